This is an optimization exercise on Yosys and OpenROAD, whose aim is small area and a short achievable clock period, not a production implementation. RTL that was checked went through simulation tests only; none was proved equivalent to the original. The runs stand in the order in which they began. Some may have run side by side, so a run need not build on the results above it, and the first need not be the original design. Some runs may be left out. An edit can pass the tests and still lose a function that they never use. For runs 1 to 7, 9, 10, 12, 15, 17, 20 to 22, 28, 30, 32, 33 and 39 to 42, only the layout was checked, not whether the RTL still works.

File: design/flow/run.sh
#!/bin/bash
# synth_recipe.tcl (not shown) runs the flow's synth.tcl, then flattens the netlist and writes it again
# the make line also repeats each setting of config.mk as NAME=value (left out here)
make -C /OpenROAD-flow-scripts/flow DESIGN_CONFIG=/design/flow/config.mk WORK_HOME=/design/flow/orfs CLKGATE_MAP_FILE= SYNTH_SCRIPT=/design/flow/synth_recipe.tcl finish
File: design/flow/constraint.sdc
create_clock -name core_clock -period 12.0 [get_ports {clk}]
set_input_delay 2.4000 -clock core_clock [delete_from_list [all_inputs] [get_ports {clk}]]
set_output_delay 2.4000 -clock core_clock [all_outputs]
set_load 0.01 [all_outputs]
File: design/flow/design.v
module fir ( clk, coefs, in, out );
parameter INPUT_SZ = 16;	
parameter COEF_SZ = 16;	
parameter REGS_NUM   = 2;	
localparam MULT_SZ = (INPUT_SZ+COEF_SZ); 
localparam RESULT_SZ = (MULT_SZ+REGS_NUM-1); 
input  wire clk;
input  wire [INPUT_SZ-1:0]in;
input  wire [REGS_NUM*32-1:0]coefs; 
output wire [RESULT_SZ-1:0]out; 
genvar i;
generate
	for( i=0; i<REGS_NUM; i=i+1 )
	begin:registers
		reg [INPUT_SZ-1:0]r;
		if(i==0) begin
			always @(posedge clk)
				r <= in;
		end
		else begin
			always @(posedge clk)
				registers[i].r <= registers[i-1].r;
		end
		wire [COEF_SZ-1:0]c;
		assign c = coefs[((REGS_NUM-1-i)*32+COEF_SZ-1):(REGS_NUM-1-i)*32];
		reg [MULT_SZ-1:0]m;
		always @(posedge clk)
			m <= $signed(r) * $signed( c );
		reg [MULT_SZ-1+i:0]a;
		if(i==0) begin
			always @*
				registers[i].a = $signed(registers[i].m);
		end
		else
		begin
			always @*
				registers[i].a = $signed(registers[i].m)+$signed(registers[i-1].a);
		end
	end
endgenerate
reg [RESULT_SZ-1:0]result;
always @(posedge clk)
	result <= registers[REGS_NUM-1].a;
assign out = result;
endmodule
module fir_bandstop ( clk, in, out );
input  wire clk;
input  wire [15:0]in;
output wire [57:0]out;
fir #( .REGS_NUM(27) ) fir_bs_inst(
	.clk(clk),
	.coefs( {
-32'd441,
32'd2765,
32'd1814,
-32'd7291,
-32'd2145,
32'd9223,
-32'd2888,
-32'd5755,
32'd12740,
32'd237,
-32'd17515,
32'd2829,
32'd8435,
-32'd3418,
32'd8435,
32'd2829,
-32'd17515,
32'd237,
32'd12740,
-32'd5755,
-32'd2888,
32'd9223,
-32'd2145,
-32'd7291,
32'd1814,
32'd2765,
-32'd441
		} ),
	.in(in),
	.out(out)
	);
endmodule
File: design/flow/config.mk
export PLATFORM = sky130hd
export DESIGN_NAME = fir_bandstop
export DESIGN_NICKNAME = fir_bandstop
export VERILOG_FILES = /design/flow/design.v
export SDC_FILE = /design/flow/constraint.sdc
export NUM_CORES = 4
export LEC_CHECK = 0
export CAP_MARGIN = 20
export CORE_MARGIN = 2
export CORE_UTILIZATION = 40
export SLEW_MARGIN = 20
==> reports/results.txt, run 1 <==
Filler Cell Count: 36200
FFs w/ async S/R, synth: 0%
Setup crit end kind: flop
H-tree depth: 4
Proportion of layout cells with a drive suffix above 1: 2.80%
CORE AREA: 376000 sq um
Clock sink total: 1222
Final core utilization: 43.5%
Antenna violations before repair: 24
Via/cell ratio: 4.78
Xor and xnor fraction of the mapped netlist area: 4.63%
Die width: 618 microns
Die area: 382000 sq um
Syn avg cell area: 10.3 sq um
FF-to-FF path depth: 26
Final min period: 8.37 ns
Post-synthesis mux area share: 0.364%
Ys flop type: dfxtp_1
PortBufs: 74
Synth top area cells: fa_1, ha_1, dfxtp_1
Synthesis-to-finish area growth: 8.31%
Fmax: 0.120 GHz
First-pass GRT wire length: 607000 microns
Yosys reg bits: 1222
Worst-path fanout max: 11
CTS Buffer Depth: 4
Initial Util: 40.2%
Post-detailed-route wirelength per cell: 19.5 microns
Worst-path clk slew: 0.06 ns
DR pass1 iterations: 5
Number of global-route vias before repair: 102000
Largest family of logic cells by synthesized area: adder cells
ANT nets after route: 0
Seq/Total Area, Yosys: 16.2%
Final Hold Vio Count: 0
Total Neg Setup Slack: 0 ns
Crit path arrival time: 9.19 ns
Leading area contributor after synthesis: fa_1
Finish-stage setup viols: 0
Largest net degree at the start of global routing: 42
CP Launch Type: flop
Mapped Cells: 14700
RSZ-0062 raised after global routing: no
DRT Wirelength: 389000 microns
Num CTS Buffers: 160
Post-synth EDFFs: 0
Count leader, synth: inv_1
Synthesized area: 151000 sq um
Final worst path period share: 69.7%
CTS resizes: 0
Post-Synth Adder-Cell Area: 56.5%
Worst skew pair latency: 0.90 ns
Chip height: 618 microns
List of most frequent post-synthesis cells: inv_1, ha_1, fa_1, dfxtp_1, a21oi_1
Overall routing resource usage: 21.0%
CTS Hold Bufs: 0
Relative slew slack: 22.8%
DRT iter0 DRCs: 4762
Simple-gate share of the synthesized area: 4.26%
GRT overflow: 0
Nets: 20200
CTS tree: done
# Post-CTS Setup Buffers: 0
I/O pins: 75
Top-area cell type share of the netlist area: 33.2%
Worst EP required: 12.82 ns
Status: no timing/DRC/antenna violations
Final Skew: 0.0661 ns
Via Count: 95800
Hold crit path type: flop to flop
Hpwl dp: 339000 microns
Site row count: 225
CTS root buffer: clkbuf_16
Yosys warnings: 1
DRC Markers: 0
Routability Congestion: 0.971
Max_cap viols: 0
Slew of the pin with the lowest slew margin: 1.14 ns
Fin. max-slew vios: 0
Distinct cells, synth: 100
Hold path depth: 0
Compound-gate portion of the synthesized area: 7.68%
Setup CP Type: flop to flop
final cells by class:
| cell class | count | area, sq um | share of cell area, % |
|---|---|---|---|
| tap | 4994 | 6250 | 3.82 |
| timing repair buffer | 102 | 951 | 0.582 |
| multi-input combinational | 9271 | 111000 | 67.8 |
| clock buffer | 199 | 4450 | 2.72 |
| antenna | 18 | 45.0 | 0.0276 |
| inverter | 4116 | 15400 | 9.45 |
| sequential | 1222 | 24500 | 15.0 |
| clock inverter | 90 | 1090 | 0.668 |
layout by cell type (no fill, tap or decap), types with 21 or more instances in the layout:
cell / synthesis / routed
nor3_1: 114 / 114
nor2_1: 375 / 375
o31ai_1: 28 / 28
nand3_1: 117 / 117
and2_1: 39 / 39
clkbuf_16: 0 / 164
or3_1: 24 / 24
clkinv_2: 0 / 27
mux2i_1: 38 / 38
a21o_1: 240 / 240
inv_1: 4113 / 4113
nor2b_1: 68 / 67
clkdlybuf4s50_1: 0 / 74
a211oi_1: 57 / 57
o21ai_0: 321 / 321
clkinvlp_4: 0 / 22
nand2_1: 290 / 290
fa_1: 2502 / 2502
a21oi_1: 583 / 583
or2_2: 45 / 45
ha_1: 2804 / 2804
nand2b_1: 87 / 87
xor2_1: 237 / 237
a31oi_1: 57 / 57
o211ai_1: 31 / 31
and3_1: 61 / 61
dfxtp_1: 1222 / 1221
o21a_1: 92 / 92
buf_4: 2 / 28
xnor2_1: 560 / 560
o21bai_1: 92 / 92
clkbuf_8: 0 / 21
nand4_1: 40 / 40
cells by family after synthesis:
kind of cell,after synthesis
fa+ha+maj,5307
buf+inv,4179
compound gates,1791
simple gates,1323
flops,1222
xor+xnor,797
mux,53
per-stage QoR:
step                hold WS (ns)  std cells  setup slack, ns  cell area (sq um)
floorplan                  0.371      14700             4.75             151000
global placement           0.380      19700             3.61             158000
detailed placement         0.385      19700             3.59             158000
CTS                        0.393      20000             3.59             163000
global route               0.407      20000             3.22             163000
finish                     0.399      20000             3.63             163000
critical path, cell delays in order, from the launching register on:
cell	delay [ns]
dfxtp_1	0.43
fa_1	0.59
ha_1	0.16
inv_1	0.06
fa_1	0.63
inv_1	0.07
ha_1	0.30
fa_1	0.54
fa_1	0.52
fa_1	0.53
inv_1	0.06
fa_1	0.53
inv_1	0.05
fa_1	0.36
ha_1	0.31
ha_1	0.22
fa_1	0.46
a21oi_1	0.31
nor3_1	0.10
o21ai_0	0.44
a211oi_1	0.16
o31ai_1	0.41
o21ai_1	0.16
or2_1	0.27
a311oi_2	0.24
buf_4	0.27
o22a_1	0.18
flip-flops by register name (all words and copies together) (netlist names):
name,count
fir_bs_inst.result,58
fir_bs_inst.registers.m,732
fir_bs_inst.registers.r,432
path summary, 6_finish.rpt:
check                                             start                               endpoint  slack (ns)
setup / recovery  fir_bs_inst.registers[3].r[0]$_DFF_P_         fir_bs_inst.result[45]$_DFF_P_        3.63
hold / removal    fir_bs_inst.registers[2].r[7]$_DFF_P_  fir_bs_inst.registers[3].r[7]$_DFF_P_        0.40
setup reg to reg  fir_bs_inst.registers[3].r[0]$_DFF_P_         fir_bs_inst.result[45]$_DFF_P_        3.63
hold reg to reg   fir_bs_inst.registers[2].r[7]$_DFF_P_  fir_bs_inst.registers[3].r[7]$_DFF_P_        0.40
per-layer routing:
layer / vias to the layer above / global-route usage (%) / share of wire (%)
li1: 46300 / - / -
met1: 47500 / 28.1 / 45
met2: 1527 / 34.6 / 46
met3: 417 / 2.79 / 4.5
met4: 2 / 7.85 / 4.4
met5: - / 0 / 0.0033
Power of run 1 is left out: the tool's default activity adds up to more than one toggle a clock period on the data nets, which glitch-free logic cannot reach.
## Run 2: large edit since run 1, in outline
design/flow/design.v: 84 -> 2316 lines; modules unchanged: 0
  fir: edited, 45 -> 2292 lines, shown in part
  fir_fa: new, 6 lines
  fir_ha: new, 6 lines
  fir_bandstop: edited, 39 -> 12 lines
==> module fir, changes in run 2, first 78 of 2336 lines <==
@@ -1,45 +1,2292 @@
-module fir ( clk, coefs, in, out );
-parameter INPUT_SZ = 16;	
-parameter COEF_SZ = 16;	
-parameter REGS_NUM   = 2;	
-localparam MULT_SZ = (INPUT_SZ+COEF_SZ); 
-localparam RESULT_SZ = (MULT_SZ+REGS_NUM-1); 
+module fir ( clk, in, y );
 input  wire clk;
-input  wire [INPUT_SZ-1:0]in;
-input  wire [REGS_NUM*32-1:0]coefs; 
-output wire [RESULT_SZ-1:0]out; 
-genvar i;
-generate
-	for( i=0; i<REGS_NUM; i=i+1 )
-	begin:registers
-		reg [INPUT_SZ-1:0]r;
-		if(i==0) begin
-			always @(posedge clk)
-				r <= in;
-		end
-		else begin
-			always @(posedge clk)
-				registers[i].r <= registers[i-1].r;
-		end
-		wire [COEF_SZ-1:0]c;
-		assign c = coefs[((REGS_NUM-1-i)*32+COEF_SZ-1):(REGS_NUM-1-i)*32];
-		reg [MULT_SZ-1:0]m;
-		always @(posedge clk)
-			m <= $signed(r) * $signed( c );
-		reg [MULT_SZ-1+i:0]a;
-		if(i==0) begin
-			always @*
-				registers[i].a = $signed(registers[i].m);
-		end
-		else
-		begin
-			always @*
-				registers[i].a = $signed(registers[i].m)+$signed(registers[i-1].a);
-		end
-	end
-endgenerate
-reg [RESULT_SZ-1:0]result;
-always @(posedge clk)
-	result <= registers[REGS_NUM-1].a;
-assign out = result;
+input  wire [15:0] in;
+output reg  [33:0] y;
+reg [15:0] r0;
+reg [15:0] r1;
+reg [15:0] r2;
+reg [15:0] r3;
+reg [15:0] r4;
+reg [15:0] r5;
+reg [15:0] r6;
+reg [15:0] r7;
+reg [15:0] r8;
+reg [15:0] r9;
+reg [15:0] r10;
+reg [15:0] r11;
+reg [15:0] r12;
+reg [15:0] r13;
+reg [15:0] r14;
+reg [15:0] r15;
+reg [15:0] r16;
+reg [15:0] r17;
+reg [15:0] r18;
+reg [15:0] r19;
+reg [15:0] r20;
+reg [15:0] r21;
+reg [15:0] r22;
+reg [15:0] r23;
+reg [15:0] r24;
+always @(posedge clk) r0 <= in;
+always @(posedge clk) r1 <= r0;
+always @(posedge clk) r2 <= r1;
+always @(posedge clk) r3 <= r2;
+always @(posedge clk) r4 <= r3;
==> module fir_fa as of run 2 <==
module fir_fa ( a, b, c, s, co );
input wire a, b, c;
output wire s, co;
assign s = a ^ b ^ c;
assign co = (a & b) | (a & c) | (b & c);
endmodule
==> module fir_ha as of run 2 <==
module fir_ha ( a, b, s, co );
input wire a, b;
output wire s, co;
assign s = a ^ b;
assign co = a & b;
endmodule
==> module fir_bandstop as of run 2 <==
module fir_bandstop ( clk, in, out );
input  wire clk;
input  wire [15:0]in;
output wire [57:0]out;
wire [33:0] y;
fir fir_bs_inst(
	.clk(clk),
	.in(in),
	.y(y)
	);
assign out = {{24{y[33]}}, y};
endmodule
--- a/design/flow/config.mk
+++ b/design/flow/config.mk
@@ -7,5 +7,7 @@
 export LEC_CHECK = 0
 export CAP_MARGIN = 20
 export CORE_MARGIN = 2
-export CORE_UTILIZATION = 40
+export CORE_UTILIZATION = 50
 export SLEW_MARGIN = 20
+export SYNTH_HIERARCHICAL = 1
+export SYNTH_MINIMUM_KEEP_SIZE = 0
==> run 2 against run 1 <==
Die area fell by 70%. Non-clock buffer count rose by 92. Critical path depth fell by 15. Core utilization rose by 13 points. Synthesized cell count fell by 74%. Via count fell by 68%. First-iteration DRC count fell by 49%. Area after synthesis fell by 63%. Wire length fell by 57%. Critical endpoint is now fir_bs_inst.q3_583$_DFF_P_.
==> reports/results.txt, run 2 <==
Status: no timing/DRC/antenna violations
Ys flop type: dfxtp_1
Final Skew: 0.0222 ns
Finish-stage setup viols: 0
Count leader, synth: fa_1
Relative slew slack: 19.3%
Fmax: 0.192 GHz
Synthesis-to-finish area growth: 13.2%
# Post-CTS Setup Buffers: 0
Commonest non-fill, non-tap cells in the layout: fa_1, dfxtp_1, inv_1
Synthesized area: 56600 sq um
CORE AREA: 112000 sq um
Final min period: 5.21 ns
DRT iter0 DRCs: 2435
CTS Buffer Depth: 3
Worst skew pair latency: 0.71 ns
First-pass GRT wire length: 241000 microns
Initial Util: 50.3%
CTS root buffer: clkbuf_16
Slew of the pin with the lowest slew margin: 1.20 ns
Synth top area cells: fa_1, dfxtp_1, ha_1
CTS resizes: 0
Mapped Cells: 3826
Yosys warnings: 7
FFs w/ async S/R, synth: 0%
Hold crit path type: flop to flop
DRT Wirelength: 166000 microns
GRT overflow: 0
Die area: 116000 sq um
Die width: 340 microns
Site row count: 123
Max_cap viols: 0
Seq/Total Area, Yosys: 35.2%
Fin. max-slew vios: 0
Yosys reg bits: 995
Proportion of layout cells with a drive suffix above 1: 8.70%
Clock sink total: 995
Hpwl dp: 142000 microns
DR pass1 iterations: 5
Setup CP Type: flop to flop
Post-synth EDFFs: 0
Crit path arrival time: 5.79 ns
I/O pins: 75
Top-area cell type share of the netlist area: 47.1%
Post-detailed-route wirelength per cell: 29.1 microns
CTS tree: done
Overall routing resource usage: 29.8%
Routability Congestion: 0.950
List of most frequent post-synthesis cells: fa_1, dfxtp_1, inv_1, ha_1, a21oi_1
CTS Hold Bufs: 0
PortBufs: 74
Commonest non-fill, non-tap cell in the layout: fa_1
Area after DPL: 60100 sq um
Largest net degree at the start of global routing: 26
Syn avg cell area: 14.8 sq um
Nets: 5657
Distinct cells, synth: 79
Final worst path period share: 43.4%
Chip height: 340 microns
Total Neg Setup Slack: 0 ns
Via Count: 30700
Antenna violations before repair: 5
CP Launch Type: flop
ANT nets after route: 0
RSZ-0062 raised after global routing: no
Finished Cell Area: 64000 sq um
Num CTS Buffers: 108
Final Hold Vio Count: 0
DRC Markers: 0
Top reg by flops: fir_bs_inst.y
Number of global-route vias before repair: 34500
Worst-path fanout max: 8
Worst EP required: 12.58 ns
Setup crit end kind: flop
Max reg flops: 34
Via/cell ratio: 5.37
H-tree depth: 3
Worst-path clk slew: 0.06 ns
Leading area contributor after synthesis: fa_1
==> run 2: changes by cell type after synthesis, moves of 288 or more <==
| cell | previous run | this run |
|---|---|---|
| nor2_1 | 375 | 87 |
| a21oi_1 | 583 | 128 |
| ha_1 | 2804 | 193 |
| inv_1 | 4113 | 336 |
| xnor2_1 | 560 | 110 |
| fa_1 | 2502 | 1332 |
==> run 2: metrics by stage <==
| stage | utilization [%] | instances | worst slack (ns) | hold slack [ns] |
|---|---|---|---|---|
| global route | 57.0 | 5708 | 6.56 | 0.326 |
| detailed placement | 53.5 | 5505 | 6.80 | 0.312 |
| finish | 57.0 | 5711 | 6.79 | 0.322 |
| floorplan | - | 3841 | 7.61 | 0.310 |
| global placement | 53.5 | 5504 | 6.66 | 0.310 |
| CTS | 57.0 | 5708 | 6.78 | 0.321 |
==> run 2: final cells by class <==
class / instances / area [sq um]
fillers: 9070 / 48300
multi-input cells: 2480 / 35400
flip-flops and latches: 995 / 19900
clock buffers: 142 / 2990
well taps: 1500 / 1880
repair buffers: 194 / 1640
inverters: 336 / 1260
clock inverters: 61 / 872
diodes: 3 / 7.51
==> run 2: final timing paths <==
kind / from / endpoint / slack [ns] / cells after the start
setup / recovery: fir_bs_inst.r0[1]$_DFF_P_ / fir_bs_inst.q3_583$_DFF_P_ / 6.79 / 11
setup reg to reg: fir_bs_inst.r0[1]$_DFF_P_ / fir_bs_inst.q3_583$_DFF_P_ / 6.79 / 11
hold / removal: fir_bs_inst.r23[9]$_DFF_P_ / fir_bs_inst.r24[9]$_DFF_P_ / 0.32 / 0
hold reg to reg: fir_bs_inst.r23[9]$_DFF_P_ / fir_bs_inst.r24[9]$_DFF_P_ / 0.32 / 0
==> run 2: modules after synthesis (local to each module, per instance) <==
module,cell area (sq um),flip-flops and latches,copies in the design,cells inside
fir,30000,995,1,2482
fir_fa,20.0,0,1320,1
fir_bandstop,180,0,1,24
==> run 2: worst max-delay path: stages, from the launching register on <==
cell       delay (ns)
dfxtp_1          0.79
inv_1            0.47
fa_1             0.60
inv_1            0.08
a21o_1           0.13
a211oi_1         0.14
o2bb2ai_1        0.23
o21ai_1          0.40
xor2_1           0.81
fa_1             0.57
fa_1             0.40
fa_1             0.46
==> run 2: cells by family after synthesis <==
kind of cell / share of synthesized area [%]
compound gates: 5.15
mux: 0.0531
buf+inv: 2.61
simple gates: 2.94
flops: 35.2
other cells: 0.0133
fa+ha+maj: 51.4
xor+xnor: 2.60
==> run 2: metal layers <==
layer | wire (microns) | vias up | global-route usage (%)
met4 | 6880 | 2 | 11.2
met2 | 77700 | 1153 | 48.1
met5 | 13 | - | 0
met3 | 11200 | 349 | 5.20
met1 | 70700 | 16400 | 40.7
li1 | - | 12800 | -
Power of run 2 is left out for the same reason.
==> run 3: too many edits to list; what changed since run 2 <==
design/flow/design.v: 2316 -> 2152 lines; modules unchanged: 3
  fir: edited, 2292 -> 2128 lines, shown in part
==> module fir as of run 3, first 66 of 2128 lines <==
module fir ( clk, in, y );
input  wire clk;
input  wire [15:0] in;
output reg  [33:0] y;
reg [15:0] r0;
reg [15:0] r1;
reg [15:0] r2;
reg [15:0] r3;
reg [15:0] r4;
reg [15:0] r5;
reg [15:0] r6;
reg [15:0] r7;
reg [15:0] r8;
reg [15:0] r9;
reg [15:0] r10;
reg [15:0] r11;
reg [15:0] r12;
reg [15:0] r13;
reg [15:0] r14;
reg [15:0] r15;
reg [15:0] r16;
reg [15:0] r17;
reg [15:0] r18;
reg [15:0] r19;
reg [15:0] r20;
reg [15:0] r21;
reg [15:0] r22;
reg [15:0] r23;
reg [15:0] r24;
reg [15:0] r25;
reg [15:0] r26;
always @(posedge clk) r0 <= in;
always @(posedge clk) r1 <= r0;
always @(posedge clk) r2 <= r1;
always @(posedge clk) r3 <= r2;
always @(posedge clk) r4 <= r3;
always @(posedge clk) r5 <= r4;
always @(posedge clk) r6 <= r5;
always @(posedge clk) r7 <= r6;
always @(posedge clk) r8 <= r7;
always @(posedge clk) r9 <= r8;
always @(posedge clk) r10 <= r9;
always @(posedge clk) r11 <= r10;
always @(posedge clk) r12 <= r11;
always @(posedge clk) r13 <= r12;
always @(posedge clk) r14 <= r13;
always @(posedge clk) r15 <= r14;
always @(posedge clk) r16 <= r15;
always @(posedge clk) r17 <= r16;
always @(posedge clk) r18 <= r17;
always @(posedge clk) r19 <= r18;
always @(posedge clk) r20 <= r19;
always @(posedge clk) r21 <= r20;
always @(posedge clk) r22 <= r21;
always @(posedge clk) r23 <= r22;
always @(posedge clk) r24 <= r23;
always @(posedge clk) r25 <= r24;
always @(posedge clk) r26 <= r25;
wire [16:0] u1 = {r6[15],r6} + {r14[15],r14};
wire n2 = ~u1[4];
wire s3, c4; fir_fa fa_s3 (.a(u1[0]), .b(u1[2]), .c(n2), .s(s3), .co(c4));
wire n5 = ~u1[5];
wire s6, c7; fir_fa fa_s6 (.a(u1[1]), .b(u1[3]), .c(n5), .s(s6), .co(c7));
wire n8 = ~u1[6];
wire s9, c10; fir_fa fa_s9 (.a(u1[2]), .b(u1[4]), .c(n8), .s(s9), .co(c10));
wire n11 = ~u1[7];
==> run 3 against run 2 <==
Still clean. Fmax rose by 0.66%. Die area is 3.1% lower. Register-to-register slack better by 0.03 ns. Critical endpoint is now fir_bs_inst.q2_2016$_DFF_P_.
==> reports/results.txt, run 3 <==
Status: no timing/DRC/antenna violations
Largest net degree at the start of global routing: 26
FFs w/ async S/R, synth: 0%
Max_cap viols: 0
Reg2reg start: fir_bs_inst.r1[0]$_DFF_P_
DRC Markers: 0
Overall routing resource usage: 31.4%
Commonest non-fill, non-tap cells in the layout: fa_1, dfxtp_1, inv_1
Worst Hold Path EP: fir_bs_inst.r26[5]$_DFF_P_
Nets: 5591
GRT overflow: 0
Reg-to-reg endpoint: fir_bs_inst.q2_2016$_DFF_P_
Hpwl dp: 140000 microns
Syn avg cell area: 14.3 sq um
CTS Hold Bufs: 0
Post-synth EDFFs: 0
CP cell instances: ha_1 -> fa_1 -> a21o_1 -> a21oi_1 -> o21ai_0 -> nand3_1 -> a31oi_1 -> o2bb2ai_2 -> fa_1 -> fa_1 -> fa_1 -> fa_1
Die area: 112000 sq um
Final Skew: 0.0410 ns
I/O pins: 75
Ys flop type: dfxtp_1
Fmax: 0.193 GHz
Kind of cell adding the most delay to the critical path: adder cells
Fin. max-slew vios: 0
Max reg flops: 34
Synthesis-to-finish area growth: 13.1%
Top-area cell type share of the netlist area: 46.4%
CORE AREA: 109000 sq um
Num CTS Buffers: 102
Relative slew slack: 19.7%
Final min period: 5.17 ns
Chip height: 335 microns
Number of global-route vias before repair: 34000
Final worst path period share: 43.1%
Distinct cells, synth: 84
Commonest non-fill, non-tap cell in the layout: fa_1
Finish-stage setup viols: 0
Post-detailed-route wirelength per cell: 30.4 microns
Mapped Cells: 3841
CTS root buffer: clkbuf_16
Crit path largest cell delay: 0.85 ns
Count leader, synth: fa_1
Buf+Inv Stages, Crit Path: 0
Setup slack after layout: 6.83 ns
Synthesized area: 54800 sq um
DRT iter0 DRCs: 2961
CP Launch Type: flop
Via/cell ratio: 5.57
Total Neg Setup Slack: 0 ns
Worst-path clk slew: 0.06 ns
Hold_sp: fir_bs_inst.r25[5]$_DFF_P_
CTS tree: done
Proportion of layout cells with a drive suffix above 1: 8.84%
H-tree depth: 3
Final Hold Vio Count: 0
CTS resizes: 0
CTS Buffer Depth: 3
DR pass1 iterations: 8
Worst skew pair latency: 0.71 ns
Seq/Total Area, Yosys: 33.7%
Routability Congestion: 0.977
Worst EP required: 12.57 ns
PortBufs: 74
List of most frequent post-synthesis cells: fa_1, dfxtp_1, inv_1, ha_1, a21oi_1
RSZ-0062 raised after global routing: no
Yosys reg bits: 923
Site row count: 121
DRT Wirelength: 170000 microns
Slowest-stage cell, CP: o2bb2ai_2
Antenna violations before repair: 3
FF-to-FF path depth: 12
Crit path top cell by count: fa_1
R2R setup slack: 6.83 ns
Yosys warnings: 7
Top reg by flops: fir_bs_inst.y
Setup CP Type: flop to flop
Setup WS pre-CTS: 6.80 ns
Worst-path fanout max: 5
Hold crit path type: flop to flop
Clock sink total: 923
Synth top area cells: fa_1, dfxtp_1, ha_1
Hold path depth: 0
Via Count: 31100
Initial Util: 50.4%
ANT nets after route: 0
# Post-CTS Setup Buffers: 0
Setup crit end kind: flop
Leading area contributor after synthesis: fa_1
First-pass GRT wire length: 243000 microns
Crit path arrival time: 5.75 ns
Die width: 335 microns
Slew of the pin with the lowest slew margin: 1.20 ns
-- run 3: cell count changes after synthesis, sizes merged, moves of 15 or more --
| cell | before | now |
|---|---|---|
| a21o | 72 | 57 |
| dfxtp | 995 | 923 |
| fa | 1332 | 1269 |
| ha | 193 | 213 |
| inv | 336 | 387 |
| nor2 | 88 | 112 |
| o21ai | 62 | 81 |
| o21bai | 18 | 39 |
-- run 3: layout make-up --
| cell class | count | area (sq um) |
|---|---|---|
| antenna | 2 | 5.00 |
| clock buffer | 142 | 3000 |
| clock inverter | 42 | 478 |
| fill | 8764 | 46800 |
| inverter | 387 | 1450 |
| multi-input combinational | 2512 | 35300 |
| sequential | 923 | 18500 |
| tap | 1414 | 1770 |
| timing repair buffer | 166 | 1440 |
-- run 3: modules after synthesis (local to each module, per instance) --
module,cell area (sq um),copies in the design
fir_bandstop,180,1
fir_fa,20.0,1256
fir,29500,1
-- run 3: cells by family after synthesis --
kind of cell	after synthesis	synth area share, %
adders and majority gates	1482	51.2
xor gates and xnor gates	170	2.72
other	2	0.0137
buffers and inverters	421	3.06
DFF	923	33.7
and+or+nand+nor	372	3.38
AOI/OAI and AO/OA	464	5.74
muxes	7	0.132
-- run 3: metal layers --
layer	GRT usage, %	part of all wire, %	vias to the layer above	wire (microns)
met2	48.7	45	1503	76500
met5	0	0	-	0
met4	13.1	4.9	0	8340
met1	42.3	40	16400	68500
li1	-	-	12800	-
met3	8.18	9.6	379	16300
-- run 3: worst register-to-register path, cell delays in order, from the launching register on --
cell and delay [ns]:
dfxtp_1 0.32, ha_1 0.23, fa_1 0.43, a21o_1 0.20, a21oi_1 0.49, o21ai_0 0.33
nand3_1 0.22, a31oi_1 0.14, o2bb2ai_2 0.85, fa_1 0.60, fa_1 0.40, fa_1 0.41
fa_1 0.44
-- run 3: worst max-delay path by stage --
stage                                       end                        from  slack [ns]  depth (start not counted)
global placement    fir_bs_inst.q2_2015$_DFF_P_   fir_bs_inst.r2[0]$_DFF_P_        6.84                         13
detailed placement  fir_bs_inst.q2_2003$_DFF_P_  fir_bs_inst.r14[0]$_DFF_P_        6.80                         14
floorplan           fir_bs_inst.q2_2002$_DFF_P_   fir_bs_inst.r0[1]$_DFF_P_        7.43                         13
global route        fir_bs_inst.q2_2003$_DFF_P_  fir_bs_inst.r14[0]$_DFF_P_        6.51                         14
finish              fir_bs_inst.q2_2016$_DFF_P_   fir_bs_inst.r1[0]$_DFF_P_        6.83                         12
CTS                 fir_bs_inst.q2_2016$_DFF_P_   fir_bs_inst.r1[0]$_DFF_P_        6.80                         12
-- run 3: per-stage QoR --
step	hold slack [ns]	utilization, %	std cells	instance area [sq um]
after global routing	0.323	57.0	5586	61900
after global placement	0.310	53.7	5401	58400
after floorplan	0.310	-	3856	54800
after CTS	0.323	57.0	5586	61900
after detailed placement	0.312	53.8	5402	58400
final	0.321	57.0	5588	61900
Power of run 3 is left out for the same reason.
==> run 4, diff against run 3 <==
--- a/design/flow/config.mk
+++ b/design/flow/config.mk
@@ -5,9 +5,9 @@
 export SDC_FILE = /design/flow/constraint.sdc
 export NUM_CORES = 4
 export LEC_CHECK = 0
-export CAP_MARGIN = 20
+export CAP_MARGIN = 50
 export CORE_MARGIN = 2
 export CORE_UTILIZATION = 50
-export SLEW_MARGIN = 20
+export SLEW_MARGIN = 75
 export SYNTH_HIERARCHICAL = 1
 export SYNTH_MINIMUM_KEEP_SIZE = 0
==> run 4 against run 3 <==
Die area unchanged. Synthesized cell count is the same. Still clean. Clock skew is 0.0021 ns higher. Area after synthesis did not move. Hold slack worse by 0.0040 ns.
==> reports/results.txt, run 4 <==
Clock sink total: 923
Top reg by flops: fir_bs_inst.y
Proportion of layout cells with a drive suffix above 1: 17.1%
Largest family of logic cells by synthesized area: adder cells
Leading area contributor after synthesis: fa_1
Commonest non-fill, non-tap cell in the layout: fa_1
Distinct cells, synth: 84
Total Neg Setup Slack: 0 ns
# Post-CTS Setup Buffers: 0
Site row count: 121
Fin. max-slew vios: 0
Fmax: 0.200 GHz
Synth top area cells: fa_1, dfxtp_1, ha_1
H-tree depth: 3
CP cell instances: ha_4 -> fa_4 -> a211oi_1 -> nor2_1 -> o31a_2 -> o21a_1 -> a21oi_1 -> nor2b_1 -> o31a_2 -> buf_4 -> fa_1 -> fa_1 -> fa_1 -> fa_1
RSZ-0062 raised after global routing: no
Post-Synth Adder-Cell Area: 51.2%
Worst EP required: 12.59 ns
DRC Markers: 0
Ys flop type: dfxtp_1
Worst-path fanout max: 4
Crit path top cell by count: fa_1
Post-synthesis mux area share: 0.132%
DRT Wirelength: 171000 microns
Nets: 5742
Chip height: 335 microns
Final Skew: 0.0431 ns
Die width: 335 microns
Crit path arrival time: 5.60 ns
Final Hold Vio Count: 0
Number of global-route vias before repair: 35200
Seq/Total Area, Yosys: 33.7%
Met1 WL: 68400 microns
Synthesis-to-finish area growth: 18.9%
Simple-gate share of the synthesized area: 3.38%
Routability Congestion: 0.977
Die area: 112000 sq um
CORE AREA: 109000 sq um
Xor and xnor fraction of the mapped netlist area: 2.72%
Post-detailed-route wirelength per cell: 29.8 microns
Mapped Cells: 3841
Crit path largest cell delay: 0.48 ns
Hpwl dp: 145000 microns
Largest net degree at the start of global routing: 26
Finish-stage setup viols: 0
CTS resizes: 0
Max_cap viols: 0
List of most frequent post-synthesis cells: fa_1, dfxtp_1, inv_1, ha_1, a21oi_1
DRT iter0 DRCs: 2823
Status: no timing/DRC/antenna violations
Count leader, synth: fa_1
Worst-path clk slew: 0.06 ns
Antenna violations before repair: 3
First-pass GRT wire length: 248000 microns
Met2 wire length: 77500 microns
Yosys reg bits: 923
ANT nets after route: 0
Max reg flops: 34
Initial Util: 50.4%
Hold crit path type: flop to flop
Syn avg cell area: 14.3 sq um
Slowest-stage cell, CP: fa_4
Setup CP Type: flop to flop
Overall routing resource usage: 31.8%
Compound-gate portion of the synthesized area: 5.74%
DR pass1 iterations: 7
Synthesized area: 54800 sq um
CP Launch Type: flop
Top-area cell type share of the netlist area: 46.4%
DR top layer: met4
PortBufs: 74
FFs w/ async S/R, synth: 0%
CTS root buffer: clkbuf_16
Via Count: 31900
Final min period: 5.01 ns
Commonest non-fill, non-tap cells in the layout: fa_1, dfxtp_1, inv_1
Worst skew pair latency: 0.72 ns
Num CTS Buffers: 101
CTS Buffer Depth: 3
Met3 wire len: 16700 microns
Setup crit end kind: flop
Final worst path period share: 41.8%
Post-synth EDFFs: 0
I/O pins: 75
Yosys warnings: 7
CTS Hold Bufs: 0
GRT overflow: 0
Via/cell ratio: 5.55
CTS tree: done
## run 4: stage by stage
stage	worst slack (ns)	utilization (%)	instances	cell area [sq um]	hold WS, ns
5_1_grt	6.87	59.9	5745	65100	0.327
3_3_place_gp	6.84	53.7	5401	58400	0.310
6_report	6.99	59.9	5747	65100	0.317
3_5_place_dp	7.08	56.3	5550	61200	0.312
2_1_floorplan	7.43	-	3856	54800	0.310
4_1_cts	7.02	59.7	5741	64900	0.320
## run 4: layout make-up
| cell class | count | area (sq um) |
|---|---|---|
| antenna | 2 | 5.00 |
| clock buffer | 133 | 2900 |
| clock inverter | 58 | 841 |
| fill | 8448 | 43600 |
| inverter | 387 | 1450 |
| multi-input combinational | 2512 | 37100 |
| sequential | 923 | 18600 |
| tap | 1414 | 1770 |
| timing repair buffer | 318 | 2430 |
## run 4: worst max-delay path, delay by kind of cell, from the launching register on
family	cells	cell delay [ns]
buf+inv	1	0.23
compound gates	5	1.61
flops	1	0.35
fa+ha+maj	6	2.48
simple gates	2	0.21
## run 4: modules after synthesis (local to each module, per instance)
module / flip-flops and latches / cells inside / times used
fir: 923 / 2561 / 1
fir_bandstop: 0 / 24 / 1
fir_fa: 0 / 1 / 1256
## run 4: logic make-up after synthesis
family                   count (synthesis)
adder cells (fa/ha/maj)               1482
flip-flops                             923
AO/OA/AOI/OAI                          464
buffers and inverters                  421
AND/OR/NAND/NOR                        372
XOR/XNOR                               170
multiplexers                             7
other                                    2
## run 4: layer usage
| metal | track usage, % | up-vias |
|---|---|---|
| met4 | 13.2 | 0 |
| li1 | - | 13100 |
| met5 | 0 | - |
| met3 | 8.03 | 413 |
| met2 | 49.6 | 1566 |
| met1 | 42.9 | 16800 |
## run 4: worst paths after layout
kind	from	endpoint	slack, ns	depth (start not counted)
hold reg to reg	fir_bs_inst.r15[5]$_DFF_P_	fir_bs_inst.r16[5]$_DFF_P_	0.32	0
setup / recovery	fir_bs_inst.r5[0]$_DFF_P_	fir_bs_inst.q2_2003$_DFF_P_	6.99	14
hold / removal	fir_bs_inst.r15[5]$_DFF_P_	fir_bs_inst.r16[5]$_DFF_P_	0.32	0
setup reg to reg	fir_bs_inst.r5[0]$_DFF_P_	fir_bs_inst.q2_2003$_DFF_P_	6.99	14
Power of run 4 is left out for the same reason.
==> run 5, diff against run 4 <==
==> design/flow/design.v: back to that of run 2 <==
==> run 5 against run 4 <==
Clock skew fell by 0.016 ns. Via count is 2.5% lower. Critical path type unchanged. Area after synthesis rose by 3.2%.
==> reports/results.txt, run 5 <==
Commonest non-fill, non-tap cells in the layout: fa_1, dfxtp_1, inv_1
Die width: 340 microns
Final min period: 5.06 ns
Yosys reg bits: 995
Initial Util: 50.3%
Clock sink total: 995
I/O pins: 75
Hpwl dp: 144000 microns
CORE AREA: 112000 sq um
Fin. max-slew vios: 0
Setup CP Type: flop to flop
PortBufs: 74
DRT iter0 DRCs: 2454
CTS resizes: 0
Commonest non-fill, non-tap cell in the layout: fa_1
Worst skew pair latency: 0.70 ns
Multi-input combinational cell area: 36700 sq um
# Post-CTS Setup Buffers: 0
Synth top area cells: fa_1, dfxtp_1, ha_1
Total Neg Setup Slack: 0 ns
Routability Congestion: 0.950
Nets: 5745
First-pass GRT wire length: 243000 microns
Final Hold Vio Count: 0
Post-synth EDFFs: 0
Syn avg cell area: 14.8 sq um
Crit path arrival time: 5.62 ns
DRT Wirelength: 168000 microns
Setup WS pre-CTS: 6.96 ns
Finish-stage setup viols: 0
Max_cap viols: 0
Largest net degree at the start of global routing: 26
GRT overflow: 0
List of most frequent post-synthesis cells: fa_1, dfxtp_1, inv_1, ha_1, a21oi_1
Via/cell ratio: 5.36
Yosys warnings: 7
Hold crit path type: flop to flop
FFs w/ async S/R, synth: 0%
Max reg flops: 34
Via Count: 31100
H-tree depth: 3
Ys flop type: dfxtp_1
CTS Hold Bufs: 0
Synthesis-to-finish area growth: 16.9%
Synthesized area: 56600 sq um
Setup slack after layout: 6.94 ns
Fmax: 0.198 GHz
Number of global-route vias before repair: 34900
Setup crit end kind: flop
Post-detailed-route wirelength per cell: 28.9 microns
Num CTS Buffers: 109
Top reg by flops: fir_bs_inst.y
Worst-path clk slew: 0.06 ns
Chip height: 340 microns
Distinct cells, synth: 79
Leading area contributor after synthesis: fa_1
Worst EP required: 12.56 ns
Proportion of layout cells with a drive suffix above 1: 15.6%
Seq/Total Area, Yosys: 35.2%
RSZ-0062 raised after global routing: no
Status: no timing/DRC/antenna violations
Final worst path period share: 42.2%
Overall routing resource usage: 29.9%
CTS Buffer Depth: 3
Final Skew: 0.0270 ns
Die area: 116000 sq um
DRC Markers: 0
CTS tree: done
CTS root buffer: clkbuf_16
Filler Cell Count: 8785
Mapped Cells: 3826
Worst-path fanout max: 8
DR pass1 iterations: 7
Count leader, synth: fa_1
CP Launch Type: flop
Min Hold Slack: 0.320 ns
Top-area cell type share of the netlist area: 47.1%
Site row count: 123
ANT nets after route: 0
Antenna violations before repair: 6
Register area: 20100 sq um
==> run 5: cell count changes after synthesis, sizes merged, moves of 9 or more <==
cell and change:
nor2 -24, ha -20, o21ai -19, o21bai -21, a21o +15, nor2b -9
inv -51, fa +63, nand2b +12, dfxtp +72
==> run 5: cell type report <==
| class | count | area share, % |
|---|---|---|
| well taps | 1500 | 2.84 |
| flip-flops and latches | 995 | 30.4 |
| diodes | 3 | 0.0114 |
| inverters | 336 | 1.91 |
| clock buffers | 151 | 4.95 |
| repair buffers | 281 | 3.31 |
| multi-input cells | 2480 | 55.5 |
| clock inverters | 55 | 1.02 |
==> run 5: Yosys stat by module (local to each module, per instance) <==
module        cell area, sq um  copies in the design  cells inside  flops+latches
fir_fa                    20.0                  1320             1              0
fir_bandstop               180                     1            24              0
fir                      30000                     1          2482            995
==> run 5: path summary, 6_finish.rpt <==
path	start	end	slack, ns	depth (start not counted)
max	fir_bs_inst.r0[0]$_DFF_P_	fir_bs_inst.q2_2235$_DFF_P_	6.94	17
min	fir_bs_inst.r23[2]$_DFF_P_	fir_bs_inst.r24[2]$_DFF_P_	0.32	0
max reg2reg	fir_bs_inst.r0[0]$_DFF_P_	fir_bs_inst.q2_2235$_DFF_P_	6.94	17
min reg2reg	fir_bs_inst.r23[2]$_DFF_P_	fir_bs_inst.r24[2]$_DFF_P_	0.32	0
==> run 5: cells by family after synthesis <==
logic type	count (synthesis)	share of synthesized area, %
fa+ha+maj	1525	51.4
compound gates	433	5.15
buf+inv	366	2.61
xor+xnor	168	2.60
simple gates	334	2.94
mux	3	0.0531
other cells	2	0.0133
flops	995	35.2
==> run 5: metal layers <==
metal  global-route usage (%)  part of all wire (%)  vias up
met3                     5.22                   6.8      361
met5                        0                     0        -
met1                     41.0                    42    16600
met4                     11.8                   4.5        0
met2                     48.0                    46     1180
li1                         -                     -    13000
==> run 5: stage by stage <==
stage          instance area (sq um)  utilization, %  std cells
2_1_floorplan                  56600               -       3841
4_1_cts                        65900            58.7       5794
3_3_place_gp                   60100            53.5       5504
6_report                       66100            58.9       5801
3_5_place_dp                   62000            55.2       5588
5_1_grt                        66100            58.8       5798
==> run 5: worst max-delay path, stage by stage (launching register included) <==
cell and delay (ns):
dfxtp_1 0.29, buf_4 0.21, ha_2 0.24, fa_2 0.39, a21oi_1 0.19, o21ai_1 0.14
o41ai_2 0.35, buf_1 0.18, clkdlybuf4s50_1 0.55, clkdlybuf4s25_1 0.29, o21ai_2 0.10, a31oi_1 0.20
nor2_1 0.06, o22ai_1 0.10, buf_4 0.25, fa_1 0.45, fa_1 0.43, fa_1 0.48
Power of run 5 is left out for the same reason.
==> run 6, diff against run 5 <==
==> design/flow/design.v: back to that of run 3 <==
==> design/flow/config.mk (replaced) <==
export PLATFORM = sky130hd
export DESIGN_NAME = fir_bandstop
export DESIGN_NICKNAME = fir_bandstop
export VERILOG_FILES = /design/flow/design.v
export SDC_FILE = /design/flow/constraint.sdc
export NUM_CORES = 4
export LEC_CHECK = 0
export CAP_MARGIN = 20
export CORE_MARGIN = 2
export CORE_UTILIZATION = 55
export CTS_BUF_LIST = sky130_fd_sc_hd__clkbuf_4 sky130_fd_sc_hd__clkbuf_8
export CTS_CLUSTER_SIZE = 25
export SLEW_MARGIN = 20
export SYNTH_HIERARCHICAL = 1
export SYNTH_MINIMUM_KEEP_SIZE = 0
==> run 6 against run 5 <==
Die area shrank 12%. First-iteration DRC count grew 12%. Cell count shrank 4.1%. Sequential share of layout area shrank 0.55 points. Count of clock-buffer cells in the layout grew 95. Highest routed layer is now met5.
==> reports/results.txt, run 6 <==
First-pass GRT wire length: 246000 microns
CTS Hold Bufs: 0
Slowest-stage cell, CP: o21ai_0
RSZ-0062 raised after global routing: no
Yosys reg bits: 923
Slew of the pin with the lowest slew margin: 1.21 ns
Via Count: 31500
List of most frequent post-synthesis cells: fa_1, dfxtp_1, inv_1, ha_1, a21oi_1
H-tree depth: 4
Max reg flops: 34
Mapped Cells: 3841
Distinct cells, synth: 84
Proportion of layout cells with a drive suffix above 1: 11.5%
Final worst path period share: 43.7%
Initial Util: 55.6%
Overall routing resource usage: 35.0%
Post-synth EDFFs: 0
Worst EP required: 12.72 ns
Finish-stage setup viols: 0
Finished Layout Cells: 5566
Commonest non-fill, non-tap cell in the layout: fa_1
Status: no timing/DRC/antenna violations
Finished Cell Area: 61800 sq um
Largest net degree at the start of global routing: 26
CORE AREA: 98600 sq um
PortBufs: 74
Site row count: 115
Final min period: 5.24 ns
Yosys warnings: 7
Top-area cell type share of the netlist area: 46.4%
Setup crit end kind: flop
Post-detailed-route wirelength per cell: 30.6 microns
Routability Congestion: 0.998
Worst skew pair latency: 0.86 ns
Area after DPL: 58300 sq um
Chip height: 320 microns
Die area: 102000 sq um
Relative slew slack: 18.1%
CP Launch Type: flop
GRT overflow: 0
Num CTS Buffers: 162
DRT iter0 DRCs: 2744
Filler Cell Count: 7611
DRC Markers: 0
Ys flop type: dfxtp_1
Die width: 320 microns
Hold crit path type: flop to flop
Commonest non-fill, non-tap cells in the layout: fa_1, dfxtp_1, inv_1
Crit path largest cell delay: 0.82 ns
Final Skew: 0.0449 ns
Hpwl dp: 140000 microns
Final Hold Vio Count: 0
CTS Buffer Depth: 3
Synthesized area: 54800 sq um
CTS root buffer: clkbuf_8
Crit path top cell by count: fa_1
CTS tree: done
Crit path arrival time: 5.96 ns
Nets: 5653
Setup CP Type: flop to flop
# Post-CTS Setup Buffers: 0
Clock sink total: 923
Number of global-route vias before repair: 35100
Seq/Total Area, Yosys: 33.7%
Syn avg cell area: 14.3 sq um
FFs w/ async S/R, synth: 0%
Antenna violations before repair: 6
I/O pins: 75
Top reg by flops: fir_bs_inst.y
Via/cell ratio: 5.66
Synth top area cells: fa_1, dfxtp_1, ha_1
DR pass1 iterations: 5
Count leader, synth: fa_1
Placed Cells: 5275
CP cell instances: ha_1 -> a21o_1 -> a21oi_1 -> o21ai_0 -> nand2_1 -> o21ai_0 -> a2111o_1 -> nand3_1 -> fa_1 -> fa_1 -> fa_1 -> fa_1
Min Hold Slack: 0.321 ns
ANT nets after route: 0
Worst-path fanout max: 6
Synthesis-to-finish area growth: 12.9%
Leading area contributor after synthesis: fa_1
Fmax: 0.191 GHz
Max_cap viols: 0
CTS resizes: 0
DRT Wirelength: 170000 microns
Total Neg Setup Slack: 0 ns
Fin. max-slew vios: 0
Worst-path clk slew: 0.06 ns
-- run 6: cell count changes in the layout (fill, tap and decap cells not counted), moves of 28 or more --
| cell | delta |
|---|---|
| buf_4 | -55 |
| clkbuf_8 | +178 |
| buf_2 | -41 |
| dfxtp_2 | -39 |
| xnor2_2 | +43 |
| clkbuf_16 | -116 |
| fa_1 | -56 |
| inv_1 | +57 |
| ha_1 | +38 |
| clkbuf_4 | +42 |
| dfxtp_4 | -40 |
| xnor2_1 | -28 |
-- run 6: Yosys stat by module, one instance, submodules excluded --
module        flops+latches  cells inside
fir                     923          2561
fir_fa                    0             1
fir_bandstop              0            24
-- run 6: layout make-up --
type / count / area, sq um / share of cell area, %
antenna: 2 / 5.00 / 0.00809
tap: 1287 / 1610 / 2.60
clock buffer: 246 / 3110 / 5.03
timing repair buffer: 168 / 1450 / 2.35
sequential: 923 / 18500 / 29.9
multi-input combinational: 2512 / 35400 / 57.2
clock inverter: 41 / 357 / 0.577
inverter: 387 / 1450 / 2.35
-- run 6: cells by family after synthesis --
| group | share of synthesized area (%) |
|---|---|
| buffers and inverters | 3.06 |
| XOR/XNOR | 2.72 |
| AND/OR/NAND/NOR | 3.38 |
| multiplexers | 0.132 |
| flip-flops | 33.7 |
| adder cells (fa/ha/maj) | 51.2 |
| AO/OA/AOI/OAI | 5.74 |
| other | 0.0137 |
-- run 6: path summary, 6_finish.rpt --
kind | cells after the start | startpoint | end | slack, ns
max | 12 | fir_bs_inst.r14[1]$_DFF_P_ | fir_bs_inst.q2_2015$_DFF_P_ | 6.76
min | 0 | fir_bs_inst.r25[2]$_DFF_P_ | fir_bs_inst.r26[2]$_DFF_P_ | 0.32
max reg2reg | 12 | fir_bs_inst.r14[1]$_DFF_P_ | fir_bs_inst.q2_2015$_DFF_P_ | 6.76
min reg2reg | 0 | fir_bs_inst.r25[2]$_DFF_P_ | fir_bs_inst.r26[2]$_DFF_P_ | 0.32
-- run 6: critical path: cells and delay by family (launching register included) --
family / cells / cell delay [ns]
AO/OA/AOI/OAI: 5 / 1.67
AND/OR/NAND/NOR: 2 / 0.74
adder cells (fa/ha/maj): 5 / 2.34
flip-flops: 1 / 0.36
-- run 6: layer usage --
layer  vias to the layer above  GRT usage (%)  share of wire (%)
li1                      12900              -                  -
met1                     16500           46.8                 40
met2                      1583           53.9                 45
met3                       470           8.17                9.1
met4                         2           17.9                5.9
met5                         -              0             0.0076
-- run 6: metrics by stage --
stage                     util, %  worst slack [ns]
after global routing         62.7              6.61
after global placement       59.1              6.85
final                        62.7              6.76
after detailed placement     59.2              6.78
after floorplan                 -              7.43
after CTS                    62.7              6.76
Power of run 6 is left out for the same reason.
--- run 7: outline of the changes from run 6 ---
design/flow/design.v: 2152 -> 2134 lines; modules unchanged: 3
  fir: edited, 2128 -> 2110 lines, shown in part
==> module fir as of run 7, first 61 of 2110 lines <==
module fir ( clk, in, y );
input  wire clk;
input  wire [15:0] in;
output reg  [33:0] y;
reg [15:0] r0;
reg [15:0] r1;
reg [15:0] r2;
reg [15:0] r3;
reg [15:0] r4;
reg [15:0] r5;
reg [15:0] r6;
reg [15:0] r7;
reg [15:0] r8;
reg [15:0] r9;
reg [15:0] r10;
reg [15:0] r11;
reg [15:0] r12;
reg [15:0] r13;
reg [15:0] r14;
reg [15:0] r15;
reg [15:0] r16;
reg [15:0] r17;
reg [15:0] r18;
reg [15:0] r19;
reg [15:0] r20;
reg [15:0] r21;
reg [15:0] r22;
reg [15:0] r23;
reg [15:0] r24;
always @(posedge clk) r0 <= in;
always @(posedge clk) r1 <= r0;
always @(posedge clk) r2 <= r1;
always @(posedge clk) r3 <= r2;
always @(posedge clk) r4 <= r3;
always @(posedge clk) r5 <= r4;
always @(posedge clk) r6 <= r5;
always @(posedge clk) r7 <= r6;
always @(posedge clk) r8 <= r7;
always @(posedge clk) r9 <= r8;
always @(posedge clk) r10 <= r9;
always @(posedge clk) r11 <= r10;
always @(posedge clk) r12 <= r11;
always @(posedge clk) r13 <= r12;
always @(posedge clk) r14 <= r13;
always @(posedge clk) r15 <= r14;
always @(posedge clk) r16 <= r15;
always @(posedge clk) r17 <= r16;
always @(posedge clk) r18 <= r17;
always @(posedge clk) r19 <= r18;
always @(posedge clk) r20 <= r19;
always @(posedge clk) r21 <= r20;
always @(posedge clk) r22 <= r21;
always @(posedge clk) r23 <= r22;
always @(posedge clk) r24 <= r23;
reg [16:0] ur1; always @(posedge clk) ur1 <= {r8[15],r8} + {r10[15],r10};
wire [16:0] u2 = {r10[15],r10};
wire s3, c4; fir_ha ha_s3 (.a(r6[0]), .b(r14[0]), .s(s3), .co(c4));
wire s5, c6; fir_fa fa_s5 (.a(r6[1]), .b(r14[1]), .c(c4), .s(s5), .co(c6));
wire s7, c8; fir_fa fa_s7 (.a(r6[2]), .b(r14[2]), .c(c6), .s(s7), .co(c8));
wire s9, c10; fir_fa fa_s9 (.a(r6[3]), .b(r14[3]), .c(c8), .s(s9), .co(c10));
wire s11, c12; fir_fa fa_s11 (.a(r6[4]), .b(r14[4]), .c(c10), .s(s11), .co(c12));
==> design/flow/config.mk (replaced) <==
export PLATFORM = sky130hd
export DESIGN_NAME = fir_bandstop
export DESIGN_NICKNAME = fir_bandstop
export VERILOG_FILES = /design/flow/design.v
export SDC_FILE = /design/flow/constraint.sdc
export NUM_CORES = 4
export LEC_CHECK = 0
export CAP_MARGIN = 20
export CORE_MARGIN = 2
export CORE_UTILIZATION = 50
export SLEW_MARGIN = 20
export SYNTH_HIERARCHICAL = 1
export SYNTH_MINIMUM_KEEP_SIZE = 0
==> run 7 against run 6 <==
Still clean. Non-clock buffer count is 67 lower. Area after synthesis rose by 1.4%. Worst setup slack better by 0.73 ns. Cell count fell by 1.1%. Critical path type is now flop to output pin. Critical endpoint is now out[47]. Highest routed layer unchanged.
==> reports/results.txt, run 7 <==
DRT Wirelength: 165000 microns
Worst skew pair latency: 0.71 ns
Leading area contributor after synthesis: fa_1
Max_cap viols: 0
H-tree depth: 3
Relative slew slack: 15.8%
Routability Congestion: 1.01
I/O pins: 75
Overall routing resource usage: 30.5%
Commonest non-fill, non-tap cell in the layout: fa_1
Yosys warnings: 7
Setup crit end kind: output pin
DRC Markers: 0
List of most frequent post-synthesis cells: fa_1, dfxtp_1, inv_1, ha_1, a21oi_1
Chip height: 337 microns
Yosys reg bits: 958
CP Launch Type: flop
RSZ-0062 raised after global routing: no
Die width: 337 microns
ANT nets after route: 0
Final worst path period share: 37.6%
Initial Util: 50.3%
Slew of the pin with the lowest slew margin: 1.25 ns
# Post-CTS Setup Buffers: 0
Proportion of layout cells with a drive suffix above 1: 5.98%
Total Neg Setup Slack: 0 ns
Synthesized area: 55600 sq um
First-pass GRT wire length: 238000 microns
Buf+Inv Stages, Crit Path: 1
Synth top area cells: fa_1, dfxtp_1, ha_1
Max reg flops: 34
Clock sink total: 958
Commonest non-fill, non-tap cells in the layout: fa_1, dfxtp_1, inv_1
Final Hold Vio Count: 0
Finished Cell Area: 61900 sq um
CTS Buffer Depth: 3
Synthesis-to-finish area growth: 11.5%
Post-synth EDFFs: 0
Via/cell ratio: 5.36
Setup CP Type: flop to output pin
DR pass1 iterations: 5
Filler Cell Count: 9012
Num CTS Buffers: 102
PortBufs: 74
Post-detailed-route wirelength per cell: 30.0 microns
Area after DPL: 58200 sq um
Slowest-stage cell, CP: dfxtp_1
Fmax: 0.222 GHz
Top-area cell type share of the netlist area: 48.5%
Kind of cell adding the most delay to the critical path: flip-flops
Count leader, synth: fa_1
Nets: 5468
Largest net degree at the start of global routing: 26
Worst-path clk slew: 0.07 ns
CTS root buffer: clkbuf_16
Worst EP required: 9.60 ns
Worst-path fanout max: 25
Distinct cells, synth: 78
GRT overflow: 0
Finish-stage setup viols: 0
Number of global-route vias before repair: 33500
CORE AREA: 111000 sq um
Mapped Cells: 3738
CTS Hold Bufs: 0
Hpwl dp: 140000 microns
Fin. max-slew vios: 0
Crit path largest cell delay: 0.74 ns
Die area: 114000 sq um
Antenna violations before repair: 4
Top reg by flops: fir_bs_inst.y
Final min period: 4.51 ns
Hold crit path type: flop to flop
DRT iter0 DRCs: 2298
CTS resizes: 0
Seq/Total Area, Yosys: 34.5%
FFs w/ async S/R, synth: 0%
Crit path arrival time: 2.11 ns
Syn avg cell area: 14.9 sq um
CTS tree: done
Final Skew: 0.0773 ns
Ys flop type: dfxtp_1
CP cell instances: clkdlybuf4s50_1
Via Count: 29500
Status: no timing/DRC/antenna violations
Site row count: 122
-- run 7: layout make-up --
| type | instances | area, sq um | share of cell area [%] |
|---|---|---|---|
| Antenna cell | 1 | 2.50 | 0.00404 |
| Clock buffer | 133 | 2840 | 4.58 |
| Clock inverter | 58 | 858 | 1.39 |
| Inverter | 366 | 1370 | 2.22 |
| Multi-Input combinational cell | 2397 | 34900 | 56.3 |
| Sequential cell | 958 | 19200 | 31.0 |
| Tap cell | 1488 | 1860 | 3.01 |
| Timing Repair Buffer | 101 | 943 | 1.52 |
-- run 7: stage by stage --
stage	util (%)	hold slack [ns]	setup slack (ns)	std cells
3_5_place_dp	52.7	0.312	7.95	5310
4_1_cts	56.0	0.312	7.43	5501
6_report	56.0	0.319	7.49	5502
5_1_grt	56.0	0.325	7.36	5501
3_3_place_gp	52.7	0.310	7.85	5310
2_1_floorplan	-	0.310	8.37	3753
-- run 7: kinds of logic after synthesis --
family | count (synthesis) | synth area share [%]
adder cells (fa/ha/maj) | 1525 | 52.5
flip-flops | 958 | 34.5
AO/OA/AOI/OAI | 417 | 5.12
buffers and inverters | 398 | 2.85
AND/OR/NAND/NOR | 278 | 2.44
XOR/XNOR | 157 | 2.47
multiplexers | 3 | 0.0563
other | 2 | 0.0135
-- run 7: worst reg2reg max path, delay by kind of cell, from the launching register on --
| kind | cells | cell delay (ns) |
|---|---|---|
| flops | 1 | 0.84 |
| fa+ha+maj | 6 | 3.14 |
-- run 7: worst paths after layout --
kind	start	to	depth (start not counted)	slack, ns
hold / removal	fir_bs_inst.r15[5]$_DFF_P_	fir_bs_inst.r16[5]$_DFF_P_	0	0.32
setup / recovery	fir_bs_inst.y[33]$_DFF_P_	out[47]	1	7.49
setup reg to reg	fir_bs_inst.r17[14]$_DFF_P_	fir_bs_inst.q1_2724$_DFF_P_	6	7.85
hold reg to reg	fir_bs_inst.r15[5]$_DFF_P_	fir_bs_inst.r16[5]$_DFF_P_	0	0.32
-- run 7: routing by layer --
| metal | vias to the layer above | routed length (microns) | share of wire, % | global-route usage [%] |
|---|---|---|---|---|
| met1 | 15900 | 68000 | 41 | 40.3 |
| met4 | 2 | 7430 | 4.5 | 12.5 |
| li1 | 12200 | - | - | - |
| met3 | 319 | 10800 | 6.5 | 5.60 |
| met2 | 1050 | 78600 | 48 | 50.1 |
| met5 | - | 10 | 0.0061 | 0 |
-- run 7: per-module statistics from Yosys (local to each module, per instance) --
module / flops+latches / times used / cells
fir_ha: 0 / 1 / 1
fir_fa: 0 / 1336 / 1
fir: 958 / 1 / 2377
fir_bandstop: 0 / 1 / 24
Power of run 7 is left out for the same reason.
## Run 8: large edit since run 7, in outline
design/flow/design.v: 2134 -> 1930 lines; modules unchanged: 3
  fir: edited, 2110 -> 1906 lines, shown in part
==> module fir as of run 8, first 60 of 1906 lines <==
module fir ( clk, in, y );
input  wire clk;
input  wire [15:0] in;
output reg  [33:0] y;
reg [15:0] r0;
reg [15:0] r1;
reg [15:0] r2;
reg [15:0] r3;
reg [15:0] r4;
reg [15:0] r5;
reg [15:0] r6;
reg [15:0] r7;
reg [15:0] r8;
reg [15:0] r9;
reg [15:0] r10;
reg [15:0] r11;
reg [15:0] r12;
reg [15:0] r13;
reg [15:0] r14;
reg [15:0] r15;
reg [15:0] r16;
reg [15:0] r17;
reg [15:0] r18;
reg [15:0] r19;
reg [15:0] r20;
reg [15:0] r21;
reg [15:0] r22;
reg [15:0] r23;
reg [15:0] r24;
always @(posedge clk) r0 <= in;
always @(posedge clk) r1 <= r0;
always @(posedge clk) r2 <= r1;
always @(posedge clk) r3 <= r2;
always @(posedge clk) r4 <= r3;
always @(posedge clk) r5 <= r4;
always @(posedge clk) r6 <= r5;
always @(posedge clk) r7 <= r6;
always @(posedge clk) r8 <= r7;
always @(posedge clk) r9 <= r8;
always @(posedge clk) r10 <= r9;
always @(posedge clk) r11 <= r10;
always @(posedge clk) r12 <= r11;
always @(posedge clk) r13 <= r12;
always @(posedge clk) r14 <= r13;
always @(posedge clk) r15 <= r14;
always @(posedge clk) r16 <= r15;
always @(posedge clk) r17 <= r16;
always @(posedge clk) r18 <= r17;
always @(posedge clk) r19 <= r18;
always @(posedge clk) r20 <= r19;
always @(posedge clk) r21 <= r20;
always @(posedge clk) r22 <= r21;
always @(posedge clk) r23 <= r22;
always @(posedge clk) r24 <= r23;
reg [16:0] ur1; always @(posedge clk) ur1 <= {r0[15],r0} + {r20[15],r20};
reg [16:0] ur2; always @(posedge clk) ur2 <= {r2[15],r2} + {r18[15],r18};
reg [16:0] ur3; always @(posedge clk) ur3 <= {r4[15],r4} + {r16[15],r16};
reg [16:0] ur4; always @(posedge clk) ur4 <= {r6[15],r6} + {r14[15],r14};
reg [16:0] ur5; always @(posedge clk) ur5 <= {r7[15],r7} + {r13[15],r13};
reg [16:0] ur6; always @(posedge clk) ur6 <= {r8[15],r8} + {r12[15],r12};
==> run 8 against run 7 <==
Via count increased by 3.4%. Hold slack got worse by 0.011 ns. Sequential share of layout area decreased by 3.1 points. Critical path depth unchanged. Register-to-register slack got worse by 0.30 ns. Design area decreased by 3.8%. Wire length increased by 9.9%. Clock skew decreased by 0.029 ns. Fmax decreased by 0.33%. First-iteration DRC count increased by 18%. Sequential cell count decreased by 129. Critical endpoint is now out[55]. Largest cell class unchanged. Highest routed layer unchanged.
==> reports/results.txt, run 8 <==
H-tree depth: 3
Top reg by flops: fir_bs_inst.y
DRT Wirelength: 181000 microns
Yosys warnings: 7
Filler Cell Count: 8652
Setup crit end kind: output pin
Top-area cell type share of the netlist area: 49.7%
Fin. max-slew vios: 0
Number of global-route vias before repair: 33800
Post-synth EDFFs: 0
CTS tree: done
ANT nets after route: 0
CTS resizes: 0
Worst EP required: 9.60 ns
Max_cap viols: 0
Finish-stage setup viols: 0
Slowest-stage cell, CP: dfxtp_1
Total Neg Setup Slack: 0 ns
Via/cell ratio: 5.66
# Post-CTS Setup Buffers: 0
CORE AREA: 107000 sq um
Finished Cell Area: 59600 sq um
Num CTS Buffers: 91
CP cell instances: clkdlybuf4s50_1
Post-detailed-route wirelength per cell: 33.6 microns
Chip height: 332 microns
DR pass1 iterations: 7
Ys flop type: dfxtp_1
Worst-path fanout max: 25
Slew of the pin with the lowest slew margin: 1.12 ns
Synthesis-to-finish area growth: 11.2%
Distinct cells, synth: 83
Area after DPL: 56200 sq um
Worst-path clk slew: 0.06 ns
Site row count: 120
PortBufs: 74
CTS Buffer Depth: 3
Crit path largest cell delay: 0.76 ns
Overall routing resource usage: 34.3%
Die area: 110000 sq um
CP Launch Type: flop
RSZ-0062 raised after global routing: no
Status: no timing/DRC/antenna violations
Hold crit path type: flop to flop
First-pass GRT wire length: 256000 microns
Fmax: 0.221 GHz
Relative slew slack: 25.4%
Mapped Cells: 3722
Final Hold Vio Count: 0
FFs w/ async S/R, synth: 0%
Final core utilization: 55.8%
Final Skew: 0.0484 ns
Initial Util: 50.2%
DRC Markers: 0
Largest net degree at the start of global routing: 26
Crit path arrival time: 2.13 ns
Synth top area cells: fa_1, dfxtp_1, ha_1
Leading area contributor after synthesis: fa_1
Proportion of layout cells with a drive suffix above 1: 5.90%
Routability Congestion: 1.04
Setup CP Type: flop to output pin
Hpwl dp: 153000 microns
Clock sink total: 829
I/O pins: 75
Count leader, synth: fa_1
Synthesized area: 53600 sq um
Final worst path period share: 37.7%
CTS Hold Bufs: 0
Antenna violations before repair: 17
Commonest non-fill, non-tap cells in the layout: fa_1, dfxtp_1, inv_1
Worst skew pair latency: 0.73 ns
Seq/Total Area, Yosys: 30.9%
GRT overflow: 0
List of most frequent post-synthesis cells: fa_1, dfxtp_1, inv_1, ha_1, nor2_1
CTS root buffer: clkbuf_16
Buf+Inv Stages, Crit Path: 1
Kind of cell adding the most delay to the critical path: flip-flops
Max reg flops: 34
Yosys reg bits: 829
Nets: 5446
Final min period: 4.53 ns
Commonest non-fill, non-tap cell in the layout: fa_1
Via Count: 30500
Die width: 332 microns
Syn avg cell area: 14.4 sq um
DRT iter0 DRCs: 2704
run 8: cell count changes in the layout (fill, tap and decap cells not counted), sizes merged, moves of 16 or more:
cell    previous run  this run
a211oi            16        33
a21oi            119        95
clkbuf           133       111
dfxtp            958       829
nor2              91       122
nor3              16        42
o31ai              7        23
run 8: stage by stage:
stage | hold WS (ns) | cells | setup slack, ns
CTS | 0.299 | 5384 | 7.36
floorplan | 0.310 | 3737 | 8.12
detailed placement | 0.312 | 5214 | 7.53
finish | 0.308 | 5388 | 7.47
global placement | 0.310 | 5214 | 7.59
global route | 0.306 | 5384 | 7.27
run 8: layout make-up:
cell class / instances / area [sq um] / area share (%)
multi-input combinational: 2513 / 35500 / 59.6
sequential: 829 / 16600 / 27.8
clock buffer: 111 / 2470 / 4.15
tap: 1403 / 1760 / 2.94
inverter: 367 / 1380 / 2.31
timing repair buffer: 102 / 951 / 1.60
clock inverter: 59 / 930 / 1.56
antenna: 4 / 10.0 / 0.0168
run 8: worst paths after layout:
kind / from / end / slack (ns) / depth (start not counted)
worst max-delay path: fir_bs_inst.y[33]$_DFF_P_ / out[55] / 7.47 / 1
worst min-delay path: fir_bs_inst.r19[1]$_DFF_P_ / fir_bs_inst.r20[1]$_DFF_P_ / 0.31 / 0
worst max register to register: fir_bs_inst.ur3[9]$_DFF_P_ / fir_bs_inst.q2_1670$_DFF_P_ / 7.55 / 7
worst min register to register: fir_bs_inst.r19[1]$_DFF_P_ / fir_bs_inst.r20[1]$_DFF_P_ / 0.31 / 0
run 8: metal layers:
metal | vias to the layer above | GRT usage [%] | wire [microns] | part of all wire [%]
li1 | 12300 | - | - | -
met1 | 16300 | 44.3 | 71600 | 40
met2 | 1443 | 54.5 | 84000 | 46
met3 | 400 | 9.51 | 16200 | 9.0
met4 | 6 | 14.9 | 9290 | 5.1
met5 | - | 0 | 41 | 0.023
run 8: logic make-up after synthesis:
kind of cell / synth area share, %
muxes: 0.0560
DFF: 30.9
other: 0.0140
xor gates and xnor gates: 2.42
AOI/OAI and AO/OA: 5.93
and+or+nand+nor: 3.48
adders and majority gates: 54.2
buffers and inverters: 2.93
run 8: per-module statistics from Yosys (local to each module, per instance):
module | flops+latches | cells inside | area (sq um) | copies in the design
fir_bandstop | 0 | 24 | 180 | 1
fir_fa | 0 | 1 | 20.0 | 1320
fir | 829 | 2378 | 27000 | 1
Power of run 8 is left out for the same reason.
## Run 9: large edit since run 8, in outline
design/flow/design.v: 1930 -> 2080 lines; modules unchanged: 2
  fir: edited, 1906 -> 2041 lines, shown in part
  fir_sreg: new, 5 lines
  fir_bandstop: edited, 12 -> 22 lines
==> module fir as of run 9, first 61 of 2041 lines <==
module fir ( clk, in, y, ys );
input  wire clk;
input  wire [15:0] in;
output reg  [33:0] y;
output wire ys;   
reg [15:0] r0;
reg [15:0] r1;
reg [15:0] r2;
reg [15:0] r3;
reg [15:0] r4;
reg [15:0] r5;
reg [15:0] r6;
reg [15:0] r7;
reg [15:0] r8;
reg [15:0] r9;
reg [15:0] r10;
reg [15:0] r11;
reg [15:0] r12;
reg [15:0] r13;
reg [15:0] r14;
reg [15:0] r15;
reg [15:0] r16;
reg [15:0] r17;
reg [15:0] r18;
reg [15:0] r19;
reg [15:0] r20;
reg [15:0] r21;
reg [15:0] r22;
reg [15:0] r23;
reg [15:0] r24;
always @(posedge clk) r0 <= in;
always @(posedge clk) r1 <= r0;
always @(posedge clk) r2 <= r1;
always @(posedge clk) r3 <= r2;
always @(posedge clk) r4 <= r3;
always @(posedge clk) r5 <= r4;
always @(posedge clk) r6 <= r5;
always @(posedge clk) r7 <= r6;
always @(posedge clk) r8 <= r7;
always @(posedge clk) r9 <= r8;
always @(posedge clk) r10 <= r9;
always @(posedge clk) r11 <= r10;
always @(posedge clk) r12 <= r11;
always @(posedge clk) r13 <= r12;
always @(posedge clk) r14 <= r13;
always @(posedge clk) r15 <= r14;
always @(posedge clk) r16 <= r15;
always @(posedge clk) r17 <= r16;
always @(posedge clk) r18 <= r17;
always @(posedge clk) r19 <= r18;
always @(posedge clk) r20 <= r19;
always @(posedge clk) r21 <= r20;
always @(posedge clk) r22 <= r21;
always @(posedge clk) r23 <= r22;
always @(posedge clk) r24 <= r23;
reg [16:0] ur1; always @(posedge clk) ur1 <= {r0[15],r0} + {r20[15],r20};
reg [16:0] ur2; always @(posedge clk) ur2 <= {r2[15],r2} + {r18[15],r18};
reg [16:0] ur3; always @(posedge clk) ur3 <= {r3[15],r3} + {r17[15],r17};
reg [16:0] ur4; always @(posedge clk) ur4 <= {r7[15],r7} + {r13[15],r13};
reg [16:0] ur5; always @(posedge clk) ur5 <= {r8[15],r8} + {r12[15],r12};
wire [16:0] u6 = {r11[15],r11};
==> module fir_sreg as of run 9 <==
module fir_sreg ( clk, d, q );
input wire clk, d;
output reg q;
always @(posedge clk) q <= d;
endmodule
==> module fir_bandstop as of run 9 <==
module fir_bandstop ( clk, in, out );
input  wire clk;
input  wire [15:0]in;
output wire [57:0]out;
wire [33:0] y;
wire ys;
wire [7:0] sg;
fir fir_bs_inst(
	.clk(clk),
	.in(in),
	.y(y),
	.ys(ys)
	);
genvar i;
generate
	for (i=0; i<8; i=i+1) begin: sign
		fir_sreg r ( .clk(clk), .d(ys), .q(sg[i]) );
	end
endgenerate
assign out = {sg[7],sg[7],sg[7],sg[6],sg[6],sg[6],sg[5],sg[5],sg[5],sg[4],sg[4],sg[4],
              sg[3],sg[3],sg[3],sg[2],sg[2],sg[2],sg[1],sg[1],sg[1],sg[0],sg[0],sg[0], y};
endmodule
==> run 9 against run 8 <==
Still clean on timing, DRC and antenna. Worst setup slack improved by 0.51 ns. Core utilization increased by 0.070 points. Clock skew decreased by 0.025 ns. Synthesized cell count increased by 0.75%. Via count decreased by 1.9%. Hold slack got worse by 0.0053 ns. Global-route usage decreased by 2.7 points. Critical path type unchanged. Highest routed layer unchanged.
==> reports/results.txt, run 9 <==
Worst-path clk slew: 0.06 ns
Hold crit path type: flop to flop
Nets: 5484
Yosys warnings: 8
Post-Synth Adder-Cell Area: 52.4%
Distinct cells, synth: 73
Final Skew: 0.0238 ns
Max_cap viols: 0
Final worst path period share: 33.5%
Post-synth EDFFs: 0
FFs w/ async S/R, synth: 0%
Number of global-route vias before repair: 33500
Total Neg Setup Slack: 0 ns
Final Hold Vio Count: 0
CORE AREA: 110000 sq um
Die area: 114000 sq um
Count leader, synth: fa_1
Yosys reg bits: 946
Via Count: 30000
Top reg by flops: fir_bs_inst.y
CTS Hold Bufs: 0
I/O pins: 75
Via/cell ratio: 5.43
Commonest non-fill, non-tap cell in the layout: fa_1
Relative slew slack: 22.9%
Xor and xnor fraction of the mapped netlist area: 2.68%
DRT iter0 DRCs: 2440
Proportion of layout cells with a drive suffix above 1: 5.82%
DRT Wirelength: 171000 microns
CTS Buffer Depth: 3
Ys flop type: dfxtp_1
Chip height: 337 microns
Leading area contributor after synthesis: fa_1
Synth top area cells: fa_1, dfxtp_1, ha_1
List of most frequent post-synthesis cells: fa_1, dfxtp_1, inv_1, ha_1, a21oi_1
Fmax: 0.249 GHz
CP Launch Type: flop
CTS root buffer: clkbuf_16
ANT nets after route: 0
Buf+Inv Stages, Crit Path: 1
Max reg flops: 34
# Post-CTS Setup Buffers: 0
PortBufs: 74
First-pass GRT wire length: 245000 microns
Worst EP required: 9.60 ns
RSZ-0062 raised after global routing: no
Seq/Total Area, Yosys: 34.1%
Synthesis-to-finish area growth: 11.2%
Slowest-stage cell, CP: clkdlybuf4s50_1
R2R setup slack: 8.03 ns
DRC Markers: 0
CTS resizes: 0
GRT overflow: 0
H-tree depth: 3
Status: no timing/DRC/antenna violations
Mapped Cells: 3750
DR pass1 iterations: 6
Filler Cell Count: 8879
Setup CP Type: flop to output pin
Finish-stage setup viols: 0
Crit path from: sign[4].r.q$_DFF_P_
Slew of the pin with the lowest slew margin: 1.15 ns
Crit path arrival time: 1.62 ns
Worst skew pair latency: 0.71 ns
Synthesized area: 55500 sq um
Commonest non-fill, non-tap cells in the layout: fa_1, dfxtp_1, inv_1
Num CTS Buffers: 102
Hold_sp: fir_bs_inst.r19[10]$_DFF_P_
Overall routing resource usage: 31.6%
Site row count: 122
Setup crit end kind: output pin
Clock sink total: 946
Largest family of logic cells by synthesized area: adder cells
Setup slack after layout: 7.98 ns
Worst-path fanout max: 3
Final min period: 4.02 ns
Routability Congestion: 0.983
Syn avg cell area: 14.8 sq um
Largest net degree at the start of global routing: 15
Kind of cell adding the most delay to the critical path: buffers and inverters
Reg2reg start: fir_bs_inst.r24[14]$_DFF_P_
Simple-gate share of the synthesized area: 2.72%
Setup WS pre-CTS: 8.01 ns
CTS tree: done
Antenna violations before repair: 7
Hpwl dp: 143000 microns
CP cell instances: clkdlybuf4s50_1
Fin. max-slew vios: 0
Compound-gate portion of the synthesized area: 5.40%
Post-synthesis mux area share: 0.0564%
Die width: 337 microns
Post-detailed-route wirelength per cell: 31.1 microns
Initial Util: 50.3%
Crit path largest cell delay: 0.56 ns
Top-area cell type share of the netlist area: 48.1%
## run 9: cell count changes after synthesis, sizes merged, moves of 13 or more
cell and delta:
a211oi -17, a21oi +46, dfxtp +117, inv -26, nor2 -34, nor3 -19
o21bai +15, o31ai -15, or3 -13, xnor2 +22
## run 9: metal layers
metal,global-route usage (%),wire length [microns]
met1,42.3,70200
met2,50.5,80100
met3,6.79,13100
met4,12.7,7840
met5,0,20
## run 9: metrics by stage
stage / std cells / hold WS [ns] / cell area (sq um) / utilization, %
floorplan: 3766 / 0.310 / 55500 / -
global placement: 5325 / 0.310 / 58100 / 52.7
CTS: 5512 / 0.292 / 61700 / 55.9
global route: 5512 / 0.297 / 61700 / 55.9
finish: 5513 / 0.302 / 61700 / 55.9
detailed placement: 5325 / 0.312 / 58200 / 52.7
## run 9: cell type report
type                       instances  area (sq um)  share of cell area, %
antenna                            1          2.50                0.00406
tap                             1488          1860                   3.02
sequential                       946         18900                   30.7
clock buffer                     134          2860                   4.64
multi-input combinational       2458         35200                   57.1
inverter                         341          1280                   2.07
timing repair buffer              92           876                   1.42
clock inverter                    53           673                   1.09
## run 9: modules after synthesis (local to each module, per instance)
module	times used	flops+latches
fir_bandstop	1	0
fir_fa	1320	0
fir	1	938
fir_sreg	8	1
## run 9: cell families (layout without fill, tap and decap cells)
group           after synthesis  count (layout)
flops                       946             946
fa+ha+maj                  1526            1526
compound gates              437             437
buf+inv                     362             620
mux                           3               3
simple gates                304             304
other cells                   2              19
xor+xnor                    170             170
## run 9: path summary, 6_finish.rpt
path | endpoint | cells after the start
hold reg to reg | fir_bs_inst.r20[10]$_DFF_P_ | 0
setup reg to reg | fir_bs_inst.q2_1460$_DFF_P_ | 6
hold / removal | fir_bs_inst.r20[10]$_DFF_P_ | 0
setup / recovery | out[48] | 1
Power of run 9 is left out for the same reason.
==> run 10: too many edits to list; what changed since run 9 <==
design/flow/design.v: 2080 -> 1948 lines; modules unchanged: 4
  fir: edited, 2041 -> 1909 lines, shown in part
==> module fir as of run 10, first 61 of 1909 lines <==
module fir ( clk, in, y, ys );
input  wire clk;
input  wire [15:0] in;
output reg  [33:0] y;
output wire ys;   
reg [15:0] r0;
reg [15:0] r1;
reg [15:0] r2;
reg [15:0] r3;
reg [15:0] r4;
reg [15:0] r5;
reg [15:0] r6;
reg [15:0] r7;
reg [15:0] r8;
reg [15:0] r9;
reg [15:0] r10;
reg [15:0] r11;
reg [15:0] r12;
reg [15:0] r13;
reg [15:0] r14;
reg [15:0] r15;
reg [15:0] r16;
reg [15:0] r17;
reg [15:0] r18;
reg [15:0] r19;
reg [15:0] r20;
reg [15:0] r21;
reg [15:0] r22;
reg [15:0] r23;
reg [15:0] r24;
always @(posedge clk) r0 <= in;
always @(posedge clk) r1 <= r0;
always @(posedge clk) r2 <= r1;
always @(posedge clk) r3 <= r2;
always @(posedge clk) r4 <= r3;
always @(posedge clk) r5 <= r4;
always @(posedge clk) r6 <= r5;
always @(posedge clk) r7 <= r6;
always @(posedge clk) r8 <= r7;
always @(posedge clk) r9 <= r8;
always @(posedge clk) r10 <= r9;
always @(posedge clk) r11 <= r10;
always @(posedge clk) r12 <= r11;
always @(posedge clk) r13 <= r12;
always @(posedge clk) r14 <= r13;
always @(posedge clk) r15 <= r14;
always @(posedge clk) r16 <= r15;
always @(posedge clk) r17 <= r16;
always @(posedge clk) r18 <= r17;
always @(posedge clk) r19 <= r18;
always @(posedge clk) r20 <= r19;
always @(posedge clk) r21 <= r20;
always @(posedge clk) r22 <= r21;
always @(posedge clk) r23 <= r22;
always @(posedge clk) r24 <= r23;
reg [16:0] ur1; always @(posedge clk) ur1 <= {r0[15],r0} + {r20[15],r20};
reg [16:0] ur2; always @(posedge clk) ur2 <= {r2[15],r2} + {r18[15],r18};
reg [16:0] ur3; always @(posedge clk) ur3 <= {r4[15],r4} + {r16[15],r16};
reg [16:0] ur4; always @(posedge clk) ur4 <= {r6[15],r6} + {r14[15],r14};
reg [16:0] ur5; always @(posedge clk) ur5 <= {r7[15],r7} + {r13[15],r13};
reg [16:0] ur6; always @(posedge clk) ur6 <= {r8[15],r8} + {r12[15],r12};
==> run 10 against run 9 <==
Still clean. Fmax decreased by 10%. Critical path depth increased by 6. Wire length increased by 2.2%. Count of clock-buffer cells in the layout decreased by 15. Sequential share of layout area decreased by 2.3 points. Register-to-register slack got worse by 0.52 ns. Non-clock buffer count decreased by 3. Core utilization increased by 0.088 points. Clock skew increased by 0.0081 ns. Largest cell class unchanged. Critical endpoint is now fir_bs_inst.q2_1693$_DFF_P_.
==> reports/results.txt, run 10 <==
Status: no timing/DRC/antenna violations
Routability Congestion: 1.03
Kind of cell adding the most delay to the critical path: adder cells
Fmax: 0.223 GHz
CORE AREA: 106000 sq um
Final min period: 4.49 ns
Commonest non-fill, non-tap cells in the layout: fa_1, dfxtp_1, inv_1
Finished Cell Area: 59100 sq um
R2R setup slack: 7.51 ns
Setup crit end kind: flop
Initial Util: 50.5%
Chip height: 331 microns
Reg2reg start: fir_bs_inst.r16[13]$_DFF_P_
FFs w/ async S/R, synth: 0%
Final worst path period share: 37.4%
Fin. max-slew vios: 0
Antenna violations before repair: 13
Ys flop type: dfxtp_1
Clock sink total: 837
Total Neg Setup Slack: 0 ns
Worst Hold Path EP: fir_bs_inst.r6[12]$_DFF_P_
Synthesis-to-finish area growth: 10.9%
DRT iter0 DRCs: 2619
Post-detailed-route wirelength per cell: 32.9 microns
Post-synth EDFFs: 0
Met1 WL: 69500 microns
Leading area contributor after synthesis: fa_1
Largest net degree at the start of global routing: 15
# Post-CTS Setup Buffers: 0
Worst-path fanout max: 7
Top-area cell type share of the netlist area: 50.0%
Distinct cells, synth: 70
Die area: 109000 sq um
Crit path arrival time: 5.03 ns
Critical path depth: 7
Number of global-route vias before repair: 33000
Hold crit path type: flop to flop
Reg-to-reg endpoint: fir_bs_inst.q2_1693$_DFF_P_
Setup CP Type: flop to flop
Commonest non-fill, non-tap cell in the layout: fa_1
CP Launch Type: flop
Synthesized area: 53300 sq um
RSZ-0062 raised after global routing: no
CTS root buffer: clkbuf_16
PortBufs: 74
Buf+Inv Stages, Crit Path: 0
ANT nets after route: 0
CTS tree: done
DRT Wirelength: 175000 microns
Final core utilization: 56.0%
Count leader, synth: fa_1
Crit path largest cell delay: 0.92 ns
Final Hold Vio Count: 0
Area after DPL: 55800 sq um
Max reg flops: 34
CP cell instances: fa_1 -> fa_1 -> fa_1 -> fa_1 -> fa_1 -> fa_1 -> fa_1
Met2 wire length: 78000 microns
Overall routing resource usage: 33.5%
Met3 wire len: 19600 microns
Worst-path clk slew: 0.06 ns
FF-to-FF path depth: 7
Slowest-stage cell, CP: dfxtp_1
Crit path top cell by count: fa_1
Yosys warnings: 8
Nets: 5380
DR pass1 iterations: 5
DRC Markers: 0
Hold_sp: fir_bs_inst.r5[12]$_DFF_P_
Num CTS Buffers: 92
Mapped Cells: 3664
Hold path depth: 0
Max_cap viols: 0
I/O pins: 75
Proportion of layout cells with a drive suffix above 1: 4.68%
CTS Hold Bufs: 0
Site row count: 119
Hpwl dp: 150000 microns
H-tree depth: 3
CTS Buffer Depth: 3
Relative slew slack: 30.8%
DR top layer: met5
Top reg by flops: fir_bs_inst.y
Filler Cell Count: 8487
Finish-stage setup viols: 0
Die width: 331 microns
Via/cell ratio: 5.59
First-pass GRT wire length: 246000 microns
List of most frequent post-synthesis cells: fa_1, dfxtp_1, inv_1, ha_1, a21oi_1
Worst skew pair latency: 0.69 ns
Final Skew: 0.0319 ns
Syn avg cell area: 14.6 sq um
Slew of the pin with the lowest slew margin: 1.04 ns
GRT overflow: 0
Worst EP required: 12.54 ns
Synth top area cells: fa_1, dfxtp_1, ha_1
Via Count: 29700
Yosys reg bits: 837
CTS resizes: 0
Seq/Total Area, Yosys: 31.4%
==> run 10: cells by family after synthesis <==
| group | share of synthesized area (%) |
|---|---|
| DFF | 31.4 |
| xor gates and xnor gates | 2.87 |
| other | 0.0141 |
| AOI/OAI and AO/OA | 5.69 |
| muxes | 0.0188 |
| buffers and inverters | 2.79 |
| adders and majority gates | 54.5 |
| and+or+nand+nor | 2.64 |
==> run 10: area by class of cell <==
class	count	area (sq um)	share of cell area [%]
multi-input combinational	2462	35100	59.4
clock buffer	119	2620	4.43
sequential	837	16800	28.3
inverter	356	1340	2.26
timing repair buffer	89	853	1.44
tap	1391	1740	2.94
antenna	7	17.5	0.0296
clock inverter	50	663	1.12
==> run 10: through the flow <==
step,std cells,hold WS (ns),setup slack [ns]
floorplan,3679,0.310,8.12
global placement,5135,0.310,7.55
detailed placement,5135,0.312,7.60
CTS,5304,0.311,7.58
global route,5304,0.316,7.47
finish,5311,0.311,7.51
==> run 10: Yosys stat by module (local to each module, per instance) <==
module	copies in the design	flip-flops and latches	cells
fir_fa	1320	0	1
fir_sreg	8	1	1
fir_bandstop	1	0	16
fir	1	829	2320
==> run 10: metal layers <==
layer  GRT usage [%]  vias to the layer above
met1            43.3                    15900
met5               0                        -
met2            51.0                     1393
li1                -                    12000
met4            13.4                        4
met3            13.0                      356
==> run 10: how the worst max path moves through the flow <==
| stage | endpoint | from |
|---|---|---|
| final | fir_bs_inst.q2_1693$_DFF_P_ | fir_bs_inst.r16[13]$_DFF_P_ |
| after global routing | fir_bs_inst.q2_1684$_DFF_P_ | fir_bs_inst.r16[13]$_DFF_P_ |
| after CTS | fir_bs_inst.q2_1684$_DFF_P_ | fir_bs_inst.r16[13]$_DFF_P_ |
| after detailed placement | fir_bs_inst.q2_1684$_DFF_P_ | fir_bs_inst.r16[5]$_DFF_P_ |
| after global placement | fir_bs_inst.q2_1684$_DFF_P_ | fir_bs_inst.r16[4]$_DFF_P_ |
| after floorplan | fir_bs_inst.q2_1684$_DFF_P_ | fir_bs_inst.r11[1]$_DFF_P_ |
Power of run 10 is left out for the same reason.
## Run 11: large edit since run 10, in outline
design/flow/design.v: 1948 -> 2080 lines; modules unchanged: 3
  fir: edited, 1909 -> 2042 lines, shown in part
  fir_bandstop: edited, 22 -> 21 lines
==> module fir as of run 11, first 61 of 2042 lines <==
module fir ( clk, in, y, ys );
input  wire clk;
input  wire [15:0] in;
output reg  [33:0] y;
output wire ys;   
reg [15:0] r0;
reg [15:0] r1;
reg [15:0] r2;
reg [15:0] r3;
reg [15:0] r4;
reg [15:0] r5;
reg [15:0] r6;
reg [15:0] r7;
reg [15:0] r8;
reg [15:0] r9;
reg [15:0] r10;
reg [15:0] r11;
reg [15:0] r12;
reg [15:0] r13;
reg [15:0] r14;
reg [15:0] r15;
reg [15:0] r16;
reg [15:0] r17;
reg [15:0] r18;
reg [15:0] r19;
reg [15:0] r20;
reg [15:0] r21;
reg [15:0] r22;
reg [15:0] r23;
reg [15:0] r24;
always @(posedge clk) r0 <= in;
always @(posedge clk) r1 <= r0;
always @(posedge clk) r2 <= r1;
always @(posedge clk) r3 <= r2;
always @(posedge clk) r4 <= r3;
always @(posedge clk) r5 <= r4;
always @(posedge clk) r6 <= r5;
always @(posedge clk) r7 <= r6;
always @(posedge clk) r8 <= r7;
always @(posedge clk) r9 <= r8;
always @(posedge clk) r10 <= r9;
always @(posedge clk) r11 <= r10;
always @(posedge clk) r12 <= r11;
always @(posedge clk) r13 <= r12;
always @(posedge clk) r14 <= r13;
always @(posedge clk) r15 <= r14;
always @(posedge clk) r16 <= r15;
always @(posedge clk) r17 <= r16;
always @(posedge clk) r18 <= r17;
always @(posedge clk) r19 <= r18;
always @(posedge clk) r20 <= r19;
always @(posedge clk) r21 <= r20;
always @(posedge clk) r22 <= r21;
always @(posedge clk) r23 <= r22;
always @(posedge clk) r24 <= r23;
reg [16:0] ur1; always @(posedge clk) ur1 <= {r0[15],r0} + {r20[15],r20};
reg [16:0] ur2; always @(posedge clk) ur2 <= {r1[15],r1} + {r19[15],r19};
reg [16:0] ur3; always @(posedge clk) ur3 <= {r2[15],r2} + {r18[15],r18};
reg [16:0] ur4; always @(posedge clk) ur4 <= {r3[15],r3} + {r17[15],r17};
reg [16:0] ur5; always @(posedge clk) ur5 <= {r4[15],r4} + {r16[15],r16};
reg [16:0] ur6; always @(posedge clk) ur6 <= {r6[15],r6} + {r14[15],r14};
==> module fir_bandstop as of run 11 <==
module fir_bandstop ( clk, in, out );
input  wire clk;
input  wire [15:0]in;
output wire [57:0]out;
wire [33:0] y;
wire ys;
wire [23:0] sg;
fir fir_bs_inst(
	.clk(clk),
	.in(in),
	.y(y),
	.ys(ys)
	);
genvar i;
generate
	for (i=0; i<24; i=i+1) begin: sign
		fir_sreg r ( .clk(clk), .d(ys), .q(sg[i]) );
	end
endgenerate
assign out = {sg, y};
endmodule
--- a/design/flow/config.mk
+++ b/design/flow/config.mk
@@ -8,6 +8,8 @@
 export CAP_MARGIN = 20
 export CORE_MARGIN = 2
 export CORE_UTILIZATION = 50
+export CTS_CLUSTER_DIAMETER = 60
+export CTS_CLUSTER_SIZE = 30
 export SLEW_MARGIN = 20
 export SYNTH_HIERARCHICAL = 1
 export SYNTH_MINIMUM_KEEP_SIZE = 0
==> run 11 against run 10 <==
Wire length rose by 6.3%. Clock skew grew 0.012 ns. Die area rose by 5.0%. Synthesized cell count up 0.16%. Non-clock buffer count rose by 22. Cell count grew 2.4%. Sequential cell count is 93 higher. Count of clock-buffer cells in the layout shrank 25. Global-route usage barely moved. Design area up 5.2%. Worst setup slack improved by 0.49 ns. Core utilization barely moved.
==> reports/results.txt, run 11 <==
Final core utilization: 56.0%
CTS resizes: 0
PortBufs: 74
Final min period: 3.99 ns
CORE AREA: 111000 sq um
Finish-stage setup viols: 0
Synthesis-to-finish area growth: 10.9%
Proportion of layout cells with a drive suffix above 1: 5.35%
Clock sink total: 930
Hold crit path type: flop to flop
FFs w/ async S/R, synth: 0%
Leading area contributor after synthesis: fa_1
CTS Buffer Depth: 3
Status: no timing/DRC/antenna violations
CTS tree: done
Worst skew pair latency: 0.71 ns
Fin. max-slew vios: 0
Crit path from: fir_bs_inst.y[30]$_DFF_P_
Final Skew: 0.0441 ns
Met3 wire len: 20300 microns
DRC Markers: 0
Site row count: 122
Synthesized area: 56000 sq um
DRT iter0 DRCs: 2702
Largest net degree at the start of global routing: 27
Finished Layout Cells: 5436
Max_cap viols: 0
DR pass1 iterations: 5
GRT overflow: 0
Post-synth EDFFs: 0
Max reg flops: 34
I/O pins: 75
Slew of the pin with the lowest slew margin: 1.12 ns
Routability Congestion: 1.04
List of most frequent post-synthesis cells: fa_1, dfxtp_1, inv_1, ha_1, a21oi_1
Setup CP Type: flop to output pin
Distinct cells, synth: 67
Count leader, synth: fa_1
Finished Cell Area: 62200 sq um
Antenna violations before repair: 5
Yosys warnings: 8
Synth top area cells: fa_1, dfxtp_1, ha_1
Seq/Total Area, Yosys: 33.2%
Overall routing resource usage: 33.5%
CP cell instances: clkdlybuf4s50_1
Post-detailed-route wirelength per cell: 34.2 microns
CTS root buffer: clkbuf_16
DRT Wirelength: 186000 microns
# Post-CTS Setup Buffers: 0
Nets: 5506
RSZ-0062 raised after global routing: no
Placed Cells: 5275
Hold_sp: fir_bs_inst.r5[3]$_DFF_P_
Die area: 115000 sq um
Top reg by flops: fir_bs_inst.y
Via/cell ratio: 5.56
Crit path arrival time: 1.59 ns
Commonest non-fill, non-tap cells in the layout: fa_1, dfxtp_1, inv_1
Met2 wire length: 81900 microns
Final worst path period share: 33.3%
Final Hold Vio Count: 0
Buf+Inv Stages, Crit Path: 1
Hpwl dp: 155000 microns
H-tree depth: 3
CTS Hold Bufs: 0
DR top layer: met4
Reg2reg start: fir_bs_inst.r7[4]$_DFF_P_
First-pass GRT wire length: 260000 microns
Yosys reg bits: 930
ANT nets after route: 0
Relative slew slack: 24.9%
Kind of cell adding the most delay to the critical path: buffers and inverters
Met1 WL: 74000 microns
Worst EP required: 9.60 ns
Top-area cell type share of the netlist area: 51.3%
Initial Util: 50.5%
Syn avg cell area: 15.3 sq um
Chip height: 339 microns
Commonest non-fill, non-tap cell in the layout: fa_1
Num CTS Buffers: 85
Mapped Cells: 3670
CP Launch Type: flop
Worst-path fanout max: 1
Area after DPL: 58900 sq um
Largest regs: fir_bs_inst.y (34), sign.r.q (24)
Setup crit end kind: output pin
Crit path largest cell delay: 0.58 ns
Fmax: 0.250 GHz
Worst-path clk slew: 0.08 ns
Number of global-route vias before repair: 33800
Via Count: 30200
Die width: 339 microns
Slowest-stage cell, CP: clkdlybuf4s50_1
Total Neg Setup Slack: 0 ns
Ys flop type: dfxtp_1
run 11: final timing paths:
| path | depth (start not counted) | to | slack, ns |
|---|---|---|---|
| max | 1 | out[30] | 8.01 |
| min | 0 | fir_bs_inst.r6[3]$_DFF_P_ | 0.33 |
| max reg2reg | 6 | fir_bs_inst.q1_2962$_DFF_P_ | 8.10 |
| min reg2reg | 0 | fir_bs_inst.r6[3]$_DFF_P_ | 0.33 |
run 11: per-layer routing:
layer  vias up  global-route usage (%)
li1      12100                       -
met1     16200                    43.9
met2      1505                    50.5
met3       433                    11.7
met4         0                    15.2
met5         -                       0
run 11: kinds of logic after synthesis:
family	after synthesis	share of synthesized area [%]
compound gates	388	4.58
xor+xnor	150	2.34
fa+ha+maj	1615	55.3
buf+inv	309	2.07
flops	930	33.2
mux	4	0.0715
other cells	2	0.0134
simple gates	272	2.38
run 11: modules after synthesis, one instance, submodules excluded, excerpt:
module	area [sq um]	flip-flops and latches	times used
fir	27000	906	1
fir_fa	20.0	0	1427
fir_sreg	20.0	1	24
run 11: cell type report:
class,instances,area (sq um)
diodes,2,5.00
inverters,298,1120
repair buffers,111,1020
fillers,8899,48800
clock inverters,65,960
well taps,1488,1860
clock buffers,94,2250
multi-input cells,2448,36300
flip-flops and latches,930,18600
run 11: per-stage QoR:
stage               setup WS (ns)  hold WS, ns
global route                 7.93        0.326
floorplan                    8.35        0.310
detailed placement           8.15        0.312
global placement             8.02        0.310
finish                       8.01        0.328
CTS                          7.94        0.320
Power of run 11 is left out for the same reason.
--- run 12: outline of the changes from run 11 ---
design/flow/design.v: 2080 -> 2286 lines; modules unchanged: 4
  fir: edited, 2042 -> 2248 lines, shown in part
==> module fir as of run 12, first 62 of 2248 lines <==
module fir ( clk, in, y, ys );
input  wire clk;
input  wire [15:0] in;
output reg  [33:0] y;
output wire ys;   
reg [15:0] r0;
reg [15:0] r1;
reg [15:0] r2;
reg [15:0] r3;
reg [15:0] r4;
reg [15:0] r5;
reg [15:0] r6;
reg [15:0] r7;
reg [15:0] r8;
reg [15:0] r9;
reg [15:0] r10;
reg [15:0] r11;
reg [15:0] r12;
reg [15:0] r13;
reg [15:0] r14;
reg [15:0] r15;
reg [15:0] r16;
reg [15:0] r17;
reg [15:0] r18;
reg [15:0] r19;
reg [15:0] r20;
reg [15:0] r21;
reg [15:0] r22;
always @(posedge clk) r0 <= in;
always @(posedge clk) r1 <= r0;
always @(posedge clk) r2 <= r1;
always @(posedge clk) r3 <= r2;
always @(posedge clk) r4 <= r3;
always @(posedge clk) r5 <= r4;
always @(posedge clk) r6 <= r5;
always @(posedge clk) r7 <= r6;
always @(posedge clk) r8 <= r7;
always @(posedge clk) r9 <= r8;
always @(posedge clk) r10 <= r9;
always @(posedge clk) r11 <= r10;
always @(posedge clk) r12 <= r11;
always @(posedge clk) r13 <= r12;
always @(posedge clk) r14 <= r13;
always @(posedge clk) r15 <= r14;
always @(posedge clk) r16 <= r15;
always @(posedge clk) r17 <= r16;
always @(posedge clk) r18 <= r17;
always @(posedge clk) r19 <= r18;
always @(posedge clk) r20 <= r19;
always @(posedge clk) r21 <= r20;
always @(posedge clk) r22 <= r21;
reg [16:0] ur1; always @(posedge clk) ur1 <= {r4[15],r4} + {r12[15],r12};
wire n2 = ~r22[0];
wire s3, c4; fir_fa fa_s3 (.a(n2), .b(ur1[0]), .c(r21[0]), .s(s3), .co(c4));
wire n5 = ~r22[1];
wire s6, c7; fir_fa fa_s6 (.a(n5), .b(ur1[1]), .c(r21[1]), .s(s6), .co(c7));
wire n8 = ~ur1[2];
wire s9, c10; fir_fa fa_s9 (.a(r22[2]), .b(ur1[0]), .c(n8), .s(s9), .co(c10));
wire n11 = ~r21[2];
wire s12, c13; fir_fa fa_s12 (.a(r21[0]), .b(n11), .c(s9), .s(s12), .co(c13));
wire s14, c15; fir_fa fa_s14 (.a(n2), .b(r22[3]), .c(ur1[1]), .s(s14), .co(c15));
wire n16 = ~r21[1];
==> run 12 against run 11 <==
Synthesized cell count is 3.2% higher. Non-clock buffer count is 1 higher. Sequential cell count is 37 higher. Fmax is 7.0% lower. Wire length is 14% lower. Register-to-register slack worse by 0.39 ns. Design area is 1.7% higher. Area after synthesis is 1.9% higher. Worst setup slack worse by 0.30 ns. Hold slack worse by 0.034 ns. First-iteration DRC count is 18% lower.
==> reports/results.txt, run 12 <==
Commonest non-fill, non-tap cell in the layout: fa_1
Seq/Total Area, Yosys: 33.9%
Final worst path period share: 35.8%
DRC Markers: 0
Crit path from: fir_bs_inst.q0_3511$_DFF_P_
Setup crit end kind: flop
Overall routing resource usage: 28.9%
Met3 wire len: 11300 microns
Ys flop type: dfxtp_1
Fin. max-slew vios: 0
Crit path arrival time: 4.94 ns
Clock sink total: 967
Worst EP required: 12.65 ns
First-pass GRT wire length: 235000 microns
Synth top area cells: fa_1, dfxtp_1, ha_1
Top reg by flops: fir_bs_inst.y
CP Launch Type: flop
FFs w/ async S/R, synth: 0%
Largest regs: fir_bs_inst.y (34), sign.r.q (24)
CTS resizes: 0
Max reg flops: 34
Max_cap viols: 0
Hpwl dp: 132000 microns
Multi-input combinational cell area: 36300 sq um
Fmax: 0.233 GHz
Synthesized area: 57100 sq um
# Post-CTS Setup Buffers: 0
DRT Wirelength: 161000 microns
Proportion of layout cells with a drive suffix above 1: 5.09%
Die width: 342 microns
Routability Congestion: 0.982
Count leader, synth: fa_1
CTS Buffer Depth: 3
Initial Util: 50.6%
PortBufs: 74
Final Skew: 0.0537 ns
Met1 WL: 65800 microns
Filler Cell Count: 9149
Commonest non-fill, non-tap cells in the layout: fa_1, dfxtp_1, inv_1
Site row count: 123
Met2 wire length: 76500 microns
Number of global-route vias before repair: 34000
Worst-path clk slew: 0.10 ns
List of most frequent post-synthesis cells: fa_1, dfxtp_1, inv_1, ha_1, a21oi_1
Num CTS Buffers: 82
Final min period: 4.29 ns
H-tree depth: 3
Distinct cells, synth: 68
CTS root buffer: clkbuf_16
Total Neg Setup Slack: 0 ns
Largest net degree at the start of global routing: 31
Via Count: 29900
DRT iter0 DRCs: 2224
Reg-to-reg endpoint: sign[8].r.q$_DFF_P_
GRT overflow: 0
Worst skew pair latency: 0.72 ns
Setup CP Type: flop to flop
Yosys reg bits: 967
Reg2reg start: fir_bs_inst.q0_3511$_DFF_P_
Critical Path End: sign[8].r.q$_DFF_P_
CTS tree: done
DR top layer: met5
R2R setup slack: 7.71 ns
Die area: 117000 sq um
I/O pins: 75
Final Hold Vio Count: 0
Top-area cell type share of the netlist area: 50.4%
CORE AREA: 113000 sq um
Slew of the pin with the lowest slew margin: 1.21 ns
Antenna violations before repair: 4
Status: no timing/DRC/antenna violations
Via/cell ratio: 5.37
Synthesis-to-finish area growth: 10.7%
DR pass1 iterations: 5
Hold crit path type: flop to flop
Nets: 5629
Register area: 19400 sq um
Mapped Cells: 3788
Yosys warnings: 8
FF-to-FF path depth: 12
Worst-path fanout max: 14
Post-synth EDFFs: 0
Relative slew slack: 19.5%
CTS Hold Bufs: 0
Finish-stage setup viols: 0
Post-detailed-route wirelength per cell: 28.8 microns
Chip height: 342 microns
Syn avg cell area: 15.1 sq um
RSZ-0062 raised after global routing: no
Leading area contributor after synthesis: fa_1
ANT nets after route: 0
-- run 12: cell count changes after synthesis, moves of 11 or more --
cell | before | now
inv_1 | 298 | 393
dfxtp_1 | 930 | 967
a21oi_1 | 124 | 103
nand2_1 | 46 | 67
nand3_1 | 39 | 20
o21ai_1 | 7 | 18
-- run 12: stage by stage --
step | hold WS (ns) | worst slack [ns] | cells | instance area (sq um) | util [%]
finish | 0.294 | 7.71 | 5570 | 63200 | 56.0
global route | 0.307 | 7.44 | 5566 | 63200 | 56.0
CTS | 0.291 | 7.47 | 5565 | 63200 | 56.0
detailed placement | 0.312 | 7.50 | 5412 | 60000 | 53.2
global placement | 0.310 | 7.52 | 5411 | 60000 | 53.2
floorplan | 0.310 | 8.25 | 3805 | 57200 | -
-- run 12: final cells by class --
| cell class | instances | area share [%] |
|---|---|---|
| sequential | 967 | 30.6 |
| inverter | 393 | 2.33 |
| antenna | 4 | 0.0158 |
| multi-input combinational | 2441 | 57.4 |
| timing repair buffer | 112 | 1.62 |
| clock buffer | 83 | 3.25 |
| tap | 1500 | 2.97 |
| clock inverter | 70 | 1.72 |
-- run 12: worst min-delay path by stage --
stage	startpoint	endpoint	slack, ns	depth (start not counted)
finish	fir_bs_inst.r5[2]$_DFF_P_	fir_bs_inst.r6[2]$_DFF_P_	0.29	0
CTS	fir_bs_inst.r5[2]$_DFF_P_	fir_bs_inst.r6[2]$_DFF_P_	0.29	0
detailed placement	fir_bs_inst.r15[5]$_DFF_P_	fir_bs_inst.r16[5]$_DFF_P_	0.31	0
global route	fir_bs_inst.r5[2]$_DFF_P_	fir_bs_inst.r6[2]$_DFF_P_	0.31	0
floorplan	fir_bs_inst.q1_3035$_DFF_P_	fir_bs_inst.q0_3506$_DFF_P_	0.31	0
global placement	fir_bs_inst.r13[2]$_DFF_P_	fir_bs_inst.r14[2]$_DFF_P_	0.31	0
-- run 12: per-module statistics from Yosys, one instance, submodules excluded, a selection --
module / flops+latches / cell area (sq um) / cells inside
fir_sreg: 1 / 20.0 / 1
fir: 943 / 28000 / 2337
fir_fa: 0 / 20.0 / 1
-- run 12: kinds of logic after synthesis --
logic type | Yosys count | synth area share, %
adders and majority gates | 1615 | 54.3
DFF | 967 | 33.9
buffers and inverters | 397 | 2.62
AOI/OAI and AO/OA | 384 | 4.54
and+or+nand+nor | 269 | 2.26
xor gates and xnor gates | 150 | 2.30
muxes | 4 | 0.0723
other | 2 | 0.0132
-- run 12: worst max-delay path: stages, from the launching register on --
cell and delay [ns]:
dfxtp_1 0.31, inv_1 0.05, fa_1 0.38, fa_1 0.38, ha_1 0.32, a41o_1 0.29
a41oi_2 0.34, o41ai_1 0.20, or4_1 0.49, and2_1 0.29, o21a_1 0.24, a221oi_2 0.66
buf_4 0.28
-- run 12: routing by layer --
metal  GRT usage [%]  vias to the layer above
met2            47.5                     1151
met4            11.2                        4
li1                -                    12400
met5               0                        -
met1            38.0                    16000
met3            5.99                      360
Power of run 12 is left out for the same reason.
==> run 13, diff against run 12 <==
==> design/flow/design.v: back to that of run 11 <==
==> design/flow/flow/run.sh (new file) <==
#!/bin/bash
# The standard layout (standard.sh: ORFS synthesis to final layout), with one change:
# the buffers that ORFS puts on every input and output port are sky130_fd_sc_hd__buf_2
# instead of the delay cell that buffer_ports picks by default.
set -euo pipefail
export BUFFER_PORTS_ARGS="-buffer_cell sky130_fd_sc_hd__buf_2"
bash standard.sh > standard.log 2>&1
==> design/flow/standard.sh (new file) <==
#!/bin/bash
# synth_recipe.tcl (not shown) runs the flow's synth.tcl, then flattens the netlist and writes it again
# the make line also repeats each setting of config.mk as NAME=value (left out here)
make -C /OpenROAD-flow-scripts/flow DESIGN_CONFIG=/design/flow/config.mk WORK_HOME=/design/flow/orfs CLKGATE_MAP_FILE= SYNTH_SCRIPT=/design/flow/synth_recipe.tcl "${@:-finish}"
removed: design/flow/run.sh
==> run 13 against run 12 <==
Still clean on timing, DRC and antenna. Design area fell by 2.1%. Clock skew fell by 0.018 ns. Cell count fell by 2.3%. Sequential cell count fell by 37. Hold slack improved by 0.022 ns. Sequential share of layout area fell by 0.55 points. Non-clock buffer count fell by 3. Via count rose by 0.86%. First-iteration DRC count rose by 27%. Global-route usage rose by 4.0 points. Fmax rose by 10%. Critical path depth fell by 6.
==> reports/results.txt, run 13 <==
Mapped Cells: 3670
Largest net degree at the start of global routing: 26
Clock sink total: 930
CP Launch Type: flop
Top reg by flops: fir_bs_inst.y
Max_cap viols: 0
CP cell instances: fa_1 -> fa_1 -> fa_1 -> fa_1 -> fa_1 -> fa_1
Post-synth EDFFs: 0
DRT Wirelength: 182000 microns
Hold_sp: fir_bs_inst.r9[9]$_DFF_P_
Number of global-route vias before repair: 34300
Count leader, synth: fa_1
RSZ-0062 raised after global routing: no
Worst-path fanout max: 7
Leading area contributor after synthesis: fa_1
I/O pins: 75
CTS tree: done
Final Hold Vio Count: 0
CTS resizes: 0
Seq/Total Area, Yosys: 33.2%
Chip height: 339 microns
GRT overflow: 0
Total Neg Setup Slack: 0 ns
Synthesis-to-finish area growth: 10.4%
Syn avg cell area: 15.3 sq um
Crit path largest cell delay: 0.91 ns
Initial Util: 50.5%
Worst EP required: 12.56 ns
Finish-stage setup viols: 0
Largest regs: fir_bs_inst.y (34), sign.r.q (24)
Via/cell ratio: 5.55
Max reg flops: 34
Final worst path period share: 32.5%
Worst skew pair latency: 0.71 ns
Slowest-stage cell, CP: dfxtp_1
Proportion of layout cells with a drive suffix above 1: 7.24%
Synth top area cells: fa_1, dfxtp_1, ha_1
Crit path from: fir_bs_inst.r17[4]$_DFF_P_
Setup crit end kind: flop
DRC Markers: 0
FFs w/ async S/R, synth: 0%
Ys flop type: dfxtp_1
Overall routing resource usage: 32.9%
Final min period: 3.90 ns
PortBufs: 74
Commonest non-fill, non-tap cells in the layout: fa_1, dfxtp_1, inv_1
CTS root buffer: clkbuf_16
CTS Buffer Depth: 3
Via Count: 30200
Commonest non-fill, non-tap cell in the layout: fa_1
Yosys warnings: 8
Fmax: 0.256 GHz
Antenna violations before repair: 6
Slew of the pin with the lowest slew margin: 1.20 ns
Hpwl dp: 152000 microns
Worst-path clk slew: 0.09 ns
Num CTS Buffers: 87
Final Skew: 0.0353 ns
H-tree depth: 3
First-pass GRT wire length: 258000 microns
Routability Congestion: 1.07
Yosys reg bits: 930
Crit path arrival time: 4.46 ns
Nets: 5506
Distinct cells, synth: 67
Die area: 115000 sq um
ANT nets after route: 0
CORE AREA: 111000 sq um
# Post-CTS Setup Buffers: 0
Setup CP Type: flop to flop
Site row count: 122
CTS Hold Bufs: 0
Fin. max-slew vios: 0
Crit path top cell by count: fa_1
Status: no timing/DRC/antenna violations
Hold crit path type: flop to flop
Reg2reg start: fir_bs_inst.r17[4]$_DFF_P_
Post-detailed-route wirelength per cell: 33.5 microns
Top-area cell type share of the netlist area: 51.3%
DRT iter0 DRCs: 2822
Die width: 339 microns
DR pass1 iterations: 5
Filler Cell Count: 8985
Synthesized area: 56000 sq um
Relative slew slack: 19.5%
List of most frequent post-synthesis cells: fa_1, dfxtp_1, inv_1, ha_1, a21oi_1
run 13: per-module statistics from Yosys (local to each module, per instance), a selection:
module | times used | cells inside | flip-flops and latches | cell area, sq um
fir | 1 | 2219 | 906 | 27000
fir_fa | 1427 | 1 | 0 | 20.0
fir_sreg | 24 | 1 | 1 | 20.0
run 13: layer usage:
| layer | global-route usage (%) | up-vias | share of wire, % |
|---|---|---|---|
| met2 | 49.3 | 1503 | 44 |
| met4 | 16.0 | 2 | 5.8 |
| met5 | 0 | - | 0.0071 |
| met1 | 42.9 | 16100 | 40 |
| li1 | - | 12100 | - |
| met3 | 11.8 | 480 | 11 |
run 13: cell families after synthesis:
logic type / share of synthesized area [%]
AO/OA/AOI/OAI: 4.58
buffers and inverters: 2.07
adder cells (fa/ha/maj): 55.3
other: 0.0134
flip-flops: 33.2
multiplexers: 0.0715
XOR/XNOR: 2.34
AND/OR/NAND/NOR: 2.38
run 13: final timing paths:
check / cells past startpoint / to / slack (ns)
worst min-delay path: 0 / fir_bs_inst.r10[9]$_DFF_P_ / 0.32
worst max-delay path: 6 / fir_bs_inst.q1_2962$_DFF_P_ / 8.10
worst max register to register: 6 / fir_bs_inst.q1_2962$_DFF_P_ / 8.10
worst min register to register: 0 / fir_bs_inst.r10[9]$_DFF_P_ / 0.32
run 13: critical path, delay by kind of cell (launching register included):
family / cells / cell delay (ns)
adders and majority gates: 6 / 2.81
DFF: 1 / 0.91
run 13: cell type report:
type / count / area, sq um / area share (%)
multi-input combinational: 2448 / 36300 / 58.7
sequential: 930 / 18600 / 30.1
clock buffer: 93 / 2220 / 3.59
tap: 1488 / 1860 / 3.01
inverter: 298 / 1120 / 1.81
clock inverter: 71 / 1090 / 1.75
timing repair buffer: 109 / 633 / 1.02
antenna: 4 / 10.0 / 0.0162
run 13: per-stage QoR:
step / area, sq um / utilization, % / hold slack, ns / setup slack (ns) / cells
2_1_floorplan: 56100 / - / 0.310 / 8.35 / 3687
3_3_place_gp: 58600 / 52.8 / 0.310 / 8.03 / 5273
3_5_place_dp: 58600 / 52.8 / 0.312 / 7.92 / 5273
4_1_cts: 61900 / 55.7 / 0.316 / 7.89 / 5437
5_1_grt: 61900 / 55.8 / 0.327 / 7.94 / 5437
6_report: 61900 / 55.8 / 0.317 / 8.10 / 5441
Power of run 13 is left out for the same reason.
==> run 14, diff against run 13 <==
--- a/design/flow/flow/run.sh
+++ b/design/flow/flow/run.sh
@@ -4,4 +4,5 @@
 # instead of the delay cell that buffer_ports picks by default.
 set -euo pipefail
 export BUFFER_PORTS_ARGS="-buffer_cell sky130_fd_sc_hd__buf_2"
+export SETUP_SLACK_MARGIN=8.3
 bash standard.sh > standard.log 2>&1
==> run 14 against run 13 <==
Still clean on timing, DRC and antenna. Critical path depth decreased by 1. Non-clock buffer count increased by 1. Sequential share of layout area increased by 0.076 points. Count of clock-buffer cells in the layout unchanged. Largest cell class unchanged.
==> reports/results.txt, run 14 <==
Status: no timing/DRC/antenna violations
CTS tree: done
Count leader, synth: fa_1
Max reg flops: 34
Synthesized area: 56000 sq um
CORE AREA: 111000 sq um
Largest net degree at the start of global routing: 26
Setup crit end kind: flop
Slowest-stage cell, CP: dfxtp_1
Hold path depth: 0
Reg-to-reg endpoint: fir_bs_inst.q2_1773$_DFF_P_
Final Skew: 0.0335 ns
Kind of cell adding the most delay to the critical path: adder cells
Proportion of layout cells with a drive suffix above 1: 9.09%
Final min period: 3.70 ns
Chip height: 339 microns
FFs w/ async S/R, synth: 0%
DRT iter0 DRCs: 2724
CTS root buffer: clkbuf_16
Worst EP required: 12.58 ns
Via Count: 30200
Post-detailed-route wirelength per cell: 33.5 microns
Routability Congestion: 1.07
Relative slew slack: 21.8%
I/O pins: 75
Syn avg cell area: 15.3 sq um
Hold crit path type: flop to flop
Clock sink total: 930
Leading area contributor after synthesis: fa_1
Number of global-route vias before repair: 34300
Final core utilization: 55.9%
Fin. max-slew vios: 0
Overall routing resource usage: 33.0%
Crit path largest cell delay: 0.93 ns
CP Launch Type: flop
RSZ-0062 raised after global routing: no
Nets: 5508
Yosys warnings: 8
Top reg by flops: fir_bs_inst.y
CP cell instances: fa_1 -> fa_1 -> fa_1 -> fa_1 -> fa_1
DRC Markers: 0
Worst-path fanout max: 6
Hpwl dp: 152000 microns
Ys flop type: dfxtp_1
Fmax: 0.270 GHz
Crit path from: fir_bs_inst.ur8[5]$_DFF_P_
Yosys reg bits: 930
Seq/Total Area, Yosys: 33.2%
DR pass1 iterations: 5
Final Hold Vio Count: 0
CTS Buffer Depth: 3
Reg2reg start: fir_bs_inst.ur8[5]$_DFF_P_
Setup slack after layout: 8.30 ns
ANT nets after route: 0
Total Neg Setup Slack: 0 ns
Largest regs: fir_bs_inst.y (34), sign.r.q (24)
Mapped Cells: 3670
Num CTS Buffers: 87
Crit path arrival time: 4.28 ns
PortBufs: 74
Setup CP Type: flop to flop
List of most frequent post-synthesis cells: fa_1, dfxtp_1, inv_1, ha_1, a21oi_1
H-tree depth: 3
First-pass GRT wire length: 258000 microns
Final worst path period share: 30.8%
FF-to-FF path depth: 5
Die area: 115000 sq um
Buf+Inv Stages, Crit Path: 0
Worst Hold Path EP: fir_bs_inst.r10[9]$_DFF_P_
Post-synth EDFFs: 0
Crit path top cell by count: fa_1
Top-area cell type share of the netlist area: 51.3%
Synth top area cells: fa_1, dfxtp_1, ha_1
DRT Wirelength: 183000 microns
Antenna violations before repair: 6
Commonest non-fill, non-tap cell in the layout: fa_1
Filler Cell Count: 8962
Distinct cells, synth: 67
R2R setup slack: 8.30 ns
Initial Util: 50.5%
Max_cap viols: 0
Site row count: 122
Worst skew pair latency: 0.71 ns
Finish-stage setup viols: 0
GRT overflow: 0
Hold_sp: fir_bs_inst.r9[9]$_DFF_P_
Slew of the pin with the lowest slew margin: 1.16 ns
Synthesis-to-finish area growth: 10.7%
Worst-path clk slew: 0.09 ns
Die width: 339 microns
Commonest non-fill, non-tap cells in the layout: fa_1, dfxtp_1, inv_1
Setup WS pre-CTS: 7.92 ns
Via/cell ratio: 5.55
[run 14: cell count changes in the layout (fill, tap and decap cells not counted), sizes merged]
| cell | delta |
|---|---|
| diode | +1 |
| a221oi | +1 |
| buf | +1 |
[run 14: metal layers]
layer / routed length (microns) / track usage [%] / share of wire [%] / vias to the layer above
met1: 72900 / 43.1 / 40 / 16100
met3: 19800 / 11.8 / 11 / 476
met4: 10500 / 16.0 / 5.8 / 2
li1: - / - / - / 12100
met5: 13 / 0 / 0.0071 / -
met2: 79300 / 49.3 / 43 / 1482
[run 14: worst register-to-register path: cells and delay by family, from the launching register on]
kind / cells / cell delay, ns
flops: 1 / 0.93
fa+ha+maj: 5 / 2.65
[run 14: cells by family after synthesis]
logic type	Yosys count	synth area share, %
multiplexers	4	0.0715
XOR/XNOR	150	2.34
other	2	0.0134
flip-flops	930	33.2
AO/OA/AOI/OAI	388	4.58
AND/OR/NAND/NOR	272	2.38
buffers and inverters	309	2.07
adder cells (fa/ha/maj)	1615	55.3
[run 14: worst max-delay path by stage]
| stage | end | slack, ns | cells past startpoint |
|---|---|---|---|
| 2_1_floorplan | fir_bs_inst.y[33]$_DFF_P_ | 8.35 | 10 |
| 3_3_place_gp | sign[12].r.q$_DFF_P_ | 8.03 | 10 |
| 3_5_place_dp | sign[19].r.q$_DFF_P_ | 7.92 | 10 |
| 4_1_cts | fir_bs_inst.q2_1758$_DFF_P_ | 8.30 | 6 |
| 5_1_grt | fir_bs_inst.q2_1773$_DFF_P_ | 8.31 | 6 |
| 6_report | fir_bs_inst.q2_1773$_DFF_P_ | 8.30 | 5 |
[run 14: final cells by class]
| type | instances | area [sq um] | area share, % |
|---|---|---|---|
| multi-input cells | 2449 | 36400 | 58.6 |
| flip-flops and latches | 930 | 18700 | 30.2 |
| clock buffers | 93 | 2220 | 3.58 |
| well taps | 1488 | 1860 | 3.00 |
| inverters | 298 | 1120 | 1.80 |
| clock inverters | 71 | 1090 | 1.75 |
| repair buffers | 110 | 653 | 1.05 |
| diodes | 5 | 12.5 | 0.0202 |
[run 14: per-module statistics from Yosys, one instance, submodules excluded, a selection]
module	flip-flops and latches	cell area (sq um)	copies in the design	cells inside
fir_fa	0	20.0	1427	1
fir	906	27000	1	2219
fir_sreg	1	20.0	24	1
[run 14: repair_timing]
action / CTS / global route
gates cloned: 1 / 0
gates resized for setup: 48 / 27
setup endpoints to repair: 49 / 38
pin swaps: 1 / 1
setup buffers: 0 / 1
hold buffers: 0 / 0
[run 14: per-stage QoR]
| stage | std cells | hold slack (ns) | cell area, sq um |
|---|---|---|---|
| CTS | 5438 | 0.316 | 62000 |
| floorplan | 3687 | 0.310 | 56100 |
| global route | 5439 | 0.327 | 62000 |
| detailed placement | 5273 | 0.312 | 58600 |
| finish | 5444 | 0.319 | 62000 |
| global placement | 5273 | 0.310 | 58600 |
Power of run 14 is left out for the same reason.
==> run 15: too many edits to list; what changed since run 14 <==
design/flow/design.v: 2080 -> 2325 lines; modules unchanged: 4
  fir: edited, 2042 -> 2287 lines, shown in part
==> module fir as of run 15, first 59 of 2287 lines <==
module fir ( clk, in, y, ys );
input  wire clk;
input  wire [15:0] in;
output reg  [33:0] y;
output wire ys;   
reg [15:0] r0;
reg [15:0] r1;
reg [15:0] r2;
reg [15:0] r3;
reg [15:0] r4;
reg [15:0] r5;
reg [15:0] r6;
reg [15:0] r7;
reg [15:0] r8;
reg [15:0] r9;
reg [15:0] r10;
reg [15:0] r11;
reg [15:0] r12;
reg [15:0] r13;
reg [15:0] r14;
reg [15:0] r15;
reg [15:0] r16;
reg [15:0] r17;
reg [15:0] r18;
reg [15:0] r19;
reg [15:0] r20;
reg [15:0] r21;
reg [15:0] r22;
always @(posedge clk) r0 <= in;
always @(posedge clk) r1 <= r0;
always @(posedge clk) r2 <= r1;
always @(posedge clk) r3 <= r2;
always @(posedge clk) r4 <= r3;
always @(posedge clk) r5 <= r4;
always @(posedge clk) r6 <= r5;
always @(posedge clk) r7 <= r6;
always @(posedge clk) r8 <= r7;
always @(posedge clk) r9 <= r8;
always @(posedge clk) r10 <= r9;
always @(posedge clk) r11 <= r10;
always @(posedge clk) r12 <= r11;
always @(posedge clk) r13 <= r12;
always @(posedge clk) r14 <= r13;
always @(posedge clk) r15 <= r14;
always @(posedge clk) r16 <= r15;
always @(posedge clk) r17 <= r16;
always @(posedge clk) r18 <= r17;
always @(posedge clk) r19 <= r18;
always @(posedge clk) r20 <= r19;
always @(posedge clk) r21 <= r20;
always @(posedge clk) r22 <= r21;
reg [16:0] ur1; always @(posedge clk) ur1 <= {r2[15],r2} + {r14[15],r14};
reg [16:0] ur2; always @(posedge clk) ur2 <= {r5[15],r5} + {r11[15],r11};
reg [16:0] ur3; always @(posedge clk) ur3 <= {r6[15],r6} + {r10[15],r10};
wire s4, c5; fir_fa fa_s4 (.a(ur1[0]), .b(ur2[0]), .c(ur3[0]), .s(s4), .co(c5));
wire s6, c7; fir_fa fa_s6 (.a(ur1[1]), .b(ur2[1]), .c(ur3[1]), .s(s6), .co(c7));
wire n8 = ~c5;
wire s9, c10; fir_fa fa_s9 (.a(r22[1]), .b(r9[0]), .c(n8), .s(s9), .co(c10));
wire s11, c12; fir_fa fa_s11 (.a(r14[0]), .b(ur1[0]), .c(ur1[2]), .s(s11), .co(c12));
==> design/flow/flow/run.sh (replaced) <==
#!/bin/bash
set -euo pipefail
export BUFFER_PORTS_ARGS="-buffer_cell sky130_fd_sc_hd__buf_2"
export SETUP_SLACK_MARGIN=8.45
bash standard.sh > standard.log 2>&1
==> run 15 against run 14 <==
Register-to-register slack gained 0.15 ns. Non-clock buffer count grew 3. Sequential cell count grew 95. Via count shrank 0.71%. Count of clock-buffer cells in the layout grew 7. Critical path depth is the same. Design area grew 4.3%. Core utilization is essentially flat. Area after synthesis grew 3.6%. Global-route usage shrank 5.0 points. Hold slack lost 0.0097 ns. Worst setup slack gained 0.15 ns.
==> reports/results.txt, run 15 <==
Mapped Cells: 3808
Chip height: 345 microns
Final core utilization: 55.9%
Die width: 345 microns
Antenna Cells: 0
Crit path arrival time: 4.10 ns
Largest net degree at the start of global routing: 30
Seq/Total Area, Yosys: 35.3%
Hold_sp: fir_bs_inst.r7[0]$_DFF_P_
Nets: 5668
List of most frequent post-synthesis cells: fa_1, dfxtp_1, inv_1, ha_1, xnor2_1
Initial Util: 50.2%
Proportion of layout cells with a drive suffix above 1: 8.50%
FF-to-FF path depth: 5
R2R setup slack: 8.45 ns
Die area: 119000 sq um
DRC Markers: 0
Antenna violations before repair: 4
Worst skew pair latency: 0.71 ns
Final worst path period share: 29.6%
Finish-stage setup viols: 0
Yosys reg bits: 1025
Final min period: 3.55 ns
H-tree depth: 3
Number of global-route vias before repair: 34000
DRT Wirelength: 158000 microns
I/O pins: 75
Fin. max-slew vios: 0
Setup crit end kind: flop
Final Hold Vio Count: 0
Commonest non-fill, non-tap cells in the layout: fa_1, dfxtp_1, inv_1
Worst-path fanout max: 8
Post-synth EDFFs: 0
Slew of the pin with the lowest slew margin: 1.01 ns
Clock sink total: 1025
DR pass1 iterations: 7
Fmax: 0.282 GHz
Worst Hold Path EP: fir_bs_inst.r8[0]$_DFF_P_
Reg2reg start: fir_bs_inst.r5[5]$_DFF_P_
Largest regs: fir_bs_inst.y (34), sign.r.q (24)
Post-detailed-route wirelength per cell: 28.0 microns
Site row count: 125
Crit path from: fir_bs_inst.r5[5]$_DFF_P_
CP Launch Type: flop
Hpwl dp: 128000 microns
DRT iter0 DRCs: 2418
Final Skew: 0.0450 ns
First-pass GRT wire length: 232000 microns
Routability Congestion: 1.00
Hold crit path type: flop to flop
Distinct cells, synth: 68
Worst EP required: 12.55 ns
PortBufs: 74
Max_cap viols: 0
Synthesis-to-finish area growth: 11.4%
Synth top area cells: fa_1, dfxtp_1, ha_1
Relative slew slack: 33.0%
Overall routing resource usage: 28.0%
CTS root buffer: clkbuf_16
RSZ-0062 raised after global routing: yes
Worst-path clk slew: 0.10 ns
GRT overflow: 0
Commonest non-fill, non-tap cell in the layout: fa_1
Top reg by flops: fir_bs_inst.y
Count leader, synth: fa_1
Setup CP Type: flop to flop
CTS Hold Bufs: 0
Total Neg Setup Slack: 0 ns
Via Count: 30000
Num CTS Buffers: 95
CTS tree: done
Leading area contributor after synthesis: fa_1
Max reg flops: 34
Top-area cell type share of the netlist area: 49.5%
ANT nets after route: 0
Syn avg cell area: 15.3 sq um
Yosys warnings: 8
Reg-to-reg endpoint: fir_bs_inst.q3_2312$_DFF_P_
FFs w/ async S/R, synth: 0%
Via/cell ratio: 5.32
Synthesized area: 58100 sq um
Hold path depth: 0
CORE AREA: 116000 sq um
Status: no timing/DRC/antenna violations
Ys flop type: dfxtp_1
CTS Buffer Depth: 3
[run 15: stage by stage]
step | worst slack (ns) | instances | hold WS, ns | cell area (sq um)
final | 8.45 | 5643 | 0.309 | 64700
after global routing | 8.40 | 5643 | 0.311 | 64700
after CTS | 8.41 | 5642 | 0.313 | 64500
after detailed placement | 7.97 | 5459 | 0.312 | 60700
after global placement | 7.73 | 5459 | 0.310 | 60700
after floorplan | 8.51 | 3825 | 0.310 | 58100
[run 15: layout make-up]
class / instances / area [sq um]
Clock buffer: 100 / 2480
Clock inverter: 80 / 1240
Fill cell: 9399 / 51000
Inverter: 364 / 1370
Multi-Input combinational cell: 2437 / 36300
Sequential cell: 1025 / 20600
Tap cell: 1524 / 1910
Timing Repair Buffer: 113 / 826
[run 15: logic make-up after synthesis]
logic type / after synthesis / synth area share [%]
DFF: 1025 / 35.3
adders and majority gates: 1615 / 53.4
muxes: 1 / 0.0172
xor gates and xnor gates: 154 / 2.32
other: 2 / 0.0129
AOI/OAI and AO/OA: 377 / 4.33
buffers and inverters: 365 / 2.36
and+or+nand+nor: 269 / 2.26
[run 15: worst max path at each step]
stage | endpoint | slack, ns | cells after the start
after floorplan | fir_bs_inst.y[33]$_DFF_P_ | 8.51 | 10
after global placement | sign[0].r.q$_DFF_P_ | 7.73 | 10
after detailed placement | sign[15].r.q$_DFF_P_ | 7.97 | 10
after CTS | out[24] | 8.41 | 1
after global routing | out[23] | 8.40 | 1
final | fir_bs_inst.q3_2312$_DFF_P_ | 8.45 | 5
[run 15: modules after synthesis, one instance, submodules excluded, excerpt]
module    cell area (sq um)  cells inside
fir_sreg               20.0             1
fir_fa                 20.0             1
fir                   29000          2357
[run 15: routing by layer]
layer	track usage [%]	vias up	share of wire [%]
met5	0	-	0
met4	12.8	0	5.1
li1	-	12500	-
met3	4.90	338	6.7
met1	37.1	16100	41
met2	45.6	1086	47
[run 15: timing repair]
item                                    in CTS  in global routing
resized for setup                           11                 58
setup buffers                                1                  1
gates cloned                                 2                  0
endpoints found under the setup margin      81                 99
pin swaps                                    2                  2
[run 15: worst max-delay path, cell delays in order (launching register included)]
cell     delay [ns]
dfxtp_1        0.95
fa_1           0.58
fa_1           0.53
fa_1           0.41
fa_1           0.46
fa_1           0.46
Power of run 15 is left out for the same reason.
==> run 16, diff against run 15 <==
==> design/flow/design.v: back to that of run 11 <==
==> run 16 against run 15 <==
Count of clock-buffer cells in the layout decreased by 13. Core utilization increased by 0.23 points. Wire length increased by 17%. Worst setup slack improved by 0.0077 ns. Largest cell class unchanged.
==> reports/results.txt, run 16 <==
Status: no timing/DRC/antenna violations
Finished Cell Area: 62300 sq um
CTS tree: done
Post-synth EDFFs: 0
Fmax: 0.282 GHz
H-tree depth: 3
Chip height: 339 microns
Post-synthesis mux area share: 0.0715%
Proportion of layout cells with a drive suffix above 1: 12.3%
Finish-stage setup viols: 0
Nets: 5512
Commonest non-fill, non-tap cells in the layout: fa_1, dfxtp_1, inv_1
DRC Markers: 0
Final Hold Vio Count: 0
Site row count: 122
Post-Synth Adder-Cell Area: 55.3%
Max reg flops: 34
Seq/Total Area, Yosys: 33.2%
Placed Cells: 5280
Antenna violations before repair: 11
DR pass1 iterations: 7
Largest net degree at the start of global routing: 26
PortBufs: 74
Post-detailed-route wirelength per cell: 34.0 microns
Clock sink total: 930
Syn avg cell area: 15.3 sq um
Final min period: 3.54 ns
Worst skew pair latency: 0.70 ns
Xor and xnor fraction of the mapped netlist area: 2.34%
Setup CP Type: flop to output pin
Via Count: 30200
Slew of the pin with the lowest slew margin: 1.17 ns
FFs w/ async S/R, synth: 0%
Synth top area cells: fa_1, dfxtp_1, ha_1
Slowest-stage cell, CP: dfxtp_1
GRT overflow: 0
Ys flop type: dfxtp_1
Die width: 339 microns
Largest regs: fir_bs_inst.y (34), sign.r.q (24)
RSZ-0062 raised after global routing: yes
I/O pins: 75
Largest family of logic cells by synthesized area: adder cells
Mapped Cells: 3670
List of most frequent post-synthesis cells: fa_1, dfxtp_1, inv_1, ha_1, a21oi_1
Top reg by flops: fir_bs_inst.y
Number of global-route vias before repair: 33900
Relative slew slack: 21.4%
Commonest non-fill, non-tap cell in the layout: fa_1
Initial Util: 50.5%
Overall routing resource usage: 33.4%
First-pass GRT wire length: 260000 microns
Distinct cells, synth: 67
DRT iter0 DRCs: 2694
Area after DPL: 58600 sq um
Top-area cell type share of the netlist area: 51.3%
Setup crit end kind: output pin
DRT Wirelength: 185000 microns
Leading area contributor after synthesis: fa_1
Fin. max-slew vios: 0
Compound-gate portion of the synthesized area: 4.58%
Yosys reg bits: 930
Finished Layout Cells: 5443
Via/cell ratio: 5.54
Buf+Inv Stages, Crit Path: 1
Hpwl dp: 155000 microns
Die area: 115000 sq um
CTS Buffer Depth: 3
Worst EP required: 9.60 ns
CTS root buffer: clkbuf_16
Final Skew: 0.0375 ns
Crit path largest cell delay: 0.32 ns
CTS Hold Bufs: 0
Synthesized area: 56000 sq um
Hold crit path type: flop to flop
Max_cap viols: 0
CP cell instances: buf_2
CP Launch Type: flop
Total Neg Setup Slack: 0 ns
Yosys warnings: 8
ANT nets after route: 0
Routability Congestion: 1.05
Count leader, synth: fa_1
Worst-path clk slew: 0.09 ns
Simple-gate share of the synthesized area: 2.38%
Worst-path fanout max: 1
Kind of cell adding the most delay to the critical path: flip-flops
Synthesis-to-finish area growth: 11.2%
Num CTS Buffers: 85
Final worst path period share: 29.5%
CORE AREA: 111000 sq um
Crit path arrival time: 1.14 ns
==> run 16: logic make-up after synthesis <==
kind of cell | after synthesis
AOI/OAI and AO/OA | 388
xor gates and xnor gates | 150
adders and majority gates | 1615
buffers and inverters | 309
DFF | 930
muxes | 4
other | 2
and+or+nand+nor | 272
==> run 16: path summary, 6_finish.rpt <==
| kind | depth (start not counted) | slack (ns) | end | start |
|---|---|---|---|---|
| setup / recovery | 1 | 8.46 | out[56] | sign[22].r.q$_DFF_P_ |
| hold / removal | 0 | 0.31 | fir_bs_inst.r22[4]$_DFF_P_ | fir_bs_inst.r21[4]$_DFF_P_ |
| setup reg to reg | 6 | 8.47 | fir_bs_inst.q2_1773$_DFF_P_ | fir_bs_inst.ur7[9]$_DFF_P_ |
| hold reg to reg | 0 | 0.31 | fir_bs_inst.r22[4]$_DFF_P_ | fir_bs_inst.r21[4]$_DFF_P_ |
==> run 16: area by class of cell <==
class / instances / area [sq um]
Timing Repair Buffer: 117 / 803
Tap cell: 1488 / 1860
Antenna cell: 4 / 10.0
Sequential cell: 930 / 18900
Clock buffer: 87 / 2150
Clock inverter: 71 / 1100
Multi-Input combinational cell: 2448 / 36400
Fill cell: 8901 / 48700
Inverter: 298 / 1120
==> run 16: per-stage QoR <==
step | setup WS (ns) | utilization, % | hold WS (ns)
after floorplan | 8.59 | - | 0.310
after global placement | 8.02 | 52.8 | 0.310
after detailed placement | 8.15 | 52.8 | 0.312
after CTS | 8.36 | 56.0 | 0.321
after global routing | 8.40 | 56.1 | 0.325
final | 8.46 | 56.1 | 0.315
==> run 16: routing by layer <==
layer  vias up  share of wire (%)  wire length [microns]  global-route usage (%)
met1     16100                 40                  73800                    43.6
met2      1448                 44                  81900                    50.5
met3       413                 11                  19800                    11.7
met5         -              0.013                     25                       0
met4         4                5.2                   9670                    15.2
li1      12100                  -                      -                       -
==> run 16: timing repair <==
item / CTS / global route
pin swaps: 0 / 1
setup endpoints to repair: 155 / 82
setup buffers: 0 / 1
resized for setup: 155 / 76
==> run 16: modules after synthesis, one instance, submodules excluded, excerpt <==
module,cells inside,cell area (sq um),flops+latches,times used
fir_fa,1,20.0,0,1427
fir_sreg,1,20.0,1,24
fir,2219,27000,906,1
Power of run 16 is left out for the same reason.
==> run 17: too many edits to list; what changed since run 16 <==
design/flow/design.v: 2080 -> 1947 lines; modules unchanged: 4
  fir: edited, 2042 -> 1909 lines, shown in part
==> module fir as of run 17, first 61 of 1909 lines <==
module fir ( clk, in, y, ys );
input  wire clk;
input  wire [15:0] in;
output reg  [33:0] y;
output wire ys;   
reg [15:0] r0;
reg [15:0] r1;
reg [15:0] r2;
reg [15:0] r3;
reg [15:0] r4;
reg [15:0] r5;
reg [15:0] r6;
reg [15:0] r7;
reg [15:0] r8;
reg [15:0] r9;
reg [15:0] r10;
reg [15:0] r11;
reg [15:0] r12;
reg [15:0] r13;
reg [15:0] r14;
reg [15:0] r15;
reg [15:0] r16;
reg [15:0] r17;
reg [15:0] r18;
reg [15:0] r19;
reg [15:0] r20;
reg [15:0] r21;
reg [15:0] r22;
reg [15:0] r23;
reg [15:0] r24;
always @(posedge clk) r0 <= in;
always @(posedge clk) r1 <= r0;
always @(posedge clk) r2 <= r1;
always @(posedge clk) r3 <= r2;
always @(posedge clk) r4 <= r3;
always @(posedge clk) r5 <= r4;
always @(posedge clk) r6 <= r5;
always @(posedge clk) r7 <= r6;
always @(posedge clk) r8 <= r7;
always @(posedge clk) r9 <= r8;
always @(posedge clk) r10 <= r9;
always @(posedge clk) r11 <= r10;
always @(posedge clk) r12 <= r11;
always @(posedge clk) r13 <= r12;
always @(posedge clk) r14 <= r13;
always @(posedge clk) r15 <= r14;
always @(posedge clk) r16 <= r15;
always @(posedge clk) r17 <= r16;
always @(posedge clk) r18 <= r17;
always @(posedge clk) r19 <= r18;
always @(posedge clk) r20 <= r19;
always @(posedge clk) r21 <= r20;
always @(posedge clk) r22 <= r21;
always @(posedge clk) r23 <= r22;
always @(posedge clk) r24 <= r23;
reg [16:0] ur1; always @(posedge clk) ur1 <= {r0[15],r0} + {r20[15],r20};
reg [16:0] ur2; always @(posedge clk) ur2 <= {r2[15],r2} + {r18[15],r18};
reg [16:0] ur3; always @(posedge clk) ur3 <= {r4[15],r4} + {r16[15],r16};
reg [16:0] ur4; always @(posedge clk) ur4 <= {r6[15],r6} + {r14[15],r14};
reg [16:0] ur5; always @(posedge clk) ur5 <= {r7[15],r7} + {r13[15],r13};
reg [16:0] ur6; always @(posedge clk) ur6 <= {r8[15],r8} + {r12[15],r12};
==> run 17 against run 16 <==
Wire length is 5.5% lower. Still clean. Design area grew 1.2%. Clock skew grew 0.0042 ns. Fmax is 8.0% lower. Sequential share of layout area is 1.8 points lower. Non-clock buffer count rose by 206. Register-to-register slack got worse by 0.32 ns. Die area fell by 4.4%. Synthesized cell count shrank 0.16%. Global-route usage is 0.23 points lower. Area after synthesis is 4.5% lower.
==> reports/results.txt, run 17 <==
Post-synth EDFFs: 0
Crit path top cell by count: fa_1
Top-area cell type share of the netlist area: 49.8%
Total Neg Setup Slack: 0 ns
Relative slew slack: 40.9%
FFs w/ async S/R, synth: 0%
RSZ-0062 raised after global routing: yes
DR pass1 iterations: 5
Top reg by flops: fir_bs_inst.y
Simple-gate share of the synthesized area: 2.63%
Synthesized area: 53500 sq um
Hpwl dp: 143000 microns
Leading area contributor after synthesis: fa_1
Worst-path clk slew: 0.10 ns
Number of global-route vias before repair: 33600
First-pass GRT wire length: 246000 microns
Die area: 110000 sq um
Met2 usage: 50.2%
Proportion of layout cells with a drive suffix above 1: 28.5%
Via Count: 30800
I/O pins: 75
Chip height: 331 microns
Crit path largest cell delay: 0.59 ns
DRT iter0 DRCs: 2408
Via/cell ratio: 5.55
ANT nets after route: 0
Hold crit path type: flop to flop
Site row count: 120
Yosys warnings: 8
List of most frequent post-synthesis cells: fa_1, dfxtp_1, inv_1, ha_1, a21oi_1
Clock sink total: 853
Initial Util: 50.2%
Yosys reg bits: 853
Compound-gate portion of the synthesized area: 5.67%
Num CTS Buffers: 79
Finish-stage setup viols: 0
Final Hold Vio Count: 0
PortBufs: 74
Status: no timing/DRC/antenna violations
Max_cap viols: 0
Overall routing resource usage: 33.2%
Fmax: 0.260 GHz
Met1 Track Usage GR: 42.7%
DRT Wirelength: 175000 microns
DRC Markers: 0
GRT overflow: 0
CORE AREA: 107000 sq um
Final min period: 3.85 ns
Setup CP Type: flop to flop
Most used routing layer: met2
Die width: 331 microns
Post-Synth Adder-Cell Area: 54.3%
Largest family of logic cells by synthesized area: adder cells
Slowest-stage cell, CP: fa_1
Final Skew: 0.0417 ns
CP cell instances: fa_1 -> fa_1 -> fa_1 -> fa_1 -> inv_1 -> fa_1 -> fa_1
Seq/Total Area, Yosys: 31.9%
Count leader, synth: fa_1
Filler Cell Count: 8338
Post-synthesis mux area share: 0.0187%
Antenna violations before repair: 10
Synthesis-to-finish area growth: 17.8%
Fin. max-slew vios: 0
CP Launch Type: flop
Final worst path period share: 32.1%
Setup crit end kind: flop
CTS root buffer: clkbuf_16
Xor and xnor fraction of the mapped netlist area: 2.86%
Worst-path fanout max: 4
CTS tree: done
Mapped Cells: 3664
Slew of the pin with the lowest slew margin: 0.880 ns
Worst EP required: 12.55 ns
Crit path arrival time: 4.40 ns
Ys flop type: dfxtp_1
Global-route track usage on met3: 11.9%
Commonest non-fill, non-tap cell in the layout: fa_1
CTS Buffer Depth: 3
H-tree depth: 3
Largest regs: fir_bs_inst.y (34), sign.r.q (24)
Worst skew pair latency: 0.69 ns
Nets: 5617
Commonest non-fill, non-tap cells in the layout: fa_1, dfxtp_1, fa_2
Largest net degree at the start of global routing: 31
Distinct cells, synth: 69
Max reg flops: 34
Syn avg cell area: 14.6 sq um
Routability Congestion: 1.00
Synth top area cells: fa_1, dfxtp_1, ha_1
Post-detailed-route wirelength per cell: 31.6 microns
run 17: cell types whose count changed in the layout (fill, tap and decap cells not counted), sizes merged, moves of 13 or more:
cell / change
a21o: +27
nand3: -16
inv: +46
o21ai: +28
ha: +15
fa: -105
buf: +206
dfxtp: -77
xor2: +13
run 17: per-layer routing:
layer  wire (microns)  up-vias
li1                 -    12600
met1            67100    16200
met2            77500     1582
met3            20200      463
met4            10200        4
met5               22        -
run 17: cell type report:
| cell class | count | area, sq um | area share [%] |
|---|---|---|---|
| antenna | 4 | 10.0 | 0.0159 |
| clock buffer | 85 | 2060 | 3.27 |
| clock inverter | 61 | 913 | 1.45 |
| inverter | 356 | 1340 | 2.13 |
| multi-input combinational | 2462 | 36100 | 57.3 |
| sequential | 853 | 18000 | 28.5 |
| tap | 1403 | 1760 | 2.78 |
| timing repair buffer | 323 | 2890 | 4.59 |
run 17: Yosys stat by module, one instance, submodules excluded, a selection:
module,flops+latches,area (sq um)
fir_sreg,1,20.0
fir_fa,0,20.0
fir,829,26600
run 17: kinds of logic after synthesis:
| family | after synthesis |
|---|---|
| AO/OA/AOI/OAI | 463 |
| XOR/XNOR | 175 |
| adder cells (fa/ha/maj) | 1525 |
| buffers and inverters | 364 |
| flip-flops | 853 |
| multiplexers | 1 |
| other | 2 |
| AND/OR/NAND/NOR | 281 |
run 17: critical path, delay by kind of cell (launching register included):
kind                     cells  cell delay, ns
buffers and inverters        1            0.09
flip-flops                   1            0.47
adder cells (fa/ha/maj)      6            3.13
run 17: what timing repair did:
| action | in CTS | in global routing |
|---|---|---|
| setup buffers | 175 | 62 |
| pin swaps | 114 | 123 |
| setup endpoints to repair | 151 | 150 |
| endpoints found under the hold margin | 0 | 0 |
| hold buffers | 0 | 0 |
| gates resized for setup | 515 | 229 |
run 17: path summary, 6_finish.rpt:
kind | start | endpoint | slack, ns | cells after the start
max | fir_bs_inst.r24[8]$_DFF_P_ | fir_bs_inst.q2_1684$_DFF_P_ | 8.15 | 7
min | fir_bs_inst.r10[14]$_DFF_P_ | fir_bs_inst.r11[14]$_DFF_P_ | 0.32 | 0
max reg2reg | fir_bs_inst.r24[8]$_DFF_P_ | fir_bs_inst.q2_1684$_DFF_P_ | 8.15 | 7
min reg2reg | fir_bs_inst.r10[14]$_DFF_P_ | fir_bs_inst.r11[14]$_DFF_P_ | 0.32 | 0
run 17: metrics by stage:
step / std cells / util [%] / setup slack (ns) / hold WS, ns / area (sq um)
2_1_floorplan: 3679 / - / 8.39 / 0.309 / 54000
3_3_place_gp: 5160 / 52.7 / 7.82 / 0.309 / 56200
3_5_place_dp: 5160 / 52.7 / 7.85 / 0.312 / 56200
4_1_cts: 5481 / 58.0 / 8.19 / 0.319 / 61900
5_1_grt: 5543 / 59.1 / 8.12 / 0.322 / 63000
6_report: 5547 / 59.1 / 8.15 / 0.319 / 63000
Power of run 17 is left out for the same reason.
==> run 18, diff against run 17 <==
==> design/flow/design.v: back to that of run 11 <==
==> design/flow/flow/run.sh (replaced) <==
#!/bin/bash
set -euo pipefail
export BUFFER_PORTS_ARGS="-buffer_cell sky130_fd_sc_hd__buf_2"
export SETUP_SLACK_MARGIN=8.7
bash standard.sh > standard.log 2>&1
--- a/design/flow/config.mk
+++ b/design/flow/config.mk
@@ -7,7 +7,7 @@
 export LEC_CHECK = 0
 export CAP_MARGIN = 20
 export CORE_MARGIN = 2
-export CORE_UTILIZATION = 50
+export CORE_UTILIZATION = 60
 export CTS_CLUSTER_DIAMETER = 60
 export CTS_CLUSTER_SIZE = 30
 export SLEW_MARGIN = 20
==> run 18 against run 17 <==
Non-clock buffer count shrank 154. Clock skew increased by 0.014 ns. Fmax rose by 6.7%. Wire length increased by 18%. Still clean. Global-route usage grew 11 points. Core utilization rose by 9.1 points.
==> reports/results.txt, run 18 <==
Status: no timing/DRC/antenna violations
I/O pins: 75
Clock sink total: 930
R2R setup slack: 8.59 ns
Yosys reg bits: 930
Proportion of layout cells with a drive suffix above 1: 18.2%
Yosys warnings: 8
Slew of the pin with the lowest slew margin: 0.951 ns
Count leader, synth: fa_1
Post-detailed-route wirelength per cell: 39.4 microns
Largest regs: fir_bs_inst.y (34), sign.r.q (24)
Relative slew slack: 36.1%
Worst-path clk slew: 0.11 ns
Leading area contributor after synthesis: fa_1
H-tree depth: 3
Overall routing resource usage: 44.6%
Reg-to-reg endpoint: fir_bs_inst.q1_2976$_DFF_P_
Worst Hold Path EP: fir_bs_inst.r16[3]$_DFF_P_
Distinct cells, synth: 67
Final worst path period share: 30.1%
Final Hold Vio Count: 0
Buf+Inv Stages, Crit Path: 1
Reg2reg start: fir_bs_inst.q2_1776$_DFF_P_
Commonest non-fill, non-tap cells in the layout: fa_1, dfxtp_1, inv_1
Setup crit end kind: output pin
Top reg by flops: fir_bs_inst.y
Antenna violations before repair: 21
Seq/Total Area, Yosys: 33.2%
Final min period: 3.61 ns
Hold crit path type: flop to flop
Critical path depth: 1
Ys flop type: dfxtp_1
DRT Wirelength: 207000 microns
CTS Buffer Depth: 3
Post-synth EDFFs: 0
Site row count: 112
CORE AREA: 92900 sq um
CP cell instances: buf_6
Fin. max-slew vios: 0
PortBufs: 74
Slowest-stage cell, CP: dfxtp_2
Die area: 95900 sq um
Crit path arrival time: 1.21 ns
GRT overflow: 0
Via Count: 32700
Hold_sp: fir_bs_inst.r15[3]$_DFF_P_
DRT iter0 DRCs: 3590
Via/cell ratio: 6.24
Synthesized area: 56000 sq um
Fmax: 0.277 GHz
List of most frequent post-synthesis cells: fa_1, dfxtp_1, inv_1, ha_1, a21oi_1
Setup CP Type: flop to output pin
CP Launch Type: flop
Max reg flops: 34
Crit path largest cell delay: 0.38 ns
RSZ-0062 raised after global routing: yes
Largest net degree at the start of global routing: 31
Syn avg cell area: 15.3 sq um
FF-to-FF path depth: 7
Chip height: 310 microns
Finished Layout Cells: 5241
Mapped Cells: 3670
Number of global-route vias before repair: 37300
Initial Util: 60.3%
Finish-stage setup viols: 0
Synth top area cells: fa_1, dfxtp_1, ha_1
Top-area cell type share of the netlist area: 51.3%
Die width: 310 microns
Worst-path fanout max: 1
Hold path depth: 0
Worst EP required: 9.60 ns
Max_cap viols: 0
Hpwl dp: 160000 microns
DR pass1 iterations: 6
DRC Markers: 0
Crit path from: fir_bs_inst.y[17]$_DFF_P_
Final Skew: 0.0559 ns
CTS root buffer: clkbuf_16
ANT nets after route: 0
Placed Cells: 5038
Synthesis-to-finish area growth: 13.2%
Routability Congestion: 1.09
Commonest non-fill, non-tap cell in the layout: fa_1
First-pass GRT wire length: 283000 microns
Kind of cell adding the most delay to the critical path: flip-flops
Total Neg Setup Slack: 0 ns
Nets: 5555
Num CTS Buffers: 75
CTS tree: done
FFs w/ async S/R, synth: 0%
Worst skew pair latency: 0.72 ns
## run 18: worst max-delay path by stage
stage               slack [ns]                     endpoint
global route              8.37                      out[38]
global placement          8.08  fir_bs_inst.q2_1729$_DFF_P_
CTS                       8.40                      out[56]
finish                    8.39                      out[17]
floorplan                 8.72  fir_bs_inst.q1_2962$_DFF_P_
detailed placement        8.02    fir_bs_inst.y[33]$_DFF_P_
## run 18: modules after synthesis (local to each module, per instance), excerpt
module / flops+latches / copies in the design / area [sq um]
fir: 906 / 1 / 27000
fir_fa: 0 / 1427 / 20.0
fir_sreg: 1 / 24 / 20.0
## run 18: cells by family (layout without fill, tap and decap cells)
family | Yosys count | count (layout) | share of synthesized area (%)
other cells | 2 | 21 | 0.0134
compound gates | 388 | 389 | 4.58
simple gates | 272 | 272 | 2.38
flops | 930 | 930 | 33.2
xor+xnor | 150 | 150 | 2.34
buf+inv | 309 | 606 | 2.07
mux | 4 | 4 | 0.0715
fa+ha+maj | 1615 | 1615 | 55.3
## run 18: metrics by stage
stage	cell area, sq um	setup WS (ns)	util, %	hold slack (ns)
2_1_floorplan	56100	8.72	-	0.310
3_3_place_gp	58300	8.08	62.7	0.310
3_5_place_dp	58300	8.02	62.7	0.312
4_1_cts	62700	8.40	67.5	0.322
5_1_grt	63400	8.37	68.2	0.314
6_report	63400	8.39	68.3	0.324
## run 18: layout make-up
class                      count  area (sq um)
clock buffer                  79          1920
multi-input combinational   2449         36700
inverter                     298          1120
fill                        5903         29500
timing repair buffer         169          1540
tap                         1254          1570
sequential                   930         19400
antenna                        2          5.00
clock inverter                60          1110
## run 18: what timing repair did
| action | in CTS | in global routing |
|---|---|---|
| endpoints found under the setup margin | 290 | 145 |
| buffers inserted | 39 | 22 |
| pin swaps | 18 | 35 |
| hold buffers | 0 | 0 |
| cloned | 1 | 0 |
| gates resized for setup | 469 | 177 |
| hold endpoints to repair | 0 | 0 |
## run 18: per-layer routing
layer / vias up / global-route usage (%) / wire length [microns]
met3: 688 / 18.0 / 27300
met1: 17500 / 55.5 / 73300
met4: 16 / 22.5 / 13700
li1: 12200 / - / -
met2: 2327 / 68.0 / 92300
met5: - / 0 / 99
Power of run 18 is left out for the same reason.
==> run 19, diff against run 18 <==
==> design/flow/flow/run.sh (replaced) <==
#!/bin/bash
set -euo pipefail
export BUFFER_PORTS_ARGS="-buffer_cell sky130_fd_sc_hd__buf_2"
export SETUP_SLACK_MARGIN=8.45
bash standard.sh > standard.log 2>&1
--- a/design/flow/config.mk
+++ b/design/flow/config.mk
@@ -7,9 +7,9 @@
 export LEC_CHECK = 0
 export CAP_MARGIN = 20
 export CORE_MARGIN = 2
-export CORE_UTILIZATION = 60
-export CTS_CLUSTER_DIAMETER = 60
-export CTS_CLUSTER_SIZE = 30
+export CORE_UTILIZATION = 50
+export CTS_CLUSTER_DIAMETER = 45
+export CTS_CLUSTER_SIZE = 40
 export SLEW_MARGIN = 20
 export SYNTH_HIERARCHICAL = 1
 export SYNTH_MINIMUM_KEEP_SIZE = 0
==> run 19 against run 18 <==
Still clean on timing, DRC and antenna. Non-clock buffer count decreased by 52. Design area shrank 0.54%. Clock skew down 0.019 ns. Via count decreased by 6.9%.
==> reports/results.txt, run 19 <==
Final Skew: 0.0374 ns
Finish-stage setup viols: 0
Clock sink total: 930
Mapped Cells: 3670
FF-to-FF path depth: 5
Synthesis-to-finish area growth: 12.5%
DRT Wirelength: 186000 microns
Yosys warnings: 8
Overall routing resource usage: 33.5%
Post-synth EDFFs: 0
Hold crit path type: flop to flop
Hold path depth: 0
Via/cell ratio: 5.53
Relative slew slack: 20.7%
Slew of the pin with the lowest slew margin: 1.18 ns
Slowest-stage cell, CP: dfxtp_1
Largest net degree at the start of global routing: 21
Max reg flops: 34
R2R setup slack: 8.45 ns
CTS Hold Bufs: 0
CORE AREA: 111000 sq um
DR pass1 iterations: 5
Reg2reg start: fir_bs_inst.r11[12]$_DFF_P_
Setup slack after layout: 8.44 ns
FFs w/ async S/R, synth: 0%
Worst Hold Path EP: fir_bs_inst.r22[4]$_DFF_P_
Total Neg Setup Slack: 0 ns
Synthesized area: 56000 sq um
Final min period: 3.56 ns
Top-area cell type share of the netlist area: 51.3%
Initial Util: 50.5%
I/O pins: 75
Hold_sp: fir_bs_inst.r21[4]$_DFF_P_
Crit path arrival time: 1.16 ns
Nets: 5539
RSZ-0062 raised after global routing: yes
PortBufs: 74
Worst-path fanout max: 1
Commonest non-fill, non-tap cells in the layout: fa_1, dfxtp_1, inv_1
CP Launch Type: flop
Buf+Inv Stages, Crit Path: 1
CTS root buffer: clkbuf_16
Seq/Total Area, Yosys: 33.2%
Worst-path clk slew: 0.07 ns
CTS Buffer Depth: 3
Setup crit end kind: output pin
ANT nets after route: 0
Fmax: 0.281 GHz
Post-detailed-route wirelength per cell: 33.8 microns
Via Count: 30400
Proportion of layout cells with a drive suffix above 1: 13.4%
Setup CP Type: flop to output pin
CTS tree: done
Worst EP required: 9.60 ns
Crit path largest cell delay: 0.31 ns
First-pass GRT wire length: 261000 microns
Max_cap viols: 0
Fin. max-slew vios: 0
Count leader, synth: fa_1
Hpwl dp: 155000 microns
Antenna violations before repair: 11
Largest regs: fir_bs_inst.y (34), sign.r.q (24)
Commonest non-fill, non-tap cell in the layout: fa_1
Setup WS pre-CTS: 8.15 ns
Top reg by flops: fir_bs_inst.y
Final Hold Vio Count: 0
Yosys reg bits: 930
Synth top area cells: fa_1, dfxtp_1, ha_1
Site row count: 122
DRC Markers: 0
Status: no timing/DRC/antenna violations
Syn avg cell area: 15.3 sq um
Routability Congestion: 1.05
Leading area contributor after synthesis: fa_1
Ys flop type: dfxtp_1
Worst skew pair latency: 0.72 ns
Die area: 115000 sq um
Chip height: 339 microns
Die width: 339 microns
DRT iter0 DRCs: 2599
Number of global-route vias before repair: 34400
GRT overflow: 0
Distinct cells, synth: 67
Final worst path period share: 29.7%
List of most frequent post-synthesis cells: fa_1, dfxtp_1, inv_1, ha_1, a21oi_1
Reg-to-reg endpoint: fir_bs_inst.q2_1773$_DFF_P_
H-tree depth: 3
Kind of cell adding the most delay to the critical path: flip-flops
CP cell instances: buf_2
Num CTS Buffers: 112
## run 19: worst max-delay path by stage
stage / startpoint / endpoint / slack [ns] / cells after the start
2_1_floorplan: fir_bs_inst.r0[6]$_DFF_P_ / fir_bs_inst.q0_3327$_DFF_P_ / 8.59 / 6
3_3_place_gp: fir_bs_inst.q0_3314$_DFF_P_ / sign[2].r.q$_DFF_P_ / 8.02 / 10
3_5_place_dp: fir_bs_inst.ur5[2]$_DFF_P_ / fir_bs_inst.q2_1773$_DFF_P_ / 8.15 / 6
4_1_cts: fir_bs_inst.ur8[5]$_DFF_P_ / fir_bs_inst.q2_1773$_DFF_P_ / 8.36 / 5
5_1_grt: fir_bs_inst.r11[4]$_DFF_P_ / fir_bs_inst.q2_1773$_DFF_P_ / 8.37 / 6
6_report: sign[20].r.q$_DFF_P_ / out[54] / 8.44 / 1
## run 19: kinds of logic (layout without fill, tap and decap cells)
| group | count (synthesis) | count (layout) | synth area share (%) |
|---|---|---|---|
| buffers and inverters | 309 | 627 | 2.07 |
| DFF | 930 | 930 | 33.2 |
| other | 2 | 26 | 0.0134 |
| adders and majority gates | 1615 | 1615 | 55.3 |
| AOI/OAI and AO/OA | 388 | 388 | 4.58 |
| and+or+nand+nor | 272 | 272 | 2.38 |
| muxes | 4 | 4 | 0.0715 |
| xor gates and xnor gates | 150 | 150 | 2.34 |
## run 19: through the flow
step	hold slack [ns]	instance area, sq um	instances	utilization [%]
2_1_floorplan	0.310	56100	3687	-
3_3_place_gp	0.310	58600	5279	52.8
3_5_place_dp	0.312	58600	5280	52.8
4_1_cts	0.321	62900	5492	56.7
5_1_grt	0.321	63000	5493	56.8
6_report	0.313	63100	5500	56.8
## run 19: Yosys stat by module, one instance, submodules excluded, a selection
module    cells  cell area, sq um  copies in the design  flip-flops and latches
fir_fa        1              20.0                  1427                       0
fir        2219             27000                     1                     906
fir_sreg      1              20.0                    24                       1
## run 19: layout make-up
class / instances / area (sq um)
Clock buffer: 120 / 2920
Fill cell: 8851 / 47900
Sequential cell: 930 / 18900
Multi-Input combinational cell: 2448 / 36400
Timing Repair Buffer: 117 / 797
Clock inverter: 92 / 1110
Inverter: 298 / 1120
Antenna cell: 7 / 17.5
Tap cell: 1488 / 1860
## run 19: per-layer routing
| layer | track usage (%) | share of wire, % | vias to the layer above |
|---|---|---|---|
| li1 | - | - | 12200 |
| met1 | 43.8 | 40 | 16300 |
| met2 | 51.0 | 44 | 1485 |
| met3 | 11.3 | 11 | 439 |
| met4 | 15.4 | 5.2 | 2 |
| met5 | 0 | 0.0038 | - |
## run 19: repair_timing
action	in CTS	in global routing
setup endpoints to repair	160	98
gates resized for setup	158	70
pin swaps	0	1
buffers inserted	0	1
Power of run 19 is left out for the same reason.
--- run 20: outline of the changes from run 19 ---
design/flow/design.v: 2080 -> 1931 lines; modules unchanged: 4
  fir: edited, 2042 -> 1893 lines, shown in part
==> module fir as of run 20, first 61 of 1893 lines <==
module fir ( clk, in, y, ys );
input  wire clk;
input  wire [15:0] in;
output reg  [33:0] y;
output wire ys;   
reg [15:0] r0;
reg [15:0] r1;
reg [15:0] r2;
reg [15:0] r3;
reg [15:0] r4;
reg [15:0] r5;
reg [15:0] r6;
reg [15:0] r7;
reg [15:0] r8;
reg [15:0] r9;
reg [15:0] r10;
reg [15:0] r11;
reg [15:0] r12;
reg [15:0] r13;
reg [15:0] r14;
reg [15:0] r15;
reg [15:0] r16;
reg [15:0] r17;
reg [15:0] r18;
reg [15:0] r19;
reg [15:0] r20;
reg [15:0] r21;
reg [15:0] r22;
reg [15:0] r23;
reg [15:0] r24;
always @(posedge clk) r0 <= in;
always @(posedge clk) r1 <= r0;
always @(posedge clk) r2 <= r1;
always @(posedge clk) r3 <= r2;
always @(posedge clk) r4 <= r3;
always @(posedge clk) r5 <= r4;
always @(posedge clk) r6 <= r5;
always @(posedge clk) r7 <= r6;
always @(posedge clk) r8 <= r7;
always @(posedge clk) r9 <= r8;
always @(posedge clk) r10 <= r9;
always @(posedge clk) r11 <= r10;
always @(posedge clk) r12 <= r11;
always @(posedge clk) r13 <= r12;
always @(posedge clk) r14 <= r13;
always @(posedge clk) r15 <= r14;
always @(posedge clk) r16 <= r15;
always @(posedge clk) r17 <= r16;
always @(posedge clk) r18 <= r17;
always @(posedge clk) r19 <= r18;
always @(posedge clk) r20 <= r19;
always @(posedge clk) r21 <= r20;
always @(posedge clk) r22 <= r21;
always @(posedge clk) r23 <= r22;
always @(posedge clk) r24 <= r23;
reg [16:0] ur1; always @(posedge clk) ur1 <= {r0[15],r0} + {r20[15],r20};
reg [16:0] ur2; always @(posedge clk) ur2 <= {r1[15],r1} + {r19[15],r19};
reg [16:0] ur3; always @(posedge clk) ur3 <= {r2[15],r2} + {r18[15],r18};
reg [16:0] ur4; always @(posedge clk) ur4 <= {r3[15],r3} + {r17[15],r17};
reg [16:0] ur5; always @(posedge clk) ur5 <= {r4[15],r4} + {r16[15],r16};
reg [16:0] ur6; always @(posedge clk) ur6 <= {r6[15],r6} + {r14[15],r14};
--- a/design/flow/config.mk
+++ b/design/flow/config.mk
@@ -8,8 +8,8 @@
 export CAP_MARGIN = 20
 export CORE_MARGIN = 2
 export CORE_UTILIZATION = 50
-export CTS_CLUSTER_DIAMETER = 45
-export CTS_CLUSTER_SIZE = 40
+export CTS_CLUSTER_DIAMETER = 60
+export CTS_CLUSTER_SIZE = 30
 export SLEW_MARGIN = 20
 export SYNTH_HIERARCHICAL = 1
 export SYNTH_MINIMUM_KEEP_SIZE = 0
==> run 20 against run 19 <==
Still clean. Critical path depth increased by 13. Worst setup slack got worse by 0.67 ns. Cell count decreased by 2.7%. Core utilization decreased by 1.1 points. Non-clock buffer count decreased by 22. Area after synthesis decreased by 3.5%. Clock skew increased by 0.012 ns. Die area decreased by 3.5%. Via count decreased by 3.1%. Sequential share of layout area increased by 1.7 points. Critical endpoint is now sign[10].r.q$_DFF_P_. Largest cell class unchanged. Highest routed layer unchanged.
==> reports/results.txt, run 20 <==
Setup slack after layout: 7.77 ns
Seq/Total Area, Yosys: 34.7%
Commonest non-fill, non-tap cells in the layout: fa_1, dfxtp_1, inv_1
Overall routing resource usage: 30.1%
Fmax: 0.236 GHz
Slowest-stage cell, CP: fa_1
DRT Wirelength: 160000 microns
Finish-stage setup viols: 0
Crit path largest cell delay: 0.50 ns
CTS tree: done
List of most frequent post-synthesis cells: fa_1, dfxtp_1, inv_1, ha_1, a21oi_1
FFs w/ async S/R, synth: 0%
Initial Util: 50.4%
Register area: 18900 sq um
Distinct cells, synth: 79
Yosys reg bits: 937
Total Neg Setup Slack: 0 ns
Worst-path clk slew: 0.09 ns
Finished Layout Cells: 5353
Synth top area cells: fa_1, dfxtp_1, ha_1
Worst skew pair latency: 0.70 ns
Worst-path fanout max: 13
ANT nets after route: 0
First-pass GRT wire length: 231000 microns
Number of global-route vias before repair: 32900
Largest net degree at the start of global routing: 28
Leading area contributor after synthesis: fa_1
Post-synth EDFFs: 0
Filler Cell Count: 8689
Crit path top cell by count: fa_2
CP cell instances: fa_1 -> fa_2 -> fa_2 -> fa_2 -> fa_2 -> fa_2 -> nor3_4 -> and3_4 -> nand3_2 -> o21bai_4 -> a21boi_2 -> o2111a_2 -> a211oi_4 -> buf_12
Kind of cell adding the most delay to the critical path: adder cells
Clock sink total: 937
Yosys warnings: 8
Compound-gate portion of the synthesized area: 5.29%
Final worst path period share: 35.3%
Final min period: 4.23 ns
Post-Synth Adder-Cell Area: 51.4%
Final Skew: 0.0495 ns
Synthesized area: 54100 sq um
Syn avg cell area: 14.6 sq um
Nets: 5362
Slew of the pin with the lowest slew margin: 1.01 ns
Post-detailed-route wirelength per cell: 29.9 microns
Hold path depth: 0
CORE AREA: 107000 sq um
FF-to-FF path depth: 14
I/O pins: 75
Hold crit path type: flop to flop
CTS Buffer Depth: 3
Commonest non-fill, non-tap cell in the layout: fa_1
Fin. max-slew vios: 0
Setup WS pre-CTS: 7.48 ns
Via/cell ratio: 5.51
Largest regs: fir_bs_inst.y (34), sign.r.q (24)
Final Hold Vio Count: 0
Routability Congestion: 1.03
Largest family of logic cells by synthesized area: adder cells
Multi-input combinational cell area: 34300 sq um
DRC Markers: 0
Num CTS Buffers: 81
GRT overflow: 0
Crit path arrival time: 4.82 ns
PortBufs: 74
Xor and xnor fraction of the mapped netlist area: 2.93%
Critical path depth: 14
Top-area cell type share of the netlist area: 46.7%
Max reg flops: 34
Top reg by flops: fir_bs_inst.y
Ys flop type: dfxtp_1
Relative slew slack: 32.2%
Count leader, synth: fa_1
Setup CP Type: flop to flop
Mapped Cells: 3706
H-tree depth: 3
CTS root buffer: clkbuf_16
CP Launch Type: flop
Hpwl dp: 135000 microns
Synthesis-to-finish area growth: 10.5%
Die width: 333 microns
Buf+Inv Stages, Crit Path: 1
DRT iter0 DRCs: 2132
Max_cap viols: 0
RSZ-0062 raised after global routing: yes
Status: no timing/DRC/antenna violations
Min Hold Slack: 0.323 ns
Placed Cells: 5190
Worst EP required: 12.59 ns
DR pass1 iterations: 7
Die area: 111000 sq um
Site row count: 120
Simple-gate share of the synthesized area: 3.18%
Proportion of layout cells with a drive suffix above 1: 10.4%
Setup crit end kind: flop
Chip height: 333 microns
Post-synthesis mux area share: 0.222%
Via Count: 29500
Antenna violations before repair: 8
## run 20: cell type report
| cell class | count | area share (%) |
|---|---|---|
| Clock inverter | 65 | 1.57 |
| Clock buffer | 85 | 3.49 |
| Antenna cell | 4 | 0.0168 |
| Sequential cell | 937 | 31.7 |
| Tap cell | 1403 | 2.94 |
| Timing Repair Buffer | 95 | 1.08 |
| Inverter | 302 | 1.90 |
| Multi-Input combinational cell | 2462 | 57.4 |
## run 20: layer usage
metal  vias up  share of wire [%]  global-route usage, %
li1      12300                  -                      -
met3       436                8.6                   7.74
met5         -              0.014                      0
met4         4                5.9                   15.1
met1     15500                 40                   38.7
met2      1231                 46                   47.6
## run 20: Yosys stat by module (local to each module, per instance), a selection
module / cells inside / cell area (sq um) / copies in the design
fir_sreg: 1 / 20.0 / 24
fir: 2434 / 28600 / 1
fir_fa: 1 / 20.0 / 1248
## run 20: kinds of logic (layout without fill, tap and decap cells)
family,Yosys count,count (layout)
adders and majority gates,1466,1466
DFF,937,937
AOI/OAI and AO/OA,435,436
and+or+nand+nor,352,352
buffers and inverters,322,547
xor gates and xnor gates,181,181
muxes,11,11
other,2,20
## run 20: final timing paths
check,to,start,slack [ns]
worst max-delay path,sign[10].r.q$_DFF_P_,fir_bs_inst.q0_2970$_DFF_P_,7.77
worst min-delay path,fir_bs_inst.r24[1]$_DFF_P_,fir_bs_inst.r23[1]$_DFF_P_,0.32
worst max register to register,sign[10].r.q$_DFF_P_,fir_bs_inst.q0_2970$_DFF_P_,7.77
worst min register to register,fir_bs_inst.r24[1]$_DFF_P_,fir_bs_inst.r23[1]$_DFF_P_,0.32
## run 20: what timing repair did
| action | CTS | global route |
|---|---|---|
| hold endpoints to repair | 0 | 0 |
| gates resized for setup | 86 | 67 |
| hold buffers | 0 | 0 |
| cloned | 1 | 0 |
| endpoints found under the setup margin | 122 | 107 |
| pin swaps | 10 | 6 |
| buffers inserted | 5 | 3 |
## run 20: worst reg2reg max path, stage by stage (launching register included)
cell and delay, ns:
dfxtp_2 0.33, fa_1 0.50, fa_2 0.42, fa_2 0.38, fa_2 0.35, fa_2 0.35
fa_2 0.48, nor3_4 0.16, and3_4 0.24, nand3_2 0.09, o21bai_4 0.19, a21boi_2 0.18
o2111a_2 0.28, a211oi_4 0.07, buf_12 0.15
## run 20: through the flow
step                      util, %  instance area, sq um
after floorplan                 -                 54200
after CTS                    55.6                 59600
after global placement       52.5                 56300
after detailed placement     52.5                 56300
final                        55.7                 59800
after global routing         55.7                 59700
Power of run 20 is left out for the same reason.
--- run 21: outline of the changes from run 20 ---
design/flow/design.v: 1931 -> 2135 lines; modules unchanged: 4
  fir: edited, 1893 -> 2097 lines, shown in part
==> module fir as of run 21, first 63 of 2097 lines <==
module fir ( clk, in, y, ys );
input  wire clk;
input  wire [15:0] in;
output reg  [33:0] y;
output wire ys;   
reg [15:0] r0;
reg [15:0] r1;
reg [15:0] r2;
reg [15:0] r3;
reg [15:0] r4;
reg [15:0] r5;
reg [15:0] r6;
reg [15:0] r7;
reg [15:0] r8;
reg [15:0] r9;
reg [15:0] r10;
reg [15:0] r11;
reg [15:0] r12;
reg [15:0] r13;
reg [15:0] r14;
reg [15:0] r15;
reg [15:0] r16;
reg [15:0] r17;
reg [15:0] r18;
reg [15:0] r19;
reg [15:0] r20;
reg [15:0] r21;
reg [15:0] r22;
reg [15:0] r23;
reg [15:0] r24;
always @(posedge clk) r0 <= in;
always @(posedge clk) r1 <= r0;
always @(posedge clk) r2 <= r1;
always @(posedge clk) r3 <= r2;
always @(posedge clk) r4 <= r3;
always @(posedge clk) r5 <= r4;
always @(posedge clk) r6 <= r5;
always @(posedge clk) r7 <= r6;
always @(posedge clk) r8 <= r7;
always @(posedge clk) r9 <= r8;
always @(posedge clk) r10 <= r9;
always @(posedge clk) r11 <= r10;
always @(posedge clk) r12 <= r11;
always @(posedge clk) r13 <= r12;
always @(posedge clk) r14 <= r13;
always @(posedge clk) r15 <= r14;
always @(posedge clk) r16 <= r15;
always @(posedge clk) r17 <= r16;
always @(posedge clk) r18 <= r17;
always @(posedge clk) r19 <= r18;
always @(posedge clk) r20 <= r19;
always @(posedge clk) r21 <= r20;
always @(posedge clk) r22 <= r21;
always @(posedge clk) r23 <= r22;
always @(posedge clk) r24 <= r23;
reg [16:0] ur1; always @(posedge clk) ur1 <= {r2[15],r2} + {r16[15],r16};
reg [16:0] ur2; always @(posedge clk) ur2 <= {r5[15],r5} + {r13[15],r13};
reg [16:0] ur3; always @(posedge clk) ur3 <= {r7[15],r7} + {r11[15],r11};
wire n4 = ~r23[0];
wire s5, c6; fir_fa fa_s5 (.a(n4), .b(ur2[0]), .c(ur3[0]), .s(s5), .co(c6));
wire n7 = ~r23[1];
wire s8, c9; fir_fa fa_s8 (.a(n7), .b(ur2[1]), .c(ur3[1]), .s(s8), .co(c9));
wire n10 = ~r10[0];
==> run 21 against run 20 <==
Global-route usage is 1.5 points lower. Clock skew decreased by 0.016 ns. Fmax up 21%. Wire length shrank 0.88%.
==> reports/results.txt, run 21 <==
Status: no timing/DRC/antenna violations
Commonest non-fill, non-tap cell in the layout: fa_1
Commonest non-fill, non-tap cells in the layout: fa_1, dfxtp_1, inv_1
Final Hold Vio Count: 0
Post-synth EDFFs: 0
Yosys reg bits: 987
Final worst path period share: 29.2%
Distinct cells, synth: 68
Ys flop type: dfxtp_1
Largest net degree at the start of global routing: 30
Seq/Total Area, Yosys: 35.2%
List of most frequent post-synthesis cells: fa_1, dfxtp_1, inv_1, ha_1, a21oi_1
I/O pins: 75
Min Hold Slack: 0.319 ns
Setup crit end kind: output pin
CTS Buffer Depth: 3
Relative slew slack: 31.7%
Final Skew: 0.0338 ns
Clock sink total: 987
Finished Layout Cells: 5571
Top-area cell type share of the netlist area: 47.5%
Buf+Inv Stages, Crit Path: 1
Crit path arrival time: 1.11 ns
Num CTS Buffers: 84
Leading area contributor after synthesis: fa_1
Overall routing resource usage: 28.7%
Mapped Cells: 3815
Hold crit path type: flop to flop
Post-detailed-route wirelength per cell: 28.5 microns
Worst-path clk slew: 0.08 ns
Proportion of layout cells with a drive suffix above 1: 12.2%
Slowest-stage cell, CP: dfxtp_1
Die area: 115000 sq um
DRC Markers: 0
Max_cap viols: 0
ANT nets after route: 0
Number of global-route vias before repair: 33700
First-pass GRT wire length: 231000 microns
Antenna violations before repair: 14
Fmax: 0.285 GHz
Fin. max-slew vios: 0
CP Launch Type: flop
Crit path largest cell delay: 0.32 ns
Top reg by flops: fir_bs_inst.y
Die width: 339 microns
Site row count: 122
Via/cell ratio: 5.29
Kind of cell adding the most delay to the critical path: flip-flops
Synth top area cells: fa_1, dfxtp_1, ha_1
Chip height: 339 microns
CORE AREA: 111000 sq um
Synthesized area: 56200 sq um
Count leader, synth: fa_1
DRT iter0 DRCs: 1938
Placed Cells: 5406
Total Neg Setup Slack: 0 ns
CTS root buffer: clkbuf_16
DRT Wirelength: 159000 microns
CP cell instances: buf_2
Largest regs: fir_bs_inst.y (34), sign.r.q (24)
Syn avg cell area: 14.7 sq um
RSZ-0062 raised after global routing: yes
H-tree depth: 3
Hpwl dp: 132000 microns
Worst skew pair latency: 0.69 ns
Setup CP Type: flop to output pin
Slew of the pin with the lowest slew margin: 1.02 ns
GRT overflow: 0
Via Count: 29500
Nets: 5555
Routability Congestion: 0.970
Yosys warnings: 8
Final min period: 3.51 ns
Initial Util: 50.6%
FFs w/ async S/R, synth: 0%
Synthesis-to-finish area growth: 11.0%
Worst-path fanout max: 1
CTS Hold Bufs: 0
PortBufs: 74
DR pass1 iterations: 5
Worst EP required: 9.60 ns
Max reg flops: 34
CTS tree: done
Finish-stage setup viols: 0
## run 21: stage by stage
step	util [%]	instance area, sq um	worst slack [ns]
6_report	56.2	62400	8.49
5_1_grt	56.2	62400	8.43
4_1_cts	55.9	62100	8.44
3_5_place_dp	52.8	58600	7.90
3_3_place_gp	52.8	58600	7.97
2_1_floorplan	-	56200	8.56
## run 21: area by class of cell
type	count	area (sq um)
Clock buffer	93	2240
Sequential cell	987	20100
Antenna cell	2	5.00
Timing Repair Buffer	105	723
Tap cell	1488	1860
Multi-Input combinational cell	2454	35100
Inverter	380	1430
Clock inverter	62	857
Fill cell	9125	48600
## run 21: kinds of logic (layout without fill, tap and decap cells)
family                   after synthesis  in the layout  share of synthesized area [%]
AO/OA/AOI/OAI                        440            441                           5.17
XOR/XNOR                             171            171                           2.67
adder cells (fa/ha/maj)             1526           1526                           51.8
buffers and inverters                391            640                           2.61
flip-flops                           987            987                           35.2
multiplexers                           1              1                         0.0178
other                                  2             20                         0.0134
AND/OR/NAND/NOR                      297            297                           2.54
## run 21: path summary, 6_finish.rpt
check / startpoint / slack [ns] / cells past startpoint / endpoint
setup / recovery: fir_bs_inst.y[5]$_DFF_P_ / 8.49 / 1 / out[5]
hold / removal: fir_bs_inst.r4[2]$_DFF_P_ / 0.32 / 0 / fir_bs_inst.r5[2]$_DFF_P_
setup reg to reg: fir_bs_inst.ur1674[5]$_DFF_P_ / 8.49 / 6 / fir_bs_inst.q1_2768$_DFF_P_
hold reg to reg: fir_bs_inst.r4[2]$_DFF_P_ / 0.32 / 0 / fir_bs_inst.r5[2]$_DFF_P_
## run 21: what timing repair did
| item | CTS | global route |
|---|---|---|
| pin swaps | 4 | 4 |
| setup buffers | 2 | 5 |
| setup endpoints to repair | 120 | 93 |
| resized for setup | 162 | 110 |
| cloned | 1 | 0 |
## run 21: routing by layer
metal	track usage (%)	routed length, microns	up-vias
li1	-	-	12500
met1	36.5	64200	15600
met2	48.2	77100	1018
met3	5.50	9610	320
met4	12.1	7880	2
met5	0	13	-
## run 21: worst reg2reg max path: stages, from the launching register on
cell and delay (ns):
dfxtp_1 0.52, fa_1 0.52, fa_1 0.45, fa_1 0.55
fa_1 0.46, fa_1 0.45, fa_1 0.44
## run 21: Yosys stat by module (local to each module, per instance), a selection
module / times used / area, sq um / cells inside
fir: 1 / 29300 / 2471
fir_fa: 1320 / 20.0 / 1
fir_sreg: 24 / 20.0 / 1
Power of run 21 is left out for the same reason.
--- run 22: outline of the changes from run 21 ---
design/flow/design.v: 2135 -> 2058 lines; modules unchanged: 4
  fir: edited, 2097 -> 2020 lines, shown in part
==> module fir as of run 22, first 61 of 2020 lines <==
module fir ( clk, in, y, ys );
input  wire clk;
input  wire [15:0] in;
output reg  [33:0] y;
output wire ys;   
reg [15:0] r0;
reg [15:0] r1;
reg [15:0] r2;
reg [15:0] r3;
reg [15:0] r4;
reg [15:0] r5;
reg [15:0] r6;
reg [15:0] r7;
reg [15:0] r8;
reg [15:0] r9;
reg [15:0] r10;
reg [15:0] r11;
reg [15:0] r12;
reg [15:0] r13;
reg [15:0] r14;
reg [15:0] r15;
reg [15:0] r16;
reg [15:0] r17;
reg [15:0] r18;
reg [15:0] r19;
reg [15:0] r20;
reg [15:0] r21;
reg [15:0] r22;
reg [15:0] r23;
reg [15:0] r24;
always @(posedge clk) r0 <= in;
always @(posedge clk) r1 <= r0;
always @(posedge clk) r2 <= r1;
always @(posedge clk) r3 <= r2;
always @(posedge clk) r4 <= r3;
always @(posedge clk) r5 <= r4;
always @(posedge clk) r6 <= r5;
always @(posedge clk) r7 <= r6;
always @(posedge clk) r8 <= r7;
always @(posedge clk) r9 <= r8;
always @(posedge clk) r10 <= r9;
always @(posedge clk) r11 <= r10;
always @(posedge clk) r12 <= r11;
always @(posedge clk) r13 <= r12;
always @(posedge clk) r14 <= r13;
always @(posedge clk) r15 <= r14;
always @(posedge clk) r16 <= r15;
always @(posedge clk) r17 <= r16;
always @(posedge clk) r18 <= r17;
always @(posedge clk) r19 <= r18;
always @(posedge clk) r20 <= r19;
always @(posedge clk) r21 <= r20;
always @(posedge clk) r22 <= r21;
always @(posedge clk) r23 <= r22;
always @(posedge clk) r24 <= r23;
reg [16:0] ur1; always @(posedge clk) ur1 <= {r0[15],r0} + {r20[15],r20};
reg [16:0] ur2; always @(posedge clk) ur2 <= {r1[15],r1} + {r19[15],r19};
reg [16:0] ur3; always @(posedge clk) ur3 <= {r3[15],r3} + {r17[15],r17};
reg [16:0] ur4; always @(posedge clk) ur4 <= {r4[15],r4} + {r16[15],r16};
reg [16:0] ur5; always @(posedge clk) ur5 <= {r7[15],r7} + {r13[15],r13};
reg [16:0] ur6; always @(posedge clk) ur6 <= {r8[15],r8} + {r12[15],r12};
==> run 22 against run 21 <==
Via count up 1.5%. Critical path type unchanged. Hold slack worse by 0.0088 ns. Worst setup slack worse by 0.058 ns. Die area is 1.8% lower. Non-clock buffer count is 56 higher.
==> reports/results.txt, run 22 <==
Status: no timing/DRC/antenna violations
Setup CP Type: flop to output pin
Top reg by flops: fir_bs_inst.y
Die area: 113000 sq um
RSZ-0062 raised after global routing: yes
Max reg flops: 34
Finished Cell Area: 62800 sq um
List of most frequent post-synthesis cells: fa_1, dfxtp_1, inv_1, ha_1, xnor2_1
H-tree depth: 3
Overall routing resource usage: 31.1%
Distinct cells, synth: 63
Met1 WL: 65100 microns
Met2 wire length: 76000 microns
CORE AREA: 109000 sq um
Worst-path fanout max: 1
DRT Wirelength: 168000 microns
Count leader, synth: fa_1
Crit path largest cell delay: 0.34 ns
Commonest non-fill, non-tap cells in the layout: fa_1, dfxtp_1, inv_1
Yosys warnings: 8
Leading area contributor after synthesis: fa_1
Final worst path period share: 29.7%
Hpwl dp: 138000 microns
FFs w/ async S/R, synth: 0%
Post-synth EDFFs: 0
Fmax: 0.280 GHz
Final Hold Vio Count: 0
DRC Markers: 0
Max_cap viols: 0
Initial Util: 50.5%
I/O pins: 75
Relative slew slack: 32.1%
Slowest-stage cell, CP: dfxtp_2
CTS root buffer: clkbuf_16
DR pass1 iterations: 5
Fin. max-slew vios: 0
ANT nets after route: 0
Worst-path clk slew: 0.10 ns
Chip height: 336 microns
Met3 wire len: 17100 microns
CP Launch Type: flop
Slew of the pin with the lowest slew margin: 1.01 ns
Crit path arrival time: 1.17 ns
Post-detailed-route wirelength per cell: 30.4 microns
Largest net degree at the start of global routing: 30
Final min period: 3.57 ns
DR top layer: met5
Nets: 5511
Top-area cell type share of the netlist area: 48.4%
Finish-stage setup viols: 0
Kind of cell adding the most delay to the critical path: flip-flops
Setup crit end kind: output pin
Area after DPL: 57600 sq um
Buf+Inv Stages, Crit Path: 1
Num CTS Buffers: 89
Routability Congestion: 1.02
Synthesis-to-finish area growth: 13.8%
CP cell instances: buf_6
Hold crit path type: flop to flop
Largest regs: fir_bs_inst.y (34), sign.r.q (24)
Ys flop type: dfxtp_1
Antenna violations before repair: 9
Clock sink total: 949
Mapped Cells: 3701
Seq/Total Area, Yosys: 34.5%
Via/cell ratio: 5.42
Site row count: 121
Die width: 336 microns
CTS tree: done
Worst EP required: 9.60 ns
CTS Hold Bufs: 0
Total Neg Setup Slack: 0 ns
GRT overflow: 0
Final Skew: 0.0488 ns
Synthesized area: 55100 sq um
Final core utilization: 57.5%
Syn avg cell area: 14.9 sq um
Number of global-route vias before repair: 33300
Synth top area cells: fa_1, dfxtp_1, ha_1
Worst skew pair latency: 0.72 ns
First-pass GRT wire length: 240000 microns
Yosys reg bits: 949
PortBufs: 74
Commonest non-fill, non-tap cell in the layout: fa_1
Proportion of layout cells with a drive suffix above 1: 15.8%
CTS Buffer Depth: 3
DRT iter0 DRCs: 2387
Via Count: 29900
-- run 22: cell types whose count changed in the layout (fill, tap and decap cells not counted), moves of 20 or more --
cell	delta
fa_1	-69
xnor2_1	+20
dfxtp_4	+103
a21oi_1	-21
fa_2	+69
dfxtp_1	-53
inv_1	-58
dfxtp_2	-88
a31oi_1	+23
buf_4	+42
-- run 22: worst paths after layout --
path	start	to	slack [ns]	depth (start not counted)
hold / removal	fir_bs_inst.r21[13]$_DFF_P_	fir_bs_inst.r22[13]$_DFF_P_	0.31	0
setup / recovery	fir_bs_inst.y[24]$_DFF_P_	out[24]	8.43	1
setup reg to reg	fir_bs_inst.ur1[7]$_DFF_P_	fir_bs_inst.q2_1616$_DFF_P_	8.45	8
hold reg to reg	fir_bs_inst.r21[13]$_DFF_P_	fir_bs_inst.r22[13]$_DFF_P_	0.31	0
-- run 22: layout make-up --
cell class,count,area [sq um]
Antenna cell,5,12.5
Clock buffer,94,2270
Clock inverter,73,1200
Fill cell,8602,46400
Inverter,322,1210
Multi-Input combinational cell,2446,35200
Sequential cell,949,19600
Tap cell,1476,1850
Timing Repair Buffer,161,1350
-- run 22: Yosys stat by module (local to each module, per instance), excerpt --
module | cell area (sq um) | times used | cells inside
fir | 28200 | 1 | 2357
fir_fa | 20.0 | 1320 | 1
fir_sreg | 20.0 | 24 | 1
-- run 22: timing repair --
item,4_1_cts,5_1_grt
buffers inserted,9,53
pin swaps,6,40
setup endpoints to repair,182,131
gates cloned,0,1
resized for setup,309,160
-- run 22: cells by family after synthesis --
logic type | synth area share [%]
buffers and inverters | 2.19
AND/OR/NAND/NOR | 2.66
adder cells (fa/ha/maj) | 52.8
AO/OA/AOI/OAI | 5.14
other | 0.0136
flip-flops | 34.5
XOR/XNOR | 2.78
-- run 22: per-stage QoR --
stage,hold WS (ns),setup WS (ns),instances
after floorplan,0.310,8.45,3716
after global placement,0.309,7.89,5291
after detailed placement,0.312,7.81,5291
after CTS,0.305,8.37,5467
after global routing,0.312,8.37,5521
final,0.310,8.43,5526
-- run 22: metal layers --
| layer | vias to the layer above | track usage [%] |
|---|---|---|
| met5 | - | 0 |
| met4 | 6 | 15.6 |
| met3 | 413 | 10.2 |
| met2 | 1351 | 48.3 |
| met1 | 15700 | 39.4 |
| li1 | 12400 | - |
Power of run 22 is left out for the same reason.
==> run 23, diff against run 22 <==
==> design/flow/design.v: back to that of run 11 <==
==> design/flow/flow/run.sh (replaced) <==
#!/bin/bash
set -euo pipefail
export BUFFER_PORTS_ARGS="-buffer_cell sky130_fd_sc_hd__buf_2"
export SETUP_SLACK_MARGIN=8.45
export CTS_ARGS="-sink_clustering_enable -repair_clock_nets -sink_clustering_size 30 -sink_clustering_max_diameter 60 -dont_use_dummy_load"
bash standard.sh > standard.log 2>&1
==> run 23 against run 22 <==
Still clean. Core utilization fell by 2.4 points. Critical path depth increased by 5. Wire length is 9.8% higher. Via count increased by 0.13%. Fmax up 0.62%.
==> reports/results.txt, run 23 <==
Clock sink total: 930
Slew of the pin with the lowest slew margin: 1.05 ns
List of most frequent post-synthesis cells: fa_1, dfxtp_1, inv_1, ha_1, a21oi_1
Worst EP required: 12.52 ns
Filler Cell Count: 9021
Post-detailed-route wirelength per cell: 34.4 microns
DRC Markers: 0
Crit path largest cell delay: 0.67 ns
Crit path arrival time: 4.06 ns
Largest net degree at the start of global routing: 26
FF-to-FF path depth: 6
Routability Congestion: 1.05
Via Count: 30000
Final worst path period share: 29.6%
CP Launch Type: flop
Setup CP Type: flop to flop
Mapped Cells: 3670
Distinct cells, synth: 67
Reg2reg start: fir_bs_inst.ur7[9]$_DFF_P_
ANT nets after route: 0
Reg-to-reg endpoint: fir_bs_inst.q2_1773$_DFF_P_
PortBufs: 74
Slowest-stage cell, CP: dfxtp_2
CTS Buffer Depth: 3
Syn avg cell area: 15.3 sq um
Synthesized area: 56000 sq um
DRT iter0 DRCs: 2720
Synthesis-to-finish area growth: 9.13%
Site row count: 122
Leading area contributor after synthesis: fa_1
Antenna violations before repair: 11
Die width: 339 microns
Ys flop type: dfxtp_1
Post-synth EDFFs: 0
GRT overflow: 0
Hpwl dp: 155000 microns
Status: no timing/DRC/antenna violations
CTS Hold Bufs: 0
Via/cell ratio: 5.58
Fin. max-slew vios: 0
Setup crit end kind: flop
Number of global-route vias before repair: 33800
Fmax: 0.282 GHz
Total Neg Setup Slack: 0 ns
Nets: 5512
Synth top area cells: fa_1, dfxtp_1, ha_1
Die area: 115000 sq um
Worst-path clk slew: 0.09 ns
Kind of cell adding the most delay to the critical path: adder cells
Chip height: 339 microns
Count leader, synth: fa_1
Setup slack after layout: 8.45 ns
Commonest non-fill, non-tap cell in the layout: fa_1
Final Skew: 0.0996 ns
Final min period: 3.55 ns
Finish-stage setup viols: 0
Hold path depth: 0
CP cell instances: fa_1 -> fa_1 -> fa_1 -> fa_1 -> fa_1 -> fa_1
CTS tree: done
Largest regs: fir_bs_inst.y (34), sign.r.q (24)
Yosys reg bits: 930
Multi-input combinational cell area: 36400 sq um
R2R setup slack: 8.45 ns
CTS root buffer: clkbuf_16
Final Hold Vio Count: 0
Commonest non-fill, non-tap cells in the layout: fa_1, dfxtp_1, inv_1
Worst skew pair latency: 0.70 ns
Worst-path fanout max: 6
Overall routing resource usage: 33.4%
H-tree depth: 3
Relative slew slack: 29.4%
Proportion of layout cells with a drive suffix above 1: 10.5%
FFs w/ async S/R, synth: 0%
First-pass GRT wire length: 259000 microns
Seq/Total Area, Yosys: 33.2%
Yosys warnings: 8
Top reg by flops: fir_bs_inst.y
RSZ-0062 raised after global routing: yes
Top-area cell type share of the netlist area: 51.3%
Register area: 18900 sq um
Setup WS pre-CTS: 8.15 ns
CORE AREA: 111000 sq um
Max_cap viols: 0
I/O pins: 75
DR pass1 iterations: 8
DRT Wirelength: 185000 microns
Worst Hold Path EP: fir_bs_inst.r10[13]$_DFF_P_
Initial Util: 50.5%
Hold crit path type: flop to flop
Hold_sp: fir_bs_inst.r9[13]$_DFF_P_
Num CTS Buffers: 85
Crit path top cell by count: fa_1
Max reg flops: 34
Buf+Inv Stages, Crit Path: 0
==> run 23: cell count changes after synthesis, moves of 19 or more <==
cell	previous run	this run
fa_1	1332	1437
dfxtp_1	949	930
xnor2_1	134	108
inv_1	322	298
nor2_1	108	78
==> run 23: per-layer routing <==
metal / wire, microns / share of wire (%) / vias to the layer above / global-route usage, %
met5: 13 / 0.0070 / - / 0
met4: 9810 / 5.3 / 2 / 15.0
met3: 20000 / 11 / 441 / 11.4
met2: 81600 / 44 / 1497 / 50.7
met1: 73400 / 40 / 16000 / 43.6
li1: - / - / 12000 / -
==> run 23: area by class of cell <==
cell class | instances | share of cell area, %
Clock buffer | 85 | 3.48
Inverter | 298 | 1.83
Timing Repair Buffer | 117 | 1.24
Tap cell | 1488 | 3.04
Sequential cell | 930 | 30.9
Antenna cell | 7 | 0.0286
Multi-Input combinational cell | 2448 | 59.5
==> run 23: per-stage QoR <==
stage               hold slack (ns)  util [%]  area, sq um  instances
floorplan                     0.310         -        56100       3687
global placement              0.310      52.8        58600       5279
detailed placement            0.312      52.8        58600       5280
CTS                           0.292      55.0        61000       5365
global route                  0.295      55.1        61100       5366
finish                        0.304      55.1        61100       5373
==> run 23: logic make-up (layout without fill, tap and decap cells) <==
group                      Yosys count  after routing  share of synthesized area (%)
muxes                                4              4                         0.0715
buffers and inverters              309            500                           2.07
and+or+nand+nor                    272            272                           2.38
xor gates and xnor gates           150            150                           2.34
adders and majority gates         1615           1615                           55.3
other                                2             26                         0.0134
DFF                                930            930                           33.2
AOI/OAI and AO/OA                  388            388                           4.58
==> run 23: what timing repair did <==
item                                    4_1_cts  5_1_grt
setup buffers                                 0        1
gates resized for setup                     153       68
endpoints found under the setup margin      133       69
pin swaps                                     0        1
==> run 23: per-module statistics from Yosys, one instance, submodules excluded, a selection <==
module | flip-flops and latches | cells
fir_sreg | 1 | 1
fir | 906 | 2219
fir_fa | 0 | 1
==> run 23: how the worst max path moves through the flow <==
stage / startpoint / end / slack, ns / cells past startpoint
floorplan: fir_bs_inst.r0[6]$_DFF_P_ / fir_bs_inst.q0_3327$_DFF_P_ / 8.59 / 6
global placement: fir_bs_inst.q0_3314$_DFF_P_ / sign[2].r.q$_DFF_P_ / 8.02 / 10
detailed placement: fir_bs_inst.ur5[2]$_DFF_P_ / fir_bs_inst.q2_1773$_DFF_P_ / 8.15 / 6
CTS: fir_bs_inst.ur2[8]$_DFF_P_ / fir_bs_inst.q2_1773$_DFF_P_ / 8.36 / 6
global route: fir_bs_inst.r11[4]$_DFF_P_ / fir_bs_inst.q2_1773$_DFF_P_ / 8.38 / 6
finish: fir_bs_inst.ur7[9]$_DFF_P_ / fir_bs_inst.q2_1773$_DFF_P_ / 8.45 / 6
Power of run 23 is left out for the same reason.
==> run 24, diff against run 23 <==
==> design/flow/flow/run.sh (replaced) <==
#!/bin/bash
set -euo pipefail
export BUFFER_PORTS_ARGS="-buffer_cell sky130_fd_sc_hd__buf_2"
export SETUP_SLACK_MARGIN=8.45
export CTS_ARGS="-sink_clustering_enable -repair_clock_nets -sink_clustering_size 12 -sink_clustering_max_diameter 40 -root_buf sky130_fd_sc_hd__clkbuf_16 -sink_clustering_buffer sky130_fd_sc_hd__clkbuf_4 -dont_use_dummy_load"
bash standard.sh > standard.log 2>&1
==> run 24 against run 23 <==
Die area unchanged. Via count increased by 0.88%. Count of clock-buffer cells in the layout increased by 49. Still clean on timing, DRC and antenna. Critical endpoint is now out[50]. Global-route usage increased by 0.11 points. Area after synthesis unchanged. First-iteration DRC count decreased by 7.4%. Wire length increased by 0.10%.
==> reports/results.txt, run 24 <==
Reg-to-reg endpoint: fir_bs_inst.q2_1773$_DFF_P_
Initial Util: 50.5%
Commonest non-fill, non-tap cells in the layout: fa_1, dfxtp_1, inv_1
FF-to-FF path depth: 6
Reg2reg start: fir_bs_inst.ur4[3]$_DFF_P_
Crit path largest cell delay: 0.33 ns
Largest regs: fir_bs_inst.y (34), sign.r.q (24)
Mapped Cells: 3670
CP Launch Type: flop
Largest net degree at the start of global routing: 19
Hold_sp: fir_bs_inst.r15[4]$_DFF_P_
Commonest non-fill, non-tap cell in the layout: fa_1
Hold path depth: 0
Worst Hold Path EP: fir_bs_inst.r16[4]$_DFF_P_
H-tree depth: 4
Num CTS Buffers: 134
Crit path from: sign[16].r.q$_DFF_P_
R2R setup slack: 8.41 ns
First-pass GRT wire length: 259000 microns
Count leader, synth: fa_1
DR pass1 iterations: 5
DRC Markers: 0
Worst EP required: 9.60 ns
Yosys reg bits: 930
Chip height: 339 microns
Finish-stage setup viols: 0
CTS tree: done
Via Count: 30200
Setup crit end kind: output pin
CORE AREA: 111000 sq um
Top reg by flops: fir_bs_inst.y
DRT Wirelength: 185000 microns
RSZ-0062 raised after global routing: yes
Setup CP Type: flop to output pin
Synthesized area: 56000 sq um
FFs w/ async S/R, synth: 0%
Slew of the pin with the lowest slew margin: 1.06 ns
Number of global-route vias before repair: 34200
ANT nets after route: 0
Final min period: 3.59 ns
Worst-path clk slew: 0.12 ns
Yosys warnings: 8
Ys flop type: dfxtp_1
Overall routing resource usage: 33.5%
CP cell instances: buf_2
DRT iter0 DRCs: 2518
Via/cell ratio: 5.58
Fin. max-slew vios: 0
Die width: 339 microns
Relative slew slack: 28.3%
Final worst path period share: 29.9%
Antenna violations before repair: 8
Worst-path fanout max: 1
I/O pins: 75
Hpwl dp: 155000 microns
PortBufs: 74
CTS root buffer: clkbuf_16
Synth top area cells: fa_1, dfxtp_1, ha_1
Crit path arrival time: 1.19 ns
Leading area contributor after synthesis: fa_1
Buf+Inv Stages, Crit Path: 1
Routability Congestion: 1.05
Post-synth EDFFs: 0
Post-detailed-route wirelength per cell: 34.1 microns
Total Neg Setup Slack: 0 ns
Top-area cell type share of the netlist area: 51.3%
List of most frequent post-synthesis cells: fa_1, dfxtp_1, inv_1, ha_1, a21oi_1
Slowest-stage cell, CP: dfxtp_1
Worst skew pair latency: 0.74 ns
Seq/Total Area, Yosys: 33.2%
Distinct cells, synth: 67
Final Hold Vio Count: 0
Synthesis-to-finish area growth: 7.74%
Hold crit path type: flop to flop
Syn avg cell area: 15.3 sq um
Kind of cell adding the most delay to the critical path: flip-flops
Nets: 5561
CTS Buffer Depth: 3
Proportion of layout cells with a drive suffix above 1: 11.8%
CTS Hold Bufs: 0
Clock sink total: 930
Status: no timing/DRC/antenna violations
Fmax: 0.279 GHz
GRT overflow: 0
Die area: 115000 sq um
Site row count: 122
Max reg flops: 34
Max_cap viols: 0
Final Skew: 0.0869 ns
[run 24: layout make-up]
class                   count  area [sq um]
fillers                  9135         50600
flip-flops and latches    930         18900
multi-input cells        2448         36400
clock buffers             134          1300
inverters                 298          1120
well taps                1488          1860
diodes                      4          10.0
repair buffers            117           808
[run 24: metal layers]
layer / GRT usage, % / wire, microns
met1: 43.2 / 72700
met2: 50.5 / 81700
met3: 12.5 / 20600
met4: 15.5 / 9820
met5: 0 / 20
[run 24: worst max path at each step]
stage / depth (start not counted) / end / slack [ns]
after global placement: 10 / sign[2].r.q$_DFF_P_ / 8.02
final: 1 / out[50] / 8.41
after CTS: 6 / fir_bs_inst.q2_1773$_DFF_P_ / 8.33
after floorplan: 6 / fir_bs_inst.q0_3327$_DFF_P_ / 8.59
after global routing: 6 / fir_bs_inst.q2_1773$_DFF_P_ / 8.34
after detailed placement: 6 / fir_bs_inst.q2_1773$_DFF_P_ / 8.15
[run 24: Yosys stat by module (local to each module, per instance), excerpt]
module | times used | cells inside | cell area [sq um] | flops+latches
fir | 1 | 2219 | 27000 | 906
fir_sreg | 24 | 1 | 20.0 | 1
fir_fa | 1427 | 1 | 20.0 | 0
[run 24: stage by stage]
stage	std cells	util [%]	hold WS [ns]	setup slack [ns]	instance area [sq um]
after detailed placement	5280	52.8	0.312	8.15	58600
after floorplan	3687	-	0.310	8.59	56100
after global placement	5279	52.8	0.310	8.02	58600
final	5419	54.4	0.292	8.41	60400
after CTS	5414	54.2	0.295	8.33	60200
after global routing	5415	54.4	0.301	8.34	60400
[run 24: kinds of logic (layout without fill, tap and decap cells)]
| logic type | count (synthesis) | in the layout | share of synthesized area [%] |
|---|---|---|---|
| and+or+nand+nor | 272 | 272 | 2.38 |
| buffers and inverters | 309 | 549 | 2.07 |
| other | 2 | 23 | 0.0134 |
| adders and majority gates | 1615 | 1615 | 55.3 |
| xor gates and xnor gates | 150 | 150 | 2.34 |
| AOI/OAI and AO/OA | 388 | 388 | 4.58 |
| muxes | 4 | 4 | 0.0715 |
| DFF | 930 | 930 | 33.2 |
[run 24: what timing repair did]
action,CTS,global route
resized for setup,153,84
pin swaps,0,1
buffers inserted,0,1
endpoints found under the setup margin,175,105
Power of run 24 is left out for the same reason.
==> run 25, diff against run 24 <==
==> design/flow/flow/run.sh (replaced) <==
#!/bin/bash
set -euo pipefail
export BUFFER_PORTS_ARGS="-buffer_cell sky130_fd_sc_hd__buf_2"
export SETUP_SLACK_MARGIN=8.45
export CTS_ARGS="-sink_clustering_enable -repair_clock_nets -sink_clustering_size 20 -sink_clustering_max_diameter 50 -root_buf sky130_fd_sc_hd__clkbuf_16 -sink_clustering_buffer sky130_fd_sc_hd__clkbuf_8 -dont_use_dummy_load"
bash standard.sh > standard.log 2>&1
==> run 25 against run 24 <==
Still clean on timing, DRC and antenna. Die area unchanged. Cell count decreased by 0.54%. Critical path depth increased by 5. Global-route usage decreased by 0.11 points. First-iteration DRC count decreased by 2.4%.
==> reports/results.txt, run 25 <==
Global-route track usage on met3: 12.2%
RSZ-0062 raised after global routing: yes
Hpwl dp: 155000 microns
Yosys reg bits: 930
Setup CP Type: flop to flop
DRT Wirelength: 185000 microns
GRT overflow: 0
CORE AREA: 111000 sq um
Crit path top cell by count: fa_1
Clock sink total: 930
Reg2reg start: fir_bs_inst.r24[12]$_DFF_P_
Nets: 5527
Setup crit end kind: flop
Slowest-stage cell, CP: fa_1
DR pass1 iterations: 5
Chip height: 339 microns
Distinct cells, synth: 67
Reg-to-reg endpoint: fir_bs_inst.q2_1758$_DFF_P_
Post-detailed-route wirelength per cell: 34.3 microns
Die area: 115000 sq um
Count leader, synth: fa_1
Commonest non-fill, non-tap cell in the layout: fa_1
H-tree depth: 3
Final Skew: 0.0776 ns
Hold crit path type: flop to flop
Filler Cell Count: 9100
Synthesis-to-finish area growth: 8.02%
Seq/Total Area, Yosys: 33.2%
Ys flop type: dfxtp_1
Min Hold Slack: 0.257 ns
Hold path depth: 0
Die width: 339 microns
Max_cap viols: 0
Synthesized area: 56000 sq um
CTS root buffer: clkbuf_16
CTS tree: done
First-pass GRT wire length: 259000 microns
Syn avg cell area: 15.3 sq um
Met2 usage: 50.6%
Largest net degree at the start of global routing: 21
Crit path largest cell delay: 0.54 ns
Crit path arrival time: 4.03 ns
Routability Congestion: 1.05
Worst-path fanout max: 4
DRT iter0 DRCs: 2458
CTS Buffer Depth: 3
Top reg by flops: fir_bs_inst.y
Site row count: 122
Worst skew pair latency: 0.68 ns
ANT nets after route: 0
CP Launch Type: flop
R2R setup slack: 8.47 ns
Area after DPL: 58600 sq um
Status: no timing/DRC/antenna violations
Hold_sp: fir_bs_inst.r15[4]$_DFF_P_
I/O pins: 75
List of most frequent post-synthesis cells: fa_1, dfxtp_1, inv_1, ha_1, a21oi_1
Number of global-route vias before repair: 34000
Final Hold Vio Count: 0
Post-synth EDFFs: 0
Worst-path clk slew: 0.09 ns
Max reg flops: 34
Finish-stage setup viols: 0
Met1 Track Usage GR: 43.2%
Via Count: 30000
Synth top area cells: fa_1, dfxtp_1, ha_1
Total Neg Setup Slack: 0 ns
FF-to-FF path depth: 6
CTS Hold Bufs: 0
Final worst path period share: 29.4%
Num CTS Buffers: 100
Antenna violations before repair: 11
Proportion of layout cells with a drive suffix above 1: 11.0%
PortBufs: 74
Relative slew slack: 19.2%
CP cell instances: fa_1 -> fa_1 -> fa_1 -> fa_1 -> fa_1 -> fa_1
Finished Cell Area: 60500 sq um
Initial Util: 50.5%
Via/cell ratio: 5.56
Largest regs: fir_bs_inst.y (34), sign.r.q (24)
Fin. max-slew vios: 0
Final min period: 3.53 ns
Mapped Cells: 3670
Final core utilization: 54.5%
Worst EP required: 12.50 ns
Commonest non-fill, non-tap cells in the layout: fa_1, dfxtp_1, inv_1
Yosys warnings: 8
DRC Markers: 0
Fmax: 0.283 GHz
Slew of the pin with the lowest slew margin: 1.20 ns
Top-area cell type share of the netlist area: 51.3%
FFs w/ async S/R, synth: 0%
Overall routing resource usage: 33.4%
Worst Hold Path EP: fir_bs_inst.r16[4]$_DFF_P_
Leading area contributor after synthesis: fa_1
Most used routing layer: met2
run 25: kinds of logic after synthesis:
logic type | Yosys count | share of synthesized area [%]
adders and majority gates | 1615 | 55.3
xor gates and xnor gates | 150 | 2.34
other | 2 | 0.0134
AOI/OAI and AO/OA | 388 | 4.58
buffers and inverters | 309 | 2.07
DFF | 930 | 33.2
and+or+nand+nor | 272 | 2.38
muxes | 4 | 0.0715
run 25: final cells by class:
class | count | area (sq um) | share of cell area (%)
antenna | 9 | 22.5 | 0.0372
clock buffer | 100 | 1480 | 2.44
inverter | 298 | 1120 | 1.85
multi-input combinational | 2448 | 36400 | 60.1
sequential | 930 | 18900 | 31.3
tap | 1488 | 1860 | 3.08
timing repair buffer | 117 | 738 | 1.22
run 25: per-stage QoR:
| stage | cells | setup WS [ns] |
|---|---|---|
| 4_1_cts | 5380 | 8.38 |
| 2_1_floorplan | 3687 | 8.59 |
| 5_1_grt | 5381 | 8.43 |
| 3_3_place_gp | 5279 | 8.02 |
| 3_5_place_dp | 5280 | 8.15 |
| 6_report | 5390 | 8.47 |
run 25: layer usage:
metal	part of all wire [%]	vias up
met5	0.0070	-
met4	5.0	2
met3	11	422
met2	44	1481
met1	40	16000
li1	-	12100
run 25: modules after synthesis, one instance, submodules excluded, a selection:
module    cells  flops+latches  times used
fir_fa        1              0        1427
fir_sreg      1              1          24
fir        2219            906           1
run 25: repair_timing:
item / 4_1_cts / 5_1_grt
resized for setup: 146 / 91
pin swaps: 0 / 1
setup buffers: 0 / 1
setup endpoints to repair: 129 / 66
run 25: worst max path at each step:
stage / from / end / slack (ns) / cells after the start
2_1_floorplan: fir_bs_inst.r0[6]$_DFF_P_ / fir_bs_inst.q0_3327$_DFF_P_ / 8.59 / 6
3_3_place_gp: fir_bs_inst.q0_3314$_DFF_P_ / sign[2].r.q$_DFF_P_ / 8.02 / 10
3_5_place_dp: fir_bs_inst.ur5[2]$_DFF_P_ / fir_bs_inst.q2_1773$_DFF_P_ / 8.15 / 6
4_1_cts: fir_bs_inst.ur3[7]$_DFF_P_ / fir_bs_inst.q2_1729$_DFF_P_ / 8.38 / 7
5_1_grt: sign[17].r.q$_DFF_P_ / out[51] / 8.43 / 1
6_report: fir_bs_inst.r24[12]$_DFF_P_ / fir_bs_inst.q2_1758$_DFF_P_ / 8.47 / 6
run 25: critical path: cells and delay by family, from the launching register on:
family     cells  cell delay (ns)
fa+ha+maj      6             2.85
flops          1             0.52
Power of run 25 is left out for the same reason.
==> run 26, diff against run 25 <==
==> design/flow/flow/run.sh (replaced) <==
#!/bin/bash
set -euo pipefail
export BUFFER_PORTS_ARGS="-buffer_cell sky130_fd_sc_hd__buf_2"
export SETUP_SLACK_MARGIN=8.45
export CTS_ARGS="-sink_clustering_enable -repair_clock_nets -sink_clustering_size 20 -sink_clustering_max_diameter 50 -root_buf sky130_fd_sc_hd__clkbuf_16 -sink_clustering_buffer sky130_fd_sc_hd__clkbuf_8 -dont_use_dummy_load"
bash standard.sh > standard.log 2>&1   # ORFS's own logs stay under orfs/logs/
==> run 26 against run 25 <==
Fmax is the same. Worst setup slack unchanged. Clock skew is the same. Non-clock buffer count unchanged. Area after synthesis unchanged. Core utilization did not move. Via count unchanged. Synthesized cell count is the same. Critical endpoint unchanged. Largest cell class unchanged.
==> reports/results.txt, run 26 <==
Ys flop type: dfxtp_1
DRT iter0 DRCs: 2458
Worst skew pair latency: 0.68 ns
Register area: 18900 sq um
Final min period: 3.53 ns
Yosys reg bits: 930
Top-area cell type share of the netlist area: 51.3%
Number of global-route vias before repair: 34000
I/O pins: 75
Post-detailed-route wirelength per cell: 34.3 microns
Antenna violations before repair: 11
Total Neg Setup Slack: 0 ns
Leading area contributor after synthesis: fa_1
CTS tree: done
Proportion of layout cells with a drive suffix above 1: 11.0%
Finish-stage setup viols: 0
CTS root buffer: clkbuf_16
Multi-input combinational cell area: 36400 sq um
Relative slew slack: 19.2%
Syn avg cell area: 15.3 sq um
Placed Cells: 5280
Synthesis-to-finish area growth: 8.02%
Worst-path fanout max: 4
Overall routing resource usage: 33.4%
Mapped Cells: 3670
Routability Congestion: 1.05
DRC Markers: 0
Synth top area cells: fa_1, dfxtp_1, ha_1
Setup crit end kind: flop
Initial Util: 50.5%
Seq/Total Area, Yosys: 33.2%
Area after DPL: 58600 sq um
First-pass GRT wire length: 259000 microns
Clock sink total: 930
Largest net degree at the start of global routing: 21
H-tree depth: 3
Largest regs: fir_bs_inst.y (34), sign.r.q (24)
Fmax: 0.283 GHz
Synthesized area: 56000 sq um
Commonest non-fill, non-tap cell in the layout: fa_1
Via Count: 30000
Filler Cell Count: 9100
RSZ-0062 raised after global routing: yes
FFs w/ async S/R, synth: 0%
Finished Layout Cells: 5390
Final worst path period share: 29.4%
GRT overflow: 0
Die width: 339 microns
Final Skew: 0.0776 ns
Site row count: 122
Post-synth EDFFs: 0
Worst-path clk slew: 0.09 ns
PortBufs: 74
DR pass1 iterations: 5
CP Launch Type: flop
Chip height: 339 microns
Count leader, synth: fa_1
Finished Cell Area: 60500 sq um
Final Hold Vio Count: 0
CTS Buffer Depth: 3
Commonest non-fill, non-tap cells in the layout: fa_1, dfxtp_1, inv_1
Fin. max-slew vios: 0
Die area: 115000 sq um
Distinct cells, synth: 67
Slew of the pin with the lowest slew margin: 1.20 ns
Hold crit path type: flop to flop
Crit path arrival time: 4.03 ns
ANT nets after route: 0
Num CTS Buffers: 100
DRT Wirelength: 185000 microns
List of most frequent post-synthesis cells: fa_1, dfxtp_1, inv_1, ha_1, a21oi_1
Status: no timing/DRC/antenna violations
CORE AREA: 111000 sq um
Top reg by flops: fir_bs_inst.y
Worst EP required: 12.50 ns
Setup CP Type: flop to flop
Max_cap viols: 0
Nets: 5527
Hpwl dp: 155000 microns
Yosys warnings: 8
Via/cell ratio: 5.56
Max reg flops: 34
CTS Hold Bufs: 0
==> run 26: cell counts in the layout (fill, tap and decap cells not counted) <==
Identical to the previous run, type by type.
==> run 26: repair_timing <==
action,CTS,global route
pin swaps,0,1
gates cloned,0,0
setup endpoints to repair,129,66
setup buffers,0,1
gates resized for setup,146,91
==> run 26: cell type report <==
class	count	area share (%)
well taps	1488	3.08
clock buffers	100	2.44
multi-input cells	2448	60.1
flip-flops and latches	930	31.3
repair buffers	117	1.22
diodes	9	0.0372
inverters	298	1.85
==> run 26: stage by stage <==
step	hold WS (ns)	util, %	setup WS, ns
2_1_floorplan	0.310	-	8.59
3_3_place_gp	0.310	52.8	8.02
3_5_place_dp	0.312	52.8	8.15
4_1_cts	0.263	54.3	8.38
5_1_grt	0.270	54.5	8.43
6_report	0.257	54.5	8.47
==> run 26: per-layer routing <==
metal  share of wire (%)  GRT usage, %
met5              0.0070             0
met4                 5.0          14.8
met3                  11          12.2
met2                  44          50.6
met1                  40          43.2
==> run 26: logic make-up after synthesis <==
kind of cell	Yosys count	synth area share (%)
compound gates	388	4.58
xor+xnor	150	2.34
fa+ha+maj	1615	55.3
buf+inv	309	2.07
flops	930	33.2
mux	4	0.0715
other cells	2	0.0134
simple gates	272	2.38
==> run 26: critical path, cell delays in order (launching register included) <==
cell and delay [ns]:
dfxtp_2 0.52, fa_1 0.53, fa_1 0.54, fa_1 0.41, fa_1 0.51, fa_1 0.43, fa_1 0.43
==> run 26: per-module statistics from Yosys, one instance, submodules excluded, excerpt <==
module	times used	area [sq um]	cells inside
fir	1	27000	2219
fir_fa	1427	20.0	1
fir_sreg	24	20.0	1
==> run 26: final timing paths <==
kind | from | end | slack [ns] | cells past startpoint
setup / recovery | fir_bs_inst.r24[12]$_DFF_P_ | fir_bs_inst.q2_1758$_DFF_P_ | 8.47 | 6
hold / removal | fir_bs_inst.r15[4]$_DFF_P_ | fir_bs_inst.r16[4]$_DFF_P_ | 0.26 | 0
setup reg to reg | fir_bs_inst.r24[12]$_DFF_P_ | fir_bs_inst.q2_1758$_DFF_P_ | 8.47 | 6
hold reg to reg | fir_bs_inst.r15[4]$_DFF_P_ | fir_bs_inst.r16[4]$_DFF_P_ | 0.26 | 0
Power of run 26 is left out for the same reason.
==> run 27, diff against run 26 <==
==> design/flow/flow/run.sh (replaced) <==
#!/bin/bash
set -euo pipefail
export BUFFER_PORTS_ARGS="-buffer_cell sky130_fd_sc_hd__buf_2"
export SETUP_SLACK_MARGIN=8.6
export CTS_ARGS="-sink_clustering_enable -repair_clock_nets -sink_clustering_size 20 -sink_clustering_max_diameter 50 -root_buf sky130_fd_sc_hd__clkbuf_16 -sink_clustering_buffer sky130_fd_sc_hd__clkbuf_8 -dont_use_dummy_load"
bash standard.sh > standard.log 2>&1   # ORFS's own logs stay under orfs/logs/
--- a/design/flow/config.mk
+++ b/design/flow/config.mk
@@ -7,7 +7,7 @@
 export LEC_CHECK = 0
 export CAP_MARGIN = 20
 export CORE_MARGIN = 2
-export CORE_UTILIZATION = 50
+export CORE_UTILIZATION = 62
 export CTS_CLUSTER_DIAMETER = 60
 export CTS_CLUSTER_SIZE = 30
 export SLEW_MARGIN = 20
==> run 27 against run 26 <==
Still clean on timing, DRC and antenna. Sequential cell count unchanged. Global-route usage increased by 9.9 points. Critical path depth decreased by 5. Critical path type is now flop to output pin. Largest cell class unchanged.
==> reports/results.txt, run 27 <==
Initial Util: 62.4%
Antenna Cells: 0
Synthesized area: 56000 sq um
DRC Markers: 0
Synth top area cells: fa_1, dfxtp_1, ha_1
Count leader, synth: fa_1
Overall routing resource usage: 43.3%
Slew of the pin with the lowest slew margin: 1.11 ns
Proportion of layout cells with a drive suffix above 1: 15.0%
FFs w/ async S/R, synth: 0%
Largest net degree at the start of global routing: 21
Final core utilization: 68.1%
CORE AREA: 89700 sq um
Setup WS pre-CTS: 7.94 ns
Nets: 5558
Final Hold Vio Count: 0
CTS Hold Bufs: 0
DRT Wirelength: 195000 microns
Antenna violations before repair: 11
Finished Layout Cells: 5100
Hpwl dp: 157000 microns
Setup crit end kind: output pin
Largest regs: fir_bs_inst.y (34), sign.r.q (24)
Max reg flops: 34
Leading area contributor after synthesis: fa_1
Fin. max-slew vios: 0
Kind of cell adding the most delay to the critical path: flip-flops
Num CTS Buffers: 89
Commonest non-fill, non-tap cell in the layout: fa_1
Post-synth EDFFs: 0
GRT overflow: 0
Buf+Inv Stages, Crit Path: 1
H-tree depth: 3
Final worst path period share: 29.7%
Via/cell ratio: 6.32
PortBufs: 74
Seq/Total Area, Yosys: 33.2%
Mapped Cells: 3670
Clock sink total: 930
CP Launch Type: flop
DR pass1 iterations: 6
First-pass GRT wire length: 270000 microns
Relative slew slack: 25.0%
Finish-stage setup viols: 0
Total Neg Setup Slack: 0 ns
Chip height: 305 microns
Yosys warnings: 8
Crit path arrival time: 1.16 ns
Distinct cells, synth: 67
Worst skew pair latency: 0.68 ns
CTS Buffer Depth: 3
Top reg by flops: fir_bs_inst.y
Yosys reg bits: 930
Die area: 92800 sq um
Crit path largest cell delay: 0.34 ns
Via Count: 32200
Hold crit path type: flop to flop
Setup slack after layout: 8.44 ns
Filler Cell Count: 5877
Synthesis-to-finish area growth: 9.01%
Fmax: 0.281 GHz
Worst-path fanout max: 1
Worst-path clk slew: 0.11 ns
RSZ-0062 raised after global routing: yes
Post-detailed-route wirelength per cell: 38.2 microns
Slowest-stage cell, CP: dfxtp_1
Ys flop type: dfxtp_1
CP cell instances: buf_2
Final min period: 3.56 ns
Routability Congestion: 1.08
Site row count: 110
Final Skew: 0.0884 ns
Syn avg cell area: 15.3 sq um
CTS tree: done
Setup CP Type: flop to output pin
ANT nets after route: 0
Number of global-route vias before repair: 36700
Commonest non-fill, non-tap cells in the layout: fa_1, dfxtp_1, inv_1
I/O pins: 75
Status: no timing/DRC/antenna violations
Worst EP required: 9.60 ns
Max_cap viols: 0
CTS root buffer: clkbuf_16
Placed Cells: 4951
Top-area cell type share of the netlist area: 51.3%
Die width: 305 microns
List of most frequent post-synthesis cells: fa_1, dfxtp_1, inv_1, ha_1, a21oi_1
DRT iter0 DRCs: 3659
==> run 27: cell count changes in the layout (fill, tap and decap cells not counted), sizes merged <==
| cell | before | now |
|---|---|---|
| diode | 9 | 0 |
| a221oi | 5 | 7 |
| buf | 117 | 157 |
| clkbuf | 100 | 89 |
==> run 27: cell families after synthesis <==
logic type / Yosys count / synth area share, %
adder cells (fa/ha/maj): 1615 / 55.3
flip-flops: 930 / 33.2
AO/OA/AOI/OAI: 388 / 4.58
buffers and inverters: 309 / 2.07
AND/OR/NAND/NOR: 272 / 2.38
XOR/XNOR: 150 / 2.34
multiplexers: 4 / 0.0715
other: 2 / 0.0134
==> run 27: routing by layer <==
| metal | routed length [microns] | up-vias | GRT usage, % |
|---|---|---|---|
| li1 | - | 12100 | - |
| met2 | 87100 | 2236 | 65.6 |
| met3 | 24700 | 685 | 15.9 |
| met5 | 40 | - | 0 |
| met4 | 14200 | 6 | 25.2 |
| met1 | 69000 | 17200 | 54.1 |
==> run 27: per-module statistics from Yosys (local to each module, per instance), a selection <==
| module | cells inside | flip-flops and latches | area (sq um) | copies in the design |
|---|---|---|---|---|
| fir | 2219 | 906 | 27000 | 1 |
| fir_fa | 1 | 0 | 20.0 | 1427 |
| fir_sreg | 1 | 1 | 20.0 | 24 |
==> run 27: through the flow <==
step           hold WS [ns]  area (sq um)
2_1_floorplan         0.310         56100
3_3_place_gp          0.310         58100
3_5_place_dp          0.312         58100
4_1_cts               0.313         60200
5_1_grt               0.303         61100
6_report              0.306         61100
==> run 27: final timing paths <==
check,start,to,slack (ns),depth (start not counted)
max,sign[9].r.q$_DFF_P_,out[43],8.44,1
min,fir_bs_inst.r5[7]$_DFF_P_,fir_bs_inst.r6[7]$_DFF_P_,0.31,0
max reg2reg,fir_bs_inst.r7[15]$_DFF_P_,fir_bs_inst.q1_2972$_DFF_P_,8.56,5
min reg2reg,fir_bs_inst.r5[7]$_DFF_P_,fir_bs_inst.r6[7]$_DFF_P_,0.31,0
==> run 27: final cells by class <==
class	count	area, sq um	share of cell area (%)
tap	1176	1470	2.41
sequential	930	19200	31.5
inverter	298	1120	1.83
multi-input combinational	2450	36600	59.8
timing repair buffer	157	1360	2.23
clock buffer	89	1330	2.17
==> run 27: timing repair <==
action	in CTS	in global routing
gates cloned	1	1
pin swaps	1	11
setup buffers	11	47
setup endpoints to repair	263	125
gates resized for setup	340	152
Power of run 27 is left out for the same reason.
==> run 28, diff against run 27 <==
==> design/flow/design.v: back to that of run 21 <==
--- a/design/flow/config.mk
+++ b/design/flow/config.mk
@@ -7,7 +7,7 @@
 export LEC_CHECK = 0
 export CAP_MARGIN = 20
 export CORE_MARGIN = 2
-export CORE_UTILIZATION = 62
+export CORE_UTILIZATION = 50
 export CTS_CLUSTER_DIAMETER = 60
 export CTS_CLUSTER_SIZE = 30
 export SLEW_MARGIN = 20
==> run 28 against run 27 <==
First-iteration DRC count fell by 49%. Highest routed layer is now met4. Die area rose by 24%. Via count decreased by 8.0%. Worst setup slack better by 0.026 ns. Sequential cell count grew 57. Still clean. Core utilization shrank 12 points.
==> reports/results.txt, run 28 <==
Final Skew: 0.0924 ns
Global-route track usage on met3: 5.48%
Worst skew pair latency: 0.68 ns
Hold path depth: 0
CTS root buffer: clkbuf_16
Yosys reg bits: 987
Finish-stage setup viols: 0
Number of global-route vias before repair: 34000
Buf+Inv Stages, Crit Path: 1
Final min period: 3.54 ns
Setup crit end kind: output pin
CTS Hold Bufs: 0
Crit path arrival time: 1.14 ns
Fmax: 0.283 GHz
Total Neg Setup Slack: 0 ns
Initial Util: 50.6%
Worst-path clk slew: 0.10 ns
Via/cell ratio: 5.32
DRT Wirelength: 161000 microns
Clock sink total: 987
Routability Congestion: 0.960
CP Launch Type: flop
Final worst path period share: 29.5%
Site row count: 122
Max_cap viols: 0
Chip height: 339 microns
Most used routing layer: met2
Via Count: 29600
Hpwl dp: 133000 microns
Num CTS Buffers: 106
CP cell instances: buf_2
Ys flop type: dfxtp_1
DR pass1 iterations: 5
Largest net degree at the start of global routing: 21
Setup CP Type: flop to output pin
List of most frequent post-synthesis cells: fa_1, dfxtp_1, inv_1, ha_1, a21oi_1
Die width: 339 microns
Synthesized area: 56200 sq um
Post-synth EDFFs: 0
Slew of the pin with the lowest slew margin: 1.07 ns
Synth top area cells: fa_1, dfxtp_1, ha_1
RSZ-0062 raised after global routing: yes
DRT iter0 DRCs: 1857
Die area: 115000 sq um
Hold_sp: fir_bs_inst.r4[4]$_DFF_P_
Slowest-stage cell, CP: dfxtp_1
Final Hold Vio Count: 0
Crit path largest cell delay: 0.33 ns
Commonest non-fill, non-tap cell in the layout: fa_1
FF-to-FF path depth: 6
Overall routing resource usage: 29.1%
FFs w/ async S/R, synth: 0%
Worst-path fanout max: 1
H-tree depth: 3
Reg2reg start: fir_bs_inst.q3_1099$_DFF_P_
Kind of cell adding the most delay to the critical path: flip-flops
Met1 Track Usage GR: 36.6%
First-pass GRT wire length: 235000 microns
Fin. max-slew vios: 0
Seq/Total Area, Yosys: 35.2%
Met2 usage: 49.6%
Syn avg cell area: 14.7 sq um
Distinct cells, synth: 68
Worst EP required: 9.60 ns
ANT nets after route: 0
I/O pins: 75
Yosys warnings: 8
Proportion of layout cells with a drive suffix above 1: 16.5%
Nets: 5627
Max reg flops: 34
Hold crit path type: flop to flop
Relative slew slack: 28.2%
R2R setup slack: 8.56 ns
Antenna violations before repair: 5
CTS tree: done
GRT overflow: 0
Worst Hold Path EP: fir_bs_inst.r5[4]$_DFF_P_
CTS Buffer Depth: 3
Top reg by flops: fir_bs_inst.y
Mapped Cells: 3815
PortBufs: 74
Status: no timing/DRC/antenna violations
Top-area cell type share of the netlist area: 47.5%
Post-detailed-route wirelength per cell: 28.9 microns
Commonest non-fill, non-tap cells in the layout: fa_1, dfxtp_1, inv_1
CORE AREA: 111000 sq um
Reg-to-reg endpoint: fir_bs_inst.q2_1651$_DFF_P_
Leading area contributor after synthesis: fa_1
Count leader, synth: fa_1
DRC Markers: 0
Synthesis-to-finish area growth: 10.2%
Largest regs: fir_bs_inst.y (34), sign.r.q (24)
==> run 28: changes by cell type in the layout (fill, tap and decap cells not counted), sizes merged, moves of 14 or more <==
cell / previous run / this run
fa: 1437 / 1332
inv: 298 / 379
dfxtp: 930 / 987
a21oi: 126 / 150
o21ai: 51 / 74
nor2: 78 / 100
clkbuf: 89 / 106
ha: 178 / 194
xor2: 42 / 58
nand3: 39 / 25
==> run 28: kinds of logic after synthesis <==
family,synth area share [%]
XOR/XNOR,2.67
AND/OR/NAND/NOR,2.54
other,0.0134
adder cells (fa/ha/maj),51.8
multiplexers,0.0178
AO/OA/AOI/OAI,5.17
buffers and inverters,2.61
flip-flops,35.2
==> run 28: cell type report <==
class / instances / area, sq um
Inverter: 380 / 1430
Antenna cell: 3 / 7.51
Tap cell: 1488 / 1860
Fill cell: 9109 / 49100
Timing Repair Buffer: 155 / 1220
Multi-Input combinational cell: 2454 / 35500
Sequential cell: 987 / 20400
Clock buffer: 106 / 1560
==> run 28: worst max-delay path by stage <==
stage	from	to	slack [ns]	cells past startpoint
after floorplan	fir_bs_inst.r5[7]$_DFF_P_	fir_bs_inst.q3_1090$_DFF_P_	8.64	6
after global placement	fir_bs_inst.r0[0]$_DFF_P_	fir_bs_inst.q1_2806$_DFF_P_	7.96	11
after detailed placement	fir_bs_inst.r0[0]$_DFF_P_	fir_bs_inst.q1_2798$_DFF_P_	7.91	11
after CTS	sign[0].r.q$_DFF_P_	out[34]	8.41	1
after global routing	sign[16].r.q$_DFF_P_	out[50]	8.39	1
final	sign[2].r.q$_DFF_P_	out[36]	8.46	1
==> run 28: Yosys stat by module (local to each module, per instance), excerpt <==
module,flip-flops and latches,area (sq um),times used,cells inside
fir_fa,0,20.0,1320,1
fir_sreg,1,20.0,24,1
fir,963,29300,1,2471
==> run 28: timing repair <==
action / CTS / global route
gates resized for setup: 344 / 192
setup buffers: 27 / 30
endpoints found under the hold margin: 0 / 0
endpoints found under the setup margin: 264 / 146
cloned: 1 / 0
pin swaps: 16 / 39
==> run 28: through the flow <==
stage	cell area (sq um)	util, %	hold WS, ns	instances	setup slack (ns)
floorplan	56200	-	0.310	3831	8.64
global placement	58600	52.8	0.310	5406	7.96
detailed placement	58600	52.8	0.312	5406	7.91
CTS	61100	55.0	0.288	5540	8.41
global route	61900	55.8	0.286	5570	8.39
finish	61900	55.8	0.285	5573	8.46
==> run 28: routing by layer <==
metal  part of all wire (%)  up-vias
li1                       -    12500
met1                     40    15800
met2                     49      964
met3                    5.4      359
met4                    4.8        0
met5                      0        -
Power of run 28 is left out for the same reason.
==> run 29, diff against run 28 <==
==> design/flow/design.v: back to that of run 11 <==
==> run 29 against run 28 <==
Non-clock buffer count shrank 11. Wire length grew 17%. Cell count shrank 2.8%. Via count grew 2.0%. Design area shrank 1.0%. Critical path depth is the same. Die area shrank 0.23%. First-iteration DRC count grew 38%. Area after synthesis shrank 0.23%. Critical path type unchanged.
==> reports/results.txt, run 29 <==
Final Hold Vio Count: 0
Nets: 5557
Post-synth EDFFs: 0
CTS tree: done
CTS Buffer Depth: 3
CTS Hold Bufs: 0
Reg-to-reg endpoint: fir_bs_inst.q2_1729$_DFF_P_
Crit path arrival time: 1.12 ns
FFs w/ async S/R, synth: 0%
Finish-stage setup viols: 0
Die width: 339 microns
Hpwl dp: 156000 microns
Leading area contributor after synthesis: fa_1
CORE AREA: 111000 sq um
CP Launch Type: flop
Initial Util: 50.5%
Critical path depth: 1
Crit path largest cell delay: 0.32 ns
Site row count: 122
Worst Hold Path EP: fir_bs_inst.r16[4]$_DFF_P_
DR pass1 iterations: 5
PortBufs: 74
Seq/Total Area, Yosys: 33.2%
Ys flop type: dfxtp_1
Clock sink total: 930
Slew of the pin with the lowest slew margin: 1.06 ns
Setup CP Type: flop to output pin
DRC Markers: 0
Max reg flops: 34
ANT nets after route: 0
Relative slew slack: 29.2%
Chip height: 339 microns
Worst skew pair latency: 0.68 ns
Total Neg Setup Slack: 0 ns
Reg2reg start: fir_bs_inst.ur1[5]$_DFF_P_
Post-detailed-route wirelength per cell: 34.7 microns
DRT Wirelength: 188000 microns
Setup crit end kind: output pin
Fin. max-slew vios: 0
Final min period: 3.52 ns
Yosys reg bits: 930
Hold_sp: fir_bs_inst.r15[4]$_DFF_P_
Commonest non-fill, non-tap cells in the layout: fa_1, dfxtp_1, inv_1
Slowest-stage cell, CP: dfxtp_1
Max_cap viols: 0
First-pass GRT wire length: 263000 microns
Filler Cell Count: 9073
Synthesis-to-finish area growth: 9.36%
Largest regs: fir_bs_inst.y (34), sign.r.q (24)
H-tree depth: 3
CTS root buffer: clkbuf_16
Largest net degree at the start of global routing: 21
Number of global-route vias before repair: 34100
Worst-path fanout max: 1
Via/cell ratio: 5.58
Proportion of layout cells with a drive suffix above 1: 14.1%
Top reg by flops: fir_bs_inst.y
Mapped Cells: 3670
Kind of cell adding the most delay to the critical path: flip-flops
GRT overflow: 0
Num CTS Buffers: 103
Die area: 115000 sq um
Worst-path clk slew: 0.10 ns
Overall routing resource usage: 33.8%
Status: no timing/DRC/antenna violations
DRT iter0 DRCs: 2560
RSZ-0062 raised after global routing: yes
Distinct cells, synth: 67
Hold crit path type: flop to flop
Yosys warnings: 8
Fmax: 0.284 GHz
Worst EP required: 9.60 ns
Via Count: 30200
Antenna violations before repair: 7
CP cell instances: buf_2
Commonest non-fill, non-tap cell in the layout: fa_1
List of most frequent post-synthesis cells: fa_1, dfxtp_1, inv_1, ha_1, a21oi_1
Final Skew: 0.0841 ns
I/O pins: 75
FF-to-FF path depth: 6
Synth top area cells: fa_1, dfxtp_1, ha_1
Count leader, synth: fa_1
Top-area cell type share of the netlist area: 51.3%
Syn avg cell area: 15.3 sq um
R2R setup slack: 8.60 ns
Final worst path period share: 29.4%
Buf+Inv Stages, Crit Path: 1
Synthesized area: 56000 sq um
Hold path depth: 0
Routability Congestion: 1.03
[run 29: changes by cell type after synthesis, sizes merged, moves of 13 or more]
cell	change
fa	+105
nand3	+14
nor2	-22
ha	-16
inv	-82
o21ai	-23
a31oi	+13
a21oi	-24
dfxtp	-57
xor2	-16
[run 29: cell type report]
cell class	instances	area (sq um)	share of cell area, %
tap	1488	1860	3.04
antenna	4	10.0	0.0163
inverter	298	1120	1.83
sequential	930	19200	31.3
clock buffer	103	1520	2.48
timing repair buffer	144	1090	1.78
multi-input combinational	2448	36500	59.6
[run 29: routing by layer]
layer / up-vias / GRT usage [%] / share of wire [%]
li1: 12100 / - / -
met1: 16400 / 44.5 / 40
met2: 1370 / 52.1 / 45
met3: 409 / 10.9 / 9.9
met4: 0 / 13.9 / 4.8
met5: - / 0 / 0
[run 29: through the flow]
stage | setup WS [ns] | std cells | util [%] | hold WS [ns] | area, sq um
after global routing | 8.44 | 5411 | 55.2 | 0.287 | 61300
after floorplan | 8.60 | 3687 | - | 0.310 | 56100
after global placement | 8.01 | 5275 | 52.8 | 0.310 | 58600
final | 8.48 | 5415 | 55.2 | 0.291 | 61300
after detailed placement | 8.13 | 5276 | 52.8 | 0.312 | 58600
after CTS | 8.43 | 5383 | 54.7 | 0.294 | 60700
[run 29: cells by family after synthesis]
kind of cell	Yosys count	synth area share [%]
flops	930	33.2
compound gates	388	4.58
xor+xnor	150	2.34
other cells	2	0.0134
fa+ha+maj	1615	55.3
mux	4	0.0715
simple gates	272	2.38
buf+inv	309	2.07
[run 29: timing repair]
action                     4_1_cts  5_1_grt
setup buffers                    4       27
pin swaps                        5       19
gates cloned                     0        1
gates resized for setup        309      115
setup endpoints to repair      267      118
[run 29: worst max-delay path by stage]
stage | startpoint | end | slack [ns]
after floorplan | fir_bs_inst.r0[3]$_DFF_P_ | fir_bs_inst.q0_3327$_DFF_P_ | 8.60
after global placement | fir_bs_inst.q0_3314$_DFF_P_ | sign[23].r.q$_DFF_P_ | 8.01
after detailed placement | fir_bs_inst.r0[3]$_DFF_P_ | fir_bs_inst.q0_3327$_DFF_P_ | 8.13
after CTS | sign[16].r.q$_DFF_P_ | out[50] | 8.43
after global routing | sign[16].r.q$_DFF_P_ | out[50] | 8.44
final | sign[16].r.q$_DFF_P_ | out[50] | 8.48
[run 29: Yosys stat by module (local to each module, per instance), a selection]
module | area [sq um] | cells inside | flip-flops and latches
fir | 27000 | 2219 | 906
fir_fa | 20.0 | 1 | 0
fir_sreg | 20.0 | 1 | 1
Power of run 29 is left out for the same reason.
==> run 30: too many edits to list; what changed since run 29 <==
design/flow/design.v: 2080 -> 2015 lines; modules unchanged: 4
  fir: edited, 2042 -> 1977 lines, shown in part
==> module fir as of run 30, first 61 of 1977 lines <==
module fir ( clk, in, y, ys );
input  wire clk;
input  wire [15:0] in;
output reg  [33:0] y;
output wire ys;   
reg [15:0] r0;
reg [15:0] r1;
reg [15:0] r2;
reg [15:0] r3;
reg [15:0] r4;
reg [15:0] r5;
reg [15:0] r6;
reg [15:0] r7;
reg [15:0] r8;
reg [15:0] r9;
reg [15:0] r10;
reg [15:0] r11;
reg [15:0] r12;
reg [15:0] r13;
reg [15:0] r14;
reg [15:0] r15;
reg [15:0] r16;
reg [15:0] r17;
reg [15:0] r18;
reg [15:0] r19;
reg [15:0] r20;
reg [15:0] r21;
reg [15:0] r22;
reg [15:0] r23;
reg [15:0] r24;
always @(posedge clk) r0 <= in;
always @(posedge clk) r1 <= r0;
always @(posedge clk) r2 <= r1;
always @(posedge clk) r3 <= r2;
always @(posedge clk) r4 <= r3;
always @(posedge clk) r5 <= r4;
always @(posedge clk) r6 <= r5;
always @(posedge clk) r7 <= r6;
always @(posedge clk) r8 <= r7;
always @(posedge clk) r9 <= r8;
always @(posedge clk) r10 <= r9;
always @(posedge clk) r11 <= r10;
always @(posedge clk) r12 <= r11;
always @(posedge clk) r13 <= r12;
always @(posedge clk) r14 <= r13;
always @(posedge clk) r15 <= r14;
always @(posedge clk) r16 <= r15;
always @(posedge clk) r17 <= r16;
always @(posedge clk) r18 <= r17;
always @(posedge clk) r19 <= r18;
always @(posedge clk) r20 <= r19;
always @(posedge clk) r21 <= r20;
always @(posedge clk) r22 <= r21;
always @(posedge clk) r23 <= r22;
always @(posedge clk) r24 <= r23;
reg [16:0] ur1; always @(posedge clk) ur1 <= {r0[15],r0} + {r20[15],r20};
reg [16:0] ur2; always @(posedge clk) ur2 <= {r1[15],r1} + {r19[15],r19};
reg [16:0] ur3; always @(posedge clk) ur3 <= {r2[15],r2} + {r18[15],r18};
reg [16:0] ur4; always @(posedge clk) ur4 <= {r3[15],r3} + {r17[15],r17};
reg [16:0] ur5; always @(posedge clk) ur5 <= {r4[15],r4} + {r16[15],r16};
reg [16:0] ur6; always @(posedge clk) ur6 <= {r5[15],r5} + {r15[15],r15};
==> run 30 against run 29 <==
Critical path depth rose by 13. Core utilization decreased by 0.60 points. Via count is 2.0% higher. Global-route usage is 0.39 points lower. Register-to-register slack worse by 0.22 ns. Critical path type is now flop to flop.
==> reports/results.txt, run 30 <==
Fmax: 0.276 GHz
Synthesized area: 56300 sq um
Reg2reg start: fir_bs_inst.q0_3186$_DFF_P_
Worst skew pair latency: 0.67 ns
Final Hold Vio Count: 0
H-tree depth: 3
Initial Util: 50.2%
Overall routing resource usage: 33.4%
Final worst path period share: 30.1%
Die width: 339 microns
DRC Markers: 0
DRT iter0 DRCs: 2650
First-pass GRT wire length: 263000 microns
Via Count: 30800
Worst EP required: 12.48 ns
RSZ-0062 raised after global routing: yes
DR pass1 iterations: 5
Yosys reg bits: 948
DRT Wirelength: 186000 microns
Via/cell ratio: 5.60
Reg-to-reg endpoint: sign[20].r.q$_DFF_P_
Relative slew slack: 28.2%
Largest regs: fir_bs_inst.y (34), sign.r.q (24)
Max_cap viols: 0
Clock sink total: 948
Commonest non-fill, non-tap cell in the layout: fa_1
CTS Hold Bufs: 0
Ys flop type: dfxtp_1
Total Neg Setup Slack: 0 ns
Worst-path fanout max: 7
Crit path from: fir_bs_inst.q0_3186$_DFF_P_
CP Launch Type: flop
FFs w/ async S/R, synth: 0%
CTS tree: done
Top reg by flops: fir_bs_inst.y
Status: no timing/DRC/antenna violations
Syn avg cell area: 14.9 sq um
Yosys warnings: 8
I/O pins: 75
GRT overflow: 0
Chip height: 339 microns
Antenna violations before repair: 11
Setup CP Type: flop to flop
Worst-path clk slew: 0.11 ns
FF-to-FF path depth: 14
Setup slack after layout: 8.38 ns
Post-synth EDFFs: 0
Largest net degree at the start of global routing: 21
Nets: 5598
Multi-input combinational cell area: 36600 sq um
Site row count: 123
Final min period: 3.62 ns
Top-area cell type share of the netlist area: 48.6%
Proportion of layout cells with a drive suffix above 1: 13.2%
Post-detailed-route wirelength per cell: 33.7 microns
Seq/Total Area, Yosys: 33.7%
R2R setup slack: 8.38 ns
Crit path arrival time: 4.10 ns
Num CTS Buffers: 102
List of most frequent post-synthesis cells: fa_1, dfxtp_1, inv_1, ha_1, a21oi_1
Number of global-route vias before repair: 34900
Setup WS pre-CTS: 8.01 ns
CTS Buffer Depth: 3
CORE AREA: 112000 sq um
Mapped Cells: 3779
Synthesis-to-finish area growth: 8.75%
Max reg flops: 34
Hpwl dp: 155000 microns
ANT nets after route: 0
Setup crit end kind: flop
Hold crit path type: flop to flop
Finished Layout Cells: 5513
Register area: 19400 sq um
Distinct cells, synth: 69
PortBufs: 74
Final Skew: 0.0945 ns
Die area: 115000 sq um
Filler Cell Count: 9245
CTS root buffer: clkbuf_16
Leading area contributor after synthesis: fa_1
Routability Congestion: 1.04
Slew of the pin with the lowest slew margin: 1.08 ns
Fin. max-slew vios: 0
Commonest non-fill, non-tap cells in the layout: fa_1, dfxtp_1, inv_1
Critical Path End: sign[20].r.q$_DFF_P_
Count leader, synth: fa_1
Synth top area cells: fa_1, dfxtp_1, ha_1
Placed Cells: 5385
Finish-stage setup viols: 0
==> run 30: cell count changes in the layout (fill, tap and decap cells not counted), sizes merged, moves of 10 or more <==
cell,previous run,this run
fa,1437,1367
nor2,78,117
o21ai,51,88
inv,297,269
buf,144,118
ha,178,202
dfxtp,930,948
nand2,46,63
xnor2,108,122
nand3,39,26
a211oi,10,22
a21o,63,74
nand2b,12,22
==> run 30: worst min-delay path by stage <==
stage | to | from | slack (ns) | cells past startpoint
final | fir_bs_inst.r22[2]$_DFF_P_ | fir_bs_inst.r21[2]$_DFF_P_ | 0.27 | 0
after global routing | fir_bs_inst.r22[2]$_DFF_P_ | fir_bs_inst.r21[2]$_DFF_P_ | 0.27 | 0
after CTS | fir_bs_inst.r22[2]$_DFF_P_ | fir_bs_inst.r21[2]$_DFF_P_ | 0.28 | 0
after detailed placement | fir_bs_inst.r10[14]$_DFF_P_ | fir_bs_inst.r9[14]$_DFF_P_ | 0.31 | 0
after global placement | fir_bs_inst.r22[10]$_DFF_P_ | fir_bs_inst.r21[10]$_DFF_P_ | 0.31 | 0
after floorplan | fir_bs_inst.q0_3162$_DFF_P_ | fir_bs_inst.q1_2821$_DFF_P_ | 0.31 | 0
==> run 30: layout make-up <==
cell class                      instances  share of cell area (%)
Antenna cell                            3                  0.0123
Clock buffer                          102                    2.46
Inverter                              269                    1.65
Timing Repair Buffer                  118                    1.30
Tap cell                             1500                    3.07
Sequential cell                       948                    31.7
Multi-Input combinational cell       2573                    59.9
==> run 30: per-layer routing <==
layer | global-route usage, % | vias to the layer above | wire, microns
met5 | 0 | - | 31
met4 | 14.4 | 6 | 9670
li1 | - | 12600 | -
met2 | 51.7 | 1410 | 83500
met3 | 9.03 | 431 | 16700
met1 | 44.7 | 16500 | 75900
==> run 30: cell families after synthesis <==
| family | Yosys count | share of synthesized area (%) |
|---|---|---|
| xor gates and xnor gates | 169 | 2.63 |
| buffers and inverters | 278 | 1.85 |
| AOI/OAI and AO/OA | 469 | 5.64 |
| and+or+nand+nor | 342 | 2.96 |
| muxes | 2 | 0.0400 |
| DFF | 948 | 33.7 |
| other | 2 | 0.0133 |
| adders and majority gates | 1569 | 53.1 |
==> run 30: per-module statistics from Yosys (local to each module, per instance), excerpt <==
module | cells inside | times used | flip-flops and latches | cell area, sq um
fir | 2401 | 1 | 924 | 28700
fir_fa | 1 | 1354 | 0 | 20.0
fir_sreg | 1 | 24 | 1 | 20.0
==> run 30: what timing repair did <==
item | in CTS | in global routing
cloned | 3 | 0
buffers inserted | 4 | 16
pin swaps | 13 | 20
gates resized for setup | 232 | 100
endpoints found under the setup margin | 206 | 123
==> run 30: per-stage QoR <==
| step | util, % | instance area (sq um) | hold WS (ns) |
|---|---|---|---|
| floorplan | - | 56400 | 0.310 |
| global placement | 52.5 | 58800 | 0.310 |
| detailed placement | 52.5 | 58800 | 0.312 |
| CTS | 54.3 | 60800 | 0.276 |
| global route | 54.6 | 61200 | 0.269 |
| finish | 54.6 | 61200 | 0.275 |
==> run 30: worst max-delay path: stages (launching register included) <==
cell and delay, ns:
dfxtp_2 0.32, inv_2 0.03, fa_2 0.33, fa_2 0.36, fa_2 0.40, fa_2 0.37
ha_4 0.28, and4_4 0.24, and2_1 0.13, nand4_1 0.20, nand3_4 0.18, a21o_1 0.20
a31oi_4 0.11, buf_12 0.16, xor2_4 0.17
Power of run 30 is left out for the same reason.
--- run 31: outline of the changes from run 30 ---
design/flow/design.v: 2015 -> 1912 lines; modules unchanged: 4
  fir: edited, 1977 -> 1874 lines, shown in part
==> module fir as of run 31, first 61 of 1874 lines <==
module fir ( clk, in, y, ys );
input  wire clk;
input  wire [15:0] in;
output reg  [33:0] y;
output wire ys;   
reg [15:0] r0;
reg [15:0] r1;
reg [15:0] r2;
reg [15:0] r3;
reg [15:0] r4;
reg [15:0] r5;
reg [15:0] r6;
reg [15:0] r7;
reg [15:0] r8;
reg [15:0] r9;
reg [15:0] r10;
reg [15:0] r11;
reg [15:0] r12;
reg [15:0] r13;
reg [15:0] r14;
reg [15:0] r15;
reg [15:0] r16;
reg [15:0] r17;
reg [15:0] r18;
reg [15:0] r19;
reg [15:0] r20;
reg [15:0] r21;
reg [15:0] r22;
reg [15:0] r23;
reg [15:0] r24;
always @(posedge clk) r0 <= in;
always @(posedge clk) r1 <= r0;
always @(posedge clk) r2 <= r1;
always @(posedge clk) r3 <= r2;
always @(posedge clk) r4 <= r3;
always @(posedge clk) r5 <= r4;
always @(posedge clk) r6 <= r5;
always @(posedge clk) r7 <= r6;
always @(posedge clk) r8 <= r7;
always @(posedge clk) r9 <= r8;
always @(posedge clk) r10 <= r9;
always @(posedge clk) r11 <= r10;
always @(posedge clk) r12 <= r11;
always @(posedge clk) r13 <= r12;
always @(posedge clk) r14 <= r13;
always @(posedge clk) r15 <= r14;
always @(posedge clk) r16 <= r15;
always @(posedge clk) r17 <= r16;
always @(posedge clk) r18 <= r17;
always @(posedge clk) r19 <= r18;
always @(posedge clk) r20 <= r19;
always @(posedge clk) r21 <= r20;
always @(posedge clk) r22 <= r21;
always @(posedge clk) r23 <= r22;
always @(posedge clk) r24 <= r23;
reg [16:0] ur1; always @(posedge clk) ur1 <= {r0[15],r0} + {r20[15],r20};
reg [16:0] ur2; always @(posedge clk) ur2 <= {r1[15],r1} + {r19[15],r19};
reg [16:0] ur3; always @(posedge clk) ur3 <= {r2[15],r2} + {r18[15],r18};
reg [16:0] ur4; always @(posedge clk) ur4 <= {r3[15],r3} + {r17[15],r17};
reg [16:0] ur5; always @(posedge clk) ur5 <= {r4[15],r4} + {r16[15],r16};
reg [16:0] ur6; always @(posedge clk) ur6 <= {r5[15],r5} + {r15[15],r15};
==> run 31 against run 30 <==
Worst setup slack better by 0.10 ns. Via count fell by 4.1%. Core utilization up 0.28 points. Die area down 4.1%. Non-clock buffer count decreased by 10. Sequential share of layout area is 0.88 points higher. Design area decreased by 4.0%. Critical path depth shrank 13. Area after synthesis shrank 4.2%. Critical endpoint is now out[46]. Largest cell class unchanged. Highest routed layer unchanged.
==> reports/results.txt, run 31 <==
Finished Cell Area: 58800 sq um
Relative slew slack: 20.0%
Post-detailed-route wirelength per cell: 30.9 microns
Finish-stage setup viols: 0
Hold crit path type: flop to flop
Crit path largest cell delay: 0.33 ns
Register area: 19100 sq um
CP cell instances: buf_2
ANT nets after route: 0
Slowest-stage cell, CP: dfxtp_1
Mapped Cells: 3689
Max reg flops: 34
Chip height: 332 microns
Status: no timing/DRC/antenna violations
Worst-path fanout max: 1
Slew of the pin with the lowest slew margin: 1.19 ns
Initial Util: 50.4%
Site row count: 120
Synthesized area: 53900 sq um
Yosys warnings: 8
Kind of cell adding the most delay to the critical path: flip-flops
Setup crit end kind: output pin
DRC Markers: 0
Final worst path period share: 29.3%
Worst skew pair latency: 0.67 ns
Final min period: 3.52 ns
Met1 Track Usage GR: 38.7%
Setup CP Type: flop to output pin
FFs w/ async S/R, synth: 0%
Hold path depth: 0
DRT Wirelength: 164000 microns
Top reg by flops: fir_bs_inst.y
Area after DPL: 56200 sq um
Via Count: 29600
Leading area contributor after synthesis: fa_1
Via/cell ratio: 5.57
I/O pins: 75
Yosys reg bits: 932
Distinct cells, synth: 64
DR pass1 iterations: 5
FF-to-FF path depth: 12
RSZ-0062 raised after global routing: yes
Ys flop type: dfxtp_1
Die width: 332 microns
Count leader, synth: fa_1
Final core utilization: 54.9%
List of most frequent post-synthesis cells: fa_1, dfxtp_1, inv_1, ha_1, a21oi_1
Nets: 5405
Met2 usage: 49.6%
H-tree depth: 3
CTS Buffer Depth: 3
Routability Congestion: 1.04
Buf+Inv Stages, Crit Path: 1
CTS Hold Bufs: 0
First-pass GRT wire length: 237000 microns
Fin. max-slew vios: 0
Clock sink total: 932
Antenna violations before repair: 6
PortBufs: 74
Top-area cell type share of the netlist area: 46.6%
Crit path arrival time: 1.12 ns
Proportion of layout cells with a drive suffix above 1: 13.1%
Worst EP required: 9.60 ns
CTS root buffer: clkbuf_16
Hpwl dp: 138000 microns
Number of global-route vias before repair: 33800
Worst-path clk slew: 0.10 ns
Final Hold Vio Count: 0
Die area: 110000 sq um
Min Hold Slack: 0.300 ns
Largest net degree at the start of global routing: 21
Fmax: 0.284 GHz
CORE AREA: 107000 sq um
Syn avg cell area: 14.6 sq um
Max_cap viols: 0
Commonest non-fill, non-tap cell in the layout: fa_1
GRT overflow: 0
CP Launch Type: flop
Post-synth EDFFs: 0
Num CTS Buffers: 99
Most used routing layer: met2
Global-route track usage on met3: 8.75%
DRT iter0 DRCs: 2108
Antenna Cells: 0
Largest regs: fir_bs_inst.y (34), sign.r.q (24)
Multi-input combinational cell area: 34400 sq um
Seq/Total Area, Yosys: 34.6%
Filler Cell Count: 8870
Synthesis-to-finish area growth: 9.01%
Synth top area cells: fa_1, dfxtp_1, ha_1
Commonest non-fill, non-tap cells in the layout: fa_1, dfxtp_1, inv_1
Overall routing resource usage: 30.9%
Total Neg Setup Slack: 0 ns
Final Skew: 0.103 ns
Critical path depth: 1
CTS tree: done
run 31: cell type report:
type	count	share of cell area [%]
repair buffers	108	1.34
clock buffers	99	2.49
inverters	324	2.07
well taps	1403	2.99
multi-input cells	2443	58.6
flip-flops and latches	932	32.5
run 31: layer usage:
| metal | vias to the layer above | wire length (microns) |
|---|---|---|
| met4 | 4 | 9560 |
| li1 | 12300 | - |
| met5 | - | 25 |
| met3 | 450 | 14600 |
| met2 | 1279 | 76000 |
| met1 | 15600 | 63900 |
run 31: final timing paths:
kind                          startpoint                        end  slack [ns]
max reg2reg  fir_bs_inst.q0_2963$_DFF_P_       sign[13].r.q$_DFF_P_        8.53
min            fir_bs_inst.r7[3]$_DFF_P_  fir_bs_inst.r8[3]$_DFF_P_        0.30
min reg2reg    fir_bs_inst.r7[3]$_DFF_P_  fir_bs_inst.r8[3]$_DFF_P_        0.30
max                 sign[12].r.q$_DFF_P_                    out[46]        8.48
run 31: kinds of logic (layout without fill, tap and decap cells):
kind of cell             count (synthesis)  after routing  share of synthesized area [%]
AO/OA/AOI/OAI                          454            455                           5.46
XOR/XNOR                               182            182                           2.96
adder cells (fa/ha/maj)               1480           1480                           51.8
buffers and inverters                  327            531                           2.28
flip-flops                             932            932                           34.6
multiplexers                             1              1                         0.0209
other                                    2             14                         0.0139
AND/OR/NAND/NOR                        311            311                           2.82
run 31: Yosys stat by module (local to each module, per instance), excerpt:
| module | copies in the design | area [sq um] |
|---|---|---|
| fir | 1 | 28600 |
| fir_fa | 1241 | 20.0 |
| fir_sreg | 24 | 20.0 |
run 31: metrics by stage:
step                std cells  setup WS [ns]
global route             5309           8.43
CTS                      5292           8.43
floorplan                3701           8.43
finish                   5309           8.48
detailed placement       5181           7.85
global placement         5181           7.95
run 31: timing repair:
action | 4_1_cts | 5_1_grt
hold endpoints to repair | 0 | 0
resized for setup | 256 | 124
pin swaps | 21 | 25
buffers inserted | 11 | 17
gates cloned | 1 | 0
endpoints found under the setup margin | 195 | 132
Power of run 31 is left out for the same reason.
==> run 32: too many edits to list; what changed since run 31 <==
design/flow/design.v: 1912 -> 1881 lines; modules unchanged: 4
  fir: edited, 1874 -> 1843 lines, shown in part
==> module fir as of run 32, first 63 of 1843 lines <==
module fir ( clk, in, y, ys );
input  wire clk;
input  wire [15:0] in;
output reg  [33:0] y;
output wire ys;   
reg [15:0] r0;
reg [15:0] r1;
reg [15:0] r2;
reg [15:0] r3;
reg [15:0] r4;
reg [15:0] r5;
reg [15:0] r6;
reg [15:0] r7;
reg [15:0] r8;
reg [15:0] r9;
reg [15:0] r10;
reg [15:0] r11;
reg [15:0] r12;
reg [15:0] r13;
reg [15:0] r14;
reg [15:0] r15;
reg [15:0] r16;
reg [15:0] r17;
reg [15:0] r18;
reg [15:0] r19;
reg [15:0] r20;
reg [15:0] r21;
reg [15:0] r22;
reg [15:0] r23;
reg [15:0] r24;
always @(posedge clk) r0 <= in;
always @(posedge clk) r1 <= r0;
always @(posedge clk) r2 <= r1;
always @(posedge clk) r3 <= r2;
always @(posedge clk) r4 <= r3;
always @(posedge clk) r5 <= r4;
always @(posedge clk) r6 <= r5;
always @(posedge clk) r7 <= r6;
always @(posedge clk) r8 <= r7;
always @(posedge clk) r9 <= r8;
always @(posedge clk) r10 <= r9;
always @(posedge clk) r11 <= r10;
always @(posedge clk) r12 <= r11;
always @(posedge clk) r13 <= r12;
always @(posedge clk) r14 <= r13;
always @(posedge clk) r15 <= r14;
always @(posedge clk) r16 <= r15;
always @(posedge clk) r17 <= r16;
always @(posedge clk) r18 <= r17;
always @(posedge clk) r19 <= r18;
always @(posedge clk) r20 <= r19;
always @(posedge clk) r21 <= r20;
always @(posedge clk) r22 <= r21;
always @(posedge clk) r23 <= r22;
always @(posedge clk) r24 <= r23;
reg [16:0] ur1; always @(posedge clk) ur1 <= {r0[15],r0} + {r20[15],r20};
reg [16:0] ur2; always @(posedge clk) ur2 <= {r6[15],r6} + {r14[15],r14};
reg [16:0] ur3; always @(posedge clk) ur3 <= {r9[15],r9} + {r11[15],r11};
wire n4 = ~r24[0];
wire s5, c6; fir_fa fa_s5 (.a(n4), .b(ur2[0]), .c(ur1[0]), .s(s5), .co(c6));
wire n7 = ~r24[1];
wire s8, c9; fir_fa fa_s8 (.a(n7), .b(ur2[1]), .c(ur1[1]), .s(s8), .co(c9));
wire n10 = ~ur3[1];
==> run 32 against run 31 <==
Core utilization rose by 1.4 points. Via count rose by 0.55%. Sequential share of layout area fell by 1.3 points. Cell count rose by 2.7%.
==> reports/results.txt, run 32 <==
RSZ-0062 raised after global routing: yes
Initial Util: 50.3%
Synth top area cells: fa_1, dfxtp_1, ha_1
Commonest non-fill, non-tap cell in the layout: fa_1
PortBufs: 74
Final min period: 3.91 ns
Ys flop type: dfxtp_1
Synthesis-to-finish area growth: 12.0%
Distinct cells, synth: 72
GRT overflow: 0
Reg2reg start: fir_bs_inst.q0_2863$_DFF_P_
Hold path depth: 0
CTS Buffer Depth: 3
Die width: 332 microns
Chip height: 332 microns
Post-synth EDFFs: 0
Synthesized area: 53800 sq um
Overall routing resource usage: 29.6%
Reg-to-reg endpoint: sign[11].r.q$_DFF_P_
CTS root buffer: clkbuf_16
Final worst path period share: 32.6%
Fmax: 0.256 GHz
Setup CP Type: flop to flop
Worst-path clk slew: 0.09 ns
Top reg by flops: fir_bs_inst.y
Worst skew pair latency: 0.69 ns
Clock sink total: 909
FF-to-FF path depth: 13
DRC Markers: 0
Count leader, synth: fa_1
Yosys warnings: 8
Number of global-route vias before repair: 33000
Num CTS Buffers: 100
First-pass GRT wire length: 229000 microns
Site row count: 120
Commonest non-fill, non-tap cells in the layout: fa_1, dfxtp_1, inv_1
DR pass1 iterations: 5
Status: no timing/DRC/antenna violations
ANT nets after route: 0
Top-area cell type share of the netlist area: 46.7%
Crit path arrival time: 4.42 ns
Fin. max-slew vios: 0
Total Neg Setup Slack: 0 ns
Largest net degree at the start of global routing: 21
Yosys reg bits: 909
I/O pins: 75
Via Count: 29800
Final Hold Vio Count: 0
Proportion of layout cells with a drive suffix above 1: 19.2%
Worst-path fanout max: 7
Final Skew: 0.109 ns
H-tree depth: 3
DRT Wirelength: 158000 microns
CORE AREA: 107000 sq um
Hold_sp: fir_bs_inst.r7[14]$_DFF_P_
List of most frequent post-synthesis cells: fa_1, dfxtp_1, inv_1, ha_1, a21oi_1
Filler Cell Count: 8672
Seq/Total Area, Yosys: 33.8%
CTS tree: done
Finish-stage setup viols: 0
FFs w/ async S/R, synth: 0%
Largest regs: fir_bs_inst.y (34), sign.r.q (24)
Hpwl dp: 133000 microns
CP Launch Type: flop
Nets: 5544
Max_cap viols: 0
Post-detailed-route wirelength per cell: 29.0 microns
R2R setup slack: 8.09 ns
Relative slew slack: 32.5%
Via/cell ratio: 5.46
Setup crit end kind: flop
Mapped Cells: 3714
Leading area contributor after synthesis: fa_1
Routability Congestion: 1.05
DRT iter0 DRCs: 2066
Syn avg cell area: 14.5 sq um
Slew of the pin with the lowest slew margin: 1.00 ns
Hold crit path type: flop to flop
Max reg flops: 34
Worst EP required: 12.51 ns
Worst Hold Path EP: fir_bs_inst.r8[14]$_DFF_P_
Antenna violations before repair: 12
Die area: 110000 sq um
run 32: cell types whose count changed after synthesis, sizes merged, moves of 11 or more:
cell | before | now
a21o | 75 | 88
a21oi | 148 | 136
a31oi | 35 | 23
dfxtp | 932 | 909
nand2 | 56 | 68
nand2b | 10 | 28
nand4 | 24 | 13
o21a | 10 | 21
o21bai | 39 | 22
run 32: final cells by class:
type	count	area, sq um	share of cell area [%]
multi-input cells	2484	35200	58.4
flip-flops and latches	909	18800	31.3
repair buffers	225	1790	2.96
well taps	1403	1760	2.91
clock buffers	100	1480	2.45
inverters	325	1220	2.03
diodes	5	12.5	0.0208
run 32: worst max-delay path, cell delays in order, from the launching register on:
cell,delay [ns]
dfxtp_2,0.32
fa_2,0.35
inv_2,0.06
fa_1,0.42
fa_2,0.36
fa_2,0.47
ha_4,0.30
nand4_1,0.21
nor4_1,0.28
nand4_1,0.19
nand3_4,0.18
o311ai_4,0.15
buf_12,0.17
o311a_4,0.34
run 32: per-layer routing:
metal  global-route usage (%)  share of wire, %  vias to the layer above  routed length (microns)
met2                     48.5                47                     1194                    74400
met5                        0             0.018                        -                       28
met1                     37.4                40                    15600                    62600
met3                     6.91               7.7                      420                    12200
met4                     14.0               5.7                        4                     9000
li1                         -                 -                    12600                        -
run 32: modules after synthesis, one instance, submodules excluded, a selection:
| module | area [sq um] | cells | times used | flip-flops and latches |
|---|---|---|---|---|
| fir | 28600 | 2454 | 1 | 885 |
| fir_fa | 20.0 | 1 | 1236 | 0 |
| fir_sreg | 20.0 | 1 | 24 | 1 |
run 32: logic make-up after synthesis:
group | after synthesis | synth area share [%]
flops | 909 | 33.8
other cells | 2 | 0.0140
mux | 2 | 0.0372
fa+ha+maj | 1482 | 52.0
buf+inv | 337 | 2.35
simple gates | 352 | 3.26
xor+xnor | 179 | 2.92
compound gates | 451 | 5.59
run 32: metrics by stage:
step | setup slack [ns] | utilization (%) | hold WS, ns | instance area, sq um | cells
after floorplan | 8.39 | - | 0.310 | 53900 | 3728
after global placement | 7.95 | 52.5 | 0.310 | 56100 | 5213
after detailed placement | 7.95 | 52.5 | 0.312 | 56100 | 5213
after CTS | 8.11 | 55.0 | 0.280 | 58800 | 5351
after global routing | 7.99 | 56.3 | 0.289 | 60200 | 5446
final | 8.09 | 56.3 | 0.280 | 60200 | 5451
run 32: worst max-delay path by stage:
stage                                 to  slack, ns                        start  cells past startpoint
2_1_floorplan  fir_bs_inst.y[33]$_DFF_P_       8.39  fir_bs_inst.q0_2857$_DFF_P_                     15
3_3_place_gp         sign[0].r.q$_DFF_P_       7.95  fir_bs_inst.q0_2857$_DFF_P_                     13
3_5_place_dp         sign[0].r.q$_DFF_P_       7.95  fir_bs_inst.q0_2857$_DFF_P_                     13
4_1_cts             sign[11].r.q$_DFF_P_       8.11  fir_bs_inst.q0_2863$_DFF_P_                     13
5_1_grt        fir_bs_inst.y[33]$_DFF_P_       7.99  fir_bs_inst.q0_2863$_DFF_P_                     13
6_report            sign[11].r.q$_DFF_P_       8.09  fir_bs_inst.q0_2863$_DFF_P_                     13
run 32: timing repair:
| item | in CTS | in global routing |
|---|---|---|
| pin swaps | 30 | 91 |
| setup endpoints to repair | 230 | 146 |
| gates resized for setup | 412 | 212 |
| gates cloned | 2 | 0 |
| hold buffers | 0 | 0 |
| buffers inserted | 36 | 95 |
Power of run 32 is left out for the same reason.
## Run 33: large edit since run 32, in outline
design/flow/design.v: 1881 -> 1856 lines; modules unchanged: 4
  fir: edited, 1843 -> 1818 lines, shown in part
==> module fir as of run 33, first 61 of 1818 lines <==
module fir ( clk, in, y, ys );
input  wire clk;
input  wire [15:0] in;
output reg  [33:0] y;
output wire ys;   
reg [15:0] r0;
reg [15:0] r1;
reg [15:0] r2;
reg [15:0] r3;
reg [15:0] r4;
reg [15:0] r5;
reg [15:0] r6;
reg [15:0] r7;
reg [15:0] r8;
reg [15:0] r9;
reg [15:0] r10;
reg [15:0] r11;
reg [15:0] r12;
reg [15:0] r13;
reg [15:0] r14;
reg [15:0] r15;
reg [15:0] r16;
reg [15:0] r17;
reg [15:0] r18;
reg [15:0] r19;
reg [15:0] r20;
reg [15:0] r21;
reg [15:0] r22;
reg [15:0] r23;
reg [15:0] r24;
always @(posedge clk) r0 <= in;
always @(posedge clk) r1 <= r0;
always @(posedge clk) r2 <= r1;
always @(posedge clk) r3 <= r2;
always @(posedge clk) r4 <= r3;
always @(posedge clk) r5 <= r4;
always @(posedge clk) r6 <= r5;
always @(posedge clk) r7 <= r6;
always @(posedge clk) r8 <= r7;
always @(posedge clk) r9 <= r8;
always @(posedge clk) r10 <= r9;
always @(posedge clk) r11 <= r10;
always @(posedge clk) r12 <= r11;
always @(posedge clk) r13 <= r12;
always @(posedge clk) r14 <= r13;
always @(posedge clk) r15 <= r14;
always @(posedge clk) r16 <= r15;
always @(posedge clk) r17 <= r16;
always @(posedge clk) r18 <= r17;
always @(posedge clk) r19 <= r18;
always @(posedge clk) r20 <= r19;
always @(posedge clk) r21 <= r20;
always @(posedge clk) r22 <= r21;
always @(posedge clk) r23 <= r22;
always @(posedge clk) r24 <= r23;
reg [16:0] ur1; always @(posedge clk) ur1 <= {r0[15],r0} + {r20[15],r20};
reg [16:0] ur2; always @(posedge clk) ur2 <= {r1[15],r1} + {r19[15],r19};
reg [16:0] ur3; always @(posedge clk) ur3 <= {r3[15],r3} + {r17[15],r17};
reg [16:0] ur4; always @(posedge clk) ur4 <= {r4[15],r4} + {r16[15],r16};
reg [16:0] ur5; always @(posedge clk) ur5 <= {r5[15],r5} + {r15[15],r15};
reg [16:0] ur6; always @(posedge clk) ur6 <= {r6[15],r6} + {r14[15],r14};
==> run 33 against run 32 <==
Register-to-register slack better by 0.29 ns. Worst setup slack better by 0.29 ns. Sequential cell count is 22 higher. Synthesized cell count is 1.6% lower. Count of clock-buffer cells in the layout is 4 lower. Critical path type unchanged. Wire length is 1.9% higher. First-iteration DRC count is 11% higher. Critical endpoint is now sign[5].r.q$_DFF_P_. Sequential share of layout area is 1.2 points higher. Global-route usage is 0.64 points higher. Die area hardly changed.
==> reports/results.txt, run 33 <==
Status: no timing/DRC/antenna violations
Fin. max-slew vios: 0
Global-route track usage on met3: 7.23%
CTS Buffer Depth: 3
Commonest non-fill, non-tap cell in the layout: fa_1
Post-synth EDFFs: 0
Initial Util: 50.3%
Synthesized area: 53800 sq um
Synth top area cells: fa_1, dfxtp_1, ha_1
Seq/Total Area, Yosys: 34.6%
Top reg by flops: fir_bs_inst.y
Worst-path clk slew: 0.09 ns
Number of global-route vias before repair: 33300
Via/cell ratio: 5.57
Hold path depth: 0
Worst-path fanout max: 13
Setup CP Type: flop to flop
Via Count: 29600
Hpwl dp: 132000 microns
Relative slew slack: 30.9%
R2R setup slack: 8.39 ns
GRT overflow: 0
DRT iter0 DRCs: 2284
Worst Hold Path EP: fir_bs_inst.r18[0]$_DFF_P_
Die area: 110000 sq um
CTS root buffer: clkbuf_16
Largest net degree at the start of global routing: 21
Final core utilization: 55.6%
Slew of the pin with the lowest slew margin: 1.03 ns
Hold_sp: fir_bs_inst.r17[0]$_DFF_P_
H-tree depth: 3
Count leader, synth: fa_1
Ys flop type: dfxtp_1
Routability Congestion: 1.03
Reg2reg start: fir_bs_inst.q0_2850$_DFF_P_
DR pass1 iterations: 5
Synthesis-to-finish area growth: 10.5%
RSZ-0062 raised after global routing: yes
List of most frequent post-synthesis cells: fa_1, dfxtp_1, inv_1, ha_1, a21oi_1
Finished Cell Area: 59500 sq um
I/O pins: 75
Area after DPL: 56100 sq um
Leading area contributor after synthesis: fa_1
Clock sink total: 931
Max_cap viols: 0
Yosys reg bits: 931
Mapped Cells: 3655
ANT nets after route: 0
Reg-to-reg endpoint: sign[5].r.q$_DFF_P_
PortBufs: 74
FF-to-FF path depth: 14
Finish-stage setup viols: 0
FFs w/ async S/R, synth: 0%
Met1 Track Usage GR: 37.9%
Distinct cells, synth: 71
Crit path arrival time: 4.18 ns
DRT Wirelength: 161000 microns
Die width: 332 microns
Setup WS pre-CTS: 7.83 ns
Final min period: 3.61 ns
Proportion of layout cells with a drive suffix above 1: 15.9%
Final Skew: 0.0979 ns
Commonest non-fill, non-tap cells in the layout: fa_1, dfxtp_1, inv_1
Post-detailed-route wirelength per cell: 30.3 microns
Syn avg cell area: 14.7 sq um
Worst EP required: 12.56 ns
Setup slack after layout: 8.39 ns
DRC Markers: 0
Yosys warnings: 8
Final Hold Vio Count: 0
CORE AREA: 107000 sq um
Chip height: 332 microns
Met2 usage: 49.4%
CTS tree: done
Antenna violations before repair: 14
Final worst path period share: 30.1%
Top-area cell type share of the netlist area: 46.6%
Fmax: 0.277 GHz
Most used routing layer: met2
Site row count: 120
Overall routing resource usage: 30.3%
Max reg flops: 34
CP Launch Type: flop
Worst skew pair latency: 0.69 ns
Nets: 5411
First-pass GRT wire length: 231000 microns
Total Neg Setup Slack: 0 ns
Hold crit path type: flop to flop
Setup crit end kind: flop
Largest regs: fir_bs_inst.y (34), sign.r.q (24)
Num CTS Buffers: 96
==> run 33: critical path, stage by stage, from the launching register on <==
cell and delay [ns]:
dfxtp_2 0.32, fa_2 0.38, fa_2 0.34, fa_1 0.50
inv_2 0.05, ha_4 0.23, and2_4 0.14, a221o_1 0.36
nor2b_4 0.14, a211o_4 0.29, o2111ai_4 0.23, a211oi_4 0.10
buf_12 0.16, xnor2_4 0.12, buf_12 0.16
==> run 33: what timing repair did <==
action / CTS / global route
gates resized for setup: 370 / 163
endpoints found under the setup margin: 229 / 138
endpoints found under the hold margin: 0 / 0
pin swaps: 21 / 36
setup buffers: 27 / 33
hold buffers: 0 / 0
gates cloned: 2 / 0
==> run 33: worst max-delay path by stage <==
stage / startpoint / to / cells after the start
3_3_place_gp: fir_bs_inst.q0_2850$_DFF_P_ / sign[15].r.q$_DFF_P_ / 12
3_5_place_dp: fir_bs_inst.q0_2850$_DFF_P_ / sign[20].r.q$_DFF_P_ / 11
2_1_floorplan: fir_bs_inst.q0_2850$_DFF_P_ / fir_bs_inst.y[33]$_DFF_P_ / 12
4_1_cts: fir_bs_inst.q0_2850$_DFF_P_ / sign[5].r.q$_DFF_P_ / 14
5_1_grt: fir_bs_inst.q0_2876$_DFF_P_ / sign[5].r.q$_DFF_P_ / 13
6_report: fir_bs_inst.q0_2850$_DFF_P_ / sign[5].r.q$_DFF_P_ / 14
==> run 33: cell type report <==
| cell class | instances | area, sq um |
|---|---|---|
| antenna | 1 | 2.50 |
| inverter | 279 | 1050 |
| tap | 1403 | 1760 |
| sequential | 931 | 19300 |
| timing repair buffer | 146 | 1170 |
| clock buffer | 96 | 1420 |
| fill | 8704 | 47400 |
| multi-input combinational | 2459 | 34800 |
==> run 33: layer usage <==
layer  wire [microns]  vias up
met5               41        -
met3            13700      479
met4             9480        6
met1            61700    15500
li1                 -    12300
met2            76300     1346
==> run 33: kinds of logic after synthesis <==
family,share of synthesized area [%]
AO/OA/AOI/OAI,5.55
XOR/XNOR,3.01
adder cells (fa/ha/maj),51.9
buffers and inverters,1.95
flip-flops,34.6
multiplexers,0.0186
other,0.0140
AND/OR/NAND/NOR,2.90
==> run 33: Yosys stat by module, one instance, submodules excluded, excerpt <==
module    cells  flip-flops and latches  cell area [sq um]
fir        2394                     907              28600
fir_fa        1                       0               20.0
fir_sreg      1                       1               20.0
==> run 33: metrics by stage <==
| step | hold slack [ns] | cells |
|---|---|---|
| floorplan | 0.310 | 3668 |
| global placement | 0.310 | 5156 |
| detailed placement | 0.312 | 5156 |
| CTS | 0.273 | 5281 |
| global route | 0.280 | 5314 |
| finish | 0.276 | 5315 |
Power of run 33 is left out for the same reason.
==> run 34, diff against run 33 <==
==> design/flow/design.v: back to that of run 31 <==
==> design/flow/flow/run.sh (replaced) <==
#!/bin/bash
set -euo pipefail
export BUFFER_PORTS_ARGS="-buffer_cell sky130_fd_sc_hd__buf_2"
export SETUP_SLACK_MARGIN=8.5
export CTS_ARGS="-sink_clustering_enable -repair_clock_nets -sink_clustering_size 20 -sink_clustering_max_diameter 50 -root_buf sky130_fd_sc_hd__clkbuf_16 -sink_clustering_buffer sky130_fd_sc_hd__clkbuf_8 -dont_use_dummy_load"
bash standard.sh > standard.log 2>&1   # ORFS's own logs stay under orfs/logs/
==> run 34 against run 33 <==
Die area is 0.18% higher. Cell count shrank 0.40%. First-iteration DRC count fell by 7.0%. Still clean. Area after synthesis increased by 0.18%. Hold slack improved by 0.026 ns. Clock skew grew 0.0027 ns. Fmax is 2.7% higher.
==> reports/results.txt, run 34 <==
Top-area cell type share of the netlist area: 46.6%
Buf+Inv Stages, Crit Path: 1
Final Skew: 0.101 ns
Via Count: 29600
CTS Hold Bufs: 0
Multi-input combinational cell area: 34300 sq um
Total Neg Setup Slack: 0 ns
Via/cell ratio: 5.59
Synthesis-to-finish area growth: 8.23%
Worst-path clk slew: 0.10 ns
CP Launch Type: flop
Max reg flops: 34
Chip height: 332 microns
Commonest non-fill, non-tap cells in the layout: fa_1, dfxtp_1, inv_1
Antenna violations before repair: 5
Routability Congestion: 1.04
Finish-stage setup viols: 0
Die width: 332 microns
Ys flop type: dfxtp_1
Initial Util: 50.4%
Kind of cell adding the most delay to the critical path: flip-flops
Number of global-route vias before repair: 33700
Count leader, synth: fa_1
DRT iter0 DRCs: 2125
Proportion of layout cells with a drive suffix above 1: 11.4%
Mapped Cells: 3689
Crit path largest cell delay: 0.33 ns
Overall routing resource usage: 30.9%
DRC Markers: 0
Commonest non-fill, non-tap cell in the layout: fa_1
Seq/Total Area, Yosys: 34.6%
Slew of the pin with the lowest slew margin: 1.17 ns
Worst EP required: 9.60 ns
Finished Layout Cells: 5294
Synth top area cells: fa_1, dfxtp_1, ha_1
Fmax: 0.284 GHz
Antenna Cells: 0
Setup crit end kind: output pin
Hpwl dp: 138000 microns
Placed Cells: 5181
Post-synth EDFFs: 0
CTS Buffer Depth: 3
RSZ-0062 raised after global routing: yes
Site row count: 120
Leading area contributor after synthesis: fa_1
Yosys warnings: 8
Post-detailed-route wirelength per cell: 31.0 microns
Setup WS pre-CTS: 7.85 ns
Max_cap viols: 0
First-pass GRT wire length: 237000 microns
Filler Cell Count: 8894
Status: no timing/DRC/antenna violations
Fin. max-slew vios: 0
Clock sink total: 932
Nets: 5390
Worst skew pair latency: 0.67 ns
Num CTS Buffers: 99
CORE AREA: 107000 sq um
Final min period: 3.52 ns
DRT Wirelength: 164000 microns
Relative slew slack: 20.8%
Distinct cells, synth: 64
PortBufs: 74
Worst-path fanout max: 1
Final worst path period share: 29.3%
Largest net degree at the start of global routing: 21
Final core utilization: 54.5%
Setup CP Type: flop to output pin
DR pass1 iterations: 6
H-tree depth: 3
I/O pins: 75
Syn avg cell area: 14.6 sq um
Crit path arrival time: 1.12 ns
Largest regs: fir_bs_inst.y (34), sign.r.q (24)
ANT nets after route: 0
Top reg by flops: fir_bs_inst.y
Hold crit path type: flop to flop
Synthesized area: 53900 sq um
FFs w/ async S/R, synth: 0%
GRT overflow: 0
List of most frequent post-synthesis cells: fa_1, dfxtp_1, inv_1, ha_1, a21oi_1
Die area: 110000 sq um
Slowest-stage cell, CP: dfxtp_2
CTS tree: done
Yosys reg bits: 932
Setup slack after layout: 8.48 ns
CTS root buffer: clkbuf_16
Final Hold Vio Count: 0
CP cell instances: buf_6
Register area: 19000 sq um
-- run 34: cell types whose count changed after synthesis, sizes merged, moves of 10 or more --
cell	previous run	this run
nor3	25	38
a31oi	17	35
nand4	8	24
nand2b	20	10
inv	279	324
nand2	69	56
-- run 34: worst register-to-register path, cell delays in order (launching register included) --
cell and delay, ns:
dfxtp_2 0.55, fa_1 0.53, fa_1 0.48, fa_1 0.48, fa_1 0.42, fa_1 0.52, fa_1 0.41
-- run 34: stage by stage --
step	cell area (sq um)	hold WS, ns
detailed placement	56200	0.312
global route	58300	0.301
CTS	58000	0.298
floorplan	54000	0.310
finish	58300	0.302
global placement	56200	0.310
-- run 34: area by class of cell --
class                           count  share of cell area (%)
Timing Repair Buffer               93                    1.07
Inverter                          324                    2.08
Multi-Input combinational cell   2443                    58.8
Sequential cell                   932                    32.5
Clock buffer                       99                    2.51
Tap cell                         1403                    3.01
-- run 34: worst paths after layout --
| path | start | end | slack (ns) | depth (start not counted) |
|---|---|---|---|---|
| max | sign[11].r.q$_DFF_P_ | out[45] | 8.48 | 1 |
| min | fir_bs_inst.r20[14]$_DFF_P_ | fir_bs_inst.r21[14]$_DFF_P_ | 0.30 | 0 |
| max reg2reg | fir_bs_inst.ur3[3]$_DFF_P_ | fir_bs_inst.q2_1749$_DFF_P_ | 8.51 | 6 |
| min reg2reg | fir_bs_inst.r20[14]$_DFF_P_ | fir_bs_inst.r21[14]$_DFF_P_ | 0.30 | 0 |
-- run 34: what timing repair did --
| item | in CTS | in global routing |
|---|---|---|
| buffers inserted | 10 | 3 |
| endpoints found under the setup margin | 129 | 93 |
| pin swaps | 14 | 17 |
| hold endpoints to repair | 0 | 0 |
| resized for setup | 163 | 97 |
| cloned | 1 | 0 |
-- run 34: cell families (layout without fill, tap and decap cells) --
kind of cell,Yosys count,in the layout,share of synthesized area [%]
buffers and inverters,327,516,2.28
DFF,932,932,34.6
AOI/OAI and AO/OA,454,455,5.46
muxes,1,1,0.0209
other,2,14,0.0139
adders and majority gates,1480,1480,51.8
and+or+nand+nor,311,311,2.82
xor gates and xnor gates,182,182,2.96
-- run 34: routing by layer --
| layer | up-vias | wire, microns | track usage (%) |
|---|---|---|---|
| li1 | 12200 | - | - |
| met1 | 15600 | 64900 | 39.3 |
| met2 | 1271 | 76100 | 49.8 |
| met3 | 467 | 13400 | 7.83 |
| met4 | 0 | 9530 | 14.9 |
| met5 | - | 0 | 0 |
-- run 34: Yosys stat by module, one instance, submodules excluded, excerpt --
module	area, sq um	cells inside	flip-flops and latches	times used
fir	28600	2424	908	1
fir_fa	20.0	1	0	1241
fir_sreg	20.0	1	1	24
Power of run 34 is left out for the same reason.
==> run 35, diff against run 34 <==
==> design/flow/flow/run.sh (replaced) <==
#!/bin/bash
set -euo pipefail
export BUFFER_PORTS_ARGS="-buffer_cell sky130_fd_sc_hd__buf_2"
export SETUP_SLACK_MARGIN=8.6
export CTS_ARGS="-sink_clustering_enable -repair_clock_nets -sink_clustering_size 24 -sink_clustering_max_diameter 45 -root_buf sky130_fd_sc_hd__clkbuf_16 -sink_clustering_buffer sky130_fd_sc_hd__clkbuf_8 -dont_use_dummy_load"
bash standard.sh > standard.log 2>&1   # ORFS's own logs stay under orfs/logs/
==> run 35 against run 34 <==
Worst setup slack gained 0.012 ns. Highest routed layer is now met5. Still clean on timing, DRC and antenna. Die area did not move. Fmax grew 0.35%. Register-to-register slack better by 0.04 ns. Via count hardly changed. Count of clock-buffer cells in the layout increased by 6. Global-route usage about the same. Non-clock buffer count grew 14.
==> reports/results.txt, run 35 <==
Number of global-route vias before repair: 33600
Slowest-stage cell, CP: dfxtp_2
Initial Util: 50.4%
Hold crit path type: flop to flop
Via Count: 29600
Mapped Cells: 3689
Synthesized area: 53900 sq um
Seq/Total Area, Yosys: 34.6%
Final Hold Vio Count: 0
FF-to-FF path depth: 12
Post-synthesis mux area share: 0.0209%
Final worst path period share: 29.2%
CP Launch Type: flop
List of most frequent post-synthesis cells: fa_1, dfxtp_1, inv_1, ha_1, a21oi_1
Overall routing resource usage: 30.9%
R2R setup slack: 8.55 ns
Count leader, synth: fa_1
Distinct cells, synth: 64
Met1 WL: 64100 microns
CTS Hold Bufs: 0
CORE AREA: 107000 sq um
Finish-stage setup viols: 0
Largest family of logic cells by synthesized area: adder cells
I/O pins: 75
Yosys warnings: 8
Die area: 110000 sq um
Yosys reg bits: 932
Proportion of layout cells with a drive suffix above 1: 13.3%
Relative slew slack: 25.3%
CTS root buffer: clkbuf_16
DR pass1 iterations: 5
Post-detailed-route wirelength per cell: 30.9 microns
Met3 wire len: 14000 microns
PortBufs: 74
CTS tree: done
DR top layer: met5
Total Neg Setup Slack: 0 ns
Via/cell ratio: 5.57
Nets: 5410
Commonest non-fill, non-tap cell in the layout: fa_1
Setup slack after layout: 8.49 ns
Final min period: 3.51 ns
Top reg by flops: fir_bs_inst.y
Worst-path clk slew: 0.09 ns
Crit path largest cell delay: 0.33 ns
Post-synth EDFFs: 0
Final Skew: 0.0758 ns
Worst skew pair latency: 0.67 ns
Setup CP Type: flop to output pin
Fin. max-slew vios: 0
Setup WS pre-CTS: 7.85 ns
Setup crit end kind: output pin
Max_cap viols: 0
Synth top area cells: fa_1, dfxtp_1, ha_1
Reg-to-reg endpoint: sign[21].r.q$_DFF_P_
Compound-gate portion of the synthesized area: 5.46%
Worst-path fanout max: 1
RSZ-0062 raised after global routing: yes
Met2 wire length: 76300 microns
Num CTS Buffers: 105
Commonest non-fill, non-tap cells in the layout: fa_1, dfxtp_1, inv_1
Fmax: 0.285 GHz
DRC Markers: 0
Largest net degree at the start of global routing: 21
Die width: 332 microns
Simple-gate share of the synthesized area: 2.82%
Syn avg cell area: 14.6 sq um
First-pass GRT wire length: 236000 microns
Crit path arrival time: 1.11 ns
Largest regs: fir_bs_inst.y (34), sign.r.q (24)
Worst EP required: 9.60 ns
Chip height: 332 microns
Max reg flops: 34
Worst Hold Path EP: fir_bs_inst.r21[7]$_DFF_P_
GRT overflow: 0
Routability Congestion: 1.04
Status: no timing/DRC/antenna violations
Xor and xnor fraction of the mapped netlist area: 2.96%
Leading area contributor after synthesis: fa_1
Kind of cell adding the most delay to the critical path: flip-flops
Antenna Cells: 0
Hold_sp: fir_bs_inst.r20[7]$_DFF_P_
Ys flop type: dfxtp_1
Top-area cell type share of the netlist area: 46.6%
ANT nets after route: 0
CP cell instances: buf_6
Reg2reg start: fir_bs_inst.q0_2963$_DFF_P_
H-tree depth: 3
FFs w/ async S/R, synth: 0%
Site row count: 120
Buf+Inv Stages, Crit Path: 1
Hold path depth: 0
DRT Wirelength: 164000 microns
Post-Synth Adder-Cell Area: 51.8%
Hpwl dp: 138000 microns
Slew of the pin with the lowest slew margin: 1.11 ns
CTS Buffer Depth: 3
Synthesis-to-finish area growth: 9.13%
Antenna violations before repair: 6
Clock sink total: 932
DRT iter0 DRCs: 2194
-- run 35: modules after synthesis, one instance, submodules excluded, a selection --
| module | cells | cell area (sq um) | flip-flops and latches |
|---|---|---|---|
| fir_fa | 1 | 20.0 | 0 |
| fir_sreg | 1 | 20.0 | 1 |
| fir | 2424 | 28600 | 908 |
-- run 35: what timing repair did --
item                                    4_1_cts  5_1_grt
pin swaps                                    20       34
resized for setup                           249      125
endpoints found under the setup margin      190      135
cloned                                        1        0
setup buffers                                11       16
-- run 35: worst max-delay path by stage --
stage               cells after the start                   endpoint                        start  slack [ns]
finish                                  1                    out[55]         sign[21].r.q$_DFF_P_        8.49
global placement                       11       sign[12].r.q$_DFF_P_  fir_bs_inst.q0_2962$_DFF_P_        7.95
global route                           12       sign[17].r.q$_DFF_P_  fir_bs_inst.q0_2981$_DFF_P_        8.44
detailed placement                     11        sign[6].r.q$_DFF_P_  fir_bs_inst.q0_2962$_DFF_P_        7.85
floorplan                              11  fir_bs_inst.y[33]$_DFF_P_  fir_bs_inst.q0_2963$_DFF_P_        8.43
CTS                                     1                    out[50]         sign[16].r.q$_DFF_P_        8.44
-- run 35: kinds of logic after synthesis --
| logic type | Yosys count |
|---|---|
| compound gates | 454 |
| fa+ha+maj | 1480 |
| mux | 1 |
| simple gates | 311 |
| xor+xnor | 182 |
| buf+inv | 327 |
| flops | 932 |
| other cells | 2 |
-- run 35: metal layers --
metal,vias to the layer above,GRT usage (%)
li1,12300,-
met1,15500,38.9
met2,1279,49.8
met3,480,8.21
met4,4,15.0
met5,-,0
-- run 35: metrics by stage --
stage                     hold WS [ns]  util (%)  std cells  cell area (sq um)
after global placement           0.310      52.5       5181              56200
after global routing             0.278      55.0       5314              58800
final                            0.287      55.0       5314              58800
after floorplan                  0.310         -       3701              54000
after CTS                        0.283      54.5       5298              58300
after detailed placement         0.312      52.5       5181              56200
-- run 35: layout make-up --
type	count	area, sq um
timing repair buffer	107	777
multi-input combinational	2443	34400
clock buffer	105	1550
inverter	324	1220
fill	8834	48200
sequential	932	19100
tap	1403	1760
Power of run 35 is left out for the same reason.
==> run 36, diff against run 35 <==
==> design/flow/flow/run.sh (replaced) <==
#!/bin/bash
set -euo pipefail
export BUFFER_PORTS_ARGS="-buffer_cell sky130_fd_sc_hd__buf_2"
export SETUP_SLACK_MARGIN=8.5
export CTS_ARGS="-sink_clustering_enable -repair_clock_nets -sink_clustering_size 24 -sink_clustering_max_diameter 45 -root_buf sky130_fd_sc_hd__clkbuf_16 -sink_clustering_buffer sky130_fd_sc_hd__clkbuf_8 -dont_use_dummy_load"
bash standard.sh > standard.log 2>&1   # ORFS's own logs stay under orfs/logs/
==> run 36 against run 35 <==
Still clean on timing, DRC and antenna. Synthesized cell count is the same. Sequential share of layout area is 0.062 points lower. Area after synthesis is the same. Clock skew shrank 0.0062 ns. Critical path depth did not move. Hold slack gained 0.0057 ns. Largest cell class unchanged. Highest routed layer unchanged.
==> reports/results.txt, run 36 <==
Yosys reg bits: 932
Post-detailed-route wirelength per cell: 30.9 microns
Setup CP Type: flop to output pin
Max reg flops: 34
Synth top area cells: fa_1, dfxtp_1, ha_1
Distinct cells, synth: 64
Crit path from: sign[21].r.q$_DFF_P_
CTS tree: done
Leading area contributor after synthesis: fa_1
CP Launch Type: flop
DRT iter0 DRCs: 2314
Final Skew: 0.0695 ns
Area after DPL: 56200 sq um
Finish-stage setup viols: 0
GRT overflow: 0
Synthesized area: 53900 sq um
List of most frequent post-synthesis cells: fa_1, dfxtp_1, inv_1, ha_1, a21oi_1
Total Neg Setup Slack: 0 ns
Worst-path clk slew: 0.09 ns
Largest regs: fir_bs_inst.y (34), sign.r.q (24)
PortBufs: 74
Syn avg cell area: 14.6 sq um
Top-area cell type share of the netlist area: 46.6%
Via Count: 29500
CTS root buffer: clkbuf_16
Count leader, synth: fa_1
Commonest non-fill, non-tap cell in the layout: fa_1
Fin. max-slew vios: 0
Setup slack after layout: 8.49 ns
Die area: 110000 sq um
Fmax: 0.285 GHz
DRC Markers: 0
Number of global-route vias before repair: 33600
First-pass GRT wire length: 236000 microns
Routability Congestion: 1.04
Final Hold Vio Count: 0
Antenna violations before repair: 6
Initial Util: 50.4%
FFs w/ async S/R, synth: 0%
Proportion of layout cells with a drive suffix above 1: 11.8%
Setup WS pre-CTS: 7.85 ns
Reg2reg start: fir_bs_inst.ur2[3]$_DFF_P_
Hold_sp: fir_bs_inst.r20[7]$_DFF_P_
CTS Buffer Depth: 3
Setup crit end kind: output pin
Via/cell ratio: 5.56
Overall routing resource usage: 30.9%
Kind of cell adding the most delay to the critical path: flip-flops
Final worst path period share: 29.3%
Clock sink total: 932
I/O pins: 75
CORE AREA: 107000 sq um
CP cell instances: buf_6
ANT nets after route: 0
Nets: 5399
Site row count: 120
DRT Wirelength: 164000 microns
Slew of the pin with the lowest slew margin: 1.16 ns
Ys flop type: dfxtp_1
Buf+Inv Stages, Crit Path: 1
Top reg by flops: fir_bs_inst.y
Crit path largest cell delay: 0.34 ns
Worst skew pair latency: 0.67 ns
Commonest non-fill, non-tap cells in the layout: fa_1, dfxtp_1, inv_1
Seq/Total Area, Yosys: 34.6%
Finished Cell Area: 58500 sq um
Die width: 332 microns
RSZ-0062 raised after global routing: yes
Largest net degree at the start of global routing: 21
Synthesis-to-finish area growth: 8.50%
Hpwl dp: 138000 microns
Num CTS Buffers: 105
Antenna Cells: 0
Post-synth EDFFs: 0
H-tree depth: 3
DR pass1 iterations: 5
Max_cap viols: 0
Chip height: 332 microns
Yosys warnings: 8
Hold crit path type: flop to flop
Worst EP required: 9.60 ns
Status: no timing/DRC/antenna violations
Slowest-stage cell, CP: dfxtp_2
Mapped Cells: 3689
Crit path arrival time: 1.11 ns
Final min period: 3.51 ns
Relative slew slack: 21.9%
Worst-path fanout max: 1
run 36: cell count changes in the layout (fill, tap and decap cells not counted), sizes merged:
cell,change
buf,-11
run 36: layout make-up:
type / count / area, sq um
tap: 1403 / 1760
clock buffer: 105 / 1550
multi-input combinational: 2443 / 34400
inverter: 324 / 1220
sequential: 932 / 19000
fill: 8845 / 48600
timing repair buffer: 96 / 662
run 36: cell families (layout without fill, tap and decap cells):
family / count (synthesis) / after routing / share of synthesized area (%)
buffers and inverters: 327 / 525 / 2.28
AO/OA/AOI/OAI: 454 / 455 / 5.46
other: 2 / 14 / 0.0139
multiplexers: 1 / 1 / 0.0209
XOR/XNOR: 182 / 182 / 2.96
AND/OR/NAND/NOR: 311 / 311 / 2.82
flip-flops: 932 / 932 / 34.6
adder cells (fa/ha/maj): 1480 / 1480 / 51.8
run 36: path summary, 6_finish.rpt:
kind | endpoint | slack, ns | cells after the start
hold reg to reg | fir_bs_inst.r21[7]$_DFF_P_ | 0.29 | 0
hold / removal | fir_bs_inst.r21[7]$_DFF_P_ | 0.29 | 0
setup / recovery | out[55] | 8.49 | 1
setup reg to reg | fir_bs_inst.q2_1742$_DFF_P_ | 8.53 | 6
run 36: repair_timing:
action	in CTS	in global routing
gates resized for setup	170	101
hold buffers	0	0
gates cloned	1	0
hold endpoints to repair	0	0
setup endpoints to repair	146	110
buffers inserted	10	6
pin swaps	14	16
run 36: routing by layer:
layer	vias up	part of all wire (%)	track usage [%]	routed length [microns]
li1	12300	-	-	-
met1	15500	39	38.6	64200
met2	1259	47	49.7	76300
met3	465	8.5	8.73	13900
met4	2	5.8	14.9	9440
met5	-	0.0073	0	12
run 36: metrics by stage:
stage / utilization (%) / hold slack (ns) / cells
after CTS: 54.3 / 0.283 / 5297
after floorplan: - / 0.310 / 3701
after global routing: 54.6 / 0.278 / 5303
final: 54.6 / 0.293 / 5303
after global placement: 52.5 / 0.310 / 5181
after detailed placement: 52.5 / 0.312 / 5181
run 36: Yosys stat by module (local to each module, per instance), a selection:
module	cells inside	cell area (sq um)	times used	flip-flops and latches
fir_sreg	1	20.0	24	1
fir	2424	28600	1	908
fir_fa	1	20.0	1241	0
run 36: worst reg2reg max path: stages, from the launching register on:
cell     delay, ns
dfxtp_2       0.53
fa_1          0.51
fa_1          0.47
fa_1          0.46
fa_1          0.49
fa_1          0.44
fa_1          0.44
Power of run 36 is left out for the same reason.
==> run 37, diff against run 36 <==
--- a/design/flow/config.mk
+++ b/design/flow/config.mk
@@ -5,6 +5,7 @@
 export SDC_FILE = /design/flow/constraint.sdc
 export NUM_CORES = 4
 export LEC_CHECK = 0
+export ABC_AREA = 1
 export CAP_MARGIN = 20
 export CORE_MARGIN = 2
 export CORE_UTILIZATION = 50
==> run 37 against run 36 <==
Still clean. Via count grew 17%. Fmax decreased by 0.64%. Global-route usage increased by 3.2 points. Design area up 5.7%. Sequential share of layout area decreased by 1.6 points. First-iteration DRC count grew 26%. Clock skew increased by 0.034 ns. Sequential cell count did not move. Die area rose by 5.4%. Critical path depth did not move.
==> reports/results.txt, run 37 <==
FF-to-FF path depth: 6
Ys flop type: dfxtp_1
Antenna violations before repair: 7
Total Neg Setup Slack: 0 ns
Worst EP required: 9.60 ns
DRT iter0 DRCs: 2926
Count leader, synth: fa_1
Fin. max-slew vios: 0
CTS tree: done
Slowest-stage cell, CP: dfxtp_1
List of most frequent post-synthesis cells: fa_1, dfxtp_1, nand2_1, inv_1
Crit path largest cell delay: 0.32 ns
CP Launch Type: flop
Worst-path fanout max: 1
Setup CP Type: flop to output pin
Routability Congestion: 1.06
Hpwl dp: 165000 microns
CORE AREA: 113000 sq um
Top reg by flops: fir_bs_inst.y
Die area: 116000 sq um
Worst Hold Path EP: fir_bs_inst.r24[1]$_DFF_P_
Num CTS Buffers: 119
Setup crit end kind: output pin
FFs w/ async S/R, synth: 0%
Site row count: 123
First-pass GRT wire length: 271000 microns
Relative slew slack: 44.6%
Largest regs: fir_bs_inst.y (34), sign.r.q (24)
Leading area contributor after synthesis: fa_1
Seq/Total Area, Yosys: 32.8%
Max reg flops: 34
Finish-stage setup viols: 0
Distinct cells, synth: 32
Reg2reg start: fir_bs_inst.ur8[5]$_DFF_P_
I/O pins: 75
Syn avg cell area: 12.2 sq um
Commonest non-fill, non-tap cells in the layout: fa_1, nand2_1, dfxtp_1
Initial Util: 50.5%
Worst-path clk slew: 0.12 ns
Final Skew: 0.104 ns
Hold path depth: 0
Mapped Cells: 4672
Crit path arrival time: 1.13 ns
Hold crit path type: flop to flop
Commonest non-fill, non-tap cell in the layout: fa_1
Via/cell ratio: 5.38
Final min period: 3.53 ns
Reg-to-reg endpoint: fir_bs_inst.q2_1749$_DFF_P_
Nets: 6411
CTS root buffer: clkbuf_16
CTS Hold Bufs: 0
Overall routing resource usage: 34.0%
Synthesized area: 56800 sq um
Kind of cell adding the most delay to the critical path: flip-flops
PortBufs: 74
Largest net degree at the start of global routing: 26
Buf+Inv Stages, Crit Path: 1
Status: no timing/DRC/antenna violations
Slew of the pin with the lowest slew margin: 0.830 ns
Post-detailed-route wirelength per cell: 30.0 microns
CTS Buffer Depth: 3
CP cell instances: buf_2
Number of global-route vias before repair: 37000
ANT nets after route: 0
Final Hold Vio Count: 0
R2R setup slack: 8.50 ns
GRT overflow: 0
Final worst path period share: 29.5%
Proportion of layout cells with a drive suffix above 1: 9.69%
DR pass1 iterations: 6
Worst skew pair latency: 0.72 ns
Chip height: 341 microns
Synthesis-to-finish area growth: 8.77%
Hold_sp: fir_bs_inst.r23[1]$_DFF_P_
Yosys reg bits: 932
Top-area cell type share of the netlist area: 44.2%
Fmax: 0.283 GHz
Post-synth EDFFs: 0
Via Count: 34500
DRT Wirelength: 192000 microns
Die width: 341 microns
Yosys warnings: 8
Clock sink total: 932
Synth top area cells: fa_1, dfxtp_1, nand2_1
H-tree depth: 3
DRC Markers: 0
Max_cap viols: 0
RSZ-0062 raised after global routing: yes
[run 37: cell count changes in the layout (fill, tap and decap cells not counted), moves of 25 or more]
cell	before	now
o21ai_0	64	39
nand3_1	32	223
a21o_1	75	31
nand3b_1	3	29
nor2_1	87	211
xor2_1	57	127
dfxtp_2	164	138
xnor2_1	124	8
nand2_1	55	769
inv_1	322	553
dfxtp_4	26	60
[run 37: metrics by stage]
step | utilization, % | hold WS (ns) | cell area [sq um] | setup WS [ns] | cells
after CTS | 54.4 | 0.256 | 61300 | 8.40 | 6385
final | 54.9 | 0.251 | 61800 | 8.47 | 6416
after floorplan | - | 0.310 | 56900 | 8.72 | 4684
after global routing | 54.9 | 0.243 | 61800 | 8.40 | 6412
after detailed placement | 52.6 | 0.312 | 59200 | 7.99 | 6266
after global placement | 52.6 | 0.310 | 59200 | 7.95 | 6266
[run 37: repair_timing]
action                                  in CTS  in global routing
endpoints found under the setup margin     170                130
cloned                                       0                  2
pin swaps                                    0                  6
buffers inserted                             0                 25
gates resized for setup                    218                 94
endpoints found under the hold margin        0                  0
[run 37: per-module statistics from Yosys, one instance, submodules excluded, a selection]
module    cells inside  copies in the design  flops+latches  area, sq um
fir_sreg             1                    24              1         20.0
fir               3407                     1            908        31500
fir_fa               1                  1241              0         20.0
[run 37: worst max-delay path by stage]
stage                     slack (ns)                        start                          end  depth (start not counted)
after CTS                       8.40         sign[16].r.q$_DFF_P_                      out[50]                          1
after floorplan                 8.72  fir_bs_inst.q0_2981$_DFF_P_    fir_bs_inst.y[33]$_DFF_P_                         12
after detailed placement        7.99  fir_bs_inst.ur3[13]$_DFF_P_  fir_bs_inst.q2_1749$_DFF_P_                          6
after global placement          7.95  fir_bs_inst.ur3[13]$_DFF_P_  fir_bs_inst.q2_1749$_DFF_P_                          6
final                           8.47          sign[5].r.q$_DFF_P_                      out[39]                          1
after global routing            8.40         sign[17].r.q$_DFF_P_                      out[51]                          1
[run 37: layout make-up]
cell class                 count  area, sq um
tap                         1500         1880
clock buffer                 119         1740
timing repair buffer         107          774
antenna                        4         10.0
fill                        9656        50800
inverter                     554         2080
sequential                   932        19100
multi-input combinational   3200        36300
[run 37: cells by family (layout without fill, tap and decap cells)]
kind of cell             Yosys count  after routing  share of synthesized area (%)
flip-flops                       932            932                           32.8
AO/OA/AOI/OAI                    272            272                           2.76
other                              2             18                         0.0132
XOR/XNOR                         135            135                           2.08
buffers and inverters            554            780                           3.66
AND/OR/NAND/NOR                 1297           1299                           9.51
adder cells (fa/ha/maj)         1480           1480                           49.2
[run 37: routing by layer]
| layer | wire, microns | track usage, % |
|---|---|---|
| met1 | 76500 | 43.9 |
| met2 | 87600 | 53.5 |
| met3 | 18300 | 10.4 |
| met4 | 9780 | 14.5 |
| met5 | 14 | 0 |
Power of run 37 is left out for the same reason.
==> run 38, diff against run 37 <==
--- a/design/flow/config.mk
+++ b/design/flow/config.mk
@@ -5,7 +5,7 @@
 export SDC_FILE = /design/flow/constraint.sdc
 export NUM_CORES = 4
 export LEC_CHECK = 0
-export ABC_AREA = 1
+export ABC_CLOCK_PERIOD_IN_PS = 3000
 export CAP_MARGIN = 20
 export CORE_MARGIN = 2
 export CORE_UTILIZATION = 50
==> run 38 against run 37 <==
Core utilization down 0.25 points. Synthesized cell count down 21%. Register-to-register slack improved by 0.03 ns. Clock skew is 0.034 ns lower. Non-clock buffer count down 11. First-iteration DRC count shrank 21%. Cell count fell by 17%. Die area is 5.1% lower. Largest cell class unchanged.
==> reports/results.txt, run 38 <==
Final min period: 3.51 ns
Top-area cell type share of the netlist area: 46.6%
Antenna Cells: 0
Setup crit end kind: output pin
Hold_sp: fir_bs_inst.r20[7]$_DFF_P_
DR top layer: met5
Die width: 332 microns
Seq/Total Area, Yosys: 34.6%
CP Launch Type: flop
Register area: 19000 sq um
Synthesized area: 53900 sq um
Die area: 110000 sq um
Min Hold Slack: 0.293 ns
Met3 wire len: 13900 microns
Crit path largest cell delay: 0.34 ns
RSZ-0062 raised after global routing: yes
Worst-path fanout max: 1
Synthesis-to-finish area growth: 8.50%
CTS tree: done
DR pass1 iterations: 5
DRC Markers: 0
Final worst path period share: 29.3%
Overall routing resource usage: 30.9%
Fmax: 0.285 GHz
Buf+Inv Stages, Crit Path: 1
Nets: 5399
Slowest-stage cell, CP: dfxtp_2
ANT nets after route: 0
Relative slew slack: 21.9%
Post-synth EDFFs: 0
Max reg flops: 34
Number of global-route vias before repair: 33600
Syn avg cell area: 14.6 sq um
Status: no timing/DRC/antenna violations
Hold path depth: 0
List of most frequent post-synthesis cells: fa_1, dfxtp_1, inv_1, ha_1, a21oi_1
Slew of the pin with the lowest slew margin: 1.16 ns
Clock sink total: 932
Finish-stage setup viols: 0
CTS Hold Bufs: 0
Via/cell ratio: 5.56
Hold crit path type: flop to flop
Routability Congestion: 1.04
Leading area contributor after synthesis: fa_1
DRT iter0 DRCs: 2314
I/O pins: 75
R2R setup slack: 8.53 ns
Met2 wire length: 76300 microns
FFs w/ async S/R, synth: 0%
Worst Hold Path EP: fir_bs_inst.r21[7]$_DFF_P_
Commonest non-fill, non-tap cell in the layout: fa_1
Max_cap viols: 0
CORE AREA: 107000 sq um
Site row count: 120
Yosys warnings: 8
Setup CP Type: flop to output pin
Commonest non-fill, non-tap cells in the layout: fa_1, dfxtp_1, inv_1
Final Hold Vio Count: 0
CP cell instances: buf_6
GRT overflow: 0
Largest regs: fir_bs_inst.y (34), sign.r.q (24)
Reg-to-reg endpoint: fir_bs_inst.q2_1742$_DFF_P_
Crit path arrival time: 1.11 ns
Ys flop type: dfxtp_1
Chip height: 332 microns
PortBufs: 74
Final Skew: 0.0695 ns
Mapped Cells: 3689
Multi-input combinational cell area: 34400 sq um
Yosys reg bits: 932
Via Count: 29500
Count leader, synth: fa_1
Worst-path clk slew: 0.09 ns
Synth top area cells: fa_1, dfxtp_1, ha_1
Top reg by flops: fir_bs_inst.y
DRT Wirelength: 164000 microns
Fin. max-slew vios: 0
Distinct cells, synth: 64
Kind of cell adding the most delay to the critical path: flip-flops
Initial Util: 50.4%
Num CTS Buffers: 105
Largest net degree at the start of global routing: 21
Total Neg Setup Slack: 0 ns
CTS Buffer Depth: 3
Post-detailed-route wirelength per cell: 30.9 microns
Filler Cell Count: 8845
FF-to-FF path depth: 6
Worst skew pair latency: 0.67 ns
H-tree depth: 3
Proportion of layout cells with a drive suffix above 1: 11.8%
Hpwl dp: 138000 microns
Reg2reg start: fir_bs_inst.ur2[3]$_DFF_P_
Met1 WL: 64200 microns
First-pass GRT wire length: 236000 microns
Worst EP required: 9.60 ns
Antenna violations before repair: 6
CTS root buffer: clkbuf_16
-- run 38: area by class of cell --
class	instances	area share (%)
Tap cell	1403	3.00
Timing Repair Buffer	96	1.13
Multi-Input combinational cell	2443	58.7
Clock buffer	105	2.64
Sequential cell	932	32.4
Inverter	324	2.08
-- run 38: logic make-up (layout without fill, tap and decap cells) --
kind of cell / Yosys count / in the layout / share of synthesized area, %
compound gates: 454 / 455 / 5.46
xor+xnor: 182 / 182 / 2.96
fa+ha+maj: 1480 / 1480 / 51.8
buf+inv: 327 / 525 / 2.28
flops: 932 / 932 / 34.6
mux: 1 / 1 / 0.0209
other cells: 2 / 14 / 0.0139
simple gates: 311 / 311 / 2.82
-- run 38: metal layers --
| metal | global-route usage (%) | vias up |
|---|---|---|
| li1 | - | 12300 |
| met1 | 38.6 | 15500 |
| met2 | 49.7 | 1259 |
| met3 | 8.73 | 465 |
| met4 | 14.9 | 2 |
| met5 | 0 | - |
-- run 38: what timing repair did --
item                       CTS  global route
setup endpoints to repair  146           110
buffers inserted            10             6
gates resized for setup    170           101
cloned                       1             0
pin swaps                   14            16
-- run 38: metrics by stage --
step / setup WS, ns / cell area (sq um) / util, % / cells
finish: 8.49 / 58500 / 54.6 / 5303
CTS: 8.44 / 58100 / 54.3 / 5297
global placement: 7.95 / 56200 / 52.5 / 5181
detailed placement: 7.85 / 56200 / 52.5 / 5181
floorplan: 8.43 / 54000 / - / 3701
global route: 8.44 / 58500 / 54.6 / 5303
-- run 38: worst max path at each step --
| stage | slack [ns] | depth (start not counted) | start | end |
|---|---|---|---|---|
| after CTS | 8.44 | 1 | sign[16].r.q$_DFF_P_ | out[50] |
| after detailed placement | 7.85 | 11 | fir_bs_inst.q0_2962$_DFF_P_ | sign[6].r.q$_DFF_P_ |
| after global routing | 8.44 | 12 | fir_bs_inst.q0_2963$_DFF_P_ | sign[21].r.q$_DFF_P_ |
| after global placement | 7.95 | 11 | fir_bs_inst.q0_2962$_DFF_P_ | sign[12].r.q$_DFF_P_ |
| final | 8.49 | 1 | sign[21].r.q$_DFF_P_ | out[55] |
| after floorplan | 8.43 | 11 | fir_bs_inst.q0_2963$_DFF_P_ | fir_bs_inst.y[33]$_DFF_P_ |
-- run 38: per-module statistics from Yosys, one instance, submodules excluded, a selection --
module	area [sq um]	flip-flops and latches	copies in the design	cells inside
fir_fa	20.0	0	1241	1
fir	28600	908	1	2424
fir_sreg	20.0	1	24	1
Power of run 38 is left out for the same reason.
## Run 39: large edit since run 38, in outline
design/flow/design.v: 1912 -> 1883 lines; modules unchanged: 4
  fir: edited, 1874 -> 1845 lines, shown in part
==> module fir as of run 39, first 61 of 1845 lines <==
module fir ( clk, in, y, ys );
input  wire clk;
input  wire [15:0] in;
output reg  [33:0] y;
output wire ys;   
reg [15:0] r0;
reg [15:0] r1;
reg [15:0] r2;
reg [15:0] r3;
reg [15:0] r4;
reg [15:0] r5;
reg [15:0] r6;
reg [15:0] r7;
reg [15:0] r8;
reg [15:0] r9;
reg [15:0] r10;
reg [15:0] r11;
reg [15:0] r12;
reg [15:0] r13;
reg [15:0] r14;
reg [15:0] r15;
reg [15:0] r16;
reg [15:0] r17;
reg [15:0] r18;
reg [15:0] r19;
reg [15:0] r20;
reg [15:0] r21;
reg [15:0] r22;
reg [15:0] r23;
reg [15:0] r24;
always @(posedge clk) r0 <= in;
always @(posedge clk) r1 <= r0;
always @(posedge clk) r2 <= r1;
always @(posedge clk) r3 <= r2;
always @(posedge clk) r4 <= r3;
always @(posedge clk) r5 <= r4;
always @(posedge clk) r6 <= r5;
always @(posedge clk) r7 <= r6;
always @(posedge clk) r8 <= r7;
always @(posedge clk) r9 <= r8;
always @(posedge clk) r10 <= r9;
always @(posedge clk) r11 <= r10;
always @(posedge clk) r12 <= r11;
always @(posedge clk) r13 <= r12;
always @(posedge clk) r14 <= r13;
always @(posedge clk) r15 <= r14;
always @(posedge clk) r16 <= r15;
always @(posedge clk) r17 <= r16;
always @(posedge clk) r18 <= r17;
always @(posedge clk) r19 <= r18;
always @(posedge clk) r20 <= r19;
always @(posedge clk) r21 <= r20;
always @(posedge clk) r22 <= r21;
always @(posedge clk) r23 <= r22;
always @(posedge clk) r24 <= r23;
reg [16:0] ur1; always @(posedge clk) ur1 <= {r0[15],r0} + {r20[15],r20};
reg [16:0] ur2; always @(posedge clk) ur2 <= {r1[15],r1} + {r19[15],r19};
reg [16:0] ur3; always @(posedge clk) ur3 <= {r2[15],r2} + {r18[15],r18};
reg [16:0] ur4; always @(posedge clk) ur4 <= {r3[15],r3} + {r17[15],r17};
reg [16:0] ur5; always @(posedge clk) ur5 <= {r4[15],r4} + {r16[15],r16};
reg [16:0] ur6; always @(posedge clk) ur6 <= {r5[15],r5} + {r15[15],r15};
--- a/design/flow/config.mk
+++ b/design/flow/config.mk
@@ -5,7 +5,6 @@
 export SDC_FILE = /design/flow/constraint.sdc
 export NUM_CORES = 4
 export LEC_CHECK = 0
-export ABC_CLOCK_PERIOD_IN_PS = 3000
 export CAP_MARGIN = 20
 export CORE_MARGIN = 2
 export CORE_UTILIZATION = 50
==> run 39 against run 38 <==
Worst setup slack got worse by 0.30 ns. Global-route usage rose by 0.21 points. Cell count rose by 0.79%. Critical path depth rose by 12. Wire length fell by 0.70%. Non-clock buffer count rose by 70. Synthesized cell count fell by 0.60%. Register-to-register slack got worse by 0.34 ns.
==> reports/results.txt, run 39 <==
Multi-input combinational cell area: 34900 sq um
DRT Wirelength: 163000 microns
Reg2reg start: fir_bs_inst.q0_2938$_DFF_P_
Finish-stage setup viols: 0
Clock sink total: 897
Final worst path period share: 31.7%
Proportion of layout cells with a drive suffix above 1: 20.4%
Worst EP required: 12.57 ns
Site row count: 119
Worst Hold Path EP: fir_bs_inst.r22[2]$_DFF_P_
Commonest non-fill, non-tap cell in the layout: fa_1
Synthesis-to-finish area growth: 11.9%
Crit path arrival time: 4.38 ns
Hold_sp: fir_bs_inst.r21[2]$_DFF_P_
CTS tree: done
Largest regs: fir_bs_inst.y (34), sign.r.q (24)
GRT overflow: 0
DRC Markers: 0
Mapped Cells: 3667
Fin. max-slew vios: 0
Crit path largest cell delay: 0.49 ns
Crit path top cell by count: fa_2
First-pass GRT wire length: 232000 microns
Hpwl dp: 137000 microns
Ys flop type: dfxtp_1
Antenna violations before repair: 7
Relative slew slack: 32.1%
Via/cell ratio: 5.49
Overall routing resource usage: 31.1%
Initial Util: 50.5%
Register area: 18700 sq um
Hold path depth: 0
Worst-path clk slew: 0.09 ns
Setup CP Type: flop to flop
CTS Buffer Depth: 3
CTS Hold Bufs: 0
Distinct cells, synth: 70
Worst skew pair latency: 0.67 ns
Filler Cell Count: 8504
Chip height: 331 microns
Max reg flops: 34
H-tree depth: 3
Nets: 5449
FF-to-FF path depth: 13
Commonest non-fill, non-tap cells in the layout: fa_1, dfxtp_1, inv_1
FFs w/ async S/R, synth: 0%
Top-area cell type share of the netlist area: 47.3%
Number of global-route vias before repair: 32700
Top reg by flops: fir_bs_inst.y
R2R setup slack: 8.19 ns
RSZ-0062 raised after global routing: yes
I/O pins: 75
Slowest-stage cell, CP: fa_1
Total Neg Setup Slack: 0 ns
Fmax: 0.263 GHz
ANT nets after route: 0
Num CTS Buffers: 106
Hold crit path type: flop to flop
Final min period: 3.81 ns
DR pass1 iterations: 5
CP cell instances: fa_1 -> fa_2 -> fa_2 -> fa_2 -> inv_2 -> fa_2 -> and4bb_2 -> and3_4 -> a31o_4 -> a41o_4 -> a211oi_4 -> nor2_2 -> xor2_1
Seq/Total Area, Yosys: 33.7%
Post-synth EDFFs: 0
Post-detailed-route wirelength per cell: 30.4 microns
Count leader, synth: fa_1
Worst-path fanout max: 3
CTS root buffer: clkbuf_16
CORE AREA: 106000 sq um
Yosys reg bits: 897
Slew of the pin with the lowest slew margin: 1.02 ns
Setup crit end kind: flop
Final Skew: 0.0817 ns
Routability Congestion: 1.04
Synthesized area: 53300 sq um
Largest net degree at the start of global routing: 18
Leading area contributor after synthesis: fa_1
CP Launch Type: flop
Final Hold Vio Count: 0
PortBufs: 74
DRT iter0 DRCs: 2024
Yosys warnings: 8
List of most frequent post-synthesis cells: fa_1, dfxtp_1, inv_1, ha_1, xnor2_1
Via Count: 29300
Die area: 109000 sq um
Status: no timing/DRC/antenna violations
Die width: 331 microns
Reg-to-reg endpoint: fir_bs_inst.y[32]$_DFF_P_
Max_cap viols: 0
Syn avg cell area: 14.5 sq um
Synth top area cells: fa_1, dfxtp_1, ha_1
[run 39: changes by cell type in the layout (fill, tap and decap cells not counted), sizes merged, moves of 9 or more]
cell    before  now
buf         96  166
inv        324  340
a31oi       35   25
nand3       34   20
dfxtp      932  897
a21o        75   65
nor2        89  121
o21bai      39   24
o21a        10   19
nor3        38   28
a21oi      148  129
[run 39: how the worst max path moves through the flow]
| stage | from | endpoint | cells after the start |
|---|---|---|---|
| after floorplan | fir_bs_inst.q0_2939$_DFF_P_ | fir_bs_inst.y[30]$_DFF_P_ | 13 |
| after global placement | fir_bs_inst.q0_2928$_DFF_P_ | sign[13].r.q$_DFF_P_ | 10 |
| after detailed placement | fir_bs_inst.q0_2928$_DFF_P_ | sign[1].r.q$_DFF_P_ | 10 |
| after CTS | fir_bs_inst.q0_2938$_DFF_P_ | fir_bs_inst.y[30]$_DFF_P_ | 13 |
| after global routing | fir_bs_inst.q0_2938$_DFF_P_ | fir_bs_inst.y[30]$_DFF_P_ | 13 |
| final | fir_bs_inst.q0_2938$_DFF_P_ | fir_bs_inst.y[32]$_DFF_P_ | 13 |
[run 39: repair_timing]
action / in CTS / in global routing
resized for setup: 520 / 185
pin swaps: 65 / 61
gates cloned: 1 / 1
buffers inserted: 52 / 31
endpoints found under the setup margin: 194 / 143
[run 39: Yosys stat by module (local to each module, per instance), a selection]
module,flops+latches,copies in the design,cell area (sq um)
fir_fa,0,1246,20.0
fir,873,1,27900
fir_sreg,1,24,20.0
[run 39: critical path, delay by kind of cell (launching register included)]
family / cells / cell delay [ns]
buf+inv: 1 / 0.07
compound gates: 3 / 0.76
flops: 1 / 0.32
xor+xnor: 1 / 0.14
fa+ha+maj: 5 / 1.95
simple gates: 3 / 0.52
[run 39: per-layer routing]
layer  wire, microns  GRT usage (%)  part of all wire, %
met4            7860           12.7                  4.8
met3           16400           10.5                   10
met2           74000           49.0                   46
met1           64400           39.5                   40
met5               0              0                    0
[run 39: kinds of logic after synthesis]
kind of cell,after synthesis,share of synthesized area [%]
simple gates,341,3.16
buf+inv,344,2.42
flops,897,33.7
compound gates,429,5.43
fa+ha+maj,1480,52.4
xor+xnor,173,2.84
mux,1,0.0188
other cells,2,0.0141
[run 39: final cells by class]
type | count | share of cell area [%]
Timing Repair Buffer | 166 | 2.52
Multi-Input combinational cell | 2441 | 58.5
Antenna cell | 4 | 0.0168
Inverter | 340 | 2.14
Sequential cell | 897 | 31.3
Tap cell | 1391 | 2.92
Clock buffer | 106 | 2.61
[run 39: stage by stage]
stage	cell area (sq um)	instances	utilization (%)	setup slack [ns]	hold WS, ns
floorplan	53400	3681	-	8.34	0.310
global placement	55600	5150	52.7	7.77	0.310
detailed placement	55600	5150	52.7	7.72	0.312
CTS	58800	5309	55.7	8.15	0.308
global route	59700	5342	56.5	8.08	0.313
finish	59700	5345	56.5	8.19	0.310
Power of run 39 is left out for the same reason.
--- run 40: outline of the changes from run 39 ---
design/flow/design.v: 1883 -> 1871 lines; modules unchanged: 4
  fir: edited, 1845 -> 1833 lines, shown in part
==> module fir as of run 40, first 61 of 1833 lines <==
module fir ( clk, in, y, ys );
input  wire clk;
input  wire [15:0] in;
output reg  [33:0] y;
output wire ys;   
reg [15:0] r0;
reg [15:0] r1;
reg [15:0] r2;
reg [15:0] r3;
reg [15:0] r4;
reg [15:0] r5;
reg [15:0] r6;
reg [15:0] r7;
reg [15:0] r8;
reg [15:0] r9;
reg [15:0] r10;
reg [15:0] r11;
reg [15:0] r12;
reg [15:0] r13;
reg [15:0] r14;
reg [15:0] r15;
reg [15:0] r16;
reg [15:0] r17;
reg [15:0] r18;
reg [15:0] r19;
reg [15:0] r20;
reg [15:0] r21;
reg [15:0] r22;
reg [15:0] r23;
reg [15:0] r24;
always @(posedge clk) r0 <= in;
always @(posedge clk) r1 <= r0;
always @(posedge clk) r2 <= r1;
always @(posedge clk) r3 <= r2;
always @(posedge clk) r4 <= r3;
always @(posedge clk) r5 <= r4;
always @(posedge clk) r6 <= r5;
always @(posedge clk) r7 <= r6;
always @(posedge clk) r8 <= r7;
always @(posedge clk) r9 <= r8;
always @(posedge clk) r10 <= r9;
always @(posedge clk) r11 <= r10;
always @(posedge clk) r12 <= r11;
always @(posedge clk) r13 <= r12;
always @(posedge clk) r14 <= r13;
always @(posedge clk) r15 <= r14;
always @(posedge clk) r16 <= r15;
always @(posedge clk) r17 <= r16;
always @(posedge clk) r18 <= r17;
always @(posedge clk) r19 <= r18;
always @(posedge clk) r20 <= r19;
always @(posedge clk) r21 <= r20;
always @(posedge clk) r22 <= r21;
always @(posedge clk) r23 <= r22;
always @(posedge clk) r24 <= r23;
reg [16:0] ur1; always @(posedge clk) ur1 <= {r0[15],r0} + {r20[15],r20};
reg [16:0] ur2; always @(posedge clk) ur2 <= {r1[15],r1} + {r19[15],r19};
reg [16:0] ur3; always @(posedge clk) ur3 <= {r2[15],r2} + {r18[15],r18};
reg [16:0] ur4; always @(posedge clk) ur4 <= {r3[15],r3} + {r17[15],r17};
reg [16:0] ur5; always @(posedge clk) ur5 <= {r4[15],r4} + {r16[15],r16};
reg [16:0] ur6; always @(posedge clk) ur6 <= {r5[15],r5} + {r15[15],r15};
==> run 40 against run 39 <==
Core utilization grew 1.2 points. Non-clock buffer count grew 99. Area after synthesis grew 0.28%. Critical endpoint is now sign[16].r.q$_DFF_P_. Critical path type unchanged. Die area grew 0.28%. Still clean.
==> reports/results.txt, run 40 <==
DRT Wirelength: 171000 microns
Status: no timing/DRC/antenna violations
Setup CP Type: flop to flop
Relative slew slack: 28.2%
CTS Buffer Depth: 3
CTS tree: done
ANT nets after route: 0
Proportion of layout cells with a drive suffix above 1: 24.8%
DRT iter0 DRCs: 2488
Distinct cells, synth: 62
Final min period: 3.94 ns
Antenna violations before repair: 5
Fmax: 0.254 GHz
Total Neg Setup Slack: 0 ns
Post-detailed-route wirelength per cell: 31.0 microns
Top reg by flops: fir_bs_inst.y
CP Launch Type: flop
Commonest non-fill, non-tap cells in the layout: fa_1, dfxtp_1, fa_2
Nets: 5641
Worst EP required: 12.61 ns
Reg2reg start: fir_bs_inst.q0_2937$_DFF_P_
CTS root buffer: clkbuf_16
Max reg flops: 34
RSZ-0062 raised after global routing: yes
Yosys warnings: 8
Leading area contributor after synthesis: fa_1
Final Skew: 0.0733 ns
Via Count: 31200
Site row count: 119
PortBufs: 74
Ys flop type: dfxtp_1
Chip height: 331 microns
Setup crit end kind: flop
CTS Hold Bufs: 0
Final Hold Vio Count: 0
Max_cap viols: 0
Synthesis-to-finish area growth: 14.2%
GRT overflow: 0
Mapped Cells: 3772
Hold_sp: fir_bs_inst.r23[2]$_DFF_P_
Crit path from: fir_bs_inst.q0_2937$_DFF_P_
CORE AREA: 106000 sq um
Hpwl dp: 139000 microns
Finish-stage setup viols: 0
FFs w/ async S/R, synth: 0%
I/O pins: 75
Via/cell ratio: 5.63
Largest net degree at the start of global routing: 20
DRC Markers: 0
Hold crit path type: flop to flop
Clock sink total: 875
Worst-path fanout max: 6
Filler Cell Count: 8421
Largest regs: fir_bs_inst.y (34), sign.r.q (24)
Num CTS Buffers: 107
Yosys reg bits: 875
Post-synth EDFFs: 0
Number of global-route vias before repair: 34400
Initial Util: 50.6%
Worst skew pair latency: 0.68 ns
Slew of the pin with the lowest slew margin: 1.06 ns
Commonest non-fill, non-tap cell in the layout: fa_1
Fin. max-slew vios: 0
Routability Congestion: 1.03
Overall routing resource usage: 32.4%
First-pass GRT wire length: 243000 microns
DR pass1 iterations: 5
Count leader, synth: fa_1
Crit path arrival time: 4.55 ns
Final worst path period share: 32.8%
H-tree depth: 3
Worst-path clk slew: 0.08 ns
Syn avg cell area: 14.2 sq um
Die width: 331 microns
Synth top area cells: fa_1, dfxtp_1, ha_1
List of most frequent post-synthesis cells: fa_1, dfxtp_1, inv_1, ha_1, a21oi_1
Die area: 110000 sq um
Top-area cell type share of the netlist area: 47.2%
Seq/Total Area, Yosys: 32.7%
Synthesized area: 53500 sq um
==> run 40: cell count changes after synthesis, sizes merged, moves of 13 or more <==
| cell | delta |
|---|---|
| o21ai | +35 |
| nand2 | +31 |
| a21oi | +23 |
| o211ai | +23 |
| dfxtp | -22 |
| xnor2 | +18 |
| a21o | -17 |
| nand3 | +16 |
| nor2 | -14 |
| clkbuf | +13 |
==> run 40: kinds of logic (layout without fill, tap and decap cells) <==
group	count (synthesis)	count (layout)	synth area share (%)
AO/OA/AOI/OAI	512	513	6.16
other	2	17	0.0140
AND/OR/NAND/NOR	360	360	3.21
multiplexers	2	2	0.0421
XOR/XNOR	185	185	3.03
adder cells (fa/ha/maj)	1479	1479	52.3
flip-flops	875	875	32.7
buffers and inverters	357	713	2.51
==> run 40: worst max-delay path, cell delays in order (launching register included) <==
cell and delay [ns]:
dfxtp_2 0.32, fa_2 0.35, fa_2 0.35, fa_2 0.34
fa_2 0.34, fa_2 0.36, fa_2 0.36, inv_2 0.07
ha_4 0.15, a311oi_2 0.15, nor2_2 0.21, nor2_1 0.10
a21oi_4 0.20, nor4b_4 0.06, buf_4 0.17, a211oi_4 0.20
buf_6 0.16
==> run 40: path summary, 6_finish.rpt <==
check / cells past startpoint / slack (ns) / to
min: 0 / 0.30 / fir_bs_inst.r24[2]$_DFF_P_
max reg2reg: 16 / 8.06 / sign[16].r.q$_DFF_P_
min reg2reg: 0 / 0.30 / fir_bs_inst.r24[2]$_DFF_P_
max: 16 / 8.06 / sign[16].r.q$_DFF_P_
==> run 40: cell type report <==
cell class	instances	area [sq um]	area share, %
Clock buffer	107	1570	2.58
Multi-Input combinational cell	2555	35600	58.4
Sequential cell	875	18300	30.0
Antenna cell	1	2.50	0.00410
Timing Repair Buffer	265	2500	4.10
Inverter	341	1290	2.11
Tap cell	1391	1740	2.85
==> run 40: modules after synthesis, one instance, submodules excluded, excerpt <==
module,flip-flops and latches,area (sq um),cells,times used
fir_sreg,1,20.0,1,24
fir_fa,0,20.0,1,1247
fir,851,28000,2501,1
==> run 40: per-stage QoR <==
stage / cells / area, sq um / worst slack [ns] / hold WS [ns] / utilization [%]
after floorplan: 3786 / 53800 / 8.27 / 0.309 / -
after global placement: 5241 / 55900 / 7.49 / 0.310 / 52.8
after detailed placement: 5241 / 55900 / 7.42 / 0.312 / 52.8
after CTS: 5468 / 60000 / 8.01 / 0.297 / 56.8
after global routing: 5534 / 61100 / 7.89 / 0.293 / 57.8
final: 5535 / 61100 / 8.06 / 0.299 / 57.8
==> run 40: repair_timing <==
action | 4_1_cts | 5_1_grt
setup endpoints to repair | 215 | 179
pin swaps | 152 | 111
gates cloned | 1 | 0
endpoints found under the hold margin | 0 | 0
gates resized for setup | 589 | 179
setup buffers | 119 | 66
==> run 40: layer usage <==
layer	routed length, microns	track usage (%)	vias to the layer above	part of all wire (%)
li1	-	-	12800	-
met1	64500	39.9	16300	38
met4	10500	16.2	0	6.1
met3	15900	8.77	498	9.3
met5	0	0	-	0
met2	80600	52.8	1558	47
Power of run 40 is left out for the same reason.
==> run 41: too many edits to list; what changed since run 40 <==
design/flow/design.v: 1871 -> 1900 lines; modules unchanged: 4
  fir: edited, 1833 -> 1862 lines, shown in part
==> module fir as of run 41, first 61 of 1862 lines <==
module fir ( clk, in, y, ys );
input  wire clk;
input  wire [15:0] in;
output reg  [33:0] y;
output wire ys;   
reg [15:0] r0;
reg [15:0] r1;
reg [15:0] r2;
reg [15:0] r3;
reg [15:0] r4;
reg [15:0] r5;
reg [15:0] r6;
reg [15:0] r7;
reg [15:0] r8;
reg [15:0] r9;
reg [15:0] r10;
reg [15:0] r11;
reg [15:0] r12;
reg [15:0] r13;
reg [15:0] r14;
reg [15:0] r15;
reg [15:0] r16;
reg [15:0] r17;
reg [15:0] r18;
reg [15:0] r19;
reg [15:0] r20;
reg [15:0] r21;
reg [15:0] r22;
reg [15:0] r23;
reg [15:0] r24;
always @(posedge clk) r0 <= in;
always @(posedge clk) r1 <= r0;
always @(posedge clk) r2 <= r1;
always @(posedge clk) r3 <= r2;
always @(posedge clk) r4 <= r3;
always @(posedge clk) r5 <= r4;
always @(posedge clk) r6 <= r5;
always @(posedge clk) r7 <= r6;
always @(posedge clk) r8 <= r7;
always @(posedge clk) r9 <= r8;
always @(posedge clk) r10 <= r9;
always @(posedge clk) r11 <= r10;
always @(posedge clk) r12 <= r11;
always @(posedge clk) r13 <= r12;
always @(posedge clk) r14 <= r13;
always @(posedge clk) r15 <= r14;
always @(posedge clk) r16 <= r15;
always @(posedge clk) r17 <= r16;
always @(posedge clk) r18 <= r17;
always @(posedge clk) r19 <= r18;
always @(posedge clk) r20 <= r19;
always @(posedge clk) r21 <= r20;
always @(posedge clk) r22 <= r21;
always @(posedge clk) r23 <= r22;
always @(posedge clk) r24 <= r23;
reg [16:0] ur1; always @(posedge clk) ur1 <= {r0[15],r0} + {r20[15],r20};
reg [16:0] ur2; always @(posedge clk) ur2 <= {r1[15],r1} + {r19[15],r19};
reg [16:0] ur3; always @(posedge clk) ur3 <= {r2[15],r2} + {r18[15],r18};
reg [16:0] ur4; always @(posedge clk) ur4 <= {r3[15],r3} + {r17[15],r17};
reg [16:0] ur5; always @(posedge clk) ur5 <= {r4[15],r4} + {r16[15],r16};
reg [16:0] ur6; always @(posedge clk) ur6 <= {r5[15],r5} + {r15[15],r15};
==> run 41 against run 40 <==
Global-route usage down 2.5 points. Via count shrank 6.6%. Largest cell class unchanged. Critical path type unchanged. Count of clock-buffer cells in the layout is 2 higher. Still clean on timing, DRC and antenna.
==> reports/results.txt, run 41 <==
Status: no timing/DRC/antenna violations
Slowest-stage cell, CP: dfxtp_2
PortBufs: 74
Relative slew slack: 32.0%
GRT overflow: 0
Proportion of layout cells with a drive suffix above 1: 13.4%
Seq/Total Area, Yosys: 34.5%
First-pass GRT wire length: 229000 microns
Total Neg Setup Slack: 0 ns
Leading area contributor after synthesis: fa_1
Slew of the pin with the lowest slew margin: 1.02 ns
FF-to-FF path depth: 6
Routability Congestion: 1.07
Fmax: 0.285 GHz
CORE AREA: 107000 sq um
Critical Path End: fir_bs_inst.q2_1743$_DFF_P_
Yosys reg bits: 925
Final worst path period share: 29.2%
Nets: 5356
Largest regs: fir_bs_inst.y (34), sign.r.q (24)
Site row count: 120
CTS tree: done
Hold crit path type: flop to flop
Via/cell ratio: 5.53
Ys flop type: dfxtp_1
R2R setup slack: 8.49 ns
Worst-path clk slew: 0.10 ns
CTS Hold Bufs: 0
RSZ-0062 raised after global routing: yes
Largest net degree at the start of global routing: 20
Post-synth EDFFs: 0
Die width: 331 microns
DRT Wirelength: 159000 microns
Area after DPL: 55900 sq um
Mapped Cells: 3633
Commonest non-fill, non-tap cells in the layout: fa_1, dfxtp_1, inv_1
Placed Cells: 5134
Count leader, synth: fa_1
Top-area cell type share of the netlist area: 46.9%
Final min period: 3.51 ns
Finish-stage setup viols: 0
Syn avg cell area: 14.8 sq um
Synthesis-to-finish area growth: 8.97%
H-tree depth: 3
ANT nets after route: 0
Synthesized area: 53600 sq um
Worst EP required: 12.52 ns
Top reg by flops: fir_bs_inst.y
I/O pins: 75
Final Skew: 0.0944 ns
Reg-to-reg endpoint: fir_bs_inst.q2_1743$_DFF_P_
Crit path arrival time: 4.02 ns
Via Count: 29100
Max_cap viols: 0
Post-detailed-route wirelength per cell: 30.1 microns
Register area: 18900 sq um
Setup CP Type: flop to flop
CTS root buffer: clkbuf_16
Clock sink total: 925
Reg2reg start: fir_bs_inst.ur3[10]$_DFF_P_
Chip height: 331 microns
Initial Util: 50.2%
Fin. max-slew vios: 0
Setup WS pre-CTS: 7.96 ns
Worst skew pair latency: 0.68 ns
Filler Cell Count: 8760
Num CTS Buffers: 109
List of most frequent post-synthesis cells: fa_1, dfxtp_1, inv_1, ha_1, a21oi_1
FFs w/ async S/R, synth: 0%
Finished Layout Cells: 5263
Critical path depth: 6
Buf+Inv Stages, Crit Path: 0
Multi-input combinational cell area: 34200 sq um
DRC Markers: 0
Number of global-route vias before repair: 32900
Commonest non-fill, non-tap cell in the layout: fa_1
DR pass1 iterations: 8
Setup slack after layout: 8.49 ns
CP Launch Type: flop
Distinct cells, synth: 71
Hold_sp: fir_bs_inst.r20[10]$_DFF_P_
Die area: 110000 sq um
Overall routing resource usage: 29.8%
Worst-path fanout max: 4
Setup crit end kind: flop
Crit path largest cell delay: 0.58 ns
Yosys warnings: 8
Final Hold Vio Count: 0
Max reg flops: 34
DRT iter0 DRCs: 2245
Crit path from: fir_bs_inst.ur3[10]$_DFF_P_
Finished Cell Area: 58400 sq um
Antenna violations before repair: 4
Synth top area cells: fa_1, dfxtp_1, ha_1
Hpwl dp: 133000 microns
CP cell instances: fa_1 -> fa_1 -> fa_1 -> fa_1 -> fa_1 -> fa_1
Crit path top cell by count: fa_1
CTS Buffer Depth: 3
Kind of cell adding the most delay to the critical path: adder cells
==> run 41: cell types whose count changed in the layout (fill, tap and decap cells not counted), moves of 34 or more <==
cell	delta
dfxtp_1	+94
fa_1	+298
dfxtp_2	+94
buf_4	-112
buf_12	-34
dfxtp_4	-138
fa_2	-302
nor2_1	-38
==> run 41: modules after synthesis, one instance, submodules excluded, a selection <==
module	area, sq um	flops+latches	cells inside	copies in the design
fir	28300	901	2367	1
fir_fa	20.0	0	1	1242
fir_sreg	20.0	1	1	24
==> run 41: what timing repair did <==
| item | 4_1_cts | 5_1_grt |
|---|---|---|
| pin swaps | 15 | 19 |
| setup endpoints to repair | 149 | 107 |
| buffers inserted | 9 | 7 |
| resized for setup | 229 | 130 |
| cloned | 1 | 0 |
==> run 41: worst min-delay path by stage <==
stage                     depth (start not counted)                     endpoint  slack (ns)
after global placement                            0  fir_bs_inst.r22[11]$_DFF_P_        0.31
final                                             0  fir_bs_inst.r21[10]$_DFF_P_        0.28
after CTS                                         0  fir_bs_inst.r21[10]$_DFF_P_        0.28
after floorplan                                   0  fir_bs_inst.q0_2983$_DFF_P_        0.31
after detailed placement                          0  fir_bs_inst.r10[10]$_DFF_P_        0.31
after global routing                              0  fir_bs_inst.r21[10]$_DFF_P_        0.28
==> run 41: cells by family (layout without fill, tap and decap cells) <==
family                     count (synthesis)  count (layout)  share of synthesized area (%)
buffers and inverters                    326             536                           2.28
xor gates and xnor gates                 185             185                           3.02
AOI/OAI and AO/OA                        433             433                           5.43
DFF                                      925             925                           34.5
and+or+nand+nor                          282             283                           2.58
other                                      2              18                         0.0140
adders and majority gates               1480            1480                           52.1
==> run 41: metrics by stage <==
stage / hold WS [ns] / util, %
after global routing: 0.276 / 54.7
after CTS: 0.279 / 54.3
after detailed placement: 0.312 / 52.4
after global placement: 0.310 / 52.4
final: 0.285 / 54.7
after floorplan: 0.310 / -
==> run 41: final cells by class <==
cell class	count	share of cell area [%]
multi-input combinational	2396	58.5
sequential	925	32.4
tap	1403	3.00
clock buffer	109	2.74
inverter	326	2.09
timing repair buffer	101	1.27
antenna	3	0.0128
==> run 41: layer usage <==
metal  wire length [microns]  vias to the layer above  part of all wire [%]  global-route usage, %
li1                        -                    12000                     -                      -
met1                   60900                    15100                    38                   37.3
met2                   70800                     1489                    45                   45.7
met3                   17100                      467                    11                   10.6
met4                    9820                        0                   6.2                   15.8
met5                       0                        -                     0                      0
Power of run 41 is left out for the same reason.
--- run 42: outline of the changes from run 41 ---
design/flow/design.v: 1900 -> 1916 lines; modules unchanged: 4
  fir: edited, 1862 -> 1878 lines, shown in part
==> module fir as of run 42, first 61 of 1878 lines <==
module fir ( clk, in, y, ys );
input  wire clk;
input  wire [15:0] in;
output reg  [33:0] y;
output wire ys;   
reg [15:0] r0;
reg [15:0] r1;
reg [15:0] r2;
reg [15:0] r3;
reg [15:0] r4;
reg [15:0] r5;
reg [15:0] r6;
reg [15:0] r7;
reg [15:0] r8;
reg [15:0] r9;
reg [15:0] r10;
reg [15:0] r11;
reg [15:0] r12;
reg [15:0] r13;
reg [15:0] r14;
reg [15:0] r15;
reg [15:0] r16;
reg [15:0] r17;
reg [15:0] r18;
reg [15:0] r19;
reg [15:0] r20;
reg [15:0] r21;
reg [15:0] r22;
reg [15:0] r23;
reg [15:0] r24;
always @(posedge clk) r0 <= in;
always @(posedge clk) r1 <= r0;
always @(posedge clk) r2 <= r1;
always @(posedge clk) r3 <= r2;
always @(posedge clk) r4 <= r3;
always @(posedge clk) r5 <= r4;
always @(posedge clk) r6 <= r5;
always @(posedge clk) r7 <= r6;
always @(posedge clk) r8 <= r7;
always @(posedge clk) r9 <= r8;
always @(posedge clk) r10 <= r9;
always @(posedge clk) r11 <= r10;
always @(posedge clk) r12 <= r11;
always @(posedge clk) r13 <= r12;
always @(posedge clk) r14 <= r13;
always @(posedge clk) r15 <= r14;
always @(posedge clk) r16 <= r15;
always @(posedge clk) r17 <= r16;
always @(posedge clk) r18 <= r17;
always @(posedge clk) r19 <= r18;
always @(posedge clk) r20 <= r19;
always @(posedge clk) r21 <= r20;
always @(posedge clk) r22 <= r21;
always @(posedge clk) r23 <= r22;
always @(posedge clk) r24 <= r23;
reg [16:0] ur1; always @(posedge clk) ur1 <= {r0[15],r0} + {r20[15],r20};
reg [16:0] ur2; always @(posedge clk) ur2 <= {r1[15],r1} + {r19[15],r19};
reg [16:0] ur3; always @(posedge clk) ur3 <= {r2[15],r2} + {r18[15],r18};
reg [16:0] ur4; always @(posedge clk) ur4 <= {r3[15],r3} + {r17[15],r17};
reg [16:0] ur5; always @(posedge clk) ur5 <= {r4[15],r4} + {r16[15],r16};
reg [16:0] ur6; always @(posedge clk) ur6 <= {r5[15],r5} + {r15[15],r15};
==> run 42 against run 41 <==
Global-route usage increased by 1.0 points. Hold slack improved by 0.0063 ns. Register-to-register slack got worse by 0.09 ns. Synthesized cell count increased by 4.8%.
==> reports/results.txt, run 42 <==
Mapped Cells: 3808
Status: no timing/DRC/antenna violations
Crit path arrival time: 4.20 ns
Finish-stage setup viols: 0
Hpwl dp: 138000 microns
Post-synth EDFFs: 0
Site row count: 121
RSZ-0062 raised after global routing: yes
Fmax: 0.278 GHz
Hold crit path type: flop to flop
PortBufs: 74
Number of global-route vias before repair: 34800
Setup CP Type: flop to flop
Setup crit end kind: flop
Overall routing resource usage: 30.9%
Final Hold Vio Count: 0
Initial Util: 50.4%
Worst-path fanout max: 13
CTS Buffer Depth: 3
Via Count: 30800
Fin. max-slew vios: 0
Yosys warnings: 8
CTS Hold Bufs: 0
Die area: 112000 sq um
Proportion of layout cells with a drive suffix above 1: 10.3%
FFs w/ async S/R, synth: 0%
CORE AREA: 109000 sq um
DRT Wirelength: 166000 microns
Worst-path clk slew: 0.09 ns
Num CTS Buffers: 115
Max reg flops: 34
Count leader, synth: fa_1
Top reg by flops: fir_bs_inst.y
Routability Congestion: 1.05
Chip height: 335 microns
H-tree depth: 3
Commonest non-fill, non-tap cell in the layout: fa_1
Relative slew slack: 39.2%
I/O pins: 75
Largest regs: fir_bs_inst.y (34), sign.r.q (24)
DRT iter0 DRCs: 2232
DRC Markers: 0
Antenna violations before repair: 5
Total Neg Setup Slack: 0 ns
Yosys reg bits: 946
Synthesized area: 54900 sq um
Slew of the pin with the lowest slew margin: 0.910 ns
Syn avg cell area: 14.4 sq um
Final worst path period share: 30.0%
Distinct cells, synth: 71
CTS tree: done
Final Skew: 0.0924 ns
Synth top area cells: fa_1, dfxtp_1, ha_1
Via/cell ratio: 5.65
Ys flop type: dfxtp_1
Worst EP required: 12.60 ns
Final min period: 3.60 ns
CP Launch Type: flop
Max_cap viols: 0
Worst skew pair latency: 0.69 ns
Seq/Total Area, Yosys: 34.5%
Largest net degree at the start of global routing: 20
GRT overflow: 0
Leading area contributor after synthesis: fa_1
Synthesis-to-finish area growth: 8.34%
Commonest non-fill, non-tap cells in the layout: fa_1, dfxtp_1, inv_1
Die width: 335 microns
Post-detailed-route wirelength per cell: 30.5 microns
ANT nets after route: 0
Nets: 5524
First-pass GRT wire length: 240000 microns
Top-area cell type share of the netlist area: 45.8%
List of most frequent post-synthesis cells: fa_1, dfxtp_1, inv_1, ha_1, a21oi_1
DR pass1 iterations: 5
CTS root buffer: clkbuf_16
Clock sink total: 946
run 42: final timing paths:
path	start	slack (ns)	endpoint	depth (start not counted)
worst min register to register	fir_bs_inst.r23[14]$_DFF_P_	0.29	fir_bs_inst.r24[14]$_DFF_P_	0
worst max-delay path	fir_bs_inst.q0_2960$_DFF_P_	8.40	sign[0].r.q$_DFF_P_	13
worst max register to register	fir_bs_inst.q0_2960$_DFF_P_	8.40	sign[0].r.q$_DFF_P_	13
worst min-delay path	fir_bs_inst.r23[14]$_DFF_P_	0.29	fir_bs_inst.r24[14]$_DFF_P_	0
run 42: modules after synthesis (local to each module, per instance), excerpt:
| module | times used | cell area, sq um | flip-flops and latches |
|---|---|---|---|
| fir_fa | 1241 | 20.0 | 0 |
| fir_sreg | 24 | 20.0 | 1 |
| fir | 1 | 29600 | 922 |
run 42: routing by layer:
| metal | wire length [microns] | GRT usage, % | vias to the layer above |
|---|---|---|---|
| li1 | - | - | 12700 |
| met1 | 64600 | 38.3 | 16200 |
| met2 | 76900 | 49.5 | 1345 |
| met3 | 13900 | 7.95 | 511 |
| met4 | 10800 | 17.1 | 4 |
| met5 | 26 | 0 | - |
run 42: per-stage QoR:
step | area, sq um | instances | util, % | setup WS, ns | hold slack, ns
after floorplan | 55000 | 3820 | - | 8.42 | 0.310
after global placement | 57100 | 5307 | 52.5 | 7.99 | 0.310
after detailed placement | 57100 | 5307 | 52.5 | 7.88 | 0.312
after CTS | 59300 | 5439 | 54.4 | 8.41 | 0.284
after global routing | 59500 | 5439 | 54.6 | 8.28 | 0.287
final | 59500 | 5443 | 54.6 | 8.40 | 0.291
run 42: worst max-delay path, cell delays in order (launching register included):
cell	delay, ns
dfxtp_2	0.32
fa_1	0.49
fa_2	0.36
fa_2	0.36
fa_2	0.37
inv_2	0.08
ha_4	0.13
nor3b_4	0.29
a211oi_2	0.14
nor3_2	0.26
nor2_4	0.10
a41o_4	0.30
a211oi_4	0.20
buf_12	0.16
run 42: layout make-up:
type	instances	area (sq um)
flip-flops and latches	946	19100
well taps	1414	1770
clock buffers	115	1680
repair buffers	96	657
inverters	324	1220
diodes	4	10.0
multi-input cells	2544	35000
fillers	8982	49400
run 42: cells by family (layout without fill, tap and decap cells):
kind of cell,count (synthesis),count (layout),share of synthesized area (%)
AOI/OAI and AO/OA,473,474,5.71
buffers and inverters,331,535,2.26
other,2,18,0.0137
DFF,946,946,34.5
and+or+nand+nor,391,391,3.60
muxes,13,13,0.246
adders and majority gates,1480,1480,50.9
xor gates and xnor gates,172,172,2.74
run 42: repair_timing:
| item | 4_1_cts | 5_1_grt |
|---|---|---|
| pin swaps | 12 | 8 |
| buffers inserted | 16 | 0 |
| cloned | 1 | 0 |
| gates resized for setup | 127 | 83 |
| setup endpoints to repair | 127 | 117 |
Power of run 42 is left out for the same reason.

## afterwards: timing with drivers on the ports
In the flow no input, the clock included, has a driving cell. The finished layouts below were timed again as built, in two steps.
Step 1: set_driving_cell puts a clkbuf_16 on clk and a buf_2 on each other input, an assumption about the parent block.
Step 2, shift: input delay + t, output delay - t, t = (earliest + latest rising clock arrival at the registers) / 2. This alone moves slack from input paths to output paths.
a / b / c = ideal / step 1 / step 2; a / b = the first two.
run	t, ns	setup slack, ns	hold slack, ns	worst register clock-pin slew, ns
run 1	0.986	3.632 / 3.632 / 3.632	0.399 / 0.399 / 0.399	0.07 / 0.07
run 2	0.777	6.794 / 6.794 / 6.794	0.322 / 0.322 / 0.322	0.07 / 0.07
run 3	0.772	6.828 / 6.828 / 6.828	0.321 / 0.321 / 0.321	0.07 / 0.07
run 4	0.770	6.989 / 6.989 / 6.989	0.317 / 0.317 / 0.317	0.07 / 0.07
run 5	0.766	6.937 / 6.937 / 6.937	0.320 / 0.320 / 0.320	0.07 / 0.07
run 6	0.909	6.760 / 6.760 / 6.760	0.321 / 0.321 / 0.321	0.07 / 0.07
run 7	0.756	7.488 / 7.408 / 7.854	0.319 / 0.319 / 0.319	0.08 / 0.08
run 8	0.773	7.473 / 7.403 / 7.545	0.308 / 0.308 / 0.308	0.07 / 0.07
run 9	0.769	7.979 / 7.905 / 8.033	0.302 / 0.302 / 0.302	0.07 / 0.07
run 10	0.742	7.513 / 7.513 / 7.513	0.311 / 0.311 / 0.311	0.07 / 0.07
run 11	0.772	8.007 / 7.928 / 8.102	0.328 / 0.328 / 0.328	0.09 / 0.09
run 12	0.766	7.705 / 7.705 / 7.705	0.294 / 0.294 / 0.294	0.10 / 0.10
run 13	0.774	8.099 / 8.099 / 8.099	0.317 / 0.317 / 0.317	0.09 / 0.09
run 14	0.774	8.299 / 8.299 / 8.299	0.319 / 0.319 / 0.319	0.09 / 0.09
run 15	0.768	8.451 / 8.393 / 8.451	0.309 / 0.309 / 0.309	0.10 / 0.10
run 16	0.764	8.459 / 8.381 / 8.465	0.315 / 0.315 / 0.315	0.09 / 0.09
run 17	0.738	8.152 / 8.152 / 8.152	0.319 / 0.319 / 0.319	0.10 / 0.10
run 18	0.768	8.394 / 8.320 / 8.587	0.324 / 0.324 / 0.324	0.11 / 0.11
run 19	0.782	8.439 / 8.361 / 8.446	0.313 / 0.313 / 0.313	0.08 / 0.08
run 20	0.738	7.769 / 7.769 / 7.769	0.323 / 0.323 / 0.323	0.09 / 0.09
run 21	0.741	8.490 / 8.418 / 8.492	0.319 / 0.319 / 0.319	0.10 / 0.10
run 22	0.769	8.432 / 8.356 / 8.446	0.310 / 0.310 / 0.310	0.10 / 0.10
run 23	0.731	8.454 / 8.388 / 8.454	0.304 / 0.304 / 0.304	0.09 / 0.09
run 24	0.769	8.415 / 8.337 / 8.415	0.292 / 0.292 / 0.292	0.12 / 0.12
run 25	0.718	8.471 / 8.398 / 8.471	0.257 / 0.257 / 0.257	0.11 / 0.11
run 26	0.718	8.471 / 8.398 / 8.471	0.257 / 0.257 / 0.257	0.11 / 0.11
run 27	0.716	8.436 / 8.360 / 8.565	0.306 / 0.306 / 0.306	0.12 / 0.12
run 28	0.718	8.463 / 8.385 / 8.564	0.285 / 0.285 / 0.285	0.11 / 0.11
run 29	0.722	8.478 / 8.396 / 8.599	0.291 / 0.291 / 0.291	0.11 / 0.11
run 30	0.706	8.382 / 8.382 / 8.382	0.275 / 0.275 / 0.275	0.11 / 0.11
run 31	0.699	8.483 / 8.404 / 8.529	0.300 / 0.300 / 0.300	0.11 / 0.11
run 32	0.702	8.093 / 8.093 / 8.093	0.280 / 0.280 / 0.280	0.11 / 0.11
run 33	0.710	8.385 / 8.385 / 8.385	0.276 / 0.276 / 0.276	0.12 / 0.12
run 34	0.691	8.480 / 8.411 / 8.513	0.302 / 0.302 / 0.302	0.11 / 0.11
run 35	0.704	8.492 / 8.419 / 8.550	0.287 / 0.287 / 0.287	0.11 / 0.11
run 36	0.705	8.488 / 8.421 / 8.535	0.293 / 0.293 / 0.293	0.11 / 0.11
run 37	0.751	8.466 / 8.387 / 8.501	0.251 / 0.251 / 0.251	0.12 / 0.12
run 38	0.705	8.488 / 8.421 / 8.535	0.293 / 0.293 / 0.293	0.11 / 0.11
run 39	0.718	8.191 / 8.191 / 8.191	0.310 / 0.310 / 0.310	0.10 / 0.10
run 40	0.713	8.060 / 8.060 / 8.060	0.299 / 0.299 / 0.299	0.11 / 0.11
run 41	0.712	8.493 / 8.423 / 8.493	0.285 / 0.285 / 0.285	0.11 / 0.11
run 42	0.716	8.401 / 8.401 / 8.401	0.291 / 0.291 / 0.291	0.10 / 0.10
After both steps setup and hold are still met in every run listed.
